What follows belongs to an exercise in optimizing a design on an open flow for small area and a short achievable clock period; a production flow would make more cautious choices.
At most, simulation tests tie the RTL to the original design; equivalence was not proved.
The runs stand in the order in which they began. Some may have run side by side, so a run need not build on the results above it, and the first need not be the original design.
Not every run is shown, and edits may drop behaviour that the tests do not exercise.
Function not checked in runs 2 to 4, 6 to 10, 12 to 14, 17 to 21, 24, 25, 27 to 29, 32 to 36, 40 and 41: the RTL went through the layout flow alone.

--- design/flow/design.v ---
`timescale 1ns / 1ps
module IIR_filter1(out, in, CLK,reset
    );
parameter no_bits = 32;
input CLK;
input reset;
input signed [no_bits-1:0]  in;
output signed [no_bits-1:0] out;
reg signed [no_bits-1:0] out;
reg signed [no_bits-1:0] in_s, diff_1, diff_2, fb1, fb2, fw1, sum_1, sum_2, delay1, delay2; 
localparam signed [no_bits-1:0] b2 = -32'd2824;
localparam signed [no_bits-1:0] a2 = -32'd3528;
localparam signed [no_bits-1:0] a3 = 32'd1778;
localparam signed [no_bits-1:0] s = 32'd1022;
always @(posedge (CLK) or negedge (reset))
begin
if(~reset) begin
		delay1 <= 32'b0;
    end
    else begin
		delay1 <= diff_2;
    end
end
always @(posedge (CLK) or negedge (reset))
begin
if(~reset) begin
		delay2 <= 32'b0;
    end
    else begin
		delay2 <= delay1;
    end
end
always @(*) in_s <= (in * s)>>>11;
always @(*) diff_1 <= in_s - fb1;
always @(*) fb1 <= (a2 * delay1)>>>11;
always @(*) diff_2 <= diff_1 - fb2;
always @(*) fb2 <= (a3 * delay2)>>>11;
always @(*) sum_1 <= diff_2 + fw1;
always @(*) fw1 <= (b2 * delay1)>>>11;
always @(*) sum_2 <= sum_1 + delay2;
always @(*) out <= sum_2; 
endmodule
`timescale 1ns / 1ps
module IIR_filter2(out, in, CLK,reset
    );
parameter no_bits = 32;
input CLK;
input reset;
input signed [no_bits-1:0]  in;
output signed [no_bits-1:0] out;
reg signed [no_bits-1:0] out;
reg signed [no_bits-1:0] in_s, diff_1, diff_2, fb1, fb2, fw1, sum_1, sum_2, delay1, delay2; 
localparam signed [no_bits-1:0] b2 = 32'd292;
localparam signed [no_bits-1:0] a2 = -32'd3538;
localparam signed [no_bits-1:0] a3 = 32'd1568;
localparam signed [no_bits-1:0] s = 32'd854;
always @(posedge (CLK) or negedge (reset))
begin
if(~reset) begin
		delay1 <= 32'b0;
    end
    else begin
		delay1 <= diff_2;
    end
end
always @(posedge (CLK) or negedge (reset))
begin
if(~reset) begin
		delay2 <= 32'b0;
    end
    else begin
		delay2 <= delay1;
    end
end
always @(*) in_s <= (in * s)>>>11;
always @(*) diff_1 <= in_s - fb1;
always @(*) fb1 <= (a2 * delay1)>>>11;
always @(*) diff_2 <= diff_1 - fb2;
always @(*) fb2 <= (a3 * delay2)>>>11;
always @(*) sum_1 <= diff_2 + fw1;
always @(*) fw1 <= (b2 * delay1)>>>11;
always @(*) sum_2 <= sum_1 + delay2;
always @(*) out <= sum_2; 
endmodule
`timescale 1ns / 1ps
module IIR_filter3(out, in, CLK,reset
    );
parameter no_bits = 32;
input CLK;
input reset;
input signed [no_bits-1:0]  in;
output signed [no_bits-1:0] out;
reg signed [no_bits-1:0] out;
reg signed [no_bits-1:0] in_s, diff_1, diff_2, fb1, fb2, fw1, sum_1, sum_2, delay1, delay2; 
localparam signed [no_bits-1:0] b2 = -32'd3248;
localparam signed [no_bits-1:0] a2 = -32'd3558;
localparam signed [no_bits-1:0] a3 = 32'd1972;
localparam signed [no_bits-1:0] s = 32'd20;
always @(posedge (CLK) or negedge (reset))
begin
if(~reset) begin
		delay1 <= 32'b0;
    end
    else begin
		delay1 <= diff_2;
    end
end
always @(posedge (CLK) or negedge (reset))
begin
if(~reset) begin
		delay2 <= 32'b0;
    end
    else begin
		delay2 <= delay1;
    end
end
always @(*) in_s <= (in * s)>>>11;
always @(*) diff_1 <= in_s - fb1;
always @(*) fb1 <= (a2 * delay1)>>>11;
always @(*) diff_2 <= diff_1 - fb2;
always @(*) fb2 <= (a3 * delay2)>>>11;
always @(*) sum_1 <= diff_2 + fw1;
always @(*) fw1 <= (b2 * delay1)>>>11;
always @(*) sum_2 <= sum_1 + delay2;
always @(*) out <= sum_2; 
endmodule
`timescale 1ns / 1ps
module Filter_IIR
          (
           Output,          
           Input,
           clk,
           reset
          );
  wire signed [31:0] Output_1;
  wire signed [31:0] Output_2;
  wire signed [31:0] Output_3;
  input   clk;
  input   reset;
  input   [31:0] Input;   
  output signed [31:0] Output;   
IIR_filter1 F1(Output_1, Input, clk,reset);
IIR_filter2 F2(Output_2, Output_1, clk,reset);
IIR_filter3 F3(Output_3, Output_2, clk,reset);
  assign Output = Output_3;
endmodule  
--- design/flow/run.sh ---
#!/bin/bash
# synth_recipe.tcl (not shown) runs the flow's synth.tcl, then flattens the netlist and writes it again
# the make line also repeats each setting of config.mk as NAME=value (left out here)
make -C /OpenROAD-flow-scripts/flow DESIGN_CONFIG=/design/flow/config.mk WORK_HOME=/design/flow/orfs CLKGATE_MAP_FILE= SYNTH_SCRIPT=/design/flow/synth_recipe.tcl finish
--- design/flow/config.mk ---
export PLATFORM = sky130hd
export DESIGN_NAME = Filter_IIR
export DESIGN_NICKNAME = Filter_IIR
export VERILOG_FILES = /design/flow/design.v
export SDC_FILE = /design/flow/constraint.sdc
export NUM_CORES = 4
export LEC_CHECK = 0
export CAP_MARGIN = 20
export CORE_MARGIN = 2
export CORE_UTILIZATION = 40
export SLEW_MARGIN = 20
--- design/flow/constraint.sdc ---
create_clock -name core_clock -period 40.0 [get_ports {clk}]
set_input_delay 8.0000 -clock core_clock [delete_from_list [all_inputs] [get_ports {clk}]]
set_output_delay 8.0000 -clock core_clock [all_outputs]
set_load 0.01 [all_outputs]
==> impl_metrics.env, run 1 <==
export IMPL_status="no timing/DRC/antenna violations"
export IMPL_wl_per_cell_um=15.0
export IMPL_synth_commonest_cells="inv_1, ha_1, fa_1, xnor2_1, nor2_1"
export IMPL_synth_main_ff_cell="dfrtp_1"
export IMPL_finalMaxSlewViolations=0
export IMPL_cts_buffer_depth=2
export IMPL_first_pass_iters=7
export IMPL_maxSlewHeadroom_pct=33.8
export IMPL_layout_area_overhead_vs_synth_pct=11.7
export IMPL_post_route_drc_count=0
export IMPL_gp_congestion=0.865
export IMPL_dp_hpwl_um=107000
export IMPL_drtIter0Drc=1236
export IMPL_avgSynthCellArea_um2=9.64
export IMPL_grt_max_degree=64
export IMPL_nets=8377
export IMPL_worst_skew_pair_late_latency_ns=0.50
export IMPL_ys_async_sr_fraction_pct=100
export IMPL_start_util_pct=40.4
export IMPL_post_place_cells=7948
export IMPL_critPathKind="in2out"
export IMPL_finalSetupTns_ns=0
export IMPL_fp_coreArea_um2=138000
export IMPL_clkTransAtPathRegs_ns=0.07
export IMPL_synthAdderAreaFrac_pct=61.6
export IMPL_antenna_found_initial=0
export IMPL_cts_root_buf="clkbuf_16"
export IMPL_synthCells=5767
export IMPL_cts_buffers_inserted=17
export IMPL_rows=136
export IMPL_vias_per_cell=4.77
export IMPL_required_ns=32.00
export IMPL_ant_nets=0
export IMPL_dieWidth_um=377
export IMPL_synth_seq_area_share_pct=6.21
export IMPL_synth_compound_area_share_pct=8.01
export IMPL_design_portCount=66
export IMPL_via_count=38100
export IMPL_path_common_cell="fa_1"
export IMPL_grt_overflow=0
export IMPL_syn_area_um2=55600
export IMPL_worstPathArrival_ns=30.82
export IMPL_ys_ff_latch=138
export IMPL_portBuffers=64
export IMPL_placed_area_um2=61000
export IMPL_cts_tree="yes"
export IMPL_finalHoldViolations=0
export IMPL_synth_top_family_by_area="adder cells"
export IMPL_dp_slack_ns=-0.254
export IMPL_hp_class="reg2reg"
export IMPL_finalNonFillerCells=7987
export IMPL_yosys_cell_count_top_type="inv_1"
export IMPL_crit_fanout=4
export IMPL_cap_violations=0
export IMPL_cp_end_kind="output port"
export IMPL_yosysWarnings=3
export IMPL_synth_xor_area_share_pct=6.82
export IMPL_finalCritPeriodShare_pct=97.1
export IMPL_grt_pass1_vias=41200
export IMPL_fin_area_um2=62100
export IMPL_dieArea_um2=142000
export IMPL_worstSetupStartpointType="input port"
export IMPL_cpPeakStageDelay_ns=0.58
export IMPL_routed_wirelength_um=120000
export IMPL_synthTopCellsByArea="fa_1, ha_1, inv_1, dfrtp_1, xnor2_1"
export IMPL_yosys_area_top_type_share_pct=34.5
export IMPL_fmax_ghz=0.0258
export IMPL_clkSinkCount=138
export IMPL_synth_edf_count=0
export IMPL_drive_gt1_share_pct=8.30
export IMPL_grt_usage_pct=17.8
export IMPL_cts_htree_levels=4
export IMPL_die_y_um=377
export IMPL_grt_first_pass_wirelength_um=204000
export IMPL_fin_ws_ns=1.18
export IMPL_crit_path_top_delay_cell="fa_1"
export IMPL_fin_skew_ns=0.0143
export IMPL_setup_viol=0
export IMPL_synth_area_mux_share_pct=0.187
export IMPL_finalCriticalPeriod_ns=38.82
export IMPL_synth_simple_gate_area_share_pct=6.20
export IMPL_synth_largest_area_cell="fa_1"
export IMPL_ys_types=67
export IMPL_worst_pin_slew_ns=0.993
export IMPL_diodes=0
[path summary, 6_finish.rpt]
path	to	cells after the start	start	slack, ns
worst max register to register	F3.delay1[30]	98	F1.delay2[6]	18.69
worst min register to register	F3.delay2[20]	0	F3.delay1[20]	0.59
worst max-delay path	Output[31]	104	Input[5]	1.18
min in group asynchronous	F2.delay2[9]	1	reset	7.37
max in group asynchronous	F3.delay1[30]	2	reset	31.34
worst min-delay path	F3.delay2[20]	0	F3.delay1[20]	0.59
[per-stage QoR]
step / hold slack, ns / utilization [%]
after floorplan: 0.471 / -
after global placement: 0.580 / 44.3
after detailed placement: 0.588 / 44.3
after CTS: 0.597 / 44.8
after global routing: 0.604 / 45.1
final: 0.593 / 45.1
[per-layer routing]
metal	global-route usage [%]	vias to the layer above	part of all wire (%)	routed length, µm
met1	23.6	18700	47	55900
met4	3.93	0	1.9	2280
li1	-	19000	-	-
met2	31.6	341	50	59500
met3	1.40	110	1.9	2240
met5	0	-	0	0
[logic make-up (layout without fill, tap and decap cells)]
| kind of cell | after synthesis | count (layout) |
|---|---|---|
| compound gates | 684 | 684 |
| xor+xnor | 433 | 433 |
| fa+ha+maj | 2163 | 2163 |
| buf+inv | 1626 | 2051 |
| flops | 138 | 138 |
| mux | 10 | 10 |
| other cells | 1 | 2 |
| simple gates | 712 | 712 |
[placed cells by master, fill, tap and decap left out, types with 17 or more instances in the layout]
cell type	instances
nand3_1	53
a21o_1	89
nor3_1	66
a31oi_1	18
ha_1	1198
a21oi_2	20
and3_1	26
dfrtp_1	138
o21bai_1	29
clkdlybuf4s50_1	49
or3_1	35
nand2_1	125
inv_1	1617
nand2b_1	41
a21oi_1	176
or2_2	25
o21ai_0	125
o21a_1	45
a31o_2	19
nor2b_1	52
xor2_1	121
fa_1	959
buf_4	337
xnor2_1	290
nor2_1	224
clkbuf_16	17
[timing repair]
item | in CTS | in global routing
hold buffers | 0 | 0
setup endpoints to repair | 10 | 21
endpoints found under the hold margin | 0 | 0
setup buffers | 1 | 6
pin swaps | 2 | 24
gates cloned | 0 | 0
resized for setup | 12 | 116
[sequential cells by signal, indices dropped and copies added (netlist names)]
signal and count:
F1.delay1 23, F1.delay2 23, F2.delay1 23, F2.delay2 23, F3.delay1 23, F3.delay2 23
[worst max-delay path, delay by kind of cell]
kind | cells | cell delay (ns)
adders and majority gates | 26 | 10.25
AOI/OAI and AO/OA | 34 | 6.29
and+or+nand+nor | 19 | 3.20
buffers and inverters | 18 | 2.07
xor gates and xnor gates | 7 | 0.95
[layout make-up]
cell class / count / area (µm²)
Fill cell: 13100 / 75500
Multi-Input combinational cell: 4004 / 46600
Inverter: 1617 / 6070
Sequential cell: 138 / 3450
Timing Repair Buffer: 402 / 3190
Tap cell: 1794 / 2240
Clock buffer: 19 / 443
Clock inverter: 13 / 168
Power of run 1 is left out: the tool's default activity adds up to more than one toggle a clock period on the data nets, which glitch-free logic cannot reach.
==> inputs of run 2 (changes only) <==
==> design/flow/design.v (replaced) <==
`timescale 1ns / 1ps
module IIR_filter1(out, in, CLK, reset);
  input CLK;
  input reset;
  input signed [31:0] in;
  output signed [23:0] out;
  reg signed [22:0] d1, d2;
  function [20:0] m_s;
    input [31:0] v;
    reg signed [30:0] x, p;
    begin
      x = v[30:0];
      p = - x + (x <<< 9);
      m_s = p[30:10];
    end
  endfunction
  function [20:0] m_a2;
    input [22:0] v;
    reg signed [28:0] x, p;
    begin
      x = {{29{v[22]}}, v};
      p = - x + (x <<< 3) + (x <<< 6) - (x <<< 9);
      m_a2 = p[28:8];
    end
  endfunction
  function [20:0] m_a3;
    input [22:0] v;
    reg signed [30:0] x, p;
    begin
      x = {{31{v[22]}}, v};
      p = x - (x <<< 3) - (x <<< 7) + (x <<< 10);
      m_a3 = p[30:10];
    end
  endfunction
  function [20:0] m_b2;
    input [22:0] v;
    reg signed [28:0] x, p;
    begin
      x = {{29{v[22]}}, v};
      p = - x + (x <<< 5) + (x <<< 7) - (x <<< 9);
      m_b2 = p[28:8];
    end
  endfunction
  wire signed [20:0] ms = m_s(in);
  wire signed [20:0] ma2 = m_a2(d1);
  wire signed [20:0] ma3 = m_a3(d2);
  wire signed [20:0] mb2 = m_b2(d1);
  wire signed [22:0] dd = - ma2 - ma3;
  wire signed [23:0] cc = dd + mb2 + d2;
  wire signed [22:0] w = ms + dd;
  assign out = ms + cc;
  always @(posedge CLK or negedge reset)
    if (~reset) begin d1 <= 23'sd0; d2 <= 23'sd0; end
    else begin d1 <= w; d2 <= d1; end
endmodule
`timescale 1ns / 1ps
module IIR_filter2(out, in, CLK, reset);
  input CLK;
  input reset;
  input signed [23:0] in;
  output signed [23:0] out;
  reg signed [22:0] d1, d2;
  function [20:0] m_s;
    input [23:0] v;
    reg signed [30:0] x, p;
    begin
      x = {{31{v[23]}}, v};
      p = - x - (x <<< 2) - (x <<< 4) - (x <<< 6) + (x <<< 9);
      m_s = p[30:10];
    end
  endfunction
  function [20:0] m_a2;
    input [22:0] v;
    reg signed [30:0] x, p;
    begin
      x = {{31{v[22]}}, v};
      p = - x - (x <<< 3) + (x <<< 5) + (x <<< 8) - (x <<< 11);
      m_a2 = p[30:10];
    end
  endfunction
  function [20:0] m_a3;
    input [22:0] v;
    reg signed [26:0] x, p;
    begin
      x = {{27{v[22]}}, v};
      p = x - (x <<< 4) + (x <<< 6);
      m_a3 = p[26:6];
    end
  endfunction
  function [20:0] m_b2;
    input [22:0] v;
    reg signed [29:0] x, p;
    begin
      x = {{30{v[22]}}, v};
      p = x + (x <<< 3) + (x <<< 6);
      m_b2 = p[29:9];
    end
  endfunction
  wire signed [20:0] ms = m_s(in);
  wire signed [20:0] ma2 = m_a2(d1);
  wire signed [20:0] ma3 = m_a3(d2);
  wire signed [20:0] mb2 = m_b2(d1);
  wire signed [22:0] dd = - ma2 - ma3;
  wire signed [23:0] cc = dd + mb2 + d2;
  wire signed [22:0] w = ms + dd;
  assign out = ms + cc;
  always @(posedge CLK or negedge reset)
    if (~reset) begin d1 <= 23'sd0; d2 <= 23'sd0; end
    else begin d1 <= w; d2 <= d1; end
endmodule
`timescale 1ns / 1ps
module IIR_filter3(out, in, CLK, reset);
  input CLK;
  input reset;
  input signed [23:0] in;
  output signed [23:0] out;
  reg signed [22:0] d1, d2;
  function [20:0] m_s;
    input [23:0] v;
    reg signed [29:0] x, p;
    begin
      x = {{30{v[23]}}, v};
      p = x + (x <<< 2);
      m_s = p[29:9];
    end
  endfunction
  function [20:0] m_a2;
    input [22:0] v;
    reg signed [30:0] x, p;
    begin
      x = {{31{v[22]}}, v};
      p = x - (x <<< 2) + (x <<< 4) + (x <<< 8) - (x <<< 11);
      m_a2 = p[30:10];
    end
  endfunction
  function [20:0] m_a3;
    input [22:0] v;
    reg signed [29:0] x, p;
    begin
      x = {{30{v[22]}}, v};
      p = x - (x <<< 2) - (x <<< 4) + (x <<< 9);
      m_a3 = p[29:9];
    end
  endfunction
  function [20:0] m_b2;
    input [22:0] v;
    reg signed [27:0] x, p;
    begin
      x = {{28{v[22]}}, v};
      p = x + (x <<< 2) - (x <<< 4) + (x <<< 6) - (x <<< 8);
      m_b2 = p[27:7];
    end
  endfunction
  wire signed [20:0] ms = m_s(in);
  wire signed [20:0] ma2 = m_a2(d1);
  wire signed [20:0] ma3 = m_a3(d2);
  wire signed [20:0] mb2 = m_b2(d1);
  wire signed [22:0] dd = - ma2 - ma3;
  wire signed [23:0] cc = dd + mb2 + d2;
  wire signed [22:0] w = ms + dd;
  assign out = ms + cc;
  always @(posedge CLK or negedge reset)
    if (~reset) begin d1 <= 23'sd0; d2 <= 23'sd0; end
    else begin d1 <= w; d2 <= d1; end
endmodule
`timescale 1ns / 1ps
module Filter_IIR(Output, Input, clk, reset);
  input clk;
  input reset;
  input [31:0] Input;
  output signed [31:0] Output;
  wire signed [23:0] o1, o2, o3;
  IIR_filter1 F1(o1, Input, clk, reset);
  IIR_filter2 F2(o2, o1, clk, reset);
  IIR_filter3 F3(o3, o2, clk, reset);
  assign Output = {{8{o3[23]}}, o3};
endmodule
==> impl_metrics.env, run 2 <==
export IMPL_synth_area_mux_share_pct=0.0986
export IMPL_ys_ff_latch=138
export IMPL_fp_coreArea_um2=100000
export IMPL_fmax_ghz=0.0291
export IMPL_finalCriticalPeriod_ns=34.41
export IMPL_cts_repair_resized=0
export IMPL_seq_area_um2=3450
export IMPL_worst_skew_pair_late_latency_ns=0.50
export IMPL_design_portCount=66
export IMPL_start_util_pct=40.5
export IMPL_fin_area_um2=43500
export IMPL_antenna_found_initial=0
export IMPL_clkSinkCount=138
export IMPL_cp_end_kind="output port"
export IMPL_multi_input_comb_area_um2=34000
export IMPL_synthTopCellsByArea="fa_1, ha_1, dfrtp_1, inv_1, xnor2_1"
export IMPL_finalHoldViolations=0
export IMPL_synth_edf_count=0
export IMPL_worst_pin_slew_ns=0.957
export IMPL_avgSynthCellArea_um2=8.98
export IMPL_yosys_area_top_type_share_pct=25.3
export IMPL_first_pass_iters=5
export IMPL_post_cts_repair_setup_buffers=0
export IMPL_met2_usage_pct=32.5
export IMPL_crit_path_top_delay_cell="clkdlybuf4s50_1"
export IMPL_synth_commonest_cells="inv_1, ha_1, fa_1, xnor2_1, a21oi_1"
export IMPL_yosys_cell_count_top_type="inv_1"
export IMPL_status="no timing/DRC/antenna violations"
export IMPL_synth_top_family_by_area="adder cells"
export IMPL_ys_types=82
export IMPL_synthCells=4521
export IMPL_placed_area_um2=42900
export IMPL_critPathKind="in2out"
export IMPL_fin_ws_ns=5.59
export IMPL_grt_pass1_vias=30600
export IMPL_clkTransAtPathRegs_ns=0.07
export IMPL_use_met3_pct=1.61
export IMPL_synth_simple_gate_area_share_pct=10.7
export IMPL_layout_common_cells="inv_1, ha_1, fa_1"
export IMPL_wl_per_cell_um=16.2
export IMPL_required_ns=32.00
export IMPL_ys_async_sr_fraction_pct=100
export IMPL_cpPeakStageDelay_ns=0.66
export IMPL_worstSetupStartpointType="input port"
export IMPL_grt_usage_pct=19.2
export IMPL_drive_gt1_share_pct=2.17
export IMPL_final_common_cell="inv_1"
export IMPL_hp_class="reg2reg"
export IMPL_rows=116
export IMPL_finalMaxSlewViolations=0
export IMPL_yosysWarnings=3
export IMPL_cts_hold_buf=0
export IMPL_cts_root_buf="clkbuf_16"
export IMPL_diodes=0
export IMPL_grt_overflow=0
export IMPL_die_y_um=323
export IMPL_synth_largest_area_cell="fa_1"
export IMPL_nets=5841
export IMPL_grt_busiest_layer="met2"
export IMPL_grt_max_degree=62
export IMPL_dp_slack_ns=5.68
export IMPL_cap_violations=0
export IMPL_maxSlewHeadroom_pct=35.2
export IMPL_fillers=9907
export IMPL_cts_buffer_depth=2
export IMPL_holdPathStages=0
export IMPL_setup_viol=0
export IMPL_syn_area_um2=40600
export IMPL_cts_htree_levels=4
export IMPL_worstRegToRegCells=80
export IMPL_cts_buffers_inserted=17
export IMPL_post_route_drc_count=0
export IMPL_grt_first_pass_wirelength_um=159000
export IMPL_ant_nets=0
export IMPL_met1_usage_pct=26.8
export IMPL_synthAdderAreaFrac_pct=47.2
export IMPL_portBuffers=64
export IMPL_fin_skew_ns=0.0195
export IMPL_synth_main_ff_cell="dfrtp_1"
export IMPL_via_count=30500
export IMPL_vias_per_cell=5.10
export IMPL_cts_tree="yes"
export IMPL_drtIter0Drc=1535
export IMPL_finalSetupTns_ns=0
export IMPL_path_common_cell="inv_1"
export IMPL_gp_congestion=0.846
export IMPL_dieArea_um2=104000
export IMPL_routed_wirelength_um=96700
export IMPL_layout_area_overhead_vs_synth_pct=7.11
export IMPL_crit_fanout=9
export IMPL_worstPathArrival_ns=26.41
export IMPL_finalCritPeriodShare_pct=86.0
export IMPL_rsz0062_at_grt="false"
export IMPL_dieWidth_um=323
export IMPL_synth_xor_area_share_pct=10.7
export IMPL_dp_hpwl_um=83600
export IMPL_synth_compound_area_share_pct=15.0
export IMPL_synth_seq_area_share_pct=8.51
run 2: cell count changes in the layout (fill, tap and decap cells not counted), moves of 33 or more:
cell / delta
fa_1: -447
nor2_1: +40
inv_1: -794
buf_4: -330
ha_1: -500
a21oi_1: +110
xor2_1: +51
nor3_1: +38
o21bai_1: +33
run 2: cell type report:
cell class                      instances  area share (%)
Clock buffer                           19            1.02
Clock inverter                         13           0.308
Inverter                              823            7.11
Multi-Input combinational cell       3546            78.1
Sequential cell                       138            7.94
Tap cell                             1357            3.91
Timing Repair Buffer                   71            1.60
run 2: cell families (layout without fill, tap and decap cells):
family | after synthesis | in the layout
adder cells (fa/ha/maj) | 1226 | 1226
AO/OA/AOI/OAI | 937 | 937
AND/OR/NAND/NOR | 885 | 885
buffers and inverters | 837 | 926
XOR/XNOR | 494 | 494
flip-flops | 138 | 138
multiplexers | 4 | 4
run 2: stage by stage:
step                      util, %  cells  hold WS (ns)
after CTS                    43.3   5967         0.426
after global routing         43.3   5967         0.437
after global placement       42.8   5935         0.404
after floorplan                 -   4521         0.380
after detailed placement     42.8   5935         0.409
final                        43.3   5967         0.420
run 2: layer usage:
metal	share of wire (%)	vias to the layer above	wire length (µm)
li1	-	15300	-
met1	49	14700	47100
met2	47	405	45700
met3	2.6	73	2480
met4	1.5	0	1420
met5	0	-	0
run 2: path summary, 6_finish.rpt:
kind                       slack (ns)      from          to
hold reg to reg                  0.42  F3.d1[0]    F3.d2[0]
setup / recovery                 5.59  Input[9]  Output[30]
hold / removal                   0.42  F3.d1[0]    F3.d2[0]
min in group asynchronous        7.41     reset    F2.d2[5]
setup reg to reg                19.21  F1.d1[1]   F3.d1[21]
max in group asynchronous       31.33     reset   F1.d2[11]
run 2: critical path: cells and delay by family:
kind | cells | cell delay (ns)
AO/OA/AOI/OAI | 27 | 5.88
XOR/XNOR | 4 | 1.33
adder cells (fa/ha/maj) | 15 | 6.22
buffers and inverters | 12 | 2.05
AND/OR/NAND/NOR | 17 | 2.88
Power of run 2 is left out for the same reason.
--- run 3: outline of the changes from run 2 ---
design/flow/design.v: 177 -> 4733 lines; modules unchanged: 0
  IIR_filter1: edited, 54 -> 1557 lines, not shown
  IIR_filter2: edited, 54 -> 1646 lines, shown in part
  IIR_filter3: edited, 54 -> 1515 lines, not shown
  Filter_IIR: edited, 11 -> 11 lines
==> module IIR_filter2, changes in run 3, first 35 of 1695 lines <==
@@ -1,54 +1,1646 @@
 module IIR_filter2(out, in, CLK, reset);
   input CLK;
   input reset;
-  input signed [23:0] in;
-  output signed [23:0] out;
-  reg signed [22:0] d1, d2;
-  function [20:0] m_s;
-    input [23:0] v;
-    reg signed [30:0] x, p;
-    begin
-      x = {{31{v[23]}}, v};
-      p = - x - (x <<< 2) - (x <<< 4) - (x <<< 6) + (x <<< 9);
-      m_s = p[30:10];
-    end
-  endfunction
-  function [20:0] m_a2;
-    input [22:0] v;
-    reg signed [30:0] x, p;
-    begin
-      x = {{31{v[22]}}, v};
-      p = - x - (x <<< 3) + (x <<< 5) + (x <<< 8) - (x <<< 11);
-      m_a2 = p[30:10];
-    end
-  endfunction
-  function [20:0] m_a3;
-    input [22:0] v;
-    reg signed [26:0] x, p;
-    begin
-      x = {{27{v[22]}}, v};
-      p = x - (x <<< 4) + (x <<< 6);
-      m_a3 = p[26:6];
-    end
-  endfunction
-  function [20:0] m_b2;
==> module Filter_IIR as of run 3 <==
module Filter_IIR(Output, Input, clk, reset);
  input clk;
  input reset;
  input [31:0] Input;
  output [31:0] Output;
  wire [23:0] o1, o2, o3;
  IIR_filter1 F1(o1, Input, clk, reset);
  IIR_filter2 F2(o2, o1, clk, reset);
  IIR_filter3 F3(o3, o2, clk, reset);
  assign Output = {{8{o3[23]}}, o3};
endmodule
==> impl_metrics.env, run 3 <==
export IMPL_routed_wirelength_um=67700
export IMPL_final_common_cell="inv_1"
export IMPL_finalMaxSlewViolations=0
export IMPL_dieWidth_um=287
export IMPL_finalHoldViolations=0
export IMPL_critPathKind="in2out"
export IMPL_cts_repair_resized=0
export IMPL_avgSynthCellArea_um2=11.2
export IMPL_yosysWarnings=3
export IMPL_finalCritPeriodShare_pct=91.5
export IMPL_rsz0062_at_grt="false"
export IMPL_synth_seq_area_share_pct=10.8
export IMPL_critPathTopFamily="adder cells"
export IMPL_cap_violations=0
export IMPL_synthTopCellsByArea="fa_1, inv_1, dfrtp_1, ha_1, xnor2_1"
export IMPL_grt_max_degree=51
export IMPL_rows=103
export IMPL_hp_class="reg2reg"
export IMPL_critPathBufInv=6
export IMPL_fp_coreArea_um2=79100
export IMPL_cts_root_buf="clkbuf_16"
export IMPL_maxSlewHeadroom_pct=38.9
export IMPL_ys_types=76
export IMPL_worst_pin_slew_ns=0.913
export IMPL_crit_fanout=9
export IMPL_crit_path_top_delay_cell="clkdlybuf4s50_1"
export IMPL_yosys_area_top_type_share_pct=53.8
export IMPL_setup_viol=0
export IMPL_grt_first_pass_wirelength_um=113000
export IMPL_layout_area_overhead_vs_synth_pct=7.27
export IMPL_multi_input_comb_area_um2=24500
export IMPL_cp_end_kind="output port"
export IMPL_grt_pass1_vias=21000
export IMPL_required_ns=32.00
export IMPL_cts_buffers_inserted=17
export IMPL_cts_hold_buf=0
export IMPL_fin_skew_ns=0.00960
export IMPL_cpPeakStageDelay_ns=0.65
export IMPL_synth_commonest_cells="inv_1, fa_1, ha_1, dfrtp_1, xnor2_1"
export IMPL_synth_main_ff_cell="dfrtp_1"
export IMPL_dp_hpwl_um=60900
export IMPL_drive_gt1_share_pct=2.29
export IMPL_post_route_drc_count=0
export IMPL_ant_nets=0
export IMPL_worst_skew_pair_late_latency_ns=0.50
export IMPL_finalCriticalPeriod_ns=36.61
export IMPL_syn_area_um2=32000
export IMPL_start_util_pct=40.4
export IMPL_ys_ff_latch=138
export IMPL_yosys_cell_count_top_type="inv_1"
export IMPL_grt_overflow=0
export IMPL_post_cts_repair_setup_buffers=0
export IMPL_diodes=0
export IMPL_dieArea_um2=82200
export IMPL_cts_tree="yes"
export IMPL_first_pass_iters=6
export IMPL_portBuffers=65
export IMPL_antenna_found_initial=0
export IMPL_drtIter0Drc=818
export IMPL_ys_async_sr_fraction_pct=100
export IMPL_design_portCount=66
export IMPL_clkTransAtPathRegs_ns=0.07
export IMPL_synth_largest_area_cell="fa_1"
export IMPL_status="no timing/DRC/antenna violations"
export IMPL_wl_per_cell_um=17.0
export IMPL_cts_htree_levels=4
export IMPL_worstPathArrival_ns=28.61
export IMPL_die_y_um=287
export IMPL_finalSetupTns_ns=0
export IMPL_vias_per_cell=4.61
export IMPL_via_count=18300
export IMPL_gp_congestion=0.867
export IMPL_layout_common_cells="inv_1, fa_1, ha_1"
export IMPL_fillers=7613
export IMPL_worstSetupStartpointType="input port"
export IMPL_grt_usage_pct=18.2
export IMPL_nets=4073
export IMPL_fmax_ghz=0.0273
export IMPL_clkSinkCount=138
export IMPL_seq_area_um2=3450
export IMPL_synth_edf_count=0
export IMPL_path_common_cell="fa_1"
export IMPL_cts_buffer_depth=2
export IMPL_synthCells=2861
==> run 3: area by class of cell <==
class                           instances  share of cell area [%]
Multi-Input combinational cell       1693                    71.5
Inverter                              993                    10.9
Clock inverter                         15                   0.525
Sequential cell                       138                    10.1
Tap cell                             1050                    3.83
Timing Repair Buffer                   67                    1.94
Clock buffer                           17                    1.24
==> run 3: kinds of logic (layout without fill, tap and decap cells) <==
| logic type | after synthesis | count (layout) | synth area share (%) |
|---|---|---|---|
| compound gates | 208 | 208 | 4.54 |
| xor+xnor | 148 | 148 | 4.08 |
| buf+inv | 1030 | 1092 | 12.5 |
| flops | 138 | 138 | 10.8 |
| mux | 4 | 4 | 0.129 |
| fa+ha+maj | 1148 | 1148 | 64.9 |
| simple gates | 185 | 185 | 3.05 |
==> run 3: through the flow <==
stage	utilization [%]	instance area, µm²	hold WS (ns)	std cells	worst slack, ns
5_1_grt	43.4	34300	0.390	3973	2.21
3_3_place_gp	42.6	33700	0.363	3941	3.75
3_5_place_dp	42.6	33700	0.378	3941	3.28
2_1_floorplan	-	32000	0.354	2861	5.85
6_report	43.4	34300	0.375	3973	3.39
4_1_cts	43.4	34300	0.386	3973	3.28
==> run 3: worst paths after layout <==
kind | startpoint | to | slack, ns | cells past startpoint
hold reg to reg | F1.d1[22] | F1.d2[22] | 0.38 | 0
setup reg to reg | F1.d1[4] | F3.d1[22] | 12.61 | 88
max in group asynchronous | reset | F3.d2[16] | 31.50 | 2
min in group asynchronous | reset | F1.d2[0] | 7.42 | 1
hold / removal | F1.d1[22] | F1.d2[22] | 0.38 | 0
setup / recovery | Input[10] | Output[27] | 3.39 | 67
==> run 3: per-layer routing <==
layer  global-route usage [%]  vias up  share of wire, %
li1                         -     8377                 -
met1                     24.2     9656                44
met2                     31.8      215                52
met3                     2.70       51               3.2
met4                     3.71        0               1.4
met5                        0        -                 0
Power of run 3 is left out for the same reason.
==> run 4: too many edits to list; what changed since run 3 <==
design/flow/design.v: 4733 -> 6425 lines; modules unchanged: 1
  IIR_filter1: edited, 1557 -> 2162 lines, not shown
  IIR_filter2: edited, 1646 -> 2183 lines, not shown
  IIR_filter3: edited, 1515 -> 2065 lines, not shown
==> impl_metrics.env, run 4 <==
export IMPL_fin_skew_ns=0.0184
export IMPL_synth_seq_area_share_pct=8.23
export IMPL_dieWidth_um=328
export IMPL_finalCritPeriodShare_pct=77.3
export IMPL_synthTopCellsByArea="fa_1, ha_1, inv_1, dfrtp_1, xnor2_1"
export IMPL_die_y_um=328
export IMPL_grt_overflow=0
export IMPL_post_route_drc_count=0
export IMPL_cts_buffer_depth=2
export IMPL_cts_hold_buf=0
export IMPL_finalHoldViolations=0
export IMPL_worstPathArrival_ns=22.91
export IMPL_cts_root_buf="clkbuf_16"
export IMPL_avgSynthCellArea_um2=9.84
export IMPL_start_util_pct=40.4
export IMPL_post_route_util_pct=43.2
export IMPL_clkTransAtPathRegs_ns=0.07
export IMPL_crit_fanout=9
export IMPL_status="no timing/DRC/antenna violations"
export IMPL_gp_congestion=0.888
export IMPL_ys_async_sr_fraction_pct=100
export IMPL_critPathBufInv=7
export IMPL_drive_gt1_share_pct=1.86
export IMPL_grt_pass1_vias=30300
export IMPL_grt_first_pass_wirelength_um=159000
export IMPL_portBuffers=65
export IMPL_synth_edf_count=0
export IMPL_post_place_cells=5693
export IMPL_vias_per_cell=4.86
export IMPL_yosys_area_top_type_share_pct=35.4
export IMPL_cts_buffers_inserted=17
export IMPL_via_count=27800
export IMPL_antenna_found_initial=1
export IMPL_rsz0062_at_grt="false"
export IMPL_crit_path_top_delay_cell="clkdlybuf4s50_1"
export IMPL_first_pass_iters=5
export IMPL_clkSinkCount=138
export IMPL_worst_pin_slew_ns=0.994
export IMPL_synth_commonest_cells="inv_1, ha_1, fa_1, a21oi_1, xnor2_1"
export IMPL_wl_per_cell_um=16.9
export IMPL_worst_skew_pair_late_latency_ns=0.50
export IMPL_cts_tree="yes"
export IMPL_finalMaxSlewViolations=0
export IMPL_yosys_cell_count_top_type="inv_1"
export IMPL_final_common_cell="inv_1"
export IMPL_design_portCount=66
export IMPL_syn_area_um2=42000
export IMPL_cts_htree_levels=4
export IMPL_synth_main_ff_cell="dfrtp_1"
export IMPL_post_cts_repair_setup_buffers=0
export IMPL_rows=118
export IMPL_grt_max_degree=71
export IMPL_synthCells=4264
export IMPL_layout_area_overhead_vs_synth_pct=6.75
export IMPL_nets=5895
export IMPL_routed_wirelength_um=96500
export IMPL_maxSlewHeadroom_pct=33.2
export IMPL_setup_viol=0
export IMPL_required_ns=32.00
export IMPL_cap_violations=0
export IMPL_cp_end_kind="output port"
export IMPL_cpPeakStageDelay_ns=0.65
export IMPL_cts_repair_resized=0
export IMPL_fin_ws_ns=9.09
export IMPL_finalCriticalPeriod_ns=30.91
export IMPL_dp_slack_ns=9.16
export IMPL_ant_nets=0
export IMPL_dieArea_um2=108000
export IMPL_ys_ff_latch=138
export IMPL_critPathTopFamily="compound AO/OA/AOI/OAI gates"
export IMPL_synth_largest_area_cell="fa_1"
export IMPL_diodes=0
export IMPL_finalNonFillerCells=5725
export IMPL_hp_class="reg2reg"
export IMPL_layout_common_cells="inv_1, ha_1, fa_1"
export IMPL_fp_coreArea_um2=104000
export IMPL_fmax_ghz=0.0324
export IMPL_critPathKind="in2out"
export IMPL_yosysWarnings=3
export IMPL_drtIter0Drc=1078
export IMPL_grt_usage_pct=18.9
export IMPL_dp_hpwl_um=87300
export IMPL_finalSetupTns_ns=0
export IMPL_worstSetupStartpointType="input port"
export IMPL_ys_types=72
run 4: cell count changes after synthesis, sizes merged, moves of 30 or more:
cell / previous run / this run
ha: 270 / 786
inv: 993 / 1178
a21oi: 63 / 188
fa: 859 / 743
a21o: 26 / 122
xor2: 36 / 125
xnor2: 112 / 184
o21ai: 28 / 92
nand2: 36 / 90
o21a: 7 / 53
nor3: 11 / 52
nor2: 59 / 99
nor2b: 7 / 40
nand2b: 11 / 41
run 4: cell families after synthesis:
family                   Yosys count  share of synthesized area [%]
AO/OA/AOI/OAI                    615                           9.65
XOR/XNOR                         309                           6.47
multiplexers                       1                         0.0358
buffers and inverters           1205                           11.0
flip-flops                       138                           8.23
adder cells (fa/ha/maj)         1530                           58.9
AND/OR/NAND/NOR                  466                           5.73
run 4: final timing paths:
kind	startpoint	to	slack (ns)	cells past startpoint
max in group asynchronous	reset	F3.d1[1]	31.01	2
min in group asynchronous	reset	F1.d2[21]	7.52	1
max	Input[11]	Output[31]	9.09	66
min	F1.d1[19]	F1.d2[19]	0.45	0
max reg2reg	F1.d1[9]	F3.d1[22]	18.28	87
min reg2reg	F1.d1[19]	F1.d2[19]	0.45	0
run 4: per-stage QoR:
stage | hold WS, ns | instance area (µm²)
floorplan | 0.417 | 42000
CTS | 0.461 | 44800
detailed placement | 0.445 | 44200
global route | 0.472 | 44800
global placement | 0.445 | 44200
finish | 0.452 | 44800
run 4: cell type report:
type	instances	area (µm²)
fillers	10000	59000
multi-input cells	2921	33900
inverters	1178	4420
flip-flops and latches	138	3450
well taps	1380	1730
repair buffers	76	734
clock buffers	20	457
clock inverters	12	113
run 4: worst reg2reg max path: cells and delay by family, from the launching register on:
kind / cells / cell delay, ns
fa+ha+maj: 21 / 7.87
buf+inv: 9 / 0.88
flops: 1 / 0.73
compound gates: 32 / 7.56
simple gates: 12 / 2.01
xor+xnor: 13 / 2.56
run 4: per-layer routing:
layer  GRT usage, %  up-vias  routed length, µm
met1           23.8    13900              41800
met5              0        -                  0
li1               -    13500                  -
met2           34.9      306              50800
met4           3.72        0               1430
met3           1.79       85               2550
Power of run 4 is left out for the same reason.
## Run 5: large edit since run 4, in outline
design/flow/design.v: 6425 -> 5793 lines; modules unchanged: 1
  IIR_filter1: edited, 2162 -> 1968 lines, not shown
  IIR_filter2: edited, 2183 -> 1969 lines, not shown
  IIR_filter3: edited, 2065 -> 1841 lines, not shown
==> impl_metrics.env, run 5 <==
export IMPL_rsz0062_at_grt="false"
export IMPL_hold_end="F1.d2[22]"
export IMPL_ys_types=62
export IMPL_via_count=22500
export IMPL_cts_htree_levels=4
export IMPL_critPathKind="in2out"
export IMPL_ant_nets=0
export IMPL_status="no timing/DRC/antenna violations"
export IMPL_portBuffers=65
export IMPL_cpPeakStageDelay_ns=0.66
export IMPL_synth_seq_area_share_pct=9.60
export IMPL_wl_per_cell_um=17.7
export IMPL_grt_pass1_vias=24800
export IMPL_path_common_cell="fa_1"
export IMPL_clkSinkCount=138
export IMPL_required_ns=32.00
export IMPL_gp_congestion=0.933
export IMPL_grt_usage_pct=19.3
export IMPL_drtIter0Drc=1113
export IMPL_post_route_drc_count=0
export IMPL_drive_gt1_share_pct=1.99
export IMPL_dp_hpwl_um=74400
export IMPL_design_portCount=66
export IMPL_finalSetupTns_ns=0
export IMPL_grt_first_pass_wirelength_um=137000
export IMPL_nets=4825
export IMPL_holdPathStages=0
export IMPL_synth_edf_count=0
export IMPL_worst_skew_pair_late_latency_ns=0.50
export IMPL_worst_hold_slack_ns=0.380
export IMPL_finalCritPeriodShare_pct=81.7
export IMPL_grt_overflow=0
export IMPL_syn_area_um2=36000
export IMPL_die_y_um=304
export IMPL_r2r_start="F1.d1[8]"
export IMPL_finalMaxSlewViolations=0
export IMPL_cts_buffer_depth=2
export IMPL_crit_fanout=9
export IMPL_cts_buffers_inserted=17
export IMPL_yosysWarnings=3
export IMPL_yosys_cell_count_top_type="inv_1"
export IMPL_finalCriticalPeriod_ns=32.67
export IMPL_synth_main_ff_cell="dfrtp_1"
export IMPL_layout_area_overhead_vs_synth_pct=7.14
export IMPL_fp_coreArea_um2=88800
export IMPL_worst_pin_slew_ns=1.03
export IMPL_rows=109
export IMPL_cts_root_buf="clkbuf_16"
export IMPL_worstPathArrival_ns=24.67
export IMPL_routed_wirelength_um=83600
export IMPL_finalHoldViolations=0
export IMPL_vias_per_cell=4.76
export IMPL_cts_repair_resized=0
export IMPL_start_util_pct=40.5
export IMPL_avgSynthCellArea_um2=10.3
export IMPL_layout_common_cells="inv_1, fa_1, ha_1"
export IMPL_worstRegToRegCells=83
export IMPL_synthCells=3484
export IMPL_maxSlewHeadroom_pct=31.2
export IMPL_fin_skew_ns=0.0154
export IMPL_cp_end_kind="output port"
export IMPL_synth_commonest_cells="inv_1, fa_1, ha_1, xnor2_1, dfrtp_1"
export IMPL_antenna_found_initial=0
export IMPL_worstReg2RegEnd="F3.d1[22]"
export IMPL_worstSetupStartpointType="input port"
export IMPL_ys_ff_latch=138
export IMPL_placed_area_um2=37900
export IMPL_final_common_cell="inv_1"
export IMPL_post_cts_repair_setup_buffers=0
export IMPL_cts_tree="yes"
export IMPL_fillers=8486
export IMPL_yosys_area_top_type_share_pct=43.8
export IMPL_grt_max_degree=94
export IMPL_crit_path_top_delay_cell="clkdlybuf4s50_1"
export IMPL_cap_violations=0
export IMPL_dieArea_um2=92300
export IMPL_first_pass_iters=5
export IMPL_hold_start="F1.d1[22]"
export IMPL_setup_viol=0
export IMPL_synthTopCellsByArea="fa_1, ha_1, inv_1, dfrtp_1, xnor2_1"
export IMPL_cts_hold_buf=0
export IMPL_fmax_ghz=0.0306
export IMPL_diodes=0
export IMPL_clkTransAtPathRegs_ns=0.06
export IMPL_ys_async_sr_fraction_pct=100
export IMPL_hp_class="reg2reg"
export IMPL_dieWidth_um=304
export IMPL_synth_largest_area_cell="fa_1"
export IMPL_fin_area_um2=38500
export IMPL_rrSetupSlack_ns=13.36
-- run 5: cell types whose count changed after synthesis, sizes merged, moves of 40 or more --
cell,delta
nor2,-40
a21o,-41
inv,-97
fa,+44
a21oi,-82
ha,-328
-- run 5: metrics by stage --
stage / setup WS, ns / cells / util [%]
floorplan: 9.67 / 3484 / -
global placement: 7.56 / 4692 / 42.7
detailed placement: 7.35 / 4692 / 42.7
CTS: 7.26 / 4724 / 43.4
global route: 6.23 / 4724 / 43.4
finish: 7.33 / 4724 / 43.4
-- run 5: critical path, delay by kind of cell --
| kind | cells | cell delay, ns |
|---|---|---|
| AOI/OAI and AO/OA | 8 | 1.72 |
| buffers and inverters | 12 | 1.81 |
| xor gates and xnor gates | 6 | 1.76 |
| and+or+nand+nor | 6 | 1.64 |
| adders and majority gates | 30 | 9.73 |
-- run 5: logic make-up (layout without fill, tap and decap cells) --
logic type                 after synthesis  after routing  synth area share, %
adders and majority gates             1254           1254                 60.0
buffers and inverters                 1113           1188                 12.0
AOI/OAI and AO/OA                      387            387                 7.31
and+or+nand+nor                        324            324                 4.60
xor gates and xnor gates               268            268                 6.55
DFF                                    138            138                 9.60
-- run 5: layout make-up --
class / instances / area, µm² / area share, %
timing repair buffer: 75 / 727 / 1.89
sequential: 138 / 3450 / 8.96
tap: 1165 / 1460 / 3.78
clock inverter: 10 / 139 / 0.360
inverter: 1081 / 4060 / 10.5
clock buffer: 22 / 484 / 1.26
multi-input combinational: 2233 / 28200 / 73.2
-- run 5: how the worst max path moves through the flow --
| stage | end | from | slack (ns) |
|---|---|---|---|
| 2_1_floorplan | Output[23] | Input[10] | 9.67 |
| 6_report | Output[31] | Input[10] | 7.33 |
| 3_3_place_gp | Output[24] | Input[10] | 7.56 |
| 4_1_cts | Output[29] | Input[10] | 7.26 |
| 5_1_grt | Output[29] | Input[10] | 6.23 |
| 3_5_place_dp | Output[29] | Input[10] | 7.35 |
-- run 5: layer usage --
layer | track usage (%) | share of wire [%]
met1 | 25.8 | 44
met3 | 2.65 | 3.7
met5 | 0 | 0
met4 | 4.44 | 2.0
met2 | 33.3 | 50
Power of run 5 is left out for the same reason.
==> run 6: too many edits to list; what changed since run 5 <==
design/flow/design.v: 5793 -> 3914 lines; modules unchanged: 1
  IIR_filter1: edited, 1968 -> 1283 lines, not shown
  IIR_filter2: edited, 1969 -> 1314 lines, not shown
  IIR_filter3: edited, 1841 -> 1302 lines, not shown
==> impl_metrics.env, run 6 <==
export IMPL_finalHoldViolations=0
export IMPL_synth_edf_count=0
export IMPL_grt_usage_pct=17.4
export IMPL_rows=106
export IMPL_cts_repair_resized=0
export IMPL_fin_skew_ns=0.0145
export IMPL_wl_per_cell_um=16.0
export IMPL_first_pass_iters=5
export IMPL_antenna_found_initial=0
export IMPL_gp_congestion=0.833
export IMPL_r2r_start="F1.d1[3]"
export IMPL_status="no timing/DRC/antenna violations"
export IMPL_crit_path_end="Output[23]"
export IMPL_yosys_area_top_type_share_pct=51.9
export IMPL_cpPeakStageDelay_ns=0.83
export IMPL_finalCriticalPeriod_ns=31.43
export IMPL_layout_common_cells="inv_1, fa_1, ha_1"
export IMPL_fillers=7986
export IMPL_grt_first_pass_wirelength_um=116000
export IMPL_crit_fanout=9
export IMPL_avgSynthCellArea_um2=10.9
export IMPL_cts_buffer_depth=2
export IMPL_vias_per_cell=4.54
export IMPL_path_common_cell="fa_1"
export IMPL_finalNonFillerCells=4265
export IMPL_ys_ff_latch=138
export IMPL_ys_async_sr_fraction_pct=100
export IMPL_cts_tree="yes"
export IMPL_rsz0062_at_grt="false"
export IMPL_synth_seq_area_share_pct=10.3
export IMPL_cts_htree_levels=4
export IMPL_ys_types=58
export IMPL_maxSlewHeadroom_pct=32.1
export IMPL_drive_gt1_share_pct=1.88
export IMPL_ant_nets=0
export IMPL_syn_area_um2=33700
export IMPL_hp_class="reg2reg"
export IMPL_cp_end_kind="output port"
export IMPL_synth_commonest_cells="inv_1, fa_1, ha_1, dfrtp_1, xnor2_1"
export IMPL_design_portCount=66
export IMPL_start_util_pct=40.3
export IMPL_dp_hpwl_um=61200
export IMPL_yosys_cell_count_top_type="inv_1"
export IMPL_yosysWarnings=3
export IMPL_worst_skew_pair_late_latency_ns=0.49
export IMPL_rrSetupSlack_ns=13.26
export IMPL_post_place_cells=4233
export IMPL_finalSetupTns_ns=0
export IMPL_die_y_um=294
export IMPL_grt_pass1_vias=22700
export IMPL_final_common_cell="inv_1"
export IMPL_synthCells=3097
export IMPL_nets=4446
export IMPL_portBuffers=64
export IMPL_diodes=0
export IMPL_worstPathArrival_ns=23.43
export IMPL_fmax_ghz=0.0318
export IMPL_worstSetupStartpointType="register"
export IMPL_multi_input_comb_area_um2=25700
export IMPL_dieArea_um2=86500
export IMPL_worstReg2RegEnd="F3.d1[22]"
export IMPL_post_route_util_pct=43.4
export IMPL_synth_main_ff_cell="dfrtp_1"
export IMPL_synthTopCellsByArea="fa_1, ha_1, inv_1, dfrtp_1, xnor2_1"
export IMPL_startpoint="F1.d1[3]"
export IMPL_required_ns=32.00
export IMPL_cap_violations=0
export IMPL_post_cts_repair_setup_buffers=0
export IMPL_layout_area_overhead_vs_synth_pct=7.58
export IMPL_drtIter0Drc=578
export IMPL_fp_coreArea_um2=83400
export IMPL_cts_root_buf="clkbuf_16"
export IMPL_post_route_drc_count=0
export IMPL_clkSinkCount=138
export IMPL_finalCritPeriodShare_pct=78.6
export IMPL_finalMaxSlewViolations=0
export IMPL_clkTransAtPathRegs_ns=0.06
export IMPL_cts_buffers_inserted=17
export IMPL_synth_largest_area_cell="fa_1"
export IMPL_seq_area_um2=3450
export IMPL_worstRegToRegCells=86
export IMPL_dieWidth_um=294
export IMPL_grt_overflow=0
export IMPL_critPathKind="reg2out"
export IMPL_setup_viol=0
export IMPL_worst_pin_slew_ns=1.00
export IMPL_grt_max_degree=84
export IMPL_cts_hold_buf=0
export IMPL_crit_path_top_delay_cell="nor4b_1"
export IMPL_routed_wirelength_um=68200
export IMPL_via_count=19300
run 6: kinds of logic after synthesis:
kind of cell / Yosys count / share of synthesized area (%)
AO/OA/AOI/OAI: 228 / 4.37
AND/OR/NAND/NOR: 167 / 2.42
buffers and inverters: 1168 / 13.3
flip-flops: 138 / 10.3
XOR/XNOR: 142 / 3.70
adder cells (fa/ha/maj): 1254 / 66.0
run 6: final cells by class:
class	count	area share, %
Clock inverter	12	0.446
Sequential cell	138	9.54
Timing Repair Buffer	79	2.08
Clock buffer	20	1.26
Inverter	1145	11.9
Multi-Input combinational cell	1791	71.1
Tap cell	1080	3.73
run 6: how the worst min path moves through the flow:
| stage | end | from | slack, ns | cells after the start |
|---|---|---|---|---|
| 2_1_floorplan | F1.d2[18] | F1.d1[18] | 0.38 | 0 |
| 3_3_place_gp | F1.d2[18] | F1.d1[18] | 0.40 | 0 |
| 3_5_place_dp | F1.d2[18] | F1.d1[18] | 0.40 | 0 |
| 4_1_cts | F1.d2[18] | F1.d1[18] | 0.42 | 0 |
| 5_1_grt | F1.d2[18] | F1.d1[18] | 0.44 | 0 |
| 6_report | F1.d2[18] | F1.d1[18] | 0.42 | 0 |
run 6: per-layer routing:
| layer | global-route usage [%] | part of all wire (%) | vias up | wire [µm] |
|---|---|---|---|---|
| li1 | - | - | 9054 | - |
| met1 | 21.8 | 42 | 10000 | 28800 |
| met2 | 32.0 | 54 | 189 | 36600 |
| met3 | 2.26 | 2.7 | 55 | 1830 |
| met4 | 3.40 | 1.4 | 0 | 937 |
| met5 | 0 | 0 | - | 0 |
run 6: through the flow:
| step | setup WS (ns) | hold slack (ns) | instance area, µm² |
|---|---|---|---|
| CTS | 8.26 | 0.416 | 36200 |
| finish | 8.57 | 0.418 | 36200 |
| detailed placement | 8.59 | 0.401 | 35600 |
| global route | 7.16 | 0.442 | 36200 |
| global placement | 8.70 | 0.397 | 35600 |
| floorplan | 11.04 | 0.378 | 33700 |
run 6: worst max-delay path: cells and delay by family, from the launching register on:
family                     cells  cell delay, ns
AOI/OAI and AO/OA             14            2.88
xor gates and xnor gates       4            0.74
adders and majority gates     36           14.73
buffers and inverters         11            1.63
DFF                            1            0.47
and+or+nand+nor               12            2.48
Power of run 6 is left out for the same reason.
==> run 7: too many edits to list; what changed since run 6 <==
design/flow/design.v: 3914 -> 4362 lines; modules unchanged: 1
  IIR_filter1: edited, 1283 -> 1450 lines, not shown
  IIR_filter2: edited, 1314 -> 1493 lines, not shown
  IIR_filter3: edited, 1302 -> 1404 lines, not shown
==> impl_metrics.env, run 7 <==
export IMPL_ys_ff_latch=138
export IMPL_final_common_cell="inv_1"
export IMPL_finalCritPeriodShare_pct=82.7
export IMPL_avgSynthCellArea_um2=11.2
export IMPL_yosys_cell_count_top_type="inv_1"
export IMPL_nets=4483
export IMPL_start_util_pct=40.4
export IMPL_vias_per_cell=4.53
export IMPL_grt_usage_pct=18.3
export IMPL_cts_buffer_depth=2
export IMPL_synth_largest_area_cell="fa_1"
export IMPL_grt_first_pass_wirelength_um=124000
export IMPL_post_place_cells=4283
export IMPL_crit_path_top_delay_cell="clkdlybuf4s50_1"
export IMPL_fp_coreArea_um2=85300
export IMPL_cp_end_kind="output port"
export IMPL_layout_common_cells="inv_1, fa_1, ha_1"
export IMPL_finalSetupTns_ns=0
export IMPL_wl_per_cell_um=17.3
export IMPL_rsz0062_at_grt="false"
export IMPL_finalCriticalPeriod_ns=33.07
export IMPL_worstSetupStartpointType="register"
export IMPL_die_y_um=297
export IMPL_drive_gt1_share_pct=2.81
export IMPL_synthTopCellsByArea="fa_1, ha_1, inv_1, dfrtp_1, xnor2_1"
export IMPL_setup_viol=0
export IMPL_post_cts_repair_setup_buffers=0
export IMPL_ant_nets=0
export IMPL_fin_skew_ns=0.0193
export IMPL_synth_seq_area_share_pct=10.0
export IMPL_finalHoldViolations=0
export IMPL_worstPathArrival_ns=25.07
export IMPL_worst_pin_slew_ns=1.16
export IMPL_fillers=8155
export IMPL_clkTransAtPathRegs_ns=0.07
export IMPL_synth_xor_area_share_pct=3.20
export IMPL_dp_hpwl_um=66700
export IMPL_dieWidth_um=297
export IMPL_portBuffers=65
export IMPL_grt_max_degree=86
export IMPL_drtIter0Drc=644
export IMPL_placed_area_um2=36500
export IMPL_fmax_ghz=0.0302
export IMPL_clkSinkCount=138
export IMPL_fin_area_um2=37000
export IMPL_cts_repair_resized=0
export IMPL_grt_overflow=0
export IMPL_synth_main_ff_cell="dfrtp_1"
export IMPL_synth_top_family_by_area="adder cells"
export IMPL_ys_async_sr_fraction_pct=100
export IMPL_synthAdderAreaFrac_pct=67.4
export IMPL_antenna_found_initial=0
export IMPL_cpPeakStageDelay_ns=0.65
export IMPL_path_common_cell="fa_1"
export IMPL_maxSlewHeadroom_pct=21.8
export IMPL_gp_congestion=0.869
export IMPL_synth_commonest_cells="inv_1, fa_1, ha_1, dfrtp_1, xnor2_1"
export IMPL_required_ns=32.00
export IMPL_first_pass_iters=4
export IMPL_grt_pass1_vias=22700
export IMPL_ys_types=74
export IMPL_cts_tree="yes"
export IMPL_routed_wirelength_um=74500
export IMPL_crit_fanout=9
export IMPL_finalNonFillerCells=4315
export IMPL_cts_hold_buf=0
export IMPL_dieArea_um2=88400
export IMPL_design_portCount=66
export IMPL_syn_area_um2=34400
export IMPL_finalMaxSlewViolations=0
export IMPL_synth_edf_count=0
export IMPL_synth_area_mux_share_pct=0.0654
export IMPL_yosysWarnings=3
export IMPL_yosys_area_top_type_share_pct=53.5
export IMPL_cts_htree_levels=4
export IMPL_worst_hold_slack_ns=0.504
export IMPL_status="no timing/DRC/antenna violations"
export IMPL_post_route_drc_count=0
export IMPL_cts_buffers_inserted=17
export IMPL_layout_area_overhead_vs_synth_pct=7.64
export IMPL_critPathKind="reg2out"
export IMPL_via_count=19600
export IMPL_cts_root_buf="clkbuf_16"
export IMPL_cap_violations=0
export IMPL_rows=107
export IMPL_synthCells=3080
export IMPL_hp_class="reg2reg"
export IMPL_worst_skew_pair_late_latency_ns=0.50
export IMPL_synth_compound_area_share_pct=4.14
export IMPL_synth_simple_gate_area_share_pct=2.22
export IMPL_diodes=0
## run 7: through the flow
step / setup slack [ns] / util, %
after global placement: 7.49 / 42.8
final: 6.93 / 43.4
after detailed placement: 7.26 / 42.8
after CTS: 6.68 / 43.4
after floorplan: 9.42 / -
after global routing: 5.40 / 43.4
## run 7: cell families (layout without fill, tap and decap cells)
| group | count (synthesis) | after routing |
|---|---|---|
| AOI/OAI and AO/OA | 202 | 202 |
| xor gates and xnor gates | 124 | 124 |
| adders and majority gates | 1307 | 1307 |
| buffers and inverters | 1158 | 1249 |
| DFF | 138 | 138 |
| muxes | 1 | 1 |
| and+or+nand+nor | 150 | 150 |
## run 7: layer usage
layer	up-vias	track usage, %	wire length, µm
met5	-	0	0
met4	0	4.23	1360
met3	67	2.15	1820
met2	206	32.9	39300
met1	10300	23.6	32000
li1	8996	-	-
## run 7: final timing paths
| check | startpoint | endpoint | slack [ns] | cells after the start |
|---|---|---|---|---|
| hold reg to reg | F1.d1[5] | F1.d2[5] | 0.50 | 0 |
| min in group asynchronous | reset | F1.d2[20] | 7.59 | 1 |
| max in group asynchronous | reset | F3.d1[22] | 31.15 | 2 |
| setup reg to reg | F1.d1[4] | F3.d1[22] | 12.26 | 88 |
| hold / removal | F1.d1[5] | F1.d2[5] | 0.50 | 0 |
| setup / recovery | F1.d1[4] | Output[30] | 6.93 | 83 |
## run 7: final cells by class
class                           instances  area [µm²]  share of cell area, %
Clock buffer                           17         425                   1.15
Clock inverter                         15         151                  0.409
Inverter                             1132        4250                   11.5
Multi-Input combinational cell       1784       26500                   71.6
Sequential cell                       138        3450                   9.32
Tap cell                             1144        1430                   3.86
Timing Repair Buffer                   85         802                   2.16
## run 7: worst max-delay path, delay by kind of cell (launching register included)
kind,cells,cell delay [ns]
fa+ha+maj,42,16.99
compound gates,12,2.40
xor+xnor,8,1.91
buf+inv,15,1.76
simple gates,6,1.01
flops,1,0.49
Power of run 7 is left out for the same reason.
## Run 8: large edit since run 7, in outline
design/flow/design.v: 4362 -> 4295 lines; modules unchanged: 1
  IIR_filter1: edited, 1450 -> 1664 lines, not shown
  IIR_filter2: edited, 1493 -> 1314 lines, not shown
  IIR_filter3: edited, 1404 -> 1302 lines, not shown
==> impl_metrics.env, run 8 <==
export IMPL_diodes=0
export IMPL_synth_main_ff_cell="dfrtp_1"
export IMPL_layout_area_overhead_vs_synth_pct=7.20
export IMPL_nets=4854
export IMPL_critPathBufInv=5
export IMPL_avgSynthCellArea_um2=10.5
export IMPL_finalMaxSlewViolations=0
export IMPL_fmax_ghz=0.0317
export IMPL_cpPeakStageDelay_ns=0.67
export IMPL_synth_compound_area_share_pct=5.96
export IMPL_rows=110
export IMPL_placed_area_um2=38100
export IMPL_drtIter0Drc=748
export IMPL_first_pass_iters=5
export IMPL_worst_skew_pair_late_latency_ns=0.48
export IMPL_critPathKind="in2out"
export IMPL_clkTransAtPathRegs_ns=0.07
export IMPL_via_count=21700
export IMPL_synth_largest_area_cell="fa_1"
export IMPL_crit_path_top_delay_cell="clkdlybuf4s50_1"
export IMPL_routed_wirelength_um=72600
export IMPL_fillers=8672
export IMPL_yosysWarnings=3
export IMPL_finalSetupTns_ns=0
export IMPL_synth_simple_gate_area_share_pct=3.65
export IMPL_crit_fanout=9
export IMPL_synth_area_mux_share_pct=0.0588
export IMPL_dp_hpwl_um=65300
export IMPL_dieArea_um2=92800
export IMPL_syn_area_um2=36100
export IMPL_drive_gt1_share_pct=1.59
export IMPL_path_common_cell="fa_1"
export IMPL_yosys_area_top_type_share_pct=47.0
export IMPL_post_route_util_pct=43.2
export IMPL_cts_buffer_depth=2
export IMPL_vias_per_cell=4.62
export IMPL_die_y_um=305
export IMPL_cap_violations=0
export IMPL_fin_skew_ns=0.0162
export IMPL_rsz0062_at_grt="false"
export IMPL_grt_first_pass_wirelength_um=125000
export IMPL_finalNonFillerCells=4692
export IMPL_dieWidth_um=305
export IMPL_status="no timing/DRC/antenna violations"
export IMPL_portBuffers=64
export IMPL_wl_per_cell_um=15.5
export IMPL_finalHoldViolations=0
export IMPL_fin_area_um2=38700
export IMPL_cts_tree="yes"
export IMPL_antenna_found_initial=0
export IMPL_cts_repair_resized=0
export IMPL_start_util_pct=40.3
export IMPL_ys_ff_latch=138
export IMPL_synthCells=3440
export IMPL_post_route_drc_count=0
export IMPL_synth_commonest_cells="inv_1, fa_1, ha_1, dfrtp_1, xnor2_1"
export IMPL_ant_nets=0
export IMPL_required_ns=32.00
export IMPL_worstSetupStartpointType="input port"
export IMPL_ys_async_sr_fraction_pct=100
export IMPL_cts_buffers_inserted=17
export IMPL_synthTopCellsByArea="fa_1, ha_1, inv_1, dfrtp_1, xnor2_1"
export IMPL_finalCritPeriodShare_pct=79.0
export IMPL_synthAdderAreaFrac_pct=63.6
export IMPL_post_cts_repair_setup_buffers=0
export IMPL_synth_edf_count=0
export IMPL_cts_root_buf="clkbuf_16"
export IMPL_design_portCount=66
export IMPL_finalCriticalPeriod_ns=31.59
export IMPL_hp_class="reg2reg"
export IMPL_grt_max_degree=71
export IMPL_maxSlewHeadroom_pct=34.2
export IMPL_synth_top_family_by_area="adder cells"
export IMPL_cp_end_kind="output port"
export IMPL_synth_xor_area_share_pct=4.37
export IMPL_synth_seq_area_share_pct=9.55
export IMPL_cts_htree_levels=4
export IMPL_final_common_cell="inv_1"
export IMPL_grt_pass1_vias=24600
export IMPL_grt_usage_pct=17.2
export IMPL_post_place_cells=4660
export IMPL_yosys_cell_count_top_type="inv_1"
export IMPL_fp_coreArea_um2=89700
export IMPL_critPathTopFamily="compound AO/OA/AOI/OAI gates"
export IMPL_worst_pin_slew_ns=0.979
export IMPL_grt_overflow=0
export IMPL_gp_congestion=0.867
export IMPL_worstPathArrival_ns=23.59
export IMPL_clkSinkCount=138
export IMPL_cts_hold_buf=0
export IMPL_ys_types=71
export IMPL_setup_viol=0
export IMPL_layout_common_cells="inv_1, fa_1, ha_1"
## run 8: changes by cell type in the layout (fill, tap and decap cells not counted), sizes merged, moves of 14 or more
cell,before,now
ha,372,468
buf,21,5
a21o,40,70
o21a,9,23
inv,1142,1193
fa,919,849
nand2,30,50
xor2,42,70
nor2,44,66
xnor2,82,107
a21oi,54,89
## run 8: worst paths after layout
path,endpoint,slack (ns),from,depth (start not counted)
hold / removal,F3.d2[0],0.51,F3.d1[0],0
setup / recovery,Output[24],8.41,Input[7],59
setup reg to reg,F3.d1[22],15.72,F1.d1[3],84
min in group asynchronous,F1.d1[2],7.51,reset,1
max in group asynchronous,F1.d1[12],31.11,reset,2
hold reg to reg,F3.d2[0],0.51,F3.d1[0],0
## run 8: metal layers
layer	GRT usage [%]	wire length (µm)	vias up
met3	2.18	1920	49
met4	3.35	1150	0
met1	22.9	33100	11100
met5	0	0	-
met2	30.1	36500	238
li1	-	-	10300
## run 8: through the flow
step	hold slack, ns	worst slack (ns)
final	0.507	8.41
after global routing	0.536	6.98
after CTS	0.505	8.19
after detailed placement	0.480	8.25
after global placement	0.499	8.29
after floorplan	0.414	11.39
## run 8: logic make-up (layout without fill, tap and decap cells)
| group | Yosys count | in the layout |
|---|---|---|
| adders and majority gates | 1331 | 1331 |
| and+or+nand+nor | 262 | 262 |
| DFF | 138 | 138 |
| AOI/OAI and AO/OA | 320 | 320 |
| xor gates and xnor gates | 178 | 178 |
| muxes | 2 | 2 |
| buffers and inverters | 1209 | 1285 |
## run 8: final cells by class
class,count,area [µm²],share of cell area (%)
Inverter,1185,4450,11.5
Multi-Input combinational cell,2093,28100,72.4
Timing Repair Buffer,68,672,1.73
Clock buffer,17,425,1.10
Clock inverter,15,209,0.539
Sequential cell,138,3450,8.91
Tap cell,1176,1470,3.80
Power of run 8 is left out for the same reason.
--- run 9: outline of the changes from run 8 ---
design/flow/design.v: 4295 -> 4525 lines; modules unchanged: 3
  IIR_filter1: edited, 1664 -> 1894 lines, not shown
==> impl_metrics.env, run 9 <==
export IMPL_layout_area_overhead_vs_synth_pct=7.18
export IMPL_finalHoldViolations=0
export IMPL_synth_main_ff_cell="dfrtp_1"
export IMPL_wl_per_cell_um=16.5
export IMPL_cts_buffer_depth=2
export IMPL_drive_gt1_share_pct=2.08
export IMPL_gp_congestion=0.893
export IMPL_ys_types=88
export IMPL_synthTopCellsByArea="fa_1, ha_1, inv_1, dfrtp_1, xnor2_1"
export IMPL_worst_skew_pair_late_latency_ns=0.50
export IMPL_dp_slack_ns=8.60
export IMPL_post_route_drc_count=0
export IMPL_cts_repair_resized=0
export IMPL_drtIter0Drc=787
export IMPL_rsz0062_at_grt="false"
export IMPL_worstPathArrival_ns=23.46
export IMPL_cpPeakStageDelay_ns=0.67
export IMPL_portBuffers=64
export IMPL_critPathKind="in2out"
export IMPL_finalMaxSlewViolations=0
export IMPL_grt_overflow=0
export IMPL_dp_hpwl_um=69700
export IMPL_antenna_found_initial=0
export IMPL_cts_hold_buf=0
export IMPL_cp_end_kind="output port"
export IMPL_finalCritPeriodShare_pct=78.6
export IMPL_first_pass_iters=5
export IMPL_grt_first_pass_wirelength_um=132000
export IMPL_yosys_area_top_type_share_pct=44.0
export IMPL_avgSynthCellArea_um2=10.3
export IMPL_setup_viol=0
export IMPL_status="no timing/DRC/antenna violations"
export IMPL_path_common_cell="inv_1"
export IMPL_crit_path_top_delay_cell="clkdlybuf4s50_1"
export IMPL_post_cts_repair_setup_buffers=0
export IMPL_grt_busiest_layer="met2"
export IMPL_nets=4895
export IMPL_cap_violations=0
export IMPL_clkSinkCount=138
export IMPL_grt_pass1_vias=25200
export IMPL_rows=110
export IMPL_ys_ff_latch=138
export IMPL_grt_max_degree=84
export IMPL_ant_nets=0
export IMPL_layout_common_cells="inv_1, fa_1, ha_1"
export IMPL_synthCells=3520
export IMPL_design_portCount=66
export IMPL_synth_commonest_cells="inv_1, fa_1, ha_1, xnor2_1, dfrtp_1"
export IMPL_grt_usage_pct=18.3
export IMPL_via_count=22600
export IMPL_vias_per_cell=4.72
export IMPL_final_common_cell="inv_1"
export IMPL_dieArea_um2=92800
export IMPL_worstSetupStartpointType="input port"
export IMPL_worst_pin_slew_ns=1.03
export IMPL_yosysWarnings=3
export IMPL_met2_usage_pct=32.2
export IMPL_synth_edf_count=0
export IMPL_cts_buffers_inserted=17
export IMPL_hp_class="reg2reg"
export IMPL_fp_coreArea_um2=89700
export IMPL_cts_htree_levels=4
export IMPL_routed_wirelength_um=78700
export IMPL_synth_seq_area_share_pct=9.55
export IMPL_critPathTopFamily="compound AO/OA/AOI/OAI gates"
export IMPL_cts_tree="yes"
export IMPL_syn_area_um2=36200
export IMPL_diodes=0
export IMPL_fmax_ghz=0.0318
export IMPL_use_met3_pct=2.75
export IMPL_start_util_pct=40.3
export IMPL_synth_largest_area_cell="fa_1"
export IMPL_cts_root_buf="clkbuf_16"
export IMPL_required_ns=32.00
export IMPL_die_y_um=305
export IMPL_finalCriticalPeriod_ns=31.46
export IMPL_dieWidth_um=305
export IMPL_critPathBufInv=9
export IMPL_yosys_cell_count_top_type="inv_1"
export IMPL_fin_ws_ns=8.54
export IMPL_met1_usage_pct=23.6
export IMPL_maxSlewHeadroom_pct=31.0
export IMPL_ys_async_sr_fraction_pct=100
export IMPL_finalSetupTns_ns=0
export IMPL_clkTransAtPathRegs_ns=0.07
export IMPL_fin_skew_ns=0.0202
export IMPL_crit_fanout=4
==> run 9: changes by cell type after synthesis, sizes merged, moves of 14 or more <==
cell,previous run,this run
o21ai,50,64
xnor2,107,145
a21o,70,49
inv,1185,1120
nor2,66,102
a21oi,89,116
fa,849,795
==> run 9: area by class of cell <==
class | count | area, µm²
sequential | 138 | 3450
tap | 1176 | 1470
timing repair buffer | 71 | 694
multi-input combinational | 2239 | 28300
fill | 8709 | 51000
clock inverter | 15 | 179
inverter | 1120 | 4200
clock buffer | 17 | 425
==> run 9: kinds of logic after synthesis <==
family	after synthesis	share of synthesized area, %
XOR/XNOR	221	5.39
adder cells (fa/ha/maj)	1287	60.9
AND/OR/NAND/NOR	350	4.97
multiplexers	2	0.0554
buffers and inverters	1143	12.1
flip-flops	138	9.55
AO/OA/AOI/OAI	379	6.99
==> run 9: final timing paths <==
check	startpoint	endpoint	slack, ns	cells after the start
worst min register to register	F1.d1[21]	F1.d2[21]	0.50	0
worst max-delay path	Input[10]	Output[15]	8.54	58
worst min-delay path	F1.d1[21]	F1.d2[21]	0.50	0
worst max register to register	F1.d1[1]	F3.d1[22]	15.96	83
min in group asynchronous	reset	F1.d2[8]	7.59	1
max in group asynchronous	reset	F3.d1[22]	31.11	2
==> run 9: worst reg2reg max path, delay by kind of cell, from the launching register on <==
kind,cells,cell delay [ns]
AO/OA/AOI/OAI,17,3.33
XOR/XNOR,9,2.72
adder cells (fa/ha/maj),40,15.51
buffers and inverters,11,0.84
flip-flops,1,0.51
AND/OR/NAND/NOR,6,1.06
==> run 9: per-layer routing <==
metal  share of wire, %  vias up
met5                  0        -
met4                2.4        0
met1                 44    11500
li1                   -    10700
met3                2.9       92
met2                 51      265
==> run 9: metrics by stage <==
stage          util, %  hold slack (ns)  area (µm²)  instances
3_3_place_gp      42.5            0.504       38200       4744
4_1_cts           43.2            0.502       38800       4776
3_5_place_dp      42.5            0.487       38200       4744
2_1_floorplan        -            0.414       36200       3520
6_report          43.2            0.496       38800       4776
5_1_grt           43.2            0.520       38800       4776
Power of run 9 is left out for the same reason.
--- run 10: outline of the changes from run 9 ---
design/flow/design.v: 4525 -> 4353 lines; modules unchanged: 0
  Filter_IIR: edited, 11 -> 4352 lines, not shown
  removed: IIR_filter1, IIR_filter2, IIR_filter3
  code outside the modules changed too, not shown
==> impl_metrics.env, run 10 <==
export IMPL_fin_skew_ns=0.0118
export IMPL_diodes=0
export IMPL_crit_fanout=9
export IMPL_design_portCount=66
export IMPL_syn_area_um2=37700
export IMPL_synth_xor_area_share_pct=3.92
export IMPL_required_ns=32.00
export IMPL_ys_types=74
export IMPL_drive_gt1_share_pct=1.60
export IMPL_crit_path_top_delay_cell="xnor2_1"
export IMPL_dp_hpwl_um=70900
export IMPL_cts_buffer_depth=2
export IMPL_rrSetupSlack_ns=17.69
export IMPL_grt_overflow=0
export IMPL_grt_pass1_vias=24900
export IMPL_clkSinkCount=138
export IMPL_synth_seq_area_share_pct=9.16
export IMPL_critPathTopFamily="compound AO/OA/AOI/OAI gates"
export IMPL_cts_repair_resized=0
export IMPL_synthTopCellsByArea="fa_1, ha_1, inv_1, dfrtp_1, xnor2_1"
export IMPL_setup_viol=0
export IMPL_hp_class="reg2reg"
export IMPL_cap_violations=0
export IMPL_drtIter0Drc=941
export IMPL_maxSlewHeadroom_pct=37.9
export IMPL_ys_ff_latch=138
export IMPL_start_util_pct=40.4
export IMPL_critPathBufInv=5
export IMPL_grt_max_degree=90
export IMPL_die_y_um=311
export IMPL_worstPathArrival_ns=23.57
export IMPL_cp_end_kind="output port"
export IMPL_fp_coreArea_um2=93300
export IMPL_path_common_cell="fa_1"
export IMPL_synth_commonest_cells="inv_1, fa_1, ha_1, dfrtp_1, xnor2_1"
export IMPL_synth_top_family_by_area="adder cells"
export IMPL_nets=4964
export IMPL_first_pass_iters=4
export IMPL_post_cts_repair_setup_buffers=0
export IMPL_fmax_ghz=0.0317
export IMPL_grt_usage_pct=17.6
export IMPL_grt_first_pass_wirelength_um=132000
export IMPL_wl_per_cell_um=16.3
export IMPL_finalCritPeriodShare_pct=78.9
export IMPL_rsz0062_at_grt="false"
export IMPL_cpPeakStageDelay_ns=0.70
export IMPL_worstSetupStartpointType="input port"
export IMPL_worst_skew_pair_late_latency_ns=0.49
export IMPL_rows=112
export IMPL_critPathKind="in2out"
export IMPL_cts_tree="yes"
export IMPL_finalCriticalPeriod_ns=31.57
export IMPL_avgSynthCellArea_um2=10.8
export IMPL_synth_compound_area_share_pct=5.94
export IMPL_portBuffers=64
export IMPL_antenna_found_initial=0
export IMPL_finalHoldViolations=0
export IMPL_cts_buffers_inserted=17
export IMPL_yosys_cell_count_top_type="inv_1"
export IMPL_ys_async_sr_fraction_pct=100
export IMPL_final_common_cell="inv_1"
export IMPL_ant_nets=0
export IMPL_status="no timing/DRC/antenna violations"
export IMPL_synthAdderAreaFrac_pct=65.2
export IMPL_synth_main_ff_cell="dfrtp_1"
export IMPL_worst_pin_slew_ns=0.925
export IMPL_synth_largest_area_cell="fa_1"
export IMPL_cts_root_buf="clkbuf_16"
export IMPL_finalMaxSlewViolations=0
export IMPL_post_route_drc_count=0
export IMPL_synth_edf_count=0
export IMPL_routed_wirelength_um=78500
export IMPL_layout_area_overhead_vs_synth_pct=7.01
export IMPL_cts_hold_buf=0
export IMPL_fillers=9010
export IMPL_synthCells=3484
export IMPL_dieWidth_um=311
export IMPL_yosysWarnings=1
export IMPL_clkTransAtPathRegs_ns=0.07
export IMPL_synth_simple_gate_area_share_pct=3.69
export IMPL_cts_htree_levels=4
export IMPL_synth_area_mux_share_pct=0.0266
export IMPL_via_count=22500
export IMPL_layout_common_cells="inv_1, fa_1, ha_1"
export IMPL_finalSetupTns_ns=0
export IMPL_dieArea_um2=96700
export IMPL_gp_congestion=0.883
export IMPL_vias_per_cell=4.67
export IMPL_yosys_area_top_type_share_pct=50.7
[run 10: per-layer routing]
layer	GRT usage (%)	part of all wire, %
met5	0	0
met4	3.45	1.5
met3	2.80	3.5
met2	29.7	50
met1	24.2	45
[run 10: cell families after synthesis]
group                      after synthesis
and+or+nand+nor                        272
adders and majority gates             1395
muxes                                    1
buffers and inverters                 1183
xor gates and xnor gates               168
DFF                                    138
AOI/OAI and AO/OA                      327
[run 10: final timing paths]
| kind | cells past startpoint | startpoint | endpoint |
|---|---|---|---|
| worst max-delay path | 48 | Input[10] | Output[28] |
| worst min-delay path | 0 | s2_d1[16] | s2_d2[16] |
| worst max register to register | 73 | s1_d2[10] | s3_d1[22] |
| worst min register to register | 0 | s2_d1[16] | s2_d2[16] |
| max in group asynchronous | 2 | reset | s1_d2[18] |
| min in group asynchronous | 1 | reset | s2_d2[5] |
[run 10: final cells by class]
type / instances / area (µm²) / area share [%]
Multi-Input combinational cell: 2163 / 29700 / 73.7
Inverter: 1159 / 4350 / 10.8
Sequential cell: 138 / 3450 / 8.56
Tap cell: 1254 / 1570 / 3.89
Timing Repair Buffer: 67 / 664 / 1.65
Clock buffer: 17 / 425 / 1.05
Clock inverter: 14 / 163 / 0.403
[run 10: stage by stage]
stage / hold slack, ns / cell area (µm²) / utilization [%] / std cells / setup slack (ns)
after floorplan: 0.378 / 37700 / - / 3484 / 11.86
after global placement: 0.470 / 39700 / 42.6 / 4781 / 8.41
after detailed placement: 0.464 / 39700 / 42.6 / 4781 / 8.31
after CTS: 0.477 / 40300 / 43.2 / 4812 / 8.24
after global routing: 0.498 / 40300 / 43.2 / 4812 / 7.26
final: 0.464 / 40300 / 43.2 / 4812 / 8.43
Power of run 10 is left out for the same reason.
--- run 11: outline of the changes from run 10 ---
design/flow/design.v: 4353 -> 3741 lines; modules unchanged: 0
  Filter_IIR: edited, 4352 -> 3728 lines, not shown
  iir_fa: new, 6 lines
  iir_ha: new, 6 lines
==> module iir_fa as of run 11 <==
module iir_fa(a, b, c, s, co);
  input a, b, c;
  output s, co;
  assign s = a ^ b ^ c;
  assign co = (a & b) | (a & c) | (b & c);
endmodule
==> module iir_ha as of run 11 <==
module iir_ha(a, b, s, co);
  input a, b;
  output s, co;
  assign s = a ^ b;
  assign co = a & b;
endmodule
--- a/design/flow/config.mk
+++ b/design/flow/config.mk
@@ -9,3 +9,5 @@
 export CORE_MARGIN = 2
 export CORE_UTILIZATION = 40
 export SLEW_MARGIN = 20
+export SYNTH_HIERARCHICAL = 1
+export SYNTH_MINIMUM_KEEP_SIZE = 0
==> impl_metrics.env, run 11 <==
export IMPL_maxSlewHeadroom_pct=34.8
export IMPL_ys_async_sr_fraction_pct=100
export IMPL_grt_overflow=0
export IMPL_fp_coreArea_um2=77600
export IMPL_setup_viol=0
export IMPL_synth_main_ff_cell="dfrtp_1"
export IMPL_diodes=0
export IMPL_dieWidth_um=284
export IMPL_vias_per_cell=4.70
export IMPL_post_route_drc_count=0
export IMPL_drtIter0Drc=632
export IMPL_final_common_cell="fa_1"
export IMPL_clkSinkCount=138
export IMPL_grt_usage_pct=17.0
export IMPL_yosys_cell_count_top_type="fa_1"
export IMPL_rows=102
export IMPL_synthCells=2476
export IMPL_required_ns=32.00
export IMPL_finalCriticalPeriod_ns=32.49
export IMPL_crit_fanout=9
export IMPL_routed_wirelength_um=62300
export IMPL_die_y_um=284
export IMPL_finalCritPeriodShare_pct=81.2
export IMPL_path_common_cell="fa_1"
export IMPL_yosysWarnings=7
export IMPL_crit_path_top_delay_cell="xor2_1"
export IMPL_via_count=16900
export IMPL_worstPathArrival_ns=24.49
export IMPL_antenna_found_initial=0
export IMPL_avgSynthCellArea_um2=12.7
export IMPL_finalMaxSlewViolations=0
export IMPL_worstReg2RegEnd="s3_d1[22]"
export IMPL_syn_area_um2=31400
export IMPL_cpPeakStageDelay_ns=0.79
export IMPL_rsz0062_at_grt="false"
export IMPL_ant_nets=0
export IMPL_fmax_ghz=0.0308
export IMPL_post_cts_repair_setup_buffers=0
export IMPL_hold_start="s1_d1[22]"
export IMPL_synth_seq_area_share_pct=11.0
export IMPL_finalSetupTns_ns=0
export IMPL_hold_end="s1_d2[22]"
export IMPL_yosys_area_top_type_share_pct=59.8
export IMPL_worst_skew_pair_late_latency_ns=0.50
export IMPL_fin_skew_ns=0.0132
export IMPL_layout_area_overhead_vs_synth_pct=7.73
export IMPL_fin_area_um2=33900
export IMPL_worstRegToRegCells=75
export IMPL_cp_end_kind="output port"
export IMPL_first_pass_iters=5
export IMPL_synth_largest_area_cell="fa_1"
export IMPL_rrSetupSlack_ns=13.12
export IMPL_dp_hpwl_um=55800
export IMPL_dieArea_um2=80800
export IMPL_startpoint="s1_d2[4]"
export IMPL_layout_common_cells="fa_1, inv_1, ha_1"
export IMPL_ys_ff_latch=138
export IMPL_design_portCount=66
export IMPL_cts_buffers_inserted=17
export IMPL_synthTopCellsByArea="fa_1, ha_1, dfrtp_1, inv_1, xnor2_1"
export IMPL_cts_hold_buf=0
export IMPL_cts_root_buf="clkbuf_16"
export IMPL_worstSetupStartpointType="register"
export IMPL_clkTransAtPathRegs_ns=0.07
export IMPL_ys_types=56
export IMPL_synth_commonest_cells="fa_1, inv_1, ha_1, dfrtp_1, xnor2_1"
export IMPL_grt_pass1_vias=20100
export IMPL_wl_per_cell_um=17.3
export IMPL_grt_first_pass_wirelength_um=106000
export IMPL_status="no timing/DRC/antenna violations"
export IMPL_hp_class="reg2reg"
export IMPL_r2r_start="s1_d2[4]"
export IMPL_cts_buffer_depth=2
export IMPL_nets=3803
export IMPL_worst_pin_slew_ns=0.975
export IMPL_holdPathStages=0
export IMPL_drive_gt1_share_pct=2.38
export IMPL_critPathKind="reg2out"
export IMPL_post_route_util_pct=43.6
export IMPL_grt_max_degree=90
export IMPL_cap_violations=0
export IMPL_cts_htree_levels=4
export IMPL_cts_repair_resized=0
export IMPL_gp_congestion=0.842
export IMPL_placed_area_um2=33300
export IMPL_synth_edf_count=0
export IMPL_worst_hold_slack_ns=0.458
export IMPL_portBuffers=64
export IMPL_start_util_pct=40.5
export IMPL_finalHoldViolations=0
export IMPL_cts_tree="yes"
run 11: cell count changes after synthesis, moves of 15 or more:
cell	delta
a21o_1	-36
a21oi_1	-25
fa_1	-15
ha_1	-145
inv_1	-518
nand2_1	-25
nor2_1	-23
nor3_1	-16
o21ai_0	-22
xnor2_1	-33
xor2_1	-24
run 11: modules after synthesis (local to each module, per instance):
module | area (µm²) | cells inside | times used | flip-flops and latches
Filter_IIR | 12100 | 1481 | 1 | 138
iir_fa | 20.0 | 1 | 921 | 0
iir_ha | 12.5 | 1 | 74 | 0
run 11: worst max-delay path by stage:
stage                      end
detailed placement  Output[27]
global placement    Output[27]
finish              Output[27]
global route        Output[27]
CTS                 Output[27]
floorplan           Output[24]
run 11: layout make-up:
cell class              count  area [µm²]
clock buffers              17         425
clock inverters            15         166
fillers                  7144       43700
inverters                 641        2410
multi-input cells        1676       25400
flip-flops and latches    138        3450
well taps                1040        1300
repair buffers             71         694
run 11: logic make-up (layout without fill, tap and decap cells):
group / count (synthesis) / count (layout) / share of synthesized area [%]
AO/OA/AOI/OAI: 178 / 178 / 3.83
XOR/XNOR: 111 / 111 / 3.14
adder cells (fa/ha/maj): 1224 / 1224 / 71.2
buffers and inverters: 662 / 744 / 8.16
flip-flops: 138 / 138 / 11.0
AND/OR/NAND/NOR: 163 / 163 / 2.70
run 11: critical path: cells and delay by family (launching register included):
kind	cells	cell delay, ns
buf+inv	7	1.06
simple gates	8	1.45
fa+ha+maj	39	15.16
compound gates	15	3.96
xor+xnor	4	1.85
flops	1	0.48
run 11: metal layers:
layer / global-route usage (%) / share of wire (%) / wire [µm] / vias up
met5: 0 / 0 / 0 / -
met4: 3.84 / 1.5 / 939 / 0
met3: 1.93 / 2.0 / 1250 / 57
met2: 29.4 / 52 / 32700 / 171
met1: 23.1 / 44 / 27400 / 9200
li1: - / - / - / 7495
run 11: per-stage QoR:
stage | std cells | worst slack [ns]
finish | 3598 | 7.51
global route | 3598 | 6.15
CTS | 3598 | 7.37
detailed placement | 3566 | 7.65
global placement | 3566 | 7.94
floorplan | 2476 | 10.99
Power of run 11 is left out for the same reason.
## Run 12: large edit since run 11, in outline
design/flow/design.v: 3741 -> 4381 lines; modules unchanged: 2
  Filter_IIR: edited, 3728 -> 4368 lines, not shown
==> impl_metrics.env, run 12 <==
export IMPL_antenna_found_initial=2
export IMPL_fp_coreArea_um2=85100
export IMPL_use_met3_pct=2.10
export IMPL_dp_hpwl_um=62100
export IMPL_layout_common_cells="fa_1, inv_1, ha_1"
export IMPL_dp_slack_ns=8.41
export IMPL_rsz0062_at_grt="false"
export IMPL_dieWidth_um=297
export IMPL_routed_wirelength_um=69000
export IMPL_synth_largest_area_cell="fa_1"
export IMPL_finalCriticalPeriod_ns=31.58
export IMPL_worst_pin_slew_ns=1.04
export IMPL_fmax_ghz=0.0317
export IMPL_vias_per_cell=4.71
export IMPL_cts_tree="yes"
export IMPL_syn_area_um2=34400
export IMPL_design_portCount=66
export IMPL_multi_input_comb_area_um2=27800
export IMPL_worstSetupStartpointType="input port"
export IMPL_ys_types=69
export IMPL_grt_pass1_vias=21800
export IMPL_maxSlewHeadroom_pct=30.1
export IMPL_status="no timing/DRC/antenna violations"
export IMPL_crit_fanout=9
export IMPL_finalMaxSlewViolations=0
export IMPL_layout_area_overhead_vs_synth_pct=7.52
export IMPL_setup_viol=0
export IMPL_cts_hold_buf=0
export IMPL_cts_htree_levels=4
export IMPL_die_y_um=297
export IMPL_ys_async_sr_fraction_pct=100
export IMPL_cts_repair_resized=0
export IMPL_ys_ff_latch=138
export IMPL_worst_hold_slack_ns=0.490
export IMPL_worst_skew_pair_late_latency_ns=0.51
export IMPL_post_cts_repair_setup_buffers=0
export IMPL_post_route_drc_count=0
export IMPL_final_common_cell="fa_1"
export IMPL_gp_congestion=0.869
export IMPL_drtIter0Drc=883
export IMPL_dieArea_um2=88200
export IMPL_rows=107
export IMPL_finalSetupTns_ns=0
export IMPL_clkSinkCount=138
export IMPL_diodes=0
export IMPL_critPathKind="in2out"
export IMPL_required_ns=32.00
export IMPL_finalHoldViolations=0
export IMPL_finalCritPeriodShare_pct=79.0
export IMPL_synth_seq_area_share_pct=10.1
export IMPL_clkTransAtPathRegs_ns=0.07
export IMPL_cts_root_buf="clkbuf_16"
export IMPL_cts_buffers_inserted=17
export IMPL_worstPathArrival_ns=23.58
export IMPL_avgSynthCellArea_um2=11.3
export IMPL_grt_max_degree=52
export IMPL_nets=4416
export IMPL_synth_edf_count=0
export IMPL_yosys_area_top_type_share_pct=49.8
export IMPL_start_util_pct=40.3
export IMPL_synth_main_ff_cell="dfrtp_1"
export IMPL_yosys_cell_count_top_type="fa_1"
export IMPL_cpPeakStageDelay_ns=0.85
export IMPL_grt_overflow=0
export IMPL_portBuffers=64
export IMPL_first_pass_iters=5
export IMPL_ant_nets=0
export IMPL_grt_busiest_layer="met2"
export IMPL_met1_usage_pct=24.5
export IMPL_yosysWarnings=7
export IMPL_hp_class="reg2reg"
export IMPL_synthTopCellsByArea="fa_1, ha_1, dfrtp_1, inv_1, xnor2_1"
export IMPL_via_count=20100
export IMPL_grt_first_pass_wirelength_um=117000
export IMPL_met2_usage_pct=27.8
export IMPL_fin_ws_ns=8.42
export IMPL_fillers=8139
export IMPL_crit_path_top_delay_cell="o41ai_1"
export IMPL_cap_violations=0
export IMPL_drive_gt1_share_pct=2.11
export IMPL_cts_buffer_depth=2
export IMPL_grt_usage_pct=17.1
export IMPL_wl_per_cell_um=16.2
export IMPL_synth_commonest_cells="fa_1, inv_1, ha_1, dfrtp_1, xnor2_1"
export IMPL_synthCells=3041
export IMPL_cp_end_kind="output port"
export IMPL_seq_area_um2=3450
export IMPL_fin_skew_ns=0.0132
run 12: final timing paths:
check / startpoint / end / slack (ns) / depth (start not counted)
worst max-delay path: Input[11] / Output[30] / 8.42 / 53
worst min-delay path: s1_d1[22] / s1_d2[22] / 0.49 / 0
worst max register to register: s1_d2[11] / s3_d1[22] / 17.01 / 70
worst min register to register: s1_d1[22] / s1_d2[22] / 0.49 / 0
max in group asynchronous: reset / s3_d2[0] / 30.90 / 3
min in group asynchronous: reset / s1_d1[20] / 7.41 / 1
run 12: cell type report:
class | count | share of cell area [%]
Clock inverter | 15 | 0.457
Sequential cell | 138 | 9.35
Clock buffer | 17 | 1.15
Timing Repair Buffer | 71 | 1.88
Tap cell | 1144 | 3.88
Inverter | 787 | 8.00
Multi-Input combinational cell | 2098 | 75.3
run 12: logic make-up (layout without fill, tap and decap cells):
group	after synthesis	after routing	share of synthesized area [%]
XOR/XNOR	197	197	5.02
AO/OA/AOI/OAI	337	337	6.70
flip-flops	138	138	10.1
adder cells (fa/ha/maj)	1269	1269	64.9
buffers and inverters	805	890	8.99
multiplexers	1	1	0.0291
AND/OR/NAND/NOR	294	294	4.32
run 12: layer usage:
layer / vias to the layer above / part of all wire, %
li1: 9501 / -
met1: 10400 / 47
met2: 197 / 49
met3: 54 / 2.7
met4: 2 / 1.6
met5: - / 0.017
run 12: metrics by stage:
step / utilization (%) / cells / area (µm²)
final: 43.4 / 4270 / 36900
after CTS: 43.4 / 4270 / 36900
after floorplan: - / 3041 / 34400
after global placement: 42.7 / 4238 / 36300
after detailed placement: 42.7 / 4238 / 36300
after global routing: 43.4 / 4270 / 36900
run 12: worst max-delay path: cells and delay by family:
family          cells  cell delay, ns
compound gates     27            6.97
fa+ha+maj          11            4.30
buf+inv             5            1.56
simple gates        5            1.19
xor+xnor            5            1.55
run 12: modules after synthesis, one instance, submodules excluded:
module	times used	flops+latches	cells	cell area [µm²]
Filter_IIR	1	138	2142	16900
iir_fa	820	0	1	20.0
iir_ha	79	0	1	12.5
Power of run 12 is left out for the same reason.
==> run 13: too many edits to list; what changed since run 12 <==
design/flow/design.v: 4381 -> 4440 lines; modules unchanged: 2
  Filter_IIR: edited, 4368 -> 4427 lines, not shown
==> impl_metrics.env, run 13 <==
export IMPL_critPathTopFamily="compound AO/OA/AOI/OAI gates"
export IMPL_nets=4506
export IMPL_worst_pin_slew_ns=1.08
export IMPL_die_y_um=303
export IMPL_gp_congestion=0.851
export IMPL_fin_skew_ns=0.0163
export IMPL_hp_class="reg2reg"
export IMPL_dieArea_um2=91800
export IMPL_fp_coreArea_um2=88500
export IMPL_fillers=8354
export IMPL_rows=109
export IMPL_fmax_ghz=0.0325
export IMPL_wl_per_cell_um=17.2
export IMPL_cts_buffer_depth=2
export IMPL_grt_overflow=0
export IMPL_finalMaxSlewViolations=0
export IMPL_first_pass_iters=16
export IMPL_cp_end_kind="output port"
export IMPL_ys_async_sr_fraction_pct=100
export IMPL_cpPeakStageDelay_ns=0.65
export IMPL_vias_per_cell=4.75
export IMPL_setup_viol=0
export IMPL_dieWidth_um=303
export IMPL_required_ns=32.00
export IMPL_antenna_found_initial=0
export IMPL_maxSlewHeadroom_pct=27.6
export IMPL_worstSetupStartpointType="input port"
export IMPL_avgSynthCellArea_um2=11.8
export IMPL_synth_edf_count=0
export IMPL_design_portCount=66
export IMPL_grt_pass1_vias=23400
export IMPL_dp_hpwl_um=64400
export IMPL_routed_wirelength_um=73600
export IMPL_cts_tree="yes"
export IMPL_finalCritPeriodShare_pct=76.9
export IMPL_grt_max_degree=72
export IMPL_clkSinkCount=138
export IMPL_synth_commonest_cells="fa_1, inv_1, ha_1, dfrtp_1, xnor2_1"
export IMPL_start_util_pct=40.4
export IMPL_rsz0062_at_grt="false"
export IMPL_ys_types=63
export IMPL_drive_gt1_share_pct=2.37
export IMPL_finalCriticalPeriod_ns=30.75
export IMPL_layout_common_cells="fa_1, inv_1, ha_1"
export IMPL_portBuffers=64
export IMPL_synth_largest_area_cell="fa_1"
export IMPL_clkTransAtPathRegs_ns=0.07
export IMPL_worstPathArrival_ns=22.75
export IMPL_cts_htree_levels=4
export IMPL_final_common_cell="fa_1"
export IMPL_status="no timing/DRC/antenna violations"
export IMPL_cap_violations=0
export IMPL_drtIter0Drc=766
export IMPL_crit_fanout=9
export IMPL_diodes=0
export IMPL_finalHoldViolations=0
export IMPL_ant_nets=0
export IMPL_yosys_area_top_type_share_pct=55.3
export IMPL_ys_ff_latch=138
export IMPL_grt_first_pass_wirelength_um=125000
export IMPL_worst_skew_pair_late_latency_ns=0.50
export IMPL_via_count=20300
export IMPL_critPathKind="in2out"
export IMPL_yosys_cell_count_top_type="fa_1"
export IMPL_syn_area_um2=35800
export IMPL_synthTopCellsByArea="fa_1, ha_1, dfrtp_1, inv_1, xnor2_1"
export IMPL_cts_buffers_inserted=17
export IMPL_synth_seq_area_share_pct=9.66
export IMPL_cts_hold_buf=0
export IMPL_cts_repair_resized=0
export IMPL_post_route_drc_count=0
export IMPL_path_common_cell="fa_1"
export IMPL_cts_root_buf="clkbuf_16"
export IMPL_synthCells=3028
export IMPL_yosysWarnings=7
export IMPL_crit_path_top_delay_cell="clkdlybuf4s50_1"
export IMPL_post_cts_repair_setup_buffers=0
export IMPL_finalSetupTns_ns=0
export IMPL_layout_area_overhead_vs_synth_pct=7.41
export IMPL_synth_main_ff_cell="dfrtp_1"
export IMPL_grt_usage_pct=17.9
export IMPL_critPathBufInv=6
-- run 13: cell types whose count changed in the layout (fill, tap and decap cells not counted), sizes merged, moves of 7 or more --
cell,change
buf,+13
ha,-37
fa,+133
a21oi,-12
xnor2,-30
o21bai,-7
nand3,-7
a21o,-24
and2,-7
or3,-7
-- run 13: cell families after synthesis --
group                      synth area share, %
AOI/OAI and AO/OA                         5.32
xor gates and xnor gates                  4.07
adders and majority gates                 68.5
buffers and inverters                     8.84
DFF                                       9.66
muxes                                   0.0560
and+or+nand+nor                           3.53
-- run 13: worst reg2reg max path: cells and delay by family, from the launching register on --
kind	cells	cell delay, ns
AND/OR/NAND/NOR	9	1.02
AO/OA/AOI/OAI	13	3.00
flip-flops	1	0.81
adder cells (fa/ha/maj)	40	16.39
XOR/XNOR	2	1.06
multiplexers	1	0.42
buffers and inverters	7	0.57
-- run 13: worst paths after layout --
check | startpoint | to | slack (ns) | cells past startpoint
worst max-delay path | Input[9] | Output[25] | 9.25 | 50
worst min register to register | s1_d1[22] | s1_d2[22] | 0.48 | 0
worst min-delay path | s1_d1[22] | s1_d2[22] | 0.48 | 0
worst max register to register | s1_d1[10] | s3_d1[22] | 16.65 | 72
max in group asynchronous | reset | s1_d1[19] | 31.08 | 2
min in group asynchronous | reset | s2_d2[7] | 7.50 | 1
-- run 13: metal layers --
layer,wire length [µm],up-vias,global-route usage (%)
met3,1990,72,2.59
met5,0,-,0
met1,31900,10800,23.4
li1,-,9311,-
met2,38100,185,31.3
met4,1630,0,4.64
-- run 13: layout make-up --
type | instances | area [µm²] | share of cell area, %
well taps | 1165 | 1460 | 3.80
repair buffers | 84 | 792 | 2.06
multi-input cells | 2072 | 29200 | 75.9
inverters | 794 | 2980 | 7.76
clock inverters | 14 | 126 | 0.329
flip-flops and latches | 138 | 3450 | 8.99
clock buffers | 18 | 429 | 1.12
-- run 13: Yosys stat by module, one instance, submodules excluded --
module / cells / area, µm² / copies in the design / flops+latches
Filter_IIR: 1983 / 15400 / 1 / 138
iir_fa: 1 / 20.0 / 963 / 0
iir_ha: 1 / 12.5 / 82 / 0
-- run 13: through the flow --
step           cell area [µm²]  worst slack [ns]  std cells  hold slack (ns)  util [%]
6_report                 38400              9.25       4285            0.479      43.4
5_1_grt                  38400              8.29       4285            0.502      43.4
4_1_cts                  38400              9.09       4285            0.495      43.4
3_5_place_dp             37800              9.14       4253            0.481      42.7
3_3_place_gp             37800              9.23       4253            0.491      42.7
2_1_floorplan            35800             12.02       3028            0.405         -
Power of run 13 is left out for the same reason.
## Run 14: large edit since run 13, in outline
design/flow/design.v: 4440 -> 3548 lines; modules unchanged: 2
  Filter_IIR: edited, 4427 -> 3535 lines, not shown
==> impl_metrics.env, run 14 <==
export IMPL_worst_pin_slew_ns=0.998
export IMPL_gp_congestion=0.897
export IMPL_maxSlewHeadroom_pct=33.0
export IMPL_post_route_drc_count=0
export IMPL_drive_gt1_share_pct=2.39
export IMPL_design_portCount=66
export IMPL_grt_pass1_vias=21100
export IMPL_portBuffers=64
export IMPL_worstPathArrival_ns=25.25
export IMPL_finalSetupTns_ns=0
export IMPL_synthAdderAreaFrac_pct=73.1
export IMPL_worstRegToRegCells=73
export IMPL_wl_per_cell_um=18.6
export IMPL_dieWidth_um=286
export IMPL_yosys_area_top_type_share_pct=62.0
export IMPL_diodes=0
export IMPL_r2r_start="s1_d2[4]"
export IMPL_synth_edf_count=0
export IMPL_vias_per_cell=4.78
export IMPL_synthCells=2466
export IMPL_grt_max_degree=85
export IMPL_cts_buffers_inserted=17
export IMPL_cts_tree="yes"
export IMPL_worstSetupStartpointType="register"
export IMPL_ys_async_sr_fraction_pct=100
export IMPL_clkSinkCount=138
export IMPL_required_ns=32.00
export IMPL_startpoint="s1_d2[4]"
export IMPL_finalMaxSlewViolations=0
export IMPL_layout_area_overhead_vs_synth_pct=7.77
export IMPL_synth_xor_area_share_pct=1.87
export IMPL_cts_root_buf="clkbuf_16"
export IMPL_synth_compound_area_share_pct=3.46
export IMPL_drtIter0Drc=672
export IMPL_worst_skew_pair_late_latency_ns=0.48
export IMPL_synth_top_family_by_area="adder cells"
export IMPL_fin_skew_ns=0.0105
export IMPL_holdPathStages=0
export IMPL_worstReg2RegEnd="s3_d1[22]"
export IMPL_synth_area_mux_share_pct=0.0315
export IMPL_finalCritPeriodShare_pct=83.1
export IMPL_cts_repair_resized=0
export IMPL_fmax_ghz=0.0301
export IMPL_synth_seq_area_share_pct=10.9
export IMPL_ys_ff_latch=138
export IMPL_ys_types=62
export IMPL_ant_nets=0
export IMPL_cp_end_kind="output port"
export IMPL_yosys_cell_count_top_type="fa_1"
export IMPL_post_cts_repair_setup_buffers=0
export IMPL_finalHoldViolations=0
export IMPL_die_y_um=286
export IMPL_start_util_pct=40.3
export IMPL_placed_area_um2=33700
export IMPL_path_common_cell="fa_1"
export IMPL_fin_area_um2=34300
export IMPL_first_pass_iters=6
export IMPL_fp_coreArea_um2=78900
export IMPL_grt_overflow=0
export IMPL_synth_commonest_cells="fa_1, inv_1, ha_1, dfrtp_1, xnor2_1"
export IMPL_hp_class="reg2reg"
export IMPL_synth_simple_gate_area_share_pct=2.11
export IMPL_cts_htree_levels=4
export IMPL_dieArea_um2=81800
export IMPL_synth_main_ff_cell="dfrtp_1"
export IMPL_setup_viol=0
export IMPL_rows=103
export IMPL_grt_usage_pct=18.1
export IMPL_routed_wirelength_um=67100
export IMPL_final_common_cell="fa_1"
export IMPL_dp_hpwl_um=59800
export IMPL_cts_hold_buf=0
export IMPL_via_count=17200
export IMPL_grt_first_pass_wirelength_um=113000
export IMPL_crit_path_top_delay_cell="clkdlybuf4s50_1"
export IMPL_layout_common_cells="fa_1, inv_1, ha_1"
export IMPL_finalCriticalPeriod_ns=33.25
export IMPL_rrSetupSlack_ns=13.18
export IMPL_syn_area_um2=31800
export IMPL_antenna_found_initial=0
export IMPL_status="no timing/DRC/antenna violations"
export IMPL_crit_path_end="Output[27]"
export IMPL_synthTopCellsByArea="fa_1, ha_1, dfrtp_1, inv_1, xnor2_1"
export IMPL_nets=3839
export IMPL_cap_violations=0
export IMPL_cpPeakStageDelay_ns=0.65
export IMPL_rsz0062_at_grt="false"
export IMPL_synth_largest_area_cell="fa_1"
export IMPL_yosysWarnings=7
export IMPL_cts_buffer_depth=2
export IMPL_avgSynthCellArea_um2=12.9
export IMPL_critPathKind="reg2out"
export IMPL_crit_fanout=9
export IMPL_clkTransAtPathRegs_ns=0.06
==> run 14: cell types whose count changed after synthesis, moves of 20 or more <==
cell	previous run	this run
inv_1	794	687
xor2_1	66	21
xnor2_1	100	47
nor2_1	79	25
ha_1	378	281
a21oi_1	84	46
nand2_1	49	29
==> run 14: kinds of logic after synthesis <==
group                    after synthesis
AO/OA/AOI/OAI                        155
XOR/XNOR                              68
adder cells (fa/ha/maj)             1266
buffers and inverters                707
flip-flops                           138
multiplexers                           1
AND/OR/NAND/NOR                      131
==> run 14: final cells by class <==
class	count	area, µm²
clock buffers	20	457
flip-flops and latches	138	3450
multi-input cells	1621	25600
repair buffers	74	717
inverters	687	2580
well taps	1050	1310
fillers	7219	44600
clock inverters	12	126
==> run 14: worst max-delay path, delay by kind of cell (launching register included) <==
family                     cells  cell delay (ns)
AOI/OAI and AO/OA             10             2.52
buffers and inverters         11             1.69
adders and majority gates     46            17.70
and+or+nand+nor               11             1.33
xor gates and xnor gates       3             0.99
DFF                            1             0.49
==> run 14: per-stage QoR <==
step	hold WS (ns)	utilization, %	instances	setup WS [ns]
3_5_place_dp	0.458	42.7	3570	7.23
3_3_place_gp	0.454	42.7	3570	7.49
4_1_cts	0.473	43.4	3602	6.66
6_report	0.481	43.4	3602	6.75
5_1_grt	0.490	43.4	3602	5.45
2_1_floorplan	0.401	-	2466	9.10
==> run 14: how the worst min path moves through the flow <==
stage / startpoint / endpoint
global placement: s1_d1[0] / s1_d2[0]
floorplan: s1_d1[0] / s1_d2[0]
CTS: s1_d1[0] / s1_d2[0]
finish: s1_d1[0] / s1_d2[0]
global route: s1_d1[0] / s1_d2[0]
detailed placement: s1_d1[0] / s1_d2[0]
==> run 14: metal layers <==
metal | vias up | track usage [%] | wire (µm)
li1 | 7396 | - | -
met1 | 9491 | 23.8 | 28100
met2 | 254 | 31.3 | 35200
met3 | 71 | 2.47 | 2150
met4 | 0 | 5.46 | 1580
met5 | - | 0 | 0
==> run 14: per-module statistics from Yosys (local to each module, per instance) <==
module	flip-flops and latches	cell area, µm²
iir_fa	0	20.0
Filter_IIR	138	12400
iir_ha	0	12.5
Power of run 14 is left out for the same reason.
==> inputs of run 15 (changes only) <==
==> design/flow/design.v: back to that of run 11 <==
==> design/flow/flow/run.sh (new file) <==
#!/bin/bash
export BUFFER_PORTS_ARGS="-buffer_cell sky130_fd_sc_hd__buf_2"
bash standard.sh > standard.log 2>&1
==> design/flow/standard.sh (new file) <==
#!/bin/bash
# synth_recipe.tcl (not shown) runs the flow's synth.tcl, then flattens the netlist and writes it again
# the make line also repeats each setting of config.mk as NAME=value (left out here)
make -C /OpenROAD-flow-scripts/flow DESIGN_CONFIG=/design/flow/config.mk WORK_HOME=/design/flow/orfs CLKGATE_MAP_FILE= SYNTH_SCRIPT=/design/flow/synth_recipe.tcl "${@:-finish}"
removed: design/flow/run.sh
==> impl_metrics.env, run 15 <==
export IMPL_ys_types=56
export IMPL_ys_async_sr_fraction_pct=100
export IMPL_wl_met2_um=32000
export IMPL_fin_skew_ns=0.0118
export IMPL_synth_main_ff_cell="dfrtp_1"
export IMPL_synth_edf_count=0
export IMPL_synth_seq_area_share_pct=11.0
export IMPL_grt_first_pass_wirelength_um=104000
export IMPL_r2r_start="s1_d2[4]"
export IMPL_worstReg2RegEnd="s3_d1[22]"
export IMPL_yosys_area_top_type_share_pct=59.8
export IMPL_finalCriticalPeriod_ns=31.95
export IMPL_finalMaxSlewViolations=0
export IMPL_final_common_cell="fa_1"
export IMPL_dieWidth_um=284
export IMPL_cts_htree_levels=4
export IMPL_met3_wirelength_um=1450
export IMPL_rrSetupSlack_ns=13.16
export IMPL_drt_met1_wl_um=26900
export IMPL_design_portCount=66
export IMPL_dp_slack_ns=8.40
export IMPL_maxSlewHeadroom_pct=32.4
export IMPL_fin_area_um2=33500
export IMPL_antenna_found_initial=0
export IMPL_fmax_ghz=0.0313
export IMPL_dieArea_um2=80800
export IMPL_status="no timing/DRC/antenna violations"
export IMPL_drtIter0Drc=808
export IMPL_cts_repair_resized=0
export IMPL_layout_area_overhead_vs_synth_pct=6.73
export IMPL_worstSetupStartpointType="register"
export IMPL_hold_end="s1_d2[0]"
export IMPL_holdPathStages=0
export IMPL_fp_coreArea_um2=77600
export IMPL_critPathBufInv=5
export IMPL_yosys_cell_count_top_type="fa_1"
export IMPL_synthTopCellsByArea="fa_1, ha_1, dfrtp_1, inv_1, xnor2_1"
export IMPL_fin_ws_ns=8.05
export IMPL_finalCritPeriodShare_pct=79.9
export IMPL_via_count=17000
export IMPL_gp_congestion=0.824
export IMPL_synthCells=2476
export IMPL_drive_gt1_share_pct=4.85
export IMPL_yosysWarnings=7
export IMPL_clkTransAtPathRegs_ns=0.06
export IMPL_rsz0062_at_grt="false"
export IMPL_placed_area_um2=33000
export IMPL_clkSinkCount=138
export IMPL_cpPeakStageDelay_ns=0.74
export IMPL_syn_area_um2=31400
export IMPL_routed_wirelength_um=61300
export IMPL_required_ns=32.00
export IMPL_worstPathArrival_ns=23.95
export IMPL_hold_start="s1_d1[0]"
export IMPL_setup_viol=0
export IMPL_crit_path_top_delay_cell="xor2_1"
export IMPL_ant_nets=0
export IMPL_highest_layer="met4"
export IMPL_hp_class="reg2reg"
export IMPL_cts_buffer_depth=2
export IMPL_synth_largest_area_cell="fa_1"
export IMPL_grt_max_degree=72
export IMPL_worstRegToRegCells=73
export IMPL_finalHoldViolations=0
export IMPL_seq_area_um2=3450
export IMPL_cts_tree="yes"
export IMPL_dp_hpwl_um=55100
export IMPL_portBuffers=64
export IMPL_critPathTopFamily="adder cells"
export IMPL_post_cts_repair_setup_buffers=0
export IMPL_ys_ff_latch=138
export IMPL_cap_violations=0
export IMPL_vias_per_cell=4.72
export IMPL_avgSynthCellArea_um2=12.7
export IMPL_first_pass_iters=7
export IMPL_nets=3804
export IMPL_finalSetupTns_ns=0
export IMPL_grt_usage_pct=16.7
export IMPL_cts_buffers_inserted=17
export IMPL_critPathKind="reg2out"
export IMPL_rows=102
export IMPL_synth_commonest_cells="fa_1, inv_1, ha_1, dfrtp_1, xnor2_1"
export IMPL_multi_input_comb_area_um2=25400
export IMPL_grt_overflow=0
export IMPL_path_common_cell="fa_1"
export IMPL_wl_per_cell_um=17.0
export IMPL_start_util_pct=40.5
export IMPL_crit_fanout=9
export IMPL_post_route_drc_count=0
export IMPL_layout_common_cells="fa_1, inv_1, ha_1"
export IMPL_grt_pass1_vias=19900
export IMPL_cp_end_kind="output port"
export IMPL_fillers=7228
export IMPL_diodes=0
export IMPL_worst_skew_pair_late_latency_ns=0.49
export IMPL_worst_pin_slew_ns=1.01
export IMPL_die_y_um=284
export IMPL_cts_hold_buf=0
export IMPL_cts_root_buf="clkbuf_16"
run 15: layout make-up:
type / count / area share, %
clock inverter: 13 / 0.433
multi-input combinational: 1676 / 75.8
sequential: 138 / 10.3
inverter: 641 / 7.17
timing repair buffer: 72 / 1.15
tap: 1040 / 3.88
clock buffer: 18 / 1.31
run 15: per-stage QoR:
step	instances	utilization [%]	hold slack, ns
after global placement	3567	42.5	0.466
after CTS	3598	43.2	0.481
after floorplan	2476	-	0.401
after global routing	3598	43.2	0.494
final	3598	43.2	0.473
after detailed placement	3567	42.5	0.470
run 15: kinds of logic after synthesis:
kind of cell / Yosys count / synth area share [%]
buffers and inverters: 662 / 8.16
XOR/XNOR: 111 / 3.14
adder cells (fa/ha/maj): 1224 / 71.2
AO/OA/AOI/OAI: 178 / 3.83
flip-flops: 138 / 11.0
AND/OR/NAND/NOR: 163 / 2.70
run 15: per-layer routing:
layer	up-vias	GRT usage, %
met4	0	3.92
met5	-	0
met1	9257	22.9
met3	45	2.09
li1	7496	-
met2	180	28.3
run 15: Yosys stat by module (local to each module, per instance):
module,flip-flops and latches,cells,copies in the design,area (µm²)
iir_ha,0,1,74,12.5
Filter_IIR,138,1481,1,12100
iir_fa,0,1,921,20.0
run 15: worst max-delay path by stage:
stage                   from    endpoint  cells after the start
floorplan           s1_d2[4]  Output[24]                     73
global placement    s1_d2[4]  Output[27]                     73
detailed placement  s1_d2[4]  Output[27]                     73
CTS                 s1_d2[4]  Output[27]                     73
global route        s1_d2[4]  Output[27]                     71
finish              s1_d2[4]  Output[27]                     71
Power of run 15 is left out for the same reason.
==> inputs of run 16 (changes only) <==
--- a/design/flow/config.mk
+++ b/design/flow/config.mk
@@ -7,7 +7,8 @@
 export LEC_CHECK = 0
 export CAP_MARGIN = 20
 export CORE_MARGIN = 2
-export CORE_UTILIZATION = 40
+export CORE_UTILIZATION = 60
+export GPL_TIMING_DRIVEN = 1
 export SLEW_MARGIN = 20
 export SYNTH_HIERARCHICAL = 1
 export SYNTH_MINIMUM_KEEP_SIZE = 0
==> impl_metrics.env, run 16 <==
export IMPL_cts_htree_levels=4
export IMPL_wl_per_cell_um=19.5
export IMPL_cts_root_buf="clkbuf_16"
export IMPL_worstPathArrival_ns=23.83
export IMPL_dp_hpwl_um=56100
export IMPL_finalCriticalPeriod_ns=31.83
export IMPL_avgSynthCellArea_um2=12.7
export IMPL_worst_pin_slew_ns=0.944
export IMPL_antenna_found_initial=1
export IMPL_ys_ff_latch=138
export IMPL_synthTopCellsByArea="fa_1, ha_1, dfrtp_1, inv_1, xnor2_1"
export IMPL_fillers=4026
export IMPL_fp_coreArea_um2=51500
export IMPL_layout_common_cells="fa_1, inv_1, ha_1"
export IMPL_post_route_drc_count=0
export IMPL_start_util_pct=61.0
export IMPL_vias_per_cell=5.25
export IMPL_worstRegToRegCells=74
export IMPL_grt_usage_pct=26.6
export IMPL_layout_area_overhead_vs_synth_pct=5.63
export IMPL_synth_seq_area_share_pct=11.0
export IMPL_synth_main_ff_cell="dfrtp_1"
export IMPL_finalHoldViolations=0
export IMPL_grt_max_degree=72
export IMPL_synth_largest_area_cell="fa_1"
export IMPL_post_cts_repair_setup_buffers=0
export IMPL_drive_gt1_share_pct=4.96
export IMPL_holdPathStages=0
export IMPL_gp_congestion=0.903
export IMPL_cts_tree="yes"
export IMPL_crit_path_top_delay_cell="xor2_1"
export IMPL_finalMaxSlewViolations=0
export IMPL_yosys_area_top_type_share_pct=59.8
export IMPL_synthCells=2476
export IMPL_finalSetupTns_ns=0
export IMPL_rsz0062_at_grt="false"
export IMPL_fin_skew_ns=0.0165
export IMPL_cpPeakStageDelay_ns=0.75
export IMPL_fmax_ghz=0.0314
export IMPL_design_portCount=66
export IMPL_finalCritPeriodShare_pct=79.6
export IMPL_synth_edf_count=0
export IMPL_diodes=0
export IMPL_required_ns=32.00
export IMPL_rrSetupSlack_ns=13.11
export IMPL_ant_nets=0
export IMPL_cts_buffer_depth=2
export IMPL_grt_first_pass_wirelength_um=108000
export IMPL_synth_commonest_cells="fa_1, inv_1, ha_1, dfrtp_1, xnor2_1"
export IMPL_dieArea_um2=54200
export IMPL_yosys_cell_count_top_type="fa_1"
export IMPL_via_count=17000
export IMPL_routed_wirelength_um=63100
export IMPL_critPathKind="reg2out"
export IMPL_worstSetupStartpointType="register"
export IMPL_cts_hold_buf=0
export IMPL_drtIter0Drc=576
export IMPL_grt_overflow=0
export IMPL_maxSlewHeadroom_pct=37.1
export IMPL_final_common_cell="fa_1"
export IMPL_ys_types=56
export IMPL_clkTransAtPathRegs_ns=0.06
export IMPL_cts_repair_resized=0
export IMPL_dieWidth_um=233
export IMPL_setup_viol=0
export IMPL_ys_async_sr_fraction_pct=100
export IMPL_grt_pass1_vias=20400
export IMPL_cp_end_kind="output port"
export IMPL_cap_violations=0
export IMPL_crit_fanout=9
export IMPL_path_common_cell="fa_1"
export IMPL_clkSinkCount=138
export IMPL_hp_class="reg2reg"
export IMPL_die_y_um=233
export IMPL_first_pass_iters=5
export IMPL_nets=3806
export IMPL_syn_area_um2=31400
export IMPL_worst_skew_pair_late_latency_ns=0.48
export IMPL_rows=83
export IMPL_yosysWarnings=7
export IMPL_portBuffers=64
export IMPL_status="no timing/DRC/antenna violations"
export IMPL_cts_buffers_inserted=17
## run 16: worst max-delay path: cells and delay by family (launching register included)
| kind | cells | cell delay [ns] |
|---|---|---|
| compound gates | 15 | 3.93 |
| xor+xnor | 4 | 1.61 |
| fa+ha+maj | 39 | 15.21 |
| simple gates | 8 | 1.46 |
| buf+inv | 7 | 0.63 |
| flops | 1 | 0.48 |
## run 16: cell families (layout without fill, tap and decap cells)
kind of cell	Yosys count	count (layout)	share of synthesized area, %
AOI/OAI and AO/OA	178	178	3.83
xor gates and xnor gates	111	111	3.14
adders and majority gates	1224	1224	71.2
buffers and inverters	662	747	8.16
DFF	138	138	11.0
and+or+nand+nor	163	163	2.70
## run 16: path summary, 6_finish.rpt
check                             end     start
setup / recovery           Output[28]  s1_d2[4]
hold / removal               s1_d2[0]  s1_d1[0]
setup reg to reg            s3_d1[22]  s1_d2[4]
hold reg to reg              s1_d2[0]  s1_d1[0]
max in group asynchronous    s1_d2[4]     reset
min in group asynchronous    s3_d1[1]     reset
## run 16: per-stage QoR
stage               setup slack, ns  hold WS, ns  instances  cell area [µm²]  utilization (%)
finish                         8.17        0.502       3241            33200             64.4
global route                   6.85        0.518       3241            33200             64.4
global placement               9.01        0.458       3209            32500             63.1
detailed placement             8.75        0.479       3209            32500             63.1
floorplan                     10.99        0.401       2476            31400                -
CTS                            8.15        0.495       3241            33200             64.4
## run 16: per-module statistics from Yosys (local to each module, per instance)
module,flops+latches,cells inside
Filter_IIR,138,1481
iir_fa,0,1
iir_ha,0,1
## run 16: area by class of cell
class / instances / area (µm²) / share of cell area [%]
clock buffer: 17 / 425 / 1.28
multi-input combinational: 1676 / 25400 / 76.5
tap: 680 / 851 / 2.56
inverter: 641 / 2410 / 7.25
sequential: 138 / 3450 / 10.4
clock inverter: 15 / 248 / 0.746
timing repair buffer: 74 / 402 / 1.21
## run 16: per-layer routing
metal | up-vias | wire length [µm] | track usage [%]
li1 | 7490 | - | -
met5 | - | 0 | 0
met2 | 337 | 30800 | 42.4
met4 | 0 | 1380 | 7.60
met3 | 71 | 2910 | 4.69
met1 | 9109 | 28100 | 38.1
Power of run 16 is left out for the same reason.
## Run 17: large edit since run 16, in outline
design/flow/design.v: 3741 -> 4193 lines; modules unchanged: 2
  Filter_IIR: edited, 3728 -> 4180 lines, not shown
--- a/design/flow/config.mk
+++ b/design/flow/config.mk
@@ -7,8 +7,7 @@
 export LEC_CHECK = 0
 export CAP_MARGIN = 20
 export CORE_MARGIN = 2
-export CORE_UTILIZATION = 60
-export GPL_TIMING_DRIVEN = 1
+export CORE_UTILIZATION = 40
 export SLEW_MARGIN = 20
 export SYNTH_HIERARCHICAL = 1
 export SYNTH_MINIMUM_KEEP_SIZE = 0
==> impl_metrics.env, run 17 <==
export IMPL_status="no timing/DRC/antenna violations"
export IMPL_fin_area_um2=34900
export IMPL_post_route_util_pct=43.1
export IMPL_crit_fanout=9
export IMPL_crit_path_top_delay_cell="xnor2_1"
export IMPL_path_common_cell="fa_1"
export IMPL_dp_hpwl_um=60000
export IMPL_placed_area_um2=34200
export IMPL_clkTransAtPathRegs_ns=0.07
export IMPL_worstSetupStartpointType="register"
export IMPL_grt_overflow=0
export IMPL_fmax_ghz=0.0321
export IMPL_cpPeakStageDelay_ns=0.88
export IMPL_design_portCount=66
export IMPL_wl_per_cell_um=17.8
export IMPL_r2r_start="s1_d2[1]"
export IMPL_dieWidth_um=290
export IMPL_post_route_drc_count=0
export IMPL_antenna_found_initial=0
export IMPL_cts_root_buf="clkbuf_16"
export IMPL_rsz0062_at_grt="false"
export IMPL_seq_area_um2=3450
export IMPL_synth_edf_count=0
export IMPL_finalCritPeriodShare_pct=77.9
export IMPL_yosysWarnings=7
export IMPL_clkSinkCount=138
export IMPL_worst_pin_slew_ns=1.10
export IMPL_startpoint="s1_d2[1]"
export IMPL_portBuffers=64
export IMPL_finalCriticalPeriod_ns=31.17
export IMPL_worst_skew_pair_late_latency_ns=0.50
export IMPL_syn_area_um2=32700
export IMPL_synth_main_ff_cell="dfrtp_1"
export IMPL_post_cts_repair_setup_buffers=0
export IMPL_grt_pass1_vias=21800
export IMPL_grt_first_pass_wirelength_um=114000
export IMPL_yosys_cell_count_top_type="fa_1"
export IMPL_vias_per_cell=4.78
export IMPL_grt_max_degree=78
export IMPL_gp_congestion=0.858
export IMPL_critPathTopFamily="adder cells"
export IMPL_routed_wirelength_um=66700
export IMPL_synthTopCellsByArea="fa_1, ha_1, dfrtp_1, inv_1, xnor2_1"
export IMPL_fin_ws_ns=8.83
export IMPL_die_y_um=290
export IMPL_hp_class="reg2reg"
export IMPL_layout_area_overhead_vs_synth_pct=6.49
export IMPL_synth_commonest_cells="fa_1, inv_1, ha_1, dfrtp_1, xnor2_1"
export IMPL_nets=4005
export IMPL_drive_gt1_share_pct=4.90
export IMPL_fillers=7436
export IMPL_start_util_pct=40.5
export IMPL_required_ns=32.00
export IMPL_critPathKind="reg2out"
export IMPL_dieArea_um2=84200
export IMPL_synth_seq_area_share_pct=10.5
export IMPL_finalSetupTns_ns=0
export IMPL_synthCells=2617
export IMPL_cts_tree="yes"
export IMPL_final_common_cell="fa_1"
export IMPL_setup_viol=0
export IMPL_hold_start="s1_d1[0]"
export IMPL_ys_async_sr_fraction_pct=100
export IMPL_diodes=0
export IMPL_drtIter0Drc=703
export IMPL_layout_common_cells="fa_1, inv_1, ha_1"
export IMPL_fin_skew_ns=0.0154
export IMPL_yosys_area_top_type_share_pct=58.3
export IMPL_ys_types=68
export IMPL_critPathBufInv=10
export IMPL_multi_input_comb_area_um2=26500
export IMPL_cts_hold_buf=0
export IMPL_finalHoldViolations=0
export IMPL_cts_buffers_inserted=17
export IMPL_ys_ff_latch=138
export IMPL_via_count=17900
export IMPL_rows=104
export IMPL_finalMaxSlewViolations=0
export IMPL_synth_largest_area_cell="fa_1"
export IMPL_fp_coreArea_um2=80800
export IMPL_cap_violations=0
export IMPL_maxSlewHeadroom_pct=26.0
export IMPL_avgSynthCellArea_um2=12.5
export IMPL_cts_htree_levels=4
export IMPL_cp_end_kind="output port"
export IMPL_worstPathArrival_ns=23.17
export IMPL_grt_usage_pct=17.5
export IMPL_first_pass_iters=5
export IMPL_ant_nets=0
export IMPL_dp_slack_ns=9.12
export IMPL_cts_buffer_depth=2
export IMPL_cts_repair_resized=0
[run 17: changes by cell type after synthesis, sizes merged, moves of 9 or more]
cell	change
fa	+14
ha	+53
inv	+60
nand2b	-11
nor2b	+10
o21a	+9
xor2	-10
[run 17: stage by stage]
step / hold WS [ns] / instances
final: 0.483 / 3753
after global routing: 0.496 / 3753
after CTS: 0.494 / 3753
after detailed placement: 0.478 / 3721
after global placement: 0.472 / 3721
after floorplan: 0.401 / 2617
[run 17: worst register-to-register path, delay by kind of cell, from the launching register on]
| kind | cells | cell delay (ns) |
|---|---|---|
| fa+ha+maj | 46 | 17.63 |
| simple gates | 5 | 0.91 |
| flops | 1 | 0.39 |
| buf+inv | 9 | 0.61 |
| compound gates | 13 | 2.46 |
| xor+xnor | 5 | 1.96 |
[run 17: cell families after synthesis]
| family | Yosys count | synth area share, % |
|---|---|---|
| buffers and inverters | 727 | 8.63 |
| AO/OA/AOI/OAI | 192 | 4.24 |
| XOR/XNOR | 101 | 2.70 |
| flip-flops | 138 | 10.5 |
| multiplexers | 1 | 0.0306 |
| AND/OR/NAND/NOR | 167 | 2.66 |
| adder cells (fa/ha/maj) | 1291 | 71.2 |
[run 17: per-layer routing]
metal,part of all wire [%],global-route usage (%),vias to the layer above
li1,-,-,7922
met1,43,22.6,9771
met2,53,30.9,185
met3,2.3,2.37,67
met4,2.3,4.75,0
met5,0,0,-
[run 17: area by class of cell]
cell class	count	area share [%]
Clock buffer	20	1.31
Clock inverter	12	0.470
Inverter	701	7.55
Multi-Input combinational cell	1752	75.9
Sequential cell	138	9.91
Tap cell	1060	3.80
Timing Repair Buffer	70	1.07
[run 17: path summary, 6_finish.rpt]
check                        endpoint  slack, ns  cells past startpoint
setup / recovery           Output[29]       8.83                     72
max in group asynchronous    s3_d2[4]      31.03                      2
hold reg to reg              s1_d2[0]       0.48                      0
hold / removal               s1_d2[0]       0.48                      0
setup reg to reg            s3_d1[22]      15.93                     78
min in group asynchronous    s2_d1[1]       7.56                      1
[run 17: modules after synthesis, one instance, submodules excluded]
| module | times used | cell area, µm² | flops+latches |
|---|---|---|---|
| iir_ha | 91 | 12.5 | 0 |
| Filter_IIR | 1 | 12800 | 138 |
| iir_fa | 937 | 20.0 | 0 |
Power of run 17 is left out for the same reason.
--- run 18: outline of the changes from run 17 ---
design/flow/design.v: 4193 -> 3642 lines; modules unchanged: 2
  Filter_IIR: edited, 4180 -> 3629 lines, not shown
==> impl_metrics.env, run 18 <==
export IMPL_first_pass_iters=5
export IMPL_critPathKind="reg2out"
export IMPL_finalSetupTns_ns=0
export IMPL_nets=3738
export IMPL_ys_async_sr_fraction_pct=100
export IMPL_post_route_drc_count=0
export IMPL_status="no timing/DRC/antenna violations"
export IMPL_synth_main_ff_cell="dfrtp_1"
export IMPL_design_portCount=66
export IMPL_finalMaxSlewViolations=0
export IMPL_drive_gt1_share_pct=4.70
export IMPL_met1_usage_pct=23.6
export IMPL_critPathBufInv=6
export IMPL_maxSlewHeadroom_pct=36.0
export IMPL_worstPathArrival_ns=23.47
export IMPL_finalCritPeriodShare_pct=78.7
export IMPL_r2r_start="s1_d2[2]"
export IMPL_antenna_found_initial=0
export IMPL_required_ns=32.00
export IMPL_fillers=7026
export IMPL_crit_fanout=9
export IMPL_synthCells=2473
export IMPL_fin_skew_ns=0.0126
export IMPL_cap_violations=0
export IMPL_multi_input_comb_area_um2=25000
export IMPL_drtIter0Drc=687
export IMPL_worstSetupStartpointType="register"
export IMPL_portBuffers=64
export IMPL_finalCriticalPeriod_ns=31.47
export IMPL_rsz0062_at_grt="false"
export IMPL_rrSetupSlack_ns=14.50
export IMPL_final_common_cell="fa_1"
export IMPL_start_util_pct=40.5
export IMPL_ys_ff_latch=138
export IMPL_hp_class="reg2reg"
export IMPL_use_met3_pct=2.68
export IMPL_cts_buffers_inserted=17
export IMPL_grt_max_degree=84
export IMPL_clkTransAtPathRegs_ns=0.06
export IMPL_cp_end_kind="output port"
export IMPL_worstRegToRegCells=74
export IMPL_cts_root_buf="clkbuf_16"
export IMPL_post_cts_repair_setup_buffers=0
export IMPL_dieWidth_um=282
export IMPL_routed_wirelength_um=62500
export IMPL_dieArea_um2=79300
export IMPL_critPathTopFamily="adder cells"
export IMPL_grt_usage_pct=17.5
export IMPL_synth_largest_area_cell="fa_1"
export IMPL_synthTopCellsByArea="fa_1, ha_1, dfrtp_1, inv_1, xnor2_1"
export IMPL_die_y_um=282
export IMPL_dp_hpwl_um=55700
export IMPL_cts_buffer_depth=2
export IMPL_hold_end="s1_d2[22]"
export IMPL_met2_usage_pct=29.7
export IMPL_grt_busiest_layer="met2"
export IMPL_holdPathStages=0
export IMPL_fp_coreArea_um2=76100
export IMPL_grt_first_pass_wirelength_um=105000
export IMPL_layout_common_cells="fa_1, inv_1, ha_1"
export IMPL_wl_per_cell_um=17.4
export IMPL_worst_skew_pair_late_latency_ns=0.49
export IMPL_finalHoldViolations=0
export IMPL_worst_pin_slew_ns=0.957
export IMPL_diodes=0
export IMPL_cts_tree="yes"
export IMPL_synth_edf_count=0
export IMPL_hold_start="s1_d1[22]"
export IMPL_via_count=17100
export IMPL_layout_area_overhead_vs_synth_pct=6.94
export IMPL_syn_area_um2=30800
export IMPL_vias_per_cell=4.77
export IMPL_synth_commonest_cells="fa_1, inv_1, ha_1, dfrtp_1, xnor2_1"
export IMPL_clkSinkCount=138
export IMPL_grt_overflow=0
export IMPL_yosys_cell_count_top_type="fa_1"
export IMPL_fmax_ghz=0.0318
export IMPL_cts_repair_resized=0
export IMPL_yosys_area_top_type_share_pct=56.8
export IMPL_worstReg2RegEnd="s3_d1[22]"
export IMPL_path_common_cell="fa_1"
export IMPL_grt_pass1_vias=20000
export IMPL_gp_congestion=0.831
export IMPL_ant_nets=0
export IMPL_synth_seq_area_share_pct=11.2
export IMPL_cpPeakStageDelay_ns=0.55
export IMPL_cts_hold_buf=0
export IMPL_cts_htree_levels=4
export IMPL_seq_area_um2=3450
export IMPL_ys_types=64
export IMPL_avgSynthCellArea_um2=12.5
export IMPL_crit_path_top_delay_cell="fa_1"
export IMPL_rows=101
export IMPL_setup_viol=0
export IMPL_yosysWarnings=7
-- run 18: cell count changes after synthesis, sizes merged, moves of 7 or more --
| cell | before | now |
|---|---|---|
| nand2b | 6 | 14 |
| inv | 701 | 601 |
| xnor2 | 64 | 92 |
| maj3 | 0 | 22 |
| a21o | 29 | 39 |
| xor2 | 37 | 54 |
| ha | 338 | 288 |
| nor2b | 14 | 7 |
| o21ai | 24 | 39 |
| nand3 | 16 | 8 |
| fa | 953 | 875 |
-- run 18: worst max-delay path by stage --
stage,startpoint,to,slack [ns],cells past startpoint
after global routing,s1_d2[2],Output[24],7.19,76
after detailed placement,s1_d2[2],Output[24],8.98,76
final,s1_d2[2],Output[24],8.53,76
after floorplan,s1_d2[2],Output[23],11.33,76
after global placement,Input[9],Output[23],9.36,56
after CTS,s1_d2[2],Output[24],8.38,76
-- run 18: cells by family after synthesis --
| logic type | after synthesis | share of synthesized area, % |
|---|---|---|
| adder cells (fa/ha/maj) | 1185 | 69.2 |
| flip-flops | 138 | 11.2 |
| buffers and inverters | 622 | 7.83 |
| AND/OR/NAND/NOR | 172 | 2.91 |
| AO/OA/AOI/OAI | 207 | 4.58 |
| XOR/XNOR | 147 | 4.22 |
| multiplexers | 2 | 0.0649 |
-- run 18: worst reg2reg max path, delay by kind of cell, from the launching register on --
kind	cells	cell delay [ns]
buf+inv	5	0.48
xor+xnor	4	1.31
compound gates	7	1.59
flops	1	0.41
simple gates	4	0.47
fa+ha+maj	54	21.13
-- run 18: layer usage --
layer | vias to the layer above | wire [µm]
met5 | - | 0
met4 | 0 | 1170
met3 | 63 | 1790
met2 | 208 | 32300
met1 | 9143 | 27200
li1 | 7666 | -
-- run 18: per-module statistics from Yosys (local to each module, per instance) --
| module | flip-flops and latches | cell area (µm²) | cells |
|---|---|---|---|
| Filter_IIR | 138 | 12800 | 1544 |
| iir_fa | 0 | 20.0 | 1 |
| iir_ha | 0 | 12.5 | 1 |
-- run 18: layout make-up --
| class | count | area share, % |
|---|---|---|
| Clock buffer | 22 | 1.44 |
| Tap cell | 1030 | 3.91 |
| Timing Repair Buffer | 70 | 1.13 |
| Inverter | 601 | 6.84 |
| Multi-Input combinational cell | 1713 | 75.7 |
| Sequential cell | 138 | 10.5 |
| Clock inverter | 10 | 0.497 |
-- run 18: metrics by stage --
stage          hold slack (ns)  area, µm²  cells  setup WS, ns  utilization (%)
3_3_place_gp             0.363      32300   3552          9.36             42.5
3_5_place_dp             0.371      32300   3552          8.98             42.5
2_1_floorplan            0.354      30800   2473         11.33                -
5_1_grt                  0.393      33000   3584          7.19             43.3
4_1_cts                  0.385      33000   3584          8.38             43.3
6_report                 0.379      33000   3584          8.53             43.3
Power of run 18 is left out for the same reason.
--- run 19: outline of the changes from run 18 ---
design/flow/design.v: 3642 -> 3510 lines; modules unchanged: 2
  Filter_IIR: edited, 3629 -> 3497 lines, not shown
==> impl_metrics.env, run 19 <==
export IMPL_dp_hpwl_um=54700
export IMPL_gp_congestion=0.880
export IMPL_syn_area_um2=29700
export IMPL_fmax_ghz=0.0301
export IMPL_finalSetupTns_ns=0
export IMPL_finalHoldViolations=0
export IMPL_via_count=16900
export IMPL_met1_usage_pct=24.2
export IMPL_path_common_cell="fa_1"
export IMPL_holdPathStages=0
export IMPL_synthCells=2497
export IMPL_met2_usage_pct=28.6
export IMPL_grt_usage_pct=17.3
export IMPL_maxSlewHeadroom_pct=36.1
export IMPL_worst_skew_pair_late_latency_ns=0.50
export IMPL_worst_pin_slew_ns=0.952
export IMPL_synth_seq_area_share_pct=11.6
export IMPL_crit_path_top_delay_cell="fa_1"
export IMPL_die_y_um=276
export IMPL_cp_end_kind="output port"
export IMPL_rrSetupSlack_ns=11.64
export IMPL_clkSinkCount=138
export IMPL_grt_max_degree=87
export IMPL_grt_first_pass_wirelength_um=103000
export IMPL_vias_per_cell=4.76
export IMPL_cts_repair_resized=0
export IMPL_rsz0062_at_grt="false"
export IMPL_synth_commonest_cells="fa_1, inv_1, ha_1, dfrtp_1, xnor2_1"
export IMPL_fillers=6704
export IMPL_diodes=0
export IMPL_synthTopCellsByArea="fa_1, ha_1, dfrtp_1, inv_1, xnor2_1"
export IMPL_ys_ff_latch=138
export IMPL_portBuffers=64
export IMPL_cts_tree="yes"
export IMPL_antenna_found_initial=0
export IMPL_cts_buffers_inserted=17
export IMPL_final_common_cell="fa_1"
export IMPL_fp_coreArea_um2=73200
export IMPL_synth_main_ff_cell="dfrtp_1"
export IMPL_cts_buffer_depth=2
export IMPL_synth_edf_count=0
export IMPL_first_pass_iters=5
export IMPL_clkTransAtPathRegs_ns=0.07
export IMPL_grt_pass1_vias=19400
export IMPL_grt_busiest_layer="met2"
export IMPL_avgSynthCellArea_um2=11.9
export IMPL_synth_largest_area_cell="fa_1"
export IMPL_yosysWarnings=7
export IMPL_layout_area_overhead_vs_synth_pct=6.81
export IMPL_r2r_start="s1_d2[0]"
export IMPL_start_util_pct=40.5
export IMPL_wl_per_cell_um=17.0
export IMPL_crit_fanout=9
export IMPL_cts_htree_levels=4
export IMPL_cts_root_buf="clkbuf_16"
export IMPL_hp_class="reg2reg"
export IMPL_layout_common_cells="fa_1, inv_1, ha_1"
export IMPL_finalCriticalPeriod_ns=33.22
export IMPL_dieArea_um2=76300
export IMPL_ant_nets=0
export IMPL_finalMaxSlewViolations=0
export IMPL_required_ns=32.00
export IMPL_cts_hold_buf=0
export IMPL_dieWidth_um=276
export IMPL_ys_types=60
export IMPL_finalCritPeriodShare_pct=83.0
export IMPL_fin_skew_ns=0.0101
export IMPL_cpPeakStageDelay_ns=0.64
export IMPL_rows=99
export IMPL_cap_violations=0
export IMPL_ys_async_sr_fraction_pct=100
export IMPL_worstReg2RegEnd="s3_d1[22]"
export IMPL_design_portCount=66
export IMPL_grt_overflow=0
export IMPL_yosys_cell_count_top_type="fa_1"
export IMPL_worstRegToRegCells=87
export IMPL_drtIter0Drc=731
export IMPL_setup_viol=0
export IMPL_worstSetupStartpointType="register"
export IMPL_startpoint="s1_d2[0]"
export IMPL_yosys_area_top_type_share_pct=53.5
export IMPL_status="no timing/DRC/antenna violations"
export IMPL_crit_path_end="Output[26]"
export IMPL_routed_wirelength_um=60200
export IMPL_post_cts_repair_setup_buffers=0
export IMPL_use_met3_pct=2.54
export IMPL_worstPathArrival_ns=25.22
export IMPL_nets=3711
export IMPL_post_route_drc_count=0
export IMPL_drive_gt1_share_pct=4.53
export IMPL_critPathKind="reg2out"
-- run 19: changes by cell type after synthesis, sizes merged, moves of 6 or more --
cell,change
nor2,+26
ha,+28
inv,+85
nand2,-10
xnor2,+9
and3,-12
o21ai,-7
fa,-83
buf,-6
xor2,-19
nor3,+7
a21o,-7
nand2b,-6
-- run 19: per-layer routing --
metal / vias to the layer above / share of wire (%)
li1: 7694 / -
met1: 8891 / 45
met2: 228 / 50
met3: 55 / 3.1
met4: 0 / 1.9
met5: - / 0
-- run 19: per-stage QoR --
step | area (µm²) | hold slack (ns) | utilization (%) | std cells | setup WS, ns
5_1_grt | 31700 | 0.421 | 43.3 | 3541 | 5.37
6_report | 31700 | 0.390 | 43.3 | 3541 | 6.78
3_5_place_dp | 31100 | 0.392 | 42.5 | 3509 | 7.21
2_1_floorplan | 29700 | 0.354 | - | 2497 | 9.12
4_1_cts | 31700 | 0.400 | 43.3 | 3541 | 6.57
3_3_place_gp | 31100 | 0.374 | 42.5 | 3509 | 7.53
-- run 19: area by class of cell --
| class | count | area (µm²) | area share (%) |
|---|---|---|---|
| Inverter | 686 | 2570 | 8.13 |
| Multi-Input combinational cell | 1658 | 23500 | 74.2 |
| Clock inverter | 13 | 134 | 0.423 |
| Clock buffer | 19 | 443 | 1.40 |
| Tap cell | 959 | 1200 | 3.79 |
| Sequential cell | 138 | 3450 | 10.9 |
| Timing Repair Buffer | 68 | 357 | 1.13 |
-- run 19: worst min-delay path by stage --
stage	slack, ns	start	endpoint
3_5_place_dp	0.39	s3_d1[2]	s3_d2[2]
5_1_grt	0.42	s3_d1[2]	s3_d2[2]
6_report	0.39	s3_d1[2]	s3_d2[2]
2_1_floorplan	0.35	s3_d1[2]	s3_d2[2]
4_1_cts	0.40	s3_d1[2]	s3_d2[2]
3_3_place_gp	0.37	s3_d1[2]	s3_d2[2]
-- run 19: cell families after synthesis --
| family | count (synthesis) | synth area share (%) |
|---|---|---|
| adders and majority gates | 1126 | 67.4 |
| xor gates and xnor gates | 136 | 4.02 |
| DFF | 138 | 11.6 |
| and+or+nand+nor | 190 | 3.18 |
| AOI/OAI and AO/OA | 206 | 4.69 |
| buffers and inverters | 701 | 9.06 |
-- run 19: per-module statistics from Yosys, one instance, submodules excluded --
module | copies in the design | area, µm²
Filter_IIR | 1 | 13400
iir_ha | 59 | 12.5
iir_fa | 774 | 20.0
-- run 19: critical path, delay by kind of cell (launching register included) --
| family | cells | cell delay, ns |
|---|---|---|
| flip-flops | 1 | 0.42 |
| adder cells (fa/ha/maj) | 41 | 15.93 |
| XOR/XNOR | 4 | 1.21 |
| AO/OA/AOI/OAI | 16 | 3.60 |
| buffers and inverters | 12 | 1.13 |
| AND/OR/NAND/NOR | 12 | 2.42 |
Power of run 19 is left out for the same reason.
--- run 20: outline of the changes from run 19 ---
design/flow/design.v: 3510 -> 3374 lines; modules unchanged: 2
  Filter_IIR: edited, 3497 -> 3361 lines, not shown
==> impl_metrics.env, run 20 <==
export IMPL_cp_end_kind="output port"
export IMPL_start_util_pct=40.3
export IMPL_design_portCount=66
export IMPL_layout_area_overhead_vs_synth_pct=6.94
export IMPL_fin_skew_ns=0.0142
export IMPL_grt_first_pass_wirelength_um=98000
export IMPL_cts_tree="yes"
export IMPL_synthCells=2410
export IMPL_maxSlewHeadroom_pct=33.6
export IMPL_clkSinkCount=138
export IMPL_grt_usage_pct=17.1
export IMPL_first_pass_iters=5
export IMPL_synth_largest_area_cell="fa_1"
export IMPL_holdPathStages=0
export IMPL_synthTopCellsByArea="fa_1, ha_1, dfrtp_1, inv_1, xnor2_1"
export IMPL_dieWidth_um=272
export IMPL_diodes=0
export IMPL_via_count=16200
export IMPL_vias_per_cell=4.73
export IMPL_critPathTopFamily="adder cells"
export IMPL_ant_nets=0
export IMPL_routed_wirelength_um=57300
export IMPL_ys_async_sr_fraction_pct=100
export IMPL_grt_max_degree=80
export IMPL_portBuffers=64
export IMPL_rows=98
export IMPL_worstSetupStartpointType="register"
export IMPL_cts_hold_buf=0
export IMPL_finalHoldViolations=0
export IMPL_finalCriticalPeriod_ns=32.91
export IMPL_yosys_area_top_type_share_pct=51.6
export IMPL_dp_hpwl_um=53000
export IMPL_die_y_um=272
export IMPL_setup_viol=0
export IMPL_crit_fanout=9
export IMPL_drtIter0Drc=750
export IMPL_drive_gt1_share_pct=4.87
export IMPL_ys_types=59
export IMPL_finalMaxSlewViolations=0
export IMPL_cts_root_buf="clkbuf_16"
export IMPL_antenna_found_initial=0
export IMPL_nets=3571
export IMPL_finalSetupTns_ns=0
export IMPL_ys_ff_latch=138
export IMPL_synth_commonest_cells="fa_1, inv_1, ha_1, dfrtp_1, xnor2_1"
export IMPL_post_route_drc_count=0
export IMPL_cap_violations=0
export IMPL_synth_main_ff_cell="dfrtp_1"
export IMPL_gp_congestion=0.898
export IMPL_yosysWarnings=7
export IMPL_worst_pin_slew_ns=0.993
export IMPL_worstPathArrival_ns=24.91
export IMPL_post_cts_repair_setup_buffers=0
export IMPL_grt_pass1_vias=18600
export IMPL_critPathBufInv=8
export IMPL_cts_repair_resized=0
export IMPL_wl_per_cell_um=16.7
export IMPL_grt_overflow=0
export IMPL_hp_class="reg2reg"
export IMPL_cts_buffers_inserted=17
export IMPL_rsz0062_at_grt="false"
export IMPL_avgSynthCellArea_um2=11.9
export IMPL_syn_area_um2=28700
export IMPL_path_common_cell="fa_1"
export IMPL_cpPeakStageDelay_ns=0.58
export IMPL_yosys_cell_count_top_type="fa_1"
export IMPL_fmax_ghz=0.0304
export IMPL_layout_common_cells="fa_1, inv_1, ha_1"
export IMPL_status="no timing/DRC/antenna violations"
export IMPL_clkTransAtPathRegs_ns=0.06
export IMPL_crit_path_top_delay_cell="fa_1"
export IMPL_finalCritPeriodShare_pct=82.3
export IMPL_final_common_cell="fa_1"
export IMPL_required_ns=32.00
export IMPL_synth_seq_area_share_pct=12.0
export IMPL_fp_coreArea_um2=71200
export IMPL_path_depth=78
export IMPL_synth_edf_count=0
export IMPL_cts_buffer_depth=2
export IMPL_cts_htree_levels=4
export IMPL_critPathKind="reg2out"
export IMPL_worst_skew_pair_late_latency_ns=0.49
export IMPL_worstRegToRegCells=79
export IMPL_dieArea_um2=73900
[run 20: cell count changes in the layout (fill, tap and decap cells not counted), sizes merged, moves of 5 or more]
| cell | delta |
|---|---|
| nand3 | +5 |
| fa | -52 |
| ha | +8 |
| maj3 | -5 |
| o21ai | +5 |
| inv | -50 |
| nand2 | +5 |
| nor3 | -8 |
| nor2 | -19 |
| o21a | +5 |
| xor2 | +9 |
[run 20: final timing paths]
kind                          start    endpoint  slack, ns
setup / recovery           s1_d2[1]  Output[23]       7.09
hold / removal             s1_d1[1]    s1_d2[1]       0.38
setup reg to reg           s1_d2[1]   s3_d1[22]      12.48
hold reg to reg            s1_d1[1]    s1_d2[1]       0.38
max in group asynchronous     reset    s2_d1[0]      31.12
min in group asynchronous     reset   s1_d2[21]       7.56
[run 20: routing by layer]
metal  share of wire, %  wire length, µm  up-vias  GRT usage [%]
met1                 45            25600     8565           23.6
met4                1.2              660        0           2.94
met2                 51            29400      190           28.9
met5                  0                0        -              0
met3                2.8             1610       43           2.85
li1                   -                -     7442              -
[run 20: layout make-up]
class	instances	area, µm²
Inverter	640	2400
Multi-Input combinational cell	1610	22700
Clock buffer	20	457
Sequential cell	138	3450
Fill cell	6513	40600
Tap cell	950	1190
Timing Repair Buffer	66	342
Clock inverter	11	169
[run 20: per-module statistics from Yosys (local to each module, per instance)]
module,area (µm²),flip-flops and latches,cells,copies in the design
Filter_IIR,13600,138,1641,1
iir_fa,20.0,0,1,722
iir_ha,12.5,0,1,47
[run 20: kinds of logic after synthesis]
kind of cell,count (synthesis),synth area share (%)
flops,138,12.0
buf+inv,662,8.95
mux,2,0.0698
compound gates,211,5.21
fa+ha+maj,1077,66.2
xor+xnor,147,4.49
simple gates,173,3.00
[run 20: through the flow]
step           worst slack [ns]  utilization (%)  instances  area, µm²  hold WS, ns
3_3_place_gp               7.90             42.2       3404      30000        0.365
3_5_place_dp               7.50             42.2       3404      30000        0.370
5_1_grt                    5.83             43.1       3435      30700        0.402
4_1_cts                    6.90             43.1       3435      30700        0.383
6_report                   7.09             43.1       3435      30700        0.381
2_1_floorplan              9.45                -       2410      28700        0.354
Power of run 20 is left out for the same reason.
==> inputs of run 21 (changes only) <==
==> design/flow/design.v: back to that of run 18 <==
==> design/flow/flow/run.sh (replaced) <==
#!/bin/bash
export BUFFER_PORTS_ARGS="-buffer_cell sky130_fd_sc_hd__buf_2"
export SETUP_SLACK_MARGIN=12
bash standard.sh > standard.log 2>&1
==> impl_metrics.env, run 21 <==
export IMPL_dieWidth_um=282
export IMPL_fp_coreArea_um2=76100
export IMPL_finalCriticalPeriod_ns=28.52
export IMPL_synth_edf_count=0
export IMPL_cts_buffer_depth=2
export IMPL_synth_xor_area_share_pct=4.22
export IMPL_cpPeakStageDelay_ns=0.63
export IMPL_critPathKind="in2out"
export IMPL_dp_slack_ns=9.66
export IMPL_finalSetupTns_ns=0
export IMPL_dieArea_um2=79300
export IMPL_synth_top_family_by_area="adder cells"
export IMPL_startpoint="Input[0]"
export IMPL_synth_compound_area_share_pct=4.58
export IMPL_yosysWarnings=7
export IMPL_worstSetupStartpointType="input port"
export IMPL_synth_main_ff_cell="dfrtp_1"
export IMPL_post_route_drc_count=0
export IMPL_synthCells=2473
export IMPL_wl_per_cell_um=18.0
export IMPL_worstReg2RegEnd="s3_d1[22]"
export IMPL_hold_start="s1_d1[22]"
export IMPL_ant_nets=0
export IMPL_cts_htree_levels=4
export IMPL_grt_max_degree=94
export IMPL_layout_area_overhead_vs_synth_pct=17.4
export IMPL_antenna_found_initial=0
export IMPL_required_ns=32.00
export IMPL_cts_tree="yes"
export IMPL_drive_gt1_share_pct=21.4
export IMPL_avgSynthCellArea_um2=12.5
export IMPL_cap_violations=0
export IMPL_diodes=0
export IMPL_grt_pass1_vias=20900
export IMPL_maxSlewHeadroom_pct=34.0
export IMPL_fin_skew_ns=0.0136
export IMPL_design_portCount=66
export IMPL_final_common_cell="fa_1"
export IMPL_cts_root_buf="clkbuf_16"
export IMPL_synth_area_mux_share_pct=0.0649
export IMPL_ys_types=64
export IMPL_clkTransAtPathRegs_ns=0.06
export IMPL_fmax_ghz=0.0351
export IMPL_synthAdderAreaFrac_pct=69.2
export IMPL_finalCritPeriodShare_pct=71.3
export IMPL_grt_usage_pct=18.2
export IMPL_rsz0062_at_grt="true"
export IMPL_routed_wirelength_um=67100
export IMPL_rrSetupSlack_ns=16.34
export IMPL_fin_area_um2=36200
export IMPL_rows=101
export IMPL_synth_simple_gate_area_share_pct=2.91
export IMPL_r2r_start="s1_d2[2]"
export IMPL_crit_fanout=4
export IMPL_holdPathStages=0
export IMPL_synthTopCellsByArea="fa_1, ha_1, dfrtp_1, inv_1, xnor2_1"
export IMPL_yosys_area_top_type_share_pct=56.8
export IMPL_critPathTopFamily="compound AO/OA/AOI/OAI gates"
export IMPL_cts_buffers_inserted=17
export IMPL_vias_per_cell=4.81
export IMPL_worst_skew_pair_late_latency_ns=0.49
export IMPL_start_util_pct=40.5
export IMPL_first_pass_iters=5
export IMPL_ys_async_sr_fraction_pct=100
export IMPL_grt_first_pass_wirelength_um=110000
export IMPL_setup_viol=0
export IMPL_cp_end_kind="output port"
export IMPL_placed_area_um2=32500
export IMPL_layout_common_cells="fa_1, inv_1, ha_1"
export IMPL_drtIter0Drc=707
export IMPL_hp_class="reg2reg"
export IMPL_post_route_util_pct=47.6
export IMPL_nets=3887
export IMPL_dp_hpwl_um=55400
export IMPL_ys_ff_latch=138
export IMPL_synth_largest_area_cell="fa_1"
export IMPL_portBuffers=64
export IMPL_grt_overflow=0
export IMPL_fin_ws_ns=11.48
export IMPL_syn_area_um2=30800
export IMPL_worstPathArrival_ns=20.52
export IMPL_yosys_cell_count_top_type="fa_1"
export IMPL_path_common_cell="ha_4"
export IMPL_hold_end="s1_d2[22]"
export IMPL_worst_pin_slew_ns=0.990
export IMPL_crit_path_top_delay_cell="fa_2"
export IMPL_status="no timing/DRC/antenna violations"
export IMPL_synth_commonest_cells="fa_1, inv_1, ha_1, dfrtp_1, xnor2_1"
export IMPL_finalHoldViolations=0
export IMPL_synth_seq_area_share_pct=11.2
export IMPL_finalMaxSlewViolations=0
export IMPL_cts_hold_buf=0
export IMPL_via_count=17900
export IMPL_worstRegToRegCells=78
export IMPL_clkSinkCount=138
export IMPL_gp_congestion=0.813
export IMPL_critPathBufInv=7
export IMPL_die_y_um=282
run 21: changes by cell type after synthesis, moves of 9 or more:
cell	previous run	this run
fa_1	740	875
xnor2_1	103	92
maj3_1	13	22
xor2_1	44	54
nand3_1	18	8
inv_1	640	601
ha_1	324	288
run 21: kinds of logic (layout without fill, tap and decap cells):
family	Yosys count	after routing
multiplexers	2	2
buffers and inverters	622	851
adder cells (fa/ha/maj)	1185	1185
flip-flops	138	138
AND/OR/NAND/NOR	172	172
AO/OA/AOI/OAI	207	207
XOR/XNOR	147	147
run 21: repair_timing:
item | 4_1_cts | 5_1_grt
setup endpoints to repair | 28 | 24
buffers inserted | 80 | 69
gates cloned | 1 | 0
pin swaps | 90 | 117
gates resized for setup | 249 | 165
run 21: cell type report:
cell class,count,area [µm²]
timing repair buffer,219,1660
fill,6751,39900
sequential,138,3470
clock buffer,21,460
inverter,601,2260
tap,1030,1290
clock inverter,10,95.1
multi-input combinational,1713,27000
run 21: worst max path at each step:
stage                  to  slack [ns]  cells past startpoint
2_1_floorplan  Output[23]       12.03                     76
3_3_place_gp   Output[27]        9.73                     55
3_5_place_dp   Output[27]        9.66                     54
4_1_cts        Output[24]       11.63                     77
5_1_grt        Output[30]       10.96                     54
6_report       Output[22]       11.48                     54
run 21: metal layers:
metal | share of wire [%] | vias to the layer above | GRT usage (%)
met2 | 53 | 231 | 31.4
met3 | 2.9 | 64 | 2.50
met1 | 43 | 9693 | 24.5
met5 | 0 | - | 0
li1 | - | 7951 | -
met4 | 1.6 | 0 | 4.24
run 21: stage by stage:
step	hold slack, ns	std cells
2_1_floorplan	0.354	2473
3_3_place_gp	0.371	3551
5_1_grt	0.395	3732
3_5_place_dp	0.370	3551
4_1_cts	0.386	3663
6_report	0.382	3732
run 21: Yosys stat by module (local to each module, per instance):
| module | flops+latches | cells | copies in the design |
|---|---|---|---|
| iir_ha | 0 | 1 | 72 |
| iir_fa | 0 | 1 | 857 |
| Filter_IIR | 138 | 1544 | 1 |
Power of run 21 is left out for the same reason.
--- run 22: outline of the changes from run 21 ---
design/flow/design.v: 3642 -> 3497 lines; modules unchanged: 2
  Filter_IIR: edited, 3629 -> 3484 lines, not shown
==> design/flow/flow/run.sh (replaced) <==
#!/bin/bash
export BUFFER_PORTS_ARGS="-buffer_cell sky130_fd_sc_hd__buf_2"
bash standard.sh > standard.log 2>&1
==> impl_metrics.env, run 22 <==
export IMPL_final_common_cell="fa_1"
export IMPL_cts_root_buf="clkbuf_16"
export IMPL_gp_congestion=0.849
export IMPL_ys_types=63
export IMPL_clkTransAtPathRegs_ns=0.07
export IMPL_hp_class="reg2reg"
export IMPL_cap_violations=0
export IMPL_cts_buffer_depth=2
export IMPL_worst_pin_slew_ns=0.925
export IMPL_ys_ff_latch=138
export IMPL_worstPathArrival_ns=23.12
export IMPL_worstSetupStartpointType="input port"
export IMPL_required_ns=32.00
export IMPL_layout_common_cells="fa_1, inv_1, ha_1"
export IMPL_synth_main_ff_cell="dfrtp_1"
export IMPL_nets=3628
export IMPL_synthTopCellsByArea="fa_1, ha_1, dfrtp_1, inv_1, xnor2_1"
export IMPL_layout_area_overhead_vs_synth_pct=6.96
export IMPL_fin_skew_ns=0.0206
export IMPL_synth_largest_area_cell="fa_1"
export IMPL_synth_simple_gate_area_share_pct=3.33
export IMPL_dp_hpwl_um=53200
export IMPL_clkSinkCount=138
export IMPL_design_portCount=66
export IMPL_dieWidth_um=275
export IMPL_synth_compound_area_share_pct=4.47
export IMPL_worst_skew_pair_late_latency_ns=0.50
export IMPL_finalSetupTns_ns=0
export IMPL_synthAdderAreaFrac_pct=68.1
export IMPL_finalNonFillerCells=3457
export IMPL_yosys_cell_count_top_type="fa_1"
export IMPL_post_cts_repair_setup_buffers=0
export IMPL_synth_commonest_cells="fa_1, inv_1, ha_1, dfrtp_1, xnor2_1"
export IMPL_grt_first_pass_wirelength_um=99500
export IMPL_finalCriticalPeriod_ns=31.12
export IMPL_wl_per_cell_um=16.8
export IMPL_fp_coreArea_um2=72800
export IMPL_post_place_cells=3425
export IMPL_start_util_pct=40.3
export IMPL_avgSynthCellArea_um2=12.1
export IMPL_portBuffers=64
export IMPL_synth_seq_area_share_pct=11.8
export IMPL_post_route_drc_count=0
export IMPL_yosysWarnings=7
export IMPL_routed_wirelength_um=58100
export IMPL_cts_tree="yes"
export IMPL_cts_buffers_inserted=17
export IMPL_status="no timing/DRC/antenna violations"
export IMPL_vias_per_cell=4.76
export IMPL_setup_viol=0
export IMPL_finalCritPeriodShare_pct=77.8
export IMPL_syn_area_um2=29400
export IMPL_dieArea_um2=75600
export IMPL_cts_htree_levels=4
export IMPL_synth_xor_area_share_pct=4.36
export IMPL_cp_end_kind="output port"
export IMPL_yosys_area_top_type_share_pct=53.8
export IMPL_first_pass_iters=5
export IMPL_synth_edf_count=0
export IMPL_fmax_ghz=0.0321
export IMPL_drive_gt1_share_pct=4.76
export IMPL_rows=99
export IMPL_crit_fanout=9
export IMPL_path_common_cell="a21oi_1"
export IMPL_cts_repair_resized=0
export IMPL_grt_max_degree=90
export IMPL_synth_top_family_by_area="adder cells"
export IMPL_grt_usage_pct=17.1
export IMPL_crit_path_top_delay_cell="xor2_1"
export IMPL_grt_pass1_vias=19000
export IMPL_via_count=16500
export IMPL_grt_overflow=0
export IMPL_diodes=0
export IMPL_rsz0062_at_grt="false"
export IMPL_synthCells=2417
export IMPL_die_y_um=275
export IMPL_ys_async_sr_fraction_pct=100
export IMPL_finalMaxSlewViolations=0
export IMPL_drtIter0Drc=773
export IMPL_ant_nets=0
export IMPL_finalHoldViolations=0
export IMPL_synth_area_mux_share_pct=0
export IMPL_antenna_found_initial=0
export IMPL_critPathKind="in2out"
export IMPL_cpPeakStageDelay_ns=0.62
export IMPL_cts_hold_buf=0
export IMPL_maxSlewHeadroom_pct=38.1
## run 22: changes by cell type in the layout (fill, tap and decap cells not counted), moves of 17 or more
cell     change
a21oi_1     +35
a21oi_2     -18
buf_4      -134
buf_6       -28
fa_1        -25
fa_2        -61
ha_1        +77
ha_4        -37
inv_1       +18
inv_2       -22
nor2_1      +31
xnor2_1     +34
xnor2_2     -17
## run 22: area by class of cell
| cell class | count | area, µm² |
|---|---|---|
| Fill cell | 6715 | 41400 |
| Inverter | 595 | 2230 |
| Tap cell | 959 | 1200 |
| Clock inverter | 15 | 203 |
| Multi-Input combinational cell | 1668 | 23500 |
| Timing Repair Buffer | 65 | 334 |
| Clock buffer | 17 | 425 |
| Sequential cell | 138 | 3450 |
## run 22: Yosys stat by module (local to each module, per instance)
module / flip-flops and latches / cells / area [µm²] / times used
Filter_IIR: 138 / 1559 / 12800 / 1
iir_ha: 0 / 1 / 12.5 / 87
iir_fa: 0 / 1 / 20.0 / 771
## run 22: stage by stage
step | utilization [%] | hold WS [ns] | setup slack, ns | instance area, µm²
3_5_place_dp | 42.2 | 0.365 | 8.86 | 30800
4_1_cts | 43.1 | 0.381 | 8.82 | 31400
6_report | 43.1 | 0.379 | 8.88 | 31400
3_3_place_gp | 42.2 | 0.360 | 9.29 | 30800
5_1_grt | 43.1 | 0.408 | 7.78 | 31400
2_1_floorplan | - | 0.354 | 11.20 | 29400
## run 22: critical path, delay by kind of cell
family | cells | cell delay (ns)
XOR/XNOR | 2 | 0.87
AND/OR/NAND/NOR | 15 | 2.85
adder cells (fa/ha/maj) | 11 | 4.31
AO/OA/AOI/OAI | 28 | 6.52
buffers and inverters | 4 | 0.55
## run 22: cells by family after synthesis
group	count (synthesis)
flip-flops	138
AO/OA/AOI/OAI	199
XOR/XNOR	143
buffers and inverters	611
adder cells (fa/ha/maj)	1127
AND/OR/NAND/NOR	199
## run 22: path summary, 6_finish.rpt
check | slack, ns | end | cells after the start | startpoint
max in group asynchronous | 31.21 | s1_d1[2] | 2 | reset
min in group asynchronous | 7.60 | s3_d1[18] | 1 | reset
setup / recovery | 8.88 | Output[28] | 60 | Input[9]
hold / removal | 0.38 | s3_d2[22] | 0 | s3_d1[22]
setup reg to reg | 14.78 | s3_d1[22] | 75 | s1_d2[2]
hold reg to reg | 0.38 | s3_d2[22] | 0 | s3_d1[22]
## run 22: metal layers
| metal | vias up | wire length (µm) | track usage [%] |
|---|---|---|---|
| met3 | 56 | 1290 | 2.24 |
| li1 | 7532 | - | - |
| met2 | 174 | 30000 | 29.0 |
| met5 | - | 0 | 0 |
| met4 | 0 | 1100 | 4.22 |
| met1 | 8706 | 25700 | 23.5 |
Power of run 22 is left out for the same reason.
==> inputs of run 23 (changes only) <==
--- a/design/flow/design.v
+++ b/design/flow/design.v
@@ -2936,542 +2936,487 @@
   iir_fa un2925 (.a(n2924), .b(n1229), .c(n2923), .s(n2925), .co(n2926));
   wire n2927 = n1229 ^ n1230;
   wire n2928 = n2927 ^ n2926;
-  wire n2929 = n1296 & n2845;
-  wire n2930 = n1298 & n2846;
-  wire n2931 = n1300 & n2847;
-  wire n2932 = n1302 & n2848;
-  wire n2933 = n1304 & n2849;
-  wire n2934 = n1306 & n2850;
-  wire n2935 = n1308 & n2851;
-  wire n2936 = n1310 & n2852;
-  wire n2937 = n1312 & n2853;
-  wire n2938 = n1314 & n2854;
-  wire n2939 = n1316 & n2855;
-  wire n2940 = n1318 & n2856;
-  wire n2941 = n1320 & n2857;
-  wire n2942 = n1322 & n2858;
-  wire n2943 = n1324 & n2859;
-  wire n2944 = n1326 & n2860;
-  wire n2945 = n1328 & ~n2861;
-  wire n2946 = n1330 & ~n2862;
-  wire n2947 = n1333 & n2863;
-  wire n2948 = ~n1336 & ~n2864;
-  wire n2949 = n1338 & ~n2865;
-  wire n2950 = ~n1338 & n1341;
-  wire n2951 = ~n1341 & ~n1344;
-  wire n2952 = n1344 & n1347;
-  wire n2953 = n1296 ^ n2845;
-  wire n2954 = n1298 ^ n2846;
-  wire n2955 = n1300 ^ n2847;
-  wire n2956 = n1302 ^ n2848;
-  wire n2957 = n1304 ^ n2849;
-  wire n2958 = n1306 ^ n2850;
-  wire n2959 = n1308 ^ n2851;
-  wire n2960 = n1310 ^ n2852;
-  wire n2961 = n1312 ^ n2853;
-  wire n2962 = n1314 ^ n2854;
-  wire n2963 = n1316 ^ n2855;
-  wire n2964 = n1318 ^ n2856;
-  wire n2965 = n1320 ^ n2857;
-  wire n2966 = n1322 ^ n2858;
-  wire n2967 = n1324 ^ n2859;
-  wire n2968 = n1326 ^ n2860;
-  wire n2969 = n1328 ^ n2861;
-  wire n2970 = n1330 ^ n2862;
-  wire n2971 = n1333 ^ n2863;
-  wire n2972 = n1336 ^ n2864;
-  wire n2973 = n1338 ^ n2865;
-  wire n2974 = n1338 ^ n1341;
-  wire n2975 = n1341 ^ n1344;
-  wire n2976 = n1344 ^ n1347;
-  wire n2977 = n2930 | (n2954 & n2929);
-  wire n2978 = n2932 | (n2956 & n2931);
-  wire n2979 = n2956 & n2955;
-  wire n2980 = n2934 | (n2958 & n2933);
-  wire n2981 = n2958 & n2957;
-  wire n2982 = n2936 | (n2960 & n2935);
-  wire n2983 = n2960 & n2959;
-  wire n2984 = n2938 | (n2962 & n2937);
-  wire n2985 = n2962 & n2961;
-  wire n2986 = n2940 | (n2964 & n2939);
-  wire n2987 = n2964 & n2963;
-  wire n2988 = n2942 | (n2966 & n2941);
-  wire n2989 = n2966 & n2965;
-  wire n2990 = n2944 | (n2968 & n2943);
-  wire n2991 = n2968 & n2967;
-  wire n2992 = n2946 | (~n2970 & n2945);
-  wire n2993 = ~n2970 & ~n2969;
-  wire n2994 = n2948 | (n2972 & n2947);
-  wire n2995 = n2972 & n2971;
-  wire n2996 = n2950 | (~n2974 & n2949);
-  wire n2997 = ~n2974 & ~n2973;
-  wire n2998 = n2952 | (n2976 & n2951);
-  wire n2999 = n2976 & n2975;
-  wire n3000 = n2931 | (n2955 & n2977);
-  wire n3001 = n2978 | (n2979 & n2977);
-  wire n3002 = n2935 | (n2959 & n2980);
-  wire n3003 = n2959 & n2981;
-  wire n3004 = n2982 | (n2983 & n2980);
-  wire n3005 = n2983 & n2981;
-  wire n3006 = n2939 | (n2963 & n2984);
-  wire n3007 = n2963 & n2985;
-  wire n3008 = n2986 | (n2987 & n2984);
-  wire n3009 = n2987 & n2985;
-  wire n3010 = n2943 | (n2967 & n2988);
-  wire n3011 = n2967 & n2989;
-  wire n3012 = n2990 | (n2991 & n2988);
-  wire n3013 = n2991 & n2989;
-  wire n3014 = n2947 | (n2971 & n2992);
-  wire n3015 = n2971 & n2993;
-  wire n3016 = n2994 | (n2995 & n2992);
-  wire n3017 = n2995 & n2993;
-  wire n3018 = n2951 | (n2975 & n2996);
-  wire n3019 = n2975 & n2997;
-  wire n3020 = n2998 | (n2999 & n2996);
-  wire n3021 = n2999 & n2997;
-  wire n3022 = n2933 | (n2957 & n3001);
-  wire n3023 = n2980 | (n2981 & n3001);
-  wire n3024 = n3002 | (n3003 & n3001);
-  wire n3025 = n3004 | (n3005 & n3001);
-  wire n3026 = n2941 | (n2965 & n3008);
-  wire n3027 = n2965 & n3009;
-  wire n3028 = n2988 | (n2989 & n3008);
-  wire n3029 = n2989 & n3009;
-  wire n3030 = n3010 | (n3011 & n3008);
-  wire n3031 = n3011 & n3009;
-  wire n3032 = n3012 | (n3013 & n3008);
-  wire n3033 = n3013 & n3009;
-  wire n3034 = n2949 | (~n2973 & n3016);
-  wire n3035 = ~n2973 & n3017;
-  wire n3036 = n2996 | (n2997 & n3016);
-  wire n3037 = n2997 & n3017;
-  wire n3038 = n3018 | (n3019 & n3016);
-  wire n3039 = n3019 & n3017;
-  wire n3040 = n3020 | (n3021 & n3016);
-  wire n3041 = n3021 & n3017;
-  wire n3042 = n2937 | (n2961 & n3025);
-  wire n3043 = n2984 | (n2985 & n3025);
-  wire n3044 = n3006 | (n3007 & n3025);
-  wire n3045 = n3008 | (n3009 & n3025);
-  wire n3046 = n3026 | (n3027 & n3025);
-  wire n3047 = n3028 | (n3029 & n3025);
-  wire n3048 = n3030 | (n3031 & n3025);
-  wire n3049 = n3032 | (n3033 & n3025);
-  wire n3050 = n2945 | (~n2969 & n3049);
-  wire n3051 = n2992 | (n2993 & n3049);
-  wire n3052 = n3014 | (n3015 & n3049);
-  wire n3053 = n3016 | (n3017 & n3049);
-  wire n3054 = n3034 | (n3035 & n3049);
-  wire n3055 = n3036 | (n3037 & n3049);
-  wire n3056 = n3038 | (n3039 & n3049);
-  wire n3057 = n3040 | (n3041 & n3049);
-  wire n3058 = n2954 ^ n2929;
-  wire n3059 = n2955 ^ n2977;
-  wire n3060 = n2956 ^ n3000;
-  wire n3061 = n2957 ^ n3001;
-  wire n3062 = n2958 ^ n3022;
-  wire n3063 = n2959 ^ n3023;
-  wire n3064 = n2960 ^ n3024;
-  wire n3065 = n2961 ^ n3025;
-  wire n3066 = n2962 ^ n3042;
-  wire n3067 = n2963 ^ n3043;
-  wire n3068 = n2964 ^ n3044;
-  wire n3069 = n2965 ^ n3045;
-  wire n3070 = n2966 ^ n3046;
-  wire n3071 = n2967 ^ n3047;
-  wire n3072 = n2968 ^ n3048;
-  wire n3073 = n2969 ^ n3049;
-  wire n3074 = n2970 ^ n3050;
-  wire n3075 = n2971 ^ n3051;
-  wire n3076 = n2972 ^ n3052;
-  wire n3077 = n2973 ^ n3053;
-  wire n3078 = n2974 ^ n3054;
-  wire n3079 = n2975 ^ n3055;
-  wire n3080 = n2976 ^ n3056;
-  wire n3081 = n2953 & n3059;
-  wire n3082 = n3058 & n3060;
-  wire n3083 = n3059 & n3061;
-  wire n3084 = n3060 & n3062;
-  wire n3085 = n3061 & n3063;
-  wire n3086 = n3062 & n3064;
-  wire n3087 = n3063 & n3065;
-  wire n3088 = n3064 & n3066;
-  wire n3089 = n3065 & n3067;
-  wire n3090 = n3066 & n3068;
-  wire n3091 = n3067 & n3069;
-  wire n3092 = n3068 & n3070;
-  wire n3093 = n3069 & n3071;
-  wire n3094 = n3070 & n3072;
-  wire n3095 = n3071 & ~n3073;
-  wire n3096 = n3072 & ~n3074;
-  wire n3097 = ~n3073 & n3075;
-  wire n3098 = n3076 & ~n3074;
-  wire n3099 = ~n3077 & n3075;
-  wire n3100 = ~n3078 & n3076;
-  wire n3101 = n3079 & ~n3077;
-  wire n3102 = n3080 & ~n3078;
-  wire n3103 = ~n3080 & ~n3079;
-  wire n3104 = n3079 & ~n3080;
-  wire n3105 = n2953 ^ n3059;
-  wire n3106 = n3058 ^ n3060;
-  wire n3107 = n3059 ^ n3061;
-  wire n3108 = n3060 ^ n3062;
-  wire n3109 = n3061 ^ n3063;
-  wire n3110 = n3062 ^ n3064;
-  wire n3111 = n3063 ^ n3065;
-  wire n3112 = n3064 ^ n3066;
-  wire n3113 = n3065 ^ n3067;
-  wire n3114 = n3066 ^ n3068;
-  wire n3115 = n3067 ^ n3069;
-  wire n3116 = n3068 ^ n3070;
-  wire n3117 = n3069 ^ n3071;
-  wire n3118 = n3070 ^ n3072;
-  wire n3119 = n3071 ^ n3073;
-  wire n3120 = n3072 ^ n3074;
-  wire n3121 = n3073 ^ n3075;
-  wire n3122 = n3076 ^ n3074;
-  wire n3123 = n3077 ^ n3075;
-  wire n3124 = n3078 ^ n3076;
-  wire n3125 = n3079 ^ n3077;
-  wire n3126 = n3080 ^ n3078;
-  wire n3127 = n3080 ^ n3079;
-  wire n3128 = n3079 ^ n3080;
-  wire n3129 = n3082 | (n3106 & n3081);
-  wire n3130 = n3106 & n3105;
-  wire n3131 = n3084 | (n3108 & n3083);
-  wire n3132 = n3108 & n3107;
-  wire n3133 = n3086 | (n3110 & n3085);
-  wire n3134 = n3110 & n3109;
-  wire n3135 = n3088 | (n3112 & n3087);
-  wire n3136 = n3112 & n3111;
-  wire n3137 = n3090 | (n3114 & n3089);
-  wire n3138 = n3114 & n3113;
-  wire n3139 = n3092 | (n3116 & n3091);
-  wire n3140 = n3116 & n3115;
-  wire n3141 = n3094 | (n3118 & n3093);
-  wire n3142 = n3118 & n3117;
-  wire n3143 = n3096 | (~n3120 & n3095);
-  wire n3144 = ~n3120 & ~n3119;
-  wire n3145 = n3098 | (~n3122 & n3097);
-  wire n3146 = ~n3122 & ~n3121;
-  wire n3147 = n3100 | (~n3124 & n3099);
-  wire n3148 = ~n3124 & ~n3123;
-  wire n3149 = n3102 | (~n3126 & n3101);
-  wire n3150 = ~n3126 & ~n3125;
-  wire n3151 = n3104 | (~n3128 & n3103);
-  wire n3152 = ~n3128 & n3127;
-  wire n3153 = n3085 | (n3109 & n3131);
-  wire n3154 = n3109 & n3132;
-  wire n3155 = n3133 | (n3134 & n3131);
-  wire n3156 = n3134 & n3132;
-  wire n3157 = n3089 | (n3113 & n3135);
-  wire n3158 = n3113 & n3136;
-  wire n3159 = n3137 | (n3138 & n3135);
-  wire n3160 = n3138 & n3136;
-  wire n3161 = n3093 | (n3117 & n3139);
-  wire n3162 = n3117 & n3140;
-  wire n3163 = n3141 | (n3142 & n3139);
-  wire n3164 = n3142 & n3140;
-  wire n3165 = n3097 | (~n3121 & n3143);
-  wire n3166 = ~n3121 & n3144;
-  wire n3167 = n3145 | (n3146 & n3143);
-  wire n3168 = n3146 & n3144;
-  wire n3169 = n3101 | (~n3125 & n3147);
-  wire n3170 = ~n3125 & n3148;
-  wire n3171 = n3149 | (n3150 & n3147);
-  wire n3172 = n3150 & n3148;
-  wire n3173 = n3083 | (n3107 & n3129);
-  wire n3174 = n3131 | (n3132 & n3129);
-  wire n3175 = n3153 | (n3154 & n3129);
-  wire n3176 = n3155 | (n3156 & n3129);
-  wire n3177 = n3091 | (n3115 & n3159);
-  wire n3178 = n3115 & n3160;
-  wire n3179 = n3139 | (n3140 & n3159);
-  wire n3180 = n3140 & n3160;
-  wire n3181 = n3161 | (n3162 & n3159);
-  wire n3182 = n3162 & n3160;
-  wire n3183 = n3163 | (n3164 & n3159);
-  wire n3184 = n3164 & n3160;
-  wire n3185 = n3099 | (~n3123 & n3167);
-  wire n3186 = ~n3123 & n3168;
-  wire n3187 = n3147 | (n3148 & n3167);
-  wire n3188 = n3148 & n3168;
-  wire n3189 = n3169 | (n3170 & n3167);
-  wire n3190 = n3170 & n3168;
-  wire n3191 = n3171 | (n3172 & n3167);
-  wire n3192 = n3172 & n3168;
-  wire n3193 = n3087 | (n3111 & n3176);
-  wire n3194 = n3135 | (n3136 & n3176);
-  wire n3195 = n3157 | (n3158 & n3176);
-  wire n3196 = n3159 | (n3160 & n3176);
-  wire n3197 = n3177 | (n3178 & n3176);
-  wire n3198 = n3179 | (n3180 & n3176);
-  wire n3199 = n3181 | (n3182 & n3176);
-  wire n3200 = n3183 | (n3184 & n3176);
-  wire n3201 = n3103 | (n3127 & n3191);
-  wire n3202 = n3127 & n3192;
-  wire n3203 = n3151 | (n3152 & n3191);
-  wire n3204 = n3152 & n3192;
-  wire n3205 = n3151 | (n3152 & n3191);
-  wire n3206 = n3152 & n3192;
-  wire n3207 = n3151 | (n3152 & n3191);
-  wire n3208 = n3152 & n3192;
-  wire n3209 = n3151 | (n3152 & n3191);
-  wire n3210 = n3152 & n3192;
-  wire n3211 = n3151 | (n3152 & n3191);
-  wire n3212 = n3152 & n3192;
-  wire n3213 = n3095 | (~n3119 & n3200);
-  wire n3214 = n3143 | (n3144 & n3200);
-  wire n3215 = n3165 | (n3166 & n3200);
-  wire n3216 = n3167 | (n3168 & n3200);
-  wire n3217 = n3185 | (n3186 & n3200);
-  wire n3218 = n3187 | (n3188 & n3200);
-  wire n3219 = n3189 | (n3190 & n3200);
-  wire n3220 = n3191 | (n3192 & n3200);
-  wire n3221 = n3201 | (n3202 & n3200);
-  wire n3222 = n3203 | (n3204 & n3200);
-  wire n3223 = n3205 | (n3206 & n3200);
-  wire n3224 = n3207 | (n3208 & n3200);
-  wire n3225 = n3209 | (n3210 & n3200);
-  wire n3226 = n3211 | (n3212 & n3200);
-  wire n3227 = n3106 ^ n3081;
-  wire n3228 = n3107 ^ n3129;
-  wire n3229 = n3108 ^ n3173;
-  wire n3230 = n3109 ^ n3174;
-  wire n3231 = n3110 ^ n3175;
-  wire n3232 = n3111 ^ n3176;
-  wire n3233 = n3112 ^ n3193;
-  wire n3234 = n3113 ^ n3194;
-  wire n3235 = n3114 ^ n3195;
-  wire n3236 = n3115 ^ n3196;
-  wire n3237 = n3116 ^ n3197;
-  wire n3238 = n3117 ^ n3198;
-  wire n3239 = n3118 ^ n3199;
-  wire n3240 = n3119 ^ n3200;
-  wire n3241 = n3120 ^ n3213;
-  wire n3242 = n3121 ^ n3214;
-  wire n3243 = n3122 ^ n3215;
-  wire n3244 = n3123 ^ n3216;
-  wire n3245 = n3124 ^ n3217;
-  wire n3246 = n3125 ^ n3218;
-  wire n3247 = n3126 ^ n3219;
-  wire n3248 = n3127 ^ n3220;
-  wire n3249 = n3128 ^ n3221;
-  wire n3250 = n1936 ^ n3233;
-  wire n3251 = ~n1936 & n3233;
-  wire n3252, n3253;
-  iir_fa un3252 (.a(n1939), .b(n3234), .c(n3251), .s(n3252), .co(n3253));
-  wire n3254, n3255;
-  iir_fa un3254 (.a(n1941), .b(n3235), .c(n3253), .s(n3254), .co(n3255));
-  wire n3256, n3257;
-  iir_fa un3256 (.a(n1943), .b(n3236), .c(n3255), .s(n3256), .co(n3257));
-  wire n3258, n3259;
-  iir_fa un3258 (.a(n1945), .b(n3237), .c(n3257), .s(n3258), .co(n3259));
-  wire n3260, n3261;
-  iir_fa un3260 (.a(n1947), .b(n3238), .c(n3259), .s(n3260), .co(n3261));
-  wire n3262, n3263;
-  iir_fa un3262 (.a(n1949), .b(n3239), .c(n3261), .s(n3262), .co(n3263));
-  wire n3264 = ~n3240;
-  wire n3265, n3266;
-  iir_fa un3265 (.a(n1951), .b(n3264), .c(n3263), .s(n3265), .co(n3266));
-  wire n3267 = ~n3241;
-  wire n3268, n3269;
-  iir_fa un3268 (.a(n1953), .b(n3267), .c(n3266), .s(n3268), .co(n3269));
-  wire n3270 = ~n3242;
-  wire n3271, n3272;
-  iir_fa un3271 (.a(n1955), .b(n3270), .c(n3269), .s(n3271), .co(n3272));
-  wire n3273 = ~n3243;
-  wire n3274, n3275;
-  iir_fa un3274 (.a(n1957), .b(n3273), .c(n3272), .s(n3274), .co(n3275));
-  wire n3276 = ~n3244;
-  wire n3277, n3278;
-  iir_fa un3277 (.a(n1959), .b(n3276), .c(n3275), .s(n3277), .co(n3278));
-  wire n3279 = ~n3245;
-  wire n3280, n3281;
-  iir_fa un3280 (.a(n1961), .b(n3279), .c(n3278), .s(n3280), .co(n3281));
-  wire n3282 = ~n3246;
-  wire n3283, n3284;
-  iir_fa un3283 (.a(n1963), .b(n3282), .c(n3281), .s(n3283), .co(n3284));
-  wire n3285 = ~n3247;
-  wire n3286, n3287;
-  iir_fa un3286 (.a(n1965), .b(n3285), .c(n3284), .s(n3286), .co(n3287));
-  wire n3288, n3289;
-  iir_fa un3288 (.a(n1967), .b(n3248), .c(n3287), .s(n3288), .co(n3289));
-  wire n3290 = ~n3249;
-  wire n3291, n3292;
-  iir_fa un3291 (.a(n1969), .b(n3290), .c(n3289), .s(n3291), .co(n3292));
-  wire n3293 = ~n3222;
-  wire n3294, n3295;
-  iir_fa un3294 (.a(n1972), .b(n3293), .c(n3292), .s(n3294), .co(n3295));
-  wire n3296 = ~n3223;
-  wire n3297, n3298;
-  iir_fa un3297 (.a(n1975), .b(n3296), .c(n3295), .s(n3297), .co(n3298));
-  wire n3299 = ~n3224;
-  wire n3300, n3301;
-  iir_fa un3300 (.a(n1978), .b(n3299), .c(n3298), .s(n3300), .co(n3301));
-  wire n3302 = ~n1981;
-  wire n3303, n3304;
-  iir_fa un3303 (.a(n3302), .b(n3225), .c(n3301), .s(n3303), .co(n3304));
-  wire n3305, n3306;
-  iir_fa un3305 (.a(n1981), .b(n1983), .c(n3304), .s(n3305), .co(n3306));
-  wire n3307 = n1983 ^ n1984;
-  wire n3308 = n3307 ^ n3306;
-  wire n3309 = ~n2034 & n3233;
-  wire n3310 = n2036 & n3234;
-  wire n3311 = n2038 & n3235;
-  wire n3312 = n2040 & n3236;
-  wire n3313 = n2042 & n3237;
-  wire n3314 = n2044 & n3238;
-  wire n3315 = n2046 & n3239;
-  wire n3316 = n2048 & ~n3240;
-  wire n3317 = n2050 & ~n3241;
-  wire n3318 = n2052 & ~n3242;
-  wire n3319 = n2054 & ~n3243;
-  wire n3320 = n2056 & ~n3244;
-  wire n3321 = n2058 & ~n3245;
-  wire n3322 = n2060 & ~n3246;
-  wire n3323 = n2062 & ~n3247;
-  wire n3324 = n2064 & n3248;
-  wire n3325 = n2066 & ~n3249;
-  wire n3326 = n2068 & ~n3222;
-  wire n3327 = n2070 & ~n3223;
-  wire n3328 = n2072 & ~n3224;
-  wire n3329 = ~n2074 & n3225;
-  wire n3330 = n2074 & ~n2077;
-  wire n3331 = n2077 & ~n2080;
-  wire n3332 = n2080 & n2083;
-  wire n3333 = n2034 ^ n3233;
-  wire n3334 = n2036 ^ n3234;
-  wire n3335 = n2038 ^ n3235;
-  wire n3336 = n2040 ^ n3236;
-  wire n3337 = n2042 ^ n3237;
-  wire n3338 = n2044 ^ n3238;
-  wire n3339 = n2046 ^ n3239;
-  wire n3340 = n2048 ^ n3240;
-  wire n3341 = n2050 ^ n3241;
-  wire n3342 = n2052 ^ n3242;
-  wire n3343 = n2054 ^ n3243;
-  wire n3344 = n2056 ^ n3244;
-  wire n3345 = n2058 ^ n3245;
-  wire n3346 = n2060 ^ n3246;
-  wire n3347 = n2062 ^ n3247;
-  wire n3348 = n2064 ^ n3248;
-  wire n3349 = n2066 ^ n3249;
-  wire n3350 = n2068 ^ n3222;
-  wire n3351 = n2070 ^ n3223;
-  wire n3352 = n2072 ^ n3224;
-  wire n3353 = n2074 ^ n3225;
-  wire n3354 = n2074 ^ n2077;
-  wire n3355 = n2077 ^ n2080;
-  wire n3356 = n2080 ^ n2083;
-  wire n3357 = n3310 | (n3334 & n3309);
-  wire n3358 = n3312 | (n3336 & n3311);
-  wire n3359 = n3336 & n3335;
-  wire n3360 = n3314 | (n3338 & n3313);
-  wire n3361 = n3338 & n3337;
-  wire n3362 = n3316 | (~n3340 & n3315);
-  wire n3363 = ~n3340 & n3339;
-  wire n3364 = n3318 | (~n3342 & n3317);
-  wire n3365 = ~n3342 & ~n3341;
-  wire n3366 = n3320 | (~n3344 & n3319);
-  wire n3367 = ~n3344 & ~n3343;
-  wire n3368 = n3322 | (~n3346 & n3321);
-  wire n3369 = ~n3346 & ~n3345;
-  wire n3370 = n3324 | (n3348 & n3323);
-  wire n3371 = n3348 & ~n3347;
-  wire n3372 = n3326 | (~n3350 & n3325);
-  wire n3373 = ~n3350 & ~n3349;
-  wire n3374 = n3328 | (~n3352 & n3327);
-  wire n3375 = ~n3352 & ~n3351;
-  wire n3376 = n3330 | (~n3354 & n3329);
-  wire n3377 = ~n3354 & ~n3353;
-  wire n3378 = n3332 | (n3356 & n3331);
-  wire n3379 = n3356 & ~n3355;
-  wire n3380 = n3311 | (n3335 & n3357);
-  wire n3381 = n3358 | (n3359 & n3357);
-  wire n3382 = n3315 | (n3339 & n3360);
-  wire n3383 = n3339 & n3361;
-  wire n3384 = n3362 | (n3363 & n3360);
-  wire n3385 = n3363 & n3361;
-  wire n3386 = n3319 | (~n3343 & n3364);
-  wire n3387 = ~n3343 & n3365;
-  wire n3388 = n3366 | (n3367 & n3364);
-  wire n3389 = n3367 & n3365;
-  wire n3390 = n3323 | (~n3347 & n3368);
-  wire n3391 = ~n3347 & n3369;
-  wire n3392 = n3370 | (n3371 & n3368);
-  wire n3393 = n3371 & n3369;
-  wire n3394 = n3327 | (~n3351 & n3372);
-  wire n3395 = ~n3351 & n3373;
-  wire n3396 = n3374 | (n3375 & n3372);
-  wire n3397 = n3375 & n3373;
-  wire n3398 = n3331 | (~n3355 & n3376);
-  wire n3399 = ~n3355 & n3377;
-  wire n3400 = n3378 | (n3379 & n3376);
-  wire n3401 = n3379 & n3377;
-  wire n3402 = n3313 | (n3337 & n3381);
-  wire n3403 = n3360 | (n3361 & n3381);
-  wire n3404 = n3382 | (n3383 & n3381);
-  wire n3405 = n3384 | (n3385 & n3381);
-  wire n3406 = n3321 | (~n3345 & n3388);
-  wire n3407 = ~n3345 & n3389;
-  wire n3408 = n3368 | (n3369 & n3388);
-  wire n3409 = n3369 & n3389;
-  wire n3410 = n3390 | (n3391 & n3388);
-  wire n3411 = n3391 & n3389;
-  wire n3412 = n3392 | (n3393 & n3388);
-  wire n3413 = n3393 & n3389;
-  wire n3414 = n3329 | (~n3353 & n3396);
-  wire n3415 = ~n3353 & n3397;
-  wire n3416 = n3376 | (n3377 & n3396);
-  wire n3417 = n3377 & n3397;
-  wire n3418 = n3398 | (n3399 & n3396);
-  wire n3419 = n3399 & n3397;
-  wire n3420 = n3400 | (n3401 & n3396);
-  wire n3421 = n3401 & n3397;
-  wire n3422 = n3317 | (~n3341 & n3405);
-  wire n3423 = n3364 | (n3365 & n3405);
-  wire n3424 = n3386 | (n3387 & n3405);
-  wire n3425 = n3388 | (n3389 & n3405);
-  wire n3426 = n3406 | (n3407 & n3405);
-  wire n3427 = n3408 | (n3409 & n3405);
-  wire n3428 = n3410 | (n3411 & n3405);
-  wire n3429 = n3412 | (n3413 & n3405);
-  wire n3430 = n3325 | (~n3349 & n3429);
-  wire n3431 = n3372 | (n3373 & n3429);
-  wire n3432 = n3394 | (n3395 & n3429);
-  wire n3433 = n3396 | (n3397 & n3429);
-  wire n3434 = n3414 | (n3415 & n3429);
-  wire n3435 = n3416 | (n3417 & n3429);
-  wire n3436 = n3418 | (n3419 & n3429);
-  wire n3437 = n3420 | (n3421 & n3429);
-  wire n3438 = n3334 ^ n3309;
-  wire n3439 = n3335 ^ n3357;
-  wire n3440 = n3336 ^ n3380;
-  wire n3441 = n3337 ^ n3381;
-  wire n3442 = n3338 ^ n3402;
-  wire n3443 = n3339 ^ n3403;
-  wire n3444 = n3340 ^ n3404;
-  wire n3445 = n3341 ^ n3405;
-  wire n3446 = n3342 ^ n3422;
-  wire n3447 = n3343 ^ n3423;
-  wire n3448 = n3344 ^ n3424;
-  wire n3449 = n3345 ^ n3425;
-  wire n3450 = n3346 ^ n3426;
-  wire n3451 = n3347 ^ n3427;
-  wire n3452 = n3348 ^ n3428;
-  wire n3453 = n3349 ^ n3429;
-  wire n3454 = n3350 ^ n3430;
-  wire n3455 = n3351 ^ n3431;
-  wire n3456 = n3352 ^ n3432;
-  wire n3457 = n3353 ^ n3433;
-  wire n3458 = n3354 ^ n3434;
-  wire n3459 = n3355 ^ n3435;
-  wire n3460 = n3356 ^ n3436;
+  wire n2929, n2930;
+  iir_ha un2929 (.a(n1296), .b(n1300), .s(n2929), .co(n2930));
+  wire n2931, n2932;
+  iir_fa un2931 (.a(n1298), .b(n1302), .c(n2846), .s(n2931), .co(n2932));
+  wire n2933, n2934;
+  iir_fa un2933 (.a(n1300), .b(n1304), .c(n2847), .s(n2933), .co(n2934));
+  wire n2935, n2936;
+  iir_fa un2935 (.a(n1302), .b(n1306), .c(n2850), .s(n2935), .co(n2936));
+  wire n2937, n2938;
+  iir_fa un2937 (.a(n1304), .b(n1308), .c(n2849), .s(n2937), .co(n2938));
+  wire n2939, n2940;
+  iir_fa un2939 (.a(n1306), .b(n1310), .c(n2850), .s(n2939), .co(n2940));
+  wire n2941, n2942;
+  iir_fa un2941 (.a(n1308), .b(n1312), .c(n2851), .s(n2941), .co(n2942));
+  wire n2943, n2944;
+  iir_fa un2943 (.a(n1310), .b(n1314), .c(n2852), .s(n2943), .co(n2944));
+  wire n2945, n2946;
+  iir_fa un2945 (.a(n1312), .b(n1316), .c(n2853), .s(n2945), .co(n2946));
+  wire n2947, n2948;
+  iir_fa un2947 (.a(n1314), .b(n1318), .c(n2854), .s(n2947), .co(n2948));
+  wire n2949, n2950;
+  iir_fa un2949 (.a(n1316), .b(n1320), .c(n2855), .s(n2949), .co(n2950));
+  wire n2951, n2952;
+  iir_fa un2951 (.a(n1318), .b(n1322), .c(n2856), .s(n2951), .co(n2952));
+  wire n2953, n2954;
+  iir_fa un2953 (.a(n1320), .b(n1324), .c(n2857), .s(n2953), .co(n2954));
+  wire n2955, n2956;
+  iir_fa un2955 (.a(n1322), .b(n1326), .c(n2858), .s(n2955), .co(n2956));
+  wire n2957, n2958;
+  iir_fa un2957 (.a(n1324), .b(n1328), .c(n2859), .s(n2957), .co(n2958));
+  wire n2959, n2960;
+  iir_fa un2959 (.a(n1326), .b(n1330), .c(n2860), .s(n2959), .co(n2960));
+  wire n2961, n2962;
+  iir_fa un2961 (.a(n1328), .b(n1333), .c(n2863), .s(n2961), .co(n2962));
+  wire n2963, n2964;
+  iir_fa un2963 (.a(n1336), .b(n2864), .c(n2862), .s(n2963), .co(n2964));
+  wire n2965, n2966;
+  iir_fa un2965 (.a(n1333), .b(n1338), .c(n2865), .s(n2965), .co(n2966));
+  wire n2967 = ~n1341;
+  wire n2968, n2969;
+  iir_fa un2968 (.a(n1333), .b(n1336), .c(n2967), .s(n2968), .co(n2969));
+  wire n2970 = ~n1344;
+  wire n2971, n2972;
+  iir_fa un2971 (.a(n1336), .b(n1338), .c(n2970), .s(n2971), .co(n2972));
+  wire n2973, n2974;
+  iir_ha un2973 (.a(n2929), .b(n2845), .s(n2973), .co(n2974));
+  wire n2975, n2976;
+  iir_fa un2975 (.a(n2930), .b(n2931), .c(n2848), .s(n2975), .co(n2976));
+  wire n2977, n2978;
+  iir_fa un2977 (.a(n2932), .b(n2849), .c(n2933), .s(n2977), .co(n2978));
+  wire n2979, n2980;
+  iir_fa un2979 (.a(n2848), .b(n2934), .c(n2935), .s(n2979), .co(n2980));
+  wire n2981, n2982;
+  iir_fa un2981 (.a(n2851), .b(n2936), .c(n2937), .s(n2981), .co(n2982));
+  wire n2983, n2984;
+  iir_fa un2983 (.a(n2938), .b(n2939), .c(n2852), .s(n2983), .co(n2984));
+  wire n2985, n2986;
+  iir_fa un2985 (.a(n2940), .b(n2853), .c(n2941), .s(n2985), .co(n2986));
+  wire n2987, n2988;
+  iir_fa un2987 (.a(n2942), .b(n2854), .c(n2943), .s(n2987), .co(n2988));
+  wire n2989, n2990;
+  iir_fa un2989 (.a(n2944), .b(n2945), .c(n2855), .s(n2989), .co(n2990));
+  wire n2991, n2992;
+  iir_fa un2991 (.a(n2946), .b(n2947), .c(n2856), .s(n2991), .co(n2992));
+  wire n2993, n2994;
+  iir_fa un2993 (.a(n2948), .b(n2949), .c(n2857), .s(n2993), .co(n2994));
+  wire n2995, n2996;
+  iir_fa un2995 (.a(n2950), .b(n2951), .c(n2858), .s(n2995), .co(n2996));
+  wire n2997, n2998;
+  iir_fa un2997 (.a(n2952), .b(n2953), .c(n2859), .s(n2997), .co(n2998));
+  wire n2999, n3000;
+  iir_fa un2999 (.a(n2954), .b(n2955), .c(n2860), .s(n2999), .co(n3000));
+  wire n3001 = ~n2861;
+  wire n3002, n3003;
+  iir_fa un3002 (.a(n2956), .b(n3001), .c(n2957), .s(n3002), .co(n3003));
+  wire n3004 = ~n2862;
+  wire n3005, n3006;
+  iir_fa un3005 (.a(n3004), .b(n2958), .c(n2959), .s(n3005), .co(n3006));
+  wire n3007 = ~n2861;
+  wire n3008, n3009;
+  iir_fa un3008 (.a(n3007), .b(n2960), .c(n2961), .s(n3008), .co(n3009));
+  wire n3010 = ~n2963;
+  wire n3011, n3012;
+  iir_fa un3011 (.a(n1330), .b(n2962), .c(n3010), .s(n3011), .co(n3012));
+  wire n3013 = ~n2863;
+  wire n3014, n3015;
+  iir_fa un3014 (.a(n3013), .b(n2964), .c(n2965), .s(n3014), .co(n3015));
+  wire n3016 = ~n2968;
+  wire n3017, n3018;
+  iir_fa un3017 (.a(n3016), .b(n2864), .c(n2966), .s(n3017), .co(n3018));
+  wire n3019 = ~n2969;
+  wire n3020, n3021;
+  iir_fa un3020 (.a(n3019), .b(n2971), .c(n2865), .s(n3020), .co(n3021));
+  wire n3022 = ~n1347;
+  wire n3023, n3024;
+  iir_fa un3023 (.a(n1341), .b(n3022), .c(n2972), .s(n3023), .co(n3024));
+  wire n3025 = n1296 & n2845;
+  wire n3026 = n1298 & n2846;
+  wire n3027 = n2973 & n2847;
+  wire n3028 = n2974 & n2975;
+  wire n3029 = n2976 & n2977;
+  wire n3030 = n2978 & n2979;
+  wire n3031 = n2980 & n2981;
+  wire n3032 = n2982 & n2983;
+  wire n3033 = n2984 & n2985;
+  wire n3034 = n2986 & n2987;
+  wire n3035 = n2988 & n2989;
+  wire n3036 = n2990 & n2991;
+  wire n3037 = n2992 & n2993;
+  wire n3038 = n2994 & n2995;
+  wire n3039 = n2996 & n2997;
+  wire n3040 = n2998 & n2999;
+  wire n3041 = n3000 & n3002;
+  wire n3042 = n3003 & n3005;
+  wire n3043 = n3006 & n3008;
+  wire n3044 = n3009 & n3011;
+  wire n3045 = n3012 & ~n3014;
+  wire n3046 = ~n3015 & ~n3017;
+  wire n3047 = ~n3018 & ~n3020;
+  wire n3048 = ~n3021 & ~n3023;
+  wire n3049 = ~n3024 & ~n1344;
+  wire n3050 = n1344 & n1347;
+  wire n3051 = n1296 ^ n2845;
+  wire n3052 = n1298 ^ n2846;
+  wire n3053 = n2973 ^ n2847;
+  wire n3054 = n2974 ^ n2975;
+  wire n3055 = n2976 ^ n2977;
+  wire n3056 = n2978 ^ n2979;
+  wire n3057 = n2980 ^ n2981;
+  wire n3058 = n2982 ^ n2983;
+  wire n3059 = n2984 ^ n2985;
+  wire n3060 = n2986 ^ n2987;
+  wire n3061 = n2988 ^ n2989;
+  wire n3062 = n2990 ^ n2991;
+  wire n3063 = n2992 ^ n2993;
+  wire n3064 = n2994 ^ n2995;
+  wire n3065 = n2996 ^ n2997;
+  wire n3066 = n2998 ^ n2999;
+  wire n3067 = n3000 ^ n3002;
+  wire n3068 = n3003 ^ n3005;
+  wire n3069 = n3006 ^ n3008;
+  wire n3070 = n3009 ^ n3011;
+  wire n3071 = n3012 ^ n3014;
+  wire n3072 = n3015 ^ n3017;
+  wire n3073 = n3018 ^ n3020;
+  wire n3074 = n3021 ^ n3023;
+  wire n3075 = n3024 ^ n1344;
+  wire n3076 = n1344 ^ n1347;
+  wire n3077 = n3026 | (n3052 & n3025);
+  wire n3078 = n3028 | (n3054 & n3027);
+  wire n3079 = n3054 & n3053;
+  wire n3080 = n3030 | (n3056 & n3029);
+  wire n3081 = n3056 & n3055;
+  wire n3082 = n3032 | (n3058 & n3031);
+  wire n3083 = n3058 & n3057;
+  wire n3084 = n3034 | (n3060 & n3033);
+  wire n3085 = n3060 & n3059;
+  wire n3086 = n3036 | (n3062 & n3035);
+  wire n3087 = n3062 & n3061;
+  wire n3088 = n3038 | (n3064 & n3037);
+  wire n3089 = n3064 & n3063;
+  wire n3090 = n3040 | (n3066 & n3039);
+  wire n3091 = n3066 & n3065;
+  wire n3092 = n3042 | (n3068 & n3041);
+  wire n3093 = n3068 & n3067;
+  wire n3094 = n3044 | (n3070 & n3043);
+  wire n3095 = n3070 & n3069;
+  wire n3096 = n3046 | (n3072 & n3045);
+  wire n3097 = n3072 & ~n3071;
+  wire n3098 = n3048 | (n3074 & n3047);
+  wire n3099 = n3074 & n3073;
+  wire n3100 = n3050 | (n3076 & n3049);
+  wire n3101 = n3076 & n3075;
+  wire n3102 = n3027 | (n3053 & n3077);
+  wire n3103 = n3078 | (n3079 & n3077);
+  wire n3104 = n3031 | (n3057 & n3080);
+  wire n3105 = n3057 & n3081;
+  wire n3106 = n3082 | (n3083 & n3080);
+  wire n3107 = n3083 & n3081;
+  wire n3108 = n3035 | (n3061 & n3084);
+  wire n3109 = n3061 & n3085;
+  wire n3110 = n3086 | (n3087 & n3084);
+  wire n3111 = n3087 & n3085;
+  wire n3112 = n3039 | (n3065 & n3088);
+  wire n3113 = n3065 & n3089;
+  wire n3114 = n3090 | (n3091 & n3088);
+  wire n3115 = n3091 & n3089;
+  wire n3116 = n3043 | (n3069 & n3092);
+  wire n3117 = n3069 & n3093;
+  wire n3118 = n3094 | (n3095 & n3092);
+  wire n3119 = n3095 & n3093;
+  wire n3120 = n3047 | (n3073 & n3096);
+  wire n3121 = n3073 & n3097;
+  wire n3122 = n3098 | (n3099 & n3096);
+  wire n3123 = n3099 & n3097;
+  wire n3124 = n3029 | (n3055 & n3103);
+  wire n3125 = n3080 | (n3081 & n3103);
+  wire n3126 = n3104 | (n3105 & n3103);
+  wire n3127 = n3106 | (n3107 & n3103);
+  wire n3128 = n3037 | (n3063 & n3110);
+  wire n3129 = n3063 & n3111;
+  wire n3130 = n3088 | (n3089 & n3110);
+  wire n3131 = n3089 & n3111;
+  wire n3132 = n3112 | (n3113 & n3110);
+  wire n3133 = n3113 & n3111;
+  wire n3134 = n3114 | (n3115 & n3110);
+  wire n3135 = n3115 & n3111;
+  wire n3136 = n3045 | (~n3071 & n3118);
+  wire n3137 = ~n3071 & n3119;
+  wire n3138 = n3096 | (n3097 & n3118);
+  wire n3139 = n3097 & n3119;
+  wire n3140 = n3120 | (n3121 & n3118);
+  wire n3141 = n3121 & n3119;
+  wire n3142 = n3122 | (n3123 & n3118);
+  wire n3143 = n3123 & n3119;
+  wire n3144 = n3033 | (n3059 & n3127);
+  wire n3145 = n3084 | (n3085 & n3127);
+  wire n3146 = n3108 | (n3109 & n3127);
+  wire n3147 = n3110 | (n3111 & n3127);
+  wire n3148 = n3128 | (n3129 & n3127);
+  wire n3149 = n3130 | (n3131 & n3127);
+  wire n3150 = n3132 | (n3133 & n3127);
+  wire n3151 = n3134 | (n3135 & n3127);
+  wire n3152 = n3049 | (n3075 & n3142);
+  wire n3153 = n3075 & n3143;
+  wire n3154 = n3100 | (n3101 & n3142);
+  wire n3155 = n3101 & n3143;
+  wire n3156 = n3100 | (n3101 & n3142);
+  wire n3157 = n3101 & n3143;
+  wire n3158 = n3100 | (n3101 & n3142);
+  wire n3159 = n3101 & n3143;
+  wire n3160 = n3100 | (n3101 & n3142);
+  wire n3161 = n3101 & n3143;
+  wire n3162 = n3100 | (n3101 & n3142);
+  wire n3163 = n3101 & n3143;
+  wire n3164 = n3041 | (n3067 & n3151);
+  wire n3165 = n3092 | (n3093 & n3151);
+  wire n3166 = n3116 | (n3117 & n3151);
+  wire n3167 = n3118 | (n3119 & n3151);
+  wire n3168 = n3136 | (n3137 & n3151);
+  wire n3169 = n3138 | (n3139 & n3151);
+  wire n3170 = n3140 | (n3141 & n3151);
+  wire n3171 = n3142 | (n3143 & n3151);
+  wire n3172 = n3152 | (n3153 & n3151);
+  wire n3173 = n3154 | (n3155 & n3151);
+  wire n3174 = n3156 | (n3157 & n3151);
+  wire n3175 = n3158 | (n3159 & n3151);
+  wire n3176 = n3160 | (n3161 & n3151);
+  wire n3177 = n3162 | (n3163 & n3151);
+  wire n3178 = n3052 ^ n3025;
+  wire n3179 = n3053 ^ n3077;
+  wire n3180 = n3054 ^ n3102;
+  wire n3181 = n3055 ^ n3103;
+  wire n3182 = n3056 ^ n3124;
+  wire n3183 = n3057 ^ n3125;
+  wire n3184 = n3058 ^ n3126;
+  wire n3185 = n3059 ^ n3127;
+  wire n3186 = n3060 ^ n3144;
+  wire n3187 = n3061 ^ n3145;
+  wire n3188 = n3062 ^ n3146;
+  wire n3189 = n3063 ^ n3147;
+  wire n3190 = n3064 ^ n3148;
+  wire n3191 = n3065 ^ n3149;
+  wire n3192 = n3066 ^ n3150;
+  wire n3193 = n3067 ^ n3151;
+  wire n3194 = n3068 ^ n3164;
+  wire n3195 = n3069 ^ n3165;
+  wire n3196 = n3070 ^ n3166;
+  wire n3197 = n3071 ^ n3167;
+  wire n3198 = n3072 ^ n3168;
+  wire n3199 = n3073 ^ n3169;
+  wire n3200 = n3074 ^ n3170;
+  wire n3201 = n3075 ^ n3171;
+  wire n3202 = n3076 ^ n3172;
+  wire n3203 = n1936 ^ n3186;
+  wire n3204 = ~n1936 & n3186;
+  wire n3205, n3206;
+  iir_fa un3205 (.a(n1939), .b(n3187), .c(n3204), .s(n3205), .co(n3206));
+  wire n3207, n3208;
+  iir_fa un3207 (.a(n1941), .b(n3188), .c(n3206), .s(n3207), .co(n3208));
+  wire n3209, n3210;
+  iir_fa un3209 (.a(n1943), .b(n3189), .c(n3208), .s(n3209), .co(n3210));
+  wire n3211, n3212;
+  iir_fa un3211 (.a(n1945), .b(n3190), .c(n3210), .s(n3211), .co(n3212));
+  wire n3213, n3214;
+  iir_fa un3213 (.a(n1947), .b(n3191), .c(n3212), .s(n3213), .co(n3214));
+  wire n3215, n3216;
+  iir_fa un3215 (.a(n1949), .b(n3192), .c(n3214), .s(n3215), .co(n3216));
+  wire n3217, n3218;
+  iir_fa un3217 (.a(n1951), .b(n3193), .c(n3216), .s(n3217), .co(n3218));
+  wire n3219, n3220;
+  iir_fa un3219 (.a(n1953), .b(n3194), .c(n3218), .s(n3219), .co(n3220));
+  wire n3221, n3222;
+  iir_fa un3221 (.a(n1955), .b(n3195), .c(n3220), .s(n3221), .co(n3222));
+  wire n3223, n3224;
+  iir_fa un3223 (.a(n1957), .b(n3196), .c(n3222), .s(n3223), .co(n3224));
+  wire n3225 = ~n3197;
+  wire n3226, n3227;
+  iir_fa un3226 (.a(n1959), .b(n3225), .c(n3224), .s(n3226), .co(n3227));
+  wire n3228, n3229;
+  iir_fa un3228 (.a(n1961), .b(n3198), .c(n3227), .s(n3228), .co(n3229));
+  wire n3230, n3231;
+  iir_fa un3230 (.a(n1963), .b(n3199), .c(n3229), .s(n3230), .co(n3231));
+  wire n3232, n3233;
+  iir_fa un3232 (.a(n1965), .b(n3200), .c(n3231), .s(n3232), .co(n3233));
+  wire n3234, n3235;
+  iir_fa un3234 (.a(n1967), .b(n3201), .c(n3233), .s(n3234), .co(n3235));
+  wire n3236, n3237;
+  iir_fa un3236 (.a(n1969), .b(n3202), .c(n3235), .s(n3236), .co(n3237));
+  wire n3238 = ~n3173;
+  wire n3239, n3240;
+  iir_fa un3239 (.a(n1972), .b(n3238), .c(n3237), .s(n3239), .co(n3240));
+  wire n3241 = ~n3174;
+  wire n3242, n3243;
+  iir_fa un3242 (.a(n1975), .b(n3241), .c(n3240), .s(n3242), .co(n3243));
+  wire n3244 = ~n3175;
+  wire n3245, n3246;
+  iir_fa un3245 (.a(n1978), .b(n3244), .c(n3243), .s(n3245), .co(n3246));
+  wire n3247 = ~n1981;
+  wire n3248, n3249;
+  iir_fa un3248 (.a(n3247), .b(n3176), .c(n3246), .s(n3248), .co(n3249));
+  wire n3250, n3251;
+  iir_fa un3250 (.a(n1981), .b(n1983), .c(n3249), .s(n3250), .co(n3251));
+  wire n3252 = n1983 ^ n1984;
+  wire n3253 = n3252 ^ n3251;
+  wire n3254 = ~n2034 & n3186;
+  wire n3255 = n2036 & n3187;
+  wire n3256 = n2038 & n3188;
+  wire n3257 = n2040 & n3189;
+  wire n3258 = n2042 & n3190;
+  wire n3259 = n2044 & n3191;
+  wire n3260 = n2046 & n3192;
+  wire n3261 = n2048 & n3193;
+  wire n3262 = n2050 & n3194;
+  wire n3263 = n2052 & n3195;
+  wire n3264 = n2054 & n3196;
+  wire n3265 = n2056 & ~n3197;
+  wire n3266 = n2058 & n3198;
+  wire n3267 = n2060 & n3199;
+  wire n3268 = n2062 & n3200;
+  wire n3269 = n2064 & n3201;
+  wire n3270 = n2066 & n3202;
+  wire n3271 = n2068 & ~n3173;
+  wire n3272 = n2070 & ~n3174;
+  wire n3273 = n2072 & ~n3175;
+  wire n3274 = ~n2074 & n3176;
+  wire n3275 = n2074 & ~n2077;
+  wire n3276 = n2077 & ~n2080;
+  wire n3277 = n2080 & n2083;
+  wire n3278 = n2034 ^ n3186;
+  wire n3279 = n2036 ^ n3187;
+  wire n3280 = n2038 ^ n3188;
+  wire n3281 = n2040 ^ n3189;
+  wire n3282 = n2042 ^ n3190;
+  wire n3283 = n2044 ^ n3191;
+  wire n3284 = n2046 ^ n3192;
+  wire n3285 = n2048 ^ n3193;
+  wire n3286 = n2050 ^ n3194;
+  wire n3287 = n2052 ^ n3195;
+  wire n3288 = n2054 ^ n3196;
+  wire n3289 = n2056 ^ n3197;
+  wire n3290 = n2058 ^ n3198;
+  wire n3291 = n2060 ^ n3199;
+  wire n3292 = n2062 ^ n3200;
+  wire n3293 = n2064 ^ n3201;
+  wire n3294 = n2066 ^ n3202;
+  wire n3295 = n2068 ^ n3173;
+  wire n3296 = n2070 ^ n3174;
+  wire n3297 = n2072 ^ n3175;
+  wire n3298 = n2074 ^ n3176;
+  wire n3299 = n2074 ^ n2077;
+  wire n3300 = n2077 ^ n2080;
+  wire n3301 = n2080 ^ n2083;
+  wire n3302 = n3255 | (n3279 & n3254);
+  wire n3303 = n3257 | (n3281 & n3256);
+  wire n3304 = n3281 & n3280;
+  wire n3305 = n3259 | (n3283 & n3258);
+  wire n3306 = n3283 & n3282;
+  wire n3307 = n3261 | (n3285 & n3260);
+  wire n3308 = n3285 & n3284;
+  wire n3309 = n3263 | (n3287 & n3262);
+  wire n3310 = n3287 & n3286;
+  wire n3311 = n3265 | (~n3289 & n3264);
+  wire n3312 = ~n3289 & n3288;
+  wire n3313 = n3267 | (n3291 & n3266);
+  wire n3314 = n3291 & n3290;
+  wire n3315 = n3269 | (n3293 & n3268);
+  wire n3316 = n3293 & n3292;
+  wire n3317 = n3271 | (~n3295 & n3270);
+  wire n3318 = ~n3295 & n3294;
+  wire n3319 = n3273 | (~n3297 & n3272);
+  wire n3320 = ~n3297 & ~n3296;
+  wire n3321 = n3275 | (~n3299 & n3274);
+  wire n3322 = ~n3299 & ~n3298;
+  wire n3323 = n3277 | (n3301 & n3276);
+  wire n3324 = n3301 & ~n3300;
+  wire n3325 = n3256 | (n3280 & n3302);
+  wire n3326 = n3303 | (n3304 & n3302);
+  wire n3327 = n3260 | (n3284 & n3305);
+  wire n3328 = n3284 & n3306;
+  wire n3329 = n3307 | (n3308 & n3305);
+  wire n3330 = n3308 & n3306;
+  wire n3331 = n3264 | (n3288 & n3309);
+  wire n3332 = n3288 & n3310;
+  wire n3333 = n3311 | (n3312 & n3309);
+  wire n3334 = n3312 & n3310;
+  wire n3335 = n3268 | (n3292 & n3313);
+  wire n3336 = n3292 & n3314;
+  wire n3337 = n3315 | (n3316 & n3313);
+  wire n3338 = n3316 & n3314;
+  wire n3339 = n3272 | (~n3296 & n3317);
+  wire n3340 = ~n3296 & n3318;
+  wire n3341 = n3319 | (n3320 & n3317);
+  wire n3342 = n3320 & n3318;
+  wire n3343 = n3276 | (~n3300 & n3321);
+  wire n3344 = ~n3300 & n3322;
+  wire n3345 = n3323 | (n3324 & n3321);
+  wire n3346 = n3324 & n3322;
+  wire n3347 = n3258 | (n3282 & n3326);
+  wire n3348 = n3305 | (n3306 & n3326);
+  wire n3349 = n3327 | (n3328 & n3326);
+  wire n3350 = n3329 | (n3330 & n3326);
+  wire n3351 = n3266 | (n3290 & n3333);
+  wire n3352 = n3290 & n3334;
+  wire n3353 = n3313 | (n3314 & n3333);
+  wire n3354 = n3314 & n3334;
+  wire n3355 = n3335 | (n3336 & n3333);
+  wire n3356 = n3336 & n3334;
+  wire n3357 = n3337 | (n3338 & n3333);
+  wire n3358 = n3338 & n3334;
+  wire n3359 = n3274 | (~n3298 & n3341);
+  wire n3360 = ~n3298 & n3342;
+  wire n3361 = n3321 | (n3322 & n3341);
+  wire n3362 = n3322 & n3342;
+  wire n3363 = n3343 | (n3344 & n3341);
+  wire n3364 = n3344 & n3342;
+  wire n3365 = n3345 | (n3346 & n3341);
+  wire n3366 = n3346 & n3342;
+  wire n3367 = n3262 | (n3286 & n3350);
+  wire n3368 = n3309 | (n3310 & n3350);
+  wire n3369 = n3331 | (n3332 & n3350);
+  wire n3370 = n3333 | (n3334 & n3350);
+  wire n3371 = n3351 | (n3352 & n3350);
+  wire n3372 = n3353 | (n3354 & n3350);
+  wire n3373 = n3355 | (n3356 & n3350);
+  wire n3374 = n3357 | (n3358 & n3350);
+  wire n3375 = n3270 | (n3294 & n3374);
+  wire n3376 = n3317 | (n3318 & n3374);
+  wire n3377 = n3339 | (n3340 & n3374);
+  wire n3378 = n3341 | (n3342 & n3374);
+  wire n3379 = n3359 | (n3360 & n3374);
+  wire n3380 = n3361 | (n3362 & n3374);
+  wire n3381 = n3363 | (n3364 & n3374);
+  wire n3382 = n3365 | (n3366 & n3374);
+  wire n3383 = n3279 ^ n3254;
+  wire n3384 = n3280 ^ n3302;
+  wire n3385 = n3281 ^ n3325;
+  wire n3386 = n3282 ^ n3326;
+  wire n3387 = n3283 ^ n3347;
+  wire n3388 = n3284 ^ n3348;
+  wire n3389 = n3285 ^ n3349;
+  wire n3390 = n3286 ^ n3350;
+  wire n3391 = n3287 ^ n3367;
+  wire n3392 = n3288 ^ n3368;
+  wire n3393 = n3289 ^ n3369;
+  wire n3394 = n3290 ^ n3370;
+  wire n3395 = n3291 ^ n3371;
+  wire n3396 = n3292 ^ n3372;
+  wire n3397 = n3293 ^ n3373;
+  wire n3398 = n3294 ^ n3374;
+  wire n3399 = n3295 ^ n3375;
+  wire n3400 = n3296 ^ n3376;
+  wire n3401 = n3297 ^ n3377;
+  wire n3402 = n3298 ^ n3378;
+  wire n3403 = n3299 ^ n3379;
+  wire n3404 = n3300 ^ n3380;
+  wire n3405 = n3301 ^ n3381;
   wire [22:0] s1_w = {~n2337, n2334, ~n2331, ~n2328, ~n2325, ~n2322, ~n2319, ~n2316, ~n2313, ~n2310, ~n2307, ~n2304, ~n2301, ~n2298, ~n2295, ~n2292, ~n2289, ~n2286, ~n2283, ~n2280, ~n2278, n2275, ~n2272};
   wire [22:0] s2_w = {n2928, ~n2925, ~n2922, ~n2920, n2917, n2914, n2911, n2908, n2906, n2904, n2902, n2899, n2896, n2893, n2890, n2887, n2884, n2881, n2878, n2875, n2872, n2869, n2866};
-  wire [22:0] s3_w = {~n3308, n3305, n3303, n3300, n3297, n3294, n3291, n3288, n3286, n3283, n3280, n3277, n3274, n3271, n3268, n3265, n3262, n3260, n3258, n3256, n3254, n3252, ~n3250};
-  wire [23:0] y = {n3460, ~n3459, ~n3458, ~n3457, ~n3456, ~n3455, ~n3454, ~n3453, n3452, ~n3451, ~n3450, ~n3449, ~n3448, ~n3447, ~n3446, ~n3445, ~n3444, n3443, n3442, n3441, n3440, n3439, n3438, ~n3333};
+  wire [22:0] s3_w = {~n3253, n3250, n3248, n3245, n3242, n3239, n3236, n3234, n3232, n3230, n3228, n3226, n3223, n3221, n3219, n3217, n3215, n3213, n3211, n3209, n3207, n3205, ~n3203};
+  wire [23:0] y = {n3405, ~n3404, ~n3403, ~n3402, ~n3401, ~n3400, ~n3399, n3398, n3397, n3396, n3395, n3394, ~n3393, n3392, n3391, n3390, n3389, n3388, n3387, n3386, n3385, n3384, n3383, ~n3278};
   assign Output = {{8{y[23]}}, y};
   always @(posedge clk or negedge reset)
     if (~reset) begin s1_d1 <= 23'd0; s1_d2 <= 23'd0; end
==> impl_metrics.env, run 23 <==
export IMPL_dieArea_um2=75900
export IMPL_synthCells=2353
export IMPL_cts_hold_buf=0
export IMPL_yosys_area_top_type_share_pct=56.0
export IMPL_layout_area_overhead_vs_synth_pct=6.58
export IMPL_yosysWarnings=7
export IMPL_gp_congestion=0.891
export IMPL_grt_first_pass_wirelength_um=106000
export IMPL_worstSetupStartpointType="register"
export IMPL_path_common_cell="fa_1"
export IMPL_yosys_cell_count_top_type="fa_1"
export IMPL_finalMaxSlewViolations=0
export IMPL_nets=3574
export IMPL_hp_class="reg2reg"
export IMPL_grt_usage_pct=18.3
export IMPL_synth_largest_area_cell="fa_1"
export IMPL_via_count=16400
export IMPL_avgSynthCellArea_um2=12.5
export IMPL_grt_max_degree=76
export IMPL_clkTransAtPathRegs_ns=0.06
export IMPL_worst_pin_slew_ns=0.985
export IMPL_setup_viol=0
export IMPL_routed_wirelength_um=61900
export IMPL_critPathKind="reg2out"
export IMPL_die_y_um=275
export IMPL_cts_buffer_depth=2
export IMPL_grt_pass1_vias=19800
export IMPL_finalSetupTns_ns=0
export IMPL_critPathTopFamily="adder cells"
export IMPL_synth_edf_count=0
export IMPL_finalCritPeriodShare_pct=75.8
export IMPL_portBuffers=64
export IMPL_clkSinkCount=138
export IMPL_synth_main_ff_cell="dfrtp_1"
export IMPL_drtIter0Drc=712
export IMPL_synth_seq_area_share_pct=11.7
export IMPL_cp_end_kind="output port"
export IMPL_worst_skew_pair_late_latency_ns=0.49
export IMPL_final_common_cell="fa_1"
export IMPL_cts_root_buf="clkbuf_16"
export IMPL_finalCriticalPeriod_ns=30.34
export IMPL_cts_repair_resized=0
export IMPL_fp_coreArea_um2=73000
export IMPL_post_route_drc_count=0
export IMPL_worstPathArrival_ns=22.34
export IMPL_dieWidth_um=275
export IMPL_start_util_pct=40.4
export IMPL_fin_skew_ns=0.0155
export IMPL_antenna_found_initial=1
export IMPL_design_portCount=66
export IMPL_crit_fanout=9
export IMPL_layout_common_cells="fa_1, inv_1, ha_1"
export IMPL_post_cts_repair_setup_buffers=0
export IMPL_vias_per_cell=4.84
export IMPL_ys_ff_latch=138
export IMPL_ys_types=66
export IMPL_cpPeakStageDelay_ns=0.68
export IMPL_synth_commonest_cells="fa_1, inv_1, ha_1, dfrtp_1, xnor2_1"
export IMPL_first_pass_iters=4
export IMPL_syn_area_um2=29500
export IMPL_cts_htree_levels=4
export IMPL_crit_path_top_delay_cell="xor2_1"
export IMPL_fmax_ghz=0.0330
export IMPL_required_ns=32.00
export IMPL_rsz0062_at_grt="false"
export IMPL_maxSlewHeadroom_pct=33.8
export IMPL_synthTopCellsByArea="fa_1, ha_1, dfrtp_1, inv_1, xnor2_1"
export IMPL_cap_violations=0
export IMPL_rows=99
export IMPL_grt_overflow=0
export IMPL_finalHoldViolations=0
export IMPL_critPathBufInv=5
export IMPL_cts_tree="yes"
export IMPL_ant_nets=0
export IMPL_dp_hpwl_um=56400
export IMPL_cts_buffers_inserted=17
export IMPL_drive_gt1_share_pct=5.11
export IMPL_ys_async_sr_fraction_pct=100
export IMPL_wl_per_cell_um=18.3
export IMPL_diodes=0
export IMPL_status="no timing/DRC/antenna violations"
==> run 23: cell types whose count changed after synthesis, sizes merged, moves of 10 or more <==
cell	change
a21oi	-13
fa	+36
ha	-19
nand2	-15
nand3	-18
o21ai	-10
xnor2	-14
==> run 23: per-module statistics from Yosys, one instance, submodules excluded <==
| module | flip-flops and latches | cells |
|---|---|---|
| Filter_IIR | 138 | 1452 |
| iir_fa | 0 | 1 |
| iir_ha | 0 | 1 |
==> run 23: cell families (layout without fill, tap and decap cells) <==
kind of cell	count (synthesis)	after routing	share of synthesized area, %
AOI/OAI and AO/OA	180	180	4.32
xor gates and xnor gates	126	126	3.77
adders and majority gates	1143	1143	69.4
DFF	138	138	11.7
muxes	1	1	0.0340
and+or+nand+nor	155	155	2.72
buffers and inverters	610	684	8.07
==> run 23: worst paths after layout <==
path,end,start,cells past startpoint,slack (ns)
max,Output[29],s1_d2[2],72,9.66
min,s1_d2[22],s1_d1[22],0,0.39
min in group asynchronous,s2_d2[6],reset,1,7.49
max in group asynchronous,s1_d1[21],reset,2,31.39
max reg2reg,s3_d1[22],s1_d2[2],72,14.72
min reg2reg,s1_d2[22],s1_d1[22],0,0.39
==> run 23: through the flow <==
step | setup slack [ns] | utilization [%] | hold slack [ns] | cells | area (µm²)
floorplan | 11.67 | - | 0.354 | 2353 | 29500
global placement | 9.75 | 42.3 | 0.369 | 3354 | 30800
detailed placement | 9.57 | 42.3 | 0.381 | 3354 | 30800
CTS | 9.31 | 43.1 | 0.396 | 3386 | 31400
global route | 8.22 | 43.1 | 0.412 | 3386 | 31400
finish | 9.66 | 43.1 | 0.390 | 3386 | 31400
==> run 23: metal layers <==
layer / up-vias / GRT usage [%] / share of wire [%]
li1: 7251 / - / -
met1: 8855 / 23.8 / 42
met2: 207 / 31.7 / 52
met3: 67 / 3.75 / 4.1
met4: 2 / 3.78 / 1.7
met5: - / 0 / 0.013
==> run 23: area by class of cell <==
| class | count | area [µm²] |
|---|---|---|
| Fill cell | 6726 | 41500 |
| Clock buffer | 18 | 439 |
| Multi-Input combinational cell | 1605 | 23700 |
| Sequential cell | 138 | 3450 |
| Clock inverter | 14 | 136 |
| Tap cell | 959 | 1200 |
| Timing Repair Buffer | 66 | 345 |
| Inverter | 586 | 2200 |
Power of run 23 is left out for the same reason.
==> run 24: too many edits to list; what changed since run 23 <==
design/flow/design.v: 3442 -> 3694 lines; modules unchanged: 2
  Filter_IIR: edited, 3429 -> 3681 lines, shown in part
==> module Filter_IIR, changes in run 24, first 25 of 3167 lines <==
@@ -1905,358 +1905,358 @@
   wire n1896 = n1843 ^ n1845;
   wire n1897 = n1896 ^ n1895;
   wire n1898, n1899;
-  iir_ha un1898 (.a(n1697), .b(n1517), .s(n1898), .co(n1899));
+  iir_ha un1898 (.a(s3_d2[0]), .b(n1852), .s(n1898), .co(n1899));
   wire n1900, n1901;
-  iir_ha un1900 (.a(n1699), .b(n1519), .s(n1900), .co(n1901));
+  iir_fa un1900 (.a(s3_d2[1]), .b(n1855), .c(n1899), .s(n1900), .co(n1901));
   wire n1902, n1903;
-  iir_ha un1902 (.a(n1701), .b(n1521), .s(n1902), .co(n1903));
+  iir_fa un1902 (.a(s3_d2[2]), .b(n1858), .c(n1901), .s(n1902), .co(n1903));
   wire n1904, n1905;
-  iir_ha un1904 (.a(n1703), .b(n1523), .s(n1904), .co(n1905));
+  iir_fa un1904 (.a(s3_d2[3]), .b(n1860), .c(n1903), .s(n1904), .co(n1905));
   wire n1906, n1907;
-  iir_ha un1906 (.a(n1705), .b(n1525), .s(n1906), .co(n1907));
+  iir_fa un1906 (.a(s3_d2[4]), .b(n1862), .c(n1905), .s(n1906), .co(n1907));
   wire n1908, n1909;
-  iir_ha un1908 (.a(n1707), .b(n1527), .s(n1908), .co(n1909));
+  iir_fa un1908 (.a(s3_d2[5]), .b(n1864), .c(n1907), .s(n1908), .co(n1909));
   wire n1910, n1911;
-  iir_ha un1910 (.a(n1709), .b(n1529), .s(n1910), .co(n1911));
+  iir_fa un1910 (.a(s3_d2[6]), .b(n1866), .c(n1909), .s(n1910), .co(n1911));
   wire n1912, n1913;
==> impl_metrics.env, run 24 <==
export IMPL_status="no timing/DRC/antenna violations"
export IMPL_die_y_um=278
export IMPL_finalSetupTns_ns=0
export IMPL_grt_pass1_vias=20400
export IMPL_finalHoldViolations=0
export IMPL_ant_nets=0
export IMPL_dieArea_um2=77300
export IMPL_worstPathArrival_ns=21.75
export IMPL_drtIter0Drc=588
export IMPL_rows=100
export IMPL_layout_area_overhead_vs_synth_pct=6.71
export IMPL_wl_per_cell_um=17.9
export IMPL_cp_end_kind="output port"
export IMPL_cts_repair_resized=0
export IMPL_finalCritPeriodShare_pct=74.4
export IMPL_yosysWarnings=7
export IMPL_synth_edf_count=0
export IMPL_drive_gt1_share_pct=4.59
export IMPL_cap_violations=0
export IMPL_worst_pin_slew_ns=0.980
export IMPL_grt_usage_pct=18.0
export IMPL_maxSlewHeadroom_pct=34.2
export IMPL_post_route_drc_count=0
export IMPL_cts_buffers_inserted=17
export IMPL_fin_area_um2=32100
export IMPL_gp_congestion=0.871
export IMPL_startpoint="s1_d2[2]"
export IMPL_cts_tree="yes"
export IMPL_synthTopCellsByArea="fa_1, ha_1, dfrtp_1, inv_1, xnor2_1"
export IMPL_rsz0062_at_grt="false"
export IMPL_met1_usage_pct=23.4
export IMPL_hold_start="s3_d1[22]"
export IMPL_portBuffers=64
export IMPL_yosys_area_top_type_share_pct=54.6
export IMPL_grt_max_degree=88
export IMPL_worstSetupStartpointType="register"
export IMPL_finalCriticalPeriod_ns=29.75
export IMPL_start_util_pct=40.4
export IMPL_grt_busiest_layer="met2"
export IMPL_routed_wirelength_um=62700
export IMPL_synthCells=2453
export IMPL_fillers=6835
export IMPL_first_pass_iters=4
export IMPL_synth_seq_area_share_pct=11.5
export IMPL_fmax_ghz=0.0336
export IMPL_yosys_cell_count_top_type="fa_1"
export IMPL_diodes=0
export IMPL_required_ns=32.00
export IMPL_hp_class="reg2reg"
export IMPL_ys_types=66
export IMPL_multi_input_comb_area_um2=24100
export IMPL_finalMaxSlewViolations=0
export IMPL_ys_async_sr_fraction_pct=100
export IMPL_fin_skew_ns=0.0125
export IMPL_nets=3692
export IMPL_clkTransAtPathRegs_ns=0.07
export IMPL_antenna_found_initial=0
export IMPL_grt_first_pass_wirelength_um=108000
export IMPL_layout_common_cells="fa_1, inv_1, ha_1"
export IMPL_placed_area_um2=31400
export IMPL_fp_coreArea_um2=74400
export IMPL_cts_root_buf="clkbuf_16"
export IMPL_dp_hpwl_um=56900
export IMPL_post_cts_repair_setup_buffers=0
export IMPL_grt_overflow=0
export IMPL_path_common_cell="fa_1"
export IMPL_syn_area_um2=30000
export IMPL_cts_htree_levels=4
export IMPL_cpPeakStageDelay_ns=0.56
export IMPL_design_portCount=66
export IMPL_synth_commonest_cells="fa_1, inv_1, ha_1, dfrtp_1, xnor2_1"
export IMPL_clkSinkCount=138
export IMPL_cts_hold_buf=0
export IMPL_final_common_cell="fa_1"
export IMPL_setup_viol=0
export IMPL_via_count=16900
export IMPL_r2r_start="s1_d2[2]"
export IMPL_seq_area_um2=3450
export IMPL_ys_ff_latch=138
export IMPL_cts_buffer_depth=2
export IMPL_crit_fanout=9
export IMPL_avgSynthCellArea_um2=12.2
export IMPL_dieWidth_um=278
export IMPL_crit_path_top_delay_cell="fa_1"
export IMPL_worst_skew_pair_late_latency_ns=0.49
export IMPL_critPathKind="reg2out"
export IMPL_met2_usage_pct=32.0
export IMPL_use_met3_pct=2.49
export IMPL_synth_largest_area_cell="fa_1"
export IMPL_vias_per_cell=4.84
export IMPL_synth_main_ff_cell="dfrtp_1"
==> run 24: cell types whose count changed after synthesis, moves of 4 or more <==
cell / before / now
xnor2_1: 81 / 91
o21a_1: 9 / 15
o21ai_0: 26 / 38
or2_2: 3 / 7
a21boi_0: 6 / 1
nor2_1: 46 / 53
fa_1: 825 / 820
nand3_1: 5 / 10
a21o_1: 37 / 20
nand2_1: 30 / 34
inv_1: 585 / 614
ha_1: 301 / 326
a21oi_1: 49 / 65
==> run 24: per-module statistics from Yosys (local to each module, per instance) <==
| module | flops+latches | area [µm²] | cells | times used |
|---|---|---|---|---|
| Filter_IIR | 138 | 12700 | 1551 | 1 |
| iir_ha | 0 | 12.5 | 1 | 95 |
| iir_fa | 0 | 20.0 | 1 | 807 |
==> run 24: cells by family (layout without fill, tap and decap cells) <==
kind of cell,after synthesis,after routing,synth area share [%]
buf+inv,639,711,8.30
simple gates,179,179,3.05
compound gates,200,200,4.44
xor+xnor,135,135,3.96
fa+ha+maj,1162,1162,68.8
flops,138,138,11.5
==> run 24: routing by layer <==
layer	up-vias	wire length (µm)
met5	-	0
met4	0	1170
met3	61	1800
met2	253	33500
met1	9024	26200
li1	7586	-
==> run 24: final timing paths <==
path | depth (start not counted) | slack, ns | endpoint
setup / recovery | 69 | 10.25 | Output[23]
hold / removal | 0 | 0.40 | s3_d2[22]
setup reg to reg | 69 | 17.45 | s3_d1[22]
hold reg to reg | 0 | 0.40 | s3_d2[22]
max in group asynchronous | 2 | 31.13 | s1_d2[20]
min in group asynchronous | 1 | 7.59 | s2_d2[6]
==> run 24: per-stage QoR <==
step	hold slack, ns	worst slack [ns]	utilization [%]	cells
2_1_floorplan	0.354	12.07	-	2453
3_3_place_gp	0.369	10.61	42.2	3462
3_5_place_dp	0.390	10.35	42.2	3462
4_1_cts	0.404	9.85	43.1	3494
5_1_grt	0.422	9.04	43.1	3494
6_report	0.405	10.25	43.1	3494
==> run 24: worst max-delay path: cells and delay by family, from the launching register on <==
kind | cells | cell delay [ns]
fa+ha+maj | 39 | 15.20
xor+xnor | 3 | 1.06
flops | 1 | 0.41
buf+inv | 8 | 0.84
simple gates | 4 | 0.93
compound gates | 15 | 2.78
==> run 24: final cells by class <==
cell class / count / share of cell area (%)
Multi-Input combinational cell: 1676 / 75.2
Sequential cell: 138 / 10.8
Inverter: 614 / 7.19
Tap cell: 969 / 3.78
Clock buffer: 25 / 1.55
Timing Repair Buffer: 65 / 1.04
Clock inverter: 7 / 0.500
Power of run 24 is left out for the same reason.
==> run 25: too many edits to list; what changed since run 24 <==
design/flow/design.v: 3694 -> 3737 lines; modules unchanged: 2
  Filter_IIR: edited, 3681 -> 3724 lines, shown in part
==> module Filter_IIR, changes in run 25, first 27 of 1512 lines <==
@@ -2936,738 +2936,781 @@
   iir_fa un2926 (.a(n2925), .b(n1229), .c(n2924), .s(n2926), .co(n2927));
   wire n2928 = n1229 ^ n1230;
   wire n2929 = n2928 ^ n2927;
-  wire n2930, n2931;
-  iir_ha un2930 (.a(n1296), .b(n1300), .s(n2930), .co(n2931));
-  wire n2932, n2933;
-  iir_fa un2932 (.a(n1298), .b(n1302), .c(n2847), .s(n2932), .co(n2933));
-  wire n2934, n2935;
-  iir_fa un2934 (.a(n1300), .b(n1304), .c(n2848), .s(n2934), .co(n2935));
-  wire n2936, n2937;
-  iir_fa un2936 (.a(n1302), .b(n1306), .c(n2851), .s(n2936), .co(n2937));
-  wire n2938, n2939;
-  iir_fa un2938 (.a(n1304), .b(n1308), .c(n2850), .s(n2938), .co(n2939));
-  wire n2940, n2941;
-  iir_fa un2940 (.a(n1306), .b(n1310), .c(n2851), .s(n2940), .co(n2941));
-  wire n2942, n2943;
-  iir_fa un2942 (.a(n1308), .b(n1312), .c(n2852), .s(n2942), .co(n2943));
-  wire n2944, n2945;
-  iir_fa un2944 (.a(n1310), .b(n1314), .c(n2853), .s(n2944), .co(n2945));
-  wire n2946, n2947;
-  iir_fa un2946 (.a(n1312), .b(n1316), .c(n2854), .s(n2946), .co(n2947));
-  wire n2948, n2949;
-  iir_fa un2948 (.a(n1314), .b(n1318), .c(n2855), .s(n2948), .co(n2949));
-  wire n2950, n2951;
-  iir_fa un2950 (.a(n1316), .b(n1320), .c(n2856), .s(n2950), .co(n2951));
-  wire n2952, n2953;
==> impl_metrics.env, run 25 <==
export IMPL_status="no timing/DRC/antenna violations"
export IMPL_syn_area_um2=29800
export IMPL_crit_fanout=9
export IMPL_yosys_cell_count_top_type="fa_1"
export IMPL_grt_first_pass_wirelength_um=103000
export IMPL_dieArea_um2=76700
export IMPL_worstPathArrival_ns=22.03
export IMPL_synth_commonest_cells="fa_1, inv_1, ha_1, dfrtp_1, xnor2_1"
export IMPL_yosys_area_top_type_share_pct=52.7
export IMPL_path_common_cell="fa_1"
export IMPL_cts_repair_resized=0
export IMPL_cts_hold_buf=0
export IMPL_cts_tree="yes"
export IMPL_ys_async_sr_fraction_pct=100
export IMPL_first_pass_iters=5
export IMPL_crit_path_top_delay_cell="fa_1"
export IMPL_worstReg2RegEnd="s3_d1[22]"
export IMPL_worstRegToRegCells=78
export IMPL_setup_viol=0
export IMPL_finalMaxSlewViolations=0
export IMPL_synth_main_ff_cell="dfrtp_1"
export IMPL_portBuffers=64
export IMPL_required_ns=32.00
export IMPL_drtIter0Drc=674
export IMPL_clkTransAtPathRegs_ns=0.06
export IMPL_cts_root_buf="clkbuf_16"
export IMPL_cp_end_kind="output port"
export IMPL_worst_skew_pair_late_latency_ns=0.50
export IMPL_hold_end="s1_d2[22]"
export IMPL_grt_usage_pct=17.3
export IMPL_synth_edf_count=0
export IMPL_vias_per_cell=4.78
export IMPL_worst_pin_slew_ns=1.08
export IMPL_grt_max_degree=92
export IMPL_finalCriticalPeriod_ns=30.03
export IMPL_ys_ff_latch=138
export IMPL_ant_nets=0
export IMPL_layout_common_cells="fa_1, inv_1, ha_1"
export IMPL_rows=100
export IMPL_maxSlewHeadroom_pct=27.3
export IMPL_worstSetupStartpointType="register"
export IMPL_holdPathStages=0
export IMPL_r2r_start="s1_d2[2]"
export IMPL_fp_coreArea_um2=74100
export IMPL_via_count=16800
export IMPL_clkSinkCount=138
export IMPL_fin_skew_ns=0.0173
export IMPL_hp_class="reg2reg"
export IMPL_fillers=6898
export IMPL_startpoint="s1_d2[2]"
export IMPL_cts_htree_levels=4
export IMPL_post_cts_repair_setup_buffers=0
export IMPL_diodes=0
export IMPL_routed_wirelength_um=59800
export IMPL_yosysWarnings=7
export IMPL_finalCritPeriodShare_pct=75.1
export IMPL_cap_violations=0
export IMPL_rrSetupSlack_ns=16.65
export IMPL_critPathKind="reg2out"
export IMPL_cpPeakStageDelay_ns=0.55
export IMPL_gp_congestion=0.874
export IMPL_drive_gt1_share_pct=4.71
export IMPL_design_portCount=66
export IMPL_dp_hpwl_um=54100
export IMPL_wl_per_cell_um=17.0
export IMPL_rsz0062_at_grt="false"
export IMPL_cts_buffer_depth=2
export IMPL_synth_largest_area_cell="fa_1"
export IMPL_synth_seq_area_share_pct=11.6
export IMPL_dieWidth_um=277
export IMPL_die_y_um=277
export IMPL_nets=3692
export IMPL_finalHoldViolations=0
export IMPL_final_common_cell="fa_1"
export IMPL_start_util_pct=40.2
export IMPL_grt_pass1_vias=19800
export IMPL_post_route_drc_count=0
export IMPL_cts_buffers_inserted=17
export IMPL_fmax_ghz=0.0333
export IMPL_avgSynthCellArea_um2=12.0
export IMPL_ys_types=67
export IMPL_layout_area_overhead_vs_synth_pct=6.49
export IMPL_grt_overflow=0
export IMPL_finalSetupTns_ns=0
export IMPL_antenna_found_initial=0
export IMPL_synthTopCellsByArea="fa_1, ha_1, dfrtp_1, inv_1, xnor2_1"
export IMPL_hold_start="s1_d1[22]"
export IMPL_synthCells=2475
run 25: routing by layer:
metal | vias up | global-route usage, % | share of wire, %
met5 | - | 0 | 0
met4 | 0 | 4.26 | 1.8
met3 | 54 | 1.85 | 2.1
met2 | 164 | 29.8 | 52
met1 | 8888 | 23.4 | 45
li1 | 7718 | - | -
run 25: worst max path at each step:
| stage | end | slack (ns) |
|---|---|---|
| final | Output[23] | 9.97 |
| after global routing | Output[23] | 8.65 |
| after CTS | Output[23] | 9.64 |
| after detailed placement | Output[23] | 10.25 |
| after global placement | Output[23] | 10.59 |
| after floorplan | Output[23] | 12.22 |
run 25: cell families (layout without fill, tap and decap cells):
group           count (synthesis)  after routing  synth area share (%)
compound gates                221            221                  5.01
xor+xnor                      146            146                  4.34
fa+ha+maj                    1143           1143                  67.6
buf+inv                       632            704                  8.27
flops                         138            138                  11.6
simple gates                  195            195                  3.24
run 25: modules after synthesis, one instance, submodules excluded:
module | cells | times used
Filter_IIR | 1616 | 1
iir_fa | 1 | 766
iir_ha | 1 | 93
run 25: cell type report:
| type | instances | area [µm²] | share of cell area [%] |
|---|---|---|---|
| Clock buffer | 18 | 439 | 1.38 |
| Clock inverter | 14 | 138 | 0.434 |
| Inverter | 607 | 2280 | 7.18 |
| Multi-Input combinational cell | 1705 | 23900 | 75.3 |
| Sequential cell | 138 | 3450 | 10.9 |
| Tap cell | 969 | 1210 | 3.82 |
| Timing Repair Buffer | 65 | 334 | 1.05 |
run 25: worst max-delay path, delay by kind of cell (launching register included):
| family | cells | cell delay, ns |
|---|---|---|
| DFF | 1 | 0.40 |
| adders and majority gates | 38 | 14.54 |
| xor gates and xnor gates | 4 | 1.59 |
| AOI/OAI and AO/OA | 15 | 3.01 |
| buffers and inverters | 8 | 0.96 |
| and+or+nand+nor | 7 | 1.00 |
run 25: metrics by stage:
stage	instances	util, %	setup slack (ns)	hold slack (ns)	cell area (µm²)
after global placement	3484	42.1	10.59	0.383	31200
final	3516	42.9	9.97	0.388	31700
after floorplan	2475	-	12.22	0.354	29800
after detailed placement	3484	42.1	10.25	0.372	31200
after CTS	3516	42.9	9.64	0.386	31700
after global routing	3516	42.9	8.65	0.410	31700
Power of run 25 is left out for the same reason.
==> inputs of run 26 (changes only) <==
==> design/flow/design.v: back to that of run 23 <==
--- a/design/flow/config.mk
+++ b/design/flow/config.mk
@@ -8,6 +8,8 @@
 export CAP_MARGIN = 20
 export CORE_MARGIN = 2
 export CORE_UTILIZATION = 40
+export CTS_BUF_LIST = sky130_fd_sc_hd__clkbuf_8
+export CTS_CLUSTER_SIZE = 30
 export SLEW_MARGIN = 20
 export SYNTH_HIERARCHICAL = 1
 export SYNTH_MINIMUM_KEEP_SIZE = 0
==> impl_metrics.env, run 26 <==
export IMPL_post_route_drc_count=0
export IMPL_path_common_cell="fa_1"
export IMPL_avgSynthCellArea_um2=12.5
export IMPL_clkTransAtPathRegs_ns=0.09
export IMPL_ant_nets=0
export IMPL_yosys_area_top_type_share_pct=56.0
export IMPL_final_common_cell="fa_1"
export IMPL_crit_fanout=9
export IMPL_cts_root_buf="clkbuf_8"
export IMPL_vias_per_cell=4.84
export IMPL_cts_hold_buf=0
export IMPL_via_count=16400
export IMPL_first_pass_iters=4
export IMPL_worstPathArrival_ns=22.47
export IMPL_synth_xor_area_share_pct=3.77
export IMPL_clkSinkCount=138
export IMPL_ys_types=66
export IMPL_setup_viol=0
export IMPL_grt_usage_pct=18.3
export IMPL_worstSetupStartpointType="register"
export IMPL_synth_commonest_cells="fa_1, inv_1, ha_1, dfrtp_1, xnor2_1"
export IMPL_ys_async_sr_fraction_pct=100
export IMPL_grt_first_pass_wirelength_um=105000
export IMPL_antenna_found_initial=1
export IMPL_maxSlewHeadroom_pct=33.4
export IMPL_drive_gt1_share_pct=5.11
export IMPL_status="no timing/DRC/antenna violations"
export IMPL_seq_area_um2=3450
export IMPL_cts_buffer_depth=2
export IMPL_cts_htree_levels=4
export IMPL_required_ns=32.00
export IMPL_finalSetupTns_ns=0
export IMPL_nets=3574
export IMPL_synth_compound_area_share_pct=4.32
export IMPL_grt_overflow=0
export IMPL_wl_per_cell_um=18.3
export IMPL_fillers=6748
export IMPL_layout_area_overhead_vs_synth_pct=5.93
export IMPL_layout_common_cells="fa_1, inv_1, ha_1"
export IMPL_synth_edf_count=0
export IMPL_diodes=0
export IMPL_dp_hpwl_um=56400
export IMPL_finalMaxSlewViolations=0
export IMPL_gp_congestion=0.891
export IMPL_worst_skew_pair_late_latency_ns=0.57
export IMPL_critPathKind="reg2out"
export IMPL_grt_pass1_vias=19800
export IMPL_ys_ff_latch=138
export IMPL_post_cts_repair_setup_buffers=0
export IMPL_finalCriticalPeriod_ns=30.47
export IMPL_worst_pin_slew_ns=0.992
export IMPL_start_util_pct=40.4
export IMPL_portBuffers=64
export IMPL_yosysWarnings=7
export IMPL_multi_input_comb_area_um2=23700
export IMPL_fin_skew_ns=0.0236
export IMPL_hp_class="reg2reg"
export IMPL_drtIter0Drc=629
export IMPL_dieWidth_um=275
export IMPL_synthAdderAreaFrac_pct=69.4
export IMPL_synth_seq_area_share_pct=11.7
export IMPL_synth_largest_area_cell="fa_1"
export IMPL_synth_area_mux_share_pct=0.0340
export IMPL_dieArea_um2=75900
export IMPL_die_y_um=275
export IMPL_grt_max_degree=76
export IMPL_synthTopCellsByArea="fa_1, ha_1, dfrtp_1, inv_1, xnor2_1"
export IMPL_synth_main_ff_cell="dfrtp_1"
export IMPL_finalCritPeriodShare_pct=76.2
export IMPL_syn_area_um2=29500
export IMPL_yosys_cell_count_top_type="fa_1"
export IMPL_routed_wirelength_um=61900
export IMPL_cp_end_kind="output port"
export IMPL_rows=99
export IMPL_crit_path_top_delay_cell="xor2_1"
export IMPL_cap_violations=0
export IMPL_rsz0062_at_grt="false"
export IMPL_cts_buffers_inserted=17
export IMPL_synth_simple_gate_area_share_pct=2.72
export IMPL_synth_top_family_by_area="adder cells"
export IMPL_cts_tree="yes"
export IMPL_cts_repair_resized=0
export IMPL_synthCells=2353
export IMPL_fp_coreArea_um2=73000
export IMPL_fmax_ghz=0.0328
export IMPL_design_portCount=66
export IMPL_cpPeakStageDelay_ns=0.69
export IMPL_finalHoldViolations=0
run 26: cell count changes in the layout (fill, tap and decap cells not counted), sizes merged, moves of 14 or more:
cell,change
a21oi,-16
nor2,-14
inv,-21
o21ai,-14
ha,-39
fa,+41
xnor2,-16
run 26: cell type report:
cell class / instances / area share, %
Sequential cell: 138 / 11.1
Tap cell: 959 / 3.84
Clock inverter: 14 / 0.437
Multi-Input combinational cell: 1605 / 75.7
Clock buffer: 18 / 0.793
Inverter: 586 / 7.04
Timing Repair Buffer: 66 / 1.11
run 26: metrics by stage:
step                      instance area (µm²)  utilization, %  setup WS (ns)  instances  hold WS (ns)
after CTS                               31200            42.8           9.15       3386         0.402
after floorplan                         29500               -          11.67       2353         0.354
after global placement                  30800            42.3           9.75       3354         0.369
after detailed placement                30800            42.3           9.57       3354         0.381
after global routing                    31200            42.8           8.06       3386         0.418
final                                   31200            42.8           9.53       3386         0.393
run 26: final timing paths:
check / startpoint / end / slack, ns / cells after the start
max in group asynchronous: reset / s1_d1[21] / 31.48 / 2
setup reg to reg: s1_d2[2] / s3_d1[22] / 14.63 / 73
hold / removal: s1_d1[22] / s1_d2[22] / 0.39 / 0
min in group asynchronous: reset / s2_d2[6] / 7.40 / 1
setup / recovery: s1_d2[2] / Output[29] / 9.53 / 72
hold reg to reg: s1_d1[22] / s1_d2[22] / 0.39 / 0
run 26: cells by family after synthesis:
kind of cell / count (synthesis)
xor+xnor: 126
buf+inv: 610
fa+ha+maj: 1143
mux: 1
simple gates: 155
compound gates: 180
flops: 138
run 26: modules after synthesis, one instance, submodules excluded:
module | copies in the design | cells | cell area [µm²]
iir_fa | 812 | 1 | 20.0
Filter_IIR | 1 | 1452 | 12100
iir_ha | 89 | 1 | 12.5
run 26: worst max-delay path, delay by kind of cell, from the launching register on:
| kind | cells | cell delay [ns] |
|---|---|---|
| fa+ha+maj | 36 | 14.33 |
| xor+xnor | 3 | 1.62 |
| compound gates | 17 | 3.79 |
| flops | 1 | 0.41 |
| buf+inv | 5 | 0.62 |
| simple gates | 11 | 1.14 |
run 26: routing by layer:
layer,up-vias,global-route usage [%],part of all wire [%]
li1,7259,-,-
met1,8834,23.8,42
met2,233,31.7,52
met3,74,3.44,4.1
met4,2,4.22,1.8
met5,-,0,0.021
Power of run 26 is left out for the same reason.
## Run 27: large edit since run 26, in outline
design/flow/design.v: 3442 -> 3361 lines; modules unchanged: 2
  Filter_IIR: edited, 3429 -> 3348 lines, not shown
--- a/design/flow/config.mk
+++ b/design/flow/config.mk
@@ -8,8 +8,6 @@
 export CAP_MARGIN = 20
 export CORE_MARGIN = 2
 export CORE_UTILIZATION = 40
-export CTS_BUF_LIST = sky130_fd_sc_hd__clkbuf_8
-export CTS_CLUSTER_SIZE = 30
 export SLEW_MARGIN = 20
 export SYNTH_HIERARCHICAL = 1
 export SYNTH_MINIMUM_KEEP_SIZE = 0
==> impl_metrics.env, run 27 <==
export IMPL_crit_fanout=5
export IMPL_drive_gt1_share_pct=4.98
export IMPL_rsz0062_at_grt="false"
export IMPL_first_pass_iters=5
export IMPL_cts_tree="yes"
export IMPL_worstPathArrival_ns=22.97
export IMPL_fmax_ghz=0.0323
export IMPL_synth_commonest_cells="fa_1, inv_1, ha_1, dfrtp_1, xnor2_1"
export IMPL_finalNonFillerCells=3411
export IMPL_finalSetupTns_ns=0
export IMPL_synth_largest_area_cell="fa_1"
export IMPL_finalHoldViolations=0
export IMPL_cts_hold_buf=0
export IMPL_largest_reg_flops=24
export IMPL_synth_main_ff_cell="dfrtp_1"
export IMPL_status="no timing/DRC/antenna violations"
export IMPL_avgSynthCellArea_um2=12.3
export IMPL_rows=99
export IMPL_portBuffers=64
export IMPL_ys_types=61
export IMPL_post_place_cells=3378
export IMPL_holdPathStages=0
export IMPL_worst_hold_slack_ns=0.433
export IMPL_yosys_area_top_type_share_pct=53.1
export IMPL_path_common_cell="fa_1"
export IMPL_ant_nets=0
export IMPL_vias_per_cell=4.78
export IMPL_fin_skew_ns=0.0152
export IMPL_nets=3552
export IMPL_dp_slack_ns=8.90
export IMPL_die_y_um=274
export IMPL_synth_seq_area_share_pct=13.9
export IMPL_hp_class="reg2reg"
export IMPL_worst_skew_pair_late_latency_ns=0.50
export IMPL_synth_edf_count=0
export IMPL_grt_max_degree=97
export IMPL_worstRegToRegCells=58
export IMPL_grt_overflow=0
export IMPL_required_ns=32.00
export IMPL_grt_usage_pct=17.9
export IMPL_maxSlewHeadroom_pct=33.6
export IMPL_grt_first_pass_wirelength_um=102000
export IMPL_cts_buffers_inserted=17
export IMPL_start_util_pct=40.2
export IMPL_cts_repair_resized=0
export IMPL_critPathKind="in2out"
export IMPL_fp_coreArea_um2=72700
export IMPL_antenna_found_initial=1
export IMPL_cp_end_kind="output port"
export IMPL_post_cts_repair_setup_buffers=0
export IMPL_cts_htree_levels=4
export IMPL_finalCriticalPeriod_ns=30.97
export IMPL_top_register="s1_c"
export IMPL_drtIter0Drc=690
export IMPL_synthCells=2374
export IMPL_crit_path_top_delay_cell="a2111oi_1"
export IMPL_dieArea_um2=75300
export IMPL_cts_buffer_depth=2
export IMPL_yosys_cell_count_top_type="fa_1"
export IMPL_clkSinkCount=162
export IMPL_wl_per_cell_um=17.9
export IMPL_cpPeakStageDelay_ns=0.91
export IMPL_ys_ff_latch=162
export IMPL_finalCritPeriodShare_pct=77.4
export IMPL_syn_area_um2=29200
export IMPL_hold_end="s3_d2[1]"
export IMPL_yosysWarnings=7
export IMPL_cts_root_buf="clkbuf_16"
export IMPL_setup_viol=0
export IMPL_r2r_start="s2_d1[0]"
export IMPL_layout_area_overhead_vs_synth_pct=6.85
export IMPL_dieWidth_um=274
export IMPL_gp_congestion=0.921
export IMPL_design_portCount=66
export IMPL_finalMaxSlewViolations=0
export IMPL_worst_pin_slew_ns=0.988
export IMPL_grt_pass1_vias=19300
export IMPL_cap_violations=0
export IMPL_clkTransAtPathRegs_ns=0.08
export IMPL_dp_hpwl_um=55900
export IMPL_layout_common_cells="fa_1, inv_1, ha_1"
export IMPL_hold_start="s3_d1[1]"
export IMPL_post_route_drc_count=0
export IMPL_rrSetupSlack_ns=18.41
export IMPL_worstReg2RegEnd="s3_d1[22]"
export IMPL_via_count=16300
export IMPL_fin_ws_ns=9.03
export IMPL_final_common_cell="fa_1"
export IMPL_synthTopCellsByArea="fa_1, dfrtp_1, ha_1, inv_1, xnor2_1"
export IMPL_routed_wirelength_um=61100
export IMPL_worstSetupStartpointType="input port"
export IMPL_ys_async_sr_fraction_pct=100
## run 27: cell count changes after synthesis, sizes merged, moves of 5 or more
| cell | previous run | this run |
|---|---|---|
| fa | 825 | 776 |
| xor2 | 45 | 29 |
| or2 | 4 | 9 |
| nand2 | 30 | 22 |
| xnor2 | 81 | 96 |
| a21oi | 50 | 55 |
| nor2 | 47 | 52 |
| dfrtp | 138 | 162 |
| a211oi | 5 | 10 |
| nand3 | 5 | 12 |
| inv | 586 | 623 |
## run 27: modules after synthesis (local to each module, per instance)
module	cell area, µm²	times used	cells
iir_fa	20.0	763	1
iir_ha	12.5	49	1
Filter_IIR	13400	1	1562
## run 27: cells by family after synthesis
kind of cell	after synthesis	share of synthesized area [%]
buf+inv	645	8.56
xor+xnor	126	3.82
compound gates	181	4.16
fa+ha+maj	1098	66.8
flops	162	13.9
simple gates	162	2.81
## run 27: worst max-delay path: cells and delay by family
family	cells	cell delay, ns
AO/OA/AOI/OAI	18	5.19
XOR/XNOR	3	1.24
adder cells (fa/ha/maj)	13	5.20
buffers and inverters	5	0.53
AND/OR/NAND/NOR	10	2.82
## run 27: worst max path at each step
stage / from / end / cells after the start
finish: Input[9] / Output[17] / 49
global placement: Input[9] / Output[17] / 49
floorplan: Input[9] / Output[17] / 47
CTS: Input[9] / Output[17] / 49
global route: Input[9] / Output[31] / 49
detailed placement: Input[9] / Output[17] / 49
## run 27: layout make-up
cell class / instances / area, µm²
timing repair buffer: 67 / 349
tap: 959 / 1200
fill: 6641 / 41500
inverter: 623 / 2340
sequential: 162 / 4050
multi-input combinational: 1567 / 22700
clock inverter: 15 / 189
clock buffer: 17 / 425
antenna: 1 / 2.50
## run 27: per-layer routing
layer | vias to the layer above | routed length, µm | global-route usage (%) | share of wire, %
li1 | 7335 | - | - | -
met1 | 8653 | 26000 | 23.2 | 43
met2 | 228 | 31500 | 30.7 | 51
met3 | 78 | 2160 | 3.21 | 3.5
met4 | 0 | 1440 | 5.22 | 2.3
met5 | - | 0 | 0 | 0
## run 27: per-stage QoR
stage | utilization, % | cell area (µm²)
2_1_floorplan | - | 29200
3_3_place_gp | 42.1 | 30600
3_5_place_dp | 42.1 | 30600
4_1_cts | 43.0 | 31200
5_1_grt | 43.0 | 31200
6_report | 43.0 | 31200
Power of run 27 is left out for the same reason.
## Run 28: large edit since run 27, in outline
design/flow/design.v: 3361 -> 3484 lines; modules unchanged: 2
  Filter_IIR: edited, 3348 -> 3471 lines, not shown
==> impl_metrics.env, run 28 <==
export IMPL_layout_common_cells="fa_1, inv_1, ha_1"
export IMPL_finalCritPeriodShare_pct=74.5
export IMPL_synth_area_mux_share_pct=0
export IMPL_cts_root_buf="clkbuf_16"
export IMPL_critPathBufInv=7
export IMPL_hold_end="s3_d2[2]"
export IMPL_finalHoldViolations=0
export IMPL_portBuffers=64
export IMPL_synth_simple_gate_area_share_pct=2.00
export IMPL_r2r_start="s2_d1[0]"
export IMPL_worstRegToRegCells=55
export IMPL_ys_ff_latch=162
export IMPL_synth_commonest_cells="fa_1, inv_1, ha_1, dfrtp_1, xnor2_1"
export IMPL_synth_main_ff_cell="dfrtp_1"
export IMPL_rows=101
export IMPL_cts_repair_resized=0
export IMPL_synthAdderAreaFrac_pct=68.6
export IMPL_start_util_pct=40.5
export IMPL_grt_overflow=0
export IMPL_fin_skew_ns=0.0115
export IMPL_cts_hold_buf=0
export IMPL_final_common_cell="fa_1"
export IMPL_ys_async_sr_fraction_pct=100
export IMPL_hold_start="s3_d1[2]"
export IMPL_finalMaxSlewViolations=0
export IMPL_syn_area_um2=30900
export IMPL_yosys_area_top_type_share_pct=56.5
export IMPL_yosys_cell_count_top_type="fa_1"
export IMPL_avgSynthCellArea_um2=12.5
export IMPL_cpPeakStageDelay_ns=0.71
export IMPL_die_y_um=282
export IMPL_fmax_ghz=0.0336
export IMPL_dieWidth_um=282
export IMPL_dieArea_um2=79400
export IMPL_design_portCount=66
export IMPL_grt_usage_pct=17.1
export IMPL_critPathKind="in2out"
export IMPL_nets=3726
export IMPL_worst_skew_pair_late_latency_ns=0.49
export IMPL_holdPathStages=0
export IMPL_crit_path_top_delay_cell="a2111oi_0"
export IMPL_finalSetupTns_ns=0
export IMPL_synthTopCellsByArea="fa_1, dfrtp_1, ha_1, inv_1, xnor2_1"
export IMPL_antenna_found_initial=0
export IMPL_grt_pass1_vias=19700
export IMPL_cp_end_kind="output port"
export IMPL_synth_xor_area_share_pct=3.37
export IMPL_grt_max_degree=65
export IMPL_worstSetupStartpointType="input port"
export IMPL_rsz0062_at_grt="false"
export IMPL_clkTransAtPathRegs_ns=0.06
export IMPL_finalCriticalPeriod_ns=29.79
export IMPL_gp_congestion=0.888
export IMPL_clkSinkCount=162
export IMPL_vias_per_cell=4.61
export IMPL_critPathTopFamily="adder cells"
export IMPL_rrSetupSlack_ns=19.12
export IMPL_diodes=0
export IMPL_drive_gt1_share_pct=4.75
export IMPL_path_common_cell="fa_1"
export IMPL_dp_hpwl_um=56000
export IMPL_post_route_drc_count=0
export IMPL_synth_largest_area_cell="fa_1"
export IMPL_required_ns=32.00
export IMPL_setup_viol=0
export IMPL_ant_nets=0
export IMPL_grt_first_pass_wirelength_um=103000
export IMPL_synth_compound_area_share_pct=3.61
export IMPL_post_place_cells=3544
export IMPL_first_pass_iters=6
export IMPL_fp_coreArea_um2=76200
export IMPL_synth_seq_area_share_pct=13.1
export IMPL_top_register="s1_c"
export IMPL_largest_reg_flops=24
export IMPL_drtIter0Drc=639
export IMPL_cts_buffer_depth=2
export IMPL_cts_htree_levels=4
export IMPL_worstReg2RegEnd="s3_d1[22]"
export IMPL_maxSlewHeadroom_pct=30.2
export IMPL_routed_wirelength_um=60500
export IMPL_yosysWarnings=7
export IMPL_cts_tree="yes"
export IMPL_layout_area_overhead_vs_synth_pct=6.77
export IMPL_wl_per_cell_um=16.9
export IMPL_worst_pin_slew_ns=1.04
export IMPL_synth_edf_count=0
export IMPL_post_cts_repair_setup_buffers=0
export IMPL_ys_types=62
export IMPL_cts_buffers_inserted=17
export IMPL_status="no timing/DRC/antenna violations"
export IMPL_cap_violations=0
export IMPL_finalNonFillerCells=3576
export IMPL_synthCells=2470
export IMPL_worstPathArrival_ns=21.79
export IMPL_via_count=16500
export IMPL_synth_top_family_by_area="adder cells"
export IMPL_hp_class="reg2reg"
export IMPL_crit_fanout=9
[run 28: cells by family (layout without fill, tap and decap cells)]
kind of cell	Yosys count	in the layout
buffers and inverters	740	816
DFF	162	162
and+or+nand+nor	122	122
AOI/OAI and AO/OA	156	156
adders and majority gates	1172	1172
xor gates and xnor gates	118	118
[run 28: worst max path at each step]
| stage | from | endpoint | slack, ns | cells after the start |
|---|---|---|---|---|
| after floorplan | Input[9] | Output[23] | 12.26 | 49 |
| after global placement | Input[9] | Output[25] | 10.04 | 50 |
| after detailed placement | Input[9] | Output[28] | 9.97 | 50 |
| after CTS | Input[9] | Output[28] | 9.95 | 50 |
| after global routing | Input[9] | Output[27] | 9.18 | 50 |
| final | Input[9] | Output[28] | 10.21 | 50 |
[run 28: layout make-up]
class                   instances  area (µm²)
clock buffers                  20         457
flip-flops and latches        162        4050
repair buffers                 69         364
multi-input cells            1568       24000
well taps                    1030        1290
inverters                     716        2690
clock inverters                11         153
fillers                      6919       43200
[run 28: metrics by stage]
step	hold WS, ns	cell area (µm²)	setup WS [ns]	util [%]
6_report	0.389	33000	10.21	43.3
2_1_floorplan	0.354	30900	12.26	-
3_3_place_gp	0.366	32300	10.04	42.4
4_1_cts	0.401	33000	9.95	43.2
3_5_place_dp	0.379	32300	9.97	42.4
5_1_grt	0.414	33000	9.18	43.3
[run 28: per-layer routing]
layer	GRT usage (%)	up-vias	wire (µm)
met5	0	-	0
met4	3.72	0	835
met3	2.66	46	1520
met2	29.3	157	31700
met1	23.1	8858	26400
li1	-	7423	-
[run 28: modules after synthesis, one instance, submodules excluded]
| module | flops+latches | copies in the design |
|---|---|---|
| iir_ha | 0 | 47 |
| iir_fa | 0 | 864 |
| Filter_IIR | 162 | 1 |
Power of run 28 is left out for the same reason.
--- run 29: outline of the changes from run 28 ---
design/flow/design.v: 3484 -> 3733 lines; modules unchanged: 2
  Filter_IIR: edited, 3471 -> 3720 lines, shown in part
==> module Filter_IIR, changes in run 29, first 25 of 4832 lines <==
@@ -1126,358 +1126,358 @@
   wire n1116 = n1063 ^ n1065;
   wire n1117 = n1116 ^ n1115;
   wire n1118, n1119;
-  iir_ha un1118 (.a(n917), .b(n737), .s(n1118), .co(n1119));
+  iir_ha un1118 (.a(s3_d2[0]), .b(n1072), .s(n1118), .co(n1119));
   wire n1120, n1121;
-  iir_ha un1120 (.a(n919), .b(n739), .s(n1120), .co(n1121));
+  iir_fa un1120 (.a(s3_d2[1]), .b(n1075), .c(n1119), .s(n1120), .co(n1121));
   wire n1122, n1123;
-  iir_ha un1122 (.a(n921), .b(n741), .s(n1122), .co(n1123));
+  iir_fa un1122 (.a(s3_d2[2]), .b(n1078), .c(n1121), .s(n1122), .co(n1123));
   wire n1124, n1125;
-  iir_ha un1124 (.a(n923), .b(n743), .s(n1124), .co(n1125));
+  iir_fa un1124 (.a(s3_d2[3]), .b(n1080), .c(n1123), .s(n1124), .co(n1125));
   wire n1126, n1127;
-  iir_ha un1126 (.a(n925), .b(n745), .s(n1126), .co(n1127));
+  iir_fa un1126 (.a(s3_d2[4]), .b(n1082), .c(n1125), .s(n1126), .co(n1127));
   wire n1128, n1129;
-  iir_ha un1128 (.a(n927), .b(n747), .s(n1128), .co(n1129));
+  iir_fa un1128 (.a(s3_d2[5]), .b(n1084), .c(n1127), .s(n1128), .co(n1129));
   wire n1130, n1131;
-  iir_ha un1130 (.a(n929), .b(n749), .s(n1130), .co(n1131));
+  iir_fa un1130 (.a(s3_d2[6]), .b(n1086), .c(n1129), .s(n1130), .co(n1131));
   wire n1132, n1133;
==> impl_metrics.env, run 29 <==
export IMPL_synth_seq_area_share_pct=12.9
export IMPL_avgSynthCellArea_um2=12.3
export IMPL_rows=102
export IMPL_critPathKind="in2out"
export IMPL_worstPathArrival_ns=20.23
export IMPL_finalMaxSlewViolations=0
export IMPL_worst_pin_slew_ns=1.00
export IMPL_dieArea_um2=81100
export IMPL_grt_usage_pct=18.1
export IMPL_cts_buffers_inserted=17
export IMPL_ant_nets=0
export IMPL_crit_path_top_delay_cell="xor2_1"
export IMPL_fp_coreArea_um2=77700
export IMPL_via_count=17600
export IMPL_dp_hpwl_um=60600
export IMPL_drtIter0Drc=762
export IMPL_finalCritPeriodShare_pct=70.6
export IMPL_post_route_drc_count=0
export IMPL_die_y_um=285
export IMPL_synthCells=2564
export IMPL_gp_congestion=0.886
export IMPL_yosys_area_top_type_share_pct=55.1
export IMPL_setup_viol=0
export IMPL_synth_largest_area_cell="fa_1"
export IMPL_cpPeakStageDelay_ns=0.79
export IMPL_fillers=7152
export IMPL_cap_violations=0
export IMPL_required_ns=32.00
export IMPL_synthTopCellsByArea="fa_1, dfrtp_1, ha_1, inv_1, xnor2_1"
export IMPL_syn_area_um2=31500
export IMPL_ys_async_sr_fraction_pct=100
export IMPL_yosys_cell_count_top_type="fa_1"
export IMPL_cts_root_buf="clkbuf_16"
export IMPL_fin_area_um2=33600
export IMPL_clkTransAtPathRegs_ns=0.08
export IMPL_design_portCount=66
export IMPL_nets=3839
export IMPL_final_common_cell="fa_1"
export IMPL_cts_buffer_depth=2
export IMPL_routed_wirelength_um=66100
export IMPL_portBuffers=64
export IMPL_ys_ff_latch=162
export IMPL_placed_area_um2=33000
export IMPL_worstRegToRegCells=59
export IMPL_cp_end_kind="output port"
export IMPL_layout_area_overhead_vs_synth_pct=6.67
export IMPL_wl_per_cell_um=18.0
export IMPL_clkSinkCount=162
export IMPL_maxSlewHeadroom_pct=32.8
export IMPL_fin_skew_ns=0.0206
export IMPL_path_common_cell="fa_1"
export IMPL_hp_class="reg2reg"
export IMPL_ys_types=69
export IMPL_grt_overflow=0
export IMPL_grt_pass1_vias=21200
export IMPL_fmax_ghz=0.0354
export IMPL_largest_reg_flops=24
export IMPL_holdPathStages=0
export IMPL_grt_first_pass_wirelength_um=113000
export IMPL_antenna_found_initial=0
export IMPL_first_pass_iters=5
export IMPL_yosysWarnings=7
export IMPL_post_cts_repair_setup_buffers=0
export IMPL_layout_common_cells="fa_1, inv_1, ha_1"
export IMPL_synth_main_ff_cell="dfrtp_1"
export IMPL_finalCriticalPeriod_ns=28.23
export IMPL_top_register="s1_c"
export IMPL_status="no timing/DRC/antenna violations"
export IMPL_finalSetupTns_ns=0
export IMPL_vias_per_cell=4.77
export IMPL_rsz0062_at_grt="false"
export IMPL_start_util_pct=40.6
export IMPL_cts_hold_buf=0
export IMPL_dieWidth_um=285
export IMPL_synth_edf_count=0
export IMPL_crit_fanout=9
export IMPL_worstSetupStartpointType="input port"
export IMPL_cts_repair_resized=0
export IMPL_grt_max_degree=62
export IMPL_drive_gt1_share_pct=4.96
export IMPL_cts_htree_levels=4
export IMPL_finalHoldViolations=0
export IMPL_worst_skew_pair_late_latency_ns=0.50
export IMPL_cts_tree="yes"
export IMPL_diodes=0
export IMPL_synth_commonest_cells="fa_1, inv_1, ha_1, dfrtp_1, xnor2_1"
-- run 29: kinds of logic after synthesis --
logic type | after synthesis | share of synthesized area [%]
AND/OR/NAND/NOR | 154 | 2.58
AO/OA/AOI/OAI | 172 | 3.99
adder cells (fa/ha/maj) | 1193 | 67.9
flip-flops | 162 | 12.9
buffers and inverters | 765 | 9.41
XOR/XNOR | 116 | 3.22
multiplexers | 2 | 0.0635
-- run 29: metal layers --
layer	routed length, µm	vias to the layer above	track usage (%)
met5	0	-	0
met4	1180	0	4.04
met3	2420	70	3.32
met2	34700	282	31.4
met1	27900	9442	23.6
li1	-	7763	-
-- run 29: final cells by class --
cell class / instances / area (µm²) / area share, %
clock buffers: 17 / 425 / 1.27
multi-input cells: 1637 / 24500 / 72.9
flip-flops and latches: 162 / 4050 / 12.1
well taps: 1040 / 1300 / 3.87
inverters: 740 / 2780 / 8.26
repair buffers: 69 / 364 / 1.08
clock inverters: 15 / 191 / 0.569
-- run 29: path summary, 6_finish.rpt --
kind	end	slack (ns)	startpoint
setup reg to reg	s3_d1[22]	19.68	s2_d1[0]
setup / recovery	Output[30]	11.77	Input[20]
min in group asynchronous	s2_d2[5]	7.47	reset
hold reg to reg	s3_d2[2]	0.42	s3_d1[2]
hold / removal	s3_d2[2]	0.42	s3_d1[2]
max in group asynchronous	s3_d2[16]	31.31	reset
-- run 29: Yosys stat by module, one instance, submodules excluded --
module      times used  flip-flops and latches  cell area, µm²  cells
Filter_IIR           1                     162           13700   1652
iir_fa             859                       0            20.0      1
iir_ha              53                       0            12.5      1
-- run 29: worst max-delay path, delay by kind of cell --
kind            cells  cell delay [ns]
compound gates     21             4.99
xor+xnor            2             1.26
fa+ha+maj          10             4.57
buf+inv             3             0.45
simple gates        5             0.95
-- run 29: through the flow --
step / worst slack (ns) / hold slack [ns] / util (%) / std cells
finish: 11.77 / 0.422 / 43.3 / 3680
global placement: 11.85 / 0.364 / 42.5 / 3648
CTS: 11.65 / 0.418 / 43.3 / 3680
floorplan: 13.43 / 0.354 / - / 2564
detailed placement: 11.71 / 0.376 / 42.5 / 3648
global route: 11.05 / 0.437 / 43.3 / 3680
Power of run 29 is left out for the same reason.
## Run 30: large edit since run 29, in outline
design/flow/design.v: 3733 -> 3610 lines; modules unchanged: 2
  Filter_IIR: edited, 3720 -> 3597 lines, not shown
==> impl_metrics.env, run 30 <==
export IMPL_status="no timing/DRC/antenna violations"
export IMPL_finalMaxSlewViolations=0
export IMPL_finalCriticalPeriod_ns=28.81
export IMPL_grt_usage_pct=17.4
export IMPL_design_portCount=66
export IMPL_finalSetupTns_ns=0
export IMPL_dp_hpwl_um=54700
export IMPL_fp_coreArea_um2=74200
export IMPL_cap_violations=0
export IMPL_cts_root_buf="clkbuf_16"
export IMPL_ant_nets=0
export IMPL_synth_largest_area_cell="fa_1"
export IMPL_fillers=6895
export IMPL_dieArea_um2=76800
export IMPL_post_route_drc_count=0
export IMPL_yosys_cell_count_top_type="fa_1"
export IMPL_post_cts_repair_setup_buffers=0
export IMPL_ys_ff_latch=162
export IMPL_avgSynthCellArea_um2=12.1
export IMPL_cts_buffers_inserted=17
export IMPL_finalCritPeriodShare_pct=72.0
export IMPL_drive_gt1_share_pct=4.74
export IMPL_multi_input_comb_area_um2=23100
export IMPL_clkTransAtPathRegs_ns=0.07
export IMPL_ys_async_sr_fraction_pct=100
export IMPL_drtIter0Drc=761
export IMPL_grt_overflow=0
export IMPL_synth_edf_count=0
export IMPL_yosys_area_top_type_share_pct=51.7
export IMPL_worst_pin_slew_ns=1.05
export IMPL_synth_main_ff_cell="dfrtp_1"
export IMPL_worst_skew_pair_late_latency_ns=0.50
export IMPL_dieWidth_um=277
export IMPL_vias_per_cell=4.77
export IMPL_path_common_cell="fa_1"
export IMPL_maxSlewHeadroom_pct=29.1
export IMPL_via_count=16700
export IMPL_layout_common_cells="fa_1, inv_1, ha_1"
export IMPL_syn_area_um2=29800
export IMPL_worstPathArrival_ns=20.81
export IMPL_hp_class="reg2reg"
export IMPL_crit_path_top_delay_cell="nor3_1"
export IMPL_cts_hold_buf=0
export IMPL_synthCells=2459
export IMPL_crit_fanout=9
export IMPL_antenna_found_initial=0
export IMPL_rows=100
export IMPL_clkSinkCount=162
export IMPL_synth_commonest_cells="fa_1, inv_1, ha_1, dfrtp_1, xnor2_1"
export IMPL_fmax_ghz=0.0347
export IMPL_critPathKind="in2out"
export IMPL_finalHoldViolations=0
export IMPL_portBuffers=64
export IMPL_top_register="s1_c"
export IMPL_rsz0062_at_grt="false"
export IMPL_synth_seq_area_share_pct=13.6
export IMPL_routed_wirelength_um=60100
export IMPL_synthTopCellsByArea="fa_1, ha_1, dfrtp_1, inv_1, xnor2_1"
export IMPL_gp_congestion=0.911
export IMPL_cts_buffer_depth=2
export IMPL_ys_types=61
export IMPL_fin_skew_ns=0.0178
export IMPL_yosysWarnings=7
export IMPL_required_ns=32.00
export IMPL_seq_area_um2=4050
export IMPL_diodes=0
export IMPL_cts_htree_levels=4
export IMPL_grt_max_degree=104
export IMPL_grt_pass1_vias=19700
export IMPL_layout_area_overhead_vs_synth_pct=6.55
export IMPL_cp_end_kind="output port"
export IMPL_cts_repair_resized=0
export IMPL_first_pass_iters=5
export IMPL_setup_viol=0
export IMPL_largest_reg_flops=24
export IMPL_nets=3653
export IMPL_worstSetupStartpointType="input port"
export IMPL_final_common_cell="fa_1"
export IMPL_grt_first_pass_wirelength_um=103000
export IMPL_rrSetupSlack_ns=19.60
export IMPL_cpPeakStageDelay_ns=0.72
export IMPL_cts_tree="yes"
export IMPL_start_util_pct=40.2
export IMPL_die_y_um=277
export IMPL_wl_per_cell_um=17.2
-- run 30: cell types whose count changed after synthesis, sizes merged, moves of 5 or more --
cell / before / now
fa: 867 / 771
inv: 740 / 656
a21o: 21 / 39
ha: 311 / 329
o21a: 21 / 12
a21oi: 49 / 57
o21ai: 23 / 31
xor2: 31 / 39
and2: 3 / 8
nand2: 21 / 26
nor2b: 7 / 12
or3: 1 / 6
-- run 30: final timing paths --
path / from / endpoint / cells after the start
min reg2reg: s3_d1[9] / s3_d2[9] / 0
max: Input[9] / Output[26] / 45
min: s3_d1[9] / s3_d2[9] / 0
min in group asynchronous: reset / s1_dd[1] / 1
max reg2reg: s2_d1[0] / s3_d1[22] / 55
max in group asynchronous: reset / s3_d2[21] / 2
-- run 30: modules after synthesis (local to each module, per instance) --
module      flip-flops and latches  cells inside  cell area (µm²)  times used
iir_ha                           0             1             12.5          55
iir_fa                           0             1             20.0         758
Filter_IIR                     162          1646            14000           1
-- run 30: final cells by class --
| class | count | area share (%) |
|---|---|---|
| Clock buffer | 17 | 1.34 |
| Clock inverter | 15 | 0.507 |
| Inverter | 656 | 7.74 |
| Multi-Input combinational cell | 1616 | 72.8 |
| Sequential cell | 162 | 12.7 |
| Tap cell | 969 | 3.81 |
| Timing Repair Buffer | 66 | 1.08 |
-- run 30: stage by stage --
stage / area (µm²) / instances / utilization [%] / setup WS [ns] / hold WS (ns)
detailed placement: 31200 / 3469 / 42.1 / 11.05 / 0.398
finish: 31800 / 3501 / 42.9 / 11.19 / 0.434
CTS: 31800 / 3501 / 42.9 / 11.03 / 0.427
global route: 31800 / 3501 / 42.9 / 10.20 / 0.435
global placement: 31200 / 3469 / 42.1 / 11.39 / 0.395
floorplan: 29800 / 2459 / - / 12.91 / 0.354
-- run 30: logic make-up (layout without fill, tap and decap cells) --
logic type	Yosys count	count (layout)	synth area share, %
adder cells (fa/ha/maj)	1118	1118	66.1
AO/OA/AOI/OAI	195	195	4.42
flip-flops	162	162	13.6
AND/OR/NAND/NOR	173	173	3.07
XOR/XNOR	130	130	3.91
buffers and inverters	681	754	8.88
-- run 30: worst max-delay path: cells and delay by family --
family                   cells  cell delay (ns)
adder cells (fa/ha/maj)     10             4.21
AO/OA/AOI/OAI               18             4.20
AND/OR/NAND/NOR              9             2.51
XOR/XNOR                     3             1.35
buffers and inverters        5             0.53
-- run 30: metal layers --
layer	wire length, µm	share of wire [%]	track usage [%]	vias up
li1	-	-	-	7599
met1	27000	45	23.6	8837
met2	30400	51	29.4	199
met3	1560	2.6	2.46	53
met4	1140	1.9	4.36	0
met5	0	0	0	-
Power of run 30 is left out for the same reason.
==> run 31: too many edits to list; what changed since run 30 <==
design/flow/design.v: 3610 -> 3789 lines; modules unchanged: 2
  Filter_IIR: edited, 3597 -> 3776 lines, not shown
==> impl_metrics.env, run 31 <==
export IMPL_worstRegToRegCells=56
export IMPL_clkTransAtPathRegs_ns=0.07
export IMPL_cts_htree_levels=4
export IMPL_fmax_ghz=0.0361
export IMPL_synth_main_ff_cell="dfrtp_1"
export IMPL_status="no timing/DRC/antenna violations"
export IMPL_post_route_drc_count=0
export IMPL_required_ns=32.00
export IMPL_yosysWarnings=7
export IMPL_r2r_start="s2_d1[0]"
export IMPL_clkSinkCount=162
export IMPL_layout_area_overhead_vs_synth_pct=6.87
export IMPL_wl_per_cell_um=18.1
export IMPL_cpPeakStageDelay_ns=0.64
export IMPL_worstReg2RegEnd="s3_d1[22]"
export IMPL_dieWidth_um=279
export IMPL_cts_buffers_inserted=17
export IMPL_via_count=17100
export IMPL_crit_path_top_delay_cell="a2111oi_0"
export IMPL_vias_per_cell=4.85
export IMPL_final_common_cell="fa_1"
export IMPL_ys_types=57
export IMPL_finalMaxSlewViolations=0
export IMPL_rows=100
export IMPL_cp_end_kind="output port"
export IMPL_cts_hold_buf=0
export IMPL_grt_first_pass_wirelength_um=108000
export IMPL_holdPathStages=0
export IMPL_worstSetupStartpointType="input port"
export IMPL_synthTopCellsByArea="fa_1, ha_1, dfrtp_1, inv_1, xnor2_1"
export IMPL_drive_gt1_share_pct=4.84
export IMPL_finalCritPeriodShare_pct=69.3
export IMPL_cts_tree="yes"
export IMPL_fin_skew_ns=0.0142
export IMPL_first_pass_iters=6
export IMPL_rsz0062_at_grt="false"
export IMPL_rrSetupSlack_ns=20.28
export IMPL_hp_class="reg2reg"
export IMPL_layout_common_cells="fa_1, inv_1, ha_1"
export IMPL_nets=3725
export IMPL_hold_end="s3_d2[1]"
export IMPL_finalSetupTns_ns=0
export IMPL_yosys_cell_count_top_type="fa_1"
export IMPL_synth_largest_area_cell="fa_1"
export IMPL_yosys_area_top_type_share_pct=52.4
export IMPL_worst_pin_slew_ns=1.03
export IMPL_synth_edf_count=0
export IMPL_ys_ff_latch=162
export IMPL_portBuffers=65
export IMPL_critPathKind="in2out"
export IMPL_maxSlewHeadroom_pct=30.9
export IMPL_cts_repair_resized=0
export IMPL_avgSynthCellArea_um2=12.2
export IMPL_grt_pass1_vias=20400
export IMPL_grt_usage_pct=18.1
export IMPL_synthCells=2477
export IMPL_largest_reg_flops=24
export IMPL_antenna_found_initial=0
export IMPL_ys_async_sr_fraction_pct=100
export IMPL_worstPathArrival_ns=19.72
export IMPL_dp_hpwl_um=57900
export IMPL_drtIter0Drc=720
export IMPL_finalCriticalPeriod_ns=27.72
export IMPL_gp_congestion=0.903
export IMPL_diodes=0
export IMPL_worst_hold_slack_ns=0.389
export IMPL_post_cts_repair_setup_buffers=0
export IMPL_cts_buffer_depth=2
export IMPL_cap_violations=0
export IMPL_start_util_pct=40.5
export IMPL_hold_start="s3_d1[1]"
export IMPL_synth_commonest_cells="fa_1, inv_1, ha_1, dfrtp_1, xnor2_1"
export IMPL_path_common_cell="fa_1"
export IMPL_routed_wirelength_um=63800
export IMPL_grt_overflow=0
export IMPL_ant_nets=0
export IMPL_grt_max_degree=68
export IMPL_synth_seq_area_share_pct=13.4
export IMPL_design_portCount=66
export IMPL_setup_viol=0
export IMPL_die_y_um=279
export IMPL_top_register="s1_c"
export IMPL_post_route_util_pct=43.3
export IMPL_cts_root_buf="clkbuf_16"
export IMPL_worst_skew_pair_late_latency_ns=0.50
export IMPL_finalHoldViolations=0
export IMPL_syn_area_um2=30200
export IMPL_fillers=6829
export IMPL_dieArea_um2=77800
export IMPL_fp_coreArea_um2=74700
export IMPL_crit_fanout=9
## run 31: per-stage QoR
stage | instance area, µm² | cells | setup WS [ns]
detailed placement | 31700 | 3497 | 12.20
global route | 32300 | 3529 | 11.08
finish | 32300 | 3529 | 12.28
floorplan | 30200 | 2477 | 13.80
CTS | 32300 | 3529 | 12.13
global placement | 31700 | 3497 | 12.44
## run 31: final cells by class
type | instances | area [µm²] | share of cell area (%)
Multi-Input combinational cell | 1641 | 23600 | 73.0
Sequential cell | 162 | 4050 | 12.5
Inverter | 650 | 2440 | 7.55
Tap cell | 969 | 1210 | 3.75
Clock buffer | 17 | 425 | 1.32
Timing Repair Buffer | 75 | 407 | 1.26
Clock inverter | 15 | 195 | 0.604
## run 31: per-layer routing
metal | global-route usage, % | vias to the layer above | routed length, µm
met1 | 23.9 | 9134 | 27700
met2 | 30.9 | 245 | 32600
met5 | 0 | - | 0
met3 | 2.90 | 78 | 1980
met4 | 5.27 | 0 | 1480
li1 | - | 7650 | -
## run 31: modules after synthesis (local to each module, per instance)
module,times used,cell area (µm²)
Filter_IIR,1,13900
iir_fa,780,20.0
iir_ha,57,12.5
## run 31: worst max path at each step
stage	from	endpoint	slack, ns
finish	Input[11]	Output[24]	12.28
global route	Input[11]	Output[30]	11.08
CTS	Input[11]	Output[24]	12.13
detailed placement	Input[11]	Output[24]	12.20
global placement	Input[11]	Output[23]	12.44
floorplan	Input[11]	Output[23]	13.80
## run 31: kinds of logic (layout without fill, tap and decap cells)
kind of cell,count (synthesis),count (layout),synth area share [%]
adders and majority gates,1159,1159,67.4
buffers and inverters,674,757,8.65
and+or+nand+nor,190,190,3.22
AOI/OAI and AO/OA,175,175,3.86
DFF,162,162,13.4
xor gates and xnor gates,117,117,3.41
## run 31: worst max-delay path: cells and delay by family
family                   cells  cell delay, ns
AO/OA/AOI/OAI               19            4.58
XOR/XNOR                     3            1.35
buffers and inverters        6            0.65
AND/OR/NAND/NOR              4            0.71
adder cells (fa/ha/maj)     10            4.43
Power of run 31 is left out for the same reason.
--- run 32: outline of the changes from run 31 ---
design/flow/design.v: 3789 -> 4288 lines; modules unchanged: 2
  Filter_IIR: edited, 3776 -> 4275 lines, not shown
==> impl_metrics.env, run 32 <==
export IMPL_status="no timing/DRC/antenna violations"
export IMPL_wl_met2_um=33200
export IMPL_yosys_cell_count_top_type="fa_1"
export IMPL_nets=3798
export IMPL_synth_edf_count=0
export IMPL_setup_viol=0
export IMPL_rows=101
export IMPL_finalHoldViolations=0
export IMPL_synth_main_ff_cell="dfrtp_1"
export IMPL_critPathTopFamily="compound AO/OA/AOI/OAI gates"
export IMPL_final_common_cell="fa_1"
export IMPL_finalMaxSlewViolations=0
export IMPL_layout_common_cells="fa_1, inv_1, ha_1"
export IMPL_r2r_start="s2_d1[0]"
export IMPL_routed_wirelength_um=65100
export IMPL_antenna_found_initial=0
export IMPL_post_route_drc_count=0
export IMPL_cts_htree_levels=4
export IMPL_drtIter0Drc=719
export IMPL_dp_hpwl_um=59300
export IMPL_worstSetupStartpointType="input port"
export IMPL_fillers=7210
export IMPL_post_place_cells=3631
export IMPL_finalCriticalPeriod_ns=28.21
export IMPL_fmax_ghz=0.0355
export IMPL_first_pass_iters=5
export IMPL_start_util_pct=40.5
export IMPL_gp_congestion=0.924
export IMPL_cts_buffer_depth=2
export IMPL_startpoint="Input[11]"
export IMPL_die_y_um=281
export IMPL_crit_path_top_delay_cell="xnor2_1"
export IMPL_cp_end_kind="output port"
export IMPL_dieWidth_um=281
export IMPL_post_cts_repair_setup_buffers=0
export IMPL_via_count=17600
export IMPL_diodes=0
export IMPL_grt_overflow=0
export IMPL_yosys_area_top_type_share_pct=51.1
export IMPL_hp_class="reg2reg"
export IMPL_avgSynthCellArea_um2=12.1
export IMPL_cts_tree="yes"
export IMPL_finalNonFillerCells=3665
export IMPL_rsz0062_at_grt="false"
export IMPL_syn_area_um2=30800
export IMPL_cts_repair_resized=0
export IMPL_finalCritPeriodShare_pct=70.5
export IMPL_met3_wirelength_um=2180
export IMPL_vias_per_cell=4.82
export IMPL_layout_area_overhead_vs_synth_pct=6.86
export IMPL_crit_fanout=9
export IMPL_cts_root_buf="clkbuf_16"
export IMPL_fin_skew_ns=0.0156
export IMPL_dieArea_um2=79200
export IMPL_grt_pass1_vias=20700
export IMPL_ant_nets=0
export IMPL_synth_largest_area_cell="fa_1"
export IMPL_worst_pin_slew_ns=1.11
export IMPL_largest_reg_flops=24
export IMPL_required_ns=32.00
export IMPL_worst_skew_pair_late_latency_ns=0.50
export IMPL_drive_gt1_share_pct=5.20
export IMPL_portBuffers=65
export IMPL_grt_usage_pct=18.2
export IMPL_cap_violations=0
export IMPL_design_portCount=66
export IMPL_cts_buffers_inserted=17
export IMPL_grt_first_pass_wirelength_um=111000
export IMPL_finalSetupTns_ns=0
export IMPL_clkTransAtPathRegs_ns=0.08
export IMPL_critPathBufInv=4
export IMPL_top_register="s1_c"
export IMPL_drt_met1_wl_um=28400
export IMPL_fp_coreArea_um2=76100
export IMPL_worstPathArrival_ns=20.21
export IMPL_clkSinkCount=162
export IMPL_maxSlewHeadroom_pct=25.5
export IMPL_ys_ff_latch=162
export IMPL_highest_layer="met4"
export IMPL_synth_commonest_cells="fa_1, inv_1, ha_1, dfrtp_1, xnor2_1"
export IMPL_ys_types=72
export IMPL_synthTopCellsByArea="fa_1, ha_1, dfrtp_1, inv_1, xnor2_1"
export IMPL_post_route_util_pct=43.3
export IMPL_ys_async_sr_fraction_pct=100
export IMPL_critPathKind="in2out"
export IMPL_yosysWarnings=7
export IMPL_synth_seq_area_share_pct=13.2
export IMPL_hold_start="s3_d1[1]"
export IMPL_cts_hold_buf=0
export IMPL_wl_per_cell_um=17.8
export IMPL_synthCells=2552
export IMPL_cpPeakStageDelay_ns=0.64
export IMPL_grt_max_degree=64
[run 32: layout make-up]
class	count	area [µm²]	area share (%)
Clock buffer	17	425	1.29
Clock inverter	15	164	0.498
Inverter	650	2440	7.41
Multi-Input combinational cell	1716	24100	73.3
Sequential cell	162	4050	12.3
Tap cell	1030	1290	3.92
Timing Repair Buffer	75	404	1.23
[run 32: per-layer routing]
metal / GRT usage, % / vias up
li1: - / 7957
met1: 24.4 / 9376
met2: 31.0 / 247
met3: 2.93 / 69
met4: 4.69 / 0
met5: 0 / -
[run 32: metrics by stage]
step / hold slack, ns / setup slack, ns / area, µm²
3_5_place_dp: 0.381 / 11.82 / 32300
3_3_place_gp: 0.368 / 12.06 / 32300
2_1_floorplan: 0.354 / 13.26 / 30800
4_1_cts: 0.399 / 11.78 / 32900
5_1_grt: 0.419 / 10.81 / 32900
6_report: 0.402 / 11.79 / 32900
[run 32: logic make-up after synthesis]
| logic type | count (synthesis) | synth area share (%) |
|---|---|---|
| fa+ha+maj | 1158 | 66.1 |
| buf+inv | 674 | 8.50 |
| compound gates | 232 | 5.21 |
| simple gates | 197 | 3.29 |
| flops | 162 | 13.2 |
| xor+xnor | 128 | 3.73 |
| mux | 1 | 0.0325 |
[run 32: modules after synthesis, one instance, submodules excluded]
module,flops+latches,cell area (µm²),cells,times used
Filter_IIR,162,14500,1715,1
iir_fa,0,20.0,1,780
iir_ha,0,12.5,1,57
[run 32: path summary, 6_finish.rpt]
kind,end,slack [ns],cells past startpoint
max in group asynchronous,s2_d1[9],31.25,2
min in group asynchronous,s1_d1[22],7.43,1
worst max-delay path,Output[27],11.79,44
worst min-delay path,s3_d2[1],0.40,0
worst min register to register,s3_d2[1],0.40,0
worst max register to register,s3_d1[22],19.79,60
Power of run 32 is left out for the same reason.
--- run 33: outline of the changes from run 32 ---
design/flow/design.v: 4288 -> 3609 lines; modules unchanged: 2
  Filter_IIR: edited, 4275 -> 3596 lines, not shown
==> impl_metrics.env, run 33 <==
export IMPL_ant_nets=0
export IMPL_avgSynthCellArea_um2=12.3
export IMPL_cts_htree_levels=4
export IMPL_dieWidth_um=279
export IMPL_synth_edf_count=0
export IMPL_layout_common_cells="fa_1, inv_1, ha_1"
export IMPL_final_common_cell="fa_1"
export IMPL_hp_class="reg2reg"
export IMPL_dp_hpwl_um=58600
export IMPL_yosysWarnings=7
export IMPL_grt_usage_pct=18.3
export IMPL_maxSlewHeadroom_pct=30.4
export IMPL_syn_area_um2=30300
export IMPL_gp_congestion=0.927
export IMPL_critPathTopFamily="compound AO/OA/AOI/OAI gates"
export IMPL_cap_violations=0
export IMPL_synthTopCellsByArea="fa_1, ha_1, dfrtp_1, inv_1, xnor2_1"
export IMPL_cts_buffer_depth=2
export IMPL_grt_pass1_vias=20400
export IMPL_placed_area_um2=31700
export IMPL_worstPathArrival_ns=19.86
export IMPL_worst_skew_pair_late_latency_ns=0.50
export IMPL_yosys_area_top_type_share_pct=52.3
export IMPL_grt_max_degree=104
export IMPL_portBuffers=65
export IMPL_cts_tree="yes"
export IMPL_worst_pin_slew_ns=1.04
export IMPL_drtIter0Drc=628
export IMPL_ys_ff_latch=162
export IMPL_cts_repair_resized=0
export IMPL_synth_largest_area_cell="fa_1"
export IMPL_synth_main_ff_cell="dfrtp_1"
export IMPL_yosys_cell_count_top_type="fa_1"
export IMPL_synthCells=2472
export IMPL_vias_per_cell=4.84
export IMPL_design_portCount=66
export IMPL_cpPeakStageDelay_ns=0.68
export IMPL_dp_slack_ns=12.15
export IMPL_layout_area_overhead_vs_synth_pct=6.77
export IMPL_critPathBufInv=5
export IMPL_die_y_um=279
export IMPL_finalHoldViolations=0
export IMPL_critPathKind="in2out"
export IMPL_crit_path_top_delay_cell="xor2_1"
export IMPL_ys_async_sr_fraction_pct=100
export IMPL_wl_per_cell_um=18.2
export IMPL_crit_fanout=9
export IMPL_drive_gt1_share_pct=4.85
export IMPL_post_cts_repair_setup_buffers=0
export IMPL_finalMaxSlewViolations=0
export IMPL_cts_root_buf="clkbuf_16"
export IMPL_finalCriticalPeriod_ns=27.86
export IMPL_cp_end_kind="output port"
export IMPL_worst_hold_slack_ns=0.407
export IMPL_first_pass_iters=5
export IMPL_finalSetupTns_ns=0
export IMPL_synth_commonest_cells="fa_1, inv_1, ha_1, dfrtp_1, xnor2_1"
export IMPL_path_common_cell="fa_1"
export IMPL_required_ns=32.00
export IMPL_routed_wirelength_um=64300
export IMPL_status="no timing/DRC/antenna violations"
export IMPL_start_util_pct=40.6
export IMPL_dieArea_um2=78000
export IMPL_grt_first_pass_wirelength_um=109000
export IMPL_setup_viol=0
export IMPL_diodes=0
export IMPL_finalCritPeriodShare_pct=69.6
export IMPL_grt_overflow=0
export IMPL_worstSetupStartpointType="input port"
export IMPL_rows=100
export IMPL_cts_buffers_inserted=17
export IMPL_post_route_drc_count=0
export IMPL_fp_coreArea_um2=74700
export IMPL_clkSinkCount=162
export IMPL_clkTransAtPathRegs_ns=0.07
export IMPL_fin_skew_ns=0.0129
export IMPL_fmax_ghz=0.0359
export IMPL_largest_reg_flops=24
export IMPL_fin_area_um2=32400
export IMPL_synth_seq_area_share_pct=13.4
export IMPL_rsz0062_at_grt="false"
export IMPL_via_count=17100
export IMPL_cts_hold_buf=0
export IMPL_antenna_found_initial=0
export IMPL_fin_ws_ns=12.14
export IMPL_ys_types=64
export IMPL_top_register="s1_c"
export IMPL_nets=3720
==> run 33: cell types whose count changed in the layout (fill, tap and decap cells not counted), moves of 5 or more <==
cell      previous run  this run
clkbuf_8             0         5
xor2_1              40        34
o21ai_0             40        29
nor2b_1              9        15
a21o_1              39        28
inv_1              649       644
and3_1               8         3
fa_1               786       791
a21oi_1             64        51
nand2_1             37        21
a211oi_1            10         1
==> run 33: worst paths after layout <==
| check | start | endpoint | slack [ns] | cells after the start |
|---|---|---|---|---|
| max in group asynchronous | reset | s2_d2[14] | 30.97 | 2 |
| worst max register to register | s2_d1[0] | s3_d1[22] | 19.74 | 63 |
| worst max-delay path | Input[12] | Output[24] | 12.14 | 42 |
| worst min-delay path | s3_d1[1] | s3_d2[1] | 0.41 | 0 |
| worst min register to register | s3_d1[1] | s3_d2[1] | 0.41 | 0 |
| min in group asynchronous | reset | s1_c[21] | 7.61 | 1 |
==> run 33: layer usage <==
| metal | vias to the layer above | share of wire [%] | global-route usage, % |
|---|---|---|---|
| met1 | 9072 | 43 | 24.0 |
| met4 | 0 | 2.4 | 5.17 |
| met5 | - | 0 | 0 |
| met2 | 256 | 51 | 31.6 |
| li1 | 7664 | - | - |
| met3 | 81 | 3.1 | 2.92 |
==> run 33: cell families after synthesis <==
| group | after synthesis | synth area share [%] |
|---|---|---|
| compound gates | 185 | 4.13 |
| xor+xnor | 118 | 3.46 |
| fa+ha+maj | 1159 | 67.3 |
| buf+inv | 665 | 8.49 |
| flops | 162 | 13.4 |
| simple gates | 183 | 3.21 |
==> run 33: layout make-up <==
| type | instances | area [µm²] |
|---|---|---|
| fill | 6836 | 42300 |
| multi-input combinational | 1645 | 23700 |
| sequential | 162 | 4050 |
| inverter | 644 | 2420 |
| tap | 969 | 1210 |
| clock buffer | 22 | 484 |
| timing repair buffer | 72 | 387 |
| clock inverter | 10 | 124 |
==> run 33: per-module statistics from Yosys, one instance, submodules excluded <==
module / cell area (µm²) / copies in the design / flip-flops and latches / cells inside
iir_fa: 20.0 / 780 / 0 / 1
iir_ha: 12.5 / 57 / 0 / 1
Filter_IIR: 14000 / 1 / 162 / 1635
==> run 33: worst register-to-register path: cells and delay by family, from the launching register on <==
kind | cells | cell delay [ns]
simple gates | 5 | 1.05
flops | 1 | 0.50
compound gates | 6 | 1.53
fa+ha+maj | 41 | 15.83
buf+inv | 8 | 0.64
xor+xnor | 3 | 0.58
==> run 33: per-stage QoR <==
stage / instances / utilization (%)
3_3_place_gp: 3492 / 42.5
5_1_grt: 3524 / 43.3
4_1_cts: 3524 / 43.3
3_5_place_dp: 3492 / 42.5
6_report: 3524 / 43.3
2_1_floorplan: 2472 / -
Power of run 33 is left out for the same reason.
## Run 34: large edit since run 33, in outline
design/flow/design.v: 3609 -> 3870 lines; modules unchanged: 2
  Filter_IIR: edited, 3596 -> 3857 lines, not shown
==> impl_metrics.env, run 34 <==
export IMPL_status="no timing/DRC/antenna violations"
export IMPL_synthTopCellsByArea="fa_1, ha_1, dfrtp_1, inv_1, xnor2_1"
export IMPL_rows=102
export IMPL_grt_usage_pct=18.0
export IMPL_design_portCount=66
export IMPL_worst_skew_pair_late_latency_ns=0.50
export IMPL_worst_pin_slew_ns=1.03
export IMPL_gp_congestion=0.914
export IMPL_synth_main_ff_cell="dfrtp_1"
export IMPL_nets=3911
export IMPL_yosysWarnings=7
export IMPL_cpPeakStageDelay_ns=0.81
export IMPL_fin_ws_ns=11.07
export IMPL_synth_largest_area_cell="fa_1"
export IMPL_yosys_area_top_type_share_pct=49.8
export IMPL_grt_first_pass_wirelength_um=112000
export IMPL_maxSlewHeadroom_pct=31.0
export IMPL_finalNonFillerCells=3760
export IMPL_critPathKind="in2out"
export IMPL_routed_wirelength_um=66500
export IMPL_fmax_ghz=0.0346
export IMPL_layout_common_cells="fa_1, inv_1, ha_1"
export IMPL_ys_types=64
export IMPL_avgSynthCellArea_um2=11.8
export IMPL_synthCells=2633
export IMPL_largest_reg_flops=24
export IMPL_synth_commonest_cells="fa_1, inv_1, ha_1, dfrtp_1, xnor2_1"
export IMPL_drtIter0Drc=719
export IMPL_cts_root_buf="clkbuf_16"
export IMPL_cts_htree_levels=4
export IMPL_post_place_cells=3728
export IMPL_ys_ff_latch=162
export IMPL_ant_nets=0
export IMPL_crit_fanout=9
export IMPL_wl_per_cell_um=17.7
export IMPL_finalCriticalPeriod_ns=28.93
export IMPL_clkTransAtPathRegs_ns=0.08
export IMPL_grt_overflow=0
export IMPL_fillers=7240
export IMPL_finalHoldViolations=0
export IMPL_cts_buffer_depth=2
export IMPL_post_cts_repair_setup_buffers=0
export IMPL_die_y_um=283
export IMPL_first_pass_iters=7
export IMPL_grt_max_degree=67
export IMPL_start_util_pct=40.3
export IMPL_synth_edf_count=0
export IMPL_layout_area_overhead_vs_synth_pct=6.98
export IMPL_clkSinkCount=162
export IMPL_diodes=0
export IMPL_dieArea_um2=80200
export IMPL_cts_buffers_inserted=17
export IMPL_drive_gt1_share_pct=4.71
export IMPL_crit_path_top_delay_cell="fa_1"
export IMPL_cts_tree="yes"
export IMPL_finalCritPeriodShare_pct=72.3
export IMPL_dieWidth_um=283
export IMPL_path_common_cell="fa_1"
export IMPL_required_ns=32.00
export IMPL_worstSetupStartpointType="input port"
export IMPL_vias_per_cell=4.78
export IMPL_hp_class="reg2reg"
export IMPL_grt_pass1_vias=21300
export IMPL_post_route_drc_count=0
export IMPL_top_register="s1_c"
export IMPL_fp_coreArea_um2=77300
export IMPL_finalMaxSlewViolations=0
export IMPL_fin_skew_ns=0.0135
export IMPL_cts_repair_resized=0
export IMPL_cap_violations=0
export IMPL_ys_async_sr_fraction_pct=100
export IMPL_via_count=18000
export IMPL_finalSetupTns_ns=0
export IMPL_syn_area_um2=31200
export IMPL_portBuffers=65
export IMPL_yosys_cell_count_top_type="fa_1"
export IMPL_cts_hold_buf=0
export IMPL_rsz0062_at_grt="false"
export IMPL_dp_hpwl_um=60700
export IMPL_worstPathArrival_ns=20.93
export IMPL_synth_seq_area_share_pct=13.0
export IMPL_dp_slack_ns=11.05
export IMPL_cp_end_kind="output port"
export IMPL_setup_viol=0
export IMPL_antenna_found_initial=1
export IMPL_final_common_cell="fa_1"
## run 34: cell types whose count changed in the layout (fill, tap and decap cells not counted), moves of 12 or more
cell	previous run	this run
a21oi_1	51	69
nor2_1	57	44
ha_1	353	395
inv_1	644	731
o21ai_0	29	41
fa_1	791	775
## run 34: Yosys stat by module (local to each module, per instance)
module / cell area, µm² / times used / flip-flops and latches / cells inside
Filter_IIR: 15100 / 1 / 162 / 1802
iir_fa: 20.0 / 761 / 0 / 1
iir_ha: 12.5 / 70 / 0 / 1
## run 34: cell type report
type | count | area [µm²] | share of cell area [%]
sequential | 162 | 4050 | 12.2
clock buffer | 18 | 439 | 1.32
inverter | 731 | 2740 | 8.23
tap | 1040 | 1300 | 3.90
clock inverter | 14 | 163 | 0.488
timing repair buffer | 79 | 437 | 1.31
multi-input combinational | 1716 | 24200 | 72.6
## run 34: final timing paths
check	startpoint	to	slack (ns)	cells after the start
min in group asynchronous	reset	s1_c[18]	7.39	1
setup reg to reg	s2_d1[0]	s3_d1[22]	18.34	67
hold / removal	s3_d1[1]	s3_d2[1]	0.37	0
setup / recovery	Input[15]	Output[25]	11.07	53
hold reg to reg	s3_d1[1]	s3_d2[1]	0.37	0
max in group asynchronous	reset	s2_d1[7]	30.51	3
## run 34: through the flow
stage	cell area [µm²]	hold WS, ns	utilization [%]
after detailed placement	32700	0.363	42.3
after floorplan	31200	0.354	-
after CTS	33300	0.381	43.1
after global placement	32700	0.385	42.3
final	33400	0.375	43.1
after global routing	33400	0.392	43.1
## run 34: logic make-up after synthesis
| logic type | synth area share [%] |
|---|---|
| AO/OA/AOI/OAI | 4.67 |
| XOR/XNOR | 3.86 |
| adder cells (fa/ha/maj) | 66.1 |
| buffers and inverters | 9.36 |
| flip-flops | 13.0 |
| multiplexers | 0.0321 |
| AND/OR/NAND/NOR | 2.98 |
## run 34: critical path: cells and delay by family
kind / cells / cell delay, ns
adder cells (fa/ha/maj): 12 / 5.54
AO/OA/AOI/OAI: 23 / 4.69
buffers and inverters: 9 / 1.02
XOR/XNOR: 4 / 0.86
AND/OR/NAND/NOR: 5 / 0.80
## run 34: metal layers
layer  share of wire (%)  vias to the layer above  GRT usage (%)
li1                    -                     8159              -
met1                  43                     9532           23.3
met2                  52                      196           31.9
met3                 2.6                       70           2.36
met4                 2.0                        0           4.44
met5                   0                        -              0
Power of run 34 is left out for the same reason.
## Run 35: large edit since run 34, in outline
design/flow/design.v: 3870 -> 3701 lines; modules unchanged: 2
  Filter_IIR: edited, 3857 -> 3688 lines, not shown
==> impl_metrics.env, run 35 <==
export IMPL_cts_hold_buf=0
export IMPL_layout_common_cells="fa_1, inv_1, ha_1"
export IMPL_dieArea_um2=80000
export IMPL_cts_tree="yes"
export IMPL_yosysWarnings=7
export IMPL_start_util_pct=40.3
export IMPL_synthAdderAreaFrac_pct=66.3
export IMPL_gp_congestion=0.934
export IMPL_ys_types=79
export IMPL_portBuffers=65
export IMPL_antenna_found_initial=1
export IMPL_cp_end_kind="output port"
export IMPL_vias_per_cell=4.82
export IMPL_path_common_cell="fa_1"
export IMPL_dieWidth_um=283
export IMPL_post_route_drc_count=0
export IMPL_hp_class="reg2reg"
export IMPL_synth_compound_area_share_pct=4.85
export IMPL_finalSetupTns_ns=0
export IMPL_cap_violations=0
export IMPL_synth_largest_area_cell="fa_1"
export IMPL_critPathKind="in2out"
export IMPL_synthCells=2568
export IMPL_finalCritPeriodShare_pct=69.0
export IMPL_hold_start="s3_d1[1]"
export IMPL_top_register="s1_c"
export IMPL_drive_gt1_share_pct=5.50
export IMPL_synthTopCellsByArea="fa_1, ha_1, dfrtp_1, inv_1, xnor2_1"
export IMPL_wl_per_cell_um=18.0
export IMPL_synth_xor_area_share_pct=3.65
export IMPL_final_common_cell="fa_1"
export IMPL_grt_usage_pct=18.0
export IMPL_fin_skew_ns=0.0148
export IMPL_worst_skew_pair_late_latency_ns=0.51
export IMPL_diodes=0
export IMPL_synth_main_ff_cell="dfrtp_1"
export IMPL_startpoint="Input[11]"
export IMPL_ant_nets=0
export IMPL_required_ns=32.00
export IMPL_avgSynthCellArea_um2=12.1
export IMPL_finalHoldViolations=0
export IMPL_worstSetupStartpointType="input port"
export IMPL_cpPeakStageDelay_ns=0.90
export IMPL_cts_buffer_depth=2
export IMPL_drtIter0Drc=820
export IMPL_largest_reg_flops=24
export IMPL_post_cts_repair_setup_buffers=0
export IMPL_grt_max_degree=67
export IMPL_synth_seq_area_share_pct=13.0
export IMPL_syn_area_um2=31100
export IMPL_finalNonFillerCells=3695
export IMPL_grt_overflow=0
export IMPL_clkTransAtPathRegs_ns=0.07
export IMPL_maxSlewHeadroom_pct=25.2
export IMPL_nets=3834
export IMPL_rsz0062_at_grt="false"
export IMPL_status="no timing/DRC/antenna violations"
export IMPL_fp_coreArea_um2=77200
export IMPL_fmax_ghz=0.0362
export IMPL_yosys_cell_count_top_type="fa_1"
export IMPL_fillers=7133
export IMPL_setup_viol=0
export IMPL_grt_pass1_vias=21200
export IMPL_crit_path_top_delay_cell="xnor2_1"
export IMPL_post_place_cells=3665
export IMPL_ys_async_sr_fraction_pct=100
export IMPL_synth_simple_gate_area_share_pct=2.96
export IMPL_synth_top_family_by_area="adder cells"
export IMPL_grt_first_pass_wirelength_um=111000
export IMPL_synth_area_mux_share_pct=0.414
export IMPL_worstPathArrival_ns=19.60
export IMPL_first_pass_iters=5
export IMPL_worst_pin_slew_ns=1.11
export IMPL_cts_htree_levels=4
export IMPL_dp_hpwl_um=60200
export IMPL_rrSetupSlack_ns=20.19
export IMPL_finalCriticalPeriod_ns=27.60
export IMPL_r2r_start="s2_d1[0]"
export IMPL_synth_commonest_cells="fa_1, inv_1, ha_1, dfrtp_1, xnor2_1"
export IMPL_ys_ff_latch=162
export IMPL_via_count=17800
export IMPL_routed_wirelength_um=66400
export IMPL_yosys_area_top_type_share_pct=51.4
export IMPL_cts_buffers_inserted=17
export IMPL_layout_area_overhead_vs_synth_pct=7.13
export IMPL_rows=102
export IMPL_crit_fanout=9
export IMPL_die_y_um=283
export IMPL_cts_root_buf="clkbuf_16"
export IMPL_clkSinkCount=162
export IMPL_finalMaxSlewViolations=0
export IMPL_cts_repair_resized=0
export IMPL_design_portCount=66
export IMPL_synth_edf_count=0
## run 35: cell types whose count changed in the layout (fill, tap and decap cells not counted), moves of 6 or more
cell,change
inv_1,-51
ha_1,-38
fa_1,+24
a21oi_1,-14
nand2b_1,-8
nor2_1,+8
mux2i_1,+7
xor2_1,-7
nand2_1,-6
## run 35: cell families after synthesis
logic type                 after synthesis
buffers and inverters                  704
DFF                                    162
and+or+nand+nor                        176
AOI/OAI and AO/OA                      216
xor gates and xnor gates               126
adders and majority gates             1173
muxes                                   11
## run 35: cell type report
class / instances / area [µm²] / share of cell area, %
clock inverters: 11 / 179 / 0.537
clock buffers: 19 / 453 / 1.36
repair buffers: 81 / 452 / 1.36
inverters: 680 / 2550 / 7.66
well taps: 1040 / 1300 / 3.90
multi-input cells: 1702 / 24300 / 73.0
flip-flops and latches: 162 / 4050 / 12.2
## run 35: Yosys stat by module, one instance, submodules excluded
module,area [µm²],flops+latches
Filter_IIR,14600,162
iir_ha,12.5,0
iir_fa,20.0,0
## run 35: path summary, 6_finish.rpt
kind                              end  cells after the start
hold reg to reg              s3_d2[1]                      0
setup / recovery           Output[27]                     42
max in group asynchronous    s2_d2[5]                      3
hold / removal               s3_d2[1]                      0
min in group asynchronous   s1_d1[21]                      1
setup reg to reg            s3_d1[22]                     64
## run 35: per-stage QoR
step	utilization, %	hold WS [ns]	setup slack [ns]	area (µm²)
6_report	43.2	0.412	12.40	33300
2_1_floorplan	-	0.354	13.65	31100
3_3_place_gp	42.4	0.392	12.70	32700
5_1_grt	43.2	0.427	11.54	33300
3_5_place_dp	42.4	0.389	12.40	32700
4_1_cts	43.2	0.409	12.37	33300
## run 35: critical path: cells and delay by family
kind	cells	cell delay (ns)
xor gates and xnor gates	2	1.43
adders and majority gates	10	4.48
muxes	1	0.18
and+or+nand+nor	2	0.39
AOI/OAI and AO/OA	21	4.44
buffers and inverters	6	0.66
## run 35: per-layer routing
layer  track usage, %  vias to the layer above  share of wire [%]
met5                0                        -                  0
met4             6.06                        0                2.8
met3             2.46                       86                3.0
met2             30.5                      260                 50
met1             23.8                     9466                 44
li1                 -                     8004                  -
Power of run 35 is left out for the same reason.
==> inputs of run 36 (changes only) <==
==> design/flow/design.v: back to that of run 33 <==
--- a/design/flow/config.mk
+++ b/design/flow/config.mk
@@ -8,6 +8,8 @@
 export CAP_MARGIN = 20
 export CORE_MARGIN = 2
 export CORE_UTILIZATION = 40
+export CTS_BUF_LIST = sky130_fd_sc_hd__clkbuf_8
+export CTS_CLUSTER_SIZE = 30
 export SLEW_MARGIN = 20
 export SYNTH_HIERARCHICAL = 1
 export SYNTH_MINIMUM_KEEP_SIZE = 0
==> impl_metrics.env, run 36 <==
export IMPL_status="no timing/DRC/antenna violations"
export IMPL_seq_area_um2=4050
export IMPL_cap_violations=0
export IMPL_design_portCount=66
export IMPL_finalMaxSlewViolations=0
export IMPL_synth_largest_area_cell="fa_1"
export IMPL_worstSetupStartpointType="input port"
export IMPL_cts_htree_levels=4
export IMPL_worst_skew_pair_late_latency_ns=0.58
export IMPL_ys_async_sr_fraction_pct=100
export IMPL_vias_per_cell=4.83
export IMPL_routed_wirelength_um=64200
export IMPL_antenna_found_initial=1
export IMPL_gp_congestion=0.927
export IMPL_cts_repair_resized=0
export IMPL_r2r_start="s2_d1[0]"
export IMPL_via_count=17000
export IMPL_worstPathArrival_ns=19.90
export IMPL_clkTransAtPathRegs_ns=0.10
export IMPL_start_util_pct=40.6
export IMPL_critPathBufInv=5
export IMPL_synth_main_ff_cell="dfrtp_1"
export IMPL_dp_hpwl_um=58600
export IMPL_cts_hold_buf=0
export IMPL_post_cts_repair_setup_buffers=0
export IMPL_multi_input_comb_area_um2=23700
export IMPL_finalHoldViolations=0
export IMPL_fin_area_um2=32200
export IMPL_synthCells=2472
export IMPL_grt_max_degree=104
export IMPL_cts_tree="yes"
export IMPL_synth_seq_area_share_pct=13.4
export IMPL_crit_path_top_delay_cell="xor2_1"
export IMPL_portBuffers=65
export IMPL_fp_coreArea_um2=74700
export IMPL_synth_commonest_cells="fa_1, inv_1, ha_1, dfrtp_1, xnor2_1"
export IMPL_yosys_area_top_type_share_pct=52.3
export IMPL_clkSinkCount=162
export IMPL_finalCriticalPeriod_ns=27.90
export IMPL_final_common_cell="fa_1"
export IMPL_synthTopCellsByArea="fa_1, ha_1, dfrtp_1, inv_1, xnor2_1"
export IMPL_dieArea_um2=78000
export IMPL_hold_start="s3_d1[1]"
export IMPL_synth_edf_count=0
export IMPL_cts_root_buf="clkbuf_8"
export IMPL_cpPeakStageDelay_ns=0.68
export IMPL_placed_area_um2=31700
export IMPL_post_route_drc_count=0
export IMPL_grt_usage_pct=18.3
export IMPL_drtIter0Drc=632
export IMPL_hp_class="reg2reg"
export IMPL_critPathTopFamily="compound AO/OA/AOI/OAI gates"
export IMPL_cts_buffer_depth=2
export IMPL_fillers=6854
export IMPL_first_pass_iters=5
export IMPL_fmax_ghz=0.0358
export IMPL_fin_skew_ns=0.0167
export IMPL_critPathKind="in2out"
export IMPL_layout_common_cells="fa_1, inv_1, ha_1"
export IMPL_wl_per_cell_um=18.2
export IMPL_startpoint="Input[12]"
export IMPL_ant_nets=0
export IMPL_maxSlewHeadroom_pct=29.9
export IMPL_avgSynthCellArea_um2=12.3
export IMPL_cts_buffers_inserted=17
export IMPL_ys_ff_latch=162
export IMPL_cp_end_kind="output port"
export IMPL_setup_viol=0
export IMPL_worst_hold_slack_ns=0.408
export IMPL_rsz0062_at_grt="false"
export IMPL_yosysWarnings=7
export IMPL_top_register="s1_c"
export IMPL_syn_area_um2=30300
export IMPL_drive_gt1_share_pct=4.85
export IMPL_worst_pin_slew_ns=1.05
export IMPL_yosys_cell_count_top_type="fa_1"
export IMPL_path_common_cell="fa_1"
export IMPL_crit_fanout=9
export IMPL_grt_overflow=0
export IMPL_die_y_um=279
export IMPL_finalSetupTns_ns=0
export IMPL_finalCritPeriodShare_pct=69.7
export IMPL_layout_area_overhead_vs_synth_pct=6.15
export IMPL_ys_types=64
export IMPL_required_ns=32.00
export IMPL_rrSetupSlack_ns=19.71
export IMPL_rows=100
export IMPL_grt_pass1_vias=20300
export IMPL_grt_first_pass_wirelength_um=109000
export IMPL_largest_reg_flops=24
export IMPL_dieWidth_um=279
export IMPL_nets=3720
## run 36: worst paths after layout
path	end	cells after the start
min reg2reg	s3_d2[1]	0
min in group asynchronous	s1_c[21]	1
max reg2reg	s3_d1[22]	63
min	s3_d2[1]	0
max in group asynchronous	s2_d2[15]	2
max	Output[24]	42
## run 36: cell families after synthesis
| kind of cell | after synthesis | synth area share, % |
|---|---|---|
| flip-flops | 162 | 13.4 |
| AND/OR/NAND/NOR | 183 | 3.21 |
| adder cells (fa/ha/maj) | 1159 | 67.3 |
| XOR/XNOR | 118 | 3.46 |
| AO/OA/AOI/OAI | 185 | 4.13 |
| buffers and inverters | 665 | 8.49 |
## run 36: per-module statistics from Yosys, one instance, submodules excluded
module	flops+latches	copies in the design	cells inside
iir_fa	0	780	1
Filter_IIR	162	1	1635
iir_ha	0	57	1
## run 36: through the flow
| stage | cells | utilization [%] | setup slack, ns |
|---|---|---|---|
| floorplan | 2472 | - | 13.71 |
| global placement | 3492 | 42.5 | 12.47 |
| detailed placement | 3492 | 42.5 | 12.15 |
| CTS | 3524 | 43.1 | 12.09 |
| global route | 3525 | 43.1 | 11.22 |
| finish | 3525 | 43.1 | 12.10 |
## run 36: routing by layer
layer  vias up  part of all wire [%]  track usage [%]
li1       7659                     -                -
met1      9041                    43             23.9
met2       239                    51             31.7
met3        78                   3.5             3.16
met4         0                   2.2             4.66
met5         -                     0                0
## run 36: cell type report
type	count	share of cell area (%)
antenna	1	0.00778
clock buffer	21	0.899
clock inverter	11	0.397
inverter	644	7.52
multi-input combinational	1645	73.6
sequential	162	12.6
tap	969	3.77
timing repair buffer	72	1.20
Power of run 36 is left out for the same reason.
==> inputs of run 37 (changes only) <==
==> design/flow/design.v: back to that of run 31 <==
==> impl_metrics.env, run 37 <==
export IMPL_post_route_util_pct=43.0
export IMPL_fin_area_um2=32100
export IMPL_design_portCount=66
export IMPL_synth_compound_area_share_pct=3.86
export IMPL_setup_viol=0
export IMPL_status="no timing/DRC/antenna violations"
export IMPL_grt_usage_pct=18.1
export IMPL_grt_first_pass_wirelength_um=108000
export IMPL_finalMaxSlewViolations=0
export IMPL_grt_overflow=0
export IMPL_synth_commonest_cells="fa_1, inv_1, ha_1, dfrtp_1, xnor2_1"
export IMPL_synthCells=2477
export IMPL_ant_nets=0
export IMPL_via_count=17100
export IMPL_grt_pass1_vias=20400
export IMPL_ys_types=57
export IMPL_synth_main_ff_cell="dfrtp_1"
export IMPL_critPathKind="in2out"
export IMPL_finalCritPeriodShare_pct=69.4
export IMPL_dieWidth_um=279
export IMPL_yosysWarnings=7
export IMPL_maxSlewHeadroom_pct=30.2
export IMPL_cts_buffer_depth=2
export IMPL_cts_tree="yes"
export IMPL_synth_simple_gate_area_share_pct=3.22
export IMPL_finalHoldViolations=0
export IMPL_placed_area_um2=31700
export IMPL_largest_reg_flops=24
export IMPL_layout_common_cells="fa_1, inv_1, ha_1"
export IMPL_finalSetupTns_ns=0
export IMPL_cts_hold_buf=0
export IMPL_clkSinkCount=162
export IMPL_post_cts_repair_setup_buffers=0
export IMPL_synth_area_mux_share_pct=0
export IMPL_fin_skew_ns=0.0222
export IMPL_synth_xor_area_share_pct=3.41
export IMPL_required_ns=32.00
export IMPL_post_route_drc_count=0
export IMPL_first_pass_iters=4
export IMPL_grt_max_degree=68
export IMPL_path_common_cell="fa_1"
export IMPL_cap_violations=0
export IMPL_worst_pin_slew_ns=1.04
export IMPL_avgSynthCellArea_um2=12.2
export IMPL_crit_path_top_delay_cell="a2111oi_0"
export IMPL_nets=3725
export IMPL_ys_ff_latch=162
export IMPL_layout_area_overhead_vs_synth_pct=6.24
export IMPL_synth_top_family_by_area="adder cells"
export IMPL_hp_class="reg2reg"
export IMPL_final_common_cell="fa_1"
export IMPL_synthAdderAreaFrac_pct=67.4
export IMPL_drtIter0Drc=712
export IMPL_cts_root_buf="clkbuf_8"
export IMPL_fmax_ghz=0.0360
export IMPL_cts_repair_resized=0
export IMPL_finalNonFillerCells=3530
export IMPL_rsz0062_at_grt="false"
export IMPL_top_register="s1_c"
export IMPL_start_util_pct=40.5
export IMPL_portBuffers=65
export IMPL_dieArea_um2=77800
export IMPL_synth_edf_count=0
export IMPL_cp_end_kind="output port"
export IMPL_synth_seq_area_share_pct=13.4
export IMPL_cpPeakStageDelay_ns=0.64
export IMPL_die_y_um=279
export IMPL_drive_gt1_share_pct=4.84
export IMPL_routed_wirelength_um=63900
export IMPL_finalCriticalPeriod_ns=27.75
export IMPL_synth_largest_area_cell="fa_1"
export IMPL_rows=100
export IMPL_antenna_found_initial=1
export IMPL_dp_hpwl_um=57900
export IMPL_cts_buffers_inserted=17
export IMPL_crit_fanout=9
export IMPL_clkTransAtPathRegs_ns=0.09
export IMPL_cts_htree_levels=4
export IMPL_yosys_area_top_type_share_pct=52.4
export IMPL_gp_congestion=0.903
export IMPL_synthTopCellsByArea="fa_1, ha_1, dfrtp_1, inv_1, xnor2_1"
export IMPL_vias_per_cell=4.84
export IMPL_worstSetupStartpointType="input port"
export IMPL_yosys_cell_count_top_type="fa_1"
export IMPL_post_place_cells=3497
export IMPL_fp_coreArea_um2=74700
export IMPL_syn_area_um2=30200
export IMPL_worst_skew_pair_late_latency_ns=0.59
export IMPL_wl_per_cell_um=18.1
export IMPL_worstPathArrival_ns=19.75
export IMPL_ys_async_sr_fraction_pct=100
[run 37: changes by cell type in the layout (fill, tap and decap cells not counted), sizes merged, moves of 5 or more]
cell and delta:
inv +11, or2 -5, nor2 +13, clkbuf -5
[run 37: kinds of logic (layout without fill, tap and decap cells)]
logic type,count (synthesis),after routing
xor+xnor,117,117
flops,162,162
compound gates,175,175
simple gates,190,190
fa+ha+maj,1159,1159
buf+inv,674,757
other cells,0,1
[run 37: per-stage QoR]
| step | worst slack (ns) | hold WS (ns) |
|---|---|---|
| 5_1_grt | 11.08 | 0.424 |
| 3_5_place_dp | 12.20 | 0.367 |
| 2_1_floorplan | 13.80 | 0.354 |
| 4_1_cts | 12.13 | 0.402 |
| 3_3_place_gp | 12.44 | 0.370 |
| 6_report | 12.25 | 0.394 |
[run 37: per-module statistics from Yosys (local to each module, per instance)]
module | cell area (µm²) | cells inside
iir_ha | 12.5 | 1
Filter_IIR | 13900 | 1640
iir_fa | 20.0 | 1
[run 37: cell type report]
type	count	area [µm²]
Clock inverter	15	195
Fill cell	6855	42600
Sequential cell	162	4050
Inverter	650	2440
Multi-Input combinational cell	1641	23600
Antenna cell	1	2.50
Clock buffer	17	234
Tap cell	969	1210
Timing Repair Buffer	75	407
[run 37: worst paths after layout]
check	startpoint	to	slack [ns]	cells after the start
hold reg to reg	s3_d1[1]	s3_d2[1]	0.39	0
max in group asynchronous	reset	s2_d1[18]	31.27	2
setup / recovery	Input[11]	Output[24]	12.25	42
setup reg to reg	s2_d1[0]	s3_d1[22]	20.24	56
hold / removal	s3_d1[1]	s3_d2[1]	0.39	0
min in group asynchronous	reset	s1_c[16]	7.39	1
[run 37: metal layers]
metal,part of all wire (%),wire [µm],global-route usage (%),vias to the layer above
li1,-,-,-,7635
met1,44,27900,23.9,9125
met2,51,32600,31.0,236
met3,3.0,1930,2.81,87
met4,2.4,1540,5.38,0
met5,0,0,0,-
[run 37: critical path: cells and delay by family]
family / cells / cell delay, ns
xor+xnor: 3 / 1.36
fa+ha+maj: 10 / 4.43
buf+inv: 6 / 0.65
compound gates: 19 / 4.59
simple gates: 4 / 0.71
Power of run 37 is left out for the same reason.
==> inputs of run 38 (changes only) <==
--- a/design/flow/design.v
+++ b/design/flow/design.v
@@ -1810,9 +1810,9 @@
   wire n1798 = n1638 ^ n1764;
   wire n1799 = n1639 ^ n1765;
   wire n1800 = n1582 ^ n1797;
-  wire n1801 = ~n1582 & n1797;
+  wire n1801 = ~(n1582) & n1797;
   wire n1802 = n1583 ^ ~n1798 ^ n1801;
-  wire n1803 = (~n1583 & ~n1798) | (~(n1583 ^ ~n1798) & n1801);
+  wire n1803 = (~(n1583) & ~n1798) | (~(n1583 ^ ~n1798) & n1801);
   wire n1804 = ~n1584 ^ ~n1799 ^ n1803;
   wire n1805 = s1_dd[1] ^ n1562;
   wire n1806 = ~s1_dd[1] & n1562;
@@ -3569,9 +3569,9 @@
   wire n3557 = n3434 ^ n3528;
   wire n3558 = n3435 ^ n3529;
   wire n3559 = ~n3381 ^ 1'b0;
-  wire n3560 = ~~n3381 & 1'b0;
+  wire n3560 = ~(~n3381) & 1'b0;
   wire n3561 = ~n3382 ^ 1'b0 ^ n3560;
-  wire n3562 = (~~n3382 & 1'b0) | (~(~n3382 ^ 1'b0) & n3560);
+  wire n3562 = (~(~n3382) & 1'b0) | (~(~n3382 ^ 1'b0) & n3560);
   wire n3563 = ~n3383 ^ 1'b0 ^ n3562;
   wire n3564 = n1120 ^ n3361;
   wire n3565 = ~n1120 & n3361;
==> impl_metrics.env, run 38 <==
export IMPL_cts_buffers_inserted=17
export IMPL_dieArea_um2=77800
export IMPL_gp_congestion=0.903
export IMPL_cts_hold_buf=0
export IMPL_post_route_drc_count=0
export IMPL_first_pass_iters=4
export IMPL_finalMaxSlewViolations=0
export IMPL_design_portCount=66
export IMPL_nets=3725
export IMPL_fmax_ghz=0.0360
export IMPL_grt_pass1_vias=20400
export IMPL_cts_tree="yes"
export IMPL_die_y_um=279
export IMPL_cpPeakStageDelay_ns=0.64
export IMPL_cts_htree_levels=4
export IMPL_layout_area_overhead_vs_synth_pct=6.24
export IMPL_maxSlewHeadroom_pct=30.2
export IMPL_worst_skew_pair_late_latency_ns=0.59
export IMPL_via_count=17100
export IMPL_synthCells=2477
export IMPL_grt_max_degree=68
export IMPL_ys_types=57
export IMPL_finalCriticalPeriod_ns=27.75
export IMPL_top_register="s1_c"
export IMPL_finalHoldViolations=0
export IMPL_start_util_pct=40.5
export IMPL_required_ns=32.00
export IMPL_path_common_cell="fa_1"
export IMPL_avgSynthCellArea_um2=12.2
export IMPL_drive_gt1_share_pct=4.84
export IMPL_antenna_found_initial=1
export IMPL_crit_path_top_delay_cell="a2111oi_0"
export IMPL_finalSetupTns_ns=0
export IMPL_rsz0062_at_grt="false"
export IMPL_hp_class="reg2reg"
export IMPL_layout_common_cells="fa_1, inv_1, ha_1"
export IMPL_largest_reg_flops=24
export IMPL_drtIter0Drc=712
export IMPL_yosys_area_top_type_share_pct=52.4
export IMPL_grt_overflow=0
export IMPL_syn_area_um2=30200
export IMPL_cts_buffer_depth=2
export IMPL_crit_fanout=9
export IMPL_setup_viol=0
export IMPL_synth_largest_area_cell="fa_1"
export IMPL_ys_ff_latch=162
export IMPL_finalCritPeriodShare_pct=69.4
export IMPL_clkTransAtPathRegs_ns=0.09
export IMPL_clkSinkCount=162
export IMPL_dp_hpwl_um=57900
export IMPL_critPathKind="in2out"
export IMPL_worst_pin_slew_ns=1.04
export IMPL_synth_seq_area_share_pct=13.4
export IMPL_cp_end_kind="output port"
export IMPL_cts_repair_resized=0
export IMPL_worstPathArrival_ns=19.75
export IMPL_routed_wirelength_um=63900
export IMPL_synthTopCellsByArea="fa_1, ha_1, dfrtp_1, inv_1, xnor2_1"
export IMPL_synth_main_ff_cell="dfrtp_1"
export IMPL_wl_per_cell_um=18.1
export IMPL_dieWidth_um=279
export IMPL_status="no timing/DRC/antenna violations"
export IMPL_grt_usage_pct=18.1
export IMPL_synth_commonest_cells="fa_1, inv_1, ha_1, dfrtp_1, xnor2_1"
export IMPL_worstSetupStartpointType="input port"
export IMPL_final_common_cell="fa_1"
export IMPL_yosys_cell_count_top_type="fa_1"
export IMPL_synth_edf_count=0
export IMPL_ant_nets=0
export IMPL_portBuffers=65
export IMPL_grt_first_pass_wirelength_um=108000
export IMPL_yosysWarnings=7
export IMPL_cts_root_buf="clkbuf_8"
export IMPL_ys_async_sr_fraction_pct=100
export IMPL_fp_coreArea_um2=74700
export IMPL_rows=100
export IMPL_fin_skew_ns=0.0222
export IMPL_cap_violations=0
export IMPL_post_cts_repair_setup_buffers=0
export IMPL_vias_per_cell=4.84
-- run 38: cell counts after synthesis --
Identical to the previous run, type by type.
-- run 38: cell families after synthesis --
logic type | after synthesis | share of synthesized area [%]
flops | 162 | 13.4
fa+ha+maj | 1159 | 67.4
xor+xnor | 117 | 3.41
compound gates | 175 | 3.86
simple gates | 190 | 3.22
buf+inv | 674 | 8.65
-- run 38: final cells by class --
cell class	instances	area [µm²]
well taps	969	1210
inverters	650	2440
multi-input cells	1641	23600
repair buffers	75	407
flip-flops and latches	162	4050
clock buffers	17	234
diodes	1	2.50
clock inverters	15	195
fillers	6855	42600
-- run 38: layer usage --
layer	global-route usage [%]	vias up	wire, µm
met5	0	-	0
met4	5.38	0	1540
met3	2.81	87	1930
met2	31.0	236	32600
met1	23.9	9125	27900
li1	-	7635	-
-- run 38: worst max-delay path, delay by kind of cell --
family	cells	cell delay (ns)
AOI/OAI and AO/OA	19	4.59
xor gates and xnor gates	3	1.36
buffers and inverters	6	0.65
adders and majority gates	10	4.43
and+or+nand+nor	4	0.71
-- run 38: per-module statistics from Yosys, one instance, submodules excluded --
module      cells  copies in the design
Filter_IIR   1640                     1
iir_ha          1                    57
iir_fa          1                   780
-- run 38: through the flow --
| step | setup slack [ns] | cells | area [µm²] | hold WS [ns] | utilization (%) |
|---|---|---|---|---|---|
| finish | 12.25 | 3530 | 32100 | 0.394 | 43.0 |
| global route | 11.08 | 3530 | 32100 | 0.424 | 43.0 |
| global placement | 12.44 | 3497 | 31700 | 0.370 | 42.4 |
| detailed placement | 12.20 | 3497 | 31700 | 0.367 | 42.4 |
| CTS | 12.13 | 3529 | 32100 | 0.402 | 43.0 |
| floorplan | 13.80 | 2477 | 30200 | 0.354 | - |
-- run 38: worst paths after layout --
| path | start | cells after the start | slack [ns] | to |
|---|---|---|---|---|
| max in group asynchronous | reset | 2 | 31.27 | s2_d1[18] |
| hold / removal | s3_d1[1] | 0 | 0.39 | s3_d2[1] |
| min in group asynchronous | reset | 1 | 7.39 | s1_c[16] |
| hold reg to reg | s3_d1[1] | 0 | 0.39 | s3_d2[1] |
| setup reg to reg | s2_d1[0] | 56 | 20.24 | s3_d1[22] |
| setup / recovery | Input[11] | 42 | 12.25 | Output[24] |
Power of run 38 is left out for the same reason.
==> inputs of run 39 (changes only) <==
--- a/design/flow/config.mk
+++ b/design/flow/config.mk
@@ -8,8 +8,6 @@
 export CAP_MARGIN = 20
 export CORE_MARGIN = 2
 export CORE_UTILIZATION = 40
-export CTS_BUF_LIST = sky130_fd_sc_hd__clkbuf_8
-export CTS_CLUSTER_SIZE = 30
 export SLEW_MARGIN = 20
 export SYNTH_HIERARCHICAL = 1
 export SYNTH_MINIMUM_KEEP_SIZE = 0
==> impl_metrics.env, run 39 <==
export IMPL_status="no timing/DRC/antenna violations"
export IMPL_cts_repair_resized=0
export IMPL_critPathKind="in2out"
export IMPL_top_register="s1_c"
export IMPL_cts_tree="yes"
export IMPL_ys_types=57
export IMPL_finalSetupTns_ns=0
export IMPL_first_pass_iters=6
export IMPL_largest_reg_flops=24
export IMPL_finalCritPeriodShare_pct=69.3
export IMPL_dieWidth_um=279
export IMPL_maxSlewHeadroom_pct=30.9
export IMPL_diodes=0
export IMPL_post_route_drc_count=0
export IMPL_gp_congestion=0.903
export IMPL_ys_ff_latch=162
export IMPL_yosys_area_top_type_share_pct=52.4
export IMPL_synth_largest_area_cell="fa_1"
export IMPL_worst_pin_slew_ns=1.03
export IMPL_synth_xor_area_share_pct=3.41
export IMPL_fillers=6829
export IMPL_clkSinkCount=162
export IMPL_ant_nets=0
export IMPL_worst_skew_pair_late_latency_ns=0.50
export IMPL_synth_top_family_by_area="adder cells"
export IMPL_clkTransAtPathRegs_ns=0.07
export IMPL_layout_area_overhead_vs_synth_pct=6.87
export IMPL_cp_end_kind="output port"
export IMPL_synth_commonest_cells="fa_1, inv_1, ha_1, dfrtp_1, xnor2_1"
export IMPL_cap_violations=0
export IMPL_cpPeakStageDelay_ns=0.64
export IMPL_dp_slack_ns=12.20
export IMPL_syn_area_um2=30200
export IMPL_post_cts_repair_setup_buffers=0
export IMPL_setup_viol=0
export IMPL_cts_htree_levels=4
export IMPL_grt_usage_pct=18.1
export IMPL_grt_max_degree=68
export IMPL_cts_buffer_depth=2
export IMPL_portBuffers=65
export IMPL_finalCriticalPeriod_ns=27.72
export IMPL_worstPathArrival_ns=19.72
export IMPL_finalHoldViolations=0
export IMPL_final_common_cell="fa_1"
export IMPL_grt_pass1_vias=20400
export IMPL_synth_area_mux_share_pct=0
export IMPL_critPathTopFamily="compound AO/OA/AOI/OAI gates"
export IMPL_synthAdderAreaFrac_pct=67.4
export IMPL_yosys_cell_count_top_type="fa_1"
export IMPL_grt_overflow=0
export IMPL_finalMaxSlewViolations=0
export IMPL_synthTopCellsByArea="fa_1, ha_1, dfrtp_1, inv_1, xnor2_1"
export IMPL_critPathBufInv=6
export IMPL_synth_compound_area_share_pct=3.86
export IMPL_routed_wirelength_um=63800
export IMPL_cts_hold_buf=0
export IMPL_path_common_cell="fa_1"
export IMPL_vias_per_cell=4.85
export IMPL_die_y_um=279
export IMPL_dieArea_um2=77800
export IMPL_wl_per_cell_um=18.1
export IMPL_cts_buffers_inserted=17
export IMPL_worstSetupStartpointType="input port"
export IMPL_crit_fanout=9
export IMPL_rsz0062_at_grt="false"
export IMPL_rows=100
export IMPL_grt_first_pass_wirelength_um=108000
export IMPL_cts_root_buf="clkbuf_16"
export IMPL_synth_edf_count=0
export IMPL_synth_seq_area_share_pct=13.4
export IMPL_dp_hpwl_um=57900
export IMPL_fin_skew_ns=0.0142
export IMPL_ys_async_sr_fraction_pct=100
export IMPL_yosysWarnings=7
export IMPL_nets=3725
export IMPL_synthCells=2477
export IMPL_fp_coreArea_um2=74700
export IMPL_fmax_ghz=0.0361
export IMPL_start_util_pct=40.5
export IMPL_antenna_found_initial=0
export IMPL_hp_class="reg2reg"
export IMPL_avgSynthCellArea_um2=12.2
export IMPL_drive_gt1_share_pct=4.84
export IMPL_fin_ws_ns=12.28
export IMPL_drtIter0Drc=720
export IMPL_synth_main_ff_cell="dfrtp_1"
export IMPL_layout_common_cells="fa_1, inv_1, ha_1"
export IMPL_design_portCount=66
export IMPL_required_ns=32.00
export IMPL_crit_path_top_delay_cell="a2111oi_0"
export IMPL_synth_simple_gate_area_share_pct=3.22
export IMPL_via_count=17100
run 39: cell counts after synthesis:
No cell type changed its count.
run 39: modules after synthesis (local to each module, per instance):
| module | cells | area, µm² | flops+latches |
|---|---|---|---|
| Filter_IIR | 1640 | 13900 | 162 |
| iir_fa | 1 | 20.0 | 0 |
| iir_ha | 1 | 12.5 | 0 |
run 39: worst reg2reg max path, delay by kind of cell (launching register included):
| family | cells | cell delay (ns) |
|---|---|---|
| AOI/OAI and AO/OA | 9 | 2.33 |
| xor gates and xnor gates | 3 | 0.61 |
| adders and majority gates | 38 | 15.68 |
| buffers and inverters | 3 | 0.19 |
| DFF | 1 | 0.50 |
| and+or+nand+nor | 3 | 0.33 |
run 39: kinds of logic after synthesis:
kind of cell	Yosys count
AOI/OAI and AO/OA	175
xor gates and xnor gates	117
and+or+nand+nor	190
DFF	162
adders and majority gates	1159
buffers and inverters	674
run 39: area by class of cell:
cell class / instances / area, µm² / area share (%)
Clock buffer: 17 / 425 / 1.32
Clock inverter: 15 / 195 / 0.604
Timing Repair Buffer: 75 / 407 / 1.26
Inverter: 650 / 2440 / 7.55
Multi-Input combinational cell: 1641 / 23600 / 73.0
Tap cell: 969 / 1210 / 3.75
Sequential cell: 162 / 4050 / 12.5
run 39: per-layer routing:
| metal | share of wire [%] | GRT usage, % |
|---|---|---|
| met5 | 0 | 0 |
| met4 | 2.3 | 5.27 |
| met3 | 3.1 | 2.90 |
| met2 | 51 | 30.9 |
| met1 | 43 | 23.9 |
run 39: metrics by stage:
| stage | util (%) | hold WS (ns) | instances | cell area (µm²) |
|---|---|---|---|---|
| 6_report | 43.3 | 0.389 | 3529 | 32300 |
| 5_1_grt | 43.3 | 0.418 | 3529 | 32300 |
| 4_1_cts | 43.3 | 0.396 | 3529 | 32300 |
| 3_5_place_dp | 42.4 | 0.367 | 3497 | 31700 |
| 3_3_place_gp | 42.4 | 0.370 | 3497 | 31700 |
| 2_1_floorplan | - | 0.354 | 2477 | 30200 |
run 39: final timing paths:
check,start,end,slack [ns],cells past startpoint
min reg2reg,s3_d1[1],s3_d2[1],0.39,0
max,Input[11],Output[24],12.28,42
max reg2reg,s2_d1[0],s3_d1[22],20.28,56
min in group asynchronous,reset,s1_c[20],7.50,1
min,s3_d1[1],s3_d2[1],0.39,0
max in group asynchronous,reset,s2_d1[18],31.17,2
Power of run 39 is left out for the same reason.
==> inputs of run 40 (changes only) <==
--- a/design/flow/design.v
+++ b/design/flow/design.v
@@ -3616,151 +3616,76 @@
   wire n3604 = n1163 ^ n3559;
   wire n3605 = ~n1163 & n3559;
   wire n3606 = n1166 ^ n3561;
-  wire n3607 = n1118 & ~n3360;
-  wire n3608 = ~n1118 & ~n3564;
-  wire n3609 = n3565 & ~n3566;
-  wire n3610 = n3567 & ~n3568;
-  wire n3611 = n3569 & ~n3570;
-  wire n3612 = n3571 & ~n3572;
-  wire n3613 = n3573 & ~n3574;
-  wire n3614 = n3575 & ~n3576;
-  wire n3615 = n3577 & ~n3578;
-  wire n3616 = n3579 & ~n3580;
-  wire n3617 = n3581 & ~n3582;
-  wire n3618 = n3583 & ~n3584;
-  wire n3619 = n3585 & n3586;
-  wire n3620 = ~n3587 & n3588;
-  wire n3621 = ~n3589 & ~n3590;
-  wire n3622 = n3591 & n3592;
-  wire n3623 = ~n3593 & n3594;
-  wire n3624 = ~n3595 & n3596;
-  wire n3625 = ~n3597 & n3598;
-  wire n3626 = ~n3599 & n3600;
-  wire n3627 = ~n3601 & n3602;
-  wire n3628 = ~n3603 & ~n3604;
-  wire n3629 = n3605 & ~n3606;
-  wire n3630 = n1118 ^ n3360;
-  wire n3631 = n1118 ^ n3564;
-  wire n3632 = n3565 ^ n3566;
-  wire n3633 = n3567 ^ n3568;
-  wire n3634 = n3569 ^ n3570;
-  wire n3635 = n3571 ^ n3572;
-  wire n3636 = n3573 ^ n3574;
-  wire n3637 = n3575 ^ n3576;
-  wire n3638 = n3577 ^ n3578;
-  wire n3639 = n3579 ^ n3580;
-  wire n3640 = n3581 ^ n3582;
-  wire n3641 = n3583 ^ n3584;
-  wire n3642 = n3585 ^ n3586;
-  wire n3643 = n3587 ^ n3588;
-  wire n3644 = n3589 ^ n3590;
-  wire n3645 = n3591 ^ n3592;
-  wire n3646 = n3593 ^ n3594;
-  wire n3647 = n3595 ^ n3596;
-  wire n3648 = n3597 ^ n3598;
-  wire n3649 = n3599 ^ n3600;
-  wire n3650 = n3601 ^ n3602;
-  wire n3651 = n3603 ^ n3604;
-  wire n3652 = n3605 ^ n3606;
-  wire n3653 = n3608 | (n3631 & n3607);
-  wire n3654 = n3610 | (~n3633 & n3609);
-  wire n3655 = ~n3633 & ~n3632;
-  wire n3656 = n3612 | (~n3635 & n3611);
-  wire n3657 = ~n3635 & ~n3634;
-  wire n3658 = n3614 | (~n3637 & n3613);
-  wire n3659 = ~n3637 & ~n3636;
-  wire n3660 = n3616 | (~n3639 & n3615);
-  wire n3661 = ~n3639 & ~n3638;
-  wire n3662 = n3618 | (~n3641 & n3617);
-  wire n3663 = ~n3641 & ~n3640;
-  wire n3664 = n3620 | (~n3643 & n3619);
-  wire n3665 = ~n3643 & n3642;
-  wire n3666 = n3622 | (n3645 & n3621);
-  wire n3667 = n3645 & n3644;
-  wire n3668 = n3624 | (~n3647 & n3623);
-  wire n3669 = ~n3647 & ~n3646;
-  wire n3670 = n3626 | (~n3649 & n3625);
-  wire n3671 = ~n3649 & ~n3648;
-  wire n3672 = n3628 | (n3651 & n3627);
-  wire n3673 = n3651 & ~n3650;
-  wire n3674 = n3609 | (~n3632 & n3653);
-  wire n3675 = n3654 | (n3655 & n3653);
-  wire n3676 = n3613 | (~n3636 & n3656);
-  wire n3677 = ~n3636 & n3657;
-  wire n3678 = n3658 | (n3659 & n3656);
-  wire n3679 = n3659 & n3657;
-  wire n3680 = n3617 | (~n3640 & n3660);
-  wire n3681 = ~n3640 & n3661;
-  wire n3682 = n3662 | (n3663 & n3660);
-  wire n3683 = n3663 & n3661;
-  wire n3684 = n3621 | (n3644 & n3664);
-  wire n3685 = n3644 & n3665;
-  wire n3686 = n3666 | (n3667 & n3664);
-  wire n3687 = n3667 & n3665;
-  wire n3688 = n3625 | (~n3648 & n3668);
-  wire n3689 = ~n3648 & n3669;
-  wire n3690 = n3670 | (n3671 & n3668);
-  wire n3691 = n3671 & n3669;
-  wire n3692 = n3629 | (~n3652 & n3672);
-  wire n3693 = ~n3652 & n3673;
-  wire n3694 = n3611 | (~n3634 & n3675);
-  wire n3695 = n3656 | (n3657 & n3675);
-  wire n3696 = n3676 | (n3677 & n3675);
-  wire n3697 = n3678 | (n3679 & n3675);
-  wire n3698 = n3619 | (n3642 & n3682);
-  wire n3699 = n3642 & n3683;
-  wire n3700 = n3664 | (n3665 & n3682);
-  wire n3701 = n3665 & n3683;
-  wire n3702 = n3684 | (n3685 & n3682);
-  wire n3703 = n3685 & n3683;
-  wire n3704 = n3686 | (n3687 & n3682);
-  wire n3705 = n3687 & n3683;
-  wire n3706 = n3627 | (~n3650 & n3690);
-  wire n3707 = ~n3650 & n3691;
-  wire n3708 = n3672 | (n3673 & n3690);
-  wire n3709 = n3673 & n3691;
-  wire n3710 = n3692 | (n3693 & n3690);
-  wire n3711 = n3693 & n3691;
-  wire n3712 = n3615 | (~n3638 & n3697);
-  wire n3713 = n3660 | (n3661 & n3697);
-  wire n3714 = n3680 | (n3681 & n3697);
-  wire n3715 = n3682 | (n3683 & n3697);
-  wire n3716 = n3698 | (n3699 & n3697);
-  wire n3717 = n3700 | (n3701 & n3697);
-  wire n3718 = n3702 | (n3703 & n3697);
-  wire n3719 = n3704 | (n3705 & n3697);
-  wire n3720 = n3623 | (~n3646 & n3719);
-  wire n3721 = n3668 | (n3669 & n3719);
-  wire n3722 = n3688 | (n3689 & n3719);
-  wire n3723 = n3690 | (n3691 & n3719);
-  wire n3724 = n3706 | (n3707 & n3719);
-  wire n3725 = n3708 | (n3709 & n3719);
-  wire n3726 = n3710 | (n3711 & n3719);
-  wire n3727 = n3631 ^ n3607;
-  wire n3728 = n3632 ^ n3653;
-  wire n3729 = n3633 ^ n3674;
-  wire n3730 = n3634 ^ n3675;
-  wire n3731 = n3635 ^ n3694;
-  wire n3732 = n3636 ^ n3695;
-  wire n3733 = n3637 ^ n3696;
-  wire n3734 = n3638 ^ n3697;
-  wire n3735 = n3639 ^ n3712;
-  wire n3736 = n3640 ^ n3713;
-  wire n3737 = n3641 ^ n3714;
-  wire n3738 = n3642 ^ n3715;
-  wire n3739 = n3643 ^ n3716;
-  wire n3740 = n3644 ^ n3717;
-  wire n3741 = n3645 ^ n3718;
-  wire n3742 = n3646 ^ n3719;
-  wire n3743 = n3647 ^ n3720;
-  wire n3744 = n3648 ^ n3721;
-  wire n3745 = n3649 ^ n3722;
-  wire n3746 = n3650 ^ n3723;
-  wire n3747 = n3651 ^ n3724;
-  wire n3748 = n3652 ^ n3725;
+  wire n3607 = n1118 ^ n3360;
+  wire n3608 = n1118 & ~n3360;
+  wire n3609 = ~n3608;
+  wire n3610, n3611;
+  iir_fa un3610 (.a(n1118), .b(n3564), .c(n3609), .s(n3610), .co(n3611));
+  wire n3612 = ~n3565;
+  wire n3613, n3614;
+  iir_fa un3613 (.a(n3612), .b(n3566), .c(n3611), .s(n3613), .co(n3614));
+  wire n3615 = ~n3567;
+  wire n3616, n3617;
+  iir_fa un3616 (.a(n3615), .b(n3568), .c(n3614), .s(n3616), .co(n3617));
+  wire n3618 = ~n3569;
+  wire n3619, n3620;
+  iir_fa un3619 (.a(n3618), .b(n3570), .c(n3617), .s(n3619), .co(n3620));
+  wire n3621 = ~n3571;
+  wire n3622, n3623;
+  iir_fa un3622 (.a(n3621), .b(n3572), .c(n3620), .s(n3622), .co(n3623));
+  wire n3624 = ~n3573;
+  wire n3625, n3626;
+  iir_fa un3625 (.a(n3624), .b(n3574), .c(n3623), .s(n3625), .co(n3626));
+  wire n3627 = ~n3575;
+  wire n3628, n3629;
+  iir_fa un3628 (.a(n3627), .b(n3576), .c(n3626), .s(n3628), .co(n3629));
+  wire n3630 = ~n3577;
+  wire n3631, n3632;
+  iir_fa un3631 (.a(n3630), .b(n3578), .c(n3629), .s(n3631), .co(n3632));
+  wire n3633 = ~n3579;
+  wire n3634, n3635;
+  iir_fa un3634 (.a(n3633), .b(n3580), .c(n3632), .s(n3634), .co(n3635));
+  wire n3636 = ~n3581;
+  wire n3637, n3638;
+  iir_fa un3637 (.a(n3636), .b(n3582), .c(n3635), .s(n3637), .co(n3638));
+  wire n3639 = ~n3583;
+  wire n3640, n3641;
+  iir_fa un3640 (.a(n3639), .b(n3584), .c(n3638), .s(n3640), .co(n3641));
+  wire n3642 = ~n3641;
+  wire n3643, n3644;
+  iir_fa un3643 (.a(n3585), .b(n3586), .c(n3642), .s(n3643), .co(n3644));
+  wire n3645 = ~n3587;
+  wire n3646, n3647;
+  iir_fa un3646 (.a(n3645), .b(n3588), .c(n3644), .s(n3646), .co(n3647));
+  wire n3648 = ~n3647;
+  wire n3649, n3650;
+  iir_fa un3649 (.a(n3589), .b(n3590), .c(n3648), .s(n3649), .co(n3650));
+  wire n3651 = ~n3650;
+  wire n3652, n3653;
+  iir_fa un3652 (.a(n3591), .b(n3592), .c(n3651), .s(n3652), .co(n3653));
+  wire n3654 = ~n3593;
+  wire n3655, n3656;
+  iir_fa un3655 (.a(n3654), .b(n3594), .c(n3653), .s(n3655), .co(n3656));
+  wire n3657 = ~n3595;
+  wire n3658, n3659;
+  iir_fa un3658 (.a(n3657), .b(n3596), .c(n3656), .s(n3658), .co(n3659));
+  wire n3660 = ~n3597;
+  wire n3661, n3662;
+  iir_fa un3661 (.a(n3660), .b(n3598), .c(n3659), .s(n3661), .co(n3662));
+  wire n3663 = ~n3599;
+  wire n3664, n3665;
+  iir_fa un3664 (.a(n3663), .b(n3600), .c(n3662), .s(n3664), .co(n3665));
+  wire n3666 = ~n3601;
+  wire n3667, n3668;
+  iir_fa un3667 (.a(n3666), .b(n3602), .c(n3665), .s(n3667), .co(n3668));
+  wire n3669 = ~n3668;
+  wire n3670, n3671;
+  iir_fa un3670 (.a(n3603), .b(n3604), .c(n3669), .s(n3670), .co(n3671));
+  wire n3672 = n3605 ^ n3606;
+  wire n3673 = n3672 ^ n3671;
   wire [22:0] s1_w = {n1914, ~n1911, ~n1908, ~n1905, ~n1902, ~n1899, ~n1896, ~n1893, ~n1890, ~n1887, ~n1884, ~n1881, ~n1878, ~n1875, ~n1872, ~n1869, ~n1866, ~n1863, ~n1860, ~n1857, ~n1854, ~n1851, ~n1848};
   wire [22:0] s2_w = {n3021, ~n3018, ~n3015, ~n3012, ~n3010, n3007, n3004, n3002, n3000, n2998, n2996, n2993, n2990, n2987, n2984, n2981, n2978, n2975, n2972, n2969, n2966, n2963, n2960};
-  wire [22:0] s3_w = {~n3748, n3747, ~n3746, ~n3745, ~n3744, ~n3743, ~n3742, n3741, n3740, ~n3739, n3738, ~n3737, ~n3736, ~n3735, ~n3734, ~n3733, ~n3732, ~n3731, ~n3730, ~n3729, ~n3728, n3727, ~n3630};
+  wire [22:0] s3_w = {n3673, ~n3670, n3667, n3664, n3661, n3658, n3655, n3652, ~n3649, n3646, n3643, ~n3640, ~n3637, ~n3634, ~n3631, ~n3628, ~n3625, ~n3622, ~n3619, ~n3616, ~n3613, ~n3610, ~n3607};
   wire [23:0] y = {n3563, n3561, n3559, ~n3380, ~n3379, ~n3378, ~n3377, ~n3376, ~n3375, n3374, ~n3373, ~n3372, n3371, n3370, n3369, n3368, n3367, n3366, n3365, n3364, n3363, n3362, n3361, ~n3360};
   assign Output = {{8{y[23]}}, y};
   wire [23:0] s1_nd = {n2429, ~n2428, ~n2425, ~n2422, n2419, n2416, n2413, n2410, n2407, n2405, n2403, n2401, n2399, n2397, n2395, n2393, n2391, n2389, n2387, n2385, n2383, n2381, n2379, n2377};
--- a/design/flow/config.mk
+++ b/design/flow/config.mk
@@ -8,6 +8,8 @@
 export CAP_MARGIN = 20
 export CORE_MARGIN = 2
 export CORE_UTILIZATION = 40
+export CTS_BUF_LIST = sky130_fd_sc_hd__clkbuf_8
+export CTS_CLUSTER_SIZE = 30
 export SLEW_MARGIN = 20
 export SYNTH_HIERARCHICAL = 1
 export SYNTH_MINIMUM_KEEP_SIZE = 0
==> impl_metrics.env, run 40 <==
export IMPL_syn_area_um2=30300
export IMPL_layout_common_cells="fa_1, inv_1, ha_1"
export IMPL_wl_per_cell_um=17.7
export IMPL_synth_seq_area_share_pct=13.4
export IMPL_cts_root_buf="clkbuf_8"
export IMPL_r2r_start="s2_d1[0]"
export IMPL_fmax_ghz=0.0353
export IMPL_worst_pin_slew_ns=0.959
export IMPL_grt_usage_pct=18.0
export IMPL_gp_congestion=0.877
export IMPL_required_ns=32.00
export IMPL_worst_skew_pair_late_latency_ns=0.59
export IMPL_grt_first_pass_wirelength_um=107000
export IMPL_finalMaxSlewViolations=0
export IMPL_synthTopCellsByArea="fa_1, ha_1, dfrtp_1, inv_1, xnor2_1"
export IMPL_cts_hold_buf=0
export IMPL_hp_class="reg2reg"
export IMPL_start_util_pct=40.5
export IMPL_cpPeakStageDelay_ns=0.60
export IMPL_maxSlewHeadroom_pct=35.6
export IMPL_dp_hpwl_um=57400
export IMPL_first_pass_iters=5
export IMPL_yosys_area_top_type_share_pct=53.4
export IMPL_ys_async_sr_fraction_pct=100
export IMPL_worst_hold_slack_ns=0.402
export IMPL_status="no timing/DRC/antenna violations"
export IMPL_cts_htree_levels=4
export IMPL_synth_commonest_cells="fa_1, inv_1, ha_1, dfrtp_1, xnor2_1"
export IMPL_yosysWarnings=7
export IMPL_worstRegToRegCells=69
export IMPL_cp_end_kind="output port"
export IMPL_largest_reg_flops=24
export IMPL_crit_fanout=9
export IMPL_fp_coreArea_um2=74700
export IMPL_portBuffers=65
export IMPL_final_common_cell="fa_1"
export IMPL_startpoint="Input[14]"
export IMPL_dieWidth_um=279
export IMPL_cts_tree="yes"
export IMPL_avgSynthCellArea_um2=12.3
export IMPL_rows=100
export IMPL_rrSetupSlack_ns=17.92
export IMPL_critPathKind="in2out"
export IMPL_top_register="s1_c"
export IMPL_vias_per_cell=4.79
export IMPL_post_route_drc_count=0
export IMPL_grt_max_degree=59
export IMPL_drtIter0Drc=821
export IMPL_clkSinkCount=162
export IMPL_worstSetupStartpointType="input port"
export IMPL_ys_types=60
export IMPL_ant_nets=0
export IMPL_antenna_found_initial=2
export IMPL_synth_main_ff_cell="dfrtp_1"
export IMPL_finalCriticalPeriod_ns=28.32
export IMPL_path_common_cell="fa_1"
export IMPL_cts_buffers_inserted=17
export IMPL_dieArea_um2=77800
export IMPL_synth_largest_area_cell="fa_1"
export IMPL_setup_viol=0
export IMPL_crit_path_top_delay_cell="fa_1"
export IMPL_nets=3713
export IMPL_finalCritPeriodShare_pct=70.8
export IMPL_cts_repair_resized=0
export IMPL_worstPathArrival_ns=20.32
export IMPL_drive_gt1_share_pct=5.05
export IMPL_cap_violations=0
export IMPL_post_route_util_pct=43.0
export IMPL_ys_ff_latch=162
export IMPL_post_cts_repair_setup_buffers=0
export IMPL_design_portCount=66
export IMPL_crit_path_end="Output[28]"
export IMPL_finalHoldViolations=0
export IMPL_cts_buffer_depth=2
export IMPL_layout_area_overhead_vs_synth_pct=6.18
export IMPL_finalSetupTns_ns=0
export IMPL_grt_overflow=0
export IMPL_rsz0062_at_grt="false"
export IMPL_routed_wirelength_um=62500
export IMPL_grt_pass1_vias=19600
export IMPL_yosys_cell_count_top_type="fa_1"
export IMPL_fin_skew_ns=0.0309
export IMPL_clkTransAtPathRegs_ns=0.08
export IMPL_via_count=16900
export IMPL_worstReg2RegEnd="s3_d1[22]"
export IMPL_synthCells=2466
export IMPL_die_y_um=279
export IMPL_synth_edf_count=0
[run 40: cell count changes in the layout (fill, tap and decap cells not counted), moves of 16 or more]
cell	change
clkbuf_16	-17
clkbuf_8	+18
ha_1	-20
inv_1	+42
nor2_1	-34
fa_1	+16
[run 40: critical path: cells and delay by family]
kind | cells | cell delay [ns]
compound gates | 15 | 4.05
xor+xnor | 1 | 0.55
fa+ha+maj | 11 | 4.89
buf+inv | 7 | 0.80
mux | 1 | 0.23
simple gates | 9 | 1.83
[run 40: worst min path at each step]
stage	depth (start not counted)	to	slack, ns	startpoint
6_report	0	s3_d2[1]	0.40	s3_d1[1]
3_3_place_gp	0	s3_d2[1]	0.39	s3_d1[1]
5_1_grt	0	s3_d2[1]	0.42	s3_d1[1]
3_5_place_dp	0	s3_d2[1]	0.39	s3_d1[1]
2_1_floorplan	0	s3_d2[1]	0.35	s3_d1[1]
4_1_cts	0	s3_d2[1]	0.41	s3_d1[1]
[run 40: layout make-up]
class,instances,area [µm²]
Antenna cell,1,2.50
Tap cell,969,1210
Clock buffer,18,248
Fill cell,6816,42600
Sequential cell,162,4050
Clock inverter,14,141
Inverter,692,2600
Timing Repair Buffer,79,437
Multi-Input combinational cell,1587,23400
[run 40: kinds of logic after synthesis]
kind of cell             count (synthesis)  share of synthesized area (%)
buffers and inverters                  717                           9.18
multiplexers                             5                          0.165
AO/OA/AOI/OAI                          166                           3.72
adder cells (fa/ha/maj)               1158                           67.8
flip-flops                             162                           13.4
XOR/XNOR                               111                           3.21
AND/OR/NAND/NOR                        147                           2.52
[run 40: stage by stage]
stage | std cells | instance area (µm²) | setup slack [ns]
after global placement | 3489 | 31700 | 11.91
final | 3522 | 32100 | 11.68
after detailed placement | 3489 | 31700 | 11.62
after floorplan | 2466 | 30300 | 13.30
after CTS | 3521 | 32100 | 11.55
after global routing | 3522 | 32100 | 10.59
[run 40: modules after synthesis, one instance, submodules excluded]
| module | cells inside | flip-flops and latches | cell area (µm²) |
|---|---|---|---|
| Filter_IIR | 1608 | 162 | 13500 |
| iir_ha | 1 | 0 | 12.5 |
| iir_fa | 1 | 0 | 20.0 |
[run 40: metal layers]
| layer | wire (µm) | share of wire, % | up-vias | GRT usage [%] |
|---|---|---|---|---|
| met5 | 7 | 0.011 | - | 0 |
| met2 | 31000 | 50 | 265 | 29.4 |
| met3 | 2460 | 3.9 | 43 | 2.86 |
| li1 | - | - | 7594 | - |
| met1 | 28000 | 45 | 8956 | 25.5 |
| met4 | 978 | 1.6 | 2 | 4.08 |
Power of run 40 is left out for the same reason.
==> inputs of run 41 (changes only) <==
--- a/design/flow/design.v
+++ b/design/flow/design.v
@@ -3648,44 +3648,88 @@
   wire n3636 = ~n3581;
   wire n3637, n3638;
   iir_fa un3637 (.a(n3636), .b(n3582), .c(n3635), .s(n3637), .co(n3638));
-  wire n3639 = ~n3583;
-  wire n3640, n3641;
-  iir_fa un3640 (.a(n3639), .b(n3584), .c(n3638), .s(n3640), .co(n3641));
-  wire n3642 = ~n3641;
-  wire n3643, n3644;
-  iir_fa un3643 (.a(n3585), .b(n3586), .c(n3642), .s(n3643), .co(n3644));
-  wire n3645 = ~n3587;
-  wire n3646, n3647;
-  iir_fa un3646 (.a(n3645), .b(n3588), .c(n3644), .s(n3646), .co(n3647));
-  wire n3648 = ~n3647;
-  wire n3649, n3650;
-  iir_fa un3649 (.a(n3589), .b(n3590), .c(n3648), .s(n3649), .co(n3650));
-  wire n3651 = ~n3650;
-  wire n3652, n3653;
-  iir_fa un3652 (.a(n3591), .b(n3592), .c(n3651), .s(n3652), .co(n3653));
-  wire n3654 = ~n3593;
-  wire n3655, n3656;
-  iir_fa un3655 (.a(n3654), .b(n3594), .c(n3653), .s(n3655), .co(n3656));
-  wire n3657 = ~n3595;
-  wire n3658, n3659;
-  iir_fa un3658 (.a(n3657), .b(n3596), .c(n3656), .s(n3658), .co(n3659));
-  wire n3660 = ~n3597;
-  wire n3661, n3662;
-  iir_fa un3661 (.a(n3660), .b(n3598), .c(n3659), .s(n3661), .co(n3662));
-  wire n3663 = ~n3599;
-  wire n3664, n3665;
-  iir_fa un3664 (.a(n3663), .b(n3600), .c(n3662), .s(n3664), .co(n3665));
-  wire n3666 = ~n3601;
-  wire n3667, n3668;
-  iir_fa un3667 (.a(n3666), .b(n3602), .c(n3665), .s(n3667), .co(n3668));
-  wire n3669 = ~n3668;
-  wire n3670, n3671;
-  iir_fa un3670 (.a(n3603), .b(n3604), .c(n3669), .s(n3670), .co(n3671));
-  wire n3672 = n3605 ^ n3606;
-  wire n3673 = n3672 ^ n3671;
+  wire n3639 = n3583 ^ n3584;
+  wire n3640 = n3583 & ~n3584;
+  wire n3641, n3642;
+  iir_fa un3641 (.a(n3585), .b(n3586), .c(n3640), .s(n3641), .co(n3642));
+  wire n3643 = ~n3587;
+  wire n3644, n3645;
+  iir_fa un3644 (.a(n3643), .b(n3588), .c(n3642), .s(n3644), .co(n3645));
+  wire n3646 = ~n3645;
+  wire n3647, n3648;
+  iir_fa un3647 (.a(n3589), .b(n3590), .c(n3646), .s(n3647), .co(n3648));
+  wire n3649 = ~n3648;
+  wire n3650, n3651;
+  iir_fa un3650 (.a(n3591), .b(n3592), .c(n3649), .s(n3650), .co(n3651));
+  wire n3652 = ~n3593;
+  wire n3653, n3654;
+  iir_fa un3653 (.a(n3652), .b(n3594), .c(n3651), .s(n3653), .co(n3654));
+  wire n3655 = ~n3595;
+  wire n3656, n3657;
+  iir_fa un3656 (.a(n3655), .b(n3596), .c(n3654), .s(n3656), .co(n3657));
+  wire n3658 = ~n3597;
+  wire n3659, n3660;
+  iir_fa un3659 (.a(n3658), .b(n3598), .c(n3657), .s(n3659), .co(n3660));
+  wire n3661 = ~n3599;
+  wire n3662, n3663;
+  iir_fa un3662 (.a(n3661), .b(n3600), .c(n3660), .s(n3662), .co(n3663));
+  wire n3664 = ~n3601;
+  wire n3665, n3666;
+  iir_fa un3665 (.a(n3664), .b(n3602), .c(n3663), .s(n3665), .co(n3666));
+  wire n3667 = ~n3666;
+  wire n3668, n3669;
+  iir_fa un3668 (.a(n3603), .b(n3604), .c(n3667), .s(n3668), .co(n3669));
+  wire n3670 = n3605 ^ n3606;
+  wire n3671 = n3670 ^ n3669;
+  wire n3672 = n3583 ^ n3584;
+  wire n3673 = ~n3583 & n3584;
+  wire n3674 = ~n3673;
+  wire n3675, n3676;
+  iir_fa un3675 (.a(n3585), .b(n3586), .c(n3674), .s(n3675), .co(n3676));
+  wire n3677 = ~n3587;
+  wire n3678, n3679;
+  iir_fa un3678 (.a(n3677), .b(n3588), .c(n3676), .s(n3678), .co(n3679));
+  wire n3680 = ~n3679;
+  wire n3681, n3682;
+  iir_fa un3681 (.a(n3589), .b(n3590), .c(n3680), .s(n3681), .co(n3682));
+  wire n3683 = ~n3682;
+  wire n3684, n3685;
+  iir_fa un3684 (.a(n3591), .b(n3592), .c(n3683), .s(n3684), .co(n3685));
+  wire n3686 = ~n3593;
+  wire n3687, n3688;
+  iir_fa un3687 (.a(n3686), .b(n3594), .c(n3685), .s(n3687), .co(n3688));
+  wire n3689 = ~n3595;
+  wire n3690, n3691;
+  iir_fa un3690 (.a(n3689), .b(n3596), .c(n3688), .s(n3690), .co(n3691));
+  wire n3692 = ~n3597;
+  wire n3693, n3694;
+  iir_fa un3693 (.a(n3692), .b(n3598), .c(n3691), .s(n3693), .co(n3694));
+  wire n3695 = ~n3599;
+  wire n3696, n3697;
+  iir_fa un3696 (.a(n3695), .b(n3600), .c(n3694), .s(n3696), .co(n3697));
+  wire n3698 = ~n3601;
+  wire n3699, n3700;
+  iir_fa un3699 (.a(n3698), .b(n3602), .c(n3697), .s(n3699), .co(n3700));
+  wire n3701 = ~n3700;
+  wire n3702, n3703;
+  iir_fa un3702 (.a(n3603), .b(n3604), .c(n3701), .s(n3702), .co(n3703));
+  wire n3704 = n3605 ^ n3606;
+  wire n3705 = n3704 ^ n3703;
+  wire n3706 = ~n3638 ? n3672 : ~n3639;
+  wire n3707 = ~n3638 ? n3675 : n3641;
+  wire n3708 = ~n3638 ? n3678 : n3644;
+  wire n3709 = ~n3638 ? ~n3681 : ~n3647;
+  wire n3710 = ~n3638 ? n3684 : n3650;
+  wire n3711 = ~n3638 ? n3687 : n3653;
+  wire n3712 = ~n3638 ? n3690 : n3656;
+  wire n3713 = ~n3638 ? n3693 : n3659;
+  wire n3714 = ~n3638 ? n3696 : n3662;
+  wire n3715 = ~n3638 ? n3699 : n3665;
+  wire n3716 = ~n3638 ? ~n3702 : ~n3668;
+  wire n3717 = ~n3638 ? n3705 : n3671;
   wire [22:0] s1_w = {n1914, ~n1911, ~n1908, ~n1905, ~n1902, ~n1899, ~n1896, ~n1893, ~n1890, ~n1887, ~n1884, ~n1881, ~n1878, ~n1875, ~n1872, ~n1869, ~n1866, ~n1863, ~n1860, ~n1857, ~n1854, ~n1851, ~n1848};
   wire [22:0] s2_w = {n3021, ~n3018, ~n3015, ~n3012, ~n3010, n3007, n3004, n3002, n3000, n2998, n2996, n2993, n2990, n2987, n2984, n2981, n2978, n2975, n2972, n2969, n2966, n2963, n2960};
-  wire [22:0] s3_w = {n3673, ~n3670, n3667, n3664, n3661, n3658, n3655, n3652, ~n3649, n3646, n3643, ~n3640, ~n3637, ~n3634, ~n3631, ~n3628, ~n3625, ~n3622, ~n3619, ~n3616, ~n3613, ~n3610, ~n3607};
+  wire [22:0] s3_w = {n3717, n3716, n3715, n3714, n3713, n3712, n3711, n3710, n3709, n3708, n3707, n3706, ~n3637, ~n3634, ~n3631, ~n3628, ~n3625, ~n3622, ~n3619, ~n3616, ~n3613, ~n3610, ~n3607};
   wire [23:0] y = {n3563, n3561, n3559, ~n3380, ~n3379, ~n3378, ~n3377, ~n3376, ~n3375, n3374, ~n3373, ~n3372, n3371, n3370, n3369, n3368, n3367, n3366, n3365, n3364, n3363, n3362, n3361, ~n3360};
   assign Output = {{8{y[23]}}, y};
   wire [23:0] s1_nd = {n2429, ~n2428, ~n2425, ~n2422, n2419, n2416, n2413, n2410, n2407, n2405, n2403, n2401, n2399, n2397, n2395, n2393, n2391, n2389, n2387, n2385, n2383, n2381, n2379, n2377};
==> impl_metrics.env, run 41 <==
export IMPL_die_y_um=280
export IMPL_clkTransAtPathRegs_ns=0.09
export IMPL_holdPathStages=0
export IMPL_portBuffers=65
export IMPL_grt_overflow=0
export IMPL_finalHoldViolations=0
export IMPL_ant_nets=0
export IMPL_grt_first_pass_wirelength_um=111000
export IMPL_synth_commonest_cells="fa_1, inv_1, ha_1, dfrtp_1, xnor2_1"
export IMPL_antenna_found_initial=3
export IMPL_cts_buffers_inserted=17
export IMPL_dp_hpwl_um=59200
export IMPL_nets=3735
export IMPL_syn_area_um2=30500
export IMPL_yosys_area_top_type_share_pct=53.6
export IMPL_critPathKind="in2out"
export IMPL_crit_fanout=9
export IMPL_avgSynthCellArea_um2=12.3
export IMPL_fmax_ghz=0.0357
export IMPL_worst_skew_pair_late_latency_ns=0.58
export IMPL_rrSetupSlack_ns=18.07
export IMPL_finalCritPeriodShare_pct=70.1
export IMPL_worst_hold_slack_ns=0.402
export IMPL_clkSinkCount=162
export IMPL_synth_main_ff_cell="dfrtp_1"
export IMPL_ys_ff_latch=162
export IMPL_yosys_cell_count_top_type="fa_1"
export IMPL_rsz0062_at_grt="false"
export IMPL_crit_path_top_delay_cell="fa_1"
export IMPL_dieArea_um2=78400
export IMPL_first_pass_iters=5
export IMPL_cts_root_buf="clkbuf_8"
export IMPL_worstPathArrival_ns=20.03
export IMPL_required_ns=32.00
export IMPL_largest_reg_flops=24
export IMPL_gp_congestion=0.901
export IMPL_cap_violations=0
export IMPL_finalSetupTns_ns=0
export IMPL_post_route_drc_count=0
export IMPL_ys_async_sr_fraction_pct=100
export IMPL_worst_pin_slew_ns=1.12
export IMPL_dieWidth_um=280
export IMPL_r2r_start="s2_d1[0]"
export IMPL_post_cts_repair_setup_buffers=0
export IMPL_synthCells=2475
export IMPL_grt_pass1_vias=20600
export IMPL_yosysWarnings=7
export IMPL_finalMaxSlewViolations=0
export IMPL_worstSetupStartpointType="input port"
export IMPL_drtIter0Drc=741
export IMPL_layout_area_overhead_vs_synth_pct=6.29
export IMPL_finalCriticalPeriod_ns=28.03
export IMPL_cts_buffer_depth=2
export IMPL_cp_end_kind="output port"
export IMPL_setup_viol=0
export IMPL_start_util_pct=40.3
export IMPL_via_count=17100
export IMPL_hold_start="s3_d1[1]"
export IMPL_fp_coreArea_um2=75700
export IMPL_worstReg2RegEnd="s3_d1[21]"
export IMPL_cts_tree="yes"
export IMPL_critPathBufInv=7
export IMPL_cts_repair_resized=0
export IMPL_path_common_cell="fa_1"
export IMPL_wl_per_cell_um=18.4
export IMPL_grt_usage_pct=18.6
export IMPL_hold_end="s3_d2[1]"
export IMPL_finalNonFillerCells=3542
export IMPL_design_portCount=66
export IMPL_hp_class="reg2reg"
export IMPL_maxSlewHeadroom_pct=25.2
export IMPL_synthTopCellsByArea="fa_1, ha_1, dfrtp_1, inv_1, xnor2_1"
export IMPL_drive_gt1_share_pct=5.38
export IMPL_cts_htree_levels=4
export IMPL_startpoint="Input[15]"
export IMPL_routed_wirelength_um=65200
export IMPL_synth_seq_area_share_pct=13.3
export IMPL_grt_max_degree=62
export IMPL_cts_hold_buf=0
export IMPL_synth_edf_count=0
export IMPL_cpPeakStageDelay_ns=0.68
export IMPL_vias_per_cell=4.81
export IMPL_status="no timing/DRC/antenna violations"
export IMPL_ys_types=59
export IMPL_post_place_cells=3509
export IMPL_fin_skew_ns=0.0226
export IMPL_final_common_cell="fa_1"
export IMPL_layout_common_cells="fa_1, inv_1, ha_1"
export IMPL_top_register="s1_c"
export IMPL_rows=101
export IMPL_worstRegToRegCells=63
export IMPL_synth_largest_area_cell="fa_1"
export IMPL_critPathTopFamily="adder cells"
==> run 41: changes by cell type in the layout (fill, tap and decap cells not counted), sizes merged, moves of 4 or more <==
cell / before / now
and4: 7 / 3
a22oi: 4 / 0
mux2: 0 / 8
fa: 807 / 816
inv: 701 / 693
nand4: 13 / 8
nor2: 36 / 40
a211oi: 7 / 11
nand3: 9 / 15
==> run 41: cell type report <==
type / instances / area, µm²
Tap cell: 978 / 1220
Timing Repair Buffer: 80 / 444
Antenna cell: 1 / 2.50
Fill cell: 6953 / 43300
Clock buffer: 18 / 248
Inverter: 686 / 2570
Multi-Input combinational cell: 1603 / 23700
Clock inverter: 14 / 169
Sequential cell: 162 / 4050
==> run 41: worst max path at each step <==
stage	end	slack, ns	cells after the start
after floorplan	Output[23]	13.61	43
after global placement	Output[23]	12.30	45
after detailed placement	Output[25]	12.01	44
after CTS	Output[25]	11.97	45
after global routing	Output[25]	11.02	44
final	Output[25]	11.97	44
==> run 41: per-layer routing <==
layer,vias to the layer above,global-route usage (%),wire [µm]
met5,-,0,0
li1,7585,-,-
met3,74,2.68,2380
met1,9126,25.0,28200
met2,269,31.3,32900
met4,0,5.64,1720
==> run 41: cells by family (layout without fill, tap and decap cells) <==
family	after synthesis	in the layout	synth area share [%]
adders and majority gates	1167	1167	67.9
and+or+nand+nor	145	145	2.43
DFF	162	162	13.3
AOI/OAI and AO/OA	165	165	3.67
xor gates and xnor gates	115	115	3.30
other	0	1	0
buffers and inverters	710	798	9.03
muxes	11	11	0.394
==> run 41: stage by stage <==
step	setup slack [ns]	instance area [µm²]	util [%]
floorplan	13.61	30500	-
global placement	12.30	32000	42.2
detailed placement	12.01	32000	42.2
CTS	11.97	32400	42.8
global route	11.02	32400	42.8
finish	11.97	32400	42.8
==> run 41: Yosys stat by module (local to each module, per instance) <==
module / area [µm²] / flip-flops and latches
Filter_IIR: 13600 / 162
iir_fa: 20.0 / 0
iir_ha: 12.5 / 0
Power of run 41 is left out for the same reason.

separate check: timing with driven ports:
How much do the figures lean on ideal ports? The routed layouts below were timed once more, with nothing changed but the port constraints.
Step 1 sets driving cells, clkbuf_16 on the clock port and buf_2 on the other inputs (assumed; they add their load-dependent delay and slew).
Step 2, shift: input delay + t, output delay - t, t = (earliest + latest rising clock arrival at the registers) / 2. This alone moves slack from input paths to output paths.
Slacks: ideal / step 1 / step 2; pairs: ideal / step 1.
run | t, ns | slack for setup (ns) | worst register clock-pin slew, ns
run 1 | 0.564 | 1.179 / 1.156 / 1.156 | 0.07 / 0.07
run 2 | 0.557 | 5.591 / 5.568 / 5.568 | 0.08 / 0.08
run 3 | 0.552 | 3.391 / 3.365 / 3.365 | 0.07 / 0.07
run 4 | 0.559 | 9.092 / 9.061 / 9.061 | 0.07 / 0.07
run 5 | 0.560 | 7.328 / 7.303 / 7.303 | 0.07 / 0.07
run 6 | 0.550 | 8.565 / 8.501 / 8.717 | 0.07 / 0.07
run 7 | 0.552 | 6.926 / 6.862 / 7.414 | 0.08 / 0.08
run 8 | 0.537 | 8.414 / 8.383 / 8.383 | 0.07 / 0.07
run 9 | 0.560 | 8.541 / 8.505 / 8.505 | 0.08 / 0.08
run 10 | 0.546 | 8.428 / 8.397 / 8.397 | 0.07 / 0.07
run 11 | 0.552 | 7.512 / 7.451 / 7.646 | 0.07 / 0.07
run 12 | 0.561 | 8.418 / 8.385 / 8.385 | 0.08 / 0.08
run 13 | 0.552 | 9.252 / 9.222 / 9.222 | 0.08 / 0.08
run 14 | 0.534 | 6.754 / 6.694 / 7.228 | 0.07 / 0.07
run 15 | 0.550 | 8.051 / 7.989 / 8.539 | 0.07 / 0.07
run 16 | 0.534 | 8.175 / 8.115 / 8.649 | 0.07 / 0.07
run 17 | 0.546 | 8.832 / 8.774 / 9.320 | 0.07 / 0.07
run 18 | 0.545 | 8.533 / 8.470 / 9.015 | 0.07 / 0.07
run 19 | 0.553 | 6.781 / 6.721 / 7.274 | 0.07 / 0.07
run 20 | 0.546 | 7.094 / 7.033 / 7.579 | 0.07 / 0.07
run 21 | 0.547 | 11.482 / 11.433 / 11.433 | 0.07 / 0.07
run 22 | 0.548 | 8.880 / 8.855 / 8.855 | 0.08 / 0.08
run 23 | 0.534 | 9.665 / 9.613 / 9.774 | 0.07 / 0.07
run 24 | 0.536 | 10.249 / 10.194 / 10.730 | 0.07 / 0.07
run 25 | 0.551 | 9.966 / 9.902 / 10.372 | 0.08 / 0.08
run 26 | 0.612 | 9.529 / 9.476 / 9.685 | 0.10 / 0.10
run 27 | 0.548 | 9.027 / 9.005 / 9.005 | 0.08 / 0.08
run 28 | 0.553 | 10.210 / 10.188 / 10.188 | 0.07 / 0.07
run 29 | 0.552 | 11.765 / 11.741 / 11.741 | 0.08 / 0.08
run 30 | 0.566 | 11.189 / 11.165 / 11.165 | 0.08 / 0.08
run 31 | 0.555 | 12.277 / 12.248 / 12.248 | 0.08 / 0.08
run 32 | 0.544 | 11.795 / 11.769 / 11.769 | 0.08 / 0.08
run 33 | 0.548 | 12.141 / 12.115 / 12.115 | 0.07 / 0.07
run 34 | 0.550 | 11.075 / 11.051 / 11.051 | 0.08 / 0.08
run 35 | 0.557 | 12.399 / 12.378 / 12.378 | 0.08 / 0.08
run 36 | 0.629 | 12.104 / 12.078 / 12.078 | 0.10 / 0.10
run 37 | 0.633 | 12.251 / 12.222 / 12.222 | 0.12 / 0.12
run 38 | 0.633 | 12.251 / 12.222 / 12.222 | 0.12 / 0.12
run 39 | 0.555 | 12.277 / 12.248 / 12.248 | 0.08 / 0.08
run 40 | 0.631 | 11.676 / 11.654 / 11.654 | 0.12 / 0.12
run 41 | 0.629 | 11.971 / 11.953 / 11.953 | 0.11 / 0.11
After both steps every run listed still meets setup and hold. For run 21, which loses most, drivers alone change the setup slack by -0.049 ns; drivers and shift together by -0.049 ns.
